Background: an optimization exercise with open tools, aiming at small area and a short achievable clock period. Do not read the settings as production practice. RTL that was checked went through simulation tests only; none was proved equivalent to the original. Runs are listed by start time; runs that overlapped did not see each other's results, and the first one shown may already differ from the original design. Some runs may be left out. An edit can pass the tests and still lose a function that they never use. The RTL of runs 5 and 11 was laid out without a check of its function. The flow treats the clock pin as an ideal source. Dropping or thinning the clock tree relies on that and would not hold on a real chip.

--- design/flow/design.v ---
module debouncer(
    input clk,
    input resetn,
    input noisy_signal,
    output reg debounced_signal
);
    parameter DEBOUNCE_INTERVAL = 100; 
    reg [19:0] counter;  
    reg last_stable_signal;   
    always @(posedge clk or negedge resetn) begin
        if (!resetn) begin
            counter <= 0;
            debounced_signal <= 0;
            last_stable_signal <= 0;
        end else begin
            if (noisy_signal != last_stable_signal) begin
                last_stable_signal <= noisy_signal;
                counter <= 0;
            end else if (counter < DEBOUNCE_INTERVAL) begin
                counter <= counter + 1;
            end else if (counter == DEBOUNCE_INTERVAL) begin
                debounced_signal <= last_stable_signal;
            end
        end
    end
endmodule
module game_logic(
	input clock,
	input resetn,
	input button1,
	input button0,
	input [7:0]player_input,
	output reg [2:0] colour,
	output reg [9:0] x,
	output reg [8:0] y,
	output reg plot
);
	reg win_flag;  
	integer row, col, tally, dir_x, dir_y, jelly;  
	reg [26:0] counter;
	reg done;
	reg [1:0] game_board[7:0][5:0];  
	integer i,j;
	integer count[7:0];  
	reg turn;  
	parameter GRID_LINE_WIDTH = 4;
	parameter CELL_WIDTH = 40;
	parameter CELL_HEIGHT = 40;
	reg GRID_COLOR;  
	wire [9:0] debounced_input;
	wire debounced_resetn;
	debouncer debounce_0(
	.clk(clock),
	.resetn(resetn),
	.noisy_signal(player_input[0]),
	.debounced_signal(debounced_input[0])
	);
	debouncer debounce_1(
	.clk(clock),
	.resetn(resetn),
	.noisy_signal(player_input[1]),
	.debounced_signal(debounced_input[1])
	);
	debouncer debounce_2(
	.clk(clock),
	.resetn(resetn),
	.noisy_signal(player_input[2]),
	.debounced_signal(debounced_input[2])
	);
	debouncer debounce_3(
	.clk(clock),
	.resetn(resetn),
	.noisy_signal(player_input[3]),
	.debounced_signal(debounced_input[3])
	);
	debouncer debounce_4(
	.clk(clock),
	.resetn(resetn),
	.noisy_signal(player_input[4]),
	.debounced_signal(debounced_input[4])
	);
	debouncer debounce_5(
	.clk(clock),
	.resetn(resetn),
	.noisy_signal(player_input[5]),
	.debounced_signal(debounced_input[5])
	);
	debouncer debounce_6(
	.clk(clock),
	.resetn(resetn),
	.noisy_signal(player_input[6]),
	.debounced_signal(debounced_input[6])
	);
	debouncer debounce_7(
	.clk(clock),
	.resetn(resetn),
	.noisy_signal(player_input[7]),
	.debounced_signal(debounced_input[7])
	);
	debouncer debounce_8(
	.clk(clock),
	.resetn(resetn),
	.noisy_signal(button1),
	.debounced_signal(debounced_input[8])
	);
	debouncer debounce_9(
	.clk(clock),
	.resetn(resetn),
	.noisy_signal(button0),
	.debounced_signal(debounced_input[9])
	);
	debouncer debounce_reset(
	.clk(clock),
	.resetn(resetn),
	.noisy_signal(resetn),
	.debounced_signal(debounced_resetn)
	);
	always @(posedge clock) begin
		if (!debounced_resetn) begin
			done <= 0;
			counter <= 0;
			x <= 0;
			y <= 0;
			win_flag <= 0;
			turn <= 0;
			colour <= 3'b000;  
			GRID_COLOR <= 3'b001;  
			plot <= 1'b0;
			for (i = 0; i < 8; i = i + 1) begin
				count[i] <= 5;
				for (j = 0; j < 6; j = j + 1) begin
					game_board[i][j] <= 2'b00;
			end
		end
	end else begin
		for (i = 0; i < 8; i = i + 1) begin
			if (debounced_input[i] && count[i] >= 0) begin
				if ((debounced_input[8] && turn % 2 == 1) ||
					(debounced_input[9] && turn % 2 == 0)) begin
						game_board[i][count[i]] <= (turn % 2 == 0) ? 2'b01 : 2'b10;
						count[i] <= count[i] - 1;
						turn <= turn + 1;
				end
			end
		end
		tally = 0;
		for (col = 0; col < 8; col = col + 1) begin
			for (row = 0; row < 6; row = row + 1) begin
				if (game_board[col][row] == 2'b01) begin
					tally = 1;  
					if (row < 3) begin
						for (jelly = 1; jelly < 4; jelly = jelly + 1) begin
							if (game_board[col][row + jelly] == 2'b01) begin
								tally = tally + 1;
							end
						end
					end
					if (tally == 4) begin
						win_flag <= 1;
					end
					tally = 1;  
					if (row > 2) begin
						for (jelly = 1; jelly < 4; jelly = jelly + 1) begin
							if (game_board[col][row - jelly] == 2'b01) begin
							tally = tally + 1;
							end
						end
					end
					if (tally == 4) begin
						win_flag <= 1;
					end
					tally = 1;  
					if (row < 3 && col < 5) begin
						for (jelly = 1; jelly < 4; jelly = jelly + 1) begin
							if (game_board[col + jelly][row + jelly] == 2'b01) begin
								tally = tally + 1;
							end
						end
					end
					if (tally == 4) begin
						win_flag <= 1;
					end
					tally = 1;  
					if (row > 2 && col < 5) begin
						for (jelly = 1; jelly < 4; jelly = jelly + 1) begin
							if (game_board[col + jelly][row - jelly] == 2'b01) begin
								tally = tally + 1;
							end
						end
					end
					if (tally == 4) begin
						win_flag <= 1;
					end
					tally = 1;  
					if (col < 5) begin
						for (jelly = 1; jelly < 4; jelly = jelly + 1) begin
							if (game_board[col + jelly][row] == 2'b01) begin
								tally = tally + 1;
							end
						end
					end
					if (tally == 4) begin
						win_flag <= 1;
					end
				end else if (game_board[col][row] == 2'b10) begin
					tally = 1;  
					if (row < 3) begin
						for (jelly = 1; jelly < 4; jelly = jelly + 1) begin
							if (game_board[col][row + jelly] == 2'b10) begin
								tally = tally + 1;
							end
						end
					end
					if (tally == 4) begin
						win_flag <= 1;
					end
					tally = 1;  
					if (row > 2) begin
						for (jelly = 1; jelly < 4; jelly = jelly + 1) begin
							if (game_board[col][row - jelly] == 2'b10) begin
								tally = tally + 1;
							end
						end
					end
					if (tally == 4) begin
						win_flag <= 1;
					end
					tally = 1;  
					if (row < 3 && col < 5) begin
						for (jelly = 1; jelly < 4; jelly = jelly + 1) begin
							if (game_board[col + jelly][row + jelly] == 2'b10) begin
								tally = tally + 1;
							end
						end
					end
					if (tally == 4) begin
						win_flag <= 1;
					end
					tally = 1;  
					if (row > 2 && col < 5) begin
						for (jelly = 1; jelly < 4; jelly = jelly + 1) begin
							if (game_board[col + jelly][row - jelly] == 2'b10) begin
								tally = tally + 1;
							end
						end
					end
					if (tally == 4) begin
						win_flag <= 1;
					end
					tally = 1;  
					if (col < 5) begin
						for (jelly = 1; jelly < 4; jelly = jelly + 1) begin
							if (game_board[col + jelly][row] == 2'b10) begin
								tally = tally + 1;
							end
						end
					end
					if (tally == 4) begin
						win_flag <= 1;
					end
				end
			end
		end
		if (!win_flag) begin
			i = x / CELL_WIDTH;
			j = (y / CELL_HEIGHT);
			if ((x % CELL_WIDTH < GRID_LINE_WIDTH) || (y % CELL_HEIGHT < GRID_LINE_WIDTH)) begin
				colour <= GRID_COLOR;  
			end else if (i < 8 && j >= 0 && j < 6) begin
					case (game_board[i][j])
					2'b01: colour <= 3'b100;  
					2'b10: colour <= 3'b010;  
					default: colour <= 3'b111;  
					endcase
				end else begin
					colour <= 3'b111;  
			end
			x <= (x < 360) ? x + 1 : 0;
			y <= (x < 360) ? y : (y < 240) ? y + 1 : 0;
			plot <= 1'b1;
		end else if (win_flag) begin
			if (turn % 2 == 0) begin
				colour <= 3'b010;
				GRID_COLOR <= 3'b010;
			end else begin
				colour <= 3'b100;
				GRID_COLOR <= 3'b100;
			end
			x <= (x < 360) ? x + 1 : 0;
			y <= (x < 360) ? y : (y < 240) ? y + 1 : 0;
			plot <= 1'b1;
		end
		end
	end
endmodule
--- design/flow/run.sh ---
#!/bin/bash
# synth_recipe.tcl (not shown) runs the flow's synth.tcl, then flattens the netlist and writes it again
# the make line also repeats each setting of config.mk as NAME=value (left out here)
make -C /OpenROAD-flow-scripts/flow DESIGN_CONFIG=/design/flow/config.mk WORK_HOME=/design/flow/orfs CLKGATE_MAP_FILE= SYNTH_SCRIPT=/design/flow/synth_recipe.tcl finish
--- design/flow/config.mk ---
export PLATFORM = sky130hd
export DESIGN_NAME = game_logic
export DESIGN_NICKNAME = game_logic
export VERILOG_FILES = /design/flow/design.v
export SDC_FILE = /design/flow/constraint.sdc
export NUM_CORES = 4
export LEC_CHECK = 0
export CAP_MARGIN = 20
export CORE_MARGIN = 2
export CORE_UTILIZATION = 40
export SLEW_MARGIN = 20
--- design/flow/constraint.sdc ---
create_clock -name core_clock -period 8.0 [get_ports {clock}]
set_input_delay 1.6000 -clock core_clock [delete_from_list [all_inputs] [get_ports {clock}]]
set_output_delay 1.6000 -clock core_clock [all_outputs]
set_load 0.01 [all_outputs]
==> results of run 1 <==
[routing by layer]
metal / part of all wire, % / wire length, µm / global-route usage (%)
met1: 44 / 56800 / 33.2
met4: 4.4 / 5590 / 10.2
met3: 7.7 / 9840 / 5.07
met5: 0.018 / 23 / 0
met2: 44 / 56100 / 37.2
[final timing paths]
check | to | startpoint | cells past startpoint
worst max-delay path | colour[0]$_SDFF_PP0_ | x[8]$_SDFF_PN0_ | 26
worst min-delay path | count[4][31]$_SDFFE_PN0P_ | count[4][31]$_SDFFE_PN0P_ | 1
worst max register to register | colour[0]$_SDFF_PP0_ | x[8]$_SDFF_PN0_ | 26
worst min register to register | count[4][31]$_SDFFE_PN0P_ | count[4][31]$_SDFFE_PN0P_ | 1
max in group asynchronous | debounce_6.counter[0]$_DFFE_PN0P_ | resetn | 2
min in group asynchronous | debounce_0.counter[12]$_DFFE_PN0P_ | resetn | 1
[layout by cell type, fill, tap and decap left out, types with 20 or more instances in the layout]
| cell type | count |
|---|---|
| nor3b_1 | 89 |
| inv_1 | 228 |
| a31oi_1 | 71 |
| mux4_2 | 27 |
| nor3_1 | 188 |
| dfrtp_1 | 241 |
| o21ai_0 | 139 |
| nand4_1 | 71 |
| xnor2_1 | 152 |
| or3_1 | 102 |
| nand3_1 | 89 |
| or4_1 | 40 |
| xor2_1 | 126 |
| o221ai_1 | 24 |
| o22ai_1 | 99 |
| nor2b_1 | 28 |
| and2_1 | 40 |
| clkbuf_16 | 73 |
| o32ai_1 | 22 |
| mux2i_1 | 21 |
| ha_1 | 377 |
| nand3b_1 | 48 |
| a22oi_1 | 35 |
| edfxtp_1 | 128 |
| dfxtp_1 | 281 |
| a41oi_1 | 20 |
| nand2_1 | 278 |
| nand2b_1 | 135 |
| buf_4 | 46 |
| nor4_1 | 97 |
| a221oi_1 | 28 |
| clkdlybuf4s50_1 | 33 |
| a211oi_1 | 24 |
| a21oi_1 | 171 |
| nor2_1 | 699 |
| and3_1 | 45 |
| a222oi_1 | 22 |
[kinds of logic (layout without fill, tap and decap cells)]
kind of cell / Yosys count / after routing
compound gates: 775 / 775
other cells: 1 / 1
flops: 652 / 652
mux: 54 / 54
simple gates: 2029 / 2029
fa+ha+maj: 379 / 379
buf+inv: 392 / 448
xor+xnor: 279 / 279
[critical path, cell delays in order, from the launching register on]
cell and delay [ps]:
dfxtp_1 510, or2_2 400, ha_1 300, o21bai_1 200
a221oi_1 420, a21oi_1 240, o21a_1 250, nor2_1 380
o32ai_1 150, o211ai_1 220, inv_1 90, ha_1 190
ha_1 280, ha_1 300, inv_1 60, fa_1 470
xor2_1 350, nand2_1 200, a311o_1 300, a221o_1 270
o2111a_1 150, a31oi_1 250, a21oi_1 90, ha_1 280
nor3b_1 210, o21a_1 170, a2111oi_2 50
[final cells by class]
class / instances / area [µm²]
repair buffers: 83 / 731
well taps: 1357 / 1700
flip-flops and latches: 652 / 15500
clock inverters: 35 / 397
multi-input cells: 3517 / 23600
fillers: 9810 / 55500
inverters: 231 / 875
clock buffers: 99 / 2050
[stage by stage]
step           area, µm²  hold WS, ps  instances  setup slack (ps)  util [%]
2_1_floorplan      40600          428       4561              2000         -
3_3_place_gp       42500          438       5838              1250      42.3
3_5_place_dp       42500          446       5838              1190      42.3
4_1_cts            44900          460       5972              1140      44.7
5_1_grt            44900          485       5974               676      44.7
6_report           44900          454       5974              1040      44.7
==> flow_summary.yaml, run 1 <==
run_status:
  status: "no timing/DRC/antenna violations"
sta:
  max-slew-margin-rel_pct: 12.4
  worst_pin_slew_ps: 1300
  finalClockSkew_ps: 31.0
  fin_crit_sh_pct: 87.0
  finalSetupViolCount: 0
  clock.fmax_mhz: 144
  rsz0062_at_grt: "no"
  report.final.slew_viol_count: 0
  period_minus_slack_ps: 6960
  tns_ps: 0
  hold_viol: 0
clocking:
  cts_buffers: 72
  clock_path_buffers: 3
  tritoncts: "done"
  cts_hold_buf: 0
  cts_root_buffer: "clkbuf_16"
  clk_pin_slew_ps: 70
  htreeDepth: 3
  cts.repair.resized: 0
  post_cts_buffers: 0
  cts_sinks: 652
  insertion_delay_ps: 640
cells_and_area:
  drive_above_1_share_pct: 5.28
  largest_reg_flops: 256
  area_growth_pct: 10.6
  top_register: "count"
  diodes: 0
  final_nets: 4948
  top_regs: "count: 256 flops, game_board: 128 flops"
placed_design:
  dpl.hpwl_um: 94200
  portBuffers: 34
  place_congestion: 1.06
detailed_routing:
  via_per_inst: 5.74
  dr_total_vias: 34300
  detail-route-antenna-nets: 0
  wl_per_cell_um: 21.5
  wl_um: 128000
  post-route-drc-count: 0
  drt-pass1-iter-count: 10
  drt_iter0_markers: 3429
floorplan:
  die-area_um2: 104000
  num_rows: 116
  core-area_um2: 100000
  die_h_um: 323
  ioPinCount: 35
  start_util_pct: 40.5
  fp.dieW_um: 323
grt:
  grt_pass1_vias: 32400
  grt_max_degree: 144
  antenna_found_initial: 2
  track_usage_pct: 24.3
  grt_remaining_overflow: 0
  grt_pass1_wl_um: 197000
yosys:
  synthSimpleGateAreaFrac_pct: 25.5
  yosys_warnings: 3
  synthAdderAreaFrac_pct: 11.7
  synth_seq_area_share_pct: 38.2
  syn_avg_cell_area_um2: 8.91
  syn_area_um2: 40600
  async_reset_ff_share_pct: 37.1
  synth-main-ff-cell: "dfxtp_1"
  yosys-mux-area-fraction_pct: 2.19
  synth_xor_area_share_pct: 6.01
  synth-seq-cells: 652
  synth-compound-area-share_pct: 12.6
  synth_top_family_by_area: "simple AND/OR/NAND/NOR gates"
  yosysTopAreaCellShare_pct: 14.9
  yosys.area.top_type: "dfrtp_1"
  synthCells: 4561
  synthDistinctLibCells: 96
  yosysMostFrequentCell: "nor2_1"
  synth_edf_count: 128
  synth_area_leaders: "dfrtp_1, dfxtp_1, ha_1"
  yosys-top-cells-count: "nor2_1, ha_1, dfxtp_1, nand2_1, dfrtp_1"
worst_setup_path:
  worst_ep_required_time_ps: 8470
  critPathLaunchType: "register"
  cp-end-kind: "register"
  cp_max_fo: 22
  path_class: "register to register"
  r2r_slack_ps: 1040
  arrival_ps: 7430
hold_path:
  min_path_type: "register to register"
job:
  drv_cap: 0
Power of run 1 is not shown: the default activity estimate is doubtful for this run.
==> run 2: changes to the inputs <==
==> design/flow/design.v (replaced) <==
module debouncer(
    input clk,
    input resetn,
    input noisy_signal,
    output reg debounced_signal
);
    reg [6:0] counter;
    reg last_stable_signal;
    wire changed = noisy_signal ^ last_stable_signal;
    wire at_interval = counter == 7'b0010110;
    always @(posedge clk or negedge resetn) begin
        if (!resetn) begin
            debounced_signal <= 0;
            last_stable_signal <= 0;
        end else begin
            last_stable_signal <= noisy_signal;
            if (at_interval && !changed)
                debounced_signal <= last_stable_signal;
        end
    end
    always @(posedge clk)
        counter <= changed ? 7'd0 : {counter[5:0], ~(counter[6] ^ counter[5])};
endmodule
module reset_debouncer(
    input clk,
    input resetn,
    output reg debounced_signal
);
    reg [6:0] counter;
    always @(posedge clk or negedge resetn) begin
        if (!resetn) begin
            counter <= 0;
            debounced_signal <= 0;
        end else begin
            counter <= {counter[5:0], ~(counter[6] ^ counter[5])};
            if (counter == 7'b0101101)
                debounced_signal <= 1'b1;
        end
    end
endmodule
module game_logic(
	input clock,
	input resetn,
	input button1,
	input button0,
	input [7:0]player_input,
	output reg [2:0] colour,
	output [9:0] x,
	output [8:0] y,
	output reg plot
);
	reg [8:0] xr;
	reg [7:0] yr;
	assign x = {1'b0, xr};
	assign y = {1'b0, yr};
	wire [9:0] debounced_input;
	wire debounced_resetn;
	genvar g;
	generate
		for (g = 0; g < 8; g = g + 1) begin : deb_col
			debouncer d(.clk(clock), .resetn(resetn), .noisy_signal(player_input[g]),
				.debounced_signal(debounced_input[g]));
		end
	endgenerate
	debouncer debounce_8(.clk(clock), .resetn(resetn), .noisy_signal(button1),
		.debounced_signal(debounced_input[8]));
	debouncer debounce_9(.clk(clock), .resetn(resetn), .noisy_signal(button0),
		.debounced_signal(debounced_input[9]));
	reset_debouncer debounce_reset(.clk(clock), .resetn(resetn),
		.debounced_signal(debounced_resetn));
	reg [2:0] height [0:7];
	reg [5:0] owner [0:7];
	reg turn;
	reg win_flag;
	function above(input [2:0] h, input integer k);
		case (k)
			0: above = h[2] | h[1] | h[0];
			1: above = h[2] | h[1];
			2: above = h[2] | (h[1] & h[0]);
			3: above = h[2];
			4: above = h[2] & (h[1] | h[0]);
			default: above = h[2] & h[1];
		endcase
	endfunction
	function [2:0] inc(input [2:0] h);
		inc = {h[2] | (h[1] & h[0]), h[1] ^ h[0], ~h[0]};
	endfunction
	reg [5:0] occ [0:7];
	reg [5:0] p1 [0:7];
	reg [5:0] p2 [0:7];
	integer c, k, d;
	always @* begin
		for (c = 0; c < 8; c = c + 1)
			for (k = 0; k < 6; k = k + 1) begin
				occ[c][k] = above(height[c], k);
				p1[c][k] = occ[c][k] & ~owner[c][k];
				p2[c][k] = occ[c][k] & owner[c][k];
			end
	end
	reg line;
	always @* begin
		line = 1'b0;
		for (c = 0; c < 8; c = c + 1)
			for (k = 0; k < 6; k = k + 1) begin
				if (k < 3) begin
					line = line | (p1[c][k] & p1[c][k+1] & p1[c][k+2] & p1[c][k+3]);
					line = line | (p2[c][k] & p2[c][k+1] & p2[c][k+2] & p2[c][k+3]);
				end
				if (c < 5) begin
					line = line | (p1[c][k] & p1[c+1][k] & p1[c+2][k] & p1[c+3][k]);
					line = line | (p2[c][k] & p2[c+1][k] & p2[c+2][k] & p2[c+3][k]);
				end
				if (c < 5 && k < 3) begin
					line = line | (p1[c][k] & p1[c+1][k+1] & p1[c+2][k+2] & p1[c+3][k+3]);
					line = line | (p2[c][k] & p2[c+1][k+1] & p2[c+2][k+2] & p2[c+3][k+3]);
				end
				if (c < 5 && k > 2) begin
					line = line | (p1[c][k] & p1[c+1][k-1] & p1[c+2][k-2] & p1[c+3][k-3]);
					line = line | (p2[c][k] & p2[c+1][k-1] & p2[c+2][k-2] & p2[c+3][k-3]);
				end
			end
	end
	wire button_ok = turn ? debounced_input[8] : debounced_input[9];
	reg [7:0] place;
	always @* begin
		for (c = 0; c < 8; c = c + 1)
			place[c] = debounced_input[c] & ~(height[c][2] & height[c][1]) & button_ok;
	end
	wire [5:0] qx = xr[8:3];
	wire [4:0] qy = yr[7:3];
	reg [3:0] cx;
	reg [2:0] ry;
	reg gx, gy;
	always @* begin
		cx = 4'bx;
		gx = 1'bx;
		for (d = 0; d < 46; d = d + 1)
			if (qx == d) begin
				cx = d / 5;
				gx = (d % 5) == 0;
			end
		ry = 3'bx;
		gy = 1'bx;
		for (d = 0; d < 31; d = d + 1)
			if (qy == d) begin
				ry = d / 5;
				gy = (d % 5) == 0;
			end
	end
	wire grid = (~xr[2] & gx) | (~yr[2] & gy);
	wire in_board = (cx < 8) & (ry < 6);
	wire [2:0] lvl = 3'd5 - ry;
	wire [5:0] ocol = occ[cx[2:0]];
	wire [5:0] wcol = owner[cx[2:0]];
	wire cell_occ = ocol[lvl];
	wire cell_own = wcol[lvl];
	always @(posedge clock) begin
		if (!debounced_resetn) begin
			xr <= 0;
			yr <= 0;
			colour <= 3'b000;
			plot <= 1'b0;
			turn <= 1'b0;
			win_flag <= 1'b0;
			for (c = 0; c < 8; c = c + 1)
				height[c] <= 0;
		end else begin
			for (c = 0; c < 8; c = c + 1)
				if (place[c])
					height[c] <= inc(height[c]);
			if (|place)
				turn <= ~turn;
			if (line)
				win_flag <= 1'b1;
			if (win_flag)
				colour <= turn ? 3'b100 : 3'b010;
			else if (grid)
				colour <= 3'b001;
			else if (in_board && cell_occ)
				colour <= cell_own ? 3'b010 : 3'b100;
			else
				colour <= 3'b111;
			xr <= (xr == 9'd360) ? 9'd0 : xr + 9'd1;
			if (xr == 9'd360)
				yr <= (yr == 8'd240) ? 8'd0 : yr + 8'd1;
			plot <= 1'b1;
		end
	end
	always @(posedge clock) begin
		for (c = 0; c < 8; c = c + 1)
			for (k = 0; k < 6; k = k + 1)
				if (height[c] == k)
					owner[c][k] <= turn;
	end
endmodule
==> run 2 against run 1 <==
  * Synthesized cell count decreased by 74%
  * Via count decreased by 72%
  * Wire length decreased by 70%
  * Critical path depth decreased by 25
  * Utilization decreased by 0.19 points
  * Non-clock buffer count decreased by 46
==> flow_summary.yaml, run 2 <==
sta:
  worst_pin_slew_ps: 1060
  period_minus_slack_ps: 3660
  finalSetupViolCount: 0
  clock.fmax_mhz: 273
  hold_viol: 0
  report.final.slew_viol_count: 0
  fin_crit_sh_pct: 45.7
  rsz0062_at_grt: "no"
  finalClockSkew_ps: 12.5
  holdWs_ps: 379
  max-slew-margin-rel_pct: 29.1
  tns_ps: 0
clocking:
  post_cts_buffers: 0
  insertion_delay_ps: 450
  cts_root_buffer: "clkbuf_16"
  clk_pin_slew_ps: 80
  cts_hold_buf: 0
  htreeDepth: 4
  clock_path_buffers: 2
  cts.repair.resized: 0
  cts_sinks: 193
  cts_buffers: 17
  tritoncts: "done"
worst_setup_path:
  cp-end-kind: "primary output"
  worst_ep_required_time_ps: 6400
  critPathLaunchType: "register"
  r2r_slack_ps: 4670
  arrival_ps: 2060
  path_cells: "clkdlybuf4s50_1"
  critPathSlowestCell: "dfxtp_1"
  worst-path-buf-inv: 1
  cp_max_fo: 27
  path_class: "register to primary output"
  crit_family: "flip-flops"
  cpPeakStageDelay_ps: 920
floorplan:
  core-area_um2: 26800
  start_util_pct: 40.5
  num_rows: 60
  die_h_um: 169
  ioPinCount: 35
  die-area_um2: 28500
  fp.dieW_um: 169
yosys:
  synth_area_leaders: "dfxtp_1, edfxtp_1, dfrtp_1"
  synth-main-ff-cell: "dfxtp_1"
  synth_edf_count: 48
  yosys_warnings: 8
  syn_avg_cell_area_um2: 9.01
  yosysTopAreaCellShare_pct: 21.6
  syn_area_um2: 10900
  yosysMostFrequentCell: "dfxtp_1"
  synthDistinctLibCells: 87
  synth_seq_area_share_pct: 41.3
  synthCells: 1205
  async_reset_ff_share_pct: 14.5
  synth-seq-cells: 193
  yosys.area.top_type: "dfxtp_1"
  yosys-top-cells-count: "dfxtp_1, and2_1, nand2_1, nor2_1, o21ai_0"
grt:
  antenna_found_initial: 0
  grt_max_degree: 52
  grt_pass1_vias: 9023
  track_usage_pct: 27.5
  grt_pass1_wl_um: 58400
  grt_remaining_overflow: 0
placed_design:
  portBuffers: 32
  dpl.hpwl_um: 29600
  place_congestion: 1.05
cells_and_area:
  final_cell_mix: "dfxtp_1, and2_1, nand2_1, nor2_1, o21ai_0"
  final_nets: 1254
  seq_area_um2: 4480
  area_growth_pct: 9.97
  top_regs: "deb_col.d.counter: 56 flops, owner: 48 flops, height: 24 flops"
  n_fill_cell: 2654
  drive_above_1_share_pct: 6.08
  largest_reg_flops: 56
  diodes: 0
  top_register: "deb_col.d.counter"
  final_common_cell: "dfxtp_1"
  multi_input_area_um2: 5950
detailed_routing:
  drt-pass1-iter-count: 6
  drt_iter0_markers: 1088
  dr_total_vias: 9614
  wl_per_cell_um: 24.9
  wl_um: 38800
  via_per_inst: 6.17
  detail-route-antenna-nets: 0
  post-route-drc-count: 0
run_status:
  status: "no timing/DRC/antenna violations"
job:
  drv_cap: 0
hold_path:
  min_path_type: "register to register"
-- run 2: layer usage --
| layer | vias to the layer above | wire length [µm] | global-route usage [%] |
|---|---|---|---|
| met5 | - | 0 | 0 |
| met4 | 0 | 1970 | 13.0 |
| met3 | 125 | 3040 | 4.93 |
| met2 | 502 | 16700 | 41.2 |
| met1 | 4607 | 17100 | 38.4 |
| li1 | 4380 | - | - |
-- run 2: logic make-up after synthesis --
family          share of synthesized area, %
compound gates                          15.6
xor+xnor                                3.55
fa+ha+maj                               4.26
buf+inv                                 3.96
flops                                   41.3
mux                                     1.23
other cells                           0.0345
simple gates                            30.0
-- run 2: worst reg2reg max path, stage by stage, from the launching register on --
cell and delay (ps):
dfxtp_1 890, or2_2 330, nand2b_2 180, or4_1 590
o311a_1 190, a211oi_1 640, nor4_1 170, nand4_1 140
o41a_1 150
-- run 2: worst paths after layout --
check	from	end	depth (start not counted)
worst max-delay path	xr[5]$_SDFF_PP0_	x[5]	1
worst min-delay path	debounce_reset.counter[2]$_DFF_PN0_	debounce_reset.counter[3]$_DFF_PN0_	0
worst max register to register	height[2][2]$_SDFFE_PN0P_	win_flag$_SDFFE_PN0P_	8
worst min register to register	debounce_reset.counter[2]$_DFF_PN0_	debounce_reset.counter[3]$_DFF_PN0_	0
max in group asynchronous	resetn	deb_col[0].d.debounced_signal$_DFFE_PN0P_	1
min in group asynchronous	resetn	deb_col[7].d.last_stable_signal$_DFF_PN0_	1
-- run 2: metrics by stage --
stage	worst slack (ps)	area, µm²	cells	utilization [%]
after floorplan	5500	10900	1206	-
after global placement	4770	11300	1527	42.3
after detailed placement	4820	11300	1527	42.3
after CTS	4360	11900	1559	44.6
after global routing	4260	11900	1559	44.6
final	4340	11900	1559	44.6
-- run 2: cell type report --
class / count / area share (%)
timing repair buffer: 37 / 2.96
clock inverter: 14 / 1.38
sequential: 193 / 37.6
clock buffer: 18 / 3.59
multi-input combinational: 920 / 49.8
tap: 341 / 3.57
inverter: 36 / 1.13
Power of run 2 is not shown: the default activity estimate is doubtful for this run.
==> run 3: changes to the inputs <==
--- a/design/flow/design.v
+++ b/design/flow/design.v
@@ -9,3 +9,3 @@
     wire changed = noisy_signal ^ last_stable_signal;
-    wire at_interval = counter == 7'b0010110;
+    wire at_interval = ~counter[5] & ~counter[3] & counter[2] & ~counter[1] & counter[0];
     always @(posedge clk or negedge resetn) begin
@@ -21,3 +21,3 @@
     always @(posedge clk)
-        counter <= changed ? 7'd0 : {counter[5:0], ~(counter[6] ^ counter[5])};
+        counter <= changed ? 7'd0 : {~counter[5:0], ~(counter[0] ^ counter[6])};
 endmodule
@@ -87,5 +87,3 @@
 	endfunction
-	reg [5:0] occ [0:7];
-	reg [5:0] p1 [0:7];
-	reg [5:0] p2 [0:7];
+	reg [5:0] mine [0:7];
 	integer c, k, d;
@@ -93,7 +91,4 @@
 		for (c = 0; c < 8; c = c + 1)
-			for (k = 0; k < 6; k = k + 1) begin
-				occ[c][k] = above(height[c], k);
-				p1[c][k] = occ[c][k] & ~owner[c][k];
-				p2[c][k] = occ[c][k] & owner[c][k];
-			end
+			for (k = 0; k < 6; k = k + 1)
+				mine[c][k] = above(height[c], k) & (owner[c][k] ^ turn);
 	end
@@ -104,18 +99,10 @@
 			for (k = 0; k < 6; k = k + 1) begin
-				if (k < 3) begin
-					line = line | (p1[c][k] & p1[c][k+1] & p1[c][k+2] & p1[c][k+3]);
-					line = line | (p2[c][k] & p2[c][k+1] & p2[c][k+2] & p2[c][k+3]);
-				end
-				if (c < 5) begin
-					line = line | (p1[c][k] & p1[c+1][k] & p1[c+2][k] & p1[c+3][k]);
-					line = line | (p2[c][k] & p2[c+1][k] & p2[c+2][k] & p2[c+3][k]);
-				end
-				if (c < 5 && k < 3) begin
-					line = line | (p1[c][k] & p1[c+1][k+1] & p1[c+2][k+2] & p1[c+3][k+3]);
-					line = line | (p2[c][k] & p2[c+1][k+1] & p2[c+2][k+2] & p2[c+3][k+3]);
-				end
-				if (c < 5 && k > 2) begin
-					line = line | (p1[c][k] & p1[c+1][k-1] & p1[c+2][k-2] & p1[c+3][k-3]);
-					line = line | (p2[c][k] & p2[c+1][k-1] & p2[c+2][k-2] & p2[c+3][k-3]);
-				end
+				if (k < 3)
+					line = line | (mine[c][k] & mine[c][k+1] & mine[c][k+2] & mine[c][k+3]);
+				if (c < 5)
+					line = line | (mine[c][k] & mine[c+1][k] & mine[c+2][k] & mine[c+3][k]);
+				if (c < 5 && k < 3)
+					line = line | (mine[c][k] & mine[c+1][k+1] & mine[c+2][k+2] & mine[c+3][k+3]);
+				if (c < 5 && k > 2)
+					line = line | (mine[c][k] & mine[c+1][k-1] & mine[c+2][k-2] & mine[c+3][k-3]);
 			end
@@ -128,4 +115,7 @@
 	end
-	wire [5:0] qx = xr[8:3];
-	wire [4:0] qy = yr[7:3];
+	wire x_wrap = xr == 9'd360;
+	wire [8:0] x_next = x_wrap ? 9'd0 : xr + 9'd1;
+	wire [7:0] y_next = x_wrap ? ((yr == 8'd240) ? 8'd0 : yr + 8'd1) : yr;
+	wire [5:0] qx = x_next[8:3];
+	wire [4:0] qy = y_next[7:3];
 	reg [3:0] cx;
@@ -149,8 +139,11 @@
 	end
-	wire grid = (~xr[2] & gx) | (~yr[2] & gy);
-	wire in_board = (cx < 8) & (ry < 6);
-	wire [2:0] lvl = 3'd5 - ry;
-	wire [5:0] ocol = occ[cx[2:0]];
-	wire [5:0] wcol = owner[cx[2:0]];
-	wire cell_occ = ocol[lvl];
+	wire grid_next = (~x_next[2] & gx) | (~y_next[2] & gy);
+	wire cell_next = ~grid_next & ~cx[3] & (ry != 3'd6);
+	reg [2:0] col;       
+	reg [2:0] lvl;       
+	reg on_grid;
+	reg on_cell;
+	wire [2:0] hcol = height[col];
+	wire [5:0] wcol = owner[col];
+	wire cell_occ = hcol > lvl;
 	wire cell_own = wcol[lvl];
@@ -162,2 +155,6 @@
 			plot <= 1'b0;
+			col <= 3'd0;
+			lvl <= 3'd5;
+			on_grid <= 1'b1;
+			on_cell <= 1'b0;
 			turn <= 1'b0;
@@ -176,5 +173,5 @@
 				colour <= turn ? 3'b100 : 3'b010;
-			else if (grid)
+			else if (on_grid)
 				colour <= 3'b001;
-			else if (in_board && cell_occ)
+			else if (on_cell && cell_occ)
 				colour <= cell_own ? 3'b010 : 3'b100;
@@ -182,5 +179,8 @@
 				colour <= 3'b111;
-			xr <= (xr == 9'd360) ? 9'd0 : xr + 9'd1;
-			if (xr == 9'd360)
-				yr <= (yr == 8'd240) ? 8'd0 : yr + 8'd1;
+			xr <= x_next;
+			yr <= y_next;
+			col <= cx[2:0];
+			lvl <= 3'd5 - ry;
+			on_grid <= grid_next;
+			on_cell <= cell_next;
 			plot <= 1'b1;
--- a/design/flow/config.mk
+++ b/design/flow/config.mk
@@ -9,3 +9,4 @@
 export CORE_MARGIN = 2
-export CORE_UTILIZATION = 40
+export CORE_UTILIZATION = 55
+export SETUP_SLACK_MARGIN = 5.0
 export SLEW_MARGIN = 20
==> run 3 against run 2 <==
  * Sequential share of layout area grew 3.0 points
  * Clock-buffer cell count grew 18
  * Final cell count shrank 13%
  * Critical endpoint is now plot
==> flow_summary.yaml, run 3 <==
clocking:
  clock_path_buffers: 3
  tritoncts: "done"
  htreeDepth: 1
  cts_sinks: 201
  cts_buffers: 22
  cts_root_buffer: "clkbuf_16"
  clk_pin_slew_ps: 60
  insertion_delay_ps: 510
yosys:
  synth_xor_area_share_pct: 8.07
  async_reset_ff_share_pct: 13.9
  synthSimpleGateAreaFrac_pct: 22.6
  yosys-top-cells-count: "nor2_1, dfxtp_1, nand2_1, xnor2_1, edfxtp_1"
  synthDistinctLibCells: 77
  yosys-mux-area-fraction_pct: 4.98
  yosysMostFrequentCell: "nor2_1"
  yosys_warnings: 6
  synth_top_family_by_area: "simple AND/OR/NAND/NOR gates"
  synth-main-ff-cell: "dfxtp_1"
  synth-compound-area-share_pct: 11.2
  yosysTopAreaCellShare_pct: 24.3
  syn_area_um2: 10300
  synthAdderAreaFrac_pct: 4.74
  synth_area_leaders: "dfxtp_1, edfxtp_1, dfrtp_1"
  synth_edf_count: 48
  yosys.area.top_type: "dfxtp_1"
  syn_avg_cell_area_um2: 9.47
  synthCells: 1087
  synth_seq_area_share_pct: 45.1
  synth-seq-cells: 201
detailed_routing:
  wl_per_cell_um: 18.4
  drt-pass1-iter-count: 5
  dr_total_vias: 7981
  post-route-drc-count: 0
  wl_um: 24900
  drt_iter0_markers: 698
  detail-route-antenna-nets: 0
  via_per_inst: 5.91
cells_and_area:
  largest_reg_flops: 56
  n_fill_cell: 1596
  top_register: "deb_col.d.counter"
  diodes: 0
  final_common_cell: "nor2_1"
  final_cell_mix: "nor2_1, dfxtp_1, nand2_1, xnor2_1, edfxtp_1"
  top_regs: "deb_col.d.counter: 56 flops, owner: 48 flops, height: 24 flops"
  area_growth_pct: 12.2
  drive_above_1_share_pct: 9.14
  final_nets: 1151
sta:
  clock.fmax_mhz: 340
  tns_ps: 0
  finalClockSkew_ps: 18.6
  worst_pin_slew_ps: 913
  max-slew-margin-rel_pct: 38.7
  rsz0062_at_grt: "no"
  finalSetupViolCount: 0
  report.final.slew_viol_count: 0
  hold_viol: 0
  fin_crit_sh_pct: 36.8
  period_minus_slack_ps: 2940
worst_setup_path:
  r2r_start: "xr[0]$_SDFF_PP0_"
  worst-path-buf-inv: 1
  path_class: "register to primary output"
  reg2regPathDepth: 9
  crit_family: "buffers and inverters"
  startpoint: "plot$_DFF_P_"
  critPathSlowestCell: "clkdlybuf4s50_1"
  arrival_ps: 1340
  critPathLaunchType: "register"
  r2r-end: "col[0]$_SDFF_PN0_"
  cp_max_fo: 1
  cp-end-kind: "primary output"
  cpPeakStageDelay_ps: 530
  r2r_slack_ps: 5210
  path_cells: "clkdlybuf4s50_1"
  worst_ep_required_time_ps: 6400
placed_design:
  dpl.hpwl_um: 17600
  portBuffers: 32
  place_congestion: 1.01
run_status:
  status: "no timing/DRC/antenna violations"
floorplan:
  ioPinCount: 35
  start_util_pct: 55.6
  num_rows: 50
  die_h_um: 141
  core-area_um2: 18500
  fp.dieW_um: 141
  die-area_um2: 19800
hold_path:
  holdPathEnd: "debounce_reset.counter[3]$_DFF_PN0_"
  hp-start: "debounce_reset.counter[2]$_DFF_PN0_"
  whs_path_depth: 0
  min_path_type: "register to register"
grt:
  grt_remaining_overflow: 0
  grt_pass1_vias: 7250
  grt_max_degree: 62
  grt_pass1_wl_um: 39500
  track_usage_pct: 24.8
  antenna_found_initial: 0
job:
  drv_cap: 0
## run 3: worst max-delay path by stage
stage	slack (ps)	end	depth (start not counted)
global route	5000	plot	1
floorplan	5170	win_flag$_SDFFE_PN0P_	11
finish	5060	plot	1
CTS	4900	x[5]	1
detailed placement	4800	deb_col[0].d.debounced_signal$_DFFE_PN0P_	5
global placement	4850	deb_col[3].d.debounced_signal$_DFFE_PN0P_	5
## run 3: routing by layer
layer	vias up	GRT usage (%)	wire, µm
met5	-	0	0
met4	0	7.32	729
met3	60	4.11	1730
met2	274	36.0	10500
met1	3796	38.0	11900
li1	3851	-	-
## run 3: stage by stage
stage                     hold slack [ps]  instance area, µm²  setup slack, ps  utilization, %  std cells
after floorplan                       345               10300             5170               -       1088
after global placement                361               10700             4850            58.0       1309
after detailed placement              359               10700             4800            58.0       1309
after CTS                             365               11500             4900            62.0       1349
after global routing                  369               11500             5000            62.4       1350
final                                 367               11500             5060            62.4       1350
## run 3: layout make-up
class	count	area [µm²]	area share, %
clock buffers	36	707	6.12
clock inverters	4	23.8	0.206
inverters	32	120	1.04
multi-input cells	805	5350	46.3
flip-flops and latches	201	4690	40.6
well taps	234	293	2.54
repair buffers	38	364	3.15
## run 3: worst register-to-register path, stage by stage (launching register included)
cell       delay, ps
dfxtp_2          400
ha_1             220
nand4_1          250
or3b_1           410
and3_1           320
or4_1            590
nand3_1          100
o21ai_1           80
a2bb2oi_1        220
nor2_1            60
## run 3: timing repair
| item | in CTS | in global routing |
|---|---|---|
| setup buffers | 0 | 1 |
| gates cloned | 0 | 0 |
| resized for setup | 41 | 7 |
| endpoints found under the setup margin | 21 | 7 |
| hold buffers | 0 | 0 |
## run 3: cell families (layout without fill, tap and decap cells)
kind of cell,count (synthesis),count (layout)
simple gates,460,460
other cells,1,2
fa+ha+maj,39,39
compound gates,172,172
flops,201,201
xor+xnor,94,94
buf+inv,82,110
mux,38,38
Power of run 3 is not shown: the default activity estimate is doubtful for this run.
==> run 4: changes to the inputs <==
--- a/design/flow/design.v
+++ b/design/flow/design.v
@@ -71,3 +71,3 @@
 	reg [2:0] height [0:7];
-	reg [5:0] owner [0:7];
+	reg [5:0] same [0:7];
 	reg turn;
@@ -92,3 +92,3 @@
 			for (k = 0; k < 6; k = k + 1)
-				mine[c][k] = above(height[c], k) & (owner[c][k] ^ turn);
+				mine[c][k] = above(height[c], k) & same[c][k];
 	end
@@ -115,36 +115,26 @@
 	end
-	wire x_wrap = xr == 9'd360;
-	wire [8:0] x_next = x_wrap ? 9'd0 : xr + 9'd1;
-	wire [7:0] y_next = x_wrap ? ((yr == 8'd240) ? 8'd0 : yr + 8'd1) : yr;
-	wire [5:0] qx = x_next[8:3];
-	wire [4:0] qy = y_next[7:3];
-	reg [3:0] cx;
-	reg [2:0] ry;
-	reg gx, gy;
-	always @* begin
-		cx = 4'bx;
-		gx = 1'bx;
-		for (d = 0; d < 46; d = d + 1)
-			if (qx == d) begin
-				cx = d / 5;
-				gx = (d % 5) == 0;
-			end
-		ry = 3'bx;
-		gy = 1'bx;
-		for (d = 0; d < 31; d = d + 1)
-			if (qy == d) begin
-				ry = d / 5;
-				gy = (d % 5) == 0;
-			end
-	end
-	wire grid_next = (~x_next[2] & gx) | (~y_next[2] & gy);
-	wire cell_next = ~grid_next & ~cx[3] & (ry != 3'd6);
-	reg [2:0] col;       
+	wire any_place = |place;
+	function mod5is(input [5:0] q, input integer r);
+		integer n;
+		begin
+			mod5is = 1'b0;
+			for (n = r; n < 46; n = n + 5)
+				if (q == n) mod5is = 1'b1;
+		end
+	endfunction
+	wire x_wrap = xr[8] & xr[6] & xr[5] & xr[3];    
+	wire y_wrap = yr[7] & yr[6] & yr[5] & yr[4];    
+	wire x_cell_end = (xr[2:0] == 3'd7) & mod5is(xr[8:3], 4);
+	wire x_grid_end = (xr[2:0] == 3'd3) & mod5is(xr[8:3], 0);
+	wire y_cell_end = (yr[2:0] == 3'd7) & mod5is({1'b0, yr[7:3]}, 4);
+	wire y_grid_end = (yr[2:0] == 3'd3) & mod5is({1'b0, yr[7:3]}, 0);
+	reg [3:0] col;       
 	reg [2:0] lvl;       
-	reg on_grid;
-	reg on_cell;
-	wire [2:0] hcol = height[col];
-	wire [5:0] wcol = owner[col];
+	reg x_grid, y_grid;
+	wire on_grid = x_grid | y_grid;
+	wire on_cell = ~col[3] & (lvl != 3'd7);
+	wire [2:0] hcol = height[col[2:0]];
+	wire [5:0] wcol = same[col[2:0]];
 	wire cell_occ = hcol > lvl;
-	wire cell_own = wcol[lvl];
+	wire cell_own = wcol[lvl] ^ turn;
 	always @(posedge clock) begin
@@ -155,6 +145,6 @@
 			plot <= 1'b0;
-			col <= 3'd0;
+			col <= 4'd0;
 			lvl <= 3'd5;
-			on_grid <= 1'b1;
-			on_cell <= 1'b0;
+			x_grid <= 1'b1;
+			y_grid <= 1'b1;
 			turn <= 1'b0;
@@ -167,3 +157,3 @@
 					height[c] <= inc(height[c]);
-			if (|place)
+			if (any_place)
 				turn <= ~turn;
@@ -179,8 +169,26 @@
 				colour <= 3'b111;
-			xr <= x_next;
-			yr <= y_next;
-			col <= cx[2:0];
-			lvl <= 3'd5 - ry;
-			on_grid <= grid_next;
-			on_cell <= cell_next;
+			if (x_wrap) begin
+				xr <= 9'd0;
+				col <= 4'd0;
+				x_grid <= 1'b1;
+				if (y_wrap) begin
+					yr <= 8'd0;
+					lvl <= 3'd5;
+					y_grid <= 1'b1;
+				end else begin
+					yr <= yr + 8'd1;
+					if (y_cell_end) begin
+						lvl <= lvl - 3'd1;
+						y_grid <= 1'b1;
+					end else if (y_grid_end)
+						y_grid <= 1'b0;
+				end
+			end else begin
+				xr <= xr + 9'd1;
+				if (x_cell_end) begin
+					col <= col + 4'd1;
+					x_grid <= 1'b1;
+				end else if (x_grid_end)
+					x_grid <= 1'b0;
+			end
 			plot <= 1'b1;
@@ -191,4 +199,3 @@
 			for (k = 0; k < 6; k = k + 1)
-				if (height[c] == k)
-					owner[c][k] <= turn;
+				same[c][k] <= ~above(height[c], k) | (same[c][k] ^ any_place);
 	end
==> run 4 against run 3 <==
  * Flip-flop and latch count up 1
  * Critical path depth unchanged
  * Final cell count down 7.6%
  * Synthesized cell count down 8.0%
  * Register-to-register slack got worse by 170 ps
  * Via count fell by 5.8%
  * Clock-buffer cell count decreased by 5
  * Global-route usage is 1.8 points higher
  * First-iteration DRC count shrank 12%
  * Die area decreased by 10%
  * Clock skew shrank 1.5 ps
  * Non-clock buffer count rose by 10
  * Critical path type unchanged
  * Largest cell class unchanged
==> flow_summary.yaml, run 4 <==
yosys:
  synth_area_leaders: "dfxtp_1, dfrtp_1, xor2_1"
  synthCells: 1000
  synthDistinctLibCells: 74
  synth-main-ff-cell: "dfxtp_1"
  syn_avg_cell_area_um2: 9.21
  synth_seq_area_share_pct: 45.5
  yosysTopAreaCellShare_pct: 37.8
  yosys-top-cells-count: "dfxtp_1, nor2_1, xor2_1, nand2_1, o21ai_0"
  synth_edf_count: 0
  yosysMostFrequentCell: "dfxtp_1"
  synth-seq-cells: 202
  yosys_warnings: 6
  async_reset_ff_share_pct: 13.9
  syn_area_um2: 9210
  yosys.area.top_type: "dfxtp_1"
detailed_routing:
  wl_per_cell_um: 19.1
  post-route-drc-count: 0
  detail-route-antenna-nets: 0
  dr_total_vias: 7522
  drt-pass1-iter-count: 6
  via_per_inst: 6.03
  wl_um: 23800
  drt_iter0_markers: 614
hold_path:
  min_path_type: "register to register"
sta:
  clock.fmax_mhz: 337
  max-slew-margin-rel_pct: 33.8
  report.final.slew_viol_count: 0
  finalSetupViolCount: 0
  period_minus_slack_ps: 2970
  rsz0062_at_grt: "yes"
  finalClockSkew_ps: 17.1
  worst_pin_slew_ps: 988
  hold_viol: 0
  setup_ws_ps: 5030
  tns_ps: 0
  fin_crit_sh_pct: 37.1
placed_design:
  place_congestion: 0.918
  pre_cts_ws_ps: 4640
  portBuffers: 32
  dpl.hpwl_um: 17000
worst_setup_path:
  cp_max_fo: 1
  worst_ep_required_time_ps: 6400
  worst-path-buf-inv: 1
  cp-end-kind: "primary output"
  critPathLaunchType: "register"
  cpPeakStageDelay_ps: 540
  path_class: "register to primary output"
  arrival_ps: 1370
  path_cells: "clkdlybuf4s50_1"
  critPathSlowestCell: "clkdlybuf4s50_1"
  crit_family: "buffers and inverters"
floorplan:
  start_util_pct: 55.9
  die-area_um2: 17800
  num_rows: 47
  core-area_um2: 16500
  die_h_um: 133
  fp.dieW_um: 133
  ioPinCount: 35
run_status:
  status: "no timing/DRC/antenna violations"
grt:
  track_usage_pct: 26.6
  antenna_found_initial: 0
  grt_remaining_overflow: 0
  grt_max_degree: 49
  grt_pass1_wl_um: 38200
  grt_pass1_vias: 7089
cells_and_area:
  area_growth_pct: 14.1
  n_fill_cell: 1387
  final_common_cell: "dfxtp_1"
  final_cell_mix: "dfxtp_1, nor2_1, xor2_1, nand2_1, o21ai_0"
  drive_above_1_share_pct: 10.4
  fin_util_pct: 63.8
  final_nets: 1057
  top_regs: "deb_col.d.counter: 56 flops, same: 48 flops, height: 24 flops"
  diodes: 0
  top_register: "deb_col.d.counter"
  largest_reg_flops: 56
clocking:
  cts_sinks: 202
  tritoncts: "done"
  insertion_delay_ps: 500
  clock_path_buffers: 3
  clk_pin_slew_ps: 60
  htreeDepth: 1
  cts_buffers: 21
  cts_root_buffer: "clkbuf_16"
job:
  drv_cap: 0
-- run 4: cells by family after synthesis --
logic type                 after synthesis  synth area share [%]
DFF                                    202                  45.5
AOI/OAI and AO/OA                      219                  16.8
other                                    1                0.0407
muxes                                   15                  1.78
and+or+nand+nor                        341                  18.2
adders and majority gates               33                  4.49
buffers and inverters                   96                  4.46
xor gates and xnor gates                93                  8.85
-- run 4: what timing repair did --
action,in CTS,in global routing
setup endpoints to repair,20,51
gates resized for setup,44,27
buffers inserted,3,10
pin swaps,0,11
endpoints found under the hold margin,0,0
hold buffers,0,0
-- run 4: area by class of cell --
class	instances	area, µm²	area share [%]
Clock inverter	7	68.8	0.655
Inverter	36	135	1.29
Multi-Input combinational cell	703	4770	45.4
Tap cell	220	275	2.62
Timing Repair Buffer	48	425	4.05
Sequential cell	202	4240	40.3
Clock buffer	31	593	5.65
-- run 4: final timing paths --
kind                                                     start                                        end  slack (ps)  cells after the start
max in group asynchronous                               resetn  deb_col[3].d.last_stable_signal$_DFF_PN0_        6220                      2
min reg2reg                debounce_reset.counter[2]$_DFF_PN0_        debounce_reset.counter[3]$_DFF_PN0_         380                      0
max                                       colour[2]$_SDFF_PN0_                                  colour[2]        5030                      1
min in group asynchronous                               resetn    debounce_8.last_stable_signal$_DFF_PN0_        1500                      2
max reg2reg                                col[1]$_SDFFE_PP0P_                       colour[2]$_SDFF_PN0_        5040                     13
min                        debounce_reset.counter[2]$_DFF_PN0_        debounce_reset.counter[3]$_DFF_PN0_         380                      0
-- run 4: stage by stage --
stage,cells,area (µm²),hold WS (ps)
finish,1247,10500,382
global route,1247,10500,383
CTS,1237,10300,382
detailed placement,1196,9560,367
global placement,1196,9560,355
floorplan,1001,9220,345
-- run 4: routing by layer --
metal	global-route usage, %	up-vias	share of wire, %
met4	8.27	0	2.7
met3	4.11	53	6.4
met5	0	-	0
met2	41.8	266	45
met1	38.0	3604	46
li1	-	3599	-
Power of run 4 is not shown: the default activity estimate is doubtful for this run.
==> run 5: changes to the inputs <==
--- a/design/flow/design.v
+++ b/design/flow/design.v
@@ -130,11 +130,17 @@
 	wire y_grid_end = (yr[2:0] == 3'd3) & mod5is({1'b0, yr[7:3]}, 0);
-	reg [3:0] col;       
-	reg [2:0] lvl;       
+	reg [7:0] col;       
+	reg [5:0] lvl;       
 	reg x_grid, y_grid;
 	wire on_grid = x_grid | y_grid;
-	wire on_cell = ~col[3] & (lvl != 3'd7);
-	wire [2:0] hcol = height[col[2:0]];
-	wire [5:0] wcol = same[col[2:0]];
-	wire cell_occ = hcol > lvl;
-	wire cell_own = wcol[lvl] ^ turn;
+	reg cell_occ, cell_same;
+	always @* begin
+		cell_occ = 1'b0;
+		cell_same = 1'b0;
+		for (c = 0; c < 8; c = c + 1)
+			for (k = 0; k < 6; k = k + 1) begin
+				cell_occ = cell_occ | (col[c] & lvl[k] & above(height[c], k));
+				cell_same = cell_same | (col[c] & lvl[k] & same[c][k]);
+			end
+	end
+	wire cell_own = cell_same ^ turn;
 	always @(posedge clock) begin
@@ -145,4 +151,4 @@
 			plot <= 1'b0;
-			col <= 4'd0;
-			lvl <= 3'd5;
+			col <= 8'd1;
+			lvl <= 6'b100000;
 			x_grid <= 1'b1;
@@ -165,3 +171,3 @@
 				colour <= 3'b001;
-			else if (on_cell && cell_occ)
+			else if (cell_occ)
 				colour <= cell_own ? 3'b010 : 3'b100;
@@ -171,3 +177,3 @@
 				xr <= 9'd0;
-				col <= 4'd0;
+				col <= 8'd1;
 				x_grid <= 1'b1;
@@ -175,3 +181,3 @@
 					yr <= 8'd0;
-					lvl <= 3'd5;
+					lvl <= 6'b100000;
 					y_grid <= 1'b1;
@@ -180,3 +186,3 @@
 					if (y_cell_end) begin
-						lvl <= lvl - 3'd1;
+						lvl <= lvl >> 1;
 						y_grid <= 1'b1;
@@ -188,3 +194,3 @@
 				if (x_cell_end) begin
-					col <= col + 4'd1;
+					col <= col << 1;
 					x_grid <= 1'b1;
==> design/flow/flow/run.sh (new file) <==
#!/bin/bash
set -euo pipefail
MARGIN=${MARGIN:-5.5}
bash standard.sh CORE_UTILIZATION=55 SETUP_SLACK_MARGIN=$MARGIN finish > standard.log 2>&1
==> design/flow/standard.sh (new file) <==
#!/bin/bash
# synth_recipe.tcl (not shown) runs the flow's synth.tcl, then flattens the netlist and writes it again
# the make line also repeats each setting of config.mk as NAME=value (left out here)
make -C /OpenROAD-flow-scripts/flow DESIGN_CONFIG=/design/flow/config.mk WORK_HOME=/design/flow/orfs CLKGATE_MAP_FILE= SYNTH_SCRIPT=/design/flow/synth_recipe.tcl "${@:-finish}"
--- a/design/flow/config.mk
+++ b/design/flow/config.mk
@@ -9,4 +9,3 @@
 export CORE_MARGIN = 2
-export CORE_UTILIZATION = 55
-export SETUP_SLACK_MARGIN = 5.0
+export CORE_UTILIZATION = 40
 export SLEW_MARGIN = 20
removed: design/flow/run.sh
==> run 5 against run 4 <==
  * Sequential share of layout area decreased by 0.24 points
  * Synthesized area increased by 2.0%
  * Flip-flop and latch count increased by 7
  * Critical path depth unchanged
  * Largest cell class unchanged
  * Die area increased by 2.0%
  * Still clean on timing, DRC and antenna
  * Via count increased by 6.9%
  * Design area increased by 4.4%
  * Global-route usage increased by 1.3 points
==> flow_summary.yaml, run 5 <==
run_status:
  status: "no timing/DRC/antenna violations"
clocking:
  cts_hold_buf: 0
  cts_sinks: 209
  clock_path_buffers: 3
  cts_root_buffer: "clkbuf_16"
  cts_buffers: 22
  tritoncts: "done"
  htreeDepth: 1
  insertion_delay_ps: 520
  clk_pin_slew_ps: 60
sta:
  holdWs_ps: 366
  tns_ps: 0
  clock.fmax_mhz: 387
  finalSetupViolCount: 0
  fin_crit_sh_pct: 32.3
  max-slew-margin-rel_pct: 43.6
  finalClockSkew_ps: 16.3
  period_minus_slack_ps: 2580
  hold_viol: 0
  rsz0062_at_grt: "yes"
  report.final.slew_viol_count: 0
  worst_pin_slew_ps: 839
worst_setup_path:
  path_class: "register to primary output"
  crit_family: "flip-flops"
  cp_max_fo: 2
  arrival_ps: 980
  path_cells: "buf_6"
  critPathLaunchType: "register"
  critPathSlowestCell: "dfxtp_4"
  worst-path-buf-inv: 1
  worst_ep_required_time_ps: 6400
  cpPeakStageDelay_ps: 350
  cp-end-kind: "primary output"
cells_and_area:
  largest_reg_flops: 56
  area_growth_pct: 16.8
  n_fill_cell: 1347
  fin_util_pct: 65.9
  instances_no_fill: 1307
  final_nets: 1105
  final_cell_mix: "dfxtp_1, nor2_1, xnor2_1, nand2_1, nand3_1"
  top_regs: "deb_col.d.counter: 56 flops, same: 48 flops, height: 24 flops"
  diodes: 0
  multi_input_area_um2: 4830
  final_common_cell: "dfxtp_1"
  drive_above_1_share_pct: 14.4
  top_register: "deb_col.d.counter"
  seq_area_um2: 4400
yosys:
  synth-main-ff-cell: "dfxtp_1"
  yosysMostFrequentCell: "dfxtp_1"
  synth-seq-cells: 209
  synth_seq_area_share_pct: 46.0
  synthDistinctLibCells: 75
  synth_edf_count: 0
  synthCells: 1040
  synth_area_leaders: "dfxtp_1, dfrtp_1, xnor2_1"
  yosysTopAreaCellShare_pct: 38.6
  syn_avg_cell_area_um2: 9.03
  syn_area_um2: 9390
  yosys.area.top_type: "dfxtp_1"
  yosys_warnings: 6
  yosys-top-cells-count: "dfxtp_1, nor2_1, xnor2_1, nand2_1, nand3_1"
  async_reset_ff_share_pct: 13.4
floorplan:
  core-area_um2: 16600
  die-area_um2: 18100
  num_rows: 47
  ioPinCount: 35
  start_util_pct: 56.4
  fp.dieW_um: 135
  die_h_um: 135
grt:
  track_usage_pct: 28.0
  grt_remaining_overflow: 0
  grt_pass1_vias: 7610
  grt_pass1_wl_um: 40600
  grt_max_degree: 50
  antenna_found_initial: 0
placed_design:
  dp_cells: 1237
  portBuffers: 32
  dpl.hpwl_um: 17200
  place_congestion: 1.02
detailed_routing:
  drt-pass1-iter-count: 6
  via_per_inst: 6.15
  dr_total_vias: 8044
  wl_um: 25200
  detail-route-antenna-nets: 0
  drt_iter0_markers: 866
  post-route-drc-count: 0
  wl_per_cell_um: 19.3
hold_path:
  min_path_type: "register to register"
job:
  drv_cap: 0
run 5: changes by cell type in the layout (fill, tap and decap cells not counted), moves of 11 or more:
cell / change
a22oi_1: +13
dlygate4sd2_1: -15
dfxtp_2: +11
nand3_1: +11
xor2_1: -55
buf_4: +17
nor3_1: +14
xnor2_1: +43
buf_6: +20
run 5: timing repair:
item / in CTS / in global routing
endpoints found under the setup margin: 79 / 48
resized for setup: 143 / 19
buffers inserted: 25 / 5
pin swaps: 8 / 4
endpoints found under the hold margin: 0 / 0
run 5: worst paths after layout:
kind                                                startpoint                                   endpoint  slack [ps]  cells past startpoint
min reg2reg                debounce_reset.counter[1]$_DFF_PN0_        debounce_reset.counter[2]$_DFF_PN0_         370                      0
max reg2reg                          height[5][1]$_SDFFE_PN0P_                      win_flag$_SDFFE_PN0P_        5560                      7
max                                         yr[2]$_SDFFE_PN0P_                                       y[2]        5420                      1
max in group asynchronous                               resetn        debounce_reset.counter[6]$_DFF_PN0_        6240                      2
min                        debounce_reset.counter[1]$_DFF_PN0_        debounce_reset.counter[2]$_DFF_PN0_         370                      0
min in group asynchronous                               resetn  deb_col[1].d.last_stable_signal$_DFF_PN0_        1470                      2
run 5: logic make-up (layout without fill, tap and decap cells):
group                    Yosys count  count (layout)  share of synthesized area, %
AND/OR/NAND/NOR                  375             375                          19.5
AO/OA/AOI/OAI                    230             230                          16.8
flip-flops                       209             209                          46.0
buffers and inverters             94             140                          4.10
XOR/XNOR                          91              91                          8.49
adder cells (fa/ha/maj)           22              22                          2.93
multiplexers                      18              18                          2.07
other                              1               2                        0.0399
run 5: cell type report:
class,instances,area share (%)
clock buffers,32,5.64
clock inverters,8,1.12
inverters,35,1.20
multi-input cells,738,44.0
flip-flops and latches,209,40.1
well taps,220,2.51
repair buffers,65,5.42
run 5: per-layer routing:
metal  global-route usage (%)  share of wire, %
met1                     39.2                43
met2                     42.3                43
met3                     5.71               9.1
met5                        0                 0
met4                     11.4               4.2
run 5: stage by stage:
step                      setup slack [ps]  area [µm²]
after CTS                             5400       10900
after global placement                4960        9840
after detailed placement              4890        9840
after floorplan                       5560        9470
final                                 5420       11000
after global routing                  5390       11000
Power of run 5 is not shown: the default activity estimate is doubtful for this run.
==> run 6: changes to the inputs <==
--- a/design/flow/design.v
+++ b/design/flow/design.v
@@ -34,4 +34,4 @@
         end else begin
-            counter <= {counter[5:0], ~(counter[6] ^ counter[5])};
-            if (counter == 7'b0101101)
+            counter <= {~counter[5:0], ~(counter[0] ^ counter[6])};
+            if (counter[6] & counter[4] & ~counter[3] & counter[2] & ~counter[1])
                 debounced_signal <= 1'b1;
@@ -135,10 +135,17 @@
 	reg cell_occ, cell_same;
-	always @* begin
+	reg [2:0] hsel;
+	reg [5:0] ssel;
+	always @* begin
+		hsel = 3'd0;
+		ssel = 6'd0;
+		for (c = 0; c < 8; c = c + 1) begin
+			hsel = hsel | ({3{col[c]}} & height[c]);
+			ssel = ssel | ({6{col[c]}} & same[c]);
+		end
 		cell_occ = 1'b0;
 		cell_same = 1'b0;
-		for (c = 0; c < 8; c = c + 1)
-			for (k = 0; k < 6; k = k + 1) begin
-				cell_occ = cell_occ | (col[c] & lvl[k] & above(height[c], k));
-				cell_same = cell_same | (col[c] & lvl[k] & same[c][k]);
-			end
+		for (k = 0; k < 6; k = k + 1) begin
+			cell_occ = cell_occ | (lvl[k] & above(hsel, k));
+			cell_same = cell_same | (lvl[k] & ssel[k]);
+		end
 	end
==> design/flow/flow/run.sh (replaced) <==
#!/bin/bash
set -euo pipefail
MARGIN=${MARGIN:-5.6}
bash standard.sh CORE_UTILIZATION=55 SETUP_SLACK_MARGIN=$MARGIN finish > standard.log 2>&1
==> run 6 against run 5 <==
  * Still clean
  * Non-clock buffer count is 6 lower
  * Critical path depth stayed put
  * Die area is 2.5% lower
  * Synthesized area is 2.5% lower
  * Synthesized cell count is 4.8% lower
  * Global-route usage is 0.83 points lower
  * Flip-flop and latch count stayed put
  * Clock skew is 3.6 ps lower
  * Register-to-register slack better by 170 ps
  * First-iteration DRC count is 14% lower
  * Worst hold slack better by 14 ps
==> flow_summary.yaml, run 6 <==
detailed_routing:
  drt_iter0_markers: 749
  wl_per_cell_um: 19.2
  wl_um: 24100
  via_per_inst: 6.09
  detail-route-antenna-nets: 0
  drt-pass1-iter-count: 5
  post-route-drc-count: 0
  dr_total_vias: 7618
yosys:
  yosys.area.top_type: "dfxtp_1"
  async_reset_ff_share_pct: 13.4
  yosysTopAreaCellShare_pct: 39.6
  yosys-top-cells-count: "dfxtp_1, nor2_1, xnor2_1, nand2_1, nand3_1"
  synth-main-ff-cell: "dfxtp_1"
  synth_area_leaders: "dfxtp_1, dfrtp_1, xnor2_1"
  synth_seq_area_share_pct: 47.3
  yosysMostFrequentCell: "dfxtp_1"
  synth-seq-cells: 209
  syn_avg_cell_area_um2: 9.24
  synthDistinctLibCells: 65
  synthCells: 990
  yosys_warnings: 6
  syn_area_um2: 9150
  synth_edf_count: 0
grt:
  grt_pass1_wl_um: 38800
  track_usage_pct: 27.1
  grt_max_degree: 50
  antenna_found_initial: 0
  grt_pass1_vias: 7533
  grt_remaining_overflow: 0
cells_and_area:
  final_common_cell: "dfxtp_1"
  multi_input_area_um2: 4600
  final_nets: 1049
  diodes: 0
  top_register: "deb_col.d.counter"
  drive_above_1_share_pct: 14.7
  seq_area_um2: 4390
  n_fill_cell: 1285
  final_cell_mix: "dfxtp_1, nor2_1, xnor2_1, nand2_1, nand3_1"
  largest_reg_flops: 56
  top_regs: "deb_col.d.counter: 56 flops, same: 48 flops, height: 24 flops"
  area_growth_pct: 17.0
floorplan:
  core-area_um2: 16400
  start_util_pct: 55.8
  ioPinCount: 35
  die_h_um: 133
  num_rows: 47
  die-area_um2: 17700
  fp.dieW_um: 133
worst_setup_path:
  critPathSlowestCell: "dfxtp_4"
  path_cells: "buf_6"
  cp_max_fo: 6
  cpPeakStageDelay_ps: 380
  r2r_slack_ps: 5730
  arrival_ps: 1000
  critPathLaunchType: "register"
  worst-path-buf-inv: 1
  cp-end-kind: "primary output"
  worst_ep_required_time_ps: 6400
  path_class: "register to primary output"
  crit_family: "flip-flops"
sta:
  finalClockSkew_ps: 12.7
  report.final.slew_viol_count: 0
  setup_ws_ps: 5400
  clock.fmax_mhz: 385
  worst_pin_slew_ps: 1060
  rsz0062_at_grt: "yes"
  fin_crit_sh_pct: 32.5
  finalSetupViolCount: 0
  tns_ps: 0
  period_minus_slack_ps: 2600
  max-slew-margin-rel_pct: 29.4
  hold_viol: 0
clocking:
  clk_pin_slew_ps: 60
  cts_hold_buf: 0
  clock_path_buffers: 3
  insertion_delay_ps: 510
  tritoncts: "done"
  cts_sinks: 209
  htreeDepth: 1
  cts_root_buffer: "clkbuf_16"
  cts_buffers: 23
placed_design:
  dpl.hpwl_um: 16600
  place_congestion: 0.950
  pre_cts_ws_ps: 4910
  portBuffers: 32
run_status:
  status: "no timing/DRC/antenna violations"
hold_path:
  min_path_type: "register to register"
job:
  drv_cap: 0
## run 6: cell types whose count changed after synthesis, sizes merged, moves of 7 or more
cell    delta
o21ai      -9
a22oi     +18
buf       +17
nor3      -11
o22ai      -7
clkbuf    -16
nand3     -11
## run 6: kinds of logic (layout without fill, tap and decap cells)
group	after synthesis	count (layout)	synth area share (%)
other cells	1	2	0.0410
buf+inv	95	135	4.70
xor+xnor	90	90	8.61
fa+ha+maj	22	22	3.01
simple gates	334	334	17.3
compound gates	215	215	16.3
flops	209	209	47.3
mux	24	24	2.78
## run 6: final timing paths
path / depth (start not counted) / startpoint / end
worst min register to register: 1 / deb_col[3].d.counter[4]$_SDFF_PP0_ / deb_col[3].d.counter[5]$_SDFF_PP0_
worst max-delay path: 1 / xr[7]$_SDFF_PP0_ / x[7]
max in group asynchronous: 2 / resetn / deb_col[3].d.debounced_signal$_DFFE_PN0P_
worst max register to register: 8 / height[4][0]$_SDFFE_PN0P_ / win_flag$_SDFFE_PN0P_
min in group asynchronous: 2 / resetn / deb_col[4].d.debounced_signal$_DFFE_PN0P_
worst min-delay path: 1 / deb_col[3].d.counter[4]$_SDFF_PP0_ / deb_col[3].d.counter[5]$_SDFF_PP0_
## run 6: final cells by class
type | instances | area share, %
Multi-Input combinational cell | 687 | 43.0
Clock inverter | 8 | 0.912
Sequential cell | 209 | 41.0
Inverter | 35 | 1.23
Tap cell | 220 | 2.57
Clock buffer | 33 | 6.29
Timing Repair Buffer | 59 | 4.99
## run 6: repair_timing
action / CTS / global route
pin swaps: 4 / 0
buffers inserted: 21 / 4
setup endpoints to repair: 81 / 74
gates resized for setup: 143 / 24
## run 6: layer usage
layer / GRT usage, % / routed length [µm] / up-vias
met5: 0 / 0 / -
met4: 11.2 / 930 / 0
met3: 4.33 / 1740 / 75
met2: 43.5 / 11100 / 309
met1: 36.7 / 10300 / 3684
li1: - / - / 3550
## run 6: metrics by stage
step                hold WS, ps  instances  cell area [µm²]  utilization (%)
floorplan                   345        991             9300                -
finish                      380       1251            10700             65.2
global placement            372       1185             9620             58.6
CTS                         382       1247            10600             64.6
global route                395       1251            10700             65.2
detailed placement          375       1185             9620             58.6
Power of run 6 is not shown: the default activity estimate is doubtful for this run.
==> run 7: changes to the inputs <==
==> design/flow/flow/run.sh (replaced) <==
#!/bin/bash
set -euo pipefail
MARGIN=${MARGIN:-5.6}
KNOBS="CORE_UTILIZATION=55 SETUP_SLACK_MARGIN=$MARGIN CTS_BUF_LIST=sky130_fd_sc_hd__clkbuf_8"
bash standard.sh $KNOBS cts > standard_cts.log 2>&1
R=orfs/results/sky130hd/game_logic/base
ODB=$R/4_cts.odb ODB_OUT=$R/4_cts.odb openroad -no_init -exit flow/drop_root.tcl > drop_root.log 2>&1
bash standard.sh $KNOBS finish > standard.log 2>&1
==> design/flow/flow/drop_root.tcl (new file) <==
# Remove the clock tree's root buffer: the clock port drives the tree's first
# level of buffers directly (two to four cell pins), which takes one buffer
# delay out of every register's clock arrival alike.
read_db $::env(ODB)
set block [ord::get_db_block]
set port_net [$block findNet clock]
set drv ""
foreach it [$port_net getITerms] {
  lappend drv $it
}
if { [llength $drv] != 1 } { error "clock port net has [llength $drv] cell pins" }
set root [[lindex $drv 0] getInst]
set root_name [$root getName]
set out_net ""
foreach it [$root getITerms] {
  if { [$it isOutputSignal] } { set out_net [$it getNet] }
}
set loads {}
foreach it [$out_net getITerms] {
  if { [$it getInst] != $root } { lappend loads $it }
}
puts "root $root_name drives [llength $loads] pins on [$out_net getName]"
if { [llength $loads] > 4 } { error "too many loads for the clock port" }
foreach it $loads {
  $it disconnect
  $it connect $port_net
}
odb::dbInst_destroy $root
odb::dbNet_destroy $out_net
puts "clock port now drives [llength [$port_net getITerms]] cell pins"
write_db $::env(ODB_OUT)
==> run 7 against run 6 <==
  * Flip-flop and latch count unchanged
  * Synthesized area unchanged
  * Utilization down 0.42 points
  * Fmax up 6.6%
  * Worst hold slack better by 1.6 ps
  * Register-to-register slack worse by 170 ps
  * Critical path depth up 5
  * Clock-buffer cell count up 7
  * Global-route usage up 0.38 points
  * First-iteration DRC count down 21%
  * Largest cell class unchanged
==> flow_summary.yaml, run 7 <==
run_status:
  status: "no timing/DRC/antenna violations"
detailed_routing:
  wl_per_cell_um: 19.1
  wl_um: 24400
  via_per_inst: 5.97
  post-route-drc-count: 0
  drt_iter0_markers: 595
  dr_total_vias: 7625
  detail-route-antenna-nets: 0
  drt-pass1-iter-count: 6
clocking:
  clock_path_buffers: 3
  cts_sinks: 209
  insertion_delay_ps: 350
  htreeDepth: 2
  cts_root_buffer: "clkbuf_8"
  cts_buffers: 35
  clk_pin_slew_ps: 60
  tritoncts: "done"
floorplan:
  die_h_um: 133
  core-area_um2: 16400
  fp.dieW_um: 133
  die-area_um2: 17700
  num_rows: 47
  start_util_pct: 55.8
  ioPinCount: 35
cells_and_area:
  final_common_cell: "dfxtp_1"
  diodes: 0
  fin_util_pct: 64.8
  top_register: "deb_col.d.counter"
  drive_above_1_share_pct: 16.1
  top_regs: "deb_col.d.counter: 56 flops, same: 48 flops, height: 24 flops"
  final_nets: 1067
  area_growth_pct: 16.2
  largest_reg_flops: 56
  final_cell_mix: "dfxtp_1, nor2_1, xnor2_1, nand2_1"
yosys:
  synthCells: 990
  yosys-top-cells-count: "dfxtp_1, nor2_1, xnor2_1, nand2_1, nand3_1"
  yosys_warnings: 6
  async_reset_ff_share_pct: 13.4
  yosysMostFrequentCell: "dfxtp_1"
  synth_seq_area_share_pct: 47.3
  synth-seq-cells: 209
  synthDistinctLibCells: 65
  yosys.area.top_type: "dfxtp_1"
  synth_edf_count: 0
  synth_area_leaders: "dfxtp_1, dfrtp_1, xnor2_1"
  syn_area_um2: 9150
  syn_avg_cell_area_um2: 9.24
  synth-main-ff-cell: "dfxtp_1"
  yosysTopAreaCellShare_pct: 39.6
sta:
  report.final.slew_viol_count: 0
  finalSetupViolCount: 0
  hold_viol: 0
  worst_pin_slew_ps: 1030
  fin_crit_sh_pct: 30.4
  clock.fmax_mhz: 411
  period_minus_slack_ps: 2440
  finalClockSkew_ps: 22.7
  rsz0062_at_grt: "yes"
  tns_ps: 0
  max-slew-margin-rel_pct: 31.1
grt:
  antenna_found_initial: 0
  grt_use_met2_pct: 44.3
  grt_busiest_layer: "met2"
  grt_max_degree: 50
  grt_pass1_vias: 7532
  track_usage_pct: 27.5
  grt_remaining_overflow: 0
  use_met3_pct: 4.18
  grt_pass1_wl_um: 39200
  grt.met1_usage_pct: 36.6
worst_setup_path:
  cp_max_fo: 19
  r2r_start: "height[4][2]$_SDFFE_PN0P_"
  critPathLaunchType: "register"
  r2r_slack_ps: 5560
  reg2regPathDepth: 6
  path_class: "register to register"
  cp-end-kind: "register"
  path_cells: "o31ai_2, nor3_1, o21bai_1, o2111ai_1, nor4_1, a41oi_1"
  cpPeakStageDelay_ps: 850
  arrival_ps: 2610
  r2r-end: "win_flag$_SDFFE_PN0P_"
  critPathSlowestCell: "o31ai_2"
  worst_ep_required_time_ps: 8170
hold_path:
  min_path_type: "register to register"
  hp-start: "deb_col[3].d.counter[4]$_SDFF_PP0_"
  holdPathEnd: "deb_col[3].d.counter[5]$_SDFF_PP0_"
  whs_path_depth: 1
placed_design:
  dpl.hpwl_um: 16600
  portBuffers: 32
  place_congestion: 0.950
job:
  drv_cap: 0
==> run 7: cell types whose count changed in the layout (fill, tap and decap cells not counted), sizes merged <==
cell,delta
inv,+12
clkbuf,+8
buf,+7
clkdlybuf4s15,+5
dlygate4sd2,-5
bufinv,-1
clkdlybuf4s50,-1
clkinv,+1
clkinvlp,+1
==> run 7: logic make-up (layout without fill, tap and decap cells) <==
family,after synthesis,in the layout,synth area share [%]
muxes,24,24,2.78
other,1,2,0.0410
and+or+nand+nor,334,334,17.3
AOI/OAI and AO/OA,215,215,16.3
adders and majority gates,22,22,3.01
DFF,209,209,47.3
buffers and inverters,95,162,4.70
xor gates and xnor gates,90,90,8.61
==> run 7: worst max-delay path, delay by kind of cell, from the launching register on <==
family             cells  cell delay, ps
and+or+nand+nor        2             430
AOI/OAI and AO/OA      4            1300
DFF                    1             530
==> run 7: worst max-delay path by stage <==
stage	slack, ps	from	end	cells past startpoint
6_report	5560	height[4][2]$_SDFFE_PN0P_	win_flag$_SDFFE_PN0P_	6
5_1_grt	5440	height[4][2]$_SDFFE_PN0P_	win_flag$_SDFFE_PN0P_	6
4_1_cts	5360	xr[7]$_SDFF_PP0_	x[7]	1
3_5_place_dp	4910	button0	debounce_9.debounced_signal$_DFFE_PN0P_	5
3_3_place_gp	4980	player_input[1]	deb_col[1].d.debounced_signal$_DFFE_PN0P_	5
2_1_floorplan	5560	player_input[0]	deb_col[0].d.debounced_signal$_DFFE_PN0P_	4
==> run 7: metrics by stage <==
step	hold slack (ps)	instance area, µm²	std cells	setup slack, ps
floorplan	345	9300	991	5560
global placement	372	9620	1185	4980
detailed placement	375	9620	1185	4910
CTS	384	10500	1268	5360
global route	395	10600	1278	5440
finish	382	10600	1278	5560
==> run 7: area by class of cell <==
cell class,count,area (µm²)
Clock buffer,40,551
Clock inverter,21,123
Fill cell,1298,5770
Timing Repair Buffer,66,582
Multi-Input combinational cell,687,4580
Tap cell,220,275
Inverter,35,131
Sequential cell,209,4390
==> run 7: routing by layer <==
metal | wire, µm | share of wire [%]
met4 | 973 | 4.0
met2 | 11400 | 47
met5 | 0 | 0
met1 | 10700 | 44
met3 | 1340 | 5.5
==> run 7: what timing repair did <==
| action | CTS | global route |
|---|---|---|
| hold buffers | 0 | 0 |
| buffers inserted | 21 | 11 |
| pin swaps | 4 | 2 |
| gates cloned | 0 | 0 |
| endpoints found under the setup margin | 81 | 79 |
| resized for setup | 144 | 25 |
Power of run 7 is not shown: the default activity estimate is doubtful for this run.
==> run 8: changes to the inputs <==
--- a/design/flow/flow/run.sh
+++ b/design/flow/flow/run.sh
@@ -3,3 +3,3 @@
 MARGIN=${MARGIN:-5.6}
-KNOBS="CORE_UTILIZATION=55 SETUP_SLACK_MARGIN=$MARGIN CTS_BUF_LIST=sky130_fd_sc_hd__clkbuf_8"
+KNOBS="CORE_UTILIZATION=55 SETUP_SLACK_MARGIN=$MARGIN"
 bash standard.sh $KNOBS cts > standard_cts.log 2>&1
==> run 8 against run 7 <==
  * Global-route usage decreased by 0.52 points
  * Sequential share of layout area decreased by 0.33 points
  * Highest routed layer unchanged
  * Via count shrank 0.67%
  * Utilization rose by 0.49 points
  * Wire length fell by 1.5%
  * Clock skew fell by 10 ps
  * Still clean
  * Fmax decreased by 1.0%
  * Final cell count is 1.5% lower
  * Synthesized cell count stayed put
==> flow_summary.yaml, run 8 <==
run_status:
  status: "no timing/DRC/antenna violations"
grt:
  grt_pass1_vias: 7523
  grt_max_degree: 50
  grt_pass1_wl_um: 38800
  grt_remaining_overflow: 0
  antenna_found_initial: 0
  track_usage_pct: 27.0
yosys:
  yosysTopAreaCellShare_pct: 39.6
  yosys_warnings: 6
  synth_edf_count: 0
  synthDistinctLibCells: 65
  synth_area_leaders: "dfxtp_1, dfrtp_1, xnor2_1"
  syn_avg_cell_area_um2: 9.24
  async_reset_ff_share_pct: 13.4
  synthCells: 990
  synth-seq-cells: 209
  synth_seq_area_share_pct: 47.3
  yosys-top-cells-count: "dfxtp_1, nor2_1, xnor2_1, nand2_1, nand3_1"
  syn_area_um2: 9150
  yosysMostFrequentCell: "dfxtp_1"
  yosys.area.top_type: "dfxtp_1"
  synth-main-ff-cell: "dfxtp_1"
detailed_routing:
  wl_per_cell_um: 19.1
  wl_um: 24100
  detail-route-antenna-nets: 0
  via_per_inst: 6.02
  dr_total_vias: 7574
  drt_iter0_markers: 571
  post-route-drc-count: 0
  drt-pass1-iter-count: 5
floorplan:
  core-area_um2: 16400
  die-area_um2: 17700
  start_util_pct: 55.8
  ioPinCount: 35
  die_h_um: 133
  num_rows: 47
  fp.dieW_um: 133
cells_and_area:
  largest_reg_flops: 56
  final_cell_area_um2: 10700
  top_regs: "deb_col.d.counter: 56 flops, same: 48 flops, height: 24 flops"
  top_register: "deb_col.d.counter"
  area_growth_pct: 17.1
  diodes: 0
  final_cell_mix: "dfxtp_1, nor2_1, xnor2_1, nand2_1, nand3_1"
  final_nets: 1057
  drive_above_1_share_pct: 14.9
  final_common_cell: "dfxtp_1"
placed_design:
  place_congestion: 0.950
  dpl.hpwl_um: 16600
  portBuffers: 32
  place_area_um2: 9620
clocking:
  cts_sinks: 209
  cts_root_buffer: "clkbuf_16"
  tritoncts: "done"
  clk_pin_slew_ps: 60
  clock_path_buffers: 3
  cts_buffers: 23
  htreeDepth: 1
  insertion_delay_ps: 370
sta:
  tns_ps: 0
  finalClockSkew_ps: 12.7
  rsz0062_at_grt: "yes"
  clock.fmax_mhz: 406
  worst_pin_slew_ps: 1030
  period_minus_slack_ps: 2460
  hold_viol: 0
  report.final.slew_viol_count: 0
  max-slew-margin-rel_pct: 31.4
  fin_crit_sh_pct: 30.8
  finalSetupViolCount: 0
worst_setup_path:
  crit_family: "flip-flops"
  critPathLaunchType: "register"
  critPathSlowestCell: "dfxtp_4"
  r2r_slack_ps: 5550
  cp_max_fo: 6
  worst-path-buf-inv: 1
  cp-end-kind: "primary output"
  arrival_ps: 860
  path_class: "register to primary output"
  worst_ep_required_time_ps: 6400
  path_cells: "buf_6"
  cpPeakStageDelay_ps: 380
job:
  drv_cap: 0
hold_path:
  min_path_type: "register to register"
==> run 8: changes by cell type in the layout (fill, tap and decap cells not counted), sizes merged, moves of 2 or more <==
cell / delta
clkbuf: -9
dlygate4sd2: +2
inv: -12
buf: +2
clkdlybuf4s15: -2
==> run 8: logic make-up after synthesis <==
logic type      after synthesis  share of synthesized area (%)
compound gates              215                           16.3
xor+xnor                     90                           8.61
fa+ha+maj                    22                           3.01
buf+inv                      95                           4.70
flops                       209                           47.3
mux                          24                           2.78
other cells                   1                         0.0410
simple gates                334                           17.3
==> run 8: layout make-up <==
cell class              instances  area (µm²)
flip-flops and latches        209        4390
fillers                      1286        5690
inverters                      35         131
clock inverters                 8        97.6
repair buffers                 68         608
multi-input cells             687        4570
clock buffers                  32         648
well taps                     220         275
==> run 8: final timing paths <==
| kind | from | to | depth (start not counted) |
|---|---|---|---|
| max | xr[7]$_SDFF_PP0_ | x[7] | 1 |
| min | deb_col[3].d.counter[4]$_SDFF_PP0_ | deb_col[3].d.counter[5]$_SDFF_PP0_ | 1 |
| max reg2reg | height[4][2]$_SDFFE_PN0P_ | win_flag$_SDFFE_PN0P_ | 6 |
| min reg2reg | deb_col[3].d.counter[4]$_SDFF_PP0_ | deb_col[3].d.counter[5]$_SDFF_PP0_ | 1 |
| max in group asynchronous | resetn | deb_col[3].d.debounced_signal$_DFFE_PN0P_ | 2 |
| min in group asynchronous | resetn | deb_col[4].d.debounced_signal$_DFFE_PN0P_ | 2 |
==> run 8: repair_timing <==
item | CTS | global route
pin swaps | 4 | 0
endpoints found under the setup margin | 81 | 81
gates resized for setup | 143 | 18
buffers inserted | 21 | 13
hold buffers | 0 | 0
==> run 8: through the flow <==
| step | hold WS (ps) | utilization (%) | setup WS, ps | std cells |
|---|---|---|---|---|
| floorplan | 345 | - | 5560 | 991 |
| global placement | 372 | 58.6 | 4980 | 1185 |
| detailed placement | 375 | 58.6 | 4910 | 1185 |
| CTS | 382 | 64.6 | 5370 | 1247 |
| global route | 395 | 65.3 | 5440 | 1259 |
| finish | 380 | 65.3 | 5540 | 1259 |
==> run 8: layer usage <==
metal | GRT usage [%] | routed length, µm | vias up
li1 | - | - | 3564
met1 | 36.7 | 10400 | 3664
met2 | 43.4 | 11100 | 270
met3 | 3.98 | 1590 | 76
met4 | 10.8 | 956 | 0
met5 | 0 | 0 | -
Power of run 8 is not shown: the default activity estimate is doubtful for this run.
==> run 9: changes to the inputs <==
--- a/design/flow/design.v
+++ b/design/flow/design.v
@@ -128,7 +128,10 @@
 	wire x_grid_end = (xr[2:0] == 3'd3) & mod5is(xr[8:3], 0);
-	wire y_cell_end = (yr[2:0] == 3'd7) & mod5is({1'b0, yr[7:3]}, 4);
-	wire y_grid_end = (yr[2:0] == 3'd3) & mod5is({1'b0, yr[7:3]}, 0);
 	reg [7:0] col;       
-	reg [5:0] lvl;       
-	reg x_grid, y_grid;
+	reg x_grid;
+	reg [5:0] lvl;
+	always @* begin
+		for (k = 0; k < 6; k = k + 1)
+			lvl[k] = (yr >= 40 * (5 - k)) && (yr < 40 * (6 - k));
+	end
+	wire y_grid = ~yr[2] & mod5is({1'b0, yr[7:3]}, 0);
 	wire on_grid = x_grid | y_grid;
@@ -159,5 +162,3 @@
 			col <= 8'd1;
-			lvl <= 6'b100000;
 			x_grid <= 1'b1;
-			y_grid <= 1'b1;
 			turn <= 1'b0;
@@ -186,14 +187,6 @@
 				x_grid <= 1'b1;
-				if (y_wrap) begin
+				if (y_wrap)
 					yr <= 8'd0;
-					lvl <= 6'b100000;
-					y_grid <= 1'b1;
-				end else begin
+				else
 					yr <= yr + 8'd1;
-					if (y_cell_end) begin
-						lvl <= lvl >> 1;
-						y_grid <= 1'b1;
-					end else if (y_grid_end)
-						y_grid <= 1'b0;
-				end
 			end else begin
--- a/design/flow/flow/run.sh
+++ b/design/flow/flow/run.sh
@@ -3,3 +3,3 @@
 MARGIN=${MARGIN:-5.6}
-KNOBS="CORE_UTILIZATION=55 SETUP_SLACK_MARGIN=$MARGIN"
+KNOBS="CORE_UTILIZATION=55 SETUP_SLACK_MARGIN=$MARGIN CTS_CLUSTER_SIZE=25 CTS_CLUSTER_DIAMETER=60"
 bash standard.sh $KNOBS cts > standard_cts.log 2>&1
==> run 9 against run 8 <==
  * Still clean
  * Flip-flop and latch count shrank 7
  * Fmax grew 1.8%
  * First-iteration DRC count shrank 6.1%
  * Wire length shrank 2.0%
  * Clock skew grew 7.5 ps
  * Critical endpoint is now x[2]
==> flow_summary.yaml, run 9 <==
run_status:
  status: "no timing/DRC/antenna violations"
worst_setup_path:
  critPathSlowestCell: "dfxtp_4"
  cp-end-kind: "primary output"
  crit_family: "flip-flops"
  cpPeakStageDelay_ps: 360
  cp_max_fo: 2
  critPathLaunchType: "register"
  path_cells: "buf_6"
  worst-path-buf-inv: 1
  worst_ep_required_time_ps: 6400
  path_class: "register to primary output"
  arrival_ps: 820
clocking:
  tritoncts: "done"
  cts_root_buffer: "clkbuf_16"
  clock_path_buffers: 3
  htreeDepth: 1
  cts_sinks: 202
  cts_buffers: 14
  clk_pin_slew_ps: 90
  cts_hold_buf: 0
  insertion_delay_ps: 350
cells_and_area:
  final_nets: 1041
  drive_above_1_share_pct: 15.9
  multi_input_area_um2: 4590
  area_growth_pct: 15.5
  largest_reg_flops: 56
  top_register: "deb_col.d.counter"
  n_fill_cell: 1295
  final_cell_mix: "dfxtp_1, nor2_1, nand2_1, xor2_1, buf_4"
  seq_area_um2: 4270
  diodes: 0
  final_common_cell: "dfxtp_1"
  top_regs: "deb_col.d.counter: 56 flops, same: 48 flops, height: 24 flops"
sta:
  hold_viol: 0
  finalClockSkew_ps: 20.2
  worst_pin_slew_ps: 695
  fin_crit_sh_pct: 30.2
  period_minus_slack_ps: 2420
  report.final.slew_viol_count: 0
  tns_ps: 0
  clock.fmax_mhz: 414
  finalSetupViolCount: 0
  max-slew-margin-rel_pct: 53.6
  rsz0062_at_grt: "yes"
  setup_ws_ps: 5580
detailed_routing:
  detail-route-antenna-nets: 0
  via_per_inst: 6.00
  drt-pass1-iter-count: 5
  dr_total_vias: 7389
  post-route-drc-count: 0
  wl_um: 23600
  wl_per_cell_um: 19.1
  drt_iter0_markers: 536
yosys:
  yosys-top-cells-count: "dfxtp_1, nor2_1, xor2_1, nand2_1"
  yosys.area.top_type: "dfxtp_1"
  synth_xor_area_share_pct: 9.15
  synth_area_leaders: "dfxtp_1, dfrtp_1, xor2_1"
  synth_edf_count: 0
  synth-seq-cells: 202
  yosys-mux-area-fraction_pct: 2.28
  synthSimpleGateAreaFrac_pct: 19.5
  syn_area_um2: 8990
  synthDistinctLibCells: 70
  yosys_warnings: 6
  yosysMostFrequentCell: "dfxtp_1"
  async_reset_ff_share_pct: 13.9
  synth-main-ff-cell: "dfxtp_1"
  synth_top_family_by_area: "simple AND/OR/NAND/NOR gates"
  synth_seq_area_share_pct: 46.5
  syn_avg_cell_area_um2: 9.24
  synthCells: 973
  synth-compound-area-share_pct: 15.0
  yosysTopAreaCellShare_pct: 38.7
  synthAdderAreaFrac_pct: 3.03
placed_design:
  pre_cts_ws_ps: 4890
  portBuffers: 32
  place_congestion: 0.926
  dpl.hpwl_um: 16900
grt:
  grt_remaining_overflow: 0
  grt_pass1_wl_um: 38300
  track_usage_pct: 26.9
  grt_pass1_vias: 7334
  antenna_found_initial: 0
  grt_max_degree: 49
floorplan:
  core-area_um2: 15900
  die-area_um2: 17400
  fp.dieW_um: 132
  die_h_um: 132
  start_util_pct: 56.4
  ioPinCount: 35
  num_rows: 46
hold_path:
  min_path_type: "register to register"
job:
  drv_cap: 0
-- run 9: worst paths after layout --
kind,startpoint,to,slack [ps],cells past startpoint
max reg2reg,height[3][1]$_SDFFE_PN0P_,win_flag$_SDFFE_PN0P_,5580,8
min,debounce_reset.counter[5]$_DFF_PN0_,debounce_reset.counter[6]$_DFF_PN0_,380,1
max,xr[2]$_SDFF_PP0_,x[2],5580,1
min reg2reg,debounce_reset.counter[5]$_DFF_PN0_,debounce_reset.counter[6]$_DFF_PN0_,380,1
min in group asynchronous,resetn,debounce_reset.counter[6]$_DFF_PN0_,1650,2
max in group asynchronous,resetn,deb_col[7].d.debounced_signal$_DFFE_PN0P_,6060,2
-- run 9: final cells by class --
cell class,instances,share of cell area (%)
Multi-Input combinational cell,684,44.2
Sequential cell,202,41.1
Timing Repair Buffer,73,6.43
Clock buffer,16,3.45
Tap cell,216,2.60
Inverter,34,1.23
Clock inverter,7,1.00
-- run 9: cell families (layout without fill, tap and decap cells) --
family,after synthesis,after routing
AOI/OAI and AO/OA,191,191
muxes,19,19
xor gates and xnor gates,94,94
DFF,202,202
adders and majority gates,22,22
other,1,2
buffers and inverters,88,130
and+or+nand+nor,356,356
-- run 9: stage by stage --
step	util [%]	hold slack [ps]	cells	cell area [µm²]
detailed placement	59.1	377	1171	9420
global placement	59.1	373	1171	9420
global route	65.1	407	1232	10400
CTS	64.8	390	1228	10300
finish	65.1	376	1232	10400
floorplan	-	368	974	9070
-- run 9: repair_timing --
action | 4_1_cts | 5_1_grt
resized for setup | 168 | 17
pin swaps | 14 | 6
setup buffers | 33 | 5
endpoints found under the setup margin | 80 | 72
-- run 9: metal layers --
layer  vias up  GRT usage (%)  wire length, µm
met5         -              0                0
met4         0           11.2             1070
met3        86           3.15             1340
met2       286           45.1            11100
met1      3548           35.5            10000
li1       3469              -                -
Power of run 9 is not shown: the default activity estimate is doubtful for this run.
==> run 10: changes to the inputs <==
--- a/design/flow/flow/drop_root.tcl
+++ b/design/flow/flow/drop_root.tcl
@@ -22,3 +22,7 @@
 puts "root $root_name drives [llength $loads] pins on [$out_net getName]"
-if { [llength $loads] > 4 } { error "too many loads for the clock port" }
+if { [llength $loads] > 4 } {
+  puts "more than 4 loads: the tree is left as it is"
+  write_db $::env(ODB_OUT)
+  exit
+}
 foreach it $loads {
==> run 10 against run 9 <==
  * Still clean
  * Setup slack did not move
  * Via count stayed put
  * Register-to-register slack hardly changed
  * Fmax is the same
  * Largest cell class unchanged
==> flow_summary.yaml, run 10 <==
run_status:
  status: "no timing/DRC/antenna violations"
floorplan:
  core-area_um2: 15900
  fp.dieW_um: 132
  num_rows: 46
  ioPinCount: 35
  die_h_um: 132
  die-area_um2: 17400
  start_util_pct: 56.4
cells_and_area:
  final_cell_area_um2: 10400
  top_register: "deb_col.d.counter"
  top_regs: "deb_col.d.counter: 56 flops, same: 48 flops, height: 24 flops"
  final_nets: 1041
  diodes: 0
  largest_reg_flops: 56
  seq_area_um2: 4270
  final_cell_mix: "dfxtp_1, nor2_1, nand2_1, xor2_1, buf_4"
  multi_input_area_um2: 4590
  n_fill_cell: 1295
  final_common_cell: "dfxtp_1"
  drive_above_1_share_pct: 15.9
  fin_util_pct: 65.1
  area_growth_pct: 15.5
clocking:
  cts_hold_buf: 0
  cts_root_buffer: "clkbuf_16"
  htreeDepth: 1
  tritoncts: "done"
  cts_buffers: 14
  clock_path_buffers: 3
  cts_sinks: 202
  insertion_delay_ps: 350
  clk_pin_slew_ps: 90
sta:
  hold_viol: 0
  finalClockSkew_ps: 20.2
  period_minus_slack_ps: 2420
  report.final.slew_viol_count: 0
  clock.fmax_mhz: 414
  tns_ps: 0
  rsz0062_at_grt: "yes"
  setup_ws_ps: 5580
  fin_crit_sh_pct: 30.2
  finalSetupViolCount: 0
  worst_pin_slew_ps: 695
  max-slew-margin-rel_pct: 53.6
worst_setup_path:
  cp-end-kind: "primary output"
  crit_family: "flip-flops"
  cp_max_fo: 2
  worst-path-buf-inv: 1
  r2r_slack_ps: 5580
  startpoint: "xr[2]$_SDFF_PP0_"
  path_cells: "buf_6"
  critPathLaunchType: "register"
  r2r-end: "win_flag$_SDFFE_PN0P_"
  cpPeakStageDelay_ps: 360
  critPathSlowestCell: "dfxtp_4"
  reg2regPathDepth: 8
  path_class: "register to primary output"
  arrival_ps: 820
  worst_ep_required_time_ps: 6400
  r2r_start: "height[3][1]$_SDFFE_PN0P_"
yosys:
  synth_seq_area_share_pct: 46.5
  yosys.area.top_type: "dfxtp_1"
  synth_area_leaders: "dfxtp_1, dfrtp_1, xor2_1"
  yosys_warnings: 6
  syn_area_um2: 8990
  syn_avg_cell_area_um2: 9.24
  synthDistinctLibCells: 70
  yosys-top-cells-count: "dfxtp_1, nor2_1, xor2_1, nand2_1"
  synth_edf_count: 0
  synthCells: 973
  yosysTopAreaCellShare_pct: 38.7
  async_reset_ff_share_pct: 13.9
  synth-main-ff-cell: "dfxtp_1"
  yosysMostFrequentCell: "dfxtp_1"
  synth-seq-cells: 202
grt:
  grt_max_degree: 49
  grt_pass1_wl_um: 38300
  antenna_found_initial: 0
  grt_pass1_vias: 7334
  grt_remaining_overflow: 0
  track_usage_pct: 26.9
placed_design:
  pre_cts_ws_ps: 4890
  place_area_um2: 9420
  place_congestion: 0.926
  portBuffers: 32
  dpl.hpwl_um: 16900
job:
  drv_cap: 0
hold_path:
  holdPathEnd: "debounce_reset.counter[6]$_DFF_PN0_"
  min_path_type: "register to register"
  whs_path_depth: 1
  hp-start: "debounce_reset.counter[5]$_DFF_PN0_"
detailed_routing:
  dr_total_vias: 7389
  via_per_inst: 6.00
  wl_per_cell_um: 19.1
  post-route-drc-count: 0
  drt-pass1-iter-count: 5
  drt_iter0_markers: 536
  detail-route-antenna-nets: 0
  wl_um: 23600
run 10: timing repair:
item | CTS | global route
endpoints found under the setup margin | 80 | 72
resized for setup | 168 | 17
setup buffers | 33 | 5
endpoints found under the hold margin | 0 | 0
pin swaps | 14 | 6
run 10: worst max path at each step:
stage / slack, ps / cells after the start / to
after CTS: 5440 / 1 / y[7]
after global placement: 4990 / 5 / deb_col[7].d.debounced_signal$_DFFE_PN0P_
after floorplan: 5560 / 4 / deb_col[7].d.debounced_signal$_DFFE_PN0P_
after detailed placement: 4890 / 5 / deb_col[0].d.debounced_signal$_DFFE_PN0P_
final: 5580 / 1 / x[2]
after global routing: 5470 / 8 / win_flag$_SDFFE_PN0P_
run 10: metal layers:
layer / global-route usage, % / vias up / share of wire [%]
met3: 3.15 / 86 / 5.7
met5: 0 / - / 0
met2: 45.1 / 286 / 47
li1: - / 3469 / -
met4: 11.2 / 0 / 4.5
met1: 35.5 / 3548 / 43
run 10: area by class of cell:
| type | count | share of cell area [%] |
|---|---|---|
| Tap cell | 216 | 2.60 |
| Clock buffer | 16 | 3.45 |
| Timing Repair Buffer | 73 | 6.43 |
| Inverter | 34 | 1.23 |
| Sequential cell | 202 | 41.1 |
| Multi-Input combinational cell | 684 | 44.2 |
| Clock inverter | 7 | 1.00 |
run 10: stage by stage:
| step | instances | hold slack [ps] |
|---|---|---|
| finish | 1232 | 376 |
| global route | 1232 | 407 |
| CTS | 1228 | 390 |
| detailed placement | 1171 | 377 |
| global placement | 1171 | 373 |
| floorplan | 974 | 368 |
run 10: cell families after synthesis:
kind of cell	Yosys count	synth area share, %
compound gates	191	15.0
xor+xnor	94	9.15
fa+ha+maj	22	3.03
buf+inv	88	4.51
flops	202	46.5
mux	19	2.28
other cells	1	0.0417
simple gates	356	19.5
Power of run 10 is not shown: the default activity estimate is doubtful for this run.
==> run 11: changes to the inputs <==
--- a/design/flow/design.v
+++ b/design/flow/design.v
@@ -126,6 +126,8 @@
 	wire y_wrap = yr[7] & yr[6] & yr[5] & yr[4];    
-	wire x_cell_end = (xr[2:0] == 3'd7) & mod5is(xr[8:3], 4);
-	wire x_grid_end = (xr[2:0] == 3'd3) & mod5is(xr[8:3], 0);
 	reg [7:0] col;       
-	reg x_grid;
+	always @* begin
+		for (c = 0; c < 8; c = c + 1)
+			col[c] = (xr >= 40 * c) && (xr < 40 * (c + 1));
+	end
+	wire x_grid = ~xr[2] & mod5is(xr[8:3], 0);
 	reg [5:0] lvl;
@@ -161,4 +163,2 @@
 			plot <= 1'b0;
-			col <= 8'd1;
-			x_grid <= 1'b1;
 			turn <= 1'b0;
@@ -185,4 +185,2 @@
 				xr <= 9'd0;
-				col <= 8'd1;
-				x_grid <= 1'b1;
 				if (y_wrap)
@@ -193,7 +191,2 @@
 				xr <= xr + 9'd1;
-				if (x_cell_end) begin
-					col <= col << 1;
-					x_grid <= 1'b1;
-				end else if (x_grid_end)
-					x_grid <= 1'b0;
 			end
==> run 11 against run 10 <==
  * Via count rose by 4.7%
  * Still clean on timing, DRC and antenna
  * Clock-buffer cell count rose by 1
  * Sequential share of layout area fell by 3.4 points
  * Critical path type is now register to register
  * Critical path depth rose by 8
  * Clock skew fell by 5.2 ps
  * Critical endpoint is now colour[2]$_SDFF_PN0_
  * Highest routed layer unchanged
  * Worst hold slack improved by 11 ps
  * Die area fell by 1.0%
==> flow_summary.yaml, run 11 <==
cells_and_area:
  top_regs: "deb_col.d.counter: 56 flops, same: 48 flops, height: 24 flops"
  drive_above_1_share_pct: 20.6
  largest_reg_flops: 56
  top_register: "deb_col.d.counter"
  final_common_cell: "dfxtp_1"
  area_growth_pct: 22.0
  final_cell_mix: "dfxtp_1, nor2_1, nand2_1, xor2_1, buf_4"
  final_cell_area_um2: 10900
  final_nets: 1078
  fin_util_pct: 68.6
  diodes: 0
run_status:
  status: "no timing/DRC/antenna violations"
sta:
  worst_pin_slew_ps: 989
  finalSetupViolCount: 0
  max-slew-margin-rel_pct: 33.5
  hold_viol: 0
  period_minus_slack_ps: 2640
  report.final.slew_viol_count: 0
  fin_crit_sh_pct: 33.0
  clock.fmax_mhz: 379
  rsz0062_at_grt: "yes"
  finalClockSkew_ps: 14.9
  tns_ps: 0
worst_setup_path:
  path_class: "register to register"
  r2r_slack_ps: 5360
  critPathLaunchType: "register"
  cp-end-kind: "register"
  r2r_start: "xr[8]$_SDFF_PP0_"
  arrival_ps: 2970
  cp_max_fo: 15
  r2r-end: "colour[2]$_SDFF_PN0_"
  reg2regPathDepth: 9
  worst_ep_required_time_ps: 8330
clocking:
  cts_buffers: 17
  clk_pin_slew_ps: 80
  cts_root_buffer: "clkbuf_16"
  clock_path_buffers: 2
  tritoncts: "done"
  insertion_delay_ps: 440
  cts_sinks: 193
  htreeDepth: 4
  cts_hold_buf: 0
hold_path:
  whs_path_depth: 1
  holdPathEnd: "debounce_8.counter[5]$_SDFF_PP0_"
  hp-start: "debounce_8.counter[4]$_SDFF_PP0_"
  min_path_type: "register to register"
grt:
  grt_pass1_wl_um: 40800
  antenna_found_initial: 0
  grt_use_met2_pct: 48.5
  track_usage_pct: 30.1
  use_met3_pct: 7.14
  grt_max_degree: 35
  grt_remaining_overflow: 0
  grt_busiest_layer: "met2"
  grt_pass1_vias: 7528
  grt.met1_usage_pct: 38.5
detailed_routing:
  drt-pass1-iter-count: 5
  wl_per_cell_um: 20.5
  post-route-drc-count: 0
  wl_um: 26100
  detail-route-antenna-nets: 0
  via_per_inst: 6.07
  drt_iter0_markers: 602
  dr_total_vias: 7738
yosys:
  yosysTopAreaCellShare_pct: 37.1
  synthCells: 980
  syn_area_um2: 8900
  yosysMostFrequentCell: "dfxtp_1"
  synth-main-ff-cell: "dfxtp_1"
  async_reset_ff_share_pct: 14.5
  synthDistinctLibCells: 83
  synth-seq-cells: 193
  synth_edf_count: 0
  syn_avg_cell_area_um2: 9.08
  synth_area_leaders: "dfxtp_1, dfrtp_1, xor2_1"
  yosys-top-cells-count: "dfxtp_1, nor2_1, nand2_1, xor2_1, o21ai_0"
  yosys_warnings: 6
  yosys.area.top_type: "dfxtp_1"
  synth_seq_area_share_pct: 45.0
floorplan:
  num_rows: 46
  die-area_um2: 17200
  fp.dieW_um: 131
  core-area_um2: 15800
  die_h_um: 131
  ioPinCount: 35
  start_util_pct: 56.2
placed_design:
  place_congestion: 1.02
  dpl.hpwl_um: 18000
  portBuffers: 32
  place_area_um2: 9390
job:
  drv_cap: 0
-- run 11: cell types whose count changed after synthesis, sizes merged, moves of 6 or more --
cell / before / now
nor3: 30 / 21
xor2: 76 / 70
dfxtp: 174 / 165
and3: 4 / 18
nor4: 14 / 3
a31oi: 0 / 6
mux2i: 7 / 0
a21oi: 24 / 34
a32oi: 3 / 9
a22oi: 38 / 7
-- run 11: cell families after synthesis --
kind of cell / synth area share, %
simple gates: 21.4
mux: 1.39
compound gates: 16.4
other cells: 0.0421
buf+inv: 4.18
xor+xnor: 8.76
flops: 45.0
fa+ha+maj: 2.81
-- run 11: through the flow --
stage / hold slack, ps / worst slack [ps] / std cells
after floorplan: 368 / 5560 / 981
after global placement: 369 / 4750 / 1184
after detailed placement: 378 / 4570 / 1184
after CTS: 389 / 5340 / 1249
after global routing: 407 / 5320 / 1275
final: 387 / 5360 / 1275
-- run 11: layout make-up --
cell class / count / area, µm²
tap: 216 / 270
multi-input combinational: 703 / 4810
timing repair buffer: 98 / 926
clock inverter: 15 / 205
clock buffer: 17 / 425
inverter: 33 / 124
fill: 1225 / 4980
sequential: 193 / 4090
-- run 11: timing repair --
action / in CTS / in global routing
cloned: 0 / 2
endpoints found under the setup margin: 83 / 67
resized for setup: 182 / 44
pin swaps: 27 / 18
setup buffers: 33 / 24
-- run 11: critical path: stages (launching register included) --
cell and delay [ps]:
dfxtp_4 370, buf_12 140, and3b_2 220, a32o_2 300, a222oi_1 490, a41oi_1 180
nor2_1 220, and3_4 230, a31oi_2 100, o221a_1 270
-- run 11: worst max path at each step --
stage | slack [ps] | cells past startpoint | start | end
floorplan | 5560 | 4 | player_input[6] | deb_col[6].d.debounced_signal$_DFFE_PN0P_
global placement | 4750 | 8 | height[0][2]$_SDFFE_PN0P_ | same[3][5]$_DFF_P_
detailed placement | 4570 | 8 | height[6][2]$_SDFFE_PN0P_ | same[6][5]$_DFF_P_
CTS | 5340 | 1 | xr[5]$_SDFF_PP0_ | x[5]
global route | 5320 | 9 | xr[8]$_SDFF_PP0_ | colour[2]$_SDFF_PN0_
finish | 5360 | 9 | xr[8]$_SDFF_PP0_ | colour[2]$_SDFF_PN0_
-- run 11: routing by layer --
layer | share of wire, % | routed length, µm | up-vias
met4 | 4.8 | 1240 | 0
li1 | - | - | 3598
met1 | 41 | 10700 | 3690
met3 | 8.0 | 2080 | 98
met5 | 0 | 0 | -
met2 | 46 | 12100 | 352
Power of run 11 is not shown: the default activity estimate is doubtful for this run.
==> run 12: changes to the inputs <==
--- a/design/flow/design.v
+++ b/design/flow/design.v
@@ -126,8 +126,6 @@
 	wire y_wrap = yr[7] & yr[6] & yr[5] & yr[4];    
+	wire x_cell_end = (xr[2:0] == 3'd7) & mod5is(xr[8:3], 4);
+	wire x_grid_end = (xr[2:0] == 3'd3) & mod5is(xr[8:3], 0);
 	reg [7:0] col;       
-	always @* begin
-		for (c = 0; c < 8; c = c + 1)
-			col[c] = (xr >= 40 * c) && (xr < 40 * (c + 1));
-	end
-	wire x_grid = ~xr[2] & mod5is(xr[8:3], 0);
+	reg x_grid;
 	reg [5:0] lvl;
@@ -163,2 +161,4 @@
 			plot <= 1'b0;
+			col <= 8'd1;
+			x_grid <= 1'b1;
 			turn <= 1'b0;
@@ -185,2 +185,4 @@
 				xr <= 9'd0;
+				col <= 8'd1;
+				x_grid <= 1'b1;
 				if (y_wrap)
@@ -191,2 +193,7 @@
 				xr <= xr + 9'd1;
+				if (x_cell_end) begin
+					col <= col << 1;
+					x_grid <= 1'b1;
+				end else if (x_grid_end)
+					x_grid <= 1'b0;
 			end
==> design/flow/flow/run.sh (replaced) <==
#!/bin/bash
# The standard layout, with these changes:
# - denser core (55 %) and larger clock-tree sink clusters (fewer leaf buffers);
# - after clock tree synthesis, flow/clock_top.tcl rebuilds the top of the
#   tree: the leaf buffers stay, everything above them is replaced by 4
#   buffers that the clock port drives directly, one per quarter of the core,
#   so every register's clock arrives earlier, all alike.
# The clock period, constraints and every other step are unchanged.
set -euo pipefail
MARGIN=${MARGIN:-5.6}
KNOBS="CORE_UTILIZATION=55 SETUP_SLACK_MARGIN=$MARGIN CTS_CLUSTER_SIZE=25 CTS_CLUSTER_DIAMETER=60"
bash standard.sh $KNOBS cts > standard_cts.log 2>&1
R=orfs/results/sky130hd/game_logic/base
ODB=$R/4_cts.odb ODB_OUT=$R/4_cts.odb openroad -no_init -exit flow/clock_top.tcl > clock_top.log 2>&1
bash standard.sh $KNOBS finish > standard.log 2>&1
==> design/flow/flow/clock_top.tcl (new file) <==
read_db $::env(ODB)
set block [ord::get_db_block]
set port_net [$block findNet clock]

proc out_net { inst } {
  foreach it [$inst getITerms] {
    if { [$it isOutputSignal] } { return [$it getNet] }
  }
  foreach it [$inst getITerms] {
    if { [[$it getMTerm] getIoType] == "OUTPUT" } { return [$it getNet] }
  }
  return ""
}
proc in_iterm { inst } {
  foreach it [$inst getITerms] {
    if { [$it isInputSignal] } { return $it }
  }
  return ""
}
# a clock buffer whose output drives something (CTS also adds buffers with a
# free output as dummy loads; those count as sinks)
proc is_dummy { inst } {
  if { ![string match "sky130_fd_sc_hd__clkbuf_*" [[$inst getMaster] getName]] } { return 0 }
  return [expr {![is_buf $inst]}]
}
proc is_buf { inst } {
  if { ![string match "sky130_fd_sc_hd__clkbuf_*" [[$inst getMaster] getName]] } { return 0 }
  set onet [out_net $inst]
  if { $onet == "" || $onet == "NULL" } { return 0 }
  return [expr {[llength [$onet getITerms]] > 1}]
}

# walk the tree from the port
set upper {}
set leaves {}
set front [list $port_net]
while { [llength $front] } {
  set next {}
  foreach net $front {
    foreach it [$net getITerms] {
      if { ![$it isInputSignal] } { continue }
      set inst [$it getInst]
      if { ![is_buf $inst] } { continue }
      set onet [out_net $inst]
      set drives_buf 0
      set drives_sink 0
      foreach lt [$onet getITerms] {
        if { [$lt getInst] == $inst } { continue }
        if { [is_dummy [$lt getInst]] } { continue }
        if { [is_buf [$lt getInst]] } { set drives_buf 1 } else { set drives_sink 1 }
      }
      if { $drives_sink } {
        if { $drives_buf } { error "[$inst getName] drives both buffers and registers" }
        lappend leaves $inst
      } else {
        lappend upper $inst
        lappend next $onet
      }
    }
  }
  set front $next
}
foreach it [$port_net getITerms] {
  if { ![is_buf [$it getInst]] } { error "the clock port drives a non-buffer" }
}
puts "[llength $upper] upper buffers, [llength $leaves] leaf buffers"
if { [llength $leaves] < 5 } {
  puts "too few leaves: the tree is left as it is"
  write_db $::env(ODB_OUT)
  exit
}

# remove the upper levels, with any dummy loads on their nets
set dummy_list {}
foreach net [concat [list $port_net] [lmap b $upper {out_net $b}]] {
  foreach it [$net getITerms] {
    set inst [$it getInst]
    if { [$it isInputSignal] && [is_dummy $inst] } { lappend dummy_list $inst }
  }
}
set dummies [llength $dummy_list]
foreach inst $dummy_list { odb::dbInst_destroy $inst }
foreach b $leaves { [in_iterm $b] disconnect }
foreach b $upper {
  set onet [out_net $b]
  odb::dbInst_destroy $b
  odb::dbNet_destroy $onet
}
puts "removed [llength $upper] upper buffers and $dummies dummy loads"

# split the leaves into 4 groups: halves by x, then each half by y
proc centre { inst } {
  set bb [$inst getBBox]
  return [list [expr {([$bb xMin] + [$bb xMax]) / 2}] [expr {([$bb yMin] + [$bb yMax]) / 2}]]
}
set pts {}
foreach b $leaves { lappend pts [concat [list $b] [centre $b]] }
set pts [lsort -integer -index 1 $pts]
set h [expr {[llength $pts] / 2}]
set groups {}
foreach half [list [lrange $pts 0 [expr {$h - 1}]] [lrange $pts $h end]] {
  set half [lsort -integer -index 2 $half]
  set q [expr {[llength $half] / 2}]
  lappend groups [lrange $half 0 [expr {$q - 1}]] [lrange $half $q end]
}
set master [[lindex $leaves 0] getMaster]
set master [[$block getDataBase] findMaster sky130_fd_sc_hd__clkbuf_16]
set n 0
foreach grp $groups {
  incr n
  set nb [odb::dbInst_create $block $master "clkbuf_top_${n}_clock"]
  set nnet [odb::dbNet_create $block "clknet_top_${n}_clock"]
  $nnet setSigType CLOCK
  set sx 0; set sy 0
  foreach p $grp {
    [in_iterm [lindex $p 0]] connect $nnet
    incr sx [lindex $p 1]; incr sy [lindex $p 2]
  }
  $nb setLocation [expr {$sx / [llength $grp]}] [expr {$sy / [llength $grp]}]
  $nb setPlacementStatus PLACED
  foreach nit [$nb getITerms] {
    set sig [[$nit getMTerm] getSigType]
    if { $sig == "POWER" || $sig == "GROUND" } { continue }
    if { [$nit isOutputSignal] } { $nit connect $nnet } elseif { [$nit isInputSignal] } { $nit connect $port_net }
  }
  puts "clkbuf_top_${n}_clock drives [llength $grp] leaf buffers"
}
puts "clock port now drives [llength [$port_net getITerms]] cell pins"
detailed_placement
check_placement
write_db $::env(ODB_OUT)
removed: design/flow/flow/drop_root.tcl
==> run 12 against run 11 <==
  * Register-to-register slack gained 140 ps
  * Via count shrank 4.4%
  * Non-clock buffer count fell by 18
  * Clock-buffer cell count decreased by 4
  * Fmax rose by 1.9%
  * Still clean
==> flow_summary.yaml, run 12 <==
run_status:
  status: "no timing/DRC/antenna violations"
cells_and_area:
  instances_no_fill: 1236
  largest_reg_flops: 56
  drive_above_1_share_pct: 17.0
  final_cell_area_um2: 10400
  top_regs: "deb_col.d.counter: 56 flops, same: 48 flops, height: 24 flops"
  final_common_cell: "dfxtp_1"
  top_register: "deb_col.d.counter"
  area_growth_pct: 16.2
  diodes: 0
  final_cell_mix: "dfxtp_1, nor2_1, nand2_1, xor2_1, buf_4"
  final_nets: 1046
placed_design:
  place_area_um2: 9420
  dpl.hpwl_um: 16900
  dp_cells: 1171
  portBuffers: 32
  place_congestion: 0.926
grt:
  grt_pass1_wl_um: 38300
  grt_pass1_vias: 7357
  grt_max_degree: 49
  track_usage_pct: 27.2
  antenna_found_initial: 0
  grt_remaining_overflow: 0
worst_setup_path:
  r2r_start: "height[6][1]$_SDFFE_PN0P_"
  worst-path-buf-inv: 1
  path_class: "primary input to register"
  cp_max_fo: 2
  startpoint: "player_input[5]"
  cp-end-kind: "register"
  critPathLaunchType: "primary input"
  arrival_ps: 2760
  r2r_slack_ps: 5500
  r2r-end: "win_flag$_SDFFE_PN0P_"
  crit_family: "buffers and inverters"
  cpPeakStageDelay_ps: 510
  worst_ep_required_time_ps: 8170
  critPathSlowestCell: "clkdlybuf4s50_1"
  path_cells: "clkdlybuf4s50_1, xor2_2, nor2_1, nand2_1, mux2_2"
  reg2regPathDepth: 6
sta:
  fin_crit_sh_pct: 32.4
  hold_viol: 0
  report.final.slew_viol_count: 0
  holdWs_ps: 375
  tns_ps: 0
  clock.fmax_mhz: 386
  period_minus_slack_ps: 2590
  finalClockSkew_ps: 32.3
  max-slew-margin-rel_pct: 50.6
  worst_pin_slew_ps: 722
  rsz0062_at_grt: "yes"
  finalSetupViolCount: 0
floorplan:
  start_util_pct: 56.4
  die-area_um2: 17400
  num_rows: 46
  die_h_um: 132
  core-area_um2: 15900
  ioPinCount: 35
  fp.dieW_um: 132
detailed_routing:
  detail-route-antenna-nets: 0
  dr_total_vias: 7399
  drt_iter0_markers: 517
  via_per_inst: 5.99
  drt-pass1-iter-count: 5
  wl_um: 23600
  wl_per_cell_um: 19.1
  post-route-drc-count: 0
yosys:
  yosysMostFrequentCell: "dfxtp_1"
  yosys_warnings: 6
  yosysTopAreaCellShare_pct: 38.7
  async_reset_ff_share_pct: 13.9
  yosys-top-cells-count: "dfxtp_1, nor2_1, xor2_1, nand2_1"
  synth_area_leaders: "dfxtp_1, dfrtp_1, xor2_1"
  yosys.area.top_type: "dfxtp_1"
  synthDistinctLibCells: 70
  synth-main-ff-cell: "dfxtp_1"
  synth-seq-cells: 202
  syn_avg_cell_area_um2: 9.24
  synthCells: 973
  synth_edf_count: 0
  synth_seq_area_share_pct: 46.5
  syn_area_um2: 8990
clocking:
  cts_sinks: 202
  cts_hold_buf: 0
  cts_root_buffer: "clkbuf_16"
  cts_buffers: 14
  tritoncts: "done"
  insertion_delay_ps: 300
  clk_pin_slew_ps: 90
  clock_path_buffers: 3
  htreeDepth: 1
hold_path:
  min_path_type: "register to register"
  hp-start: "debounce_reset.counter[5]$_DFF_PN0_"
  whs_path_depth: 1
  holdPathEnd: "debounce_reset.counter[6]$_DFF_PN0_"
job:
  drv_cap: 0
-- run 12: per-layer routing --
metal / up-vias / share of wire [%] / track usage (%)
li1: 3469 / - / -
met1: 3552 / 42 / 35.3
met2: 295 / 47 / 45.0
met3: 83 / 5.8 / 3.31
met4: 0 / 4.8 / 13.3
met5: - / 0 / 0
-- run 12: worst max-delay path by stage --
stage,endpoint,slack (ps),cells after the start
detailed placement,deb_col[0].d.debounced_signal$_DFFE_PN0P_,4890,5
finish,deb_col[5].d.debounced_signal$_DFFE_PN0P_,5410,5
global placement,deb_col[7].d.debounced_signal$_DFFE_PN0P_,4990,5
CTS,y[7],5440,1
floorplan,deb_col[7].d.debounced_signal$_DFFE_PN0P_,5560,4
global route,deb_col[5].d.debounced_signal$_DFFE_PN0P_,5340,5
-- run 12: logic make-up after synthesis --
| family | share of synthesized area (%) |
|---|---|
| other cells | 0.0417 |
| flops | 46.5 |
| xor+xnor | 9.15 |
| mux | 2.28 |
| buf+inv | 4.51 |
| fa+ha+maj | 3.03 |
| simple gates | 19.5 |
| compound gates | 15.0 |
-- run 12: layout make-up --
type | instances | area [µm²]
flip-flops and latches | 202 | 4260
plain buffers | 4 | 100
inverters | 34 | 128
clock inverters | 7 | 104
fillers | 1292 | 5500
multi-input cells | 684 | 4620
well taps | 216 | 270
clock buffers | 13 | 283
repair buffers | 76 | 679
-- run 12: what timing repair did --
item,in CTS,in global routing
pin swaps,14,12
setup endpoints to repair,80,45
buffers inserted,33,8
resized for setup,168,23
-- run 12: per-stage QoR --
step,util [%],setup WS (ps)
floorplan,-,5560
global placement,59.1,4990
detailed placement,59.1,4890
CTS,64.8,5440
global route,65.5,5340
finish,65.5,5410
-- run 12: worst reg2reg max path, delay by kind of cell, from the launching register on --
family	cells	cell delay, ps
AND/OR/NAND/NOR	1	280
AO/OA/AOI/OAI	4	1340
flip-flops	1	450
adder cells (fa/ha/maj)	1	310
Power of run 12 is not shown: the default activity estimate is doubtful for this run.
==> run 13: changes to the inputs <==
--- a/design/flow/flow/run.sh
+++ b/design/flow/flow/run.sh
@@ -2,2 +2,4 @@
 # The standard layout, with these changes:
+# - the port buffers that every input and output gets are buf_2 cells (ORFS
+#   picks a slow delay cell otherwise, which its repair then leaves alone);
 # - denser core (55 %) and larger clock-tree sink clusters (fewer leaf buffers);
@@ -9,7 +11,8 @@
 set -euo pipefail
-MARGIN=${MARGIN:-5.6}
+MARGIN=${MARGIN:-5.85}
 KNOBS="CORE_UTILIZATION=55 SETUP_SLACK_MARGIN=$MARGIN CTS_CLUSTER_SIZE=25 CTS_CLUSTER_DIAMETER=60"
-bash standard.sh $KNOBS cts > standard_cts.log 2>&1
+PORTS="BUFFER_PORTS_ARGS=-buffer_cell sky130_fd_sc_hd__buf_2"
+bash standard.sh $KNOBS "$PORTS" cts > standard_cts.log 2>&1
 R=orfs/results/sky130hd/game_logic/base
 ODB=$R/4_cts.odb ODB_OUT=$R/4_cts.odb openroad -no_init -exit flow/clock_top.tcl > clock_top.log 2>&1
-bash standard.sh $KNOBS finish > standard.log 2>&1
+bash standard.sh $KNOBS "$PORTS" finish > standard.log 2>&1
==> run 13 against run 12 <==
  * Still clean on timing, DRC and antenna
  * Fmax up 9.3%
  * Final cell count increased by 5.7%
  * Non-clock buffer count increased by 66
  * Synthesized cell count did not move
  * Sequential share of layout area down 3.4 points
  * Die area unchanged
  * Synthesized area stayed put
  * Wire length grew 13%
  * Critical endpoint is now y[0]
==> flow_summary.yaml, run 13 <==
run_status:
  status: "no timing/DRC/antenna violations"
clocking:
  clock_path_buffers: 3
  tritoncts: "done"
  cts_root_buffer: "clkbuf_16"
  clk_pin_slew_ps: 90
  cts_buffers: 16
  insertion_delay_ps: 300
  cts_sinks: 202
  htreeDepth: 1
worst_setup_path:
  worst_ep_required_time_ps: 6400
  path_class: "register to primary output"
  worst-path-buf-inv: 1
  arrival_ps: 770
  cpPeakStageDelay_ps: 360
  cp_max_fo: 2
  crit_family: "flip-flops"
  path_cells: "buf_6"
  cp-end-kind: "primary output"
  critPathSlowestCell: "dfxtp_4"
  critPathLaunchType: "register"
sta:
  rsz0062_at_grt: "yes"
  finalClockSkew_ps: 20.1
  max-slew-margin-rel_pct: 56.5
  tns_ps: 0
  report.final.slew_viol_count: 0
  clock.fmax_mhz: 422
  finalSetupViolCount: 0
  worst_pin_slew_ps: 652
  hold_viol: 0
  fin_crit_sh_pct: 29.7
  period_minus_slack_ps: 2370
cells_and_area:
  instances_no_fill: 1306
  largest_reg_flops: 56
  drive_above_1_share_pct: 28.2
  area_growth_pct: 28.4
  top_register: "deb_col.d.counter"
  n_fill_cell: 1142
  final_cell_mix: "dfxtp_1, nor2_1, buf_4, nand2_1, xor2_1"
  diodes: 0
  top_regs: "deb_col.d.counter: 56 flops, same: 48 flops, height: 24 flops"
  final_common_cell: "dfxtp_1"
  final_nets: 1114
  fin_util_pct: 72.4
placed_design:
  dp_cells: 1170
  portBuffers: 32
  dpl.hpwl_um: 16900
  place_congestion: 0.954
detailed_routing:
  drt-pass1-iter-count: 6
  wl_um: 26600
  drt_iter0_markers: 627
  via_per_inst: 6.05
  wl_per_cell_um: 20.4
  detail-route-antenna-nets: 0
  dr_total_vias: 7902
  post-route-drc-count: 0
floorplan:
  ioPinCount: 35
  fp.dieW_um: 132
  die-area_um2: 17400
  die_h_um: 132
  core-area_um2: 15900
  start_util_pct: 56.4
  num_rows: 46
yosys:
  yosysTopAreaCellShare_pct: 38.7
  synthCells: 973
  yosys_warnings: 6
  yosysMostFrequentCell: "dfxtp_1"
  synth-main-ff-cell: "dfxtp_1"
  synth_area_leaders: "dfxtp_1, dfrtp_1, xor2_1"
  synth_seq_area_share_pct: 46.5
  yosys-top-cells-count: "dfxtp_1, nor2_1, xor2_1, nand2_1"
  syn_area_um2: 8990
  syn_avg_cell_area_um2: 9.24
  synthDistinctLibCells: 70
  synth_edf_count: 0
  yosys.area.top_type: "dfxtp_1"
  synth-seq-cells: 202
  async_reset_ff_share_pct: 13.9
hold_path:
  min_path_type: "register to register"
grt:
  grt_pass1_wl_um: 39700
  track_usage_pct: 28.3
  grt_max_degree: 29
  antenna_found_initial: 0
  grt_pass1_vias: 7458
  grt_remaining_overflow: 0
job:
  drv_cap: 0
[run 13: cell counts after synthesis]
No cell type changed its count.
[run 13: repair_timing]
action                                  CTS  global route
endpoints found under the setup margin   73            91
gates cloned                              1             5
resized for setup                       118            99
buffers inserted                         46            56
pin swaps                                17            33
hold buffers                              0             0
[run 13: cell type report]
class | instances | area (µm²) | share of cell area (%)
flip-flops and latches | 202 | 4320 | 37.5
clock inverters | 8 | 104 | 0.900
clock buffers | 16 | 347 | 3.00
plain buffers | 4 | 100 | 0.867
well taps | 216 | 270 | 2.34
multi-input cells | 684 | 4980 | 43.1
inverters | 34 | 133 | 1.15
repair buffers | 142 | 1280 | 11.1
[run 13: per-layer routing]
metal	vias to the layer above	global-route usage [%]	part of all wire [%]
li1	3625	-	-
met1	3785	37.0	40
met2	378	46.6	48
met3	114	4.04	7.2
met4	0	13.3	5.2
met5	-	0	0
[run 13: final timing paths]
kind	endpoint	cells after the start	slack (ps)	start
hold / removal	deb_col[7].d.counter[5]$_SDFF_PP0_	1	390	deb_col[7].d.counter[4]$_SDFF_PP0_
max in group asynchronous	deb_col[3].d.last_stable_signal$_DFF_PN0_	1	6260	resetn
setup reg to reg	same[6][4]$_DFF_P_	9	5690	height[0][1]$_SDFFE_PN0P_
setup / recovery	y[0]	1	5630	yr[0]$_SDFFE_PN0P_
min in group asynchronous	deb_col[3].d.debounced_signal$_DFFE_PN0P_	1	1320	resetn
hold reg to reg	deb_col[7].d.counter[5]$_SDFF_PP0_	1	390	deb_col[7].d.counter[4]$_SDFF_PP0_
[run 13: logic make-up after synthesis]
logic type	after synthesis	share of synthesized area (%)
AOI/OAI and AO/OA	191	15.0
xor gates and xnor gates	94	9.15
adders and majority gates	22	3.03
buffers and inverters	88	4.51
DFF	202	46.5
muxes	19	2.28
other	1	0.0417
and+or+nand+nor	356	19.5
[run 13: through the flow]
step	instance area, µm²	setup WS [ps]	hold WS (ps)
2_1_floorplan	9190	5610	368
3_3_place_gp	9360	5290	372
3_5_place_dp	9360	5230	372
6_report	11500	5630	385
5_1_grt	11500	5610	399
4_1_cts	10700	5450	389
Power of run 13 is not shown: the default activity estimate is doubtful for this run.
==> run 14: changes to the inputs <==
--- a/design/flow/flow/run.sh
+++ b/design/flow/flow/run.sh
@@ -11,3 +11,3 @@
 set -euo pipefail
-MARGIN=${MARGIN:-5.85}
+MARGIN=${MARGIN:-5.6}
 KNOBS="CORE_UTILIZATION=55 SETUP_SLACK_MARGIN=$MARGIN CTS_CLUSTER_SIZE=25 CTS_CLUSTER_DIAMETER=60"
==> run 14 against run 13 <==
  * Non-clock buffer count fell by 84
  * Clock-buffer cell count did not move
  * Final cell count shrank 6.4%
  * Synthesized area is the same
  * Worst hold slack got worse by 19 ps
  * Setup slack worse by 18 ps
  * Design area decreased by 10%
  * Register-to-register slack worse by 40 ps
  * Clock skew up 15 ps
  * Still clean
  * Critical path type unchanged
  * Fmax decreased by 0.74%
  * Via count decreased by 7.6%
  * Critical path depth stayed put
==> flow_summary.yaml, run 14 <==
yosys:
  synth-seq-cells: 202
  synth_area_leaders: "dfxtp_1, dfrtp_1, xor2_1"
  async_reset_ff_share_pct: 13.9
  synth_xor_area_share_pct: 9.15
  synth_seq_area_share_pct: 46.5
  yosysMostFrequentCell: "dfxtp_1"
  synth_top_family_by_area: "simple AND/OR/NAND/NOR gates"
  synth-main-ff-cell: "dfxtp_1"
  synthSimpleGateAreaFrac_pct: 19.5
  yosys-mux-area-fraction_pct: 2.28
  synth_edf_count: 0
  synthAdderAreaFrac_pct: 3.03
  yosys.area.top_type: "dfxtp_1"
  synthCells: 973
  syn_avg_cell_area_um2: 9.24
  yosysTopAreaCellShare_pct: 38.7
  yosys-top-cells-count: "dfxtp_1, nor2_1, xor2_1, nand2_1"
  synthDistinctLibCells: 70
  synth-compound-area-share_pct: 15.0
  syn_area_um2: 8990
  yosys_warnings: 6
cells_and_area:
  largest_reg_flops: 56
  instances_no_fill: 1222
  top_register: "deb_col.d.counter"
  diodes: 0
  final_cell_mix: "dfxtp_1, nor2_1, nand2_1, xor2_1, a22oi_1"
  top_regs: "deb_col.d.counter: 56 flops, same: 48 flops, height: 24 flops"
  n_fill_cell: 1275
  final_common_cell: "dfxtp_1"
  drive_above_1_share_pct: 16.7
  area_growth_pct: 15.6
  final_nets: 1030
sta:
  fin_crit_sh_pct: 29.9
  worst_pin_slew_ps: 779
  setup_ws_ps: 5610
  report.final.slew_viol_count: 0
  tns_ps: 0
  max-slew-margin-rel_pct: 48.1
  rsz0062_at_grt: "yes"
  finalSetupViolCount: 0
  holdWs_ps: 366
  period_minus_slack_ps: 2390
  finalClockSkew_ps: 35.3
  clock.fmax_mhz: 418
  hold_viol: 0
floorplan:
  start_util_pct: 56.4
  fp.dieW_um: 132
  die_h_um: 132
  die-area_um2: 17400
  ioPinCount: 35
  num_rows: 46
  core-area_um2: 15900
clocking:
  cts_root_buffer: "clkbuf_16"
  insertion_delay_ps: 320
  tritoncts: "done"
  clock_path_buffers: 3
  cts_buffers: 16
  clk_pin_slew_ps: 90
  htreeDepth: 1
  cts_sinks: 202
worst_setup_path:
  crit_family: "flip-flops"
  arrival_ps: 790
  worst-path-buf-inv: 1
  cp-end-kind: "primary output"
  worst_ep_required_time_ps: 6400
  critPathSlowestCell: "dfxtp_4"
  path_class: "register to primary output"
  cpPeakStageDelay_ps: 360
  path_cells: "buf_6"
  cp_max_fo: 2
  critPathLaunchType: "register"
grt:
  grt_pass1_vias: 6990
  antenna_found_initial: 1
  grt_use_met2_pct: 42.9
  grt_busiest_layer: "met2"
  use_met3_pct: 3.61
  grt_remaining_overflow: 0
  grt_max_degree: 49
  track_usage_pct: 26.4
  grt_pass1_wl_um: 37100
  grt.met1_usage_pct: 35.9
detailed_routing:
  via_per_inst: 5.98
  wl_per_cell_um: 18.8
  drt-pass1-iter-count: 5
  drt_iter0_markers: 517
  wl_um: 23000
  detail-route-antenna-nets: 0
  post-route-drc-count: 0
  dr_total_vias: 7302
run_status:
  status: "no timing/DRC/antenna violations"
placed_design:
  place_congestion: 0.905
  dp_cells: 1170
  portBuffers: 32
  dpl.hpwl_um: 16400
  pre_cts_ws_ps: 5200
job:
  drv_cap: 0
hold_path:
  min_path_type: "register to register"
## run 14: area by class of cell
cell class              instances  area (µm²)  share of cell area [%]
plain buffers                   4         100                   0.963
clock buffers                  16         347                    3.33
clock inverters                 8         168                    1.61
inverters                      34         128                    1.23
multi-input cells             684        4620                    44.5
flip-flops and latches        202        4270                    41.1
well taps                     216         270                    2.60
repair buffers                 58         487                    4.68
## run 14: worst paths after layout
path / depth (start not counted) / slack [ps] / endpoint / start
worst min register to register: 1 / 370 / deb_col[5].d.counter[5]$_SDFF_PP0_ / deb_col[5].d.counter[4]$_SDFF_PP0_
max in group asynchronous: 1 / 6260 / deb_col[7].d.last_stable_signal$_DFF_PN0_ / resetn
worst min-delay path: 1 / 370 / deb_col[5].d.counter[5]$_SDFF_PP0_ / deb_col[5].d.counter[4]$_SDFF_PP0_
worst max-delay path: 1 / 5610 / y[7] / yr[7]$_SDFFE_PN0P_
min in group asynchronous: 1 / 1300 / deb_col[2].d.debounced_signal$_DFFE_PN0P_ / resetn
worst max register to register: 8 / 5650 / win_flag$_SDFFE_PN0P_ / height[1][0]$_SDFFE_PN0P_
## run 14: cells by family after synthesis
group	Yosys count
buf+inv	88
fa+ha+maj	22
xor+xnor	94
simple gates	356
mux	19
compound gates	191
other cells	1
flops	202
## run 14: what timing repair did
action | CTS | global route
resized for setup | 73 | 25
pin swaps | 4 | 5
setup buffers | 21 | 3
endpoints found under the setup margin | 70 | 52
hold buffers | 0 | 0
## run 14: per-layer routing
metal  part of all wire [%]  up-vias  routed length [µm]
li1                       -     3441                   -
met1                     44     3537               10000
met2                     47      263               10800
met3                    5.9       59                1350
met4                    3.8        2                 865
met5                  0.056        -                  13
## run 14: metrics by stage
step / util [%] / cell area, µm²
after floorplan: - / 9070
after global placement: 58.0 / 9250
after detailed placement: 58.0 / 9250
after CTS: 64.3 / 10300
after global routing: 65.2 / 10400
final: 65.2 / 10400
Power of run 14 is not shown: the default activity estimate is doubtful for this run.
==> run 15: changes to the inputs <==
--- a/design/flow/design.v
+++ b/design/flow/design.v
@@ -16,4 +16,6 @@
             last_stable_signal <= noisy_signal;
-            if (at_interval && !changed)
-                debounced_signal <= last_stable_signal;
+            if (at_interval)
+                debounced_signal <= (noisy_signal & last_stable_signal) |
+                                    (noisy_signal & debounced_signal) |
+                                    (last_stable_signal & debounced_signal);
         end
--- a/design/flow/flow/run.sh
+++ b/design/flow/flow/run.sh
@@ -12,3 +12,3 @@
 MARGIN=${MARGIN:-5.6}
-KNOBS="CORE_UTILIZATION=55 SETUP_SLACK_MARGIN=$MARGIN CTS_CLUSTER_SIZE=25 CTS_CLUSTER_DIAMETER=60"
+KNOBS="CORE_UTILIZATION=68 SETUP_SLACK_MARGIN=$MARGIN CTS_CLUSTER_SIZE=25 CTS_CLUSTER_DIAMETER=60"
 PORTS="BUFFER_PORTS_ARGS=-buffer_cell sky130_fd_sc_hd__buf_2"
==> run 15 against run 14 <==
  * Still clean on timing, DRC and antenna
  * Wire length rose by 6.8%
  * First-iteration DRC count rose by 90%
  * Via count rose by 6.7%
  * Setup slack improved by 8.5 ps
  * Non-clock buffer count fell by 6
  * Largest cell class unchanged
==> flow_summary.yaml, run 15 <==
yosys:
  synthCells: 999
  yosys_warnings: 6
  syn_area_um2: 9120
  yosys.area.top_type: "dfxtp_1"
  synth-seq-cells: 202
  synthDistinctLibCells: 68
  yosys-top-cells-count: "dfxtp_1, nor2_1, xnor2_1, nand2_1, nand3_1"
  async_reset_ff_share_pct: 13.9
  synth_seq_area_share_pct: 45.9
  syn_avg_cell_area_um2: 9.13
  yosysMostFrequentCell: "dfxtp_1"
  synth-main-ff-cell: "dfxtp_1"
  synth_edf_count: 0
  yosysTopAreaCellShare_pct: 38.2
  synth_area_leaders: "dfxtp_1, dfrtp_1, nor2_1"
worst_setup_path:
  path_cells: "buf_6"
  worst-path-buf-inv: 1
  critPathLaunchType: "register"
  cp_max_fo: 2
  path_class: "register to primary output"
  r2r_slack_ps: 5660
  cp-end-kind: "primary output"
  arrival_ps: 780
  cpPeakStageDelay_ps: 360
  critPathSlowestCell: "dfxtp_4"
  cp_num_cells: 1
  worst_ep_required_time_ps: 6400
  crit_family: "flip-flops"
  reg2regPathDepth: 8
clocking:
  cts_hold_buf: 0
  cts_buffers: 14
  clock_path_buffers: 3
  cts_root_buffer: "clkbuf_16"
  cts_sinks: 202
  insertion_delay_ps: 310
  htreeDepth: 1
  tritoncts: "done"
  clk_pin_slew_ps: 90
floorplan:
  start_util_pct: 69.1
  core-area_um2: 13200
  die_h_um: 120
  num_rows: 42
  die-area_um2: 14400
  fp.dieW_um: 120
  ioPinCount: 35
cells_and_area:
  final_common_cell: "dfxtp_1"
  drive_above_1_share_pct: 11.6
  diodes: 0
  top_register: "deb_col.d.counter"
  n_fill_cell: 842
  instances_no_fill: 1195
  final_cell_mix: "dfxtp_1, nor2_1, xnor2_1, nand2_1, nand3_1"
  multi_input_area_um2: 4560
  top_regs: "deb_col.d.counter: 56 flops, same: 48 flops, height: 24 flops"
  seq_area_um2: 4250
  area_growth_pct: 10.7
  final_nets: 1055
  largest_reg_flops: 56
grt:
  grt_max_degree: 50
  track_usage_pct: 34.8
  grt_pass1_vias: 7520
  grt_pass1_wl_um: 39600
  grt_remaining_overflow: 0
  antenna_found_initial: 0
detailed_routing:
  drt-pass1-iter-count: 6
  drt_iter0_markers: 980
  via_per_inst: 6.52
  post-route-drc-count: 0
  wirelength_met1_um: 9720
  wl_met2_um: 11700
  highest_layer: "met4"
  detail-route-antenna-nets: 0
  wl_um: 24600
  dr_total_vias: 7788
  wl_per_cell_um: 20.6
  wl_met3_um: 2050
job:
  drv_cap: 0
hold_path:
  min_path_type: "register to register"
  whs_path_depth: 1
placed_design:
  place_congestion: 1.04
  dp_cells: 1152
  portBuffers: 32
  dpl.hpwl_um: 16700
sta:
  report.final.slew_viol_count: 0
  clock.fmax_mhz: 420
  period_minus_slack_ps: 2380
  worst_pin_slew_ps: 745
  tns_ps: 0
  finalSetupViolCount: 0
  hold_viol: 0
  fin_crit_sh_pct: 29.8
  rsz0062_at_grt: "no"
  max-slew-margin-rel_pct: 50.3
  finalClockSkew_ps: 28.3
run_status:
  status: "no timing/DRC/antenna violations"
[run 15: worst paths after layout]
| path | to | startpoint |
|---|---|---|
| max in group asynchronous | deb_col[0].d.debounced_signal$_DFFE_PN0P_ | resetn |
| setup reg to reg | win_flag$_SDFFE_PN0P_ | height[4][0]$_SDFFE_PN0P_ |
| hold reg to reg | deb_col[3].d.counter[5]$_SDFF_PP0_ | deb_col[3].d.counter[4]$_SDFF_PP0_ |
| min in group asynchronous | deb_col[1].d.last_stable_signal$_DFF_PN0_ | resetn |
| setup / recovery | y[0] | yr[0]$_SDFFE_PN0P_ |
| hold / removal | deb_col[3].d.counter[5]$_SDFF_PP0_ | deb_col[3].d.counter[4]$_SDFF_PP0_ |
[run 15: layout make-up]
cell class / instances / area share [%]
sequential: 202 / 42.1
multi-input combinational: 706 / 45.2
timing repair buffer: 52 / 4.23
clock buffer: 14 / 2.84
buffer: 4 / 0.992
tap: 176 / 2.18
inverter: 35 / 1.30
clock inverter: 6 / 1.19
[run 15: cell families (layout without fill, tap and decap cells)]
| family | Yosys count | in the layout | synth area share [%] |
|---|---|---|---|
| AOI/OAI and AO/OA | 205 | 205 | 15.9 |
| xor gates and xnor gates | 83 | 83 | 7.97 |
| adders and majority gates | 31 | 31 | 4.25 |
| buffers and inverters | 92 | 111 | 4.68 |
| DFF | 202 | 202 | 45.9 |
| muxes | 9 | 9 | 1.00 |
| other | 1 | 2 | 0.0411 |
| and+or+nand+nor | 376 | 376 | 20.2 |
[run 15: layer usage]
metal  vias to the layer above  global-route usage [%]
met4                         0                    14.9
li1                       3561                       -
met3                        99                    6.04
met2                       412                    57.3
met5                         -                       0
met1                      3716                    45.3
[run 15: stage by stage]
stage | util, % | area [µm²] | setup WS, ps | hold slack, ps
6_report | 76.5 | 10100 | 5620 | 384
3_3_place_gp | 69.9 | 9220 | 5550 | 367
4_1_cts | 76.1 | 10000 | 5450 | 385
3_5_place_dp | 69.9 | 9220 | 5500 | 372
5_1_grt | 76.5 | 10100 | 5600 | 394
2_1_floorplan | - | 9120 | 5880 | 345
[run 15: timing repair]
| action | 4_1_cts | 5_1_grt |
|---|---|---|
| setup buffers | 17 | 2 |
| cloned | 0 | 0 |
| endpoints found under the setup margin | 65 | 47 |
| gates resized for setup | 51 | 15 |
Power of run 15 is not shown: the default activity estimate is doubtful for this run.
==> run 16: changes to the inputs <==
--- a/design/flow/flow/run.sh
+++ b/design/flow/flow/run.sh
@@ -12,3 +12,3 @@
 MARGIN=${MARGIN:-5.6}
-KNOBS="CORE_UTILIZATION=68 SETUP_SLACK_MARGIN=$MARGIN CTS_CLUSTER_SIZE=25 CTS_CLUSTER_DIAMETER=60"
+KNOBS="CORE_UTILIZATION=76 SETUP_SLACK_MARGIN=$MARGIN CTS_CLUSTER_SIZE=25 CTS_CLUSTER_DIAMETER=60"
 PORTS="BUFFER_PORTS_ARGS=-buffer_cell sky130_fd_sc_hd__buf_2"
==> run 16 against run 15 <==
  * Worst hold slack gained 12 ps
  * Via count increased by 11%
  * Wire length grew 25%
==> flow_summary.yaml, run 16 <==
yosys:
  synth_seq_area_share_pct: 45.9
  async_reset_ff_share_pct: 13.9
  syn_area_um2: 9120
  synth_edf_count: 0
  yosys-top-cells-count: "dfxtp_1, nor2_1, xnor2_1, nand2_1, nand3_1"
  syn_avg_cell_area_um2: 9.13
  yosys_warnings: 6
  synth_area_leaders: "dfxtp_1, dfrtp_1, nor2_1"
  synth-seq-cells: 202
  synthDistinctLibCells: 68
  yosysMostFrequentCell: "dfxtp_1"
  yosysTopAreaCellShare_pct: 38.2
  yosys.area.top_type: "dfxtp_1"
  synthCells: 999
  synth-main-ff-cell: "dfxtp_1"
grt:
  track_usage_pct: 47.2
  grt_pass1_vias: 8548
  grt_pass1_wl_um: 47300
  grt_remaining_overflow: 0
  antenna_found_initial: 0
  grt_max_degree: 50
detailed_routing:
  post-route-drc-count: 0
  dr_total_vias: 8637
  wl_per_cell_um: 26.4
  via_per_inst: 7.43
  drt_iter0_markers: 1696
  drt-pass1-iter-count: 8
  detail-route-antenna-nets: 0
  wl_um: 30700
hold_path:
  hp-start: "debounce_8.counter[4]$_SDFF_PP0_"
  whs_path_depth: 1
  min_path_type: "register to register"
  holdPathEnd: "debounce_8.counter[5]$_SDFF_PP0_"
sta:
  report.final.slew_viol_count: 0
  period_minus_slack_ps: 2400
  finalSetupViolCount: 0
  max-slew-margin-rel_pct: 32.8
  holdWs_ps: 396
  setup_ws_ps: 5600
  clock.fmax_mhz: 417
  hold_viol: 0
  fin_crit_sh_pct: 30.0
  tns_ps: 0
  worst_pin_slew_ps: 999
  rsz0062_at_grt: "yes"
  finalClockSkew_ps: 27.6
worst_setup_path:
  path_class: "register to register"
  critPathSlowestCell: "dfxtp_1"
  cp_max_fo: 49
  arrival_ps: 2570
  path_cells: "nand2_1, a221oi_2, a21boi_4, buf_6, xnor2_1, nand3b_1"
  reg2regPathDepth: 6
  worst-path-buf-inv: 1
  critPathLaunchType: "register"
  crit_family: "flip-flops"
  r2r_start: "height[5][1]$_SDFFE_PN0P_"
  cp-end-kind: "register"
  worst_ep_required_time_ps: 8170
  r2r-end: "same[2][4]$_DFF_P_"
  cpPeakStageDelay_ps: 650
  r2r_slack_ps: 5600
cells_and_area:
  top_register: "deb_col.d.counter"
  drive_above_1_share_pct: 11.5
  largest_reg_flops: 56
  top_regs: "deb_col.d.counter: 56 flops, same: 48 flops, height: 24 flops"
  fin_util_pct: 84.1
  area_growth_pct: 9.37
  final_nets: 1053
  diodes: 0
  final_cell_mix: "nor2_1, dfxtp_1, xnor2_1, nand2_1, nand3_1"
floorplan:
  die_h_um: 114
  core-area_um2: 11900
  fp.dieW_um: 114
  ioPinCount: 35
  start_util_pct: 76.9
  num_rows: 40
  die-area_um2: 12900
clocking:
  cts_hold_buf: 0
  cts_root_buffer: "clkbuf_16"
  tritoncts: "done"
  clk_pin_slew_ps: 100
  insertion_delay_ps: 310
  cts_buffers: 13
  cts_sinks: 202
  htreeDepth: 1
  clock_path_buffers: 3
placed_design:
  place_congestion: 1.00
  pre_cts_ws_ps: 5490
  dpl.hpwl_um: 18200
  portBuffers: 32
run_status:
  status: "no timing/DRC/antenna violations"
job:
  drv_cap: 0
run 16: repair_timing:
action	CTS	global route
resized for setup	52	16
setup endpoints to repair	70	51
setup buffers	17	1
pin swaps	0	0
endpoints found under the hold margin	0	0
run 16: area by class of cell:
cell class	instances	area, µm²
Inverter	35	131
Tap cell	147	184
Clock buffer	13	262
Clock inverter	4	85.1
Buffer	4	100
Timing Repair Buffer	51	413
Multi-Input combinational cell	706	4540
Sequential cell	202	4260
Fill cell	552	1890
run 16: how the worst max path moves through the flow:
| stage | startpoint | to | cells past startpoint |
|---|---|---|---|
| 2_1_floorplan | player_input[0] | deb_col[0].d.counter[0]$_SDFF_PP0_ | 2 |
| 3_3_place_gp | yr[5]$_SDFFE_PN0P_ | y[5] | 1 |
| 3_5_place_dp | height[3][2]$_SDFFE_PN0P_ | same[0][0]$_DFF_P_ | 7 |
| 4_1_cts | yr[5]$_SDFFE_PN0P_ | y[5] | 1 |
| 5_1_grt | height[5][1]$_SDFFE_PN0P_ | same[2][4]$_DFF_P_ | 6 |
| 6_report | height[5][1]$_SDFFE_PN0P_ | same[2][4]$_DFF_P_ | 6 |
run 16: cell families after synthesis:
group                    count (synthesis)  synth area share (%)
buffers and inverters                   92                  4.68
XOR/XNOR                                83                  7.97
AO/OA/AOI/OAI                          205                  15.9
AND/OR/NAND/NOR                        376                  20.2
multiplexers                             9                  1.00
flip-flops                             202                  45.9
adder cells (fa/ha/maj)                 31                  4.25
other                                    1                0.0411
run 16: per-stage QoR:
| step | cells | area, µm² |
|---|---|---|
| final | 1162 | 9970 |
| after global routing | 1162 | 9970 |
| after CTS | 1160 | 9910 |
| after detailed placement | 1123 | 9190 |
| after global placement | 1123 | 9190 |
| after floorplan | 1000 | 9120 |
run 16: per-layer routing:
| metal | GRT usage, % | vias to the layer above | wire length (µm) |
|---|---|---|---|
| li1 | - | 3550 | - |
| met1 | 55.9 | 3960 | 10400 |
| met2 | 75.7 | 843 | 13800 |
| met3 | 11.1 | 284 | 3540 |
| met4 | 33.9 | 0 | 2910 |
| met5 | 0 | - | 0 |
Power of run 16 is not shown: the default activity estimate is doubtful for this run.
==> run 17: changes to the inputs <==
--- a/design/flow/flow/run.sh
+++ b/design/flow/flow/run.sh
@@ -11,4 +11,4 @@
 set -euo pipefail
-MARGIN=${MARGIN:-5.6}
-KNOBS="CORE_UTILIZATION=76 SETUP_SLACK_MARGIN=$MARGIN CTS_CLUSTER_SIZE=25 CTS_CLUSTER_DIAMETER=60"
+MARGIN=${MARGIN:-5.7}
+KNOBS="CORE_UTILIZATION=68 SETUP_SLACK_MARGIN=$MARGIN CTS_CLUSTER_SIZE=25 CTS_CLUSTER_DIAMETER=60"
 PORTS="BUFFER_PORTS_ARGS=-buffer_cell sky130_fd_sc_hd__buf_2"
==> run 17 against run 16 <==
  * Still clean
  * Synthesized area unchanged
  * Worst hold slack worse by 17 ps
  * Register-to-register slack better by 110 ps
  * Flip-flop and latch count unchanged
  * Global-route usage down 12 points
  * Clock skew about the same
  * Clock-buffer cell count up 1
  * Critical path depth down 5
  * First-iteration DRC count down 42%
  * Wire length down 20%
  * Critical endpoint is now y[0]
==> flow_summary.yaml, run 17 <==
cells_and_area:
  final_cell_mix: "nor2_1, dfxtp_1, xnor2_1, nand2_1, nand3_1"
  final_common_cell: "nor2_1"
  seq_area_um2: 4260
  drive_above_1_share_pct: 12.1
  area_growth_pct: 10.7
  n_fill_cell: 839
  largest_reg_flops: 56
  top_register: "deb_col.d.counter"
  diodes: 0
  multi_input_area_um2: 4550
  final_nets: 1055
  top_regs: "deb_col.d.counter: 56 flops, same: 48 flops, height: 24 flops"
worst_setup_path:
  critPathLaunchType: "register"
  cp-end-kind: "primary output"
  worst_ep_required_time_ps: 6400
  crit_family: "flip-flops"
  path_class: "register to primary output"
  path_cells: "buf_6"
  cp_max_fo: 2
  arrival_ps: 780
  worst-path-buf-inv: 1
  critPathSlowestCell: "dfxtp_4"
  cpPeakStageDelay_ps: 360
floorplan:
  start_util_pct: 69.1
  die-area_um2: 14400
  core-area_um2: 13200
  ioPinCount: 35
  fp.dieW_um: 120
  num_rows: 42
  die_h_um: 120
yosys:
  synth-main-ff-cell: "dfxtp_1"
  yosys-top-cells-count: "dfxtp_1, nor2_1, xnor2_1, nand2_1, nand3_1"
  synthCells: 999
  yosys_warnings: 6
  yosysMostFrequentCell: "dfxtp_1"
  synth_area_leaders: "dfxtp_1, dfrtp_1, nor2_1"
  synth_edf_count: 0
  syn_area_um2: 9120
  synth_seq_area_share_pct: 45.9
  synthDistinctLibCells: 68
  yosys.area.top_type: "dfxtp_1"
  async_reset_ff_share_pct: 13.9
  syn_avg_cell_area_um2: 9.13
  yosysTopAreaCellShare_pct: 38.2
  synth-seq-cells: 202
job:
  drv_cap: 0
detailed_routing:
  wl_per_cell_um: 20.5
  wl_um: 24600
  via_per_inst: 6.55
  post-route-drc-count: 0
  drt-pass1-iter-count: 9
  detail-route-antenna-nets: 0
  drt_iter0_markers: 981
  dr_total_vias: 7829
sta:
  finalSetupViolCount: 0
  hold_viol: 0
  worst_pin_slew_ps: 640
  report.final.slew_viol_count: 0
  tns_ps: 0
  rsz0062_at_grt: "yes"
  finalClockSkew_ps: 27.8
  max-slew-margin-rel_pct: 57.0
  period_minus_slack_ps: 2380
  fin_crit_sh_pct: 29.8
  clock.fmax_mhz: 420
clocking:
  cts_buffers: 14
  clk_pin_slew_ps: 90
  cts_hold_buf: 0
  clock_path_buffers: 3
  tritoncts: "done"
  htreeDepth: 1
  cts_sinks: 202
  cts_root_buffer: "clkbuf_16"
  insertion_delay_ps: 300
placed_design:
  portBuffers: 32
  dpl.hpwl_um: 16700
  place_congestion: 1.04
grt:
  grt_pass1_vias: 7533
  grt_max_degree: 50
  grt_pass1_wl_um: 39900
  track_usage_pct: 35.0
  antenna_found_initial: 0
  grt_remaining_overflow: 0
hold_path:
  min_path_type: "register to register"
run_status:
  status: "no timing/DRC/antenna violations"
run 17: cell counts after synthesis:
No cell type changed its count.
run 17: final timing paths:
path | from | to | slack, ps | depth (start not counted)
max | yr[0]$_SDFFE_PN0P_ | y[0] | 5620 | 1
min | deb_col[3].d.counter[4]$_SDFF_PP0_ | deb_col[3].d.counter[5]$_SDFF_PP0_ | 380 | 1
max reg2reg | height[2][0]$_SDFFE_PN0P_ | win_flag$_SDFFE_PN0P_ | 5710 | 8
min reg2reg | deb_col[3].d.counter[4]$_SDFF_PP0_ | deb_col[3].d.counter[5]$_SDFF_PP0_ | 380 | 1
max in group asynchronous | resetn | deb_col[0].d.debounced_signal$_DFFE_PN0P_ | 6270 | 1
min in group asynchronous | resetn | deb_col[1].d.last_stable_signal$_DFF_PN0_ | 1290 | 1
run 17: metal layers:
layer / vias to the layer above / wire length (µm) / share of wire [%] / GRT usage [%]
met4: 0 / 1070 / 4.3 / 14.9
li1: 3566 / - / - / -
met3: 97 / 2050 / 8.3 / 6.08
met5: - / 0 / 0 / 0
met2: 391 / 11700 / 48 / 57.3
met1: 3775 / 9740 / 40 / 46.0
run 17: final cells by class:
| type | instances | area share [%] |
|---|---|---|
| clock buffers | 14 | 2.84 |
| well taps | 176 | 2.18 |
| plain buffers | 4 | 0.991 |
| multi-input cells | 706 | 45.0 |
| flip-flops and latches | 202 | 42.2 |
| repair buffers | 52 | 4.29 |
| clock inverters | 6 | 1.19 |
| inverters | 35 | 1.30 |
run 17: logic make-up after synthesis:
group           share of synthesized area (%)
flops                                    45.9
buf+inv                                  4.68
xor+xnor                                 7.97
mux                                      1.00
simple gates                             20.2
compound gates                           15.9
other cells                            0.0411
fa+ha+maj                                4.25
run 17: repair_timing:
action,CTS,global route
buffers inserted,19,0
cloned,0,0
pin swaps,0,0
endpoints found under the setup margin,71,72
gates resized for setup,59,11
run 17: metrics by stage:
step                      instances  hold WS, ps  util, %  area (µm²)  worst slack (ps)
after floorplan                1000          345        -        9120              5880
after global placement         1152          367     69.9        9220              5550
after detailed placement       1152          372     69.9        9220              5500
after CTS                      1195          385     76.3       10100              5450
after global routing           1195          394     76.5       10100              5600
final                          1195          379     76.5       10100              5620
Power of run 17 is not shown: the default activity estimate is doubtful for this run.
==> run 18: changes to the inputs <==
--- a/design/flow/flow/run.sh
+++ b/design/flow/flow/run.sh
@@ -11,3 +11,3 @@
 set -euo pipefail
-MARGIN=${MARGIN:-5.7}
+MARGIN=${MARGIN:-5.8}
 KNOBS="CORE_UTILIZATION=68 SETUP_SLACK_MARGIN=$MARGIN CTS_CLUSTER_SIZE=25 CTS_CLUSTER_DIAMETER=60"
--- a/design/flow/flow/clock_top.tcl
+++ b/design/flow/flow/clock_top.tcl
@@ -52,3 +52,7 @@
       if { $drives_sink } {
-        if { $drives_buf } { error "[$inst getName] drives both buffers and registers" }
+        if { $drives_buf } {
+          puts "[$inst getName] drives both buffers and registers: the tree is left as it is"
+          write_db $::env(ODB_OUT)
+          exit
+        }
         lappend leaves $inst
@@ -105,4 +109,11 @@
 }
-set master [[lindex $leaves 0] getMaster]
-set master [[$block getDataBase] findMaster sky130_fd_sc_hd__clkbuf_16]
+set db [$block getDataBase]
+set top_cell sky130_fd_sc_hd__clkbuf_16
+if { [info exists ::env(TOP_CELL)] } { set top_cell $::env(TOP_CELL) }
+set master [$db findMaster $top_cell]
+if { [info exists ::env(LEAF_CELL)] } {
+  set lm [$db findMaster $::env(LEAF_CELL)]
+  foreach b $leaves { $b swapMaster $lm }
+  puts "leaf buffers are now $::env(LEAF_CELL)"
+}
 set n 0
==> run 18 against run 17 <==
  * Non-clock buffer count increased by 1
  * Register-to-register slack improved by 20 ps
  * Critical path depth unchanged
  * Synthesized area unchanged
  * Via count increased by 0.11%
  * Design area increased by 0.43%
  * Still clean on timing, DRC and antenna
  * Fmax decreased by 0.12%
  * Setup slack got worse by 2.9 ps
  * Final cell count about the same
  * Wire length increased by 1.2%
  * Clock-buffer cell count unchanged
==> flow_summary.yaml, run 18 <==
grt:
  grt_pass1_vias: 7578
  grt_pass1_wl_um: 40200
  use_met3_pct: 5.70
  grt_busiest_layer: "met2"
  grt_remaining_overflow: 0
  grt.met1_usage_pct: 46.3
  track_usage_pct: 35.1
  antenna_found_initial: 0
  grt_max_degree: 50
  grt_use_met2_pct: 57.6
floorplan:
  num_rows: 42
  start_util_pct: 69.1
  fp.dieW_um: 120
  ioPinCount: 35
  core-area_um2: 13200
  die-area_um2: 14400
  die_h_um: 120
detailed_routing:
  via_per_inst: 6.55
  dr_total_vias: 7838
  detail-route-antenna-nets: 0
  post-route-drc-count: 0
  drt-pass1-iter-count: 5
  wl_um: 24800
  wl_per_cell_um: 20.8
  drt_iter0_markers: 940
worst_setup_path:
  worst_ep_required_time_ps: 6400
  crit_family: "flip-flops"
  r2r-end: "win_flag$_SDFFE_PN0P_"
  cp_max_fo: 2
  path_cells: "buf_6"
  critPathSlowestCell: "dfxtp_4"
  path_class: "register to primary output"
  r2r_slack_ps: 5730
  r2r_start: "height[2][0]$_SDFFE_PN0P_"
  cpPeakStageDelay_ps: 360
  critPathLaunchType: "register"
  worst-path-buf-inv: 1
  reg2regPathDepth: 8
  arrival_ps: 780
  cp-end-kind: "primary output"
placed_design:
  portBuffers: 32
  dpl.hpwl_um: 16700
  dp_cells: 1152
  place_congestion: 1.04
cells_and_area:
  diodes: 0
  top_regs: "deb_col.d.counter: 56 flops, same: 48 flops, height: 24 flops"
  multi_input_area_um2: 4570
  top_register: "deb_col.d.counter"
  final_common_cell: "nor2_1"
  drive_above_1_share_pct: 12.7
  largest_reg_flops: 56
  instances_no_fill: 1196
  seq_area_um2: 4270
  final_cell_mix: "nor2_1, dfxtp_1, xnor2_1, nand2_1, nand3_1"
  n_fill_cell: 832
  final_nets: 1056
  area_growth_pct: 11.2
yosys:
  yosysMostFrequentCell: "dfxtp_1"
  yosys.area.top_type: "dfxtp_1"
  synth_seq_area_share_pct: 45.9
  yosys-top-cells-count: "dfxtp_1, nor2_1, xnor2_1, nand2_1, nand3_1"
  yosysTopAreaCellShare_pct: 38.2
  syn_area_um2: 9120
  synthCells: 999
  synth_edf_count: 0
  syn_avg_cell_area_um2: 9.13
  synth-main-ff-cell: "dfxtp_1"
  async_reset_ff_share_pct: 13.9
  yosys_warnings: 6
  synth_area_leaders: "dfxtp_1, dfrtp_1, nor2_1"
  synthDistinctLibCells: 68
  synth-seq-cells: 202
sta:
  worst_pin_slew_ps: 616
  report.final.slew_viol_count: 0
  finalClockSkew_ps: 32.2
  clock.fmax_mhz: 420
  finalSetupViolCount: 0
  period_minus_slack_ps: 2380
  fin_crit_sh_pct: 29.8
  hold_viol: 0
  tns_ps: 0
  rsz0062_at_grt: "yes"
  max-slew-margin-rel_pct: 58.9
clocking:
  clk_pin_slew_ps: 90
  cts_buffers: 14
  insertion_delay_ps: 310
  cts_sinks: 202
  cts_root_buffer: "clkbuf_16"
  tritoncts: "done"
  clock_path_buffers: 3
  cts_hold_buf: 0
  htreeDepth: 1
hold_path:
  whs_path_depth: 1
  holdPathEnd: "deb_col[3].d.counter[5]$_SDFF_PP0_"
  min_path_type: "register to register"
  hp-start: "deb_col[3].d.counter[4]$_SDFF_PP0_"
job:
  drv_cap: 0
run_status:
  status: "no timing/DRC/antenna violations"
run 18: cell count changes in the layout (fill, tap and decap cells not counted):
cell / before / now
dfxtp_1: 144 / 139
o21ai_1: 9 / 8
buf_8: 0 / 1
dfxtp_4: 14 / 17
dfxtp_2: 16 / 18
buf_4: 19 / 20
o21ai_2: 6 / 5
buf_6: 20 / 19
o21ai_4: 2 / 4
run 18: worst max path at each step:
stage	start	depth (start not counted)	endpoint
floorplan	player_input[0]	2	deb_col[0].d.counter[0]$_SDFF_PP0_
global placement	yr[5]$_SDFFE_PN0P_	1	y[5]
detailed placement	yr[5]$_SDFFE_PN0P_	1	y[5]
CTS	yr[3]$_SDFFE_PN0P_	1	y[3]
global route	yr[0]$_SDFFE_PN0P_	1	y[0]
finish	yr[0]$_SDFFE_PN0P_	1	y[0]
run 18: final cells by class:
| cell class | instances | share of cell area [%] |
|---|---|---|
| Clock inverter | 6 | 1.18 |
| Tap cell | 176 | 2.17 |
| Clock buffer | 14 | 2.83 |
| Multi-Input combinational cell | 706 | 45.0 |
| Timing Repair Buffer | 53 | 4.38 |
| Sequential cell | 202 | 42.1 |
| Inverter | 35 | 1.30 |
| Buffer | 4 | 0.987 |
run 18: routing by layer:
layer | vias up | wire length (µm)
met5 | - | 0
met4 | 0 | 1040
met3 | 100 | 1890
met2 | 422 | 12000
met1 | 3755 | 9950
li1 | 3561 | -
run 18: worst register-to-register path, cell delays in order (launching register included):
cell,delay (ps)
dfxtp_1,480
inv_1,120
ha_1,220
nand3b_1,350
a2111oi_0,590
a211oi_1,80
nand3_1,120
nor4_1,60
a41oi_1,170
run 18: cell families after synthesis:
family	synth area share [%]
simple gates	20.2
fa+ha+maj	4.25
compound gates	15.9
other cells	0.0411
mux	1.00
buf+inv	4.68
xor+xnor	7.97
flops	45.9
run 18: metrics by stage:
step                      setup WS, ps  area (µm²)  hold WS (ps)  utilization, %
after floorplan                   5880        9120           345               -
after global placement            5550        9220           367            69.9
after detailed placement          5500        9220           372            69.9
after CTS                         5450       10100           385            76.5
after global routing              5600       10100           394            76.9
final                             5620       10100           377            76.9
run 18: what timing repair did:
action,in CTS,in global routing
gates resized for setup,66,17
buffers inserted,20,0
endpoints found under the setup margin,71,73
Power of run 18 is not shown: the default activity estimate is doubtful for this run.
==> run 19: changes to the inputs <==
--- a/design/flow/flow/run.sh
+++ b/design/flow/flow/run.sh
@@ -4,3 +4,3 @@
 #   picks a slow delay cell otherwise, which its repair then leaves alone);
-# - denser core (55 %) and larger clock-tree sink clusters (fewer leaf buffers);
+# - denser core (68 %) and larger clock-tree sink clusters (fewer leaf buffers);
 # - after clock tree synthesis, flow/clock_top.tcl rebuilds the top of the
@@ -11,3 +11,3 @@
 set -euo pipefail
-MARGIN=${MARGIN:-5.8}
+MARGIN=${MARGIN:-5.7}
 KNOBS="CORE_UTILIZATION=68 SETUP_SLACK_MARGIN=$MARGIN CTS_CLUSTER_SIZE=25 CTS_CLUSTER_DIAMETER=60"
==> run 19 against run 18 <==
  * Sequential share of layout area hardly changed
  * Clock-buffer cell count did not move
  * Worst hold slack better by 1.8 ps
  * Design area shrank 0.43%
  * Die area unchanged
  * First-iteration DRC count rose by 4.4%
  * Critical path type unchanged
  * Critical endpoint unchanged
  * Largest cell class unchanged
==> flow_summary.yaml, run 19 <==
cells_and_area:
  diodes: 0
  n_fill_cell: 839
  top_regs: "deb_col.d.counter: 56 flops, same: 48 flops, height: 24 flops"
  drive_above_1_share_pct: 12.1
  final_nets: 1055
  largest_reg_flops: 56
  final_cell_mix: "nor2_1, dfxtp_1, xnor2_1, nand2_1, nand3_1"
  final_cell_area_um2: 10100
  top_register: "deb_col.d.counter"
  area_growth_pct: 10.7
  final_common_cell: "nor2_1"
detailed_routing:
  wl_per_cell_um: 20.5
  post-route-drc-count: 0
  drt-pass1-iter-count: 9
  wirelength_met1_um: 9740
  wl_met3_um: 2050
  highest_layer: "met4"
  drt_iter0_markers: 981
  wl_met2_um: 11700
  detail-route-antenna-nets: 0
  via_per_inst: 6.55
  dr_total_vias: 7829
  wl_um: 24600
clocking:
  clk_pin_slew_ps: 90
  htreeDepth: 1
  clock_path_buffers: 3
  insertion_delay_ps: 300
  tritoncts: "done"
  cts_buffers: 14
  cts_root_buffer: "clkbuf_16"
  cts_sinks: 202
  cts_hold_buf: 0
yosys:
  synth_seq_area_share_pct: 45.9
  yosysMostFrequentCell: "dfxtp_1"
  yosys_warnings: 6
  async_reset_ff_share_pct: 13.9
  yosys.area.top_type: "dfxtp_1"
  yosysTopAreaCellShare_pct: 38.2
  synth_area_leaders: "dfxtp_1, dfrtp_1, nor2_1"
  synthDistinctLibCells: 68
  synth-seq-cells: 202
  synthCells: 999
  syn_area_um2: 9120
  syn_avg_cell_area_um2: 9.13
  synth-main-ff-cell: "dfxtp_1"
  synth_edf_count: 0
  yosys-top-cells-count: "dfxtp_1, nor2_1, xnor2_1, nand2_1, nand3_1"
run_status:
  status: "no timing/DRC/antenna violations"
placed_design:
  place_congestion: 1.04
  place_area_um2: 9220
  pre_cts_ws_ps: 5500
  portBuffers: 32
  dpl.hpwl_um: 16700
sta:
  finalClockSkew_ps: 27.8
  clock.fmax_mhz: 420
  setup_ws_ps: 5620
  worst_pin_slew_ps: 640
  finalSetupViolCount: 0
  fin_crit_sh_pct: 29.8
  report.final.slew_viol_count: 0
  period_minus_slack_ps: 2380
  rsz0062_at_grt: "yes"
  tns_ps: 0
  hold_viol: 0
  max-slew-margin-rel_pct: 57.0
floorplan:
  start_util_pct: 69.1
  ioPinCount: 35
  core-area_um2: 13200
  num_rows: 42
  die_h_um: 120
  die-area_um2: 14400
  fp.dieW_um: 120
worst_setup_path:
  path_class: "register to primary output"
  critPathSlowestCell: "dfxtp_4"
  startpoint: "yr[0]$_SDFFE_PN0P_"
  critPathLaunchType: "register"
  arrival_ps: 780
  path_cells: "buf_6"
  crit_family: "flip-flops"
  cp_max_fo: 2
  cpPeakStageDelay_ps: 360
  worst_ep_required_time_ps: 6400
  cp-end-kind: "primary output"
  worst-path-buf-inv: 1
  r2r_start: "height[2][0]$_SDFFE_PN0P_"
grt:
  antenna_found_initial: 0
  grt_remaining_overflow: 0
  grt_max_degree: 50
  grt_pass1_wl_um: 39900
  grt_pass1_vias: 7533
  track_usage_pct: 35.0
job:
  drv_cap: 0
hold_path:
  hp-start: "deb_col[3].d.counter[4]$_SDFF_PP0_"
  min_path_type: "register to register"
[run 19: cell counts after synthesis]
Identical to the previous run, type by type.
[run 19: area by class of cell]
type	count	area (µm²)	area share, %
Sequential cell	202	4260	42.2
Tap cell	176	220	2.18
Clock buffer	14	287	2.84
Buffer	4	100	0.991
Clock inverter	6	120	1.19
Inverter	35	131	1.30
Timing Repair Buffer	52	433	4.29
Multi-Input combinational cell	706	4550	45.0
[run 19: kinds of logic after synthesis]
family	share of synthesized area (%)
fa+ha+maj	4.25
compound gates	15.9
other cells	0.0411
xor+xnor	7.97
mux	1.00
flops	45.9
buf+inv	4.68
simple gates	20.2
[run 19: timing repair]
| action | CTS | global route |
|---|---|---|
| resized for setup | 59 | 11 |
| cloned | 0 | 0 |
| setup buffers | 19 | 0 |
| endpoints found under the setup margin | 71 | 72 |
| pin swaps | 0 | 0 |
[run 19: final timing paths]
kind	endpoint	slack, ps	depth (start not counted)
worst max-delay path	y[0]	5620	1
max in group asynchronous	deb_col[0].d.debounced_signal$_DFFE_PN0P_	6270	1
worst max register to register	win_flag$_SDFFE_PN0P_	5710	8
min in group asynchronous	deb_col[1].d.last_stable_signal$_DFF_PN0_	1290	1
worst min-delay path	deb_col[3].d.counter[5]$_SDFF_PP0_	380	1
worst min register to register	deb_col[3].d.counter[5]$_SDFF_PP0_	380	1
[run 19: stage by stage]
step / util [%] / instances / hold slack [ps]
3_3_place_gp: 69.9 / 1152 / 367
4_1_cts: 76.3 / 1195 / 385
6_report: 76.5 / 1195 / 379
2_1_floorplan: - / 1000 / 345
3_5_place_dp: 69.9 / 1152 / 372
5_1_grt: 76.5 / 1195 / 394
[run 19: per-layer routing]
layer	vias to the layer above	global-route usage [%]
li1	3566	-
met1	3775	46.0
met2	391	57.3
met3	97	6.08
met4	0	14.9
met5	-	0
Power of run 19 is not shown: the default activity estimate is doubtful for this run.
==> run 20: changes to the inputs <==
--- a/design/flow/flow/run.sh
+++ b/design/flow/flow/run.sh
@@ -16,3 +16,3 @@
 R=orfs/results/sky130hd/game_logic/base
-ODB=$R/4_cts.odb ODB_OUT=$R/4_cts.odb openroad -no_init -exit flow/clock_top.tcl > clock_top.log 2>&1
+TOP_CELL=sky130_fd_sc_hd__clkbuf_8 ODB=$R/4_cts.odb ODB_OUT=$R/4_cts.odb openroad -no_init -exit flow/clock_top.tcl > clock_top.log 2>&1
 bash standard.sh $KNOBS "$PORTS" finish > standard.log 2>&1
==> run 20 against run 19 <==
  * Critical path depth stayed put
  * Design area shrank 0.46%
  * Largest cell class unchanged
  * Flip-flop and latch count unchanged
  * Register-to-register slack got worse by 20 ps
  * Setup slack worse by 21 ps
  * Clock-buffer cell count did not move
  * Highest routed layer unchanged
  * Worst hold slack got worse by 5.7 ps
==> flow_summary.yaml, run 20 <==
run_status:
  status: "no timing/DRC/antenna violations"
detailed_routing:
  wl_um: 24400
  dr_total_vias: 7745
  detail-route-antenna-nets: 0
  drt_iter0_markers: 942
  wl_per_cell_um: 20.4
  post-route-drc-count: 0
  via_per_inst: 6.48
  drt-pass1-iter-count: 6
cells_and_area:
  final_nets: 1055
  n_fill_cell: 841
  largest_reg_flops: 56
  top_register: "deb_col.d.counter"
  diodes: 0
  final_cell_mix: "nor2_1, dfxtp_1, xnor2_1, nand2_1, nand3_1"
  final_common_cell: "nor2_1"
  area_growth_pct: 10.2
  fin_util_pct: 76.2
  drive_above_1_share_pct: 12.0
  top_regs: "deb_col.d.counter: 56 flops, same: 48 flops, height: 24 flops"
worst_setup_path:
  cpPeakStageDelay_ps: 360
  critPathSlowestCell: "dfxtp_4"
  path_class: "register to primary output"
  path_cells: "buf_6"
  worst_ep_required_time_ps: 6400
  critPathLaunchType: "register"
  cp_max_fo: 2
  cp-end-kind: "primary output"
  arrival_ps: 800
  crit_family: "flip-flops"
  worst-path-buf-inv: 1
yosys:
  async_reset_ff_share_pct: 13.9
  synthDistinctLibCells: 68
  syn_avg_cell_area_um2: 9.13
  yosys-top-cells-count: "dfxtp_1, nor2_1, xnor2_1, nand2_1, nand3_1"
  synth_seq_area_share_pct: 45.9
  synthCells: 999
  synth_edf_count: 0
  yosysTopAreaCellShare_pct: 38.2
  synth-seq-cells: 202
  syn_area_um2: 9120
  yosys.area.top_type: "dfxtp_1"
  synth-main-ff-cell: "dfxtp_1"
  yosys_warnings: 6
  synth_area_leaders: "dfxtp_1, dfrtp_1, nor2_1"
  yosysMostFrequentCell: "dfxtp_1"
clocking:
  clock_path_buffers: 3
  cts_buffers: 14
  cts_sinks: 202
  tritoncts: "done"
  htreeDepth: 1
  cts_root_buffer: "clkbuf_16"
  insertion_delay_ps: 330
  clk_pin_slew_ps: 90
sta:
  rsz0062_at_grt: "yes"
  fin_crit_sh_pct: 30.0
  tns_ps: 0
  clock.fmax_mhz: 416
  hold_viol: 0
  report.final.slew_viol_count: 0
  period_minus_slack_ps: 2400
  max-slew-margin-rel_pct: 57.6
  finalClockSkew_ps: 41.8
  finalSetupViolCount: 0
  worst_pin_slew_ps: 635
placed_design:
  portBuffers: 32
  dpl.hpwl_um: 16700
  place_congestion: 1.04
grt:
  antenna_found_initial: 0
  grt_remaining_overflow: 0
  grt_pass1_vias: 7505
  track_usage_pct: 34.9
  grt_max_degree: 50
  grt_pass1_wl_um: 39800
hold_path:
  min_path_type: "register to register"
floorplan:
  start_util_pct: 69.1
  fp.dieW_um: 120
  core-area_um2: 13200
  num_rows: 42
  die-area_um2: 14400
  die_h_um: 120
  ioPinCount: 35
job:
  drv_cap: 0
==> run 20: logic make-up after synthesis <==
family / count (synthesis) / synth area share [%]
AND/OR/NAND/NOR: 376 / 20.2
AO/OA/AOI/OAI: 205 / 15.9
flip-flops: 202 / 45.9
buffers and inverters: 92 / 4.68
XOR/XNOR: 83 / 7.97
adder cells (fa/ha/maj): 31 / 4.25
multiplexers: 9 / 1.00
other: 1 / 0.0411
==> run 20: layout make-up <==
class	count	area, µm²	area share [%]
clock buffer	14	287	2.85
multi-input combinational	706	4550	45.3
tap	176	220	2.19
sequential	202	4260	42.3
clock inverter	6	120	1.20
buffer	4	55.1	0.548
inverter	35	131	1.31
timing repair buffer	52	433	4.31
==> run 20: metrics by stage <==
stage | setup slack [ps] | hold WS [ps] | area (µm²) | cells
2_1_floorplan | 5880 | 345 | 9120 | 1000
3_3_place_gp | 5550 | 367 | 9220 | 1152
3_5_place_dp | 5500 | 372 | 9220 | 1152
4_1_cts | 5450 | 385 | 10100 | 1195
5_1_grt | 5570 | 389 | 10000 | 1195
6_report | 5600 | 373 | 10000 | 1195
==> run 20: final timing paths <==
| kind | from | to | slack (ps) | cells past startpoint |
|---|---|---|---|---|
| max | yr[0]$_SDFFE_PN0P_ | y[0] | 5600 | 1 |
| min | deb_col[3].d.counter[4]$_SDFF_PP0_ | deb_col[3].d.counter[5]$_SDFF_PP0_ | 370 | 1 |
| max reg2reg | height[6][2]$_SDFFE_PN0P_ | win_flag$_SDFFE_PN0P_ | 5690 | 6 |
| min reg2reg | deb_col[3].d.counter[4]$_SDFF_PP0_ | deb_col[3].d.counter[5]$_SDFF_PP0_ | 370 | 1 |
| max in group asynchronous | resetn | deb_col[4].d.debounced_signal$_DFFE_PN0P_ | 6290 | 1 |
| min in group asynchronous | resetn | deb_col[1].d.last_stable_signal$_DFF_PN0_ | 1270 | 1 |
==> run 20: timing repair <==
action                                  4_1_cts  5_1_grt
endpoints found under the setup margin       71       72
gates cloned                                  0        0
resized for setup                            59       10
hold buffers                                  0        0
buffers inserted                             19        0
==> run 20: layer usage <==
layer  vias up  share of wire (%)  wire length (µm)  global-route usage (%)
met2       399                 48             11700                    57.3
met5         -                  0                 0                       0
met4         0                3.6               880                    13.3
met3        77                8.1              1990                    7.46
li1       3568                  -                 -                       -
met1      3701                 40              9870                    45.4
Power of run 20 is not shown: the default activity estimate is doubtful for this run.
==> run 21: changes to the inputs <==
--- a/design/flow/flow/run.sh
+++ b/design/flow/flow/run.sh
@@ -11,3 +11,3 @@
 set -euo pipefail
-MARGIN=${MARGIN:-5.7}
+MARGIN=${MARGIN:-5.65}
 KNOBS="CORE_UTILIZATION=68 SETUP_SLACK_MARGIN=$MARGIN CTS_CLUSTER_SIZE=25 CTS_CLUSTER_DIAMETER=60"
@@ -16,3 +16,3 @@
 R=orfs/results/sky130hd/game_logic/base
-TOP_CELL=sky130_fd_sc_hd__clkbuf_8 ODB=$R/4_cts.odb ODB_OUT=$R/4_cts.odb openroad -no_init -exit flow/clock_top.tcl > clock_top.log 2>&1
+ODB=$R/4_cts.odb ODB_OUT=$R/4_cts.odb openroad -no_init -exit flow/clock_top.tcl > clock_top.log 2>&1
 bash standard.sh $KNOBS "$PORTS" finish > standard.log 2>&1
==> run 21 against run 20 <==
  * First-iteration DRC count is 12% lower
  * Largest cell class unchanged
  * Still clean
  * Synthesized area stayed put
  * Sequential share of layout area is 0.22 points lower
==> flow_summary.yaml, run 21 <==
clocking:
  tritoncts: "done"
  cts_root_buffer: "clkbuf_16"
  clk_pin_slew_ps: 90
  htreeDepth: 1
  cts_sinks: 202
  insertion_delay_ps: 310
  clock_path_buffers: 3
  cts_buffers: 14
cells_and_area:
  largest_reg_flops: 56
  drive_above_1_share_pct: 12.0
  final_cell_mix: "nor2_1, dfxtp_1, xnor2_1, nand2_1, nand3_1"
  area_growth_pct: 10.8
  n_fill_cell: 836
  top_regs: "deb_col.d.counter: 56 flops, same: 48 flops, height: 24 flops"
  multi_input_area_um2: 4560
  top_register: "deb_col.d.counter"
  final_nets: 1055
  final_common_cell: "nor2_1"
  diodes: 0
  seq_area_um2: 4260
yosys:
  yosys_warnings: 6
  synth_top_family_by_area: "simple AND/OR/NAND/NOR gates"
  synth_seq_area_share_pct: 45.9
  yosysTopAreaCellShare_pct: 38.2
  synthCells: 999
  yosys.area.top_type: "dfxtp_1"
  synthSimpleGateAreaFrac_pct: 20.2
  syn_area_um2: 9120
  yosysMostFrequentCell: "dfxtp_1"
  synth-compound-area-share_pct: 15.9
  synth_edf_count: 0
  syn_avg_cell_area_um2: 9.13
  synth_area_leaders: "dfxtp_1, dfrtp_1, nor2_1"
  synth-seq-cells: 202
  yosys-top-cells-count: "dfxtp_1, nor2_1, xnor2_1, nand2_1, nand3_1"
  synthAdderAreaFrac_pct: 4.25
  async_reset_ff_share_pct: 13.9
  synth_xor_area_share_pct: 7.97
  yosys-mux-area-fraction_pct: 1.00
  synth-main-ff-cell: "dfxtp_1"
  synthDistinctLibCells: 68
sta:
  report.final.slew_viol_count: 0
  hold_viol: 0
  fin_crit_sh_pct: 29.8
  worst_pin_slew_ps: 622
  tns_ps: 0
  finalClockSkew_ps: 28.2
  rsz0062_at_grt: "yes"
  clock.fmax_mhz: 419
  max-slew-margin-rel_pct: 58.5
  finalSetupViolCount: 0
  period_minus_slack_ps: 2380
worst_setup_path:
  worst-path-buf-inv: 1
  worst_ep_required_time_ps: 6400
  critPathLaunchType: "register"
  crit_family: "flip-flops"
  critPathSlowestCell: "dfxtp_4"
  cp-end-kind: "primary output"
  cpPeakStageDelay_ps: 360
  path_cells: "buf_6"
  arrival_ps: 780
  path_class: "register to primary output"
  cp_max_fo: 2
floorplan:
  die_h_um: 120
  start_util_pct: 69.1
  ioPinCount: 35
  fp.dieW_um: 120
  num_rows: 42
  core-area_um2: 13200
  die-area_um2: 14400
grt:
  track_usage_pct: 34.9
  grt_pass1_wl_um: 39800
  grt_pass1_vias: 7527
  antenna_found_initial: 0
  grt_remaining_overflow: 0
  grt_max_degree: 50
run_status:
  status: "no timing/DRC/antenna violations"
detailed_routing:
  drt-pass1-iter-count: 5
  wl_um: 24600
  drt_iter0_markers: 833
  post-route-drc-count: 0
  wl_per_cell_um: 20.6
  via_per_inst: 6.52
  detail-route-antenna-nets: 0
  dr_total_vias: 7788
placed_design:
  place_congestion: 1.04
  dpl.hpwl_um: 16700
  portBuffers: 32
job:
  drv_cap: 0
hold_path:
  min_path_type: "register to register"
-- run 21: cell type report --
type | count | area share, %
Clock inverter | 6 | 1.19
Multi-Input combinational cell | 706 | 45.1
Clock buffer | 14 | 2.84
Inverter | 35 | 1.30
Buffer | 4 | 0.991
Timing Repair Buffer | 52 | 4.29
Tap cell | 176 | 2.18
Sequential cell | 202 | 42.1
-- run 21: per-stage QoR --
stage                     cells  utilization [%]  hold slack (ps)  area [µm²]  setup slack, ps
after floorplan            1000                -              345        9120             5880
after global placement     1152             69.9              367        9220             5550
after detailed placement   1152             69.9              372        9220             5500
after CTS                  1195             76.2              385       10100             5450
after global routing       1195             76.6              394       10100             5600
final                      1195             76.6              384       10100             5620
-- run 21: worst paths after layout --
path	startpoint	endpoint	slack, ps	cells after the start
min in group asynchronous	resetn	deb_col[1].d.last_stable_signal$_DFF_PN0_	1300	1
worst min register to register	deb_col[3].d.counter[4]$_SDFF_PP0_	deb_col[3].d.counter[5]$_SDFF_PP0_	380	1
max in group asynchronous	resetn	deb_col[0].d.debounced_signal$_DFFE_PN0P_	6270	1
worst min-delay path	deb_col[3].d.counter[4]$_SDFF_PP0_	deb_col[3].d.counter[5]$_SDFF_PP0_	380	1
worst max register to register	height[1][1]$_SDFFE_PN0P_	win_flag$_SDFFE_PN0P_	5710	6
worst max-delay path	yr[0]$_SDFFE_PN0P_	y[0]	5620	1
-- run 21: cells by family (layout without fill, tap and decap cells) --
family	Yosys count	in the layout
mux	9	9
xor+xnor	83	83
other cells	1	2
compound gates	205	205
buf+inv	92	111
fa+ha+maj	31	31
simple gates	376	376
flops	202	202
-- run 21: metal layers --
layer | routed length [µm] | track usage [%] | vias to the layer above
met1 | 9770 | 45.8 | 3723
met4 | 1160 | 14.3 | 0
met2 | 11700 | 57.4 | 394
li1 | - | - | 3563
met5 | 0 | 0 | -
met3 | 2010 | 5.99 | 108
-- run 21: repair_timing --
| item | CTS | global route |
|---|---|---|
| endpoints found under the setup margin | 71 | 71 |
| endpoints found under the hold margin | 0 | 0 |
| gates resized for setup | 52 | 18 |
| hold buffers | 0 | 0 |
| buffers inserted | 19 | 0 |
-- run 21: worst reg2reg max path: cells and delay by family, from the launching register on --
family / cells / cell delay (ps)
flops: 1 / 500
compound gates: 5 / 1310
fa+ha+maj: 1 / 360
Power of run 21 is not shown: the default activity estimate is doubtful for this run.
==> run 22: changes to the inputs <==
--- a/design/flow/flow/run.sh
+++ b/design/flow/flow/run.sh
@@ -11,3 +11,3 @@
 set -euo pipefail
-MARGIN=${MARGIN:-5.65}
+MARGIN=${MARGIN:-5.75}
 KNOBS="CORE_UTILIZATION=68 SETUP_SLACK_MARGIN=$MARGIN CTS_CLUSTER_SIZE=25 CTS_CLUSTER_DIAMETER=60"
==> run 22 against run 21 <==
  * Sequential share of layout area about the same
  * Clock-buffer cell count unchanged
  * Critical path depth up 5
  * Worst hold slack worse by 4.2 ps
  * Wire length up 0.53%
  * First-iteration DRC count up 8.0%
  * Synthesized area unchanged
==> flow_summary.yaml, run 22 <==
cells_and_area:
  final_nets: 1055
  final_common_cell: "nor2_1"
  largest_reg_flops: 56
  area_growth_pct: 10.8
  final_cell_area_um2: 10100
  diodes: 0
  top_regs: "deb_col.d.counter: 56 flops, same: 48 flops, height: 24 flops"
  fin_util_pct: 76.6
  drive_above_1_share_pct: 12.4
  final_cell_mix: "nor2_1, dfxtp_1, xnor2_1, nand2_1, nand3_1"
  top_register: "deb_col.d.counter"
  instances_no_fill: 1195
yosys:
  syn_area_um2: 9120
  yosysTopAreaCellShare_pct: 38.2
  yosysMostFrequentCell: "dfxtp_1"
  syn_avg_cell_area_um2: 9.13
  yosys.area.top_type: "dfxtp_1"
  synth_area_leaders: "dfxtp_1, dfrtp_1, nor2_1"
  synthDistinctLibCells: 68
  synth-seq-cells: 202
  synthCells: 999
  yosys-top-cells-count: "dfxtp_1, nor2_1, xnor2_1, nand2_1, nand3_1"
  yosys_warnings: 6
  synth_edf_count: 0
  synth_seq_area_share_pct: 45.9
  async_reset_ff_share_pct: 13.9
  synth-main-ff-cell: "dfxtp_1"
worst_setup_path:
  r2r_slack_ps: 5590
  cp_max_fo: 16
  cp-end-kind: "register"
  r2r_start: "height[6][2]$_SDFFE_PN0P_"
  worst_ep_required_time_ps: 8160
  r2r-end: "win_flag$_SDFFE_PN0P_"
  reg2regPathDepth: 6
  critPathLaunchType: "register"
  path_class: "register to register"
  arrival_ps: 2570
clocking:
  clk_pin_slew_ps: 90
  cts_buffers: 14
  cts_sinks: 202
  cts_hold_buf: 0
  insertion_delay_ps: 310
  clock_path_buffers: 3
  tritoncts: "done"
  cts_root_buffer: "clkbuf_16"
  htreeDepth: 1
floorplan:
  fp.dieW_um: 120
  start_util_pct: 69.1
  ioPinCount: 35
  core-area_um2: 13200
  die_h_um: 120
  die-area_um2: 14400
  num_rows: 42
sta:
  period_minus_slack_ps: 2410
  max-slew-margin-rel_pct: 54.3
  report.final.slew_viol_count: 0
  worst_pin_slew_ps: 684
  finalClockSkew_ps: 29.3
  fin_crit_sh_pct: 30.1
  finalSetupViolCount: 0
  tns_ps: 0
  hold_viol: 0
  clock.fmax_mhz: 415
  rsz0062_at_grt: "yes"
grt:
  grt_busiest_layer: "met2"
  antenna_found_initial: 0
  grt_pass1_vias: 7540
  grt_remaining_overflow: 0
  grt.met1_usage_pct: 46.0
  grt_use_met2_pct: 57.5
  grt_max_degree: 50
  grt_pass1_wl_um: 40000
  use_met3_pct: 6.18
  track_usage_pct: 35.0
hold_path:
  whs_path_depth: 1
  min_path_type: "register to register"
  holdPathEnd: "deb_col[3].d.counter[5]$_SDFF_PP0_"
  hp-start: "deb_col[3].d.counter[4]$_SDFF_PP0_"
detailed_routing:
  via_per_inst: 6.54
  wl_per_cell_um: 20.7
  wl_um: 24700
  detail-route-antenna-nets: 0
  dr_total_vias: 7821
  drt_iter0_markers: 900
  drt-pass1-iter-count: 5
  post-route-drc-count: 0
placed_design:
  dpl.hpwl_um: 16700
  portBuffers: 32
  place_congestion: 1.04
  dp_cells: 1152
  place_area_um2: 9220
run_status:
  status: "no timing/DRC/antenna violations"
job:
  drv_cap: 0
[run 22: changes by cell type in the layout (fill, tap and decap cells not counted)]
| cell | delta |
|---|---|
| dfxtp_1 | -3 |
| dfxtp_2 | +3 |
| o21ai_2 | +2 |
| o21ai_1 | -1 |
| o21ai_4 | -1 |
[run 22: worst max path at each step]
stage | cells after the start | slack (ps) | start | end
6_report | 6 | 5590 | height[6][2]$_SDFFE_PN0P_ | win_flag$_SDFFE_PN0P_
5_1_grt | 1 | 5600 | yr[0]$_SDFFE_PN0P_ | y[0]
4_1_cts | 1 | 5450 | yr[3]$_SDFFE_PN0P_ | y[3]
3_5_place_dp | 1 | 5500 | yr[5]$_SDFFE_PN0P_ | y[5]
3_3_place_gp | 1 | 5550 | yr[5]$_SDFFE_PN0P_ | y[5]
2_1_floorplan | 2 | 5880 | player_input[0] | deb_col[0].d.counter[0]$_SDFF_PP0_
[run 22: metal layers]
| layer | vias to the layer above | wire length (µm) |
|---|---|---|
| met2 | 412 | 11800 |
| met3 | 93 | 2000 |
| li1 | 3561 | - |
| met1 | 3755 | 9920 |
| met5 | - | 0 |
| met4 | 0 | 1060 |
[run 22: stage by stage]
step	hold WS (ps)	setup slack, ps
final	379	5590
after global placement	367	5550
after CTS	385	5450
after floorplan	345	5880
after detailed placement	372	5500
after global routing	394	5600
[run 22: cells by family after synthesis]
group | count (synthesis) | synth area share [%]
other cells | 1 | 0.0411
fa+ha+maj | 31 | 4.25
flops | 202 | 45.9
compound gates | 205 | 15.9
xor+xnor | 83 | 7.97
mux | 9 | 1.00
buf+inv | 92 | 4.68
simple gates | 376 | 20.2
[run 22: area by class of cell]
type | instances | area (µm²)
buffer | 4 | 100
inverter | 35 | 131
clock inverter | 6 | 120
fill | 840 | 3090
tap | 176 | 220
multi-input combinational | 706 | 4550
sequential | 202 | 4260
clock buffer | 14 | 287
timing repair buffer | 52 | 433
[run 22: repair_timing]
action / CTS / global route
gates cloned: 0 / 0
setup endpoints to repair: 71 / 72
gates resized for setup: 63 / 10
buffers inserted: 19 / 0
[run 22: critical path, cell delays in order, from the launching register on]
cell and delay (ps):
dfxtp_1 540, o31ai_1 660, nor3_1 90, a221oi_1 340
o22ai_1 140, nor4_1 320, a41oi_1 170
Power of run 22 is not shown: the default activity estimate is doubtful for this run.
==> run 23: changes to the inputs <==
--- a/design/flow/flow/run.sh
+++ b/design/flow/flow/run.sh
@@ -11,4 +11,4 @@
 set -euo pipefail
-MARGIN=${MARGIN:-5.75}
-KNOBS="CORE_UTILIZATION=68 SETUP_SLACK_MARGIN=$MARGIN CTS_CLUSTER_SIZE=25 CTS_CLUSTER_DIAMETER=60"
+MARGIN=${MARGIN:-5.7}
+KNOBS="CORE_UTILIZATION=68 SETUP_SLACK_MARGIN=$MARGIN CTS_CLUSTER_SIZE=20 CTS_CLUSTER_DIAMETER=50"
 PORTS="BUFFER_PORTS_ARGS=-buffer_cell sky130_fd_sc_hd__buf_2"
==> run 23 against run 22 <==
  * Sequential share of layout area shrank 0.82 points
  * Fmax fell by 6.3%
  * Highest routed layer unchanged
  * Register-to-register slack better by 180 ps
  * Largest cell class unchanged
  * Final cell count up 1.0%
==> flow_summary.yaml, run 23 <==
yosys:
  yosysMostFrequentCell: "dfxtp_1"
  yosys-top-cells-count: "dfxtp_1, nor2_1, xnor2_1, nand2_1, nand3_1"
  synthDistinctLibCells: 68
  synthCells: 999
  synth_edf_count: 0
  yosys.area.top_type: "dfxtp_1"
  async_reset_ff_share_pct: 13.9
  synth-seq-cells: 202
  synth-main-ff-cell: "dfxtp_1"
  syn_area_um2: 9120
  syn_avg_cell_area_um2: 9.13
  synth_area_leaders: "dfxtp_1, dfrtp_1, nor2_1"
  yosysTopAreaCellShare_pct: 38.2
  synth_seq_area_share_pct: 45.9
  yosys_warnings: 6
clocking:
  insertion_delay_ps: 500
  cts_sinks: 202
  cts_root_buffer: "clkbuf_16"
  clk_pin_slew_ps: 80
  cts_hold_buf: 0
  clock_path_buffers: 3
  cts_buffers: 19
  tritoncts: "done"
  htreeDepth: 1
detailed_routing:
  wl_um: 25800
  wl_per_cell_um: 21.4
  via_per_inst: 6.61
  drt_iter0_markers: 941
  post-route-drc-count: 0
  detail-route-antenna-nets: 0
  drt-pass1-iter-count: 8
  dr_total_vias: 7980
floorplan:
  core-area_um2: 13200
  fp.dieW_um: 120
  ioPinCount: 35
  num_rows: 42
  start_util_pct: 69.1
  die-area_um2: 14400
  die_h_um: 120
grt:
  grt_pass1_vias: 7791
  grt_pass1_wl_um: 41500
  grt_remaining_overflow: 0
  grt_max_degree: 50
  track_usage_pct: 36.3
  antenna_found_initial: 0
worst_setup_path:
  cp_max_fo: 2
  cpPeakStageDelay_ps: 350
  critPathLaunchType: "register"
  path_cells: "buf_6"
  critPathSlowestCell: "dfxtp_4"
  crit_family: "flip-flops"
  cp-end-kind: "primary output"
  path_class: "register to primary output"
  arrival_ps: 970
  worst_ep_required_time_ps: 6400
  worst-path-buf-inv: 1
cells_and_area:
  top_register: "deb_col.d.counter"
  n_fill_cell: 811
  largest_reg_flops: 56
  diodes: 0
  final_common_cell: "nor2_1"
  area_growth_pct: 13.0
  final_nets: 1061
  top_regs: "deb_col.d.counter: 56 flops, same: 48 flops, height: 24 flops"
  drive_above_1_share_pct: 13.8
  final_cell_mix: "nor2_1, dfxtp_1, xnor2_1, nand2_1, nand3_1"
placed_design:
  place_congestion: 1.04
  portBuffers: 32
  dpl.hpwl_um: 16700
sta:
  holdWs_ps: 381
  worst_pin_slew_ps: 624
  period_minus_slack_ps: 2570
  report.final.slew_viol_count: 0
  tns_ps: 0
  hold_viol: 0
  rsz0062_at_grt: "yes"
  finalClockSkew_ps: 15.4
  clock.fmax_mhz: 389
  finalSetupViolCount: 0
  fin_crit_sh_pct: 32.1
  max-slew-margin-rel_pct: 58.0
hold_path:
  min_path_type: "register to register"
job:
  drv_cap: 0
run_status:
  status: "no timing/DRC/antenna violations"
-- run 23: cell counts after synthesis --
Identical to the previous run, type by type.
-- run 23: kinds of logic after synthesis --
logic type | Yosys count | synth area share [%]
AO/OA/AOI/OAI | 205 | 15.9
XOR/XNOR | 83 | 7.97
adder cells (fa/ha/maj) | 31 | 4.25
buffers and inverters | 92 | 4.68
flip-flops | 202 | 45.9
multiplexers | 9 | 1.00
other | 1 | 0.0411
AND/OR/NAND/NOR | 376 | 20.2
-- run 23: cell type report --
type	count	area, µm²	area share, %
inverter	35	131	1.27
multi-input combinational	706	4580	44.4
sequential	202	4260	41.3
tap	176	220	2.14
timing repair buffer	54	448	4.35
clock buffer	21	483	4.69
clock inverter	13	184	1.78
-- run 23: per-stage QoR --
step                      utilization (%)  instances  area, µm²  worst slack, ps
final                                78.1       1207      10300             5430
after global routing                 78.1       1207      10300             5410
after global placement               69.9       1152       9220             5550
after floorplan                         -       1000       9120             5880
after detailed placement             69.9       1152       9220             5500
after CTS                            77.5       1205      10200             5420
-- run 23: final timing paths --
| check | depth (start not counted) | start | end | slack, ps |
|---|---|---|---|---|
| max in group asynchronous | 1 | resetn | debounce_reset.counter[2]$_DFF_PN0_ | 6480 |
| min in group asynchronous | 1 | resetn | deb_col[1].d.last_stable_signal$_DFF_PN0_ | 1110 |
| max reg2reg | 9 | height[3][0]$_SDFFE_PN0P_ | win_flag$_SDFFE_PN0P_ | 5770 |
| min | 1 | deb_col[7].d.counter[4]$_SDFF_PP0_ | deb_col[7].d.counter[5]$_SDFF_PP0_ | 380 |
| min reg2reg | 1 | deb_col[7].d.counter[4]$_SDFF_PP0_ | deb_col[7].d.counter[5]$_SDFF_PP0_ | 380 |
| max | 1 | yr[7]$_SDFFE_PN0P_ | y[7] | 5430 |
-- run 23: what timing repair did --
item                       in CTS  in global routing
buffers inserted               19                  2
hold endpoints to repair        0                  0
resized for setup              58                 24
setup endpoints to repair      71                 71
-- run 23: layer usage --
| metal | track usage [%] | part of all wire, % | wire length (µm) |
|---|---|---|---|
| met4 | 16.4 | 4.6 | 1180 |
| met1 | 46.0 | 39 | 9990 |
| met5 | 0 | 0 | 0 |
| met3 | 6.70 | 8.0 | 2070 |
| met2 | 60.5 | 49 | 12600 |
Power of run 23 is not shown: the default activity estimate is doubtful for this run.
==> run 24: changes to the inputs <==
--- a/design/flow/design.v
+++ b/design/flow/design.v
@@ -90,3 +90,3 @@
 	reg [5:0] mine [0:7];
-	integer c, k, d;
+	integer c, k;
 	always @* begin
--- a/design/flow/flow/run.sh
+++ b/design/flow/flow/run.sh
@@ -12,3 +12,3 @@
 MARGIN=${MARGIN:-5.7}
-KNOBS="CORE_UTILIZATION=68 SETUP_SLACK_MARGIN=$MARGIN CTS_CLUSTER_SIZE=20 CTS_CLUSTER_DIAMETER=50"
+KNOBS="CORE_UTILIZATION=68 SETUP_SLACK_MARGIN=$MARGIN CTS_CLUSTER_SIZE=25 CTS_CLUSTER_DIAMETER=60"
 PORTS="BUFFER_PORTS_ARGS=-buffer_cell sky130_fd_sc_hd__buf_2"
==> run 24 against run 23 <==
  * Still clean
  * Clock-buffer cell count down 7
  * Utilization shrank 1.6 points
  * Synthesized area unchanged
  * Non-clock buffer count up 2
  * Synthesized cell count is the same
  * First-iteration DRC count grew 4.3%
  * Largest cell class unchanged
  * Highest routed layer unchanged
==> flow_summary.yaml, run 24 <==
detailed_routing:
  dr_total_vias: 7829
  post-route-drc-count: 0
  wl_met3_um: 2050
  drt_iter0_markers: 981
  wl_per_cell_um: 20.5
  wirelength_met1_um: 9740
  wl_um: 24600
  wl_met2_um: 11700
  drt-pass1-iter-count: 9
  via_per_inst: 6.55
  detail-route-antenna-nets: 0
  highest_layer: "met4"
clocking:
  htreeDepth: 1
  cts_sinks: 202
  cts_hold_buf: 0
  tritoncts: "done"
  insertion_delay_ps: 300
  clock_path_buffers: 3
  clk_pin_slew_ps: 90
  cts_buffers: 14
  cts_root_buffer: "clkbuf_16"
cells_and_area:
  final_cell_mix: "nor2_1, dfxtp_1, xnor2_1, nand2_1, nand3_1"
  n_fill_cell: 839
  multi_input_area_um2: 4550
  final_common_cell: "nor2_1"
  top_regs: "deb_col.d.counter: 56 flops, same: 48 flops, height: 24 flops"
  final_nets: 1055
  seq_area_um2: 4260
  area_growth_pct: 10.7
  drive_above_1_share_pct: 12.1
  top_register: "deb_col.d.counter"
  diodes: 0
  largest_reg_flops: 56
floorplan:
  num_rows: 42
  start_util_pct: 69.1
  ioPinCount: 35
  fp.dieW_um: 120
  core-area_um2: 13200
  die-area_um2: 14400
  die_h_um: 120
worst_setup_path:
  cpPeakStageDelay_ps: 360
  cp-end-kind: "primary output"
  path_cells: "buf_6"
  arrival_ps: 780
  cp_max_fo: 2
  worst-path-buf-inv: 1
  critPathSlowestCell: "dfxtp_4"
  path_class: "register to primary output"
  critPathLaunchType: "register"
  crit_family: "flip-flops"
  worst_ep_required_time_ps: 6400
yosys:
  synth-main-ff-cell: "dfxtp_1"
  synth_seq_area_share_pct: 45.9
  async_reset_ff_share_pct: 13.9
  synth_edf_count: 0
  yosys-top-cells-count: "dfxtp_1, nor2_1, xnor2_1, nand2_1, nand3_1"
  synth_area_leaders: "dfxtp_1, dfrtp_1, nor2_1"
  yosys_warnings: 6
  yosys.area.top_type: "dfxtp_1"
  yosysTopAreaCellShare_pct: 38.2
  synthDistinctLibCells: 68
  syn_area_um2: 9120
  yosysMostFrequentCell: "dfxtp_1"
  synthCells: 999
  synth-seq-cells: 202
  syn_avg_cell_area_um2: 9.13
sta:
  finalClockSkew_ps: 27.8
  clock.fmax_mhz: 420
  tns_ps: 0
  fin_crit_sh_pct: 29.8
  finalSetupViolCount: 0
  hold_viol: 0
  max-slew-margin-rel_pct: 57.0
  rsz0062_at_grt: "yes"
  worst_pin_slew_ps: 640
  report.final.slew_viol_count: 0
  period_minus_slack_ps: 2380
hold_path:
  min_path_type: "register to register"
placed_design:
  portBuffers: 32
  dpl.hpwl_um: 16700
  place_congestion: 1.04
run_status:
  status: "no timing/DRC/antenna violations"
grt:
  grt_max_degree: 50
  grt_remaining_overflow: 0
  grt_pass1_vias: 7533
  antenna_found_initial: 0
  grt_pass1_wl_um: 39900
  track_usage_pct: 35.0
job:
  drv_cap: 0
==> run 24: what timing repair did <==
item	4_1_cts	5_1_grt
setup buffers	19	0
resized for setup	59	11
setup endpoints to repair	71	72
==> run 24: final cells by class <==
cell class                 count  area share [%]
multi-input combinational    706            45.0
sequential                   202            42.2
timing repair buffer          52            4.29
clock buffer                  14            2.84
tap                          176            2.18
inverter                      35            1.30
clock inverter                 6            1.19
buffer                         4           0.991
==> run 24: layer usage <==
| layer | vias up | global-route usage [%] |
|---|---|---|
| met5 | - | 0 |
| met4 | 0 | 14.9 |
| met3 | 97 | 6.08 |
| met2 | 391 | 57.3 |
| met1 | 3775 | 46.0 |
| li1 | 3566 | - |
==> run 24: cells by family after synthesis <==
logic type / synth area share (%)
fa+ha+maj: 4.25
simple gates: 20.2
flops: 45.9
buf+inv: 4.68
xor+xnor: 7.97
mux: 1.00
compound gates: 15.9
other cells: 0.0411
==> run 24: per-stage QoR <==
step / cells / util (%) / hold slack, ps / setup slack, ps / cell area [µm²]
2_1_floorplan: 1000 / - / 345 / 5880 / 9120
3_3_place_gp: 1152 / 69.9 / 367 / 5550 / 9220
3_5_place_dp: 1152 / 69.9 / 372 / 5500 / 9220
4_1_cts: 1195 / 76.3 / 385 / 5450 / 10100
5_1_grt: 1195 / 76.5 / 394 / 5600 / 10100
6_report: 1195 / 76.5 / 379 / 5620 / 10100
==> run 24: path summary, 6_finish.rpt <==
kind | to | slack, ps | cells past startpoint | start
max | y[0] | 5620 | 1 | yr[0]$_SDFFE_PN0P_
min in group asynchronous | deb_col[1].d.last_stable_signal$_DFF_PN0_ | 1290 | 1 | resetn
max in group asynchronous | deb_col[0].d.debounced_signal$_DFFE_PN0P_ | 6270 | 1 | resetn
max reg2reg | win_flag$_SDFFE_PN0P_ | 5710 | 8 | height[2][0]$_SDFFE_PN0P_
min reg2reg | deb_col[3].d.counter[5]$_SDFF_PP0_ | 380 | 1 | deb_col[3].d.counter[4]$_SDFF_PP0_
min | deb_col[3].d.counter[5]$_SDFF_PP0_ | 380 | 1 | deb_col[3].d.counter[4]$_SDFF_PP0_
Power of run 24 is not shown: the default activity estimate is doubtful for this run.
==> run 25: changes to the inputs <==
--- a/design/flow/design.v
+++ b/design/flow/design.v
@@ -90,3 +90,3 @@
 	reg [5:0] mine [0:7];
-	integer c, k;
+	integer c, k, d;
 	always @* begin
--- a/design/flow/flow/run.sh
+++ b/design/flow/flow/run.sh
@@ -12,3 +12,3 @@
 MARGIN=${MARGIN:-5.7}
-KNOBS="CORE_UTILIZATION=68 SETUP_SLACK_MARGIN=$MARGIN CTS_CLUSTER_SIZE=25 CTS_CLUSTER_DIAMETER=60"
+KNOBS="CORE_UTILIZATION=68 SETUP_SLACK_MARGIN=$MARGIN CTS_CLUSTER_SIZE=25 CTS_CLUSTER_DIAMETER=80"
 PORTS="BUFFER_PORTS_ARGS=-buffer_cell sky130_fd_sc_hd__buf_2"
==> run 25 against run 24 <==
  * First-iteration DRC count down 14%
  * Synthesized cell count unchanged
  * Final cell count about the same
  * Global-route usage up 0.12 points
  * Sequential share of layout area up 0.31 points
  * Worst hold slack better by 13 ps
  * Non-clock buffer count up 3
  * Setup slack worse by 6.0 ps
  * Via count about the same
  * Die area unchanged
  * Largest cell class unchanged
==> flow_summary.yaml, run 25 <==
run_status:
  status: "no timing/DRC/antenna violations"
yosys:
  synth_edf_count: 0
  yosysTopAreaCellShare_pct: 38.2
  yosys-top-cells-count: "dfxtp_1, nor2_1, xnor2_1, nand2_1, nand3_1"
  synth-main-ff-cell: "dfxtp_1"
  yosys_warnings: 6
  syn_area_um2: 9120
  synth_area_leaders: "dfxtp_1, dfrtp_1, nor2_1"
  synthDistinctLibCells: 68
  synthCells: 999
  async_reset_ff_share_pct: 13.9
  synth-seq-cells: 202
  synth_seq_area_share_pct: 45.9
  syn_avg_cell_area_um2: 9.13
  yosysMostFrequentCell: "dfxtp_1"
  yosys.area.top_type: "dfxtp_1"
detailed_routing:
  wl_per_cell_um: 20.9
  drt-pass1-iter-count: 6
  via_per_inst: 6.56
  drt_iter0_markers: 845
  wl_um: 25000
  detail-route-antenna-nets: 0
  dr_total_vias: 7834
  post-route-drc-count: 0
clocking:
  clock_path_buffers: 3
  cts_root_buffer: "clkbuf_16"
  clk_pin_slew_ps: 100
  cts_sinks: 202
  insertion_delay_ps: 320
  tritoncts: "done"
  htreeDepth: 1
  cts_buffers: 12
grt:
  antenna_found_initial: 0
  track_usage_pct: 35.2
  grt_remaining_overflow: 0
  grt_pass1_wl_um: 40100
  grt_max_degree: 50
  grt_pass1_vias: 7635
floorplan:
  fp.dieW_um: 120
  core-area_um2: 13200
  ioPinCount: 35
  die_h_um: 120
  num_rows: 42
  die-area_um2: 14400
  start_util_pct: 69.1
placed_design:
  pre_cts_ws_ps: 5500
  portBuffers: 32
  place_congestion: 1.04
  dpl.hpwl_um: 16700
cells_and_area:
  top_register: "deb_col.d.counter"
  final_common_cell: "nor2_1"
  top_regs: "deb_col.d.counter: 56 flops, same: 48 flops, height: 24 flops"
  drive_above_1_share_pct: 11.9
  largest_reg_flops: 56
  diodes: 0
  final_nets: 1056
  area_growth_pct: 9.85
  final_cell_mix: "nor2_1, dfxtp_1, xnor2_1, nand2_1, nand3_1"
  n_fill_cell: 834
hold_path:
  whs_path_depth: 1
  min_path_type: "register to register"
sta:
  clock.fmax_mhz: 419
  finalClockSkew_ps: 43.8
  worst_pin_slew_ps: 659
  rsz0062_at_grt: "yes"
  period_minus_slack_ps: 2390
  fin_crit_sh_pct: 29.8
  hold_viol: 0
  max-slew-margin-rel_pct: 56.0
  report.final.slew_viol_count: 0
  setup_ws_ps: 5610
  finalSetupViolCount: 0
  tns_ps: 0
worst_setup_path:
  worst-path-buf-inv: 1
  critPathSlowestCell: "dfxtp_4"
  worst_ep_required_time_ps: 6400
  arrival_ps: 790
  reg2regPathDepth: 6
  cp-end-kind: "primary output"
  path_class: "register to primary output"
  cp_max_fo: 2
  cpPeakStageDelay_ps: 360
  path_cells: "buf_6"
  cp_num_cells: 1
  crit_family: "flip-flops"
  critPathLaunchType: "register"
job:
  drv_cap: 0
==> run 25: what timing repair did <==
action,in CTS,in global routing
gates resized for setup,58,14
pin swaps,0,1
buffers inserted,20,2
hold buffers,0,0
setup endpoints to repair,71,72
==> run 25: worst reg2reg max path: stages (launching register included) <==
cell and delay (ps):
dfxtp_1 750, nand2_1 300, a2111oi_0 580, nor3_1 130
or4b_1 240, nor3_2 70, a41oi_1 220
==> run 25: final cells by class <==
class	instances	area, µm²	area share (%)
multi-input combinational	706	4560	45.5
sequential	202	4260	42.5
timing repair buffer	55	455	4.55
clock buffer	13	240	2.40
tap	176	220	2.20
inverter	35	131	1.31
buffer	4	100	0.999
clock inverter	3	55.1	0.550
==> run 25: stage by stage <==
step,std cells,hold WS [ps],cell area (µm²),utilization [%]
finish,1194,392,10000,76.0
detailed placement,1152,372,9220,69.9
CTS,1192,386,9960,75.5
global route,1194,397,10000,76.0
floorplan,1000,345,9120,-
global placement,1152,367,9220,69.9
==> run 25: logic make-up after synthesis <==
family,share of synthesized area [%]
other cells,0.0411
simple gates,20.2
buf+inv,4.68
flops,45.9
xor+xnor,7.97
mux,1.00
compound gates,15.9
fa+ha+maj,4.25
==> run 25: path summary, 6_finish.rpt <==
path                                                           from                                        end  slack (ps)
max in group asynchronous                                    resetn  deb_col[0].d.last_stable_signal$_DFF_PN0_        6260
worst min-delay path            debounce_reset.counter[1]$_DFF_PN0_        debounce_reset.counter[2]$_DFF_PN0_         390
worst max-delay path                               xr[4]$_SDFF_PP0_                                       x[4]        5610
min in group asynchronous                                    resetn  deb_col[2].d.last_stable_signal$_DFF_PN0_        1290
worst min register to register  debounce_reset.counter[1]$_DFF_PN0_        debounce_reset.counter[2]$_DFF_PN0_         390
worst max register to register            height[6][2]$_SDFFE_PN0P_                      win_flag$_SDFFE_PN0P_        5640
==> run 25: layer usage <==
| metal | share of wire (%) | GRT usage, % |
|---|---|---|
| met5 | 0 | 0 |
| met4 | 4.6 | 14.3 |
| met3 | 8.8 | 7.08 |
| met2 | 48 | 58.5 |
| met1 | 39 | 45.0 |
Power of run 25 is not shown: the default activity estimate is doubtful for this run.
==> run 26: changes to the inputs <==
--- a/design/flow/design.v
+++ b/design/flow/design.v
@@ -90,3 +90,3 @@
 	reg [5:0] mine [0:7];
-	integer c, k, d;
+	integer c, k;
 	always @* begin
--- a/design/flow/flow/run.sh
+++ b/design/flow/flow/run.sh
@@ -8,3 +8,6 @@
 #   buffers that the clock port drives directly, one per quarter of the core,
-#   so every register's clock arrives earlier, all alike.
+#   so every register's clock arrives earlier, all alike.  The two levels
+#   are inverters (clkinv_8 at the top, clkinv_16 at the leaves), which are
+#   faster than buffers; two inversions keep every register on the rising
+#   edge of the clock port.
 # The clock period, constraints and every other step are unchanged.
@@ -12,3 +15,3 @@
 MARGIN=${MARGIN:-5.7}
-KNOBS="CORE_UTILIZATION=68 SETUP_SLACK_MARGIN=$MARGIN CTS_CLUSTER_SIZE=25 CTS_CLUSTER_DIAMETER=80"
+KNOBS="CORE_UTILIZATION=68 SETUP_SLACK_MARGIN=$MARGIN CTS_CLUSTER_SIZE=25 CTS_CLUSTER_DIAMETER=60"
 PORTS="BUFFER_PORTS_ARGS=-buffer_cell sky130_fd_sc_hd__buf_2"
@@ -16,3 +19,3 @@
 R=orfs/results/sky130hd/game_logic/base
-ODB=$R/4_cts.odb ODB_OUT=$R/4_cts.odb openroad -no_init -exit flow/clock_top.tcl > clock_top.log 2>&1
+LEAF_CELL=sky130_fd_sc_hd__clkinv_16 TOP_CELL=sky130_fd_sc_hd__clkinv_8 ODB=$R/4_cts.odb ODB_OUT=$R/4_cts.odb openroad -no_init -exit flow/clock_top.tcl > clock_top.log 2>&1
 bash standard.sh $KNOBS "$PORTS" finish > standard.log 2>&1
--- a/design/flow/flow/clock_top.tcl
+++ b/design/flow/flow/clock_top.tcl
@@ -76,2 +76,26 @@
 
+# replace a cell by one of another master, keeping its input and output nets
+proc replace_cell { inst master } {
+  set block [$inst getBlock]
+  set name [$inst getName]
+  set in_net [[in_iterm $inst] getNet]
+  set o_net [out_net $inst]
+  set loc [$inst getLocation]
+  odb::dbInst_destroy $inst
+  set ni [odb::dbInst_create $block $master $name]
+  $ni setLocation [lindex $loc 0] [lindex $loc 1]
+  $ni setPlacementStatus PLACED
+  foreach it [$ni getITerms] {
+    set sig [[$it getMTerm] getSigType]
+    if { $sig == "POWER" || $sig == "GROUND" } { continue }
+    if { [$it isOutputSignal] } { $it connect $o_net } elseif { [$it isInputSignal] } { $it connect $in_net }
+  }
+  return $ni
+}
+if { [info exists ::env(LEAF_CELL)] } {
+  set lm [[$block getDataBase] findMaster $::env(LEAF_CELL)]
+  set leaves [lmap b $leaves {replace_cell $b $lm}]
+  puts "leaf buffers are now $::env(LEAF_CELL)"
+}
+
 # remove the upper levels, with any dummy loads on their nets
@@ -113,7 +137,3 @@
 set master [$db findMaster $top_cell]
-if { [info exists ::env(LEAF_CELL)] } {
-  set lm [$db findMaster $::env(LEAF_CELL)]
-  foreach b $leaves { $b swapMaster $lm }
-  puts "leaf buffers are now $::env(LEAF_CELL)"
-}
+
 set n 0
==> run 26 against run 25 <==
  * Still clean on timing, DRC and antenna
  * Synthesized area is the same
  * Register-to-register slack improved by 20 ps
  * Setup slack improved by 50 ps
  * Clock-buffer cell count is 10 lower
  * Via count down 0.86%
  * Utilization grew 0.75 points
  * Fmax up 2.1%
==> flow_summary.yaml, run 26 <==
cells_and_area:
  final_cell_mix: "nor2_1, dfxtp_1, xnor2_1, nand2_1, nand3_1"
  multi_input_area_um2: 4560
  diodes: 0
  final_nets: 1055
  top_register: "deb_col.d.counter"
  n_fill_cell: 840
  final_common_cell: "nor2_1"
  instances_no_fill: 1195
  drive_above_1_share_pct: 12.0
  seq_area_um2: 4260
  top_regs: "deb_col.d.counter: 56 flops, same: 48 flops, height: 24 flops"
  area_growth_pct: 10.9
  largest_reg_flops: 56
detailed_routing:
  post-route-drc-count: 0
  via_per_inst: 6.50
  wl_per_cell_um: 20.7
  dr_total_vias: 7767
  drt_iter0_markers: 859
  wl_um: 24800
  drt-pass1-iter-count: 6
  detail-route-antenna-nets: 0
yosys:
  async_reset_ff_share_pct: 13.9
  yosysTopAreaCellShare_pct: 38.2
  yosysMostFrequentCell: "dfxtp_1"
  syn_avg_cell_area_um2: 9.13
  synthCells: 999
  syn_area_um2: 9120
  synth_edf_count: 0
  yosys_warnings: 6
  synth_seq_area_share_pct: 45.9
  synth_area_leaders: "dfxtp_1, dfrtp_1, nor2_1"
  synth-seq-cells: 202
  synth-main-ff-cell: "dfxtp_1"
  yosys.area.top_type: "dfxtp_1"
  yosys-top-cells-count: "dfxtp_1, nor2_1, xnor2_1, nand2_1, nand3_1"
  synthDistinctLibCells: 68
floorplan:
  num_rows: 42
  core-area_um2: 13200
  die-area_um2: 14400
  ioPinCount: 35
  fp.dieW_um: 120
  die_h_um: 120
  start_util_pct: 69.1
worst_setup_path:
  cpPeakStageDelay_ps: 730
  cp-end-kind: "register"
  worst-path-buf-inv: 0
  arrival_ps: 2470
  path_class: "register to register"
  critPathLaunchType: "register"
  critPathSlowestCell: "dfxtp_1"
  crit_family: "compound AO/OA/AOI/OAI gates"
  cp_max_fo: 16
  path_cells: "nand2_1, a2111oi_0, nor3_1, or4b_1, nor3_2, a41oi_1"
  worst_ep_required_time_ps: 8130
placed_design:
  dpl.hpwl_um: 16700
  dp_cells: 1152
  place_congestion: 1.04
  portBuffers: 32
grt:
  grt_max_degree: 50
  antenna_found_initial: 0
  grt_pass1_vias: 7582
  track_usage_pct: 35.4
  grt_remaining_overflow: 0
  grt_pass1_wl_um: 40200
sta:
  worst_pin_slew_ps: 639
  tns_ps: 0
  max-slew-margin-rel_pct: 57.0
  hold_viol: 0
  finalSetupViolCount: 0
  fin_crit_sh_pct: 29.2
  finalClockSkew_ps: 54.0
  report.final.slew_viol_count: 0
  rsz0062_at_grt: "yes"
  clock.fmax_mhz: 428
  period_minus_slack_ps: 2340
hold_path:
  min_path_type: "register to register"
run_status:
  status: "no timing/DRC/antenna violations"
clocking:
  clk_pin_slew_ps: 70
  cts_sinks: 202
  cts_hold_buf: 0
  insertion_delay_ps: 220
job:
  drv_cap: 0
[run 26: cell counts after synthesis]
No cell type changed its count.
[run 26: layout make-up]
| cell class | instances | share of cell area (%) |
|---|---|---|
| inverters | 50 | 5.21 |
| clock inverters | 6 | 1.19 |
| clock buffers | 3 | 0.111 |
| well taps | 176 | 2.18 |
| multi-input cells | 706 | 45.0 |
| flip-flops and latches | 202 | 42.1 |
| repair buffers | 52 | 4.22 |
[run 26: worst paths after layout]
path,startpoint,endpoint,slack (ps),cells past startpoint
min in group asynchronous,resetn,deb_col[1].d.last_stable_signal$_DFF_PN0_,1390,1
max in group asynchronous,resetn,deb_col[0].d.debounced_signal$_DFFE_PN0P_,6140,1
setup / recovery,height[6][2]$_SDFFE_PN0P_,win_flag$_SDFFE_PN0P_,5660,6
hold reg to reg,deb_col[6].d.counter[4]$_SDFF_PP0_,deb_col[6].d.counter[5]$_SDFF_PP0_,340,1
setup reg to reg,height[6][2]$_SDFFE_PN0P_,win_flag$_SDFFE_PN0P_,5660,6
hold / removal,deb_col[6].d.counter[4]$_SDFF_PP0_,deb_col[6].d.counter[5]$_SDFF_PP0_,340,1
[run 26: worst register-to-register path, stage by stage, from the launching register on]
cell	delay [ps]
dfxtp_1	730
nand2_1	300
a2111oi_0	570
nor3_1	130
or4b_1	240
nor3_2	70
a41oi_1	210
[run 26: stage by stage]
stage | hold WS, ps | instance area (µm²) | setup WS (ps) | util, %
finish | 344 | 10100 | 5660 | 76.7
global route | 362 | 10100 | 5640 | 76.7
CTS | 385 | 10100 | 5450 | 76.3
detailed placement | 372 | 9220 | 5500 | 69.9
global placement | 367 | 9220 | 5550 | 69.9
floorplan | 345 | 9120 | 5880 | -
[run 26: metal layers]
metal  share of wire, %  track usage [%]  up-vias
li1                   -                -     3547
met1                 40             45.7     3730
met2                 48             58.2      390
met3                7.9             7.37      100
met4                4.2             14.5        0
met5                  0                0        -
[run 26: cells by family after synthesis]
group | after synthesis | share of synthesized area [%]
flip-flops | 202 | 45.9
multiplexers | 9 | 1.00
AND/OR/NAND/NOR | 376 | 20.2
buffers and inverters | 92 | 4.68
AO/OA/AOI/OAI | 205 | 15.9
XOR/XNOR | 83 | 7.97
adder cells (fa/ha/maj) | 31 | 4.25
other | 1 | 0.0411
[run 26: repair_timing]
item	in CTS	in global routing
resized for setup	59	11
endpoints found under the setup margin	71	57
setup buffers	19	0
Power of run 26 is not shown: the default activity estimate is doubtful for this run.
==> run 27: changes to the inputs <==
--- a/design/flow/flow/run.sh
+++ b/design/flow/flow/run.sh
@@ -19,3 +19,3 @@
 R=orfs/results/sky130hd/game_logic/base
-LEAF_CELL=sky130_fd_sc_hd__clkinv_16 TOP_CELL=sky130_fd_sc_hd__clkinv_8 ODB=$R/4_cts.odb ODB_OUT=$R/4_cts.odb openroad -no_init -exit flow/clock_top.tcl > clock_top.log 2>&1
+LEAF_CELL=sky130_fd_sc_hd__inv_16 TOP_CELL=sky130_fd_sc_hd__clkinv_8 ODB=$R/4_cts.odb ODB_OUT=$R/4_cts.odb openroad -no_init -exit flow/clock_top.tcl > clock_top.log 2>&1
 bash standard.sh $KNOBS "$PORTS" finish > standard.log 2>&1
==> run 27 against run 26 <==
  * Global-route usage shrank 0.28 points
  * Clock skew rose by 5.4 ps
  * Synthesized area did not move
  * Synthesized cell count is the same
  * Clock-buffer cell count is the same
  * Design area fell by 1.1%
  * Wire length down 1.3%
  * Worst hold slack better by 1.4 ps
  * Critical path type unchanged
  * Critical path depth grew 1
  * Final cell count stayed put
  * Setup slack better by 12 ps
==> flow_summary.yaml, run 27 <==
run_status:
  status: "no timing/DRC/antenna violations"
sta:
  max-slew-margin-rel_pct: 57.9
  rsz0062_at_grt: "yes"
  fin_crit_sh_pct: 29.0
  tns_ps: 0
  hold_viol: 0
  finalSetupViolCount: 0
  report.final.slew_viol_count: 0
  period_minus_slack_ps: 2320
  worst_pin_slew_ps: 626
  clock.fmax_mhz: 430
  finalClockSkew_ps: 59.4
floorplan:
  ioPinCount: 35
  fp.dieW_um: 120
  start_util_pct: 69.1
  die-area_um2: 14400
  num_rows: 42
  core-area_um2: 13200
  die_h_um: 120
worst_setup_path:
  crit_family: "simple AND/OR/NAND/NOR gates"
  worst_ep_required_time_ps: 8080
  cpMostUsedCell: "nor4_1"
  critPathLaunchType: "register"
  path_cells: "ha_1, o21ai_2, nor4_1, nor4_1, nand2_1, nor3_2, a41oi_1"
  cp_max_fo: 11
  cp-end-kind: "register"
  worst-path-buf-inv: 0
  critPathSlowestCell: "o21ai_2"
  path_class: "register to register"
  arrival_ps: 2410
  cpPeakStageDelay_ps: 460
placed_design:
  place_congestion: 1.04
  dpl.hpwl_um: 16700
  portBuffers: 32
yosys:
  synthDistinctLibCells: 68
  syn_area_um2: 9120
  yosys_warnings: 6
  yosysMostFrequentCell: "dfxtp_1"
  yosysTopAreaCellShare_pct: 38.2
  yosys-top-cells-count: "dfxtp_1, nor2_1, xnor2_1, nand2_1, nand3_1"
  synth-seq-cells: 202
  synth_seq_area_share_pct: 45.9
  synth_edf_count: 0
  async_reset_ff_share_pct: 13.9
  synthCells: 999
  synth-main-ff-cell: "dfxtp_1"
  yosys.area.top_type: "dfxtp_1"
  synth_area_leaders: "dfxtp_1, dfrtp_1, nor2_1"
  syn_avg_cell_area_um2: 9.13
cells_and_area:
  diodes: 0
  largest_reg_flops: 56
  area_growth_pct: 9.73
  final_nets: 1055
  drive_above_1_share_pct: 12.0
  final_cell_mix: "nor2_1, dfxtp_1, xnor2_1, nand2_1, nand3_1"
  n_fill_cell: 857
  top_register: "deb_col.d.counter"
  final_common_cell: "nor2_1"
  top_regs: "deb_col.d.counter: 56 flops, same: 48 flops, height: 24 flops"
detailed_routing:
  wl_met3_um: 2090
  wl_met2_um: 11600
  highest_layer: "met4"
  dr_total_vias: 7756
  post-route-drc-count: 0
  wl_um: 24500
  drt_iter0_markers: 850
  wirelength_met1_um: 9650
  detail-route-antenna-nets: 0
  drt-pass1-iter-count: 6
  via_per_inst: 6.49
  wl_per_cell_um: 20.5
clocking:
  clk_pin_slew_ps: 80
  cts_sinks: 202
  insertion_delay_ps: 230
  cts_hold_buf: 0
grt:
  grt_max_degree: 50
  grt_pass1_vias: 7537
  grt_pass1_wl_um: 39900
  antenna_found_initial: 0
  grt_remaining_overflow: 0
  track_usage_pct: 35.1
hold_path:
  min_path_type: "register to register"
job:
  drv_cap: 0
[run 27: cell count changes in the layout (fill, tap and decap cells not counted)]
cell / delta
clkinv_16: -11
inv_16: +11
[run 27: kinds of logic after synthesis]
logic type / Yosys count / share of synthesized area (%)
and+or+nand+nor: 376 / 20.2
other: 1 / 0.0411
muxes: 9 / 1.00
DFF: 202 / 45.9
xor gates and xnor gates: 83 / 7.97
buffers and inverters: 92 / 4.68
adders and majority gates: 31 / 4.25
AOI/OAI and AO/OA: 205 / 15.9
[run 27: cell type report]
cell class              count  area [µm²]  area share [%]
well taps                 176         220            2.20
clock inverters             6         120            1.20
multi-input cells         706        4560            45.5
flip-flops and latches    202        4260            42.5
clock buffers               3        11.3           0.113
inverters                  50         417            4.16
repair buffers             52         427            4.26
[run 27: routing by layer]
| metal | track usage [%] | vias up |
|---|---|---|
| li1 | - | 3566 |
| met1 | 45.2 | 3677 |
| met2 | 57.6 | 416 |
| met3 | 6.89 | 97 |
| met4 | 15.5 | 0 |
| met5 | 0 | - |
[run 27: through the flow]
stage / setup WS, ps / hold slack (ps) / cells / util (%) / instance area, µm²
6_report: 5680 / 346 / 1195 / 75.9 / 10000
2_1_floorplan: 5880 / 345 / 1000 / - / 9120
4_1_cts: 5450 / 385 / 1195 / 76.3 / 10100
5_1_grt: 5640 / 364 / 1195 / 75.9 / 10000
3_5_place_dp: 5500 / 372 / 1152 / 69.9 / 9220
3_3_place_gp: 5550 / 367 / 1152 / 69.9 / 9220
[run 27: final timing paths]
path	startpoint	slack (ps)	to	cells after the start
worst max-delay path	height[2][1]$_SDFFE_PN0P_	5680	win_flag$_SDFFE_PN0P_	7
worst max register to register	height[2][1]$_SDFFE_PN0P_	5680	win_flag$_SDFFE_PN0P_	7
max in group asynchronous	resetn	6160	debounce_reset.counter[0]$_DFF_PN0_	1
worst min register to register	deb_col[6].d.counter[4]$_SDFF_PP0_	350	deb_col[6].d.counter[5]$_SDFF_PP0_	1
min in group asynchronous	resetn	1380	deb_col[7].d.last_stable_signal$_DFF_PN0_	1
worst min-delay path	deb_col[6].d.counter[4]$_SDFF_PP0_	350	deb_col[6].d.counter[5]$_SDFF_PP0_	1
[run 27: what timing repair did]
| item | 4_1_cts | 5_1_grt |
|---|---|---|
| gates resized for setup | 59 | 11 |
| setup buffers | 19 | 0 |
| gates cloned | 0 | 0 |
| endpoints found under the setup margin | 71 | 60 |
Power of run 27 is not shown: the default activity estimate is doubtful for this run.
==> run 28: changes to the inputs <==
--- a/design/flow/flow/run.sh
+++ b/design/flow/flow/run.sh
@@ -14,3 +14,3 @@
 set -euo pipefail
-MARGIN=${MARGIN:-5.7}
+MARGIN=${MARGIN:-5.8}
 KNOBS="CORE_UTILIZATION=68 SETUP_SLACK_MARGIN=$MARGIN CTS_CLUSTER_SIZE=25 CTS_CLUSTER_DIAMETER=60"
==> run 28 against run 27 <==
  * Still clean on timing, DRC and antenna
  * Wire length grew 1.0%
  * Synthesized cell count is the same
  * Non-clock buffer count grew 9
  * Clock-buffer cell count is the same
  * Flip-flop and latch count is the same
  * Synthesized area is the same
  * Utilization grew 1.2 points
  * Die area is the same
  * Clock skew grew 3.5 ps
  * Final cell count grew 0.75%
  * Sequential share of layout area shrank 0.46 points
==> flow_summary.yaml, run 28 <==
run_status:
  status: "no timing/DRC/antenna violations"
sta:
  report.final.slew_viol_count: 0
  tns_ps: 0
  max-slew-margin-rel_pct: 56.0
  finalClockSkew_ps: 62.9
  rsz0062_at_grt: "yes"
  period_minus_slack_ps: 2300
  finalSetupViolCount: 0
  hold_viol: 0
  clock.fmax_mhz: 434
  fin_crit_sh_pct: 28.8
  worst_pin_slew_ps: 655
  setup_ws_ps: 5700
grt:
  grt_pass1_vias: 7571
  antenna_found_initial: 0
  track_usage_pct: 35.2
  grt_max_degree: 50
  grt_pass1_wl_um: 40000
  grt_remaining_overflow: 0
hold_path:
  min_path_type: "register to register"
  hp-start: "deb_col[6].d.counter[4]$_SDFF_PP0_"
  holdPathEnd: "deb_col[6].d.counter[5]$_SDFF_PP0_"
  whs_path_depth: 1
worst_setup_path:
  critPathSlowestCell: "dfxtp_4"
  worst_ep_required_time_ps: 6400
  r2r_start: "height[6][1]$_SDFFE_PN0P_"
  reg2regPathDepth: 9
  cp-end-kind: "primary output"
  crit_family: "flip-flops"
  arrival_ps: 700
  worst-path-buf-inv: 1
  cpPeakStageDelay_ps: 360
  r2r-end: "win_flag$_SDFFE_PN0P_"
  cp_max_fo: 2
  r2r_slack_ps: 5750
  critPathLaunchType: "register"
  path_cells: "buf_6"
  path_class: "register to primary output"
yosys:
  syn_avg_cell_area_um2: 9.13
  async_reset_ff_share_pct: 13.9
  synth-main-ff-cell: "dfxtp_1"
  syn_area_um2: 9120
  yosysTopAreaCellShare_pct: 38.2
  synthCells: 999
  synth_area_leaders: "dfxtp_1, dfrtp_1, nor2_1"
  synth_seq_area_share_pct: 45.9
  synthDistinctLibCells: 68
  synth-seq-cells: 202
  yosysMostFrequentCell: "dfxtp_1"
  yosys_warnings: 6
  yosys-top-cells-count: "dfxtp_1, nor2_1, xnor2_1, nand2_1, nand3_1"
  synth_edf_count: 0
  yosys.area.top_type: "dfxtp_1"
detailed_routing:
  via_per_inst: 6.49
  drt-pass1-iter-count: 8
  detail-route-antenna-nets: 0
  drt_iter0_markers: 806
  wl_per_cell_um: 20.5
  wl_um: 24700
  dr_total_vias: 7812
  post-route-drc-count: 0
cells_and_area:
  final_nets: 1064
  top_register: "deb_col.d.counter"
  drive_above_1_share_pct: 14.3
  diodes: 0
  n_fill_cell: 831
  final_common_cell: "nor2_1"
  largest_reg_flops: 56
  area_growth_pct: 11.5
  final_cell_mix: "nor2_1, dfxtp_1, xnor2_1, nand2_1, nand3_1"
  top_regs: "deb_col.d.counter: 56 flops, same: 48 flops, height: 24 flops"
floorplan:
  ioPinCount: 35
  fp.dieW_um: 120
  core-area_um2: 13200
  start_util_pct: 69.1
  num_rows: 42
  die_h_um: 120
  die-area_um2: 14400
placed_design:
  place_congestion: 1.04
  pre_cts_ws_ps: 5500
  portBuffers: 32
  dpl.hpwl_um: 16700
clocking:
  insertion_delay_ps: 230
  cts_sinks: 202
  clk_pin_slew_ps: 80
  cts_hold_buf: 0
job:
  drv_cap: 0
run 28: cell types whose count changed in the layout (fill, tap and decap cells not counted), moves of 2 or more:
cell	change
buf_4	+8
dfxtp_1	-8
dfxtp_4	+5
dfxtp_2	+3
nor3_1	-2
nor4_1	-2
nor4_2	+2
o21ai_4	+2
run 28: worst max path at each step:
| stage | startpoint | endpoint | slack (ps) | depth (start not counted) |
|---|---|---|---|---|
| floorplan | player_input[0] | deb_col[0].d.counter[0]$_SDFF_PP0_ | 5880 | 2 |
| global placement | yr[5]$_SDFFE_PN0P_ | y[5] | 5550 | 1 |
| detailed placement | yr[5]$_SDFFE_PN0P_ | y[5] | 5500 | 1 |
| CTS | yr[3]$_SDFFE_PN0P_ | y[3] | 5450 | 1 |
| global route | height[6][0]$_SDFFE_PN0P_ | win_flag$_SDFFE_PN0P_ | 5670 | 9 |
| finish | yr[0]$_SDFFE_PN0P_ | y[0] | 5700 | 1 |
run 28: what timing repair did:
action | CTS | global route
pin swaps | 0 | 1
endpoints found under the setup margin | 71 | 73
setup buffers | 20 | 8
gates resized for setup | 66 | 33
run 28: worst register-to-register path: stages (launching register included):
cell and delay [ps]:
dfxtp_2 500, inv_1 80, ha_1 200, nand3b_1 210, buf_4 200, nor3_2 280, a41oi_1 240, nand4_1 210
nor3_4 50, a41oi_1 210
run 28: per-layer routing:
metal | global-route usage (%) | vias up | part of all wire [%]
met5 | 0 | - | 0
met4 | 15.6 | 0 | 4.4
met3 | 6.37 | 98 | 7.9
met2 | 57.7 | 388 | 48
met1 | 45.6 | 3738 | 40
li1 | - | 3588 | -
run 28: layout make-up:
class / instances / area, µm² / area share, %
Inverter: 50 / 417 / 4.10
Tap cell: 176 / 220 / 2.17
Multi-Input combinational cell: 706 / 4620 / 45.4
Timing Repair Buffer: 61 / 507 / 4.98
Sequential cell: 202 / 4280 / 42.1
Clock buffer: 3 / 11.3 / 0.111
Clock inverter: 6 / 120 / 1.18
run 28: cell families after synthesis:
logic type | after synthesis | synth area share (%)
simple gates | 376 | 20.2
compound gates | 205 | 15.9
flops | 202 | 45.9
buf+inv | 92 | 4.68
xor+xnor | 83 | 7.97
fa+ha+maj | 31 | 4.25
mux | 9 | 1.00
other cells | 1 | 0.0411
run 28: stage by stage:
stage / util (%) / std cells / cell area (µm²) / hold WS (ps)
floorplan: - / 1000 / 9120 / 345
global placement: 69.9 / 1152 / 9220 / 367
detailed placement: 69.9 / 1152 / 9220 / 372
CTS: 76.5 / 1196 / 10100 / 385
global route: 77.1 / 1204 / 10200 / 364
finish: 77.1 / 1204 / 10200 / 344
Power of run 28 is not shown: the default activity estimate is doubtful for this run.
==> run 29: changes to the inputs <==
--- a/design/flow/flow/run.sh
+++ b/design/flow/flow/run.sh
@@ -19,3 +19,3 @@
 R=orfs/results/sky130hd/game_logic/base
-LEAF_CELL=sky130_fd_sc_hd__inv_16 TOP_CELL=sky130_fd_sc_hd__clkinv_8 ODB=$R/4_cts.odb ODB_OUT=$R/4_cts.odb openroad -no_init -exit flow/clock_top.tcl > clock_top.log 2>&1
+LEAF_CELL=sky130_fd_sc_hd__clkinv_16 TOP_CELL=sky130_fd_sc_hd__clkinv_8 ODB=$R/4_cts.odb ODB_OUT=$R/4_cts.odb openroad -no_init -exit flow/clock_top.tcl > clock_top.log 2>&1
 bash standard.sh $KNOBS "$PORTS" finish > standard.log 2>&1
==> run 29 against run 28 <==
  * Clock-buffer cell count did not move
  * Fmax increased by 0.42%
  * First-iteration DRC count is 5.6% higher
  * Design area up 0.96%
  * Synthesized area did not move
  * Clock skew down 6.8 ps
  * Synthesized cell count is the same
  * Flip-flop and latch count unchanged
  * Die area unchanged
  * Utilization grew 0.74 points
  * Critical path type unchanged
  * Critical endpoint unchanged
==> flow_summary.yaml, run 29 <==
floorplan:
  start_util_pct: 69.1
  core-area_um2: 13200
  fp.dieW_um: 120
  die-area_um2: 14400
  die_h_um: 120
  num_rows: 42
  ioPinCount: 35
cells_and_area:
  final_nets: 1064
  top_regs: "deb_col.d.counter: 56 flops, same: 48 flops, height: 24 flops"
  final_cell_mix: "nor2_1, dfxtp_1, xnor2_1, nand2_1, nand3_1"
  final_common_cell: "nor2_1"
  top_register: "deb_col.d.counter"
  largest_reg_flops: 56
  drive_above_1_share_pct: 14.3
  diodes: 0
  fin_util_pct: 77.8
  area_growth_pct: 12.6
yosys:
  synthAdderAreaFrac_pct: 4.25
  synth-seq-cells: 202
  yosysTopAreaCellShare_pct: 38.2
  synthCells: 999
  yosys-mux-area-fraction_pct: 1.00
  synth-compound-area-share_pct: 15.9
  yosysMostFrequentCell: "dfxtp_1"
  synthDistinctLibCells: 68
  synth_edf_count: 0
  syn_avg_cell_area_um2: 9.13
  yosys.area.top_type: "dfxtp_1"
  synth_area_leaders: "dfxtp_1, dfrtp_1, nor2_1"
  synthSimpleGateAreaFrac_pct: 20.2
  syn_area_um2: 9120
  synth-main-ff-cell: "dfxtp_1"
  synth_xor_area_share_pct: 7.97
  yosys-top-cells-count: "dfxtp_1, nor2_1, xnor2_1, nand2_1, nand3_1"
  synth_top_family_by_area: "simple AND/OR/NAND/NOR gates"
  yosys_warnings: 6
  async_reset_ff_share_pct: 13.9
  synth_seq_area_share_pct: 45.9
sta:
  finalSetupViolCount: 0
  hold_viol: 0
  report.final.slew_viol_count: 0
  rsz0062_at_grt: "yes"
  period_minus_slack_ps: 2290
  clock.fmax_mhz: 436
  finalClockSkew_ps: 56.2
  fin_crit_sh_pct: 28.7
  max-slew-margin-rel_pct: 55.3
  tns_ps: 0
  worst_pin_slew_ps: 664
worst_setup_path:
  arrival_ps: 690
  critPathSlowestCell: "dfxtp_4"
  cpPeakStageDelay_ps: 350
  cp-end-kind: "primary output"
  path_cells: "buf_6"
  crit_family: "flip-flops"
  cp_max_fo: 2
  r2r_slack_ps: 5790
  r2r_start: "height[6][0]$_SDFFE_PN0P_"
  r2r-end: "win_flag$_SDFFE_PN0P_"
  critPathLaunchType: "register"
  worst-path-buf-inv: 1
  path_class: "register to primary output"
  worst_ep_required_time_ps: 6400
  reg2regPathDepth: 9
hold_path:
  whs_path_depth: 1
  min_path_type: "register to register"
  holdPathEnd: "deb_col[6].d.counter[5]$_SDFF_PP0_"
  hp-start: "deb_col[6].d.counter[4]$_SDFF_PP0_"
grt:
  grt_pass1_vias: 7589
  grt_pass1_wl_um: 40300
  grt_remaining_overflow: 0
  grt_max_degree: 50
  antenna_found_initial: 0
  track_usage_pct: 35.5
detailed_routing:
  wl_um: 25100
  dr_total_vias: 7922
  detail-route-antenna-nets: 0
  wl_per_cell_um: 20.9
  drt-pass1-iter-count: 5
  drt_iter0_markers: 851
  via_per_inst: 6.58
  post-route-drc-count: 0
job:
  drv_cap: 0
clocking:
  insertion_delay_ps: 220
  cts_sinks: 202
  clk_pin_slew_ps: 60
placed_design:
  portBuffers: 32
  dpl.hpwl_um: 16700
  place_congestion: 1.04
run_status:
  status: "no timing/DRC/antenna violations"
-- run 29: timing repair --
| item | 4_1_cts | 5_1_grt |
|---|---|---|
| endpoints found under the hold margin | 0 | 0 |
| pin swaps | 0 | 1 |
| hold buffers | 0 | 0 |
| resized for setup | 66 | 31 |
| cloned | 0 | 0 |
| buffers inserted | 20 | 8 |
| setup endpoints to repair | 71 | 73 |
-- run 29: metal layers --
metal  GRT usage [%]  up-vias  routed length [µm]
met1            46.3     3848               10000
met2            58.5      408               12200
li1                -     3570                   -
met3            7.18       96                1970
met5               0        -                   0
met4            13.8        0                 976
-- run 29: stage by stage --
step	setup slack, ps	hold WS, ps	cells	area, µm²
2_1_floorplan	5880	345	1000	9120
3_3_place_gp	5550	367	1152	9220
3_5_place_dp	5500	372	1152	9220
4_1_cts	5450	385	1196	10100
5_1_grt	5680	362	1204	10300
6_report	5710	343	1204	10300
-- run 29: worst max path at each step --
stage | from | to | slack (ps) | cells after the start
floorplan | player_input[0] | deb_col[0].d.counter[0]$_SDFF_PP0_ | 5880 | 2
global placement | yr[5]$_SDFFE_PN0P_ | y[5] | 5550 | 1
detailed placement | yr[5]$_SDFFE_PN0P_ | y[5] | 5500 | 1
CTS | yr[3]$_SDFFE_PN0P_ | y[3] | 5450 | 1
global route | yr[0]$_SDFFE_PN0P_ | y[0] | 5680 | 1
finish | yr[0]$_SDFFE_PN0P_ | y[0] | 5710 | 1
-- run 29: cell type report --
class                      instances  area, µm²
multi-input combinational        706       4610
clock inverter                     6        120
sequential                       202       4280
tap                              176        220
clock buffer                       3       11.3
inverter                          50        527
fill                             827       2920
timing repair buffer              61        503
-- run 29: cells by family (layout without fill, tap and decap cells) --
family | after synthesis | in the layout
XOR/XNOR | 83 | 83
adder cells (fa/ha/maj) | 31 | 31
AND/OR/NAND/NOR | 376 | 376
other | 1 | 2
flip-flops | 202 | 202
AO/OA/AOI/OAI | 205 | 205
buffers and inverters | 92 | 120
multiplexers | 9 | 9
Power of run 29 is not shown: the default activity estimate is doubtful for this run.
==> run 30: changes to the inputs <==
--- a/design/flow/flow/run.sh
+++ b/design/flow/flow/run.sh
@@ -9,3 +9,3 @@
 #   so every register's clock arrives earlier, all alike.  The two levels
-#   are inverters (clkinv_8 at the top, clkinv_16 at the leaves), which are
+#   are inverters (clkinv_8 at the top, inv_16 at the leaves), which are
 #   faster than buffers; two inversions keep every register on the rising
@@ -19,3 +19,3 @@
 R=orfs/results/sky130hd/game_logic/base
-LEAF_CELL=sky130_fd_sc_hd__clkinv_16 TOP_CELL=sky130_fd_sc_hd__clkinv_8 ODB=$R/4_cts.odb ODB_OUT=$R/4_cts.odb openroad -no_init -exit flow/clock_top.tcl > clock_top.log 2>&1
+LEAF_CELL=sky130_fd_sc_hd__inv_16 TOP_CELL=sky130_fd_sc_hd__clkinv_8 ODB=$R/4_cts.odb ODB_OUT=$R/4_cts.odb openroad -no_init -exit flow/clock_top.tcl > clock_top.log 2>&1
 bash standard.sh $KNOBS "$PORTS" finish > standard.log 2>&1
==> run 30 against run 29 <==
  * Critical path type unchanged
  * Highest routed layer unchanged
  * Largest cell class unchanged
  * Critical path depth unchanged
  * Register-to-register slack worse by 40 ps
  * Synthesized cell count unchanged
  * Fmax down 0.41%
  * Non-clock buffer count unchanged
==> flow_summary.yaml, run 30 <==
floorplan:
  fp.dieW_um: 120
  die_h_um: 120
  core-area_um2: 13200
  num_rows: 42
  ioPinCount: 35
  die-area_um2: 14400
  start_util_pct: 69.1
sta:
  finalSetupViolCount: 0
  tns_ps: 0
  finalClockSkew_ps: 62.9
  worst_pin_slew_ps: 655
  report.final.slew_viol_count: 0
  fin_crit_sh_pct: 28.8
  rsz0062_at_grt: "yes"
  period_minus_slack_ps: 2300
  hold_viol: 0
  clock.fmax_mhz: 434
  max-slew-margin-rel_pct: 56.0
grt:
  antenna_found_initial: 0
  grt_pass1_vias: 7571
  track_usage_pct: 35.2
  grt_remaining_overflow: 0
  grt_max_degree: 50
  grt_pass1_wl_um: 40000
detailed_routing:
  detail-route-antenna-nets: 0
  dr_total_vias: 7812
  wl_met3_um: 1950
  wl_per_cell_um: 20.5
  via_per_inst: 6.49
  wirelength_met1_um: 9870
  highest_layer: "met4"
  drt-pass1-iter-count: 8
  post-route-drc-count: 0
  wl_um: 24700
  wl_met2_um: 11800
  drt_iter0_markers: 806
worst_setup_path:
  worst_ep_required_time_ps: 6400
  cp-end-kind: "primary output"
  path_cells: "buf_6"
  critPathLaunchType: "register"
  cpPeakStageDelay_ps: 360
  path_class: "register to primary output"
  crit_family: "flip-flops"
  critPathSlowestCell: "dfxtp_4"
  worst-path-buf-inv: 1
  cp_max_fo: 2
  arrival_ps: 700
yosys:
  synth_seq_area_share_pct: 45.9
  async_reset_ff_share_pct: 13.9
  synth-seq-cells: 202
  synthCells: 999
  syn_area_um2: 9120
  yosys.area.top_type: "dfxtp_1"
  synth_area_leaders: "dfxtp_1, dfrtp_1, nor2_1"
  synth-main-ff-cell: "dfxtp_1"
  yosysMostFrequentCell: "dfxtp_1"
  yosysTopAreaCellShare_pct: 38.2
  yosys_warnings: 6
  synthDistinctLibCells: 68
  yosys-top-cells-count: "dfxtp_1, nor2_1, xnor2_1, nand2_1, nand3_1"
  syn_avg_cell_area_um2: 9.13
  synth_edf_count: 0
placed_design:
  portBuffers: 32
  dpl.hpwl_um: 16700
  place_congestion: 1.04
cells_and_area:
  area_growth_pct: 11.5
  seq_area_um2: 4280
  drive_above_1_share_pct: 14.3
  diodes: 0
  top_register: "deb_col.d.counter"
  largest_reg_flops: 56
  final_nets: 1064
  multi_input_area_um2: 4620
  top_regs: "deb_col.d.counter: 56 flops, same: 48 flops, height: 24 flops"
  final_cell_mix: "nor2_1, dfxtp_1, xnor2_1, nand2_1, nand3_1"
  final_common_cell: "nor2_1"
  n_fill_cell: 831
job:
  drv_cap: 0
clocking:
  cts_sinks: 202
  clk_pin_slew_ps: 80
  insertion_delay_ps: 230
hold_path:
  min_path_type: "register to register"
run_status:
  status: "no timing/DRC/antenna violations"
-- run 30: path summary, 6_finish.rpt --
kind | depth (start not counted) | slack [ps] | start | to
worst max register to register | 9 | 5750 | height[6][1]$_SDFFE_PN0P_ | win_flag$_SDFFE_PN0P_
max in group asynchronous | 1 | 6160 | resetn | debounce_9.last_stable_signal$_DFF_PN0_
worst max-delay path | 1 | 5700 | yr[0]$_SDFFE_PN0P_ | y[0]
worst min-delay path | 1 | 340 | deb_col[6].d.counter[4]$_SDFF_PP0_ | deb_col[6].d.counter[5]$_SDFF_PP0_
worst min register to register | 1 | 340 | deb_col[6].d.counter[4]$_SDFF_PP0_ | deb_col[6].d.counter[5]$_SDFF_PP0_
min in group asynchronous | 1 | 1380 | resetn | deb_col[2].d.last_stable_signal$_DFF_PN0_
-- run 30: cells by family (layout without fill, tap and decap cells) --
group	after synthesis	after routing	synth area share [%]
XOR/XNOR	83	83	7.97
other	1	2	0.0411
AO/OA/AOI/OAI	205	205	15.9
AND/OR/NAND/NOR	376	376	20.2
flip-flops	202	202	45.9
multiplexers	9	9	1.00
buffers and inverters	92	120	4.68
adder cells (fa/ha/maj)	31	31	4.25
-- run 30: cell type report --
type / instances / share of cell area, %
Multi-Input combinational cell: 706 / 45.4
Timing Repair Buffer: 61 / 4.98
Sequential cell: 202 / 42.1
Inverter: 50 / 4.10
Tap cell: 176 / 2.17
Clock inverter: 6 / 1.18
Clock buffer: 3 / 0.111
-- run 30: metrics by stage --
stage                     setup slack, ps  hold slack [ps]  utilization (%)  cell area (µm²)  instances
after floorplan                      5880              345                -             9120       1000
after global placement               5550              367             69.9             9220       1152
after detailed placement             5500              372             69.9             9220       1152
after CTS                            5450              385             76.5            10100       1196
after global routing                 5670              364             77.1            10200       1204
final                                5700              344             77.1            10200       1204
-- run 30: metal layers --
metal / GRT usage (%) / vias to the layer above
met4: 15.6 / 0
met2: 57.7 / 388
met3: 6.37 / 98
met5: 0 / -
li1: - / 3588
met1: 45.6 / 3738
-- run 30: what timing repair did --
item	in CTS	in global routing
setup endpoints to repair	71	73
hold buffers	0	0
gates resized for setup	66	33
pin swaps	0	1
buffers inserted	20	8
hold endpoints to repair	0	0
-- run 30: worst reg2reg max path: cells and delay by family, from the launching register on --
| family | cells | cell delay, ps |
|---|---|---|
| simple gates | 4 | 750 |
| compound gates | 2 | 450 |
| buf+inv | 2 | 280 |
| fa+ha+maj | 1 | 200 |
| flops | 1 | 500 |
Power of run 30 is not shown: the default activity estimate is doubtful for this run.
==> run 31: changes to the inputs <==
--- a/design/flow/flow/run.sh
+++ b/design/flow/flow/run.sh
@@ -14,3 +14,3 @@
 set -euo pipefail
-MARGIN=${MARGIN:-5.8}
+MARGIN=${MARGIN:-5.9}
 KNOBS="CORE_UTILIZATION=68 SETUP_SLACK_MARGIN=$MARGIN CTS_CLUSTER_SIZE=25 CTS_CLUSTER_DIAMETER=60"
==> run 31 against run 30 <==
  * Non-clock buffer count increased by 6
  * Flip-flop and latch count unchanged
  * Via count increased by 8.2%
  * Critical path depth unchanged
  * Utilization increased by 3.2 points
  * Die area unchanged
  * Setup slack got worse by 280 ps
  * Synthesized area unchanged
  * Clock-buffer cell count increased by 16
  * Largest cell class unchanged
  * Highest routed layer unchanged
==> flow_summary.yaml, run 31 <==
clocking:
  cts_hold_buf: 0
  cts_root_buffer: "clkbuf_16"
  insertion_delay_ps: 500
  clock_path_buffers: 3
  clk_pin_slew_ps: 90
  cts_sinks: 202
  cts_buffers: 14
  tritoncts: "done"
  htreeDepth: 1
cells_and_area:
  largest_reg_flops: 56
  top_register: "deb_col.d.counter"
  area_growth_pct: 16.1
  n_fill_cell: 702
  drive_above_1_share_pct: 18.6
  final_common_cell: "nor2_1"
  diodes: 0
  top_regs: "deb_col.d.counter: 56 flops, same: 48 flops, height: 24 flops"
  final_cell_mix: "nor2_1, dfxtp_1, xnor2_1, nand2_1, nand3_1"
  final_nets: 1071
floorplan:
  fp.dieW_um: 120
  die-area_um2: 14400
  core-area_um2: 13200
  ioPinCount: 35
  num_rows: 42
  start_util_pct: 69.1
  die_h_um: 120
worst_setup_path:
  reg2regPathDepth: 5
  cp_max_fo: 2
  worst-path-buf-inv: 1
  critPathLaunchType: "register"
  r2r_slack_ps: 5860
  r2r-end: "same[1][2]$_DFF_P_"
  critPathSlowestCell: "dfxtp_4"
  arrival_ps: 980
  cp-end-kind: "primary output"
  path_class: "register to primary output"
  r2r_start: "turn$_SDFFE_PN0N_"
  crit_family: "flip-flops"
  cpPeakStageDelay_ps: 360
  worst_ep_required_time_ps: 6400
  path_cells: "buf_6"
detailed_routing:
  dr_total_vias: 8452
  wl_um: 29500
  detail-route-antenna-nets: 0
  wl_per_cell_um: 24.3
  post-route-drc-count: 0
  via_per_inst: 6.97
  drt-pass1-iter-count: 6
  drt_iter0_markers: 1173
yosys:
  yosys_warnings: 6
  yosys-mux-area-fraction_pct: 1.00
  yosys-top-cells-count: "dfxtp_1, nor2_1, xnor2_1, nand2_1, nand3_1"
  synth-main-ff-cell: "dfxtp_1"
  async_reset_ff_share_pct: 13.9
  synthSimpleGateAreaFrac_pct: 20.2
  synth_top_family_by_area: "simple AND/OR/NAND/NOR gates"
  synth_xor_area_share_pct: 7.97
  synth_seq_area_share_pct: 45.9
  syn_area_um2: 9120
  synth-seq-cells: 202
  yosys.area.top_type: "dfxtp_1"
  synthAdderAreaFrac_pct: 4.25
  synth-compound-area-share_pct: 15.9
  synth_area_leaders: "dfxtp_1, dfrtp_1, nor2_1"
  yosysMostFrequentCell: "dfxtp_1"
  yosysTopAreaCellShare_pct: 38.2
  syn_avg_cell_area_um2: 9.13
  synthCells: 999
  synth_edf_count: 0
  synthDistinctLibCells: 68
placed_design:
  portBuffers: 32
  place_congestion: 1.01
  dpl.hpwl_um: 17800
sta:
  period_minus_slack_ps: 2580
  finalClockSkew_ps: 48.4
  tns_ps: 0
  worst_pin_slew_ps: 652
  hold_viol: 0
  max-slew-margin-rel_pct: 56.5
  clock.fmax_mhz: 388
  report.final.slew_viol_count: 0
  rsz0062_at_grt: "yes"
  finalSetupViolCount: 0
  fin_crit_sh_pct: 32.2
run_status:
  status: "no timing/DRC/antenna violations"
job:
  drv_cap: 0
grt:
  grt_remaining_overflow: 0
  track_usage_pct: 38.3
  antenna_found_initial: 0
  grt_max_degree: 50
  grt_pass1_vias: 8050
  grt_pass1_wl_um: 43500
hold_path:
  hp-start: "deb_col[6].d.counter[4]$_SDFF_PP0_"
  min_path_type: "register to register"
  holdPathEnd: "deb_col[6].d.counter[5]$_SDFF_PP0_"
  whs_path_depth: 1
run 31: cell counts after synthesis:
No cell type changed its count.
run 31: what timing repair did:
action,in CTS,in global routing
endpoints found under the setup margin,73,74
gates resized for setup,88,64
endpoints found under the hold margin,0,0
buffers inserted,22,12
cloned,0,2
pin swaps,0,13
run 31: how the worst max path moves through the flow:
stage	startpoint	to	slack, ps	cells after the start
finish	xr[2]$_SDFF_PP0_	x[2]	5420	1
global route	xr[2]$_SDFF_PP0_	x[2]	5410	1
CTS	xr[2]$_SDFF_PP0_	x[2]	5430	1
detailed placement	yr[5]$_SDFFE_PN0P_	y[5]	5470	1
global placement	yr[5]$_SDFFE_PN0P_	y[5]	5510	1
floorplan	player_input[5]	deb_col[5].d.debounced_signal$_DFFE_PN0P_	5930	3
run 31: cells by family after synthesis:
kind of cell / after synthesis
and+or+nand+nor: 376
AOI/OAI and AO/OA: 205
DFF: 202
buffers and inverters: 92
xor gates and xnor gates: 83
adders and majority gates: 31
muxes: 9
other: 1
run 31: final cells by class:
type / count / area, µm² / share of cell area (%)
inverters: 35 / 134 / 1.26
clock inverters: 5 / 72.6 / 0.685
repair buffers: 67 / 572 / 5.40
flip-flops and latches: 202 / 4310 / 40.7
multi-input cells: 708 / 4910 / 46.3
clock buffers: 19 / 379 / 3.58
well taps: 176 / 220 / 2.08
run 31: metal layers:
layer / global-route usage (%) / share of wire (%)
met2: 62.8 / 46
met4: 20.2 / 7.5
met3: 7.37 / 10
met1: 47.9 / 36
met5: 0 / 0
run 31: through the flow:
stage	setup WS, ps	cells	area, µm²	utilization (%)	hold slack, ps
after global placement	5510	1152	9350	70.9	370
after floorplan	5930	1000	9250	-	345
final	5420	1212	10600	80.3	390
after global routing	5410	1212	10600	80.3	396
after CTS	5430	1198	10300	77.8	389
after detailed placement	5470	1152	9350	70.9	374
Power of run 31 is not shown: the default activity estimate is doubtful for this run.
==> run 32: changes to the inputs <==
--- a/design/flow/flow/run.sh
+++ b/design/flow/flow/run.sh
@@ -14,3 +14,3 @@
 set -euo pipefail
-MARGIN=${MARGIN:-5.9}
+MARGIN=${MARGIN:-5.8}
 KNOBS="CORE_UTILIZATION=68 SETUP_SLACK_MARGIN=$MARGIN CTS_CLUSTER_SIZE=25 CTS_CLUSTER_DIAMETER=60"
@@ -19,3 +19,3 @@
 R=orfs/results/sky130hd/game_logic/base
-LEAF_CELL=sky130_fd_sc_hd__inv_16 TOP_CELL=sky130_fd_sc_hd__clkinv_8 ODB=$R/4_cts.odb ODB_OUT=$R/4_cts.odb openroad -no_init -exit flow/clock_top.tcl > clock_top.log 2>&1
+LEAF_CELL=sky130_fd_sc_hd__inv_16 TOP_CELL=sky130_fd_sc_hd__clkinv_16 ODB=$R/4_cts.odb ODB_OUT=$R/4_cts.odb openroad -no_init -exit flow/clock_top.tcl > clock_top.log 2>&1
 bash standard.sh $KNOBS "$PORTS" finish > standard.log 2>&1
==> run 32 against run 31 <==
  * Final cell count decreased by 0.74%
  * Design area decreased by 3.4%
  * Synthesized cell count unchanged
  * Clock skew decreased by 7.9 ps
  * Setup slack improved by 320 ps
  * Die area unchanged
  * Clock-buffer cell count decreased by 16
  * Critical path depth unchanged
  * Flip-flop and latch count unchanged
  * Via count decreased by 7.3%
  * Critical endpoint is now y[0]
  * Largest cell class unchanged
  * Highest routed layer unchanged
==> flow_summary.yaml, run 32 <==
hold_path:
  min_path_type: "register to register"
sta:
  fin_crit_sh_pct: 28.2
  rsz0062_at_grt: "yes"
  worst_pin_slew_ps: 641
  finalClockSkew_ps: 40.5
  report.final.slew_viol_count: 0
  clock.fmax_mhz: 443
  max-slew-margin-rel_pct: 56.9
  hold_viol: 0
  finalSetupViolCount: 0
  tns_ps: 0
  period_minus_slack_ps: 2260
floorplan:
  ioPinCount: 35
  start_util_pct: 69.1
  die-area_um2: 14400
  num_rows: 42
  fp.dieW_um: 120
  core-area_um2: 13200
  die_h_um: 120
job:
  drv_cap: 0
worst_setup_path:
  cpPeakStageDelay_ps: 360
  critPathLaunchType: "register"
  arrival_ps: 660
  crit_end: "y[0]"
  critPathSlowestCell: "dfxtp_4"
  startpoint: "yr[0]$_SDFFE_PN0P_"
  r2r-end: "win_flag$_SDFFE_PN0P_"
  cp_max_fo: 2
  r2r_start: "height[6][1]$_SDFFE_PN0P_"
  cp-end-kind: "primary output"
  path_cells: "buf_6"
  reg2regPathDepth: 8
  worst_ep_required_time_ps: 6400
  crit_family: "flip-flops"
  path_class: "register to primary output"
  r2r_slack_ps: 5880
  worst-path-buf-inv: 1
  cp_num_cells: 1
detailed_routing:
  drt_iter0_markers: 923
  dr_total_vias: 7833
  via_per_inst: 6.51
  drt-pass1-iter-count: 8
  post-route-drc-count: 0
  wl_um: 25000
  wl_per_cell_um: 20.8
  detail-route-antenna-nets: 0
grt:
  antenna_found_initial: 0
  grt_remaining_overflow: 0
  grt_pass1_vias: 7595
  track_usage_pct: 35.6
  grt_pass1_wl_um: 40400
  grt_max_degree: 50
yosys:
  synthCells: 999
  yosys_warnings: 6
  synthDistinctLibCells: 68
  yosysMostFrequentCell: "dfxtp_1"
  synth_edf_count: 0
  syn_area_um2: 9120
  yosysTopAreaCellShare_pct: 38.2
  synth_seq_area_share_pct: 45.9
  yosys.area.top_type: "dfxtp_1"
  async_reset_ff_share_pct: 13.9
  synth_area_leaders: "dfxtp_1, dfrtp_1, nor2_1"
  synth-seq-cells: 202
  syn_avg_cell_area_um2: 9.13
  synth-main-ff-cell: "dfxtp_1"
  yosys-top-cells-count: "dfxtp_1, nor2_1, xnor2_1, nand2_1, nand3_1"
cells_and_area:
  final_common_cell: "nor2_1"
  fin_util_pct: 77.6
  diodes: 0
  top_register: "deb_col.d.counter"
  largest_reg_flops: 56
  final_cell_area_um2: 10200
  drive_above_1_share_pct: 14.5
  final_cell_mix: "nor2_1, dfxtp_1, xnor2_1, nand2_1, nand3_1"
  area_growth_pct: 12.2
  top_regs: "deb_col.d.counter: 56 flops, same: 48 flops, height: 24 flops"
  final_nets: 1063
clocking:
  insertion_delay_ps: 180
  clk_pin_slew_ps: 80
  cts_hold_buf: 0
  cts_sinks: 202
placed_design:
  portBuffers: 32
  place_area_um2: 9220
  place_congestion: 1.04
  dpl.hpwl_um: 16700
run_status:
  status: "no timing/DRC/antenna violations"
==> run 32: cell counts after synthesis <==
No cell type changed its count.
==> run 32: layout make-up <==
cell class / instances / area, µm²
multi-input combinational: 706 / 4630
sequential: 202 / 4270
fill: 825 / 2960
timing repair buffer: 60 / 500
inverter: 50 / 472
tap: 176 / 220
clock inverter: 6 / 120
clock buffer: 3 / 11.3
==> run 32: worst min-delay path by stage <==
stage | endpoint | slack, ps | depth (start not counted) | startpoint
finish | deb_col[3].d.counter[5]$_SDFF_PP0_ | 360 | 1 | deb_col[3].d.counter[4]$_SDFF_PP0_
global route | deb_col[6].d.counter[5]$_SDFF_PP0_ | 390 | 1 | deb_col[6].d.counter[4]$_SDFF_PP0_
CTS | deb_col[7].d.counter[5]$_SDFF_PP0_ | 390 | 1 | deb_col[7].d.counter[4]$_SDFF_PP0_
detailed placement | deb_col[7].d.counter[5]$_SDFF_PP0_ | 370 | 1 | deb_col[7].d.counter[4]$_SDFF_PP0_
global placement | deb_col[7].d.counter[5]$_SDFF_PP0_ | 370 | 1 | deb_col[7].d.counter[4]$_SDFF_PP0_
floorplan | plot$_DFF_P_ | 350 | 0 | debounce_reset.debounced_signal$_DFFE_PN0P_
==> run 32: cell families (layout without fill, tap and decap cells) <==
family	Yosys count	after routing	synth area share (%)
other cells	1	2	0.0411
fa+ha+maj	31	31	4.25
buf+inv	92	119	4.68
simple gates	376	376	20.2
compound gates	205	205	15.9
xor+xnor	83	83	7.97
flops	202	202	45.9
mux	9	9	1.00
==> run 32: repair_timing <==
item                                    CTS  global route
endpoints found under the setup margin   71            75
pin swaps                                 0             2
gates resized for setup                  66            38
endpoints found under the hold margin     0             0
buffers inserted                         20             7
==> run 32: per-stage QoR <==
stage                     instances  hold slack [ps]  worst slack [ps]
after floorplan                1000              345              5880
after global placement         1152              367              5550
after detailed placement       1152              372              5500
after CTS                      1196              385              5450
after global routing           1203              387              5720
final                          1203              365              5740
==> run 32: per-layer routing <==
metal	track usage, %	wire [µm]
met1	46.1	9910
met3	6.13	1900
met5	0	0
met2	59.0	12200
met4	15.1	993
Power of run 32 is not shown: the default activity estimate is doubtful for this run.
==> run 33: changes to the inputs <==
--- a/design/flow/flow/run.sh
+++ b/design/flow/flow/run.sh
@@ -9,3 +9,3 @@
 #   so every register's clock arrives earlier, all alike.  The two levels
-#   are inverters (clkinv_8 at the top, inv_16 at the leaves), which are
+#   are inverters (clkinv_16 at the top, inv_16 at the leaves), which are
 #   faster than buffers; two inversions keep every register on the rising
==> run 33 against run 32 <==
  * Synthesized cell count stayed put
  * Clock-buffer cell count stayed put
  * Critical path depth unchanged
  * Still clean on timing, DRC and antenna
  * Wire length did not move
  * Global-route usage stayed put
  * Clock skew did not move
  * Critical endpoint unchanged
  * Utilization stayed put
  * Design area stayed put
==> flow_summary.yaml, run 33 <==
run_status:
  status: "no timing/DRC/antenna violations"
cells_and_area:
  top_register: "deb_col.d.counter"
  final_nets: 1063
  largest_reg_flops: 56
  diodes: 0
  top_regs: "deb_col.d.counter: 56 flops, same: 48 flops, height: 24 flops"
  n_fill_cell: 825
  area_growth_pct: 12.2
  final_common_cell: "nor2_1"
  drive_above_1_share_pct: 14.5
  final_cell_mix: "nor2_1, dfxtp_1, xnor2_1, nand2_1, nand3_1"
worst_setup_path:
  crit_family: "flip-flops"
  cpPeakStageDelay_ps: 360
  r2r_slack_ps: 5880
  crit_end: "y[0]"
  cp_max_fo: 2
  critPathSlowestCell: "dfxtp_4"
  path_cells: "buf_6"
  r2r_start: "height[6][1]$_SDFFE_PN0P_"
  worst-path-buf-inv: 1
  r2r-end: "win_flag$_SDFFE_PN0P_"
  reg2regPathDepth: 8
  cp-end-kind: "primary output"
  cp_num_cells: 1
  path_class: "register to primary output"
  worst_ep_required_time_ps: 6400
  arrival_ps: 660
  critPathLaunchType: "register"
  startpoint: "yr[0]$_SDFFE_PN0P_"
detailed_routing:
  drt-pass1-iter-count: 8
  dr_total_vias: 7833
  wl_per_cell_um: 20.8
  drt_iter0_markers: 923
  via_per_inst: 6.51
  wl_um: 25000
  post-route-drc-count: 0
  detail-route-antenna-nets: 0
sta:
  fin_crit_sh_pct: 28.2
  finalSetupViolCount: 0
  report.final.slew_viol_count: 0
  max-slew-margin-rel_pct: 56.9
  tns_ps: 0
  holdWs_ps: 365
  clock.fmax_mhz: 443
  finalClockSkew_ps: 40.5
  period_minus_slack_ps: 2260
  hold_viol: 0
  rsz0062_at_grt: "yes"
  worst_pin_slew_ps: 641
grt:
  grt_max_degree: 50
  grt_pass1_wl_um: 40400
  track_usage_pct: 35.6
  grt_pass1_vias: 7595
  antenna_found_initial: 0
  grt_remaining_overflow: 0
yosys:
  synth-seq-cells: 202
  async_reset_ff_share_pct: 13.9
  synth_edf_count: 0
  yosys.area.top_type: "dfxtp_1"
  yosys-top-cells-count: "dfxtp_1, nor2_1, xnor2_1, nand2_1, nand3_1"
  synth_area_leaders: "dfxtp_1, dfrtp_1, nor2_1"
  synth_seq_area_share_pct: 45.9
  yosys_warnings: 6
  yosysMostFrequentCell: "dfxtp_1"
  synthDistinctLibCells: 68
  yosysTopAreaCellShare_pct: 38.2
  syn_avg_cell_area_um2: 9.13
  syn_area_um2: 9120
  synth-main-ff-cell: "dfxtp_1"
  synthCells: 999
clocking:
  cts_sinks: 202
  insertion_delay_ps: 180
  cts_hold_buf: 0
  clk_pin_slew_ps: 80
floorplan:
  ioPinCount: 35
  die-area_um2: 14400
  num_rows: 42
  start_util_pct: 69.1
  fp.dieW_um: 120
  die_h_um: 120
  core-area_um2: 13200
job:
  drv_cap: 0
hold_path:
  min_path_type: "register to register"
placed_design:
  portBuffers: 32
  place_congestion: 1.04
  dpl.hpwl_um: 16700
## run 33: cell counts after synthesis
No cell type changed its count.
## run 33: worst register-to-register path, delay by kind of cell (launching register included)
family	cells	cell delay, ps
and+or+nand+nor	4	890
DFF	1	500
AOI/OAI and AO/OA	2	380
adders and majority gates	1	190
buffers and inverters	1	80
## run 33: through the flow
stage | cells | utilization, % | area [µm²] | setup slack, ps
3_3_place_gp | 1152 | 69.9 | 9220 | 5550
4_1_cts | 1196 | 76.5 | 10100 | 5450
2_1_floorplan | 1000 | - | 9120 | 5880
6_report | 1203 | 77.6 | 10200 | 5740
5_1_grt | 1203 | 77.6 | 10200 | 5720
3_5_place_dp | 1152 | 69.9 | 9220 | 5500
## run 33: layout make-up
| cell class | instances | area [µm²] | area share (%) |
|---|---|---|---|
| Multi-Input combinational cell | 706 | 4630 | 45.3 |
| Tap cell | 176 | 220 | 2.15 |
| Sequential cell | 202 | 4270 | 41.8 |
| Inverter | 50 | 472 | 4.61 |
| Clock inverter | 6 | 120 | 1.17 |
| Timing Repair Buffer | 60 | 500 | 4.89 |
| Clock buffer | 3 | 11.3 | 0.110 |
## run 33: timing repair
action / CTS / global route
buffers inserted: 20 / 7
pin swaps: 0 / 2
endpoints found under the setup margin: 71 / 75
hold endpoints to repair: 0 / 0
gates resized for setup: 66 / 38
## run 33: per-layer routing
layer | up-vias | routed length [µm] | track usage (%)
met4 | 0 | 993 | 15.1
met1 | 3751 | 9910 | 46.1
li1 | 3587 | - | -
met3 | 89 | 1900 | 6.13
met2 | 406 | 12200 | 59.0
met5 | - | 0 | 0
## run 33: cell families (layout without fill, tap and decap cells)
logic type / count (synthesis) / count (layout) / synth area share [%]
AOI/OAI and AO/OA: 205 / 205 / 15.9
other: 1 / 2 / 0.0411
DFF: 202 / 202 / 45.9
adders and majority gates: 31 / 31 / 4.25
and+or+nand+nor: 376 / 376 / 20.2
buffers and inverters: 92 / 119 / 4.68
muxes: 9 / 9 / 1.00
xor gates and xnor gates: 83 / 83 / 7.97
## run 33: worst min path at each step
stage,depth (start not counted),start,slack (ps),endpoint
4_1_cts,1,deb_col[7].d.counter[4]$_SDFF_PP0_,390,deb_col[7].d.counter[5]$_SDFF_PP0_
5_1_grt,1,deb_col[6].d.counter[4]$_SDFF_PP0_,390,deb_col[6].d.counter[5]$_SDFF_PP0_
6_report,1,deb_col[3].d.counter[4]$_SDFF_PP0_,360,deb_col[3].d.counter[5]$_SDFF_PP0_
2_1_floorplan,0,debounce_reset.debounced_signal$_DFFE_PN0P_,350,plot$_DFF_P_
3_3_place_gp,1,deb_col[7].d.counter[4]$_SDFF_PP0_,370,deb_col[7].d.counter[5]$_SDFF_PP0_
3_5_place_dp,1,deb_col[7].d.counter[4]$_SDFF_PP0_,370,deb_col[7].d.counter[5]$_SDFF_PP0_
Power of run 33 is not shown: the default activity estimate is doubtful for this run.
==> run 34: changes to the inputs <==
--- a/design/flow/flow/run.sh
+++ b/design/flow/flow/run.sh
@@ -14,3 +14,3 @@
 set -euo pipefail
-MARGIN=${MARGIN:-5.8}
+MARGIN=${MARGIN:-5.85}
 KNOBS="CORE_UTILIZATION=68 SETUP_SLACK_MARGIN=$MARGIN CTS_CLUSTER_SIZE=25 CTS_CLUSTER_DIAMETER=60"
==> run 34 against run 33 <==
  * Still clean
  * Synthesized area unchanged
  * Clock-buffer cell count unchanged
  * Worst hold slack got worse by 5.3 ps
  * Clock skew is 1.8 ps higher
  * Design area fell by 0.56%
  * Die area unchanged
  * First-iteration DRC count is 4.4% higher
  * Final cell count shrank 0.42%
  * Setup slack about the same
  * Non-clock buffer count is 5 lower
  * Critical path type unchanged
==> flow_summary.yaml, run 34 <==
detailed_routing:
  wl_per_cell_um: 20.9
  detail-route-antenna-nets: 0
  drt_iter0_markers: 964
  drt-pass1-iter-count: 5
  dr_total_vias: 7843
  wl_um: 25100
  post-route-drc-count: 0
  via_per_inst: 6.55
grt:
  grt_max_degree: 50
  grt_remaining_overflow: 0
  grt_pass1_vias: 7591
  grt_pass1_wl_um: 40300
  track_usage_pct: 35.5
  antenna_found_initial: 0
worst_setup_path:
  path_class: "register to primary output"
  cp-end-kind: "primary output"
  arrival_ps: 660
  critPathSlowestCell: "dfxtp_4"
  path_cells: "buf_6"
  worst_ep_required_time_ps: 6400
  critPathLaunchType: "register"
  cp_max_fo: 2
  cpPeakStageDelay_ps: 360
  worst-path-buf-inv: 1
  crit_family: "flip-flops"
cells_and_area:
  final_cell_mix: "nor2_1, dfxtp_1, xnor2_1, nand2_1, nand3_1"
  diodes: 0
  drive_above_1_share_pct: 14.2
  final_nets: 1058
  top_regs: "deb_col.d.counter: 56 flops, same: 48 flops, height: 24 flops"
  area_growth_pct: 11.5
  top_register: "deb_col.d.counter"
  largest_reg_flops: 56
  final_common_cell: "nor2_1"
  final_cell_area_um2: 10200
run_status:
  status: "no timing/DRC/antenna violations"
yosys:
  synthCells: 999
  yosysTopAreaCellShare_pct: 38.2
  async_reset_ff_share_pct: 13.9
  synth_seq_area_share_pct: 45.9
  syn_area_um2: 9120
  synth_area_leaders: "dfxtp_1, dfrtp_1, nor2_1"
  yosys_warnings: 6
  synth-seq-cells: 202
  synth_edf_count: 0
  synthDistinctLibCells: 68
  yosysMostFrequentCell: "dfxtp_1"
  synth-main-ff-cell: "dfxtp_1"
  yosys-top-cells-count: "dfxtp_1, nor2_1, xnor2_1, nand2_1, nand3_1"
  yosys.area.top_type: "dfxtp_1"
  syn_avg_cell_area_um2: 9.13
placed_design:
  place_congestion: 1.04
  dpl.hpwl_um: 16700
  pre_cts_ws_ps: 5500
  place_area_um2: 9220
  portBuffers: 32
sta:
  max-slew-margin-rel_pct: 57.8
  clock.fmax_mhz: 443
  finalSetupViolCount: 0
  report.final.slew_viol_count: 0
  period_minus_slack_ps: 2260
  hold_viol: 0
  setup_ws_ps: 5740
  rsz0062_at_grt: "yes"
  worst_pin_slew_ps: 627
  fin_crit_sh_pct: 28.2
  finalClockSkew_ps: 42.3
  tns_ps: 0
floorplan:
  die-area_um2: 14400
  die_h_um: 120
  core-area_um2: 13200
  num_rows: 42
  ioPinCount: 35
  start_util_pct: 69.1
  fp.dieW_um: 120
clocking:
  clk_pin_slew_ps: 70
  cts_sinks: 202
  insertion_delay_ps: 190
job:
  drv_cap: 0
hold_path:
  min_path_type: "register to register"
==> run 34: changes by cell type in the layout (fill, tap and decap cells not counted), sizes merged <==
| cell | previous run | this run |
|---|---|---|
| buf | 60 | 55 |
==> run 34: cell families (layout without fill, tap and decap cells) <==
group           after synthesis  in the layout  synth area share (%)
compound gates              205            205                  15.9
xor+xnor                     83             83                  7.97
fa+ha+maj                    31             31                  4.25
buf+inv                      92            114                  4.68
flops                       202            202                  45.9
mux                           9              9                  1.00
other cells                   1              2                0.0411
simple gates                376            376                  20.2
==> run 34: stage by stage <==
stage	cells	hold slack, ps	utilization, %
after CTS	1197	385	76.7
final	1198	360	77.1
after global routing	1198	386	77.1
after floorplan	1000	345	-
after detailed placement	1152	372	69.9
after global placement	1152	367	69.9
==> run 34: final timing paths <==
kind	from	end	slack [ps]	cells past startpoint
setup / recovery	yr[0]$_SDFFE_PN0P_	y[0]	5740	1
max in group asynchronous	resetn	debounce_reset.counter[3]$_DFF_PN0_	6130	1
min in group asynchronous	resetn	deb_col[7].d.last_stable_signal$_DFF_PN0_	1420	1
setup reg to reg	height[3][0]$_SDFFE_PN0P_	win_flag$_SDFFE_PN0P_	5820	9
hold reg to reg	deb_col[6].d.counter[4]$_SDFF_PP0_	deb_col[6].d.counter[5]$_SDFF_PP0_	360	1
hold / removal	deb_col[6].d.counter[4]$_SDFF_PP0_	deb_col[6].d.counter[5]$_SDFF_PP0_	360	1
==> run 34: routing by layer <==
metal	GRT usage [%]	wire length (µm)	share of wire, %	vias up
met2	58.9	12100	48	418
met4	15.3	1030	4.1	0
li1	-	-	-	3577
met1	45.8	9960	40	3758
met5	0	0	0	-
met3	6.13	1980	7.9	90
==> run 34: area by class of cell <==
class / instances / area [µm²]
multi-input cells: 706 / 4620
flip-flops and latches: 202 / 4270
fillers: 833 / 3020
inverters: 50 / 472
repair buffers: 55 / 459
well taps: 176 / 220
clock inverters: 6 / 120
clock buffers: 3 / 11.3
==> run 34: repair_timing <==
item / in CTS / in global routing
buffers inserted: 21 / 1
pin swaps: 0 / 1
resized for setup: 74 / 27
hold buffers: 0 / 0
hold endpoints to repair: 0 / 0
setup endpoints to repair: 71 / 114
Power of run 34 is not shown: the default activity estimate is doubtful for this run.
==> run 35: changes to the inputs <==
--- a/design/flow/flow/run.sh
+++ b/design/flow/flow/run.sh
@@ -15,3 +15,3 @@
 MARGIN=${MARGIN:-5.85}
-KNOBS="CORE_UTILIZATION=68 SETUP_SLACK_MARGIN=$MARGIN CTS_CLUSTER_SIZE=25 CTS_CLUSTER_DIAMETER=60"
+KNOBS="CORE_UTILIZATION=68 SETUP_SLACK_MARGIN=$MARGIN CTS_CLUSTER_SIZE=30 CTS_CLUSTER_DIAMETER=60"
 PORTS="BUFFER_PORTS_ARGS=-buffer_cell sky130_fd_sc_hd__buf_2"
==> run 35 against run 34 <==
  * Still clean
  * Die area stayed put
  * Synthesized area unchanged
  * Fmax about the same
  * Setup slack lost 1.2 ps
  * Final cell count rose by 1.5%
  * Wire length up 3.3%
  * Critical path depth is the same
  * Register-to-register slack improved by 20 ps
  * Design area rose by 2.8%
  * Worst hold slack improved by 13 ps
==> flow_summary.yaml, run 35 <==
job:
  drv_cap: 0
cells_and_area:
  final_cell_mix: "nor2_1, dfxtp_1, xnor2_1, nand2_1, nand3_1"
  final_nets: 1076
  drive_above_1_share_pct: 17.4
  largest_reg_flops: 56
  n_fill_cell: 777
  area_growth_pct: 14.7
  fin_util_pct: 79.3
  final_common_cell: "nor2_1"
  top_regs: "deb_col.d.counter: 56 flops, same: 48 flops, height: 24 flops"
  diodes: 0
  top_register: "deb_col.d.counter"
  instances_no_fill: 1216
grt:
  grt_max_degree: 50
  grt_pass1_wl_um: 40800
  antenna_found_initial: 0
  grt_pass1_vias: 7631
  track_usage_pct: 35.9
  grt_remaining_overflow: 0
worst_setup_path:
  worst-path-buf-inv: 1
  critPathLaunchType: "register"
  crit_family: "flip-flops"
  cp_max_fo: 2
  arrival_ps: 660
  r2r_start: "height[4][2]$_SDFFE_PN0P_"
  path_cells: "buf_6"
  reg2regPathDepth: 6
  cp-end-kind: "primary output"
  path_class: "register to primary output"
  cpPeakStageDelay_ps: 350
  worst_ep_required_time_ps: 6400
  r2r_slack_ps: 5840
  critPathSlowestCell: "dfxtp_4"
  r2r-end: "win_flag$_SDFFE_PN0P_"
floorplan:
  start_util_pct: 69.1
  die_h_um: 120
  num_rows: 42
  die-area_um2: 14400
  core-area_um2: 13200
  fp.dieW_um: 120
  ioPinCount: 35
hold_path:
  holdPathEnd: "deb_col[3].d.counter[5]$_SDFF_PP0_"
  hp-start: "deb_col[3].d.counter[4]$_SDFF_PP0_"
  min_path_type: "register to register"
  whs_path_depth: 1
placed_design:
  place_congestion: 1.04
  pre_cts_ws_ps: 5500
  dpl.hpwl_um: 16700
  dp_cells: 1152
  portBuffers: 32
detailed_routing:
  wl_per_cell_um: 21.3
  highest_layer: "met4"
  post-route-drc-count: 0
  wl_met3_um: 2270
  drt_iter0_markers: 983
  wl_um: 25900
  wl_met2_um: 12400
  wirelength_met1_um: 9920
  detail-route-antenna-nets: 0
  drt-pass1-iter-count: 8
  via_per_inst: 6.55
  dr_total_vias: 7965
yosys:
  synth-main-ff-cell: "dfxtp_1"
  synth_edf_count: 0
  syn_area_um2: 9120
  async_reset_ff_share_pct: 13.9
  synthDistinctLibCells: 68
  synth_area_leaders: "dfxtp_1, dfrtp_1, nor2_1"
  synth-seq-cells: 202
  synthCells: 999
  syn_avg_cell_area_um2: 9.13
  yosys_warnings: 6
  yosys-top-cells-count: "dfxtp_1, nor2_1, xnor2_1, nand2_1, nand3_1"
  yosysMostFrequentCell: "dfxtp_1"
  yosysTopAreaCellShare_pct: 38.2
  yosys.area.top_type: "dfxtp_1"
  synth_seq_area_share_pct: 45.9
clocking:
  insertion_delay_ps: 190
  clk_pin_slew_ps: 90
  cts_sinks: 202
sta:
  finalClockSkew_ps: 30.4
  finalSetupViolCount: 0
  max-slew-margin-rel_pct: 58.6
  hold_viol: 0
  tns_ps: 0
  report.final.slew_viol_count: 0
  rsz0062_at_grt: "yes"
  clock.fmax_mhz: 443
  setup_ws_ps: 5740
  worst_pin_slew_ps: 621
  fin_crit_sh_pct: 28.2
  period_minus_slack_ps: 2260
run_status:
  status: "no timing/DRC/antenna violations"
[run 35: stage by stage]
step | hold slack, ps | instance area, µm²
2_1_floorplan | 345 | 9120
3_3_place_gp | 367 | 9220
3_5_place_dp | 372 | 9220
4_1_cts | 380 | 10200
5_1_grt | 384 | 10500
6_report | 372 | 10500
[run 35: logic make-up (layout without fill, tap and decap cells)]
family,Yosys count,after routing,share of synthesized area [%]
compound gates,205,205,15.9
xor+xnor,83,83,7.97
fa+ha+maj,31,31,4.25
buf+inv,92,132,4.68
flops,202,202,45.9
mux,9,9,1.00
other cells,1,2,0.0411
simple gates,376,376,20.2
[run 35: per-layer routing]
metal / GRT usage [%] / vias up
met2: 60.2 / 493
met4: 16.1 / 0
met5: 0 / -
met1: 45.6 / 3759
met3: 6.08 / 110
li1: - / 3603
[run 35: what timing repair did]
action,in CTS,in global routing
hold buffers,0,0
endpoints found under the hold margin,0,0
endpoints found under the setup margin,72,102
resized for setup,75,54
pin swaps,0,9
buffers inserted,23,17
[run 35: worst max-delay path by stage]
stage,startpoint,depth (start not counted),end,slack [ps]
after floorplan,player_input[0],2,deb_col[0].d.counter[0]$_SDFF_PP0_,5880
after global placement,yr[5]$_SDFFE_PN0P_,1,y[5],5550
after detailed placement,yr[5]$_SDFFE_PN0P_,1,y[5],5500
after CTS,yr[3]$_SDFFE_PN0P_,1,y[3],5430
after global routing,yr[6]$_SDFFE_PN0P_,1,y[6],5720
final,yr[0]$_SDFFE_PN0P_,1,y[0],5740
[run 35: area by class of cell]
type	count	area (µm²)	share of cell area, %
inverters	50	472	4.51
clock inverters	8	156	1.50
clock buffers	1	13.8	0.132
repair buffers	73	598	5.72
well taps	176	220	2.11
flip-flops and latches	202	4290	41.1
multi-input cells	706	4710	45.0
Power of run 35 is not shown: the default activity estimate is doubtful for this run.
==> run 36: changes to the inputs <==
--- a/design/flow/flow/run.sh
+++ b/design/flow/flow/run.sh
@@ -15,3 +15,3 @@
 MARGIN=${MARGIN:-5.85}
-KNOBS="CORE_UTILIZATION=68 SETUP_SLACK_MARGIN=$MARGIN CTS_CLUSTER_SIZE=30 CTS_CLUSTER_DIAMETER=60"
+KNOBS="CORE_UTILIZATION=62 SETUP_SLACK_MARGIN=$MARGIN CTS_CLUSTER_SIZE=25 CTS_CLUSTER_DIAMETER=60"
 PORTS="BUFFER_PORTS_ARGS=-buffer_cell sky130_fd_sc_hd__buf_2"
==> run 36 against run 35 <==
  * Sequential share of layout area increased by 0.76 points
  * Critical path depth unchanged
  * Clock-buffer cell count grew 2
  * Fmax up 0.46%
  * Design area decreased by 2.3%
  * Global-route usage fell by 4.7 points
  * Wire length down 4.3%
  * Critical path type unchanged
  * Highest routed layer unchanged
==> flow_summary.yaml, run 36 <==
yosys:
  yosysTopAreaCellShare_pct: 38.2
  syn_avg_cell_area_um2: 9.13
  synth_seq_area_share_pct: 45.9
  yosysMostFrequentCell: "dfxtp_1"
  async_reset_ff_share_pct: 13.9
  synthCells: 999
  synth-main-ff-cell: "dfxtp_1"
  synth_edf_count: 0
  yosys.area.top_type: "dfxtp_1"
  syn_area_um2: 9120
  yosys_warnings: 6
  yosys-top-cells-count: "dfxtp_1, nor2_1, xnor2_1, nand2_1, nand3_1"
  synth_area_leaders: "dfxtp_1, dfrtp_1, nor2_1"
  synthDistinctLibCells: 68
  synth-seq-cells: 202
grt:
  grt_pass1_vias: 7317
  grt_max_degree: 50
  track_usage_pct: 31.2
  grt_remaining_overflow: 0
  grt_pass1_wl_um: 39400
  antenna_found_initial: 0
detailed_routing:
  wl_per_cell_um: 20.4
  dr_total_vias: 7677
  wl_um: 24800
  post-route-drc-count: 0
  via_per_inst: 6.33
  detail-route-antenna-nets: 0
  drt-pass1-iter-count: 6
  drt_iter0_markers: 921
cells_and_area:
  diodes: 0
  seq_area_um2: 4270
  drive_above_1_share_pct: 13.9
  multi_input_area_um2: 4600
  top_register: "deb_col.d.counter"
  n_fill_cell: 1056
  largest_reg_flops: 56
  final_common_cell: "nor2_1"
  top_regs: "deb_col.d.counter: 56 flops, same: 48 flops, height: 24 flops"
  final_nets: 1062
  area_growth_pct: 12.0
  final_cell_mix: "nor2_1, dfxtp_1, xnor2_1, nand2_1, nand3_1"
  instances_no_fill: 1212
worst_setup_path:
  r2r_start: "height[2][0]$_SDFFE_PN0P_"
  critPathSlowestCell: "dfxtp_4"
  worst-path-buf-inv: 1
  critPathLaunchType: "register"
  path_class: "register to primary output"
  reg2regPathDepth: 8
  path_cells: "buf_6"
  arrival_ps: 650
  crit_end: "y[4]"
  cp-end-kind: "primary output"
  r2r_slack_ps: 5820
  worst_ep_required_time_ps: 6400
  crit_family: "flip-flops"
  cpPeakStageDelay_ps: 360
  cp_num_cells: 1
  startpoint: "yr[4]$_SDFFE_PN0P_"
  r2r-end: "win_flag$_SDFFE_PN0P_"
  cp_max_fo: 2
run_status:
  status: "no timing/DRC/antenna violations"
placed_design:
  dpl.hpwl_um: 17100
  place_congestion: 1.00
  portBuffers: 32
  dp_cells: 1160
sta:
  fin_crit_sh_pct: 28.1
  period_minus_slack_ps: 2250
  report.final.slew_viol_count: 0
  max-slew-margin-rel_pct: 53.7
  hold_viol: 0
  finalClockSkew_ps: 30.6
  finalSetupViolCount: 0
  worst_pin_slew_ps: 689
  tns_ps: 0
  clock.fmax_mhz: 445
  rsz0062_at_grt: "yes"
  holdWs_ps: 386
floorplan:
  start_util_pct: 63.0
  num_rows: 44
  fp.dieW_um: 125
  core-area_um2: 14500
  die-area_um2: 15700
  ioPinCount: 35
  die_h_um: 125
clocking:
  clk_pin_slew_ps: 80
  cts_sinks: 202
  cts_hold_buf: 0
  insertion_delay_ps: 190
hold_path:
  min_path_type: "register to register"
job:
  drv_cap: 0
## run 36: cell counts after synthesis
Identical to the previous run, type by type.
## run 36: area by class of cell
cell class | count | share of cell area [%]
multi-input cells | 707 | 45.0
flip-flops and latches | 202 | 41.8
inverters | 52 | 5.01
repair buffers | 56 | 4.72
well taps | 184 | 2.25
clock inverters | 8 | 1.10
clock buffers | 3 | 0.110
## run 36: cells by family after synthesis
group | share of synthesized area (%)
flops | 45.9
compound gates | 15.9
mux | 1.00
xor+xnor | 7.97
buf+inv | 4.68
simple gates | 20.2
fa+ha+maj | 4.25
other cells | 0.0411
## run 36: worst min path at each step
stage                                           startpoint                                  to  depth (start not counted)
3_5_place_dp            deb_col[7].d.counter[4]$_SDFF_PP0_  deb_col[7].d.counter[5]$_SDFF_PP0_                          1
2_1_floorplan  debounce_reset.debounced_signal$_DFFE_PN0P_                        plot$_DFF_P_                          0
5_1_grt                 deb_col[4].d.counter[4]$_SDFF_PP0_  deb_col[4].d.counter[5]$_SDFF_PP0_                          1
3_3_place_gp            deb_col[7].d.counter[4]$_SDFF_PP0_  deb_col[7].d.counter[5]$_SDFF_PP0_                          1
4_1_cts                 deb_col[7].d.counter[4]$_SDFF_PP0_  deb_col[7].d.counter[5]$_SDFF_PP0_                          1
6_report                deb_col[6].d.counter[4]$_SDFF_PP0_  deb_col[6].d.counter[5]$_SDFF_PP0_                          1
## run 36: layer usage
| layer | track usage (%) | vias up | part of all wire [%] | routed length [µm] |
|---|---|---|---|---|
| li1 | - | 3591 | - | - |
| met1 | 42.3 | 3679 | 42 | 10500 |
| met2 | 49.5 | 322 | 46 | 11500 |
| met3 | 6.25 | 85 | 6.7 | 1660 |
| met4 | 12.2 | 0 | 4.5 | 1110 |
| met5 | 0 | - | 0 | 0 |
## run 36: metrics by stage
step                      utilization, %  worst slack (ps)  instance area (µm²)
final                               70.6              5750                10200
after global routing                70.6              5730                10200
after CTS                           70.1              5420                10100
after detailed placement            63.8              5450                 9230
after global placement              63.8              5500                 9230
after floorplan                        -              5880                 9120
## run 36: timing repair
action / CTS / global route
setup endpoints to repair: 71 / 91
buffers inserted: 20 / 3
cloned: 0 / 1
resized for setup: 71 / 24
pin swaps: 0 / 3
Power of run 36 is not shown: the default activity estimate is doubtful for this run.
==> run 37: changes to the inputs <==
--- a/design/flow/flow/run.sh
+++ b/design/flow/flow/run.sh
@@ -4,3 +4,3 @@
 #   picks a slow delay cell otherwise, which its repair then leaves alone);
-# - denser core (68 %) and larger clock-tree sink clusters (fewer leaf buffers);
+# - denser core (62 %) and larger clock-tree sink clusters (fewer leaf buffers);
 # - after clock tree synthesis, flow/clock_top.tcl rebuilds the top of the
==> run 37 against run 36 <==
  * Still clean
  * Non-clock buffer count stayed put
  * Register-to-register slack barely moved
  * First-iteration DRC count stayed put
  * Wire length is the same
  * Critical path depth did not move
  * Sequential share of layout area did not move
  * Worst hold slack did not move
  * Critical path type unchanged
==> flow_summary.yaml, run 37 <==
detailed_routing:
  dr_total_vias: 7677
  wl_per_cell_um: 20.4
  wl_um: 24800
  drt-pass1-iter-count: 6
  drt_iter0_markers: 921
  detail-route-antenna-nets: 0
  via_per_inst: 6.33
  post-route-drc-count: 0
worst_setup_path:
  arrival_ps: 650
  reg2regPathDepth: 8
  worst-path-buf-inv: 1
  cp-end-kind: "primary output"
  crit_family: "flip-flops"
  worst_ep_required_time_ps: 6400
  r2r_slack_ps: 5820
  path_class: "register to primary output"
  critPathSlowestCell: "dfxtp_4"
  r2r-end: "win_flag$_SDFFE_PN0P_"
  r2r_start: "height[2][0]$_SDFFE_PN0P_"
  critPathLaunchType: "register"
  cp_num_cells: 1
  path_cells: "buf_6"
  cpPeakStageDelay_ps: 360
  crit_end: "y[4]"
  startpoint: "yr[4]$_SDFFE_PN0P_"
  cp_max_fo: 2
placed_design:
  portBuffers: 32
  place_congestion: 1.00
  dpl.hpwl_um: 17100
  dp_cells: 1160
sta:
  finalClockSkew_ps: 30.6
  rsz0062_at_grt: "yes"
  worst_pin_slew_ps: 689
  report.final.slew_viol_count: 0
  holdWs_ps: 386
  finalSetupViolCount: 0
  max-slew-margin-rel_pct: 53.7
  hold_viol: 0
  clock.fmax_mhz: 445
  tns_ps: 0
  period_minus_slack_ps: 2250
  fin_crit_sh_pct: 28.1
floorplan:
  die_h_um: 125
  start_util_pct: 63.0
  die-area_um2: 15700
  num_rows: 44
  core-area_um2: 14500
  ioPinCount: 35
  fp.dieW_um: 125
cells_and_area:
  diodes: 0
  final_cell_mix: "nor2_1, dfxtp_1, xnor2_1, nand2_1, nand3_1"
  area_growth_pct: 12.0
  n_fill_cell: 1056
  fin_util_pct: 70.6
  top_register: "deb_col.d.counter"
  top_regs: "deb_col.d.counter: 56 flops, same: 48 flops, height: 24 flops"
  instances_no_fill: 1212
  final_common_cell: "nor2_1"
  drive_above_1_share_pct: 13.9
  largest_reg_flops: 56
  final_nets: 1062
grt:
  grt.met1_usage_pct: 42.3
  grt_use_met2_pct: 49.5
  grt_busiest_layer: "met2"
  grt_remaining_overflow: 0
  grt_pass1_vias: 7317
  grt_pass1_wl_um: 39400
  antenna_found_initial: 0
  grt_max_degree: 50
  track_usage_pct: 31.2
  use_met3_pct: 6.25
clocking:
  clk_pin_slew_ps: 80
  cts_sinks: 202
  insertion_delay_ps: 190
yosys:
  synthCells: 999
  synthDistinctLibCells: 68
  synth-main-ff-cell: "dfxtp_1"
  synth_area_leaders: "dfxtp_1, dfrtp_1, nor2_1"
  yosysTopAreaCellShare_pct: 38.2
  syn_avg_cell_area_um2: 9.13
  async_reset_ff_share_pct: 13.9
  yosys_warnings: 6
  yosys-top-cells-count: "dfxtp_1, nor2_1, xnor2_1, nand2_1, nand3_1"
  yosys.area.top_type: "dfxtp_1"
  synth-seq-cells: 202
  synth_edf_count: 0
  yosysMostFrequentCell: "dfxtp_1"
  syn_area_um2: 9120
  synth_seq_area_share_pct: 45.9
hold_path:
  min_path_type: "register to register"
run_status:
  status: "no timing/DRC/antenna violations"
job:
  drv_cap: 0
-- run 37: kinds of logic (layout without fill, tap and decap cells) --
logic type / Yosys count / after routing / share of synthesized area [%]
AOI/OAI and AO/OA: 205 / 206 / 15.9
xor gates and xnor gates: 83 / 83 / 7.97
adders and majority gates: 31 / 31 / 4.25
buffers and inverters: 92 / 119 / 4.68
DFF: 202 / 202 / 45.9
muxes: 9 / 9 / 1.00
other: 1 / 2 / 0.0411
and+or+nand+nor: 376 / 376 / 20.2
-- run 37: area by class of cell --
class | instances | area (µm²) | area share [%]
clock inverter | 8 | 113 | 1.10
timing repair buffer | 56 | 482 | 4.72
tap | 184 | 230 | 2.25
sequential | 202 | 4270 | 41.8
clock buffer | 3 | 11.3 | 0.110
multi-input combinational | 707 | 4600 | 45.0
inverter | 52 | 512 | 5.01
-- run 37: what timing repair did --
item / 4_1_cts / 5_1_grt
endpoints found under the setup margin: 71 / 91
gates resized for setup: 71 / 24
setup buffers: 20 / 3
hold buffers: 0 / 0
hold endpoints to repair: 0 / 0
pin swaps: 0 / 3
cloned: 0 / 1
-- run 37: worst min-delay path by stage --
stage                                                startpoint                                  to  cells past startpoint
floorplan           debounce_reset.debounced_signal$_DFFE_PN0P_                        plot$_DFF_P_                      0
global placement             deb_col[7].d.counter[4]$_SDFF_PP0_  deb_col[7].d.counter[5]$_SDFF_PP0_                      1
detailed placement           deb_col[7].d.counter[4]$_SDFF_PP0_  deb_col[7].d.counter[5]$_SDFF_PP0_                      1
CTS                          deb_col[7].d.counter[4]$_SDFF_PP0_  deb_col[7].d.counter[5]$_SDFF_PP0_                      1
global route                 deb_col[4].d.counter[4]$_SDFF_PP0_  deb_col[4].d.counter[5]$_SDFF_PP0_                      1
finish                       deb_col[6].d.counter[4]$_SDFF_PP0_  deb_col[6].d.counter[5]$_SDFF_PP0_                      1
-- run 37: metal layers --
layer,part of all wire (%),vias to the layer above
li1,-,3591
met1,42,3679
met2,46,322
met3,6.7,85
met4,4.5,0
met5,0,-
-- run 37: through the flow --
step           instance area [µm²]  setup slack [ps]
2_1_floorplan                 9120              5880
3_3_place_gp                  9230              5500
3_5_place_dp                  9230              5450
5_1_grt                      10200              5730
4_1_cts                      10100              5420
6_report                     10200              5750
Power of run 37 is not shown: the default activity estimate is doubtful for this run.

afterwards: timing with drivers on the ports:
No port has a modelled driver above. Below, the same layouts with a new extraction and two added sets of constraints.
Step 1: set_driving_cell puts a clkbuf_16 on clock and a buf_2 on each other input, an assumption about the parent block.
Step 2, shift: input delay + t, output delay - t, t = (earliest + latest rising clock arrival at the registers) / 2. This alone moves slack from input paths to output paths.
Three values: no drivers, after step 1, after step 2; two values: the first two.
run	t, ns	setup slack, ns	hold WS [ns]	worst slew at a driven data input, ns	pins driven straight from the clock port
run 1	0.691	1.038 / 1.038 / 1.038	0.454 / 0.454 / 0.454	0.06	1
run 2	0.493	4.341 / 4.293 / 4.669	0.379 / 0.379 / 0.379	0.03	1
run 3	0.550	5.059 / 5.010 / 4.772	0.367 / 0.367 / 0.367	0.03	1
run 4	0.538	5.034 / 4.988 / 4.785	0.382 / 0.382 / 0.382	0.03	1
run 5	0.558	5.416 / 5.372 / 5.022	0.366 / 0.366 / 0.366	0.03	1
run 6	0.547	5.402 / 5.357 / 5.098	0.380 / 0.380 / 0.380	0.03	1
run 7	0.412	5.564 / 5.493 / 5.236	0.382 / 0.382 / 0.382	0.03	4
run 8	0.422	5.539 / 5.483 / 5.205	0.380 / 0.380 / 0.380	0.03	2
run 9	0.394	5.582 / 5.526 / 5.275	0.376 / 0.376 / 0.376	0.03	2
run 10	0.394	5.582 / 5.526 / 5.275	0.376 / 0.376 / 0.376	0.03	2
run 11	0.479	5.358 / 5.358 / 5.209	0.387 / 0.387 / 0.387	0.03	1
run 12	0.378	5.407 / 5.473 / 5.095	0.375 / 0.375 / 0.375	0.03	4
run 13	0.385	5.628 / 5.537 / 5.483	0.385 / 0.385 / 0.385	0.06	4
run 14	0.379	5.610 / 5.525 / 5.368	0.366 / 0.366 / 0.366	0.03	4
run 15	0.382	5.619 / 5.529 / 5.643	0.384 / 0.384 / 0.384	0.04	4
run 16	0.386	5.602 / 5.523 / 5.483	0.396 / 0.396 / 0.396	0.05	4
run 17	0.381	5.620 / 5.529 / 5.639	0.379 / 0.379 / 0.379	0.04	4
run 18	0.383	5.617 / 5.526 / 5.636	0.377 / 0.377 / 0.377	0.04	4
run 19	0.381	5.620 / 5.529 / 5.639	0.379 / 0.379 / 0.379	0.04	4
run 20	0.389	5.598 / 5.519 / 5.641	0.373 / 0.374 / 0.374	0.04	4
run 21	0.382	5.615 / 5.525 / 5.643	0.384 / 0.384 / 0.384	0.04	4
run 22	0.382	5.590 / 5.526 / 5.590	0.379 / 0.379 / 0.379	0.04	4
run 23	0.542	5.428 / 5.383 / 5.611	0.381 / 0.381 / 0.381	0.04	1
run 24	0.381	5.620 / 5.529 / 5.639	0.379 / 0.379 / 0.379	0.04	4
run 25	0.381	5.614 / 5.528 / 5.587	0.392 / 0.392 / 0.392	0.04	4
run 26	0.347	5.664 / 5.556 / 5.614	0.344 / 0.345 / 0.345	0.04	4
run 27	0.351	5.676 / 5.544 / 5.631	0.346 / 0.345 / 0.345	0.04	4
run 28	0.354	5.698 / 5.545 / 5.628	0.344 / 0.344 / 0.344	0.04	4
run 29	0.349	5.707 / 5.551 / 5.612	0.343 / 0.343 / 0.343	0.04	4
run 30	0.354	5.698 / 5.545 / 5.628	0.344 / 0.344 / 0.344	0.04	4
run 31	0.518	5.420 / 5.378 / 5.698	0.390 / 0.390 / 0.390	0.03	1
run 32	0.385	5.742 / 5.515 / 5.650	0.365 / 0.356 / 0.356	0.04	4
run 33	0.385	5.742 / 5.515 / 5.650	0.365 / 0.356 / 0.356	0.04	4
run 34	0.384	5.742 / 5.517 / 5.676	0.360 / 0.351 / 0.351	0.04	4
run 35	0.391	5.741 / 5.518 / 5.676	0.372 / 0.366 / 0.366	0.04	4
run 36	0.402	5.752 / 5.525 / 5.688	0.386 / 0.387 / 0.387	0.03	4
run 37	0.402	5.752 / 5.525 / 5.688	0.386 / 0.387 / 0.387	0.03	4
After both steps setup and hold are still met in every run listed. The setup slack of run 5, which loses most, moves by -0.044 ns with the drivers and by -0.394 ns with both steps.
